This design comes from an exercise in tuning for small area, a short achievable clock period and few clock cycles per item on the open sky130 flow, not from production work. Only simulation tests tie the RTL to the original design; equivalence was not proved. The runs stand in the order in which they began. Some may have run side by side, so a run need not build on the results above it, and the first need not be the original design. Not every run is shown, and edits may drop behaviour that the tests do not exercise.

**flow/run.sh**
```bash
#!/bin/bash
# synth_recipe.tcl (not shown) runs the flow's synth.tcl, then flattens the netlist and writes it again
# the make line also repeats each setting of config.mk as NAME=value (left out here)
make -C /OpenROAD-flow-scripts/flow DESIGN_CONFIG=/design/flow/config.mk WORK_HOME=/design/flow/orfs CLKGATE_MAP_FILE= SYNTH_SCRIPT=/design/flow/synth_recipe.tcl finish
```
**flow/config.mk**
```make
export PLATFORM = sky130hd
export DESIGN_NAME = top_sha
export DESIGN_NICKNAME = top_sha
export VERILOG_FILES = /design/flow/design.v
export SDC_FILE = /design/flow/constraint.sdc
export NUM_CORES = 4
export LEC_CHECK = 0
export CAP_MARGIN = 20
export CORE_MARGIN = 2
export CORE_UTILIZATION = 40
export SLEW_MARGIN = 20
```
**flow/constraint.sdc**
```tcl
create_clock -name core_clock -period 8.0 [get_ports {clk}]
set_input_delay 1.6000 -clock core_clock [delete_from_list [all_inputs] [get_ports {clk}]]
set_output_delay 1.6000 -clock core_clock [all_outputs]
set_load 0.01 [all_outputs]
```
**flow/design.v**
```verilog
`timescale 1ns / 1ps
module m_pader_parser(input clk,rst,byte_rdy,byte_stop,input [7:0] data_in,
								output reg overflow_err,flag_0_15,output reg [31:0] padd_out,output reg padding_done,output reg strt_a_h
    );
	 reg [511:0] block_512;  
	 reg [6:0] add_512_block;  
	 reg [63:0] m_size;   
	 reg temp_chk;  
	 reg [6:0] add_out0;
	 reg [6:0] add_out1;
	 reg [6:0] add_out2;
	 reg [6:0] add_out3;
	 reg overflow_err_v,flag_0_15_v,padding_done_v,strt_a_h_v;
	 reg [31:0] padd_out_v;
	 reg [6:0] wr_add;
	 reg [7:0] wr_byte;
	 reg wr_en;
	 integer j;
	 function [7:0] blk_byte;
		input [511:0] blk;
		input [6:0] adr;
		begin
			blk_byte = adr[6] ? 8'd0 : blk[{adr[5:0], 3'b000} +: 8];
		end
	 endfunction
	 always@(posedge clk)
	 begin
	 overflow_err_v = overflow_err;
	 flag_0_15_v = flag_0_15;
	 padd_out_v = padd_out;
	 padding_done_v = padding_done;
	 strt_a_h_v = strt_a_h;
	 if(rst==0)
	 begin
		add_out0=7'd0;
		add_out1=7'd1;
		add_out2=7'd2;
		add_out3=7'd3;
		add_512_block=7'd0;
		m_size=64'd0;
		padding_done_v=1'b0;
		padd_out_v=32'd0;
		overflow_err_v=1'b0;
		temp_chk=1'b0;
		flag_0_15_v=1'b0;
		strt_a_h_v=1'b0;
	 end
	 else
	 begin
	 if(byte_rdy)  
	 begin
	 for (j = 0; j < 64; j = j + 1)
		if (add_512_block == j) block_512[8*j +: 8] = data_in;
	 add_512_block=add_512_block+1;
	 end
	 else  	 
	 begin
		if(byte_stop)
		begin
			if(add_512_block<55)
			begin
				wr_en = 1'b0;
				wr_add = add_512_block;
				wr_byte = 8'b1_000_0000;
				if(temp_chk==0)
				begin
				padding_done_v=1'b0;  
				m_size[63:0]=(add_512_block)*8;  
				wr_en = 1'b1;  
				temp_chk=1'b1;
				end  
				if(add_512_block != 7'd0)
				begin
					if (wr_en)
						for (j = 0; j < 64; j = j + 1)
							if (wr_add == j) block_512[8*j +: 8] = wr_byte;
					add_512_block=add_512_block+1;
					wr_en = 1'b1;
					wr_add = add_512_block;
					wr_byte = 8'd0;
				end
				else
				begin
					overflow_err_v=1'b1;  
					padding_done_v=1'b0;  
				end
				if (wr_en)
					for (j = 0; j < 64; j = j + 1)
						if (wr_add == j) block_512[8*j +: 8] = wr_byte;
			end
			else
			begin
			strt_a_h_v=1'b1; 
			block_512[8*63 +: 8]=m_size[7:0];
			block_512[8*62 +: 8]=m_size[15:8];
			block_512[8*61 +: 8]=m_size[23:16];
			block_512[8*60 +: 8]=m_size[31:24];
			block_512[8*59 +: 8]=m_size[39:32];	 
			block_512[8*58 +: 8]=m_size[47:40];
			block_512[8*57 +: 8]=m_size[55:48];
			block_512[8*56 +: 8]=m_size[63:56];   
			padding_done_v=1'b1;  
			end
		end
		else
		begin
		end
	 end
	 if(add_512_block==55 && byte_stop==0)	 
	 begin
	 overflow_err_v=1'b1;
	 padding_done_v=1'b0;  
	 end
	 else
	 begin
	 overflow_err_v=1'b0;				 
	 end
	 if(padding_done_v==1)		 
	 begin
		if(add_out0==0 || add_out3<64)		 
		begin
			padd_out_v[7:0]=blk_byte(block_512, add_out3);
			padd_out_v[15:8]=blk_byte(block_512, add_out2);		 
			padd_out_v[23:16]=blk_byte(block_512, add_out1);
			padd_out_v[31:24]=blk_byte(block_512, add_out0);
			add_out0=add_out0+7'd4;
			add_out1=add_out1+7'd4;
			add_out2=add_out2+7'd4;		 
			add_out3=add_out3+7'd4;
		end
		else
		begin
			flag_0_15_v=1'b1;
		end
	 end
	 else
	 begin
	 end
	 end
	 overflow_err <= overflow_err_v;
	 flag_0_15 <= flag_0_15_v;
	 padd_out <= padd_out_v;
	 padding_done <= padding_done_v;
	 strt_a_h <= strt_a_h_v;
	 end
endmodule
`timescale 1ns / 1ps
module m_scheduler(input clk,rst,flag_0_15,padding_done,input [31:0] data_in,
							output reg [31:0] mreg_15,output reg [6:0] iteration_out
					);   
		reg temp_case;
		reg [6:0] counter_iteration;
		(*S="TRUE"*) reg [31:0] mreg_0,mreg_1,mreg_2,mreg_3,mreg_4,mreg_5,mreg_6,mreg_7,mreg_8,mreg_9,mreg_10,mreg_11,mreg_12,mreg_13,mreg_14;
		wire [31:0] sigma_0,sigma_1,m_in_mreg15;
		assign sigma_0=({mreg_1[6:0],mreg_1[31:7]} ^ {mreg_1[17:0],mreg_1[31:18]} ^ mreg_1[31:0]>>2'b11);
		assign sigma_1=({mreg_14[16:0],mreg_14[31:17]} ^ {mreg_14[18:0],mreg_14[31:19]} ^ mreg_14[31:0]>>4'b1010);
		assign m_in_mreg15=(mreg_0 + sigma_0 + mreg_9 + sigma_1);
		always@(posedge clk)
		begin
		if(rst==0)
		begin
		temp_case<=1'b0;
		iteration_out<=7'd0;
		counter_iteration<=7'd1;
		mreg_15<=32'd0;
		mreg_14<=32'd0;
		mreg_13<=32'd0;
		mreg_12<=32'd0;
		mreg_11<=32'd0;
		mreg_10<=32'd0;
		mreg_9<=32'd0;
		mreg_8<=32'd0;
		mreg_7<=32'd0;
		mreg_6<=32'd0;
		mreg_5<=32'd0;
		mreg_4<=32'd0;
		mreg_3<=32'd0;
		mreg_2<=32'd0;
		mreg_1<=32'd0;
		mreg_0<=32'd0;
		end
		else
		begin
		if(flag_0_15==0 && counter_iteration<17 && counter_iteration>0)
		begin
		mreg_15<=data_in;
		mreg_14<=mreg_15;
		mreg_13<=mreg_14;
		mreg_12<=mreg_13;
		mreg_11<=mreg_12;
		mreg_10<=mreg_11;
		mreg_9<=mreg_10;
		mreg_8<=mreg_9;
		mreg_7<=mreg_8;
		mreg_6<=mreg_7;
		mreg_5<=mreg_6;
		mreg_4<=mreg_5;
		mreg_3<=mreg_4;
		mreg_2<=mreg_3;
		mreg_1<=mreg_2;
		mreg_0<=mreg_1;
		end
		else				 
		begin
		if(counter_iteration!=64 && counter_iteration>0)
		begin
		mreg_15<=m_in_mreg15;
		mreg_14<=mreg_15;
		mreg_13<=mreg_14;
		mreg_12<=mreg_13;
		mreg_11<=mreg_12;
		mreg_10<=mreg_11;
		mreg_9<=mreg_10;
		mreg_8<=mreg_9;
		mreg_7<=mreg_8;
		mreg_6<=mreg_7;
		mreg_5<=mreg_6;
		mreg_4<=mreg_5;
		mreg_3<=mreg_4;
		mreg_2<=mreg_3;
		mreg_1<=mreg_2;
		mreg_0<=mreg_1;
		end
		end
			if(counter_iteration==0 && padding_done==0)
			begin
			counter_iteration<=7'd0;
			end
			else
			begin
				if(counter_iteration==64 && padding_done==1)
				begin
				counter_iteration<=7'd64;
				iteration_out<=67'd64;
				mreg_15<=mreg_15;
				end
				else
				begin
					if(padding_done==0)
					begin
					counter_iteration<=7'd1;
					end
					else
					begin
					case(temp_case)
					1'b0: temp_case<=1'b1;
					1'b1: begin
							iteration_out<=counter_iteration;
							counter_iteration<=counter_iteration+1;
							end
					endcase
					end
				end
			end
		end
		end
endmodule
`timescale 1ns / 1ps
module interative_processing(clk,rst,w,k,counter_iteration,padding_done,a_out,b_out,c_out,d_out,e_out,f_out,g_out,h_out
	);
	 input clk,rst,padding_done;
	 input [6:0] counter_iteration;
	 input [31:0] w,k;
	 output reg [31:0] a_out,b_out,c_out,d_out,e_out,f_out,g_out,h_out;
	 reg temp_case,temp_if;
	 reg [31:0] a_temp,b_temp,c_temp,d_temp,e_temp,f_temp,g_temp,h_temp;
	 reg [31:0] semation_0,semation_1,ch,maj;
	 reg [31:0] a_out_v,b_out_v,c_out_v,d_out_v,e_out_v,f_out_v,g_out_v,h_out_v;
	 always@(posedge clk)
	 begin
	 a_out_v = a_out;
	 b_out_v = b_out;
	 c_out_v = c_out;
	 d_out_v = d_out;
	 e_out_v = e_out;
	 f_out_v = f_out;
	 g_out_v = g_out;
	 h_out_v = h_out;
	 if(rst==0)
	 begin
			temp_case=1'b0;
			temp_if=1'b0;
			a_out_v=32'h6a09e667;
			b_out_v=32'hbb67ae85;
			c_out_v=32'h3c6ef372;
			d_out_v=32'ha54ff53a;
			e_out_v=32'h510e527f;
			f_out_v=32'h9b05688c;
			g_out_v=32'h1f83d9ab;
			h_out_v=32'h5be0cd19;
	 end
	 else
	 begin
			semation_0=({a_out_v[1:0],a_out_v[31:2]}) ^ ({a_out_v[12:0],a_out_v[31:13]}) ^ ({a_out_v[21:0],a_out_v[31:22]});  
			semation_1=({e_out_v[5:0],e_out_v[31:6]}) ^ ({e_out_v[10:0],e_out_v[31:11]}) ^ ({e_out_v[24:0],e_out_v[31:25]});
			maj=(a_out_v & b_out_v) ^ (a_out_v & c_out_v) ^ (b_out_v & c_out_v);
			ch=(e_out_v & f_out_v) ^ (~e_out_v & g_out_v);
			if(counter_iteration==65)
			begin
			a_out_v=a_out_v;
			b_out_v=b_out_v;
			c_out_v=c_out_v;
			d_out_v=d_out_v;
			e_out_v=e_out_v;
			f_out_v=f_out_v;
			g_out_v=g_out_v;
			h_out_v=h_out_v;
			end
			else
			begin
			if(padding_done==1)
			begin
			case(temp_case)
			1'b0: temp_case=1'b1;
			1'b1: temp_if=1'b1;
			endcase
			end
			if(temp_if==1 && counter_iteration!=64)
			begin
			a_temp= h_out_v + semation_1 + ch + k + w + semation_0 + maj; 	 
			b_temp= a_out_v;
			c_temp= b_out_v;
			d_temp= c_out_v;
			e_temp= d_out_v + h_out_v + semation_1 + ch + k + w;		 
			f_temp= e_out_v;
			g_temp= f_out_v;
	 		h_temp= g_out_v;
			a_out_v=a_temp;
			b_out_v=b_temp;
			c_out_v=c_temp;
			d_out_v=d_temp;  
			e_out_v=e_temp;
			f_out_v=f_temp;
			g_out_v=g_temp;
	 		h_out_v=h_temp;
			end
			end
	 end
	 a_out <= a_out_v;
	 b_out <= b_out_v;
	 c_out <= c_out_v;
	 d_out <= d_out_v;
	 e_out <= e_out_v;
	 f_out <= f_out_v;
	 g_out <= g_out_v;
	 h_out <= h_out_v;
	 end
endmodule
`timescale 1ns / 1ps
module m_digest(clk,rst,counter_iteration,a_in,b_in,c_in,d_in,e_in,f_in,g_in,h_in,m_digest_final,hashing_done
    );
	 output reg [255:0] m_digest_final;
	 input clk,rst;
	 input [6:0] counter_iteration;  
	 (*S="TRUE"*)input [31:0] a_in,b_in,c_in,d_in,e_in,f_in,g_in,h_in;
	 output reg hashing_done;
	 reg temp_delay;
	 reg [31:0] H0 ;
	 reg [31:0] H1 ;
	 reg [31:0] H2 ;
	 reg [31:0] H3 ;
	 reg [31:0] H4 ;
	 reg [31:0] H5 ;
	 reg [31:0] H6 ;
	 reg [31:0] H7 ;
	 reg [31:0] temp_H0;
	 reg [31:0] temp_H1;
	 reg [31:0] temp_H2;
	 reg [31:0] temp_H3;
	 reg [31:0] temp_H4;
	 reg [31:0] temp_H5;
	 reg [31:0] temp_H6;
	 reg [31:0] temp_H7;
	 reg [255:0] m_digest_final_v;
	 reg hashing_done_v;
	 always@(posedge clk)
	 begin
	 m_digest_final_v = m_digest_final;
	 hashing_done_v = hashing_done;
	 if(rst==0)
	 begin
	 temp_delay=1'b0;
	 m_digest_final_v=256'd0;
	 H0=32'h6a09e667;
	 H1=32'hbb67ae85;
	 H2=32'h3c6ef372;
	 H3=32'ha54ff53a;
	 H4=32'h510e527f;
	 H5=32'h9b05688c;
	 H6=32'h1f83d9ab;
	 H7=32'h5be0cd19;
	 temp_H0=32'd0;
	 temp_H1=32'd0;
	 temp_H2=32'd0;
	 temp_H3=32'd0;
	 temp_H4=32'd0;
	 temp_H5=32'd0;
	 temp_H6=32'd0;
	 temp_H7=32'd0;
	 hashing_done_v = 1'b0;
	 m_digest_final_v=256'd0;
	 end
	 else
	 begin
	 if(counter_iteration==7'd64)  
			 begin 
				hashing_done_v = 1'b1;
				temp_H0=H0+a_in;
				if(temp_H0<32'hFFFFFFFF || temp_H0==32'hFFFFFFFF)H0=temp_H0;
				else H0=temp_H0-32'hFFFFFFFF;
				temp_H1=H1+b_in;
				if(temp_H1<32'hFFFFFFFF || temp_H1==32'hFFFFFFFF)H1=temp_H1;
				else H1=temp_H1-32'hFFFFFFFF;
				temp_H2=H2+c_in;
				if(temp_H2<32'hFFFFFFFF || temp_H2==32'hFFFFFFFF)H2=temp_H2;
				else H2=temp_H2-32'hFFFFFFFF;
				temp_H3=H3+d_in;
				if(temp_H3<32'hFFFFFFFF || temp_H3==32'hFFFFFFFF)H3=temp_H3;
				else H3=temp_H3-32'hFFFFFFFF;
				temp_H4=H4+e_in;
				if(temp_H4<32'hFFFFFFFF || temp_H4==32'hFFFFFFFF)H4=temp_H4;
				else H4=temp_H4-32'hFFFFFFFF;
				temp_H5=H5+f_in;
				if(temp_H5<32'hFFFFFFFF || temp_H5==32'hFFFFFFFF)H5=temp_H5;
				else H5=temp_H5-32'hFFFFFFFF;
				temp_H6=H6+g_in;
				if(temp_H6<32'hFFFFFFFF || temp_H6==32'hFFFFFFFF)H6=temp_H6;
				else H6=temp_H6-32'hFFFFFFFF;
				temp_H7=H7+h_in;
				if(temp_H7<32'hFFFFFFFF || temp_H7==32'hFFFFFFFF)H7=temp_H7;
				else H7=temp_H7-32'hFFFFFFFF;
				if(temp_delay==0)
					begin
					temp_delay=temp_delay+1;
					m_digest_final_v={H0,H1,H2,H3,H4,H5,H6,H7};
					end
			 end else begin
      			hashing_done_v = 1'b0;
    		end
	 end
	 m_digest_final <= m_digest_final_v;
	 hashing_done <= hashing_done_v;
	 end
	 endmodule
`timescale 1ns / 1ps
module top_sha(input clk,rst,byte_rdy,byte_stop,input [7:0] data_in,
					output overflow_err,output [255:0] Hash_Digest, output hashing_done
    );
	 reg [31:0] K;
	 reg temp_case;
	 wire flag_0_15,padding_done;
	 wire [6:0] counter_iteration;
	 wire [31:0] data_in_padd,w_data_schdulr;
	 wire [31:0] a_out,b_out,c_out,d_out,e_out,f_out,g_out,h_out;
	 m_pader_parser			m_pad_pars(clk,rst,byte_rdy,byte_stop,data_in,overflow_err,flag_0_15,data_in_padd,padding_done,strt_a_h);
	 m_scheduler 				msg_scheduler(clk,rst,flag_0_15,padding_done,data_in_padd,w_data_schdulr,counter_iteration);
	 interative_processing	iter_processing(clk,rst,w_data_schdulr,K,counter_iteration,padding_done,a_out,b_out,c_out,d_out,e_out,f_out,g_out,h_out);
	 m_digest					m_out_digest(clk,rst,counter_iteration,a_out,b_out,c_out,d_out,e_out,f_out,g_out,h_out,Hash_Digest, hashing_done);
	 reg [31:0] K_v;
	 always@(posedge clk)
	 begin
	 K_v = K;
	 if(rst==0)
	 begin
	 K_v=32'd0;
	 temp_case=1'b0;
	 end
	 else
	 begin
	 if(padding_done==1)
	 begin
	 case(temp_case)
	 1'b0: temp_case=1'b1;
	 1'b1: begin
		 case(counter_iteration)
		 7'd0: K_v = 32'h71374491;
		 7'd1: K_v = 32'hb5c0fbcf;
		 7'd2: K_v = 32'he9b5dba5;
		 7'd3: K_v = 32'h3956c25b;
		 7'd4: K_v = 32'h59f111f1;
		 7'd5: K_v = 32'h923f82a4;
		 7'd6: K_v = 32'hab1c5ed5;
		 7'd7: K_v = 32'hd807aa98;
		 7'd8: K_v = 32'h12835b01;
		 7'd9: K_v = 32'h243185be;
		 7'd10: K_v = 32'h550c7dc3;
		 7'd11: K_v = 32'h72be5d74;
		 7'd12: K_v = 32'h80deb1fe;
		 7'd13: K_v = 32'h9bdc06a7;
		 7'd14: K_v = 32'hc19bf174;
		 7'd15: K_v = 32'he49b69c1;
		 7'd16: K_v = 32'hefbe4786;
		 7'd17: K_v = 32'h0fc19dc6;
		 7'd18: K_v = 32'h240ca1cc;
		 7'd19: K_v = 32'h2de92c6f;
		 7'd20: K_v = 32'h4a7484aa;
		 7'd21: K_v = 32'h5cb0a9dc;
		 7'd22: K_v = 32'h76f988da;
		 7'd23: K_v = 32'h983e5152;
		 7'd24: K_v = 32'ha831c66d;
		 7'd25: K_v = 32'hb00327c8;
		 7'd26: K_v = 32'hbf597fc7;
		 7'd27: K_v = 32'hc6e00bf3;
		 7'd28: K_v = 32'hd5a79147;
		 7'd29: K_v = 32'h06ca6351;
		 7'd30: K_v = 32'h14292967;
		 7'd31: K_v = 32'h27b70a85;
		 7'd32: K_v = 32'h2e1b2138;
		 7'd33: K_v = 32'h4d2c6dfc;
		 7'd34: K_v = 32'h53380d13;
		 7'd35: K_v = 32'h650a7354;
		 7'd36: K_v = 32'h766a0abb;
		 7'd37: K_v = 32'h81c2c92e;
		 7'd38: K_v = 32'h92722c85;
		 7'd39: K_v = 32'ha2bfe8a1;
		 7'd40: K_v = 32'ha81a664b;
		 7'd41: K_v = 32'hc24b8b70;
		 7'd42: K_v = 32'hc76c51a3;
		 7'd43: K_v = 32'hd192e819;
		 7'd44: K_v = 32'hd6990624;
		 7'd45: K_v = 32'hf40e3585;
		 7'd46: K_v = 32'h106aa070;
		 7'd47: K_v = 32'h19a4c116;
		 7'd48: K_v = 32'h1e376c08;
		 7'd49: K_v = 32'h2748774c;
		 7'd50: K_v = 32'h34b0bcb5;
		 7'd51: K_v = 32'h391c0cb3;
		 7'd52: K_v = 32'h4ed8aa4a;
		 7'd53: K_v = 32'h5b9cca4f;
		 7'd54: K_v = 32'h682e6ff3;
		 7'd55: K_v = 32'h748f82ee;
		 7'd56: K_v = 32'h78a5636f;
		 7'd57: K_v = 32'h84c87814;
		 7'd58: K_v = 32'h8cc70208;
		 7'd59: K_v = 32'h90befffa;
		 7'd60: K_v = 32'ha4506ceb;
		 7'd61: K_v = 32'hbef9a3f7;
		 7'd62: K_v = 32'hc67178f2;  
		 default:K_v=32'd0;
		 endcase
		 end
		 endcase			 
	 end
	 else
	 begin
	 K_v=32'h428a2f98;  
	 end
	 end
	 K <= K_v;
	 end
endmodule
```
==> results by group, run 1 <==
Run status
  – Status: timing/DRC/antenna clean

Detailed routing
  – Routed len/inst: between 20 and 25 µm
  – Vias per inst: roughly 5.7
  – Antenna Nets Post-Route: 0
  – Vias: 94.78k
  – WL final: between 300000 and 400000 µm
  – Residual DRC count: 0
  – DR pass1 iterations: 6
  – Drt first-iter violations: roughly 10k

Worst setup path
  – Critical path type: flop to flop
  – Reg2reg end: iter_processing.a_out[20]$_SDFFE_PN0P_
  – Critical Path Fanout Max: 7
  – Cell family with most CP delay: compound AO/OA/AOI/OAI gates
  – Critical path's largest stage delay: approximately 740 ps
  – CP arrival: roughly 7500 ps
  – Reg2reg path depth: 20
  – Worst path cell trace: xnor2_1 -> xnor2_1 -> fa_1 -> fa_1 -> fa_1 -> inv_1 -> fa_1 -> inv_1 -> ha_1 -> a21o_1 -> a21o_1 -> a2111oi_0 -> o21ai_0 -> and4_1 -> o21ai_0 -> o21ai_0 -> a21o_1 -> a21oi_1 -> xor2_1 -> o21ai_0
  – Crit path launch type: flop
  – FF-to-FF Start: iter_processing.a_out[23]$_SDFFE_PN0P_
  – Worst Setup End Kind: flop
  – CP Data Required Time: around 8700 ps
  – CP Buf/Inv Count: 2
  – CP max stage cell: a2111oi_0
  – R2R setup slack: 1180 ps

Timing
  – Relative slew slack: 0.1994
  – Crit share post-route: 0.8527
  – TNS Setup: 0 ps
  – RSZ-0062 raised after global routing: false
  – Fmax achieved: 146.6 MHz
  – Min Hold Slack: between 300 and 400 ps
  – Worst Tran Pin Value: approximately 1200 ps
  – Hold Fails Final Rpt: 0
  – Final setup vio count: 0
  – Period minus WS final: about 7000 ps
  – Pins Over Slew Limit: 0
  – Post-Route Skew: just under 80 ps

Clocking
  – Post_cts resized: 0
  – Clock root buffer: clkbuf_16
  – Cts bufs inserted: between 200 and 250
  – Clock transition at path regs: ~70 ps
  – Hold Buf Count CTS: 0
  – Clock sink total: between 1.5k and 2k
  – H-Tree Depth: 4
  – Clock latency (worst-skew pair): about 940 ps
  – Clock buffer depth: 4
  – CTS tree: yes
  – Post-CTS Setup Repair Bufs: 0

Yosys
  – Post-synth top area share: 0.2596
  – Number of flops mapped to enable cells by yosys: approximately 510
  – Number of register bits inferred by synthesis: 1946
  – Post-synthesis cell count: 13.08k
  – Top_reg_cell synth: dfxtp_1
  – Syn. warnings: 6
  – Register area share after synthesis: 0.3987
  – Synth Area per Inst: ~8.5 µm²
  – Net count after synthesis: approximately 14k
  – Ranking of synthesized cells by area: dfxtp_1, edfxtp_1, nand2_1, a21oi_1, fa_1
  – Yosys top cell by area: dfxtp_1
  – Post-synth ARST share: 0
  – Count of different cell masters after synthesis: 110
  – Syn Std Cell Area: about 0.11 mm²

Placed design
  – Hpwl dp: ~270000 µm
  – Number of I/O port buffers: around 270
  – Placed Cells incl. Taps: approximately 16k
  – GPL Wtd Cong: ~0.97

Final layout
  – Layout area overhead: 11.71%
  – Commonest cells after routing, fill and taps aside: nand2_1, a21oi_1, dfxtp_1
  – Leading cell type in the layout, fill and taps excluded: nand2_1
  – Final Net Count: 13.52k
  – Final core occ: 0.4479
  – Fraction of layout cells with a size suffix above 1: 0.06172
  – Fin cells: between 15k and 20k
  – Largest register FFs: roughly 510

Floorplan
  – FP Rows: ~190
  – Core ar.: 0.2758 mm²
  – Ports: 270
  – Die footprint: roughly 0.28 mm²
  – Starting Density: 0.4010
  – Chip height: about 530 µm
  – Die Wd: between 500 and 600 µm

Worst hold path
  – Hold Path Class: flop to flop
  – Hold endpoint: msg_scheduler.mreg_5[2]$_SDFFE_PN0P_
  – Hold depth: 2
  – Worst hold path startpoint: msg_scheduler.mreg_6[2]$_SDFFE_PN0P_

Global route
  – Total GRT Usage: 0.2630
  – Antenna violations before repair: 8
  – Total gr overflow: 0
  – First-pass GRT wire length: 570600 µm
  – Largest net degree at the start of global routing: approximately 210
  – Vias in the first global route: ~88k

Run
  – Maxcap violations: 0
[cell usage after synthesis (39+ instances only)]
cell / n
ha_1: 373
clkbuf_1: 810
buf_1: 52
fa_1: 314
o21ai_0: 488
and2_1: 55
nand4_1: 46
o21bai_1: 44
xnor2_1: 392
mux2_2: 69
o211ai_1: 182
a211oi_1: 144
xor2_1: 171
or3_1: 43
a221oi_1: 64
mux4_2: 39
mux2i_1: 299
nor2_1: 736
a31oi_1: 92
nor2b_1: 90
nand2_1: 2734
a22oi_1: 45
a21oi_1: 1669
buf_2: 54
nand2b_1: 76
o21a_1: 85
dfxtp_1: 1434
and3_1: 63
nor3_1: 128
nand3_1: 423
inv_1: 571
edfxtp_1: 512
a21o_1: 146
o22ai_1: 43
[routing by layer]
layer  GRT usage  vias to the layer above  part of all wire
met4      0.1088                       12             0.046
met3     0.04176                      717             0.080
met2      0.3990                     3867              0.44
li1            -                    44770                 -
met5           0                        -           0.00017
met1      0.3704                    45410              0.44
[per-stage QoR]
stage	worst slack, ps	area, µm²
after floorplan	2368	110600
after global placement	1309	115900
after detailed placement	1358	115900
after CTS	1330	123500
after global routing	798.0	123500
final	1179	123500
[worst max path at each step]
stage / from / end / cells after the start
final: iter_processing.a_out[23]$_SDFFE_PN0P_ / iter_processing.a_out[20]$_SDFFE_PN0P_ / 20
after global routing: iter_processing.e_out[27]$_SDFFE_PN0P_ / iter_processing.a_out[20]$_SDFFE_PN0P_ / 22
after CTS: iter_processing.a_out[23]$_SDFFE_PN0P_ / iter_processing.a_out[20]$_SDFFE_PN0P_ / 20
after detailed placement: iter_processing.a_out[23]$_SDFFE_PN0P_ / iter_processing.a_out[20]$_SDFFE_PN0P_ / 20
after global placement: iter_processing.a_out[23]$_SDFFE_PN0P_ / iter_processing.a_out[20]$_SDFFE_PN0P_ / 20
after floorplan: iter_processing.a_out[15]$_SDFFE_PN1P_ / iter_processing.a_out[20]$_SDFFE_PN0P_ / 23
[logic make-up after synthesis]
kind of cell | count (synthesis) | synth area share
flops | 1946 | 0.3987
fa+ha+maj | 715 | 0.1016
xor+xnor | 563 | 0.04459
simple gates | 4516 | 0.1726
mux | 407 | 0.04204
compound gates | 3426 | 0.1884
buf+inv | 1504 | 0.05205
[final cells by class]
| type | count | area (µm²) |
|---|---|---|
| fillers | 27370 | 152200 |
| clock buffers | 288 | 6206 |
| flip-flops and latches | 1946 | 44080 |
| clock inverters | 123 | 1401 |
| multi-input cells | 9627 | 60830 |
| well taps | 3705 | 4636 |
| repair buffers | 449 | 4182 |
| inverters | 578 | 2180 |
| diodes | 2 | 5.005 |
[worst register-to-register path: cells and delay by family (launching register included)]
family / cells / cell delay, ps
buffers and inverters: 2 / 110
XOR/XNOR: 3 / 720
AND/OR/NAND/NOR: 1 / 240
flip-flops: 1 / 600
adder cells (fa/ha/maj): 5 / 2230
AO/OA/AOI/OAI: 9 / 2770
Testbench counts, summed over its fixed seeds: cycles 47,232, items 384.
Power of run 1 is not shown: the default activity estimate is doubtful for this run.
==> run 2: changes to the inputs <==
==> flow/design.v (replaced) <==
`timescale 1ns / 1ps
module top_sha(input clk,rst,byte_rdy,byte_stop,input [7:0] data_in,
					output overflow_err,output [255:0] Hash_Digest, output hashing_done
    );
	localparam [31:0] IV0 = 32'h6a09e667, IV1 = 32'hbb67ae85,
	                  IV2 = 32'h3c6ef372, IV3 = 32'ha54ff53a,
	                  IV4 = 32'h510e527f, IV5 = 32'h9b05688c,
	                  IV6 = 32'h1f83d9ab, IV7 = 32'h5be0cd19;
	reg [5:0] len;           
	reg       stp;           
	reg [6:0] lcnt;          
	reg       kst;           
	reg       rv;            
	reg       rlast;         
	reg       done_r;
	reg       ovf_r;
	reg [23:0] abuf;         
	reg [31:0] w0,w1,w2,w3,w4,w5,w6,w7,w8,w9,w10,w11,w12,w13,w14,w15;
	reg [31:0] KW;
	reg [31:0] a,b,c,d,e,f,g,h;
	wire [5:0] len_nx = len + 6'd1;
	wire ld_msg = byte_rdy & (len[1:0] == 2'd3);
	wire ld_pad = stp & ~lcnt[6];
	wire ld     = ld_msg | ld_pad;
	reg [31:0] padw;
	always @(*) begin
		case (len[1:0])
			2'd0: padw = 32'h80000000;
			2'd1: padw = {abuf[7:0], 24'h800000};
			2'd2: padw = {abuf[15:0], 16'h8000};
			default: padw = {abuf[23:0], 8'h80};
		endcase
	end
	wire [31:0] s0w = {w1[6:0],w1[31:7]} ^ {w1[17:0],w1[31:18]} ^ (w1 >> 3);
	wire [31:0] s1w = {w14[16:0],w14[31:17]} ^ {w14[18:0],w14[31:19]} ^ (w14 >> 10);
	wire [31:0] wexp = s1w + w9 + s0w + w0;
	reg [31:0] wnew;
	always @(*) begin
		if (!stp)
			wnew = {abuf, data_in};
		else if (lcnt[6:4] != 3'd0)
			wnew = wexp;
		else if (lcnt[3:0] == len[5:2])
			wnew = padw;
		else if (lcnt[3:0] == 4'd15)
			wnew = {23'd0, len, 3'd0};
		else
			wnew = 32'd0;
	end
	reg [31:0] K;
	always @(*) begin
		case (lcnt[5:0])
			6'd1: K = 32'h428a2f98; 6'd2: K = 32'h71374491; 6'd3: K = 32'hb5c0fbcf; 6'd4: K = 32'he9b5dba5;
			6'd5: K = 32'h3956c25b; 6'd6: K = 32'h59f111f1; 6'd7: K = 32'h923f82a4; 6'd8: K = 32'hab1c5ed5;
			6'd9: K = 32'hd807aa98; 6'd10: K = 32'h12835b01; 6'd11: K = 32'h243185be; 6'd12: K = 32'h550c7dc3;
			6'd13: K = 32'h72be5d74; 6'd14: K = 32'h80deb1fe; 6'd15: K = 32'h9bdc06a7; 6'd16: K = 32'hc19bf174;
			6'd17: K = 32'he49b69c1; 6'd18: K = 32'hefbe4786; 6'd19: K = 32'h0fc19dc6; 6'd20: K = 32'h240ca1cc;
			6'd21: K = 32'h2de92c6f; 6'd22: K = 32'h4a7484aa; 6'd23: K = 32'h5cb0a9dc; 6'd24: K = 32'h76f988da;
			6'd25: K = 32'h983e5152; 6'd26: K = 32'ha831c66d; 6'd27: K = 32'hb00327c8; 6'd28: K = 32'hbf597fc7;
			6'd29: K = 32'hc6e00bf3; 6'd30: K = 32'hd5a79147; 6'd31: K = 32'h06ca6351; 6'd32: K = 32'h14292967;
			6'd33: K = 32'h27b70a85; 6'd34: K = 32'h2e1b2138; 6'd35: K = 32'h4d2c6dfc; 6'd36: K = 32'h53380d13;
			6'd37: K = 32'h650a7354; 6'd38: K = 32'h766a0abb; 6'd39: K = 32'h81c2c92e; 6'd40: K = 32'h92722c85;
			6'd41: K = 32'ha2bfe8a1; 6'd42: K = 32'ha81a664b; 6'd43: K = 32'hc24b8b70; 6'd44: K = 32'hc76c51a3;
			6'd45: K = 32'hd192e819; 6'd46: K = 32'hd6990624; 6'd47: K = 32'hf40e3585; 6'd48: K = 32'h106aa070;
			6'd49: K = 32'h19a4c116; 6'd50: K = 32'h1e376c08; 6'd51: K = 32'h2748774c; 6'd52: K = 32'h34b0bcb5;
			6'd53: K = 32'h391c0cb3; 6'd54: K = 32'h4ed8aa4a; 6'd55: K = 32'h5b9cca4f; 6'd56: K = 32'h682e6ff3;
			6'd57: K = 32'h748f82ee; 6'd58: K = 32'h78a5636f; 6'd59: K = 32'h84c87814; 6'd60: K = 32'h8cc70208;
			6'd61: K = 32'h90befffa; 6'd62: K = 32'ha4506ceb; 6'd63: K = 32'hbef9a3f7; default: K = 32'hc67178f2;
		endcase
	end
	wire [31:0] S0 = {a[1:0],a[31:2]} ^ {a[12:0],a[31:13]} ^ {a[21:0],a[31:22]};
	wire [31:0] S1 = {e[5:0],e[31:6]} ^ {e[10:0],e[31:11]} ^ {e[24:0],e[31:25]};
	wire [31:0] MJ = (a & b) | (c & (a | b));
	wire [31:0] CH = (e & f) | (~e & g);
	wire [31:0] a_nx = S0 + MJ + h + KW + S1 + CH;
	wire [31:0] e_nx = d + S1 + CH + h + KW;
	always @(posedge clk) begin
		if (!rst) begin
			len <= 6'd0;
			stp <= 1'b0;
			lcnt <= 7'd0;
			kst <= 1'b0;
			rv <= 1'b0;
			rlast <= 1'b0;
			done_r <= 1'b0;
			ovf_r <= 1'b0;
		end else begin
			if (byte_rdy) begin
				len <= len_nx;
				abuf <= {abuf[15:0], data_in};
			end
			if (byte_stop) stp <= 1'b1;
			ovf_r <= ((byte_rdy ? len_nx : len) == 6'd55) & ~byte_stop;
			if (ld) lcnt <= lcnt + 7'd1;
			kst <= ld;
			rv <= kst;
			if (kst) begin
				KW <= K + w15;
				rlast <= lcnt[6];
			end
			if (rv & rlast) done_r <= 1'b1;
		end
	end
	always @(posedge clk) begin
		if (ld) begin
			w0 <= w1; w1 <= w2; w2 <= w3; w3 <= w4; w4 <= w5; w5 <= w6; w6 <= w7; w7 <= w8;
			w8 <= w9; w9 <= w10; w10 <= w11; w11 <= w12; w12 <= w13; w13 <= w14; w14 <= w15;
			w15 <= wnew;
		end
	end
	always @(posedge clk) begin
		if (!rst) begin
			a <= IV0; b <= IV1; c <= IV2; d <= IV3;
			e <= IV4; f <= IV5; g <= IV6; h <= IV7;
		end else if (rv) begin
			a <= a_nx; b <= a; c <= b; d <= c;
			e <= e_nx; f <= e; g <= f; h <= g;
		end
	end
	assign Hash_Digest = {a + IV0, b + IV1, c + IV2, d + IV3,
	                      e + IV4, f + IV5, g + IV6, h + IV7};
	assign hashing_done = done_r;
	assign overflow_err = ovf_r;
endmodule
==> results by group, run 2 <==
Clocking
  – Post-CTS Setup Repair Bufs: 0 (unchanged)
  – Clock sink total: 875 (-55%)
  – Hold Buf Count CTS: 0 (unchanged)
  – Clock latency (worst-skew pair): 750 ps (-190 ps)
  – Cts bufs inserted: 97 (-56%)
  – Clock buffer depth: 3 (-1)
  – H-Tree Depth: 3 (-1)
  – Clock root buffer: clkbuf_16
  – Clock transition at path regs: 60 ps (about the same)
  – Post_cts resized: 0 (unchanged)
  – CTS tree: yes

Worst setup path
  – Worst Setup End Kind: output pin
  – CP max stage cell: clkdlybuf4s50_1
  – FF-to-FF Start: e[27]$_SDFFE_PN0P_
  – Critical Path Fanout Max: 7 (unchanged)
  – CP arrival: 5230 ps (-2310 ps)
  – Critical path's largest stage delay: 580 ps (-160 ps)
  – CP Data Required Time: 6400 ps (-2320 ps)
  – Reg2reg end: e[28]$_SDFFE_PN1P_
  – Crit path launch type: flop
  – Critical path type: flop to output pin
  – Crit. Startpoint: a[1]$_SDFFE_PN1P_
  – Worst Setup EP: Hash_Digest[254]
  – Reg2reg path depth: 18 (-10%)
  – Worst path cell trace: inv_1 -> ha_1 -> nand2b_1 -> a311o_1 -> a311oi_1 -> o21ai_1 -> a31oi_1 -> nor2_1 -> o21a_1 -> o21a_1 -> nor2_1 -> xor2_1 -> clkdlybuf4s50_1
  – R2R setup slack: 1590 ps (+410 ps)

Floorplan
  – FP Rows: 132 (-32%)
  – Core ar.: 0.1292 mm² (-53%)
  – Starting Density: 0.4018 (+0.0008121)
  – Die footprint: 0.1326 mm² (-53%)
  – Die Wd: 364.2 µm (-31%)
  – Ports: 270 (unchanged)
  – Chip height: 364.2 µm (-31%)

Detailed routing
  – DR pass1 iterations: 5 (-1)
  – Routed len/inst: 23.35 µm (+2.4%)
  – Vias per inst: 5.312 (-6.3%)
  – WL final: 159200 µm (-58%)
  – Residual DRC count: 0 (unchanged)
  – Drt first-iter violations: 3217 (-68%)
  – Vias: 36.21k (-62%)
  – Antenna Nets Post-Route: 0 (unchanged)

Yosys
  – Count of different cell masters after synthesis: 93 (-15%)
  – Yosys top cell by area: edfxtp_1
  – Number of register bits inferred by synthesis: 875 (-55%)
  – Syn Std Cell Area: 0.05189 mm² (-53%)
  – Register area share after synthesis: 0.4471 (+0.04847)
  – Ranking of synthesized cells by area: edfxtp_1, dfxtp_1, fa_1, xnor2_1, mux2i_1
  – Post-synthesis cell count: 4823 (-63%)
  – Top_reg_cell synth: edfxtp_1
  – Number of flops mapped to enable cells by yosys: 568 (+11%)
  – Post-synth top area share: 0.3287 (+0.06907)
  – Count leader, synth: edfxtp_1
  – Post-synth ARST share: 0 (unchanged)
  – Syn. warnings: 1 (-5)
  – Synth top cells by count: edfxtp_1, inv_1, xnor2_1
  – Net count after synthesis: 5269 (-62%)
  – Synth Area per Inst: 10.76 µm² (+27%)

Timing
  – Fmax achieved: 146.3 MHz (-0.18%)
  – Pins Over Slew Limit: 0 (unchanged)
  – Crit share post-route: 0.8542 (+0.001530)
  – Post-Route Skew: 79.37 ps (+1.226 ps)
  – Worst Tran Pin Value: 1172 ps (-24.02 ps)
  – RSZ-0062 raised after global routing: false
  – Period minus WS final: 6834 ps (+12.24 ps)
  – Final setup vio count: 0 (unchanged)
  – Relative slew slack: 0.2184 (+0.01896)
  – TNS Setup: 0 ps (unchanged)
  – Hold Fails Final Rpt: 0 (unchanged)

Placed design
  – Number of I/O port buffers: 269 (unchanged)
  – Hpwl dp: 121000 µm (-56%)
  – GPL Wtd Cong: 0.9485 (-2.1%)

Final layout
  – Commonest cells after routing, fill and taps aside: edfxtp_1, inv_1, xnor2_1
  – Leading cell type in the layout, fill and taps excluded: edfxtp_1
  – Fraction of layout cells with a size suffix above 1: 0.05203 (-0.009687)
  – Layout area overhead: 14.52%
  – Fillers: 12.21k (-55%)
  – Final Net Count: 5437 (-60%)

Global route
  – Vias in the first global route: 34.64k (-61%)
  – Total GRT Usage: 0.2375 (-0.02550)
  – First-pass GRT wire length: 231800 µm (-59%)
  – Largest net degree at the start of global routing: 203 (-2.9%)
  – Antenna violations before repair: 5 (-3)
  – Total gr overflow: 0 (unchanged)

Run status
  – Status: timing/DRC/antenna clean

Worst hold path
  – Hold Path Class: flop to flop

Run
  – Maxcap violations: 0 (unchanged)
## run 2: worst min path at each step
stage	from	end	slack, ps	cells past startpoint
detailed placement	w11[11]$_DFFE_PN_	w10[11]$_DFFE_PN_	400	0
floorplan	w11[0]$_DFFE_PN_	w10[0]$_DFFE_PN_	400	0
global placement	w5[14]$_DFFE_PN_	w4[14]$_DFFE_PN_	400	0
global route	w12[17]$_DFFE_PN_	w11[17]$_DFFE_PN_	360	0
finish	w13[18]$_DFFE_PN_	w12[18]$_DFFE_PN_	350	0
CTS	w13[18]$_DFFE_PN_	w12[18]$_DFFE_PN_	350	0
## run 2: cell families after synthesis
group | count (synthesis) | share of synthesized area
adder cells (fa/ha/maj) | 450 | 0.1480
AO/OA/AOI/OAI | 867 | 0.1103
XOR/XNOR | 578 | 0.09756
flip-flops | 875 | 0.4471
AND/OR/NAND/NOR | 1030 | 0.09433
buffers and inverters | 798 | 0.05852
multiplexers | 225 | 0.04417
## run 2: worst max-delay path: cells and delay by family (launching register included)
family	cells	cell delay (ps)
AND/OR/NAND/NOR	3	370
AO/OA/AOI/OAI	6	2110
adder cells (fa/ha/maj)	1	290
XOR/XNOR	1	240
buffers and inverters	2	1070
flip-flops	1	450
## run 2: final cells by class
| class | count | area [µm²] | area share |
|---|---|---|---|
| diodes | 2 | 5.005 | 0.00008422 |
| clock buffers | 118 | 2577 | 0.04337 |
| clock inverters | 64 | 629.4 | 0.01059 |
| inverters | 542 | 2034 | 0.03424 |
| multi-input cells | 3150 | 25660 | 0.4319 |
| flip-flops and latches | 875 | 23210 | 0.3905 |
| well taps | 1742 | 2180 | 0.03668 |
| repair buffers | 325 | 3129 | 0.05266 |
## run 2: per-layer routing
layer,vias to the layer above,share of wire,global-route usage
met2,1162,0.44,0.3624
met3,211,0.071,0.04202
met5,-,0.00030,0
li1,16800,-,-
met1,18040,0.46,0.3465
met4,8,0.025,0.06352
## run 2: through the flow
step                      setup WS, ps  hold WS (ps)  utilization  std cells  area, µm²
final                             1166         347.3       0.4601       6818      59430
after global routing             911.5         360.0       0.4601       6816      59420
after CTS                         1229         349.4       0.4600       6816      59420
after detailed placement          1819         404.5       0.4352       6634      56210
after global placement            1808         400.2       0.4352       6634      56210
after floorplan                   1309         400.3            -       4823      51900
Testbench counts for the RTL of run 2, summed over its fixed seeds: cycles 34,019, items 384.
Power of run 2 is not shown: the default activity estimate is doubtful for this run.
==> run 3: changes to the inputs <==
--- a/flow/design.v
+++ b/flow/design.v
@@ -16,3 +16,4 @@
 	reg       ovf_r;
-	reg [23:0] abuf;         
+	reg [31:0] abuf;         
+	reg       wrdy;          
 	reg [31:0] w0,w1,w2,w3,w4,w5,w6,w7,w8,w9,w10,w11,w12,w13,w14,w15;
@@ -21,3 +22,3 @@
 	wire [5:0] len_nx = len + 6'd1;
-	wire ld_msg = byte_rdy & (len[1:0] == 2'd3);
+	wire ld_msg = wrdy;
 	wire ld_pad = stp & ~lcnt[6];
@@ -39,3 +40,3 @@
 		if (!stp)
-			wnew = {abuf, data_in};
+			wnew = abuf;
 		else if (lcnt[6:4] != 3'd0)
@@ -74,4 +75,4 @@
 	wire [31:0] CH = (e & f) | (~e & g);
-	wire [31:0] a_nx = S0 + MJ + h + KW + S1 + CH;
-	wire [31:0] e_nx = d + S1 + CH + h + KW;
+	wire [31:0] a_nx = S0 + MJ + KW + S1 + CH;
+	wire [31:0] e_nx = d + S1 + CH + KW;
 	always @(posedge clk) begin
@@ -86,6 +87,8 @@
 			ovf_r <= 1'b0;
+			wrdy <= 1'b0;
 		end else begin
+			wrdy <= byte_rdy & (len[1:0] == 2'd3);
 			if (byte_rdy) begin
 				len <= len_nx;
-				abuf <= {abuf[15:0], data_in};
+				abuf <= {abuf[23:0], data_in};
 			end
@@ -97,3 +100,3 @@
 			if (kst) begin
-				KW <= K + w15;
+				KW <= K + w15 + (rv ? g : h);
 				rlast <= lcnt[6];
--- a/flow/config.mk
+++ b/flow/config.mk
@@ -10,2 +10,3 @@
 export CORE_UTILIZATION = 40
+export SETUP_SLACK_MARGIN = 4.0
 export SLEW_MARGIN = 20
==> results by group, run 3 <==
Worst hold path
  – Hold endpoint: w11[14]$_DFFE_PN_
  – Hold depth: 0 (unchanged)
  – Worst hold path startpoint: w12[14]$_DFFE_PN_
  – Hold Path Class: flop to flop

Timing
  – Hold Fails Final Rpt: 0 (unchanged)
  – Final setup vio count: 0 (unchanged)
  – Pins Over Slew Limit: 0 (unchanged)
  – TNS Setup: 0 ps (unchanged)
  – Period minus WS final: 4929 ps (-1904 ps)
  – Crit share post-route: 0.6162 (-0.2380)
  – RSZ-0062 raised after global routing: true
  – Post-Route Skew: 57.43 ps (-21.94 ps)
  – Worst Tran Pin Value: 1058 ps (-114.4 ps)
  – Fmax achieved: 202.9 MHz (+39%)
  – Relative slew slack: 0.2946 (+0.07625)

Yosys
  – Syn. warnings: 1 (unchanged)
  – Post-synthesis cell count: 4753 (-1.5%)
  – Synth top cells by count: edfxtp_1, inv_1, xnor2_1
  – Number of register bits inferred by synthesis: 884 (+1.0%)
  – Register area share after synthesis: 0.4557 (+0.008520)
  – Top_reg_cell synth: edfxtp_1
  – Count leader, synth: edfxtp_1
  – Count of different cell masters after synthesis: 104 (+12%)
  – Number of flops mapped to enable cells by yosys: 576 (+1.4%)
  – Post-synth ARST share: 0 (unchanged)
  – Syn Std Cell Area: 0.05149 mm² (-0.77%)
  – Synth Area per Inst: 10.83 µm² (+0.69%)
  – Net count after synthesis: 5169 (-1.9%)
  – Yosys top cell by area: edfxtp_1
  – Ranking of synthesized cells by area: edfxtp_1, dfxtp_1, fa_1, xnor2_1, ha_1
  – Post-synth top area share: 0.3359 (+0.007213)

Clocking
  – Hold Buf Count CTS: 0 (unchanged)
  – Cts bufs inserted: 95 (-2.1%)
  – Clock sink total: 884 (+1.0%)
  – Clock transition at path regs: 60 ps (about the same)
  – Clock root buffer: clkbuf_16
  – H-Tree Depth: 3 (unchanged)
  – CTS tree: yes
  – Clock latency (worst-skew pair): 710 ps (-40 ps)
  – Clock buffer depth: 3 (unchanged)

Run status
  – Status: timing/DRC/antenna clean

Detailed routing
  – Routed len/inst: 24.33 µm (+4.2%)
  – Vias: 39.00k (+7.7%)
  – Antenna Nets Post-Route: 0 (unchanged)
  – Residual DRC count: 0 (unchanged)
  – Vias per inst: 5.513 (+3.8%)
  – WL final: 172100 µm (+8.1%)
  – DR pass1 iterations: 8 (+3)
  – Drt first-iter violations: 4007 (+25%)

Final layout
  – Leading cell type in the layout, fill and taps excluded: edfxtp_1
  – Fraction of layout cells with a size suffix above 1: 0.3007 (+0.2487)
  – Final Net Count: 5745 (+5.7%)
  – Layout area overhead: 31.08%
  – Commonest cells after routing, fill and taps aside: edfxtp_1, inv_1, nand2_1

Placed design
  – Number of I/O port buffers: 269 (unchanged)
  – GPL Wtd Cong: 0.9356 (-1.4%)
  – Hpwl dp: 120100 µm (-0.72%)

Run
  – Maxcap violations: 0 (unchanged)

Worst setup path
  – R2R setup slack: 3250 ps (+1660 ps)
  – CP Data Required Time: 6400 ps (about the same)
  – Reg2reg path depth: 17 (-1)
  – Worst Setup End Kind: output pin
  – Critical path type: flop to output pin
  – CP arrival: 3330 ps (-1900 ps)
  – Critical Path Fanout Max: 4 (-3)
  – Reg2reg end: a[27]$_SDFFE_PN1P_
  – FF-to-FF Start: a[19]$_SDFFE_PN1P_
  – Crit path launch type: flop

Floorplan
  – Core ar.: 0.1277 mm² (-1.1%)
  – Chip height: 362.8 µm (-0.38%)
  – Ports: 270 (unchanged)
  – Die footprint: 0.1316 mm² (-0.76%)
  – FP Rows: 131 (-0.76%)
  – Die Wd: 362.8 µm (-0.38%)
  – Starting Density: 0.4033 (+0.001500)

Global route
  – Total GRT Usage: 0.2502 (+0.01273)
  – Total gr overflow: 0 (unchanged)
  – Largest net degree at the start of global routing: 167 (-18%)
  – First-pass GRT wire length: 246200 µm (+6.2%)
  – Antenna violations before repair: 12 (+7)
  – Vias in the first global route: 36.56k (+5.6%)
run 3: changes by cell type in the layout (fill, tap and decap cells not counted), moves of 95 or more:
cell / change
buf_4: +248
clkdlybuf4s50_1: -214
buf_6: +180
xnor2_1: -147
buf_2: +141
inv_1: -132
nor2b_1: -117
dfxtp_1: -98
xnor2_2: +95
run 3: cell families after synthesis:
family,synth area share
AOI/OAI and AO/OA,0.1153
xor gates and xnor gates,0.09812
DFF,0.4557
adders and majority gates,0.1390
buffers and inverters,0.05236
muxes,0.04624
and+or+nand+nor,0.09328
run 3: metal layers:
metal | track usage | routed length, µm | vias up | part of all wire
met1 | 0.3833 | 78870 | 19540 | 0.46
met4 | 0.08543 | 5713 | 2 | 0.033
met5 | 0 | 9 | - | 0.000052
li1 | - | - | 17590 | -
met2 | 0.3550 | 73710 | 1603 | 0.43
met3 | 0.04040 | 13750 | 264 | 0.080
run 3: final cells by class:
class,instances,area [µm²]
fillers,10880,60190
multi-input cells,3173,30510
flip-flops and latches,884,23770
repair buffers,739,6312
clock buffers,121,2515
well taps,1662,2079
inverters,436,1680
clock inverters,57,629.4
diodes,1,2.502
run 3: critical path: stages, from the launching register on:
cell	delay [ps]
dfxtp_4	370
ha_4	160
or4_4	460
a31o_4	270
a21oi_4	230
buf_4	150
buf_6	80
buf_6	100
nor2_4	40
buf_4	150
nor4_2	220
xor2_1	230
buf_2	160
run 3: how the worst max path moves through the flow:
| stage | depth (start not counted) | from | slack (ps) | to |
|---|---|---|---|---|
| 6_report | 12 | d[1]$_SDFFE_PN1P_ | 3070 | Hash_Digest[143] |
| 5_1_grt | 12 | d[1]$_SDFFE_PN1P_ | 3000 | Hash_Digest[143] |
| 4_1_cts | 13 | e[1]$_SDFFE_PN1P_ | 3010 | Hash_Digest[126] |
| 3_5_place_dp | 12 | a[0]$_SDFFE_PN1P_ | 2550 | Hash_Digest[252] |
| 3_3_place_gp | 10 | e[4]$_SDFFE_PN1P_ | 2560 | Hash_Digest[123] |
| 2_1_floorplan | 9 | stp$_SDFFE_PN0P_ | 2170 | K[5]$_DFF_P_ |
run 3: what timing repair did:
| action | 4_1_cts | 5_1_grt |
|---|---|---|
| resized for setup | 1474 | 506 |
| setup endpoints to repair | 404 | 362 |
| gates cloned | 0 | 1 |
| buffers inserted | 243 | 176 |
| pin swaps | 335 | 333 |
run 3: metrics by stage:
| stage | std cells | hold WS (ps) | setup slack, ps | util | cell area (µm²) |
|---|---|---|---|---|---|
| finish | 7073 | 395.9 | 3071 | 0.5286 | 67490 |
| global route | 7072 | 389.5 | 2998 | 0.5286 | 67490 |
| CTS | 6895 | 384.6 | 3009 | 0.5006 | 63920 |
| detailed placement | 6474 | 404.5 | 2546 | 0.4385 | 55980 |
| floorplan | 4753 | 400.3 | 2166 | - | 52080 |
| global placement | 6474 | 400.0 | 2561 | 0.4385 | 55980 |
Testbench counts for the RTL of run 3, summed over its fixed seeds: cycles 34,019, items 384.
Power of run 3 is not shown: the default activity estimate is doubtful for this run.
==> run 4: changes to the inputs <==
--- a/flow/config.mk
+++ b/flow/config.mk
@@ -10,3 +10,3 @@
 export CORE_UTILIZATION = 40
-export SETUP_SLACK_MARGIN = 4.0
+export SETUP_SLACK_MARGIN = 4.6
 export SLEW_MARGIN = 20
==> results by group, run 4 <==
Detailed routing
  – Drt first-iter violations: 4318 (+7.8%)
  – Vias per inst: 5.594 (+1.5%)
  – Vias: 40.08k (+2.8%)
  – Residual DRC count: 0 (unchanged)
  – Routed len/inst: 24.76 µm (+1.8%)
  – Antenna Nets Post-Route: 0 (unchanged)
  – WL final: 177400 µm (+3.1%)
  – DR pass1 iterations: 8 (unchanged)

Global route
  – Met1 Use GR: 0.3726 (-0.01068)
  – Vias in the first global route: 37.53k (+2.7%)
  – GR Util met3: 0.06678 (+0.02638)
  – First-pass GRT wire length: 249700 µm (+1.4%)
  – Met2 usage: 0.3667 (+0.01167)
  – Antenna violations before repair: 9 (-3)
  – Largest net degree at the start of global routing: 179 (+7.2%)
  – Gr busiest metal: met1
  – Total GRT Usage: 0.2551 (+0.004877)
  – Total gr overflow: 0 (unchanged)

Worst setup path
  – CP max stage cell: or4_4
  – CP Data Required Time: 6400 ps (about the same)
  – CP arrival: 3350 ps (+20 ps)
  – Worst path cell trace: ha_4 -> or4_4 -> a31o_4 -> a21oi_4 -> o211ai_4 -> nand2_2 -> a31oi_4 -> o211a_1 -> o21ai_2 -> xor2_1 -> buf_2
  – Critical path type: flop to output pin
  – Critical Path Fanout Max: 5 (+1)
  – Crit path launch type: flop
  – Cell family with most CP delay: compound AO/OA/AOI/OAI gates
  – Worst Setup End Kind: output pin
  – Critical path's largest stage delay: 460 ps (about the same)
  – CP Buf/Inv Count: 1 (-4)

Timing
  – RSZ-0062 raised after global routing: true
  – Worst Tran Pin Value: 1011 ps (-46.96 ps)
  – Hold Fails Final Rpt: 0 (unchanged)
  – Relative slew slack: 0.3201 (+0.02554)
  – TNS Setup: 0 ps (unchanged)
  – Min Hold Slack: 408.2 ps (+12.31 ps)
  – Fmax achieved: 201.9 MHz (-0.49%)
  – Crit share post-route: 0.6192 (+0.003064)
  – Post-Route Skew: 50.28 ps (-7.149 ps)
  – Final setup vio count: 0 (unchanged)
  – Pins Over Slew Limit: 0 (unchanged)
  – Period minus WS final: 4954 ps (+24.51 ps)

Floorplan
  – Die footprint: 0.1316 mm² (unchanged)
  – FP Rows: 131 (unchanged)
  – Core ar.: 0.1277 mm² (unchanged)
  – Die Wd: 362.8 µm (unchanged)
  – Starting Density: 0.4033 (unchanged)
  – Ports: 270 (unchanged)
  – Chip height: 362.8 µm (unchanged)

Yosys
  – Post-synth ARST share: 0 (unchanged)
  – Syn Std Cell Area: 0.05149 mm² (unchanged)
  – Syn. warnings: 1 (unchanged)
  – Net count after synthesis: 5169 (unchanged)
  – Ranking of synthesized cells by area: edfxtp_1, dfxtp_1, fa_1, xnor2_1, ha_1
  – Yosys top cell by area: edfxtp_1
  – Number of flops mapped to enable cells by yosys: 576 (unchanged)
  – Synth Area per Inst: 10.83 µm² (unchanged)
  – Top_reg_cell synth: edfxtp_1
  – Synth top cells by count: edfxtp_1, inv_1, xnor2_1
  – Count of different cell masters after synthesis: 104 (unchanged)
  – Post-synthesis cell count: 4753 (unchanged)
  – Post-synth top area share: 0.3359 (unchanged)
  – Count leader, synth: edfxtp_1
  – Register area share after synthesis: 0.4557 (unchanged)
  – Number of register bits inferred by synthesis: 884 (unchanged)

Clocking
  – Clock latency (worst-skew pair): 710 ps (about the same)
  – CTS tree: yes
  – Clock buffer depth: 3 (unchanged)
  – Cts bufs inserted: 94 (-1.1%)
  – H-Tree Depth: 3 (unchanged)
  – Clock transition at path regs: 60 ps (about the same)
  – Clock sink total: 884 (unchanged)
  – Clock root buffer: clkbuf_16

Final layout
  – Commonest cells after routing, fill and taps aside: edfxtp_1, inv_1, buf_4
  – Final Net Count: 5838 (+1.6%)
  – Reg area: 0.02379 mm² (about the same)
  – Multi-input logic area: 0.03189 mm² (+4.5%)
  – Layout area overhead: 36.33%
  – Fraction of layout cells with a size suffix above 1: 0.3545 (+0.05374)
  – Fillers: 10.52k (-3.4%)
  – Leading cell type in the layout, fill and taps excluded: edfxtp_1

Worst hold path
  – Hold Path Class: flop to flop

Run
  – Maxcap violations: 0 (unchanged)

Placed design
  – GPL Wtd Cong: 0.9274 (-0.88%)
  – Hpwl dp: 118700 µm (-1.2%)
  – Number of I/O port buffers: 269 (unchanged)

Run status
  – Status: timing/DRC/antenna clean
## run 4: through the flow
step / util / instance area (µm²) / setup slack, ps / std cells
global placement: 0.4398 / 56150 / 2648 / 6469
CTS: 0.5178 / 66120 / 3020 / 6968
floorplan: - / 52340 / 2166 / 4753
global route: 0.5498 / 70200 / 2928 / 7163
detailed placement: 0.4398 / 56150 / 2602 / 6469
finish: 0.5498 / 70200 / 3046 / 7164
## run 4: cell families (layout without fill, tap and decap cells)
logic type / count (synthesis) / in the layout / share of synthesized area
AOI/OAI and AO/OA: 891 / 891 / 0.1153
xor gates and xnor gates: 576 / 576 / 0.09812
adders and majority gates: 431 / 431 / 0.1390
buffers and inverters: 696 / 1440 / 0.05236
DFF: 884 / 884 / 0.4557
muxes: 232 / 232 / 0.04624
other: 0 / 1 / 0
and+or+nand+nor: 1043 / 1047 / 0.09328
## run 4: layer usage
layer	vias up	wire (µm)	part of all wire
met2	1764	76730	0.43
li1	17790	-	-
met1	20160	76670	0.43
met5	-	77	0.00043
met3	347	17740	0.10
met4	12	6165	0.035
## run 4: worst register-to-register path: stages, from the launching register on
cell	delay, ps
dfxtp_4	400
xnor2_2	300
xnor2_2	160
xor2_1	190
ha_1	280
inv_1	40
fa_1	470
inv_1	50
fa_1	490
ha_2	200
inv_2	50
fa_2	420
nor2b_4	180
o2111ai_4	150
nand4_1	210
a211oi_4	100
nor2_4	210
a41oi_4	190
o311ai_2	320
xnor2_1	150
a21oi_1	80
## run 4: repair_timing
item                                    4_1_cts  5_1_grt
pin swaps                                   371      348
endpoints found under the setup margin      634      446
hold buffers                                  0        0
gates cloned                                  5        6
buffers inserted                            319      189
resized for setup                          2028      532
## run 4: layout make-up
type	instances	share of cell area
Tap cell	1662	0.02962
Multi-Input combinational cell	3177	0.4543
Clock inverter	60	0.01112
Antenna cell	1	0.00003565
Sequential cell	884	0.3389
Timing Repair Buffer	829	0.1059
Clock buffer	115	0.03563
Inverter	436	0.02449
## run 4: path summary, 6_finish.rpt
path,slack (ps),depth (start not counted),endpoint,from
worst max-delay path,3050,11,Hash_Digest[159],d[2]$_SDFFE_PN0P_
worst min-delay path,410,0,w9[22]$_DFFE_PN_,w10[22]$_DFFE_PN_
worst max register to register,3200,20,a[31]$_SDFFE_PN0P_,a[14]$_SDFFE_PN1P_
worst min register to register,410,0,w9[22]$_DFFE_PN_,w10[22]$_DFFE_PN_
Power of run 4 is not shown: the default activity estimate is doubtful for this run.
==> run 5: changes to the inputs <==
==> flow/design.v (replaced) <==
`timescale 1ns / 1ps
module top_sha(input clk,rst,byte_rdy,byte_stop,input [7:0] data_in,
					output overflow_err,output [255:0] Hash_Digest, output hashing_done
    );
	localparam [31:0] IV0 = 32'h6a09e667, IV1 = 32'hbb67ae85,
	                  IV2 = 32'h3c6ef372, IV3 = 32'ha54ff53a,
	                  IV4 = 32'h510e527f, IV5 = 32'h9b05688c,
	                  IV6 = 32'h1f83d9ab, IV7 = 32'h5be0cd19;
	function [31:0] csa_s;
		input [31:0] x, y, z;
		csa_s = x ^ y ^ z;
	endfunction
	function [31:0] csa_c;
		input [31:0] x, y, z;
		csa_c = {((x & y) | (z & (x | y))), 1'b0} ;
	endfunction
	reg [5:0] len;           
	reg       stp;           
	reg [6:0] lcnt;          
	reg [5:0] kidx;          
	reg       kst;           
	reg       ev;            
	reg       av;            
	reg       elast;         
	reg       alast;         
	reg       done_r;
	reg       ovf_r;
	reg [23:0] abuf;         
	reg [31:0] w0,w1,w2,w3,w4,w5,w6,w7,w8,w9,w10,w11,w12,w13,w14,w15;
	reg [31:0] X;            
	reg [31:0] KW;           
	reg [31:0] DKW;          
	reg [31:0] T1;           
	reg [31:0] a,b,c,d,e,f,g,h;
	wire [5:0] len_nx = len + 6'd1;
	wire ld_msg = byte_rdy & (len[1:0] == 2'd3);
	wire ld_pad = (stp | byte_stop) & ~lcnt[6];
	wire ld     = ld_msg | ld_pad;
	reg [31:0] padw;
	always @(*) begin
		case (len[1:0])
			2'd0: padw = 32'h80000000;
			2'd1: padw = {abuf[7:0], 24'h800000};
			2'd2: padw = {abuf[15:0], 16'h8000};
			default: padw = {abuf[23:0], 8'h80};
		endcase
	end
	wire [31:0] s0w = {w2[6:0],w2[31:7]} ^ {w2[17:0],w2[31:18]} ^ (w2 >> 3);
	wire [31:0] s1w = {w15[16:0],w15[31:17]} ^ {w15[18:0],w15[31:19]} ^ (w15 >> 10);
	wire [31:0] xs1 = csa_s(w10, w1, s0w);
	wire [31:0] xc1 = csa_c(w10, w1, s0w);
	wire [31:0] wexp = csa_s(xs1, xc1, s1w) + csa_c(xs1, xc1, s1w);
	reg [31:0] wnew;
	always @(*) begin
		if (byte_rdy)
			wnew = {abuf, data_in};
		else if (lcnt[6:4] != 3'd0)
			wnew = X;
		else if (lcnt[3:0] == len[5:2])
			wnew = padw;
		else if (lcnt[3:0] == 4'd15)
			wnew = {23'd0, len, 3'd0};
		else
			wnew = 32'd0;
	end
	reg [31:0] K;
	always @(*) begin
		case (kidx)
			6'd0: K = 32'h428a2f98; 6'd1: K = 32'h71374491; 6'd2: K = 32'hb5c0fbcf; 6'd3: K = 32'he9b5dba5;
			6'd4: K = 32'h3956c25b; 6'd5: K = 32'h59f111f1; 6'd6: K = 32'h923f82a4; 6'd7: K = 32'hab1c5ed5;
			6'd8: K = 32'hd807aa98; 6'd9: K = 32'h12835b01; 6'd10: K = 32'h243185be; 6'd11: K = 32'h550c7dc3;
			6'd12: K = 32'h72be5d74; 6'd13: K = 32'h80deb1fe; 6'd14: K = 32'h9bdc06a7; 6'd15: K = 32'hc19bf174;
			6'd16: K = 32'he49b69c1; 6'd17: K = 32'hefbe4786; 6'd18: K = 32'h0fc19dc6; 6'd19: K = 32'h240ca1cc;
			6'd20: K = 32'h2de92c6f; 6'd21: K = 32'h4a7484aa; 6'd22: K = 32'h5cb0a9dc; 6'd23: K = 32'h76f988da;
			6'd24: K = 32'h983e5152; 6'd25: K = 32'ha831c66d; 6'd26: K = 32'hb00327c8; 6'd27: K = 32'hbf597fc7;
			6'd28: K = 32'hc6e00bf3; 6'd29: K = 32'hd5a79147; 6'd30: K = 32'h06ca6351; 6'd31: K = 32'h14292967;
			6'd32: K = 32'h27b70a85; 6'd33: K = 32'h2e1b2138; 6'd34: K = 32'h4d2c6dfc; 6'd35: K = 32'h53380d13;
			6'd36: K = 32'h650a7354; 6'd37: K = 32'h766a0abb; 6'd38: K = 32'h81c2c92e; 6'd39: K = 32'h92722c85;
			6'd40: K = 32'ha2bfe8a1; 6'd41: K = 32'ha81a664b; 6'd42: K = 32'hc24b8b70; 6'd43: K = 32'hc76c51a3;
			6'd44: K = 32'hd192e819; 6'd45: K = 32'hd6990624; 6'd46: K = 32'hf40e3585; 6'd47: K = 32'h106aa070;
			6'd48: K = 32'h19a4c116; 6'd49: K = 32'h1e376c08; 6'd50: K = 32'h2748774c; 6'd51: K = 32'h34b0bcb5;
			6'd52: K = 32'h391c0cb3; 6'd53: K = 32'h4ed8aa4a; 6'd54: K = 32'h5b9cca4f; 6'd55: K = 32'h682e6ff3;
			6'd56: K = 32'h748f82ee; 6'd57: K = 32'h78a5636f; 6'd58: K = 32'h84c87814; 6'd59: K = 32'h8cc70208;
			6'd60: K = 32'h90befffa; 6'd61: K = 32'ha4506ceb; 6'd62: K = 32'hbef9a3f7; 6'd63: K = 32'h307b5f59;
		endcase
	end
	wire [31:0] Kd = K ^ ((kidx == 6'd63) ? 32'h27049428 : 32'd0);
	wire [31:0] hsel = ev ? g : h;
	wire [31:0] dsel = (ev & av) ? b : (ev | av) ? c : d;
	wire [31:0] ks1 = csa_s(K, w15, hsel);
	wire [31:0] kc1 = csa_c(K, w15, hsel);
	wire [31:0] ds1 = csa_s(Kd, w15, hsel);
	wire [31:0] dc1 = csa_c(Kd, w15, hsel);
	wire [31:0] kw_nx = ks1 + kc1;
	wire [31:0] dkw_nx = csa_s(ds1, dc1, dsel) + csa_c(ds1, dc1, dsel);
	wire [31:0] S0 = {a[1:0],a[31:2]} ^ {a[12:0],a[31:13]} ^ {a[21:0],a[31:22]};
	wire [31:0] S1 = {e[5:0],e[31:6]} ^ {e[10:0],e[31:11]} ^ {e[24:0],e[31:25]};
	wire [31:0] MJ = (a & b) | (c & (a | b));
	wire [31:0] CH = (e & f) | (~e & g);
	wire [31:0] e_nx  = csa_s(S1, CH, DKW) + csa_c(S1, CH, DKW);
	wire [31:0] t1_nx = csa_s(S1, CH, KW) + csa_c(S1, CH, KW);
	wire [31:0] a_nx  = csa_s(S0, MJ, T1) + csa_c(S0, MJ, T1);
	always @(posedge clk) begin
		if (!rst) begin
			len <= 6'd0;
			stp <= 1'b0;
			lcnt <= 7'd0;
			kidx <= 6'd0;
			kst <= 1'b0;
			ev <= 1'b0;
			av <= 1'b0;
			elast <= 1'b0;
			alast <= 1'b0;
			done_r <= 1'b0;
			ovf_r <= 1'b0;
		end else begin
			if (byte_rdy) begin
				len <= len_nx;
				abuf <= {abuf[15:0], data_in};
			end
			if (byte_stop) stp <= 1'b1;
			ovf_r <= ((byte_rdy ? len_nx : len) == 6'd55) & ~byte_stop;
			if (ld) lcnt <= lcnt + 7'd1;
			kst <= ld;
			ev <= kst;
			av <= ev;
			if (kst) begin
				kidx <= kidx + 6'd1;
				elast <= (kidx == 6'd63);
			end
			if (ev) alast <= elast;
			if (av & alast) done_r <= 1'b1;
		end
	end
	always @(posedge clk) begin
		if (kst) begin
			KW <= kw_nx;
			DKW <= dkw_nx;
		end
	end
	always @(posedge clk) begin
		if (ld) begin
			w0 <= w1; w1 <= w2; w2 <= w3; w3 <= w4; w4 <= w5; w5 <= w6; w6 <= w7; w7 <= w8;
			w8 <= w9; w9 <= w10; w10 <= w11; w11 <= w12; w12 <= w13; w13 <= w14; w14 <= w15;
			w15 <= wnew;
			X <= wexp;
		end
	end
	always @(posedge clk) begin
		if (!rst) begin
			a <= IV0; b <= IV1; c <= IV2; d <= IV3;
			e <= IV4; f <= IV5; g <= IV6; h <= IV7;
		end else begin
			if (av) begin
				a <= a_nx;
				if (alast) begin
					b <= a + IV1; c <= b + IV2; d <= c + IV3;
				end else begin
					b <= a; c <= b; d <= c;
				end
			end
			if (ev) begin
				e <= e_nx;
				T1 <= t1_nx;
				if (elast) begin
					f <= e + IV5; g <= f + IV6; h <= g + IV7;
				end else begin
					f <= e; g <= f; h <= g;
				end
			end
		end
	end
	assign Hash_Digest = {a, b, c, d, e, f, g, h};
	assign hashing_done = done_r;
	assign overflow_err = ovf_r;
endmodule
--- a/flow/config.mk
+++ b/flow/config.mk
@@ -10,3 +10,3 @@
 export CORE_UTILIZATION = 40
-export SETUP_SLACK_MARGIN = 4.6
+export SETUP_SLACK_MARGIN = 4.5
 export SLEW_MARGIN = 20
==> results by group, run 5 <==
Placed design
  – Post-DP Area: 0.06042 mm² (+7.6%)
  – Hpwl dp: 141400 µm (+19%)
  – Placement Setup Slack: 2710 ps (+107.7 ps)
  – GPL Wtd Cong: 0.9719 (+4.8%)
  – Number of I/O port buffers: 269 (unchanged)

Worst setup path
  – CP Buf/Inv Count: 1 (unchanged)
  – CP arrival: 4990 ps (+1640 ps)
  – Worst path cell trace: buf_6 -> mux2i_1 -> o21ai_0 -> fa_1 -> ha_1 -> o21a_1 -> o41ai_4 -> a31oi_2 -> or2_1 -> a311o_1 -> a21oi_2 -> xnor2_1
  – Worst Setup End Kind: flop
  – Cell family with most CP delay: compound AO/OA/AOI/OAI gates
  – Reg2reg end: DKW[31]$_DFFE_PP_
  – CP Data Required Time: 8430 ps (+2030 ps)
  – Worst Setup EP: DKW[31]$_DFFE_PP_
  – Crit path launch type: flop
  – CP max stage cell: o21ai_0
  – Reg2reg path depth: 12 (-40%)
  – FF-to-FF Start: av$_SDFF_PN0_
  – Critical Path Fanout Max: 13 (+8)
  – Crit. Startpoint: av$_SDFF_PN0_
  – Critical path type: flop to flop
  – Crit path depth: 12 (+1)
  – Critical path's largest stage delay: 780 ps (+320 ps)
  – R2R setup slack: 3440 ps (+240 ps)

Timing
  – RSZ-0062 raised after global routing: true
  – Hold Fails Final Rpt: 0 (unchanged)
  – Period minus WS final: 4564 ps (-390.2 ps)
  – Crit share post-route: 0.5704 (-0.04878)
  – Final setup vio count: 0 (unchanged)
  – Pins Over Slew Limit: 0 (unchanged)
  – Final worst slack: 3436 ps (+390.2 ps)
  – Worst Tran Pin Value: 1107 ps (+96.19 ps)
  – Relative slew slack: 0.2591 (-0.06109)
  – Post-Route Skew: 80.94 ps (+30.67 ps)
  – TNS Setup: 0 ps (unchanged)
  – Fmax achieved: 219.1 MHz (+8.6%)

Floorplan
  – Chip height: 377.0 µm (+3.9%)
  – Die Wd: 377.0 µm (+3.9%)
  – Core ar.: 0.1378 mm² (+7.9%)
  – FP Rows: 136 (+3.8%)
  – Ports: 270 (unchanged)
  – Starting Density: 0.4039 (+0.0005902)
  – Die footprint: 0.1422 mm² (+8.0%)

Final layout
  – Fillers: 12.30k (+17%)
  – Fraction of layout cells with a size suffix above 1: 0.2124 (-0.1421)
  – Design area: 0.07028 mm² (+0.12%)
  – Final core occ: 0.5099 (-0.03987)
  – Final Net Count: 6211 (+6.4%)
  – Leading cell type in the layout, fill and taps excluded: edfxtp_1
  – Layout area overhead: 26.26%
  – Commonest cells after routing, fill and taps aside: edfxtp_1, nand2_1, nor2_1

Clocking
  – Clock sink total: 947 (+7.1%)
  – Clock transition at path regs: 70 ps (about the same)
  – H-Tree Depth: 3 (unchanged)
  – Clock buffer depth: 3 (unchanged)
  – Clock latency (worst-skew pair): 760 ps (+50 ps)
  – Hold Buf Count CTS: 0 (unchanged)
  – Clock root buffer: clkbuf_16
  – CTS tree: yes
  – Cts bufs inserted: 106 (+13%)

Detailed routing
  – Routed len/inst: 26.55 µm (+7.2%)
  – Vias: 44.28k (+10%)
  – Drt first-iter violations: 4988 (+16%)
  – WL final: 202900 µm (+14%)
  – Residual DRC count: 0 (unchanged)
  – Vias per inst: 5.793 (+3.6%)
  – DR pass1 iterations: 6 (-2)
  – Antenna Nets Post-Route: 0 (unchanged)

Worst hold path
  – Hold Path Class: flop to flop

Run
  – Maxcap violations: 0 (unchanged)

Global route
  – First-pass GRT wire length: 290400 µm (+16%)
  – Antenna violations before repair: 9 (unchanged)
  – Total GRT Usage: 0.2773 (+0.02224)
  – Total gr overflow: 0 (unchanged)
  – Largest net degree at the start of global routing: 142 (-21%)
  – Vias in the first global route: 41.73k (+11%)

Yosys
  – Post-synth ARST share: 0 (unchanged)
  – Post-synth top area share: 0.3409 (+0.005022)
  – Number of register bits inferred by synthesis: 947 (+7.1%)
  – Net count after synthesis: 5801 (+12%)
  – Syn Std Cell Area: 0.05567 mm² (+8.1%)
  – Synth top cells by count: edfxtp_1, nand2_1, o21ai_0
  – Ranking of synthesized cells by area: edfxtp_1, dfxtp_1, fa_1, xnor2_1, ha_1
  – Register area share after synthesis: 0.4542 (-0.001440)
  – Count leader, synth: edfxtp_1
  – Number of flops mapped to enable cells by yosys: 632 (+9.7%)
  – Yosys top cell by area: edfxtp_1
  – Count of different cell masters after synthesis: 94 (-9.6%)
  – Post-synthesis cell count: 5347 (+12%)
  – Syn. warnings: 1 (unchanged)
  – Synth Area per Inst: 10.41 µm² (-3.9%)
  – Top_reg_cell synth: edfxtp_1

Run status
  – Status: timing/DRC/antenna clean
==> run 5: worst min-delay path by stage <==
stage | startpoint | to | slack [ps] | depth (start not counted)
floorplan | w11[0]$_DFFE_PP_ | w10[0]$_DFFE_PP_ | 400 | 0
global placement | w12[30]$_DFFE_PP_ | w11[30]$_DFFE_PP_ | 400 | 0
detailed placement | w11[11]$_DFFE_PP_ | w10[11]$_DFFE_PP_ | 400 | 0
CTS | w11[11]$_DFFE_PP_ | w10[11]$_DFFE_PP_ | 370 | 0
global route | w13[12]$_DFFE_PP_ | w12[12]$_DFFE_PP_ | 390 | 0
finish | w11[11]$_DFFE_PP_ | w10[11]$_DFFE_PP_ | 370 | 0
==> run 5: what timing repair did <==
item / in CTS / in global routing
endpoints found under the setup margin: 666 / 470
buffers inserted: 191 / 89
pin swaps: 190 / 166
gates resized for setup: 690 / 244
gates cloned: 11 / 0
==> run 5: cell type report <==
class,instances,area [µm²],area share
diodes,3,7.507,0.0001068
clock buffers,131,2828,0.04023
clock inverters,67,747.0,0.01063
inverters,346,1346,0.01916
multi-input cells,3740,31250,0.4446
flip-flops and latches,947,25700,0.3657
well taps,1794,2245,0.03194
repair buffers,616,6165,0.08771
==> run 5: metal layers <==
metal,up-vias,GRT usage,share of wire
met1,21970,0.3969,0.43
met3,422,0.05620,0.094
li1,19650,-,-
met2,2234,0.4116,0.43
met5,-,0,0.00025
met4,8,0.1062,0.044
==> run 5: through the flow <==
stage	hold slack, ps	instances
floorplan	400.3	5347
global placement	400.3	7152
detailed placement	404.5	7152
CTS	372.0	7552
global route	386.6	7641
finish	365.8	7644
==> run 5: kinds of logic after synthesis <==
family                     share of synthesized area
AOI/OAI and AO/OA                             0.1508
and+or+nand+nor                               0.1007
DFF                                           0.4542
buffers and inverters                        0.04525
xor gates and xnor gates                     0.09267
adders and majority gates                     0.1336
muxes                                        0.02286
==> run 5: worst register-to-register path, stage by stage (launching register included) <==
cell and delay (ps):
dfxtp_4 560, buf_6 270, mux2i_1 130, o21ai_0 780, fa_1 550, ha_1 400
o21a_1 190, o41ai_4 360, a31oi_2 180, or2_1 290, a311o_1 340, a21oi_2 140
xnor2_1 70
Testbench counts for the RTL of run 5, summed over its fixed seeds: cycles 34,019, items 384.
Power of run 5 is not shown: the default activity estimate is doubtful for this run.
==> run 6: changes to the inputs <==
--- a/flow/config.mk
+++ b/flow/config.mk
@@ -10,3 +10,3 @@
 export CORE_UTILIZATION = 40
-export SETUP_SLACK_MARGIN = 4.5
+export SETUP_SLACK_MARGIN = 5.0
 export SLEW_MARGIN = 20
==> results by group, run 6 <==
Final layout
  – Commonest cells after routing, fill and taps aside: edfxtp_1, nand2_1, buf_4
  – Fraction of layout cells with a size suffix above 1: 0.3256 (+0.1131)
  – Fin cells: 8006 (+4.7%)
  – Reg area: 0.02612 mm² (+1.6%)
  – Layout area overhead: 35.23%
  – Leading cell type in the layout, fill and taps excluded: edfxtp_1
  – Multi-input logic area: 0.03206 mm² (+2.6%)
  – Final Net Count: 6573 (+5.8%)
  – Fillers: 11.77k (-4.3%)

Placed design
  – Hpwl dp: 140800 µm (-0.44%)
  – GPL Wtd Cong: 0.9701 (-0.19%)
  – Placed Cells incl. Taps: 7155 (+0.042%)
  – Number of I/O port buffers: 269 (unchanged)

Clocking
  – H-Tree Depth: 3 (unchanged)
  – Hold Buf Count CTS: 0 (unchanged)
  – Clock transition at path regs: 60 ps (about the same)
  – Clock sink total: 947 (unchanged)
  – CTS tree: yes
  – Clock latency (worst-skew pair): 750 ps (about the same)
  – Clock buffer depth: 3 (unchanged)
  – Cts bufs inserted: 106 (unchanged)
  – Clock root buffer: clkbuf_16

Worst setup path
  – R2R setup slack: 3440 ps (about the same)
  – Worst Setup End Kind: flop
  – CP Buf/Inv Count: 2 (+1)
  – Crit path launch type: flop
  – Critical path's largest stage delay: 570 ps (-210 ps)
  – Worst path cell trace: and3_4 -> and3_4 -> buf_12 -> xnor2_4 -> fa_1 -> inv_1 -> fa_1 -> ha_4 -> nor2b_4 -> o21a_1 -> o21a_1 -> o41ai_4 -> a31oi_4 -> or2_4 -> a311o_1 -> a21oi_2 -> xnor2_1
  – CP arrival: 4990 ps (about the same)
  – Critical Path Fanout Max: 4 (-9)
  – Critical path type: flop to flop
  – CP Data Required Time: 8430 ps (about the same)
  – CP max stage cell: fa_1
  – Cell family with most CP delay: compound AO/OA/AOI/OAI gates

Timing
  – Fmax achieved: 219.5 MHz (+0.18%)
  – Pins Over Slew Limit: 0 (unchanged)
  – Worst Tran Pin Value: 1066 ps (-41.41 ps)
  – Relative slew slack: 0.2894 (+0.03033)
  – Final setup vio count: 0 (unchanged)
  – Post-Route Skew: 77.77 ps (-3.173 ps)
  – Crit share post-route: 0.5694 (-0.001001)
  – RSZ-0062 raised after global routing: true
  – Period minus WS final: 4556 ps (-8.010 ps)
  – Hold Fails Final Rpt: 0 (unchanged)

Yosys
  – Register area share after synthesis: 0.4542 (unchanged)
  – Syn Std Cell Area: 0.05567 mm² (unchanged)
  – Ranking of synthesized cells by area: edfxtp_1, dfxtp_1, fa_1, xnor2_1, ha_1
  – Post-synth ARST share: 0 (unchanged)
  – Post-synthesis cell count: 5347 (unchanged)
  – Number of register bits inferred by synthesis: 947 (unchanged)
  – Net count after synthesis: 5801 (unchanged)
  – Synth Area per Inst: 10.41 µm² (unchanged)
  – Syn. warnings: 1 (unchanged)
  – Count of different cell masters after synthesis: 94 (unchanged)
  – Post-synth top area share: 0.3409 (unchanged)
  – Top_reg_cell synth: edfxtp_1
  – Synth top cells by count: edfxtp_1, nand2_1, o21ai_0
  – Count leader, synth: edfxtp_1
  – Yosys top cell by area: edfxtp_1
  – Number of flops mapped to enable cells by yosys: 632 (unchanged)

Floorplan
  – Die Wd: 377.0 µm (unchanged)
  – Die footprint: 0.1422 mm² (unchanged)
  – Core ar.: 0.1378 mm² (unchanged)
  – FP Rows: 136 (unchanged)
  – Starting Density: 0.4039 (unchanged)
  – Ports: 270 (unchanged)
  – Chip height: 377.0 µm (unchanged)

Detailed routing
  – Residual DRC count: 0 (unchanged)
  – Vias: 46.22k (+4.4%)
  – DR pass1 iterations: 7 (+1)
  – Drt first-iter violations: 4866 (-2.4%)
  – Vias per inst: 5.773 (-0.34%)
  – Routed len/inst: 26.49 µm (-0.22%)
  – Antenna Nets Post-Route: 0 (unchanged)
  – WL final: 212100 µm (+4.5%)

Global route
  – Largest net degree at the start of global routing: 102 (-28%)
  – Total GRT Usage: 0.2880 (+0.01065)
  – Antenna violations before repair: 12 (+3)
  – First-pass GRT wire length: 301000 µm (+3.6%)
  – Total gr overflow: 0 (unchanged)
  – Vias in the first global route: 43.42k (+4.1%)

Run status
  – Status: timing/DRC/antenna clean

Worst hold path
  – Hold Path Class: flop to flop

Run
  – Maxcap violations: 0 (unchanged)
-- run 6: cell types whose count changed in the layout (fill, tap and decap cells not counted), moves of 16 or more --
| cell | delta |
|---|---|
| a21oi_1 | -16 |
| buf_12 | +20 |
| buf_2 | +35 |
| buf_4 | +180 |
| buf_6 | +243 |
| buf_8 | +39 |
| clkdlybuf4s15_1 | +17 |
| clkdlybuf4s15_2 | +66 |
| clkdlybuf4s50_1 | -235 |
| dfxtp_1 | -82 |
| dfxtp_2 | -45 |
| dfxtp_4 | +127 |
| ha_1 | -19 |
| o21ai_0 | -33 |
-- run 6: worst paths after layout --
kind | from | to | cells after the start
setup reg to reg | kidx[3]$_SDFFE_PN0P_ | DKW[31]$_DFFE_PP_ | 17
setup / recovery | kidx[3]$_SDFFE_PN0P_ | DKW[31]$_DFFE_PP_ | 17
hold reg to reg | w13[31]$_DFFE_PP_ | w12[31]$_DFFE_PP_ | 0
hold / removal | w13[31]$_DFFE_PP_ | w12[31]$_DFFE_PP_ | 0
-- run 6: timing repair --
item,CTS,global route
gates cloned,12,6
gates resized for setup,2222,385
buffers inserted,477,155
endpoints found under the setup margin,1081,758
pin swaps,243,238
-- run 6: logic make-up (layout without fill, tap and decap cells) --
kind of cell / after synthesis / in the layout / synth area share
AOI/OAI and AO/OA: 1330 / 1331 / 0.1508
and+or+nand+nor: 1238 / 1240 / 0.1007
DFF: 947 / 947 / 0.4542
buffers and inverters: 661 / 1522 / 0.04525
xor gates and xnor gates: 589 / 589 / 0.09267
adders and majority gates: 459 / 459 / 0.1336
muxes: 123 / 123 / 0.02286
other: 0 / 1 / 0
-- run 6: layout make-up --
type | count | share of cell area
tap | 1794 | 0.02982
clock inverter | 50 | 0.007197
inverter | 346 | 0.01808
clock buffer | 150 | 0.03959
multi-input combinational | 3742 | 0.4259
sequential | 947 | 0.3470
antenna | 1 | 0.00003324
timing repair buffer | 976 | 0.1324
-- run 6: stage by stage --
| stage | TNS (ps) | setup slack, ps | utilization | cell area (µm²) | hold slack (ps) |
|---|---|---|---|---|---|
| floorplan | -1259080 | -3446 | - | 56660 | 400.3 |
| global placement | 0 | 2714 | 0.4391 | 60520 | 400.0 |
| detailed placement | 0 | 2671 | 0.4391 | 60520 | 404.5 |
| CTS | 0 | 3460 | 0.5258 | 72480 | 406.5 |
| global route | 0 | 3313 | 0.5461 | 75280 | 418.8 |
| finish | 0 | 3444 | 0.5462 | 75280 | 384.7 |
-- run 6: per-layer routing --
| metal | share of wire | GRT usage | vias to the layer above |
|---|---|---|---|
| met3 | 0.10 | 0.06687 | 439 |
| met4 | 0.046 | 0.1188 | 14 |
| met1 | 0.42 | 0.4020 | 23050 |
| li1 | - | - | 20410 |
| met5 | 0.00045 | 0 | - |
| met2 | 0.44 | 0.4290 | 2309 |
Power of run 6 is not shown: the default activity estimate is doubtful for this run.
==> run 7: changes to the inputs <==
--- a/flow/design.v
+++ b/flow/design.v
@@ -31,3 +31,2 @@
 	reg [31:0] KW;           
-	reg [31:0] DKW;          
 	reg [31:0] T1;           
@@ -83,14 +82,9 @@
 			6'd56: K = 32'h748f82ee; 6'd57: K = 32'h78a5636f; 6'd58: K = 32'h84c87814; 6'd59: K = 32'h8cc70208;
-			6'd60: K = 32'h90befffa; 6'd61: K = 32'ha4506ceb; 6'd62: K = 32'hbef9a3f7; 6'd63: K = 32'h307b5f59;
+			6'd60: K = 32'h90befffa; 6'd61: K = 32'ha4506ceb; 6'd62: K = 32'hbef9a3f7; 6'd63: K = 32'h177fcb71;
 		endcase
 	end
-	wire [31:0] Kd = K ^ ((kidx == 6'd63) ? 32'h27049428 : 32'd0);
 	wire [31:0] hsel = ev ? g : h;
-	wire [31:0] dsel = (ev & av) ? b : (ev | av) ? c : d;
 	wire [31:0] ks1 = csa_s(K, w15, hsel);
 	wire [31:0] kc1 = csa_c(K, w15, hsel);
-	wire [31:0] ds1 = csa_s(Kd, w15, hsel);
-	wire [31:0] dc1 = csa_c(Kd, w15, hsel);
 	wire [31:0] kw_nx = ks1 + kc1;
-	wire [31:0] dkw_nx = csa_s(ds1, dc1, dsel) + csa_c(ds1, dc1, dsel);
 	wire [31:0] S0 = {a[1:0],a[31:2]} ^ {a[12:0],a[31:13]} ^ {a[21:0],a[31:22]};
@@ -99,4 +93,10 @@
 	wire [31:0] CH = (e & f) | (~e & g);
-	wire [31:0] e_nx  = csa_s(S1, CH, DKW) + csa_c(S1, CH, DKW);
-	wire [31:0] t1_nx = csa_s(S1, CH, KW) + csa_c(S1, CH, KW);
+	wire [31:0] dsel = av ? c : d;
+	wire [31:0] es1 = csa_s(dsel, KW, CH);
+	wire [31:0] ec1 = csa_c(dsel, KW, CH);
+	wire [31:0] e_nx  = csa_s(es1, ec1, S1) + csa_c(es1, ec1, S1);
+	wire [31:0] t1k = elast ? 32'h18fb93e8 : 32'd0;
+	wire [31:0] ts1 = csa_s(t1k, KW, CH);
+	wire [31:0] tc1 = csa_c(t1k, KW, CH);
+	wire [31:0] t1_nx = csa_s(ts1, tc1, S1) + csa_c(ts1, tc1, S1);
 	wire [31:0] a_nx  = csa_s(S0, MJ, T1) + csa_c(S0, MJ, T1);
@@ -135,6 +135,5 @@
 	always @(posedge clk) begin
-		if (kst) begin
-			KW <= kw_nx;
-			DKW <= dkw_nx;
-		end
+		KW <= kw_nx;
+		T1 <= t1_nx;
+		X <= wexp;
 	end
@@ -145,3 +144,2 @@
 			w15 <= wnew;
-			X <= wexp;
 		end
@@ -163,3 +161,2 @@
 				e <= e_nx;
-				T1 <= t1_nx;
 				if (elast) begin
--- a/flow/config.mk
+++ b/flow/config.mk
@@ -10,3 +10,3 @@
 export CORE_UTILIZATION = 40
-export SETUP_SLACK_MARGIN = 5.0
+export SETUP_SLACK_MARGIN = 4.0
 export SLEW_MARGIN = 20
==> results by group, run 7 <==
Run status
  – Status: timing/DRC/antenna clean

Detailed routing
  – Drt first-iter violations: 4520 (-7.1%)
  – Vias per inst: 5.575 (-3.4%)
  – DR pass1 iterations: 5 (-2)
  – Residual DRC count: 0 (unchanged)
  – Routed len/inst: 24.54 µm (-7.3%)
  – WL final: 178000 µm (-16%)
  – Vias: 40.43k (-13%)
  – Antenna Nets Post-Route: 0 (unchanged)

Final layout
  – Layout area overhead: 21.41%
  – Leading cell type in the layout, fill and taps excluded: edfxtp_1
  – Commonest cells after routing, fill and taps aside: edfxtp_1, inv_1, nand2_1
  – Final Net Count: 5867 (-11%)
  – Fraction of layout cells with a size suffix above 1: 0.1358 (-0.1898)

Timing
  – Pins Over Slew Limit: 0 (unchanged)
  – Final worst slack: 3607 ps (+162.2 ps)
  – Fmax achieved: 227.6 MHz (+3.7%)
  – TNS Setup: 0 ps (unchanged)
  – Relative slew slack: 0.2938 (+0.004369)
  – RSZ-0062 raised after global routing: true
  – Final setup vio count: 0 (unchanged)
  – Period minus WS final: 4393 ps (-162.1 ps)
  – Crit share post-route: 0.5492 (-0.02027)
  – Hold Fails Final Rpt: 0 (unchanged)
  – Worst Tran Pin Value: 1059 ps (-6.554 ps)
  – Post-Route Skew: 69.92 ps (-7.848 ps)
  – Min Hold Slack: 358.8 ps (-25.94 ps)

Floorplan
  – FP Rows: 132 (-2.9%)
  – Die footprint: 0.1341 mm² (-5.7%)
  – Die Wd: 366.2 µm (-2.9%)
  – Core ar.: 0.1298 mm² (-5.8%)
  – Ports: 270 (unchanged)
  – Chip height: 366.2 µm (-2.9%)
  – Starting Density: 0.4042 (about the same)

Global route
  – First-pass GRT wire length: 258700 µm (-14%)
  – Largest net degree at the start of global routing: 194 (+90%)
  – Total gr overflow: 0 (unchanged)
  – Antenna violations before repair: 4 (-8)
  – Vias in the first global route: 38.16k (-12%)
  – Total GRT Usage: 0.2566 (-0.03141)

Yosys
  – Register area share after synthesis: 0.4453 (-0.008922)
  – Syn Std Cell Area: 0.05247 mm² (-5.7%)
  – Number of register bits inferred by synthesis: 915 (-3.4%)
  – Count of different cell masters after synthesis: 87 (-7.4%)
  – Mux cell area share after synthesis: 0.02387 (+0.001013)
  – Post-synth top area share: 0.2885 (-0.05246)
  – Main combinational cell family by area after synthesis: compound AO/OA/AOI/OAI gates
  – Simple-gate share of the synthesized area: 0.09930 (-0.001371)
  – Syn. warnings: 1 (unchanged)
  – Count leader, synth: edfxtp_1
  – Synth top cells by count: edfxtp_1, inv_1, dfxtp_1
  – Synth Area in Compound Gates: 0.1461 (-0.004658)
  – Number of flops mapped to enable cells by yosys: 504 (-20%)
  – Ranking of synthesized cells by area: edfxtp_1, dfxtp_1, fa_1, xnor2_1, ha_1
  – Synth Area per Inst: 10.25 µm² (-1.6%)
  – Post-synth ARST share: 0 (unchanged)
  – Yosys top cell by area: edfxtp_1
  – Post-synthesis cell count: 5121 (-4.2%)
  – Xor/xnor share of the synthesized area: 0.09131 (-0.001358)
  – Top_reg_cell synth: edfxtp_1
  – Post-Synth Adder-Cell Area: 0.1381 (+0.004523)
  – Net count after synthesis: 5564 (-4.1%)

Worst setup path
  – Crit path launch type: flop
  – CP max stage cell: edfxtp_1
  – Critical path's largest stage delay: 510 ps (-60 ps)
  – CP Buf/Inv Count: 1 (-1)
  – Cell family with most CP delay: adder cells
  – CP Data Required Time: 8600 ps (+170 ps)
  – Worst Setup End Kind: flop
  – Worst path cell trace: xnor2_2 -> xnor2_1 -> fa_1 -> fa_1 -> ha_2 -> fa_2 -> a21o_1 -> and4_1 -> o211ai_1 -> o21ai_2 -> o31a_1 -> buf_4 -> a31oi_4 -> o21bai_1 -> a21oi_1 -> xnor2_1
  – CP arrival: 5000 ps (about the same)
  – Critical path type: flop to flop
  – Critical Path Fanout Max: 3 (-1)

Clocking
  – Clock buffer depth: 3 (unchanged)
  – Clock latency (worst-skew pair): 770 ps (+20 ps)
  – Clock sink total: 915 (-3.4%)
  – Cts bufs inserted: 100 (-5.7%)
  – H-Tree Depth: 3 (unchanged)
  – Clock root buffer: clkbuf_16
  – Hold Buf Count CTS: 0 (unchanged)
  – Clock transition at path regs: 60 ps (about the same)
  – CTS tree: yes

Placed design
  – GPL Wtd Cong: 0.9434 (-2.8%)
  – Hpwl dp: 126000 µm (-10%)
  – Number of I/O port buffers: 269 (unchanged)
  – Placement Setup Slack: 2492 ps (-179.3 ps)

Worst hold path
  – Hold Path Class: flop to flop

Run
  – Maxcap violations: 0 (unchanged)
[run 7: cell type report]
| type | instances | area, µm² |
|---|---|---|
| Multi-Input combinational cell | 3453 | 27970 |
| Timing Repair Buffer | 488 | 4732 |
| Antenna cell | 1 | 2.502 |
| Tap cell | 1742 | 2180 |
| Fill cell | 11930 | 66120 |
| Clock inverter | 56 | 772.0 |
| Clock buffer | 132 | 2774 |
| Sequential cell | 915 | 23500 |
| Inverter | 466 | 1769 |
[run 7: path summary, 6_finish.rpt]
kind                startpoint                end  slack, ps  cells after the start
max            w2[4]$_DFFE_PP_      X[17]$_DFF_P_       3610                     16
min          w14[20]$_DFFE_PP_  w13[20]$_DFFE_PP_        360                      0
max reg2reg    w2[4]$_DFFE_PP_      X[17]$_DFF_P_       3610                     16
min reg2reg  w14[20]$_DFFE_PP_  w13[20]$_DFFE_PP_        360                      0
[run 7: kinds of logic after synthesis]
logic type | count (synthesis)
flip-flops | 915
adder cells (fa/ha/maj) | 439
AND/OR/NAND/NOR | 1149
XOR/XNOR | 547
AO/OA/AOI/OAI | 1197
multiplexers | 121
buffers and inverters | 753
[run 7: metal layers]
metal	global-route usage	vias to the layer above	routed length, µm	share of wire
met1	0.3757	19940	80350	0.45
met4	0.09489	2	7343	0.041
met2	0.3839	1729	77530	0.44
li1	-	18430	-	-
met3	0.03702	338	12780	0.072
met5	0	-	13	0.000073
[run 7: what timing repair did]
item                                    4_1_cts  5_1_grt
pin swaps                                    99       94
resized for setup                           308      151
endpoints found under the hold margin         0        0
endpoints found under the setup margin      117       76
setup buffers                                96       43
cloned                                        2        2
[run 7: metrics by stage]
| stage | cell area [µm²] | utilization | cells |
|---|---|---|---|
| 6_report | 63700 | 0.4907 | 7253 |
| 5_1_grt | 63700 | 0.4907 | 7252 |
| 4_1_cts | 62710 | 0.4831 | 7206 |
| 3_5_place_dp | 56920 | 0.4385 | 6920 |
| 3_3_place_gp | 56920 | 0.4385 | 6920 |
| 2_1_floorplan | 52740 | - | 5121 |
Testbench counts for the RTL of run 7, summed over its fixed seeds: cycles 34,019, items 384.
Power of run 7 is not shown: the default activity estimate is doubtful for this run.
==> run 8: changes to the inputs <==
--- a/flow/config.mk
+++ b/flow/config.mk
@@ -7,2 +7,3 @@
 export LEC_CHECK = 0
+export ABC_AREA = 1
 export CAP_MARGIN = 20
@@ -10,3 +11,3 @@
 export CORE_UTILIZATION = 40
-export SETUP_SLACK_MARGIN = 4.0
+export SETUP_SLACK_MARGIN = 4.5
 export SLEW_MARGIN = 20
==> results by group, run 8 <==
Run status
  – Status: timing/DRC/antenna clean

Detailed routing
  – Vias per inst: 5.490 (-1.5%)
  – WL final: 232700 µm (+31%)
  – Vias: 52.00k (+29%)
  – Routed len/inst: 24.57 µm (+0.11%)
  – Drt first-iter violations: 5930 (+31%)
  – Antenna Nets Post-Route: 0 (unchanged)
  – DR pass1 iterations: 6 (+1)
  – Residual DRC count: 0 (unchanged)

Yosys
  – Number of flops mapped to enable cells by yosys: 504 (unchanged)
  – Post-Synth Adder-Cell Area: 0.1251 (-0.01299)
  – Synth Area per Inst: 8.065 µm² (-21%)
  – Count leader, synth: nand2_1
  – Xor/xnor share of the synthesized area: 0.05848 (-0.03284)
  – Yosys top cell by area: edfxtp_1
  – Syn. warnings: 1 (unchanged)
  – Mux cell area share after synthesis: 0.001566 (-0.02231)
  – Syn Std Cell Area: 0.05751 mm² (+9.6%)
  – Synth Area in Compound Gates: 0.1076 (-0.03856)
  – Net count after synthesis: 7574 (+36%)
  – Ranking of synthesized cells by area: edfxtp_1, dfxtp_1, nand2_1, fa_1, inv_1
  – Post-synth top area share: 0.2632 (-0.02532)
  – Count of different cell masters after synthesis: 54 (-38%)
  – Number of register bits inferred by synthesis: 915 (unchanged)
  – Register area share after synthesis: 0.4062 (-0.03908)
  – Post-synth ARST share: 0 (unchanged)
  – Synth top cells by count: nand2_1, inv_1, nand3_1
  – Simple-gate share of the synthesized area: 0.2109 (+0.1116)
  – Top_reg_cell synth: edfxtp_1
  – Post-synthesis cell count: 7131 (+39%)
  – Main combinational cell family by area after synthesis: simple AND/OR/NAND/NOR gates

Global route
  – Vias in the first global route: 49.26k (+29%)
  – First-pass GRT wire length: 333400 µm (+29%)
  – Largest net degree at the start of global routing: 148 (-24%)
  – Total GRT Usage: 0.3074 (+0.05079)
  – Antenna violations before repair: 11 (+7)
  – Total gr overflow: 0 (unchanged)

Final layout
  – Fraction of layout cells with a size suffix above 1: 0.1422 (+0.006424)
  – Fillers: 13.80k (+16%)
  – Fin cells: 9472 (+31%)
  – Layout area overhead: 23.12%
  – Leading cell type in the layout, fill and taps excluded: nand2_1
  – Commonest cells after routing, fill and taps aside: nand2_1, inv_1, nand3_1, edfxtp_1, nor2_1
  – Final Net Count: 7923 (+35%)

Timing
  – Period minus WS final: 3649 ps (-744.9 ps)
  – Relative slew slack: 0.2000 (-0.09372)
  – RSZ-0062 raised after global routing: true
  – Final setup vio count: 0 (unchanged)
  – Pins Over Slew Limit: 0 (unchanged)
  – Min Hold Slack: 376.3 ps (+17.53 ps)
  – Post-Route Skew: 83.42 ps (+13.50 ps)
  – Fmax achieved: 274.1 MHz (+20%)
  – Hold Fails Final Rpt: 0 (unchanged)
  – Worst Tran Pin Value: 1192 ps (+132.6 ps)
  – Crit share post-route: 0.4561 (-0.09311)

Worst setup path
  – Critical path type: flop to flop
  – Critical path's largest stage delay: 610 ps (+100 ps)
  – CP dominant cell by count: nand3_4
  – Crit path launch type: flop
  – Worst path cell trace: buf_6 -> xnor2_4 -> xnor2_2 -> fa_2 -> fa_1 -> ha_2 -> fa_2 -> nand3_2 -> nand2_2 -> nand3_2 -> nand2_4 -> nand3_4 -> nand3_4 -> nand3_4 -> nand2_1 -> nand2_1 -> nand2_2
  – CP Data Required Time: 8570 ps (-30 ps)
  – Critical Path Fanout Max: 4 (+1)
  – Worst Setup End Kind: flop
  – CP max stage cell: fa_2
  – CP arrival: 4220 ps (-780 ps)

Clocking
  – Clock sink total: 915 (unchanged)
  – Clock buffer depth: 3 (unchanged)
  – Clock root buffer: clkbuf_16
  – Clock transition at path regs: 60 ps (about the same)
  – Clock latency (worst-skew pair): 770 ps (about the same)
  – H-Tree Depth: 3 (unchanged)
  – CTS tree: yes
  – Cts bufs inserted: 103 (+3.0%)

Floorplan
  – Chip height: 383.2 µm (+4.6%)
  – Ports: 270 (unchanged)
  – Die Wd: 383.2 µm (+4.6%)
  – Die footprint: 0.1468 mm² (+9.5%)
  – FP Rows: 139 (+5.3%)
  – Core ar.: 0.1431 mm² (+10%)
  – Starting Density: 0.4018 (-0.002345)

Placed design
  – Hpwl dp: 174600 µm (+39%)
  – Number of I/O port buffers: 269 (unchanged)
  – Placed Cells incl. Taps: 9117 (+32%)
  – GPL Wtd Cong: 0.9829 (+4.2%)

Worst hold path
  – Hold Path Class: flop to flop

Run
  – Maxcap violations: 0 (unchanged)
-- run 8: layout make-up --
cell class	instances	area [µm²]	area share
multi-input combinational	4867	32040	0.4524
sequential	915	23680	0.3344
timing repair buffer	487	4945	0.06983
inverter	1105	4262	0.06018
clock buffer	141	2884	0.04073
tap	1903	2381	0.03362
clock inverter	52	609.3	0.008605
timing repair inverter	1	8.758	0.0001237
antenna	1	2.502	0.00003534
-- run 8: final timing paths --
check	from	endpoint	slack (ps)	cells past startpoint
max	w2[8]$_DFFE_PP_	X[23]$_DFF_P_	4350	17
min	w13[5]$_DFFE_PP_	w12[5]$_DFFE_PP_	380	0
max reg2reg	w2[8]$_DFFE_PP_	X[23]$_DFF_P_	4350	17
min reg2reg	w13[5]$_DFFE_PP_	w12[5]$_DFFE_PP_	380	0
-- run 8: timing repair --
item                       CTS  global route
resized for setup          641           396
hold buffers                 0             0
setup endpoints to repair  699           243
pin swaps                   82           106
cloned                       7             3
setup buffers               68            82
-- run 8: per-layer routing --
metal | GRT usage | share of wire
met1 | 0.4336 | 0.43
met2 | 0.4700 | 0.44
met3 | 0.05245 | 0.086
met4 | 0.1167 | 0.043
met5 | 0 | 0.00018
-- run 8: cell families (layout without fill, tap and decap cells) --
| group | count (synthesis) | after routing |
|---|---|---|
| adders and majority gates | 434 | 434 |
| xor gates and xnor gates | 384 | 384 |
| DFF | 915 | 915 |
| buffers and inverters | 1349 | 1786 |
| other | 0 | 1 |
| AOI/OAI and AO/OA | 1121 | 1121 |
| and+or+nand+nor | 2919 | 2919 |
| muxes | 9 | 9 |
-- run 8: critical path: cells and delay by family, from the launching register on --
kind                     cells  cell delay [ps]
XOR/XNOR                     2              280
adder cells (fa/ha/maj)      4             1640
buffers and inverters        1              180
flip-flops                   1              500
AND/OR/NAND/NOR             10              870
-- run 8: metrics by stage --
step,TNS [ps],setup WS [ps],area (µm²),util
after floorplan,-747870,-1553,57580,-
after global placement,0,3018,62090,0.4338
after detailed placement,0,3104,62090,0.4338
after CTS,0,4386,68320,0.4773
after global routing,0,4255,70810,0.4947
final,0,4351,70810,0.4947
Power of run 8 is not shown: the default activity estimate is doubtful for this run.
==> run 9: changes to the inputs <==
--- a/flow/config.mk
+++ b/flow/config.mk
@@ -11,3 +11,3 @@
 export CORE_UTILIZATION = 40
-export SETUP_SLACK_MARGIN = 4.5
+export SETUP_SLACK_MARGIN = 4.0
 export SLEW_MARGIN = 20
==> results by group, run 9 <==
Run status
  – Status: complete, but fails checks
  – Blocking Checks: antenna rules

Yosys
  – Syn Std Cell Area: 0.05751 mm² (unchanged)
  – Number of register bits inferred by synthesis: 915 (unchanged)
  – Number of flops mapped to enable cells by yosys: 504 (unchanged)
  – Register area share after synthesis: 0.4062 (unchanged)
  – Post-synthesis cell count: 7131 (unchanged)
  – Yosys top cell by area: edfxtp_1
  – Top_reg_cell synth: edfxtp_1
  – Post-synth top area share: 0.2632 (unchanged)
  – Synth top cells by count: nand2_1, inv_1, nand3_1
  – Count of different cell masters after synthesis: 54 (unchanged)
  – Syn. warnings: 1 (unchanged)
  – Ranking of synthesized cells by area: edfxtp_1, dfxtp_1, nand2_1, fa_1, inv_1
  – Synth Area per Inst: 8.065 µm² (unchanged)
  – Net count after synthesis: 7574 (unchanged)
  – Post-synth ARST share: 0 (unchanged)
  – Count leader, synth: nand2_1

Final layout
  – Final core occ: 0.4622 (-0.03252)
  – Commonest cells after routing, fill and taps aside: nand2_1, inv_1, nand3_1
  – Fillers: 14.14k (+2.5%)
  – Fraction of layout cells with a size suffix above 1: 0.05119 (-0.09099)
  – Layout area overhead: 15.03%
  – Leading cell type in the layout, fill and taps excluded: nand2_1
  – Final Net Count: 7786 (-1.7%)
  – Design area: 0.06616 mm² (-6.6%)

Floorplan
  – Core ar.: 0.1431 mm² (unchanged)
  – FP Rows: 139 (unchanged)
  – Chip height: 383.2 µm (unchanged)
  – Ports: 270 (unchanged)
  – Die Wd: 383.2 µm (unchanged)
  – Starting Density: 0.4018 (unchanged)
  – Die footprint: 0.1468 mm² (unchanged)

Global route
  – First-pass GRT wire length: 328700 µm (-1.4%)
  – Total gr overflow: 0 (unchanged)
  – Total GRT Usage: 0.3045 (-0.002865)
  – Largest net degree at the start of global routing: 202 (+36%)
  – Vias in the first global route: 48.11k (-2.3%)
  – Antenna violations before repair: 6 (-5)

Worst setup path
  – Critical Path Fanout Max: 56 (+52)
  – Reg2reg end: e[31]$_SDFFE_PN0P_
  – Critical path type: flop to flop
  – Worst Setup EP: e[31]$_SDFFE_PN0P_
  – FF-to-FF Start: av$_SDFF_PN0_
  – CP arrival: 4600 ps (+380 ps)
  – CP Data Required Time: 8650 ps (+80 ps)
  – Crit path launch type: flop
  – Crit. Startpoint: av$_SDFF_PN0_
  – R2R setup slack: 4050 ps (-300 ps)
  – Worst Setup End Kind: flop
  – Reg2reg path depth: 20 (+3)

Timing
  – Final setup vio count: 0 (unchanged)
  – Hold Fails Final Rpt: 0 (unchanged)
  – Period minus WS final: 3951 ps (+302.0 ps)
  – Pins Over Slew Limit: 0 (unchanged)
  – Fmax achieved: 253.1 MHz (-7.6%)
  – Post-Route Skew: 41.09 ps (-42.33 ps)
  – Crit share post-route: 0.4938 (+0.03775)
  – Relative slew slack: 0.2637 (+0.06363)
  – Final worst slack: 4049 ps (-302.0 ps)
  – RSZ-0062 raised after global routing: true
  – Worst Tran Pin Value: 1105 ps (-87.45 ps)
  – TNS Setup: 0 ps (unchanged)

Clocking
  – Clock transition at path regs: 60 ps (about the same)
  – Cts bufs inserted: 103 (unchanged)
  – Clock buffer depth: 3 (unchanged)
  – H-Tree Depth: 3 (unchanged)
  – CTS tree: yes
  – Clock root buffer: clkbuf_16
  – Clock sink total: 915 (unchanged)
  – Hold Buf Count CTS: 0 (unchanged)
  – Clock latency (worst-skew pair): 760 ps (about the same)

Detailed routing
  – Drt first-iter violations: 5422 (-8.6%)
  – Antenna Nets Post-Route: 1 (+1)
  – WL final: 228100 µm (-2.0%)
  – Routed len/inst: 24.44 µm (-0.52%)
  – Vias per inst: 5.419 (-1.3%)
  – Residual DRC count: 0 (unchanged)
  – Vias: 50.58k (-2.7%)
  – DR pass1 iterations: 6 (unchanged)

Run
  – Maxcap violations: 0 (unchanged)

Placed design
  – GPL Wtd Cong: 0.9671 (-1.6%)
  – Placement Setup Slack: 3346 ps (+242.2 ps)
  – Post-DP Area: 0.06211 mm² (about the same)
  – Number of I/O port buffers: 269 (unchanged)
  – Hpwl dp: 176400 µm (+1.0%)

Worst hold path
  – Hold Path Class: flop to flop
==> run 9: cell counts after synthesis <==
Identical to the previous run, type by type.
==> run 9: cell type report <==
type	count	area, µm²	share of cell area
flip-flops and latches	915	23440	0.3543
repair buffers	351	3432	0.05188
multi-input cells	4867	29140	0.4405
diodes	7	17.52	0.0002648
inverters	1105	4205	0.06356
well taps	1903	2381	0.03599
clock inverters	54	726.9	0.01099
clock buffers	132	2813	0.04252
==> run 9: metal layers <==
layer	up-vias	GRT usage	routed length, µm
met5	-	0	46
met4	4	0.1067	8963
met3	413	0.06038	20210
met2	2332	0.4598	97840
met1	24260	0.4326	101100
li1	23570	-	-
==> run 9: per-stage QoR <==
stage	std cells	hold slack, ps
after floorplan	7131	400.3
after global placement	9121	400.1
after detailed placement	9121	404.5
after CTS	9312	392.3
after global routing	9328	395.6
final	9334	394.5
==> run 9: cells by family (layout without fill, tap and decap cells) <==
group | after synthesis | after routing | synth area share
other | 0 | 7 | 0
AO/OA/AOI/OAI | 1121 | 1121 | 0.1076
flip-flops | 915 | 915 | 0.4062
adder cells (fa/ha/maj) | 434 | 434 | 0.1251
AND/OR/NAND/NOR | 2919 | 2919 | 0.2109
buffers and inverters | 1349 | 1642 | 0.09018
XOR/XNOR | 384 | 384 | 0.05848
multiplexers | 9 | 9 | 0.001566
==> run 9: critical path, cell delays in order, from the launching register on <==
cell and delay (ps):
dfxtp_4 420, buf_12 140, inv_16 60, nand2_1 70, inv_1 50, a21oi_1 710, fa_1 570, fa_1 510
inv_1 50, ha_1 320, inv_1 80, nor3_1 270, nand2_1 110, inv_1 70, nand2_1 50, nand2_1 70
a21oi_1 40, nand2_1 60, nand3_1 80, nand2_1 90, inv_1 40
==> run 9: worst min path at each step <==
stage / slack (ps) / startpoint / depth (start not counted) / end
after floorplan: 400 / w11[0]$_DFFE_PP_ / 0 / w10[0]$_DFFE_PP_
after global placement: 400 / w6[30]$_DFFE_PP_ / 0 / w5[30]$_DFFE_PP_
after detailed placement: 400 / w11[14]$_DFFE_PP_ / 0 / w10[14]$_DFFE_PP_
after CTS: 390 / w14[25]$_DFFE_PP_ / 0 / w13[25]$_DFFE_PP_
after global routing: 400 / w4[31]$_DFFE_PP_ / 0 / w3[31]$_DFFE_PP_
final: 390 / w14[18]$_DFFE_PP_ / 0 / w13[18]$_DFFE_PP_
==> run 9: what timing repair did <==
action | 4_1_cts | 5_1_grt
gates resized for setup | 34 | 100
buffers inserted | 5 | 14
endpoints found under the setup margin | 49 | 69
pin swaps | 0 | 2
gates cloned | 0 | 1
Power of run 9 is not shown: the default activity estimate is doubtful for this run.
==> run 10: changes to the inputs <==
--- a/flow/config.mk
+++ b/flow/config.mk
@@ -11,3 +11,3 @@
 export CORE_UTILIZATION = 40
-export SETUP_SLACK_MARGIN = 4.0
+export SETUP_SLACK_MARGIN = 5.0
 export SLEW_MARGIN = 20
==> results by group, run 10 <==
Detailed routing
  – Residual DRC count: 0 (unchanged)
  – Routed len/inst: 25.16 µm (+2.9%)
  – DR pass1 iterations: 6 (unchanged)
  – Drt first-iter violations: 6036 (+11%)
  – Vias: 54.95k (+8.6%)
  – Vias per inst: 5.556 (+2.5%)
  – Antenna Nets Post-Route: 0 (-1)
  – WL final: 248900 µm (+9.1%)

Worst setup path
  – Cell family with most CP delay: adder cells
  – Critical path's largest stage delay: 560 ps (-150 ps)
  – Crit path launch type: flop
  – Critical path type: flop to flop
  – CP arrival: 4280 ps (-320 ps)
  – Worst Setup End Kind: flop
  – Critical Path Fanout Max: 7 (-88%)
  – CP max stage cell: fa_1
  – CP Buf/Inv Count: 4 (-3)
  – CP dominant cell by count: nand2_1
  – Worst path cell trace: buf_12 -> buf_6 -> mux2i_4 -> fa_1 -> fa_1 -> inv_1 -> ha_4 -> nand2_4 -> nor2_4 -> nand2_1 -> nor2_1 -> nand2_1 -> nand3_1 -> nand3_2 -> nand2_1 -> inv_1
  – CP Data Required Time: 8640 ps (about the same)

Yosys
  – Post-synthesis cell count: 7131 (unchanged)
  – Count of different cell masters after synthesis: 54 (unchanged)
  – Synth Area per Inst: 8.065 µm² (unchanged)
  – Ranking of synthesized cells by area: edfxtp_1, dfxtp_1, nand2_1, fa_1, inv_1
  – Syn Std Cell Area: 0.05751 mm² (unchanged)
  – Post-synth ARST share: 0 (unchanged)
  – Net count after synthesis: 7574 (unchanged)
  – Synth top cells by count: nand2_1, inv_1, nand3_1
  – Yosys top cell by area: edfxtp_1
  – Top_reg_cell synth: edfxtp_1
  – Number of flops mapped to enable cells by yosys: 504 (unchanged)
  – Count leader, synth: nand2_1
  – Register area share after synthesis: 0.4062 (unchanged)
  – Post-synth top area share: 0.2632 (unchanged)
  – Syn. warnings: 1 (unchanged)
  – Number of register bits inferred by synthesis: 915 (unchanged)

Final layout
  – Final Net Count: 8335 (+7.1%)
  – Fillers: 12.86k (-9.0%)
  – Leading cell type in the layout, fill and taps excluded: nand2_1
  – Layout area overhead: 38.20%
  – Fraction of layout cells with a size suffix above 1: 0.3071 (+0.2559)
  – Commonest cells after routing, fill and taps aside: nand2_1, inv_1, edfxtp_1

Timing
  – Pins Over Slew Limit: 0 (unchanged)
  – Hold Fails Final Rpt: 0 (unchanged)
  – Worst Tran Pin Value: 1070 ps (-34.76 ps)
  – Fmax achieved: 274.8 MHz (+8.5%)
  – Min Hold Slack: 399.9 ps (+5.448 ps)
  – Crit share post-route: 0.4549 (-0.03887)
  – RSZ-0062 raised after global routing: true
  – Final setup vio count: 0 (unchanged)
  – Post-Route Skew: 59.52 ps (+18.42 ps)
  – Relative slew slack: 0.2868 (+0.02317)
  – Period minus WS final: 3640 ps (-311.0 ps)

Clocking
  – Cts bufs inserted: 105 (+1.9%)
  – Clock root buffer: clkbuf_16
  – CTS tree: yes
  – Clock latency (worst-skew pair): 770 ps (about the same)
  – Clock sink total: 915 (unchanged)
  – H-Tree Depth: 3 (unchanged)
  – Hold Buf Count CTS: 0 (unchanged)
  – Clock buffer depth: 3 (unchanged)
  – Clock transition at path regs: 60 ps (about the same)

Placed design
  – Number of I/O port buffers: 269 (unchanged)
  – GPL Wtd Cong: 0.9876 (+2.1%)
  – Hpwl dp: 172500 µm (-2.2%)

Global route
  – Total gr overflow: 0 (unchanged)
  – Antenna violations before repair: 10 (+4)
  – First-pass GRT wire length: 353500 µm (+7.5%)
  – Largest net degree at the start of global routing: 111 (-45%)
  – Total GRT Usage: 0.3271 (+0.02258)
  – Vias in the first global route: 52.14k (+8.4%)

Floorplan
  – Starting Density: 0.4018 (unchanged)
  – Ports: 270 (unchanged)
  – FP Rows: 139 (unchanged)
  – Chip height: 383.2 µm (unchanged)
  – Die footprint: 0.1468 mm² (unchanged)
  – Die Wd: 383.2 µm (unchanged)
  – Core ar.: 0.1431 mm² (unchanged)

Run
  – Maxcap violations: 0 (unchanged)

Run status
  – Status: timing/DRC/antenna clean

Worst hold path
  – Hold Path Class: flop to flop
-- run 10: kinds of logic after synthesis --
family,share of synthesized area
muxes,0.001566
xor gates and xnor gates,0.05848
AOI/OAI and AO/OA,0.1076
buffers and inverters,0.09018
DFF,0.4062
adders and majority gates,0.1251
and+or+nand+nor,0.2109
-- run 10: final cells by class --
type | count | area, µm² | share of cell area
Inverter | 1105 | 4325 | 0.05442
Antenna cell | 2 | 5.005 | 0.00006297
Clock buffer | 121 | 2748 | 0.03457
Multi-Input combinational cell | 4867 | 35990 | 0.4529
Sequential cell | 915 | 24120 | 0.3035
Clock inverter | 79 | 1119 | 0.01407
Timing Repair Buffer | 889 | 8673 | 0.1091
Tap cell | 1903 | 2381 | 0.02996
Timing Repair inverter | 9 | 112.6 | 0.001417
-- run 10: per-layer routing --
layer	track usage	vias up	routed length, µm	share of wire
met1	0.4417	26560	101600	0.41
met2	0.4926	2942	106300	0.43
met5	0	-	37	0.00015
met4	0.1680	6	15970	0.064
li1	-	24670	-	-
met3	0.07024	769	25000	0.10
-- run 10: what timing repair did --
item / 4_1_cts / 5_1_grt
pin swaps: 179 / 434
resized for setup: 2200 / 937
gates cloned: 20 / 1
setup buffers: 390 / 165
endpoints found under the setup margin: 952 / 553
-- run 10: final timing paths --
| check | cells after the start | slack, ps | from | end |
|---|---|---|---|---|
| worst max-delay path | 16 | 4360 | av$_SDFF_PN0_ | e[27]$_SDFFE_PN0P_ |
| worst min-delay path | 0 | 400 | w12[3]$_DFFE_PP_ | w11[3]$_DFFE_PP_ |
| worst max register to register | 16 | 4360 | av$_SDFF_PN0_ | e[27]$_SDFFE_PN0P_ |
| worst min register to register | 0 | 400 | w12[3]$_DFFE_PP_ | w11[3]$_DFFE_PP_ |
-- run 10: worst register-to-register path: stages (launching register included) --
cell and delay [ps]:
dfxtp_4 360, buf_12 160, buf_6 130, mux2i_4 430, fa_1 570, fa_1 560
inv_1 80, ha_4 330, nand2_4 90, nor2_4 170, nand2_1 110, nor2_1 110
nand2_1 80, nand3_1 140, nand3_2 130, nand2_1 80, inv_1 40
-- run 10: per-stage QoR --
step / setup TNS, ps / utilization / cell area (µm²) / cells / worst slack (ps)
finish: 0 / 0.5553 / 79480 / 9890 / 4360
CTS: 0 / 0.5181 / 74150 / 9722 / 4502
global route: 0 / 0.5553 / 79480 / 9888 / 4262
global placement: 0 / 0.4361 / 62410 / 9112 / 3240
detailed placement: 0 / 0.4361 / 62410 / 9112 / 3222
floorplan: -747870 / - / 58130 / 7131 / -1553
Power of run 10 is not shown: the default activity estimate is doubtful for this run.
==> run 11: changes to the inputs <==
--- a/flow/design.v
+++ b/flow/design.v
@@ -27,4 +27,3 @@
 	reg       ovf_r;
-	reg [23:0] abuf;         
-	reg [31:0] w0,w1,w2,w3,w4,w5,w6,w7,w8,w9,w10,w11,w12,w13,w14,w15;
+	reg [31:0] w1,w2,w3,w4,w5,w6,w7,w8,w9,w10,w11,w12,w13,w14,w15;
 	reg [31:0] X;            
@@ -37,2 +36,4 @@
 	wire ld     = ld_msg | ld_pad;
+	wire sh     = (byte_rdy & (len[1:0] == 2'd0) & (len != 6'd0)) |
+	              (ld_pad & ~((lcnt == {3'd0, len[5:2]}) & (len[1:0] != 2'd0)));
 	reg [31:0] padw;
@@ -41,5 +42,5 @@
 			2'd0: padw = 32'h80000000;
-			2'd1: padw = {abuf[7:0], 24'h800000};
-			2'd2: padw = {abuf[15:0], 16'h8000};
-			default: padw = {abuf[23:0], 8'h80};
+			2'd1: padw = {w15[7:0], 24'h800000};
+			2'd2: padw = {w15[15:0], 16'h8000};
+			default: padw = {w15[23:0], 8'h80};
 		endcase
@@ -54,3 +55,3 @@
 		if (byte_rdy)
-			wnew = {abuf, data_in};
+			wnew = {w15[23:0], data_in};
 		else if (lcnt[6:4] != 3'd0)
@@ -94,9 +95,7 @@
 	wire [31:0] dsel = av ? c : d;
-	wire [31:0] es1 = csa_s(dsel, KW, CH);
-	wire [31:0] ec1 = csa_c(dsel, KW, CH);
-	wire [31:0] e_nx  = csa_s(es1, ec1, S1) + csa_c(es1, ec1, S1);
+	wire [31:0] us = csa_s(KW, CH, S1);
+	wire [31:0] uc = csa_c(KW, CH, S1);
+	wire [31:0] e_nx  = csa_s(us, uc, dsel) + csa_c(us, uc, dsel);
 	wire [31:0] t1k = elast ? 32'h18fb93e8 : 32'd0;
-	wire [31:0] ts1 = csa_s(t1k, KW, CH);
-	wire [31:0] tc1 = csa_c(t1k, KW, CH);
-	wire [31:0] t1_nx = csa_s(ts1, tc1, S1) + csa_c(ts1, tc1, S1);
+	wire [31:0] t1_nx = csa_s(us, uc, t1k) + csa_c(us, uc, t1k);
 	wire [31:0] a_nx  = csa_s(S0, MJ, T1) + csa_c(S0, MJ, T1);
@@ -118,3 +117,2 @@
 				len <= len_nx;
-				abuf <= {abuf[15:0], data_in};
 			end
@@ -140,7 +138,8 @@
 	always @(posedge clk) begin
-		if (ld) begin
-			w0 <= w1; w1 <= w2; w2 <= w3; w3 <= w4; w4 <= w5; w5 <= w6; w6 <= w7; w7 <= w8;
+		if (sh) begin
+			w1 <= w2; w2 <= w3; w3 <= w4; w4 <= w5; w5 <= w6; w6 <= w7; w7 <= w8;
 			w8 <= w9; w9 <= w10; w10 <= w11; w11 <= w12; w12 <= w13; w13 <= w14; w14 <= w15;
+		end
+		if (byte_rdy | ld_pad)
 			w15 <= wnew;
-		end
 	end
--- a/flow/config.mk
+++ b/flow/config.mk
@@ -11,3 +11,3 @@
 export CORE_UTILIZATION = 40
-export SETUP_SLACK_MARGIN = 5.0
+export SETUP_SLACK_MARGIN = 4.3
 export SLEW_MARGIN = 20
==> results by group, run 11 <==
Clocking
  – Clock latency (worst-skew pair): 760 ps (about the same)
  – Clock root buffer: clkbuf_16
  – Cts bufs inserted: 103 (-1.9%)
  – Clock transition at path regs: 70 ps (about the same)
  – H-Tree Depth: 3 (unchanged)
  – Hold Buf Count CTS: 0 (unchanged)
  – Clock sink total: 891 (-2.6%)
  – Clock buffer depth: 3 (unchanged)
  – CTS tree: yes

Worst setup path
  – Worst Setup End Kind: flop
  – CP Data Required Time: 8600 ps (-40 ps)
  – Critical Path Fanout Max: 89 (+82)
  – Crit path launch type: flop
  – FF-to-FF Start: ev$_SDFF_PN0_
  – Critical path type: flop to flop
  – Crit. Startpoint: ev$_SDFF_PN0_
  – CP arrival: 4270 ps (about the same)

Yosys
  – Synth top cells by count: nand2_1, inv_1, nand3_1
  – Post-synth ARST share: 0 (unchanged)
  – Syn. warnings: 1 (unchanged)
  – Net count after synthesis: 7315 (-3.4%)
  – Synth Area per Inst: 8.050 µm² (-0.18%)
  – Syn Std Cell Area: 0.05559 mm² (-3.3%)
  – Count of different cell masters after synthesis: 59 (+9.3%)
  – Number of flops mapped to enable cells by yosys: 480 (-4.8%)
  – Top_reg_cell synth: edfxtp_1
  – Ranking of synthesized cells by area: edfxtp_1, dfxtp_1, nand2_1, fa_1, inv_1
  – Post-synth top area share: 0.2593 (-0.003849)
  – Yosys top cell by area: edfxtp_1
  – Count leader, synth: nand2_1
  – Register area share after synthesis: 0.4073 (+0.001107)
  – Number of register bits inferred by synthesis: 891 (-2.6%)
  – Post-synthesis cell count: 6905 (-3.2%)

Floorplan
  – FP Rows: 136 (-2.2%)
  – Chip height: 376.8 µm (-1.7%)
  – Die Wd: 376.8 µm (-1.7%)
  – Ports: 270 (unchanged)
  – Core ar.: 0.1377 mm² (-3.8%)
  – Die footprint: 0.1420 mm² (-3.3%)
  – Starting Density: 0.4038 (+0.001982)

Placed design
  – GPL Wtd Cong: 0.9939 (+0.64%)
  – Hpwl dp: 165100 µm (-4.3%)
  – Number of I/O port buffers: 269 (unchanged)

Global route
  – Total GRT Usage: 0.3009 (-0.02614)
  – Total gr overflow: 0 (unchanged)
  – Largest net degree at the start of global routing: 120 (+8.1%)
  – Antenna violations before repair: 7 (-3)
  – First-pass GRT wire length: 316600 µm (-10%)
  – Vias in the first global route: 46.91k (-10%)

Final layout
  – Final Net Count: 7562 (-9.3%)
  – Leading cell type in the layout, fill and taps excluded: nand2_1
  – Fraction of layout cells with a size suffix above 1: 0.08913 (-0.2180)
  – Commonest cells after routing, fill and taps aside: nand2_1, inv_1, nand3_1
  – Layout area overhead: 17.53%

Worst hold path
  – Hold Path Class: flop to flop
  – Worst hold path startpoint: w13[29]$_DFFE_PP_

Detailed routing
  – DR pass1 iterations: 6 (unchanged)
  – Routed len/inst: 24.17 µm (-3.9%)
  – Vias per inst: 5.543 (-0.24%)
  – Antenna Nets Post-Route: 0 (unchanged)
  – Residual DRC count: 0 (unchanged)
  – Drt first-iter violations: 5279 (-13%)
  – Vias: 50.06k (-8.9%)
  – WL final: 218300 µm (-12%)

Timing
  – Pins Over Slew Limit: 0 (unchanged)
  – Crit share post-route: 0.4581 (+0.003199)
  – RSZ-0062 raised after global routing: true
  – Post-Route Skew: 44.53 ps (-14.99 ps)
  – Period minus WS final: 3665 ps (+25.59 ps)
  – Final setup vio count: 0 (unchanged)
  – Fmax achieved: 272.8 MHz (-0.70%)
  – Hold Fails Final Rpt: 0 (unchanged)
  – Min Hold Slack: 404.1 ps (+4.243 ps)
  – Worst Tran Pin Value: 1182 ps (+111.8 ps)
  – Relative slew slack: 0.2040 (-0.08287)

Run
  – Maxcap violations: 0 (unchanged)

Run status
  – Status: timing/DRC/antenna clean
-- run 11: critical path: stages (launching register included) --
cell      delay (ps)
dfxtp_4          550
inv_16           170
o21ai_1          520
fa_1             530
ha_1             360
inv_1            150
o21ai_0          140
o21bai_1         200
o21bai_1         190
a21oi_1          280
xor2_1           360
-- run 11: cell type report --
cell class	instances	area, µm²
repair buffers	392	3826
well taps	1794	2245
clock inverters	59	716.9
multi-input cells	4788	29120
clock buffers	131	2793
repair inverters	1	5.005
inverters	975	3749
flip-flops and latches	891	22880
fillers	13400	72330
diodes	1	2.502
-- run 11: final timing paths --
| path | end | slack [ps] | cells after the start |
|---|---|---|---|
| worst min-delay path | w12[29]$_DFFE_PP_ | 400 | 0 |
| worst max-delay path | KW[23]$_DFF_P_ | 4330 | 10 |
| worst min register to register | w12[29]$_DFFE_PP_ | 400 | 0 |
| worst max register to register | KW[23]$_DFF_P_ | 4330 | 10 |
-- run 11: cell families (layout without fill, tap and decap cells) --
family,Yosys count,in the layout,share of synthesized area
compound gates,1151,1151,0.1138
other cells,0,1,0
buf+inv,1226,1558,0.08549
fa+ha+maj,400,400,0.1178
xor+xnor,375,375,0.05909
simple gates,2860,2860,0.2161
flops,891,891,0.4073
mux,2,2,0.0003602
-- run 11: stage by stage --
| stage | worst slack (ps) | cell area, µm² | utilization | instances | setup TNS (ps) |
|---|---|---|---|---|---|
| final | 4335 | 65330 | 0.4746 | 9032 | 0 |
| after global routing | 4234 | 65330 | 0.4746 | 9031 | 0 |
| after CTS | 4250 | 63890 | 0.4641 | 8968 | 0 |
| after detailed placement | 3238 | 59840 | 0.4347 | 8760 | 0 |
| after global placement | 3293 | 59840 | 0.4347 | 8760 | 0 |
| after floorplan | -1491 | 55620 | - | 6905 | -668120 |
-- run 11: repair_timing --
item                       in CTS  in global routing
gates cloned                    1                  4
resized for setup             165                276
setup buffers                  17                 58
setup endpoints to repair     467                525
pin swaps                       1                 35
-- run 11: metal layers --
metal  GRT usage  share of wire  wire [µm]  vias up
met2      0.4458           0.43      92980     2543
met3     0.05260          0.091      19940      458
li1            -              -          -    23140
met1      0.4304           0.44      95270    23920
met4      0.1291          0.046      10090        4
met5           0       0.000096         21        -
Testbench counts for the RTL of run 11, summed over its fixed seeds: cycles 34,019, items 384.
Power of run 11 is not shown: the default activity estimate is doubtful for this run.
==> run 12: changes to the inputs <==
==> flow/flow/run.sh (new file) <==
#!/bin/bash
# Standard layout, with the smallest buffer on the ports.
set -euo pipefail
export BUFFER_PORTS_ARGS="-buffer_cell sky130_fd_sc_hd__buf_1"
bash standard.sh > standard_make.log 2>&1
==> flow/standard.sh (new file) <==
#!/bin/bash
# synth_recipe.tcl (not shown) runs the flow's synth.tcl, then flattens the netlist and writes it again
# the make line also repeats each setting of config.mk as NAME=value (left out here)
make -C /OpenROAD-flow-scripts/flow DESIGN_CONFIG=/design/flow/config.mk WORK_HOME=/design/flow/orfs CLKGATE_MAP_FILE= SYNTH_SCRIPT=/design/flow/synth_recipe.tcl "${@:-finish}"
removed: flow/run.sh
==> results by group, run 12 <==
Global route
  – First-pass GRT wire length: 317400 µm (+0.25%)
  – Total gr overflow: 0 (unchanged)
  – Largest net degree at the start of global routing: 221 (+84%)
  – Vias in the first global route: 47.08k (+0.36%)
  – Antenna violations before repair: 8 (+1)
  – Total GRT Usage: 0.3021 (+0.001211)

Yosys
  – Count of different cell masters after synthesis: 59 (unchanged)
  – Post-synthesis cell count: 6905 (unchanged)
  – Syn. warnings: 1 (unchanged)
  – Net count after synthesis: 7315 (unchanged)
  – Number of register bits inferred by synthesis: 891 (unchanged)
  – Number of flops mapped to enable cells by yosys: 480 (unchanged)
  – Synth top cells by count: nand2_1, inv_1, nand3_1
  – Syn Std Cell Area: 0.05559 mm² (unchanged)
  – Ranking of synthesized cells by area: edfxtp_1, dfxtp_1, nand2_1, fa_1, inv_1
  – Post-synth top area share: 0.2593 (unchanged)
  – Count leader, synth: nand2_1
  – Yosys top cell by area: edfxtp_1
  – Top_reg_cell synth: edfxtp_1
  – Post-synth ARST share: 0 (unchanged)
  – Synth Area per Inst: 8.050 µm² (unchanged)
  – Register area share after synthesis: 0.4073 (unchanged)

Worst setup path
  – R2R setup slack: 4320 ps (about the same)
  – CP Buf/Inv Count: 3 (+1)
  – Critical path type: flop to flop
  – Worst Setup End Kind: flop
  – CP arrival: 4270 ps (about the same)
  – Reg2reg path depth: 14 (+4)
  – Crit path launch type: flop
  – FF-to-FF Start: av$_SDFF_PN0_
  – Cell family with most CP delay: simple AND/OR/NAND/NOR gates
  – Critical path's largest stage delay: 530 ps (-20 ps)
  – Reg2reg end: e[26]$_SDFFE_PN0P_
  – CP max stage cell: fa_1
  – Critical Path Fanout Max: 74 (-17%)
  – CP Data Required Time: 8600 ps (about the same)
  – Worst path cell trace: inv_12 -> nand2_1 -> o21ai_1 -> fa_1 -> ha_2 -> nand2_1 -> nor2_1 -> inv_1 -> nor3_2 -> nand3_1 -> nand3_1 -> nand3_1 -> nand2_1 -> inv_1

Timing
  – Post-Route Skew: 70.74 ps (+26.21 ps)
  – Final setup vio count: 0 (unchanged)
  – Pins Over Slew Limit: 0 (unchanged)
  – RSZ-0062 raised after global routing: true
  – Crit share post-route: 0.4597 (+0.001551)
  – Fmax achieved: 271.9 MHz (-0.34%)
  – TNS Setup: 0 ps (unchanged)
  – Hold Fails Final Rpt: 0 (unchanged)
  – Period minus WS final: 3678 ps (+12.41 ps)
  – Worst Tran Pin Value: 1205 ps (+23.25 ps)
  – Relative slew slack: 0.1883 (-0.01567)

Floorplan
  – Die Wd: 376.8 µm (unchanged)
  – Starting Density: 0.4038 (unchanged)
  – Ports: 270 (unchanged)
  – Chip height: 376.8 µm (unchanged)
  – Core ar.: 0.1377 mm² (unchanged)
  – FP Rows: 136 (unchanged)
  – Die footprint: 0.1420 mm² (unchanged)

Clocking
  – Clock latency (worst-skew pair): 760 ps (about the same)
  – Cts bufs inserted: 102 (-0.97%)
  – CTS tree: yes
  – Clock root buffer: clkbuf_16
  – Clock buffer depth: 3 (unchanged)
  – H-Tree Depth: 3 (unchanged)
  – Clock transition at path regs: 60 ps (about the same)
  – Clock sink total: 891 (unchanged)

Worst hold path
  – Hold depth: 0 (unchanged)
  – Worst hold path startpoint: w12[12]$_DFFE_PP_
  – Hold Path Class: flop to flop
  – Hold endpoint: w11[12]$_DFFE_PP_

Final layout
  – Commonest cells after routing, fill and taps aside: nand2_1, inv_1, nand3_1
  – Layout area overhead: 15.06%
  – Fillers: 13.58k (+1.3%)
  – Design area: 0.06396 mm² (-2.1%)
  – Leading cell type in the layout, fill and taps excluded: nand2_1
  – Final Net Count: 7570 (+0.11%)
  – Fraction of layout cells with a size suffix above 1: 0.09674 (+0.007618)
  – Fin cells: 9043 (+0.12%)

Detailed routing
  – Drt first-iter violations: 6113 (+16%)
  – WL final: 220800 µm (+1.1%)
  – Vias: 50.36k (+0.58%)
  – Antenna Nets Post-Route: 0 (unchanged)
  – DR pass1 iterations: 7 (+1)
  – Residual DRC count: 0 (unchanged)
  – Routed len/inst: 24.42 µm (+1.0%)
  – Vias per inst: 5.569 (+0.46%)

Placed design
  – Hpwl dp: 167700 µm (+1.6%)
  – Number of I/O port buffers: 269 (unchanged)
  – Placed Cells incl. Taps: 8758 (-0.023%)
  – GPL Wtd Cong: 0.9912 (-0.27%)
  – Post-DP Area: 0.05815 mm² (-2.8%)

Run status
  – Status: timing/DRC/antenna clean

Run
  – Maxcap violations: 0 (unchanged)
## run 12: cell counts after synthesis
No cell type changed its count.
## run 12: worst reg2reg max path, delay by kind of cell, from the launching register on
kind / cells / cell delay (ps)
buffers and inverters: 3 / 450
adders and majority gates: 2 / 950
and+or+nand+nor: 8 / 1280
DFF: 1 / 420
AOI/OAI and AO/OA: 1 / 410
## run 12: repair_timing
| item | CTS | global route |
|---|---|---|
| resized for setup | 189 | 296 |
| hold buffers | 0 | 0 |
| pin swaps | 4 | 38 |
| cloned | 0 | 5 |
| endpoints found under the setup margin | 506 | 514 |
| hold endpoints to repair | 0 | 0 |
| setup buffers | 18 | 69 |
## run 12: metal layers
metal,global-route usage,share of wire
met4,0.1193,0.044
met2,0.4520,0.43
met1,0.4345,0.44
met5,0,0.000059
met3,0.04964,0.092
## run 12: through the flow
stage                     utilization  setup slack [ps]  hold WS [ps]
after floorplan                     -             -1491         400.3
after global placement         0.4224              3378         400.2
after detailed placement       0.4224              3357         404.5
after CTS                      0.4528              4210         391.3
after global routing           0.4646              4235         380.5
final                          0.4646              4322         391.4
## run 12: cell type report
type	count	area (µm²)	share of cell area
multi-input combinational	4788	29360	0.4590
inverter	975	3764	0.05884
tap	1794	2245	0.03509
sequential	891	22860	0.3574
antenna	3	7.507	0.0001174
clock buffer	126	2764	0.04321
timing repair inverter	1	5.005	0.00007825
clock inverter	64	803.3	0.01256
timing repair buffer	401	2151	0.03363
## run 12: cell families after synthesis
group                      share of synthesized area
AOI/OAI and AO/OA                             0.1138
buffers and inverters                        0.08549
xor gates and xnor gates                     0.05909
adders and majority gates                     0.1178
and+or+nand+nor                               0.2161
DFF                                           0.4073
muxes                                      0.0003602
## run 12: how the worst max path moves through the flow
stage / startpoint / to / slack (ps) / depth (start not counted)
floorplan: byte_stop / w10[0]$_DFFE_PP_ / -1490 / 4
global route: w2[20]$_DFFE_PP_ / X[31]$_DFF_P_ / 4240 / 17
finish: av$_SDFF_PN0_ / e[26]$_SDFFE_PN0P_ / 4320 / 14
global placement: byte_rdy / w2[29]$_DFFE_PP_ / 3380 / 6
detailed placement: byte_rdy / w4[28]$_DFFE_PP_ / 3360 / 6
CTS: av$_SDFF_PN0_ / e[21]$_SDFFE_PN0P_ / 4210 / 19
Power of run 12 is not shown: default switching activity piles up to over one toggle a cycle in this logic, so the estimate is an artifact.
==> run 13: changes to the inputs <==
--- a/flow/design.v
+++ b/flow/design.v
@@ -19,3 +19,3 @@
 	reg [6:0] lcnt;          
-	reg [5:0] kidx;          
+	reg [6:0] kidx;          
 	reg       kst;           
@@ -24,2 +24,4 @@
 	reg       elast;         
+	reg       efin;          
+	reg       edone;         
 	reg       alast;         
@@ -34,3 +36,3 @@
 	wire ld_msg = byte_rdy & (len[1:0] == 2'd3);
-	wire ld_pad = (stp | byte_stop) & ~lcnt[6];
+	wire ld_pad = (stp | byte_stop) & (lcnt < 7'd67);
 	wire ld     = ld_msg | ld_pad;
@@ -56,3 +58,5 @@
 			wnew = {w15[23:0], data_in};
-		else if (lcnt[6:4] != 3'd0)
+		else if (lcnt[6])
+			wnew = 32'd0;
+		else if (lcnt[5:4] != 2'd0)
 			wnew = X;
@@ -68,18 +72,19 @@
 		case (kidx)
-			6'd0: K = 32'h428a2f98; 6'd1: K = 32'h71374491; 6'd2: K = 32'hb5c0fbcf; 6'd3: K = 32'he9b5dba5;
-			6'd4: K = 32'h3956c25b; 6'd5: K = 32'h59f111f1; 6'd6: K = 32'h923f82a4; 6'd7: K = 32'hab1c5ed5;
-			6'd8: K = 32'hd807aa98; 6'd9: K = 32'h12835b01; 6'd10: K = 32'h243185be; 6'd11: K = 32'h550c7dc3;
-			6'd12: K = 32'h72be5d74; 6'd13: K = 32'h80deb1fe; 6'd14: K = 32'h9bdc06a7; 6'd15: K = 32'hc19bf174;
-			6'd16: K = 32'he49b69c1; 6'd17: K = 32'hefbe4786; 6'd18: K = 32'h0fc19dc6; 6'd19: K = 32'h240ca1cc;
-			6'd20: K = 32'h2de92c6f; 6'd21: K = 32'h4a7484aa; 6'd22: K = 32'h5cb0a9dc; 6'd23: K = 32'h76f988da;
-			6'd24: K = 32'h983e5152; 6'd25: K = 32'ha831c66d; 6'd26: K = 32'hb00327c8; 6'd27: K = 32'hbf597fc7;
-			6'd28: K = 32'hc6e00bf3; 6'd29: K = 32'hd5a79147; 6'd30: K = 32'h06ca6351; 6'd31: K = 32'h14292967;
-			6'd32: K = 32'h27b70a85; 6'd33: K = 32'h2e1b2138; 6'd34: K = 32'h4d2c6dfc; 6'd35: K = 32'h53380d13;
-			6'd36: K = 32'h650a7354; 6'd37: K = 32'h766a0abb; 6'd38: K = 32'h81c2c92e; 6'd39: K = 32'h92722c85;
-			6'd40: K = 32'ha2bfe8a1; 6'd41: K = 32'ha81a664b; 6'd42: K = 32'hc24b8b70; 6'd43: K = 32'hc76c51a3;
-			6'd44: K = 32'hd192e819; 6'd45: K = 32'hd6990624; 6'd46: K = 32'hf40e3585; 6'd47: K = 32'h106aa070;
-			6'd48: K = 32'h19a4c116; 6'd49: K = 32'h1e376c08; 6'd50: K = 32'h2748774c; 6'd51: K = 32'h34b0bcb5;
-			6'd52: K = 32'h391c0cb3; 6'd53: K = 32'h4ed8aa4a; 6'd54: K = 32'h5b9cca4f; 6'd55: K = 32'h682e6ff3;
-			6'd56: K = 32'h748f82ee; 6'd57: K = 32'h78a5636f; 6'd58: K = 32'h84c87814; 6'd59: K = 32'h8cc70208;
-			6'd60: K = 32'h90befffa; 6'd61: K = 32'ha4506ceb; 6'd62: K = 32'hbef9a3f7; 6'd63: K = 32'h177fcb71;
+			7'd0: K = 32'h428a2f98; 7'd1: K = 32'h71374491; 7'd2: K = 32'hb5c0fbcf; 7'd3: K = 32'he9b5dba5;
+			7'd4: K = 32'h3956c25b; 7'd5: K = 32'h59f111f1; 7'd6: K = 32'h923f82a4; 7'd7: K = 32'hab1c5ed5;
+			7'd8: K = 32'hd807aa98; 7'd9: K = 32'h12835b01; 7'd10: K = 32'h243185be; 7'd11: K = 32'h550c7dc3;
+			7'd12: K = 32'h72be5d74; 7'd13: K = 32'h80deb1fe; 7'd14: K = 32'h9bdc06a7; 7'd15: K = 32'hc19bf174;
+			7'd16: K = 32'he49b69c1; 7'd17: K = 32'hefbe4786; 7'd18: K = 32'h0fc19dc6; 7'd19: K = 32'h240ca1cc;
+			7'd20: K = 32'h2de92c6f; 7'd21: K = 32'h4a7484aa; 7'd22: K = 32'h5cb0a9dc; 7'd23: K = 32'h76f988da;
+			7'd24: K = 32'h983e5152; 7'd25: K = 32'ha831c66d; 7'd26: K = 32'hb00327c8; 7'd27: K = 32'hbf597fc7;
+			7'd28: K = 32'hc6e00bf3; 7'd29: K = 32'hd5a79147; 7'd30: K = 32'h06ca6351; 7'd31: K = 32'h14292967;
+			7'd32: K = 32'h27b70a85; 7'd33: K = 32'h2e1b2138; 7'd34: K = 32'h4d2c6dfc; 7'd35: K = 32'h53380d13;
+			7'd36: K = 32'h650a7354; 7'd37: K = 32'h766a0abb; 7'd38: K = 32'h81c2c92e; 7'd39: K = 32'h92722c85;
+			7'd40: K = 32'ha2bfe8a1; 7'd41: K = 32'ha81a664b; 7'd42: K = 32'hc24b8b70; 7'd43: K = 32'hc76c51a3;
+			7'd44: K = 32'hd192e819; 7'd45: K = 32'hd6990624; 7'd46: K = 32'hf40e3585; 7'd47: K = 32'h106aa070;
+			7'd48: K = 32'h19a4c116; 7'd49: K = 32'h1e376c08; 7'd50: K = 32'h2748774c; 7'd51: K = 32'h34b0bcb5;
+			7'd52: K = 32'h391c0cb3; 7'd53: K = 32'h4ed8aa4a; 7'd54: K = 32'h5b9cca4f; 7'd55: K = 32'h682e6ff3;
+			7'd56: K = 32'h748f82ee; 7'd57: K = 32'h78a5636f; 7'd58: K = 32'h84c87814; 7'd59: K = 32'h8cc70208;
+			7'd60: K = 32'h90befffa; 7'd61: K = 32'ha4506ceb; 7'd62: K = 32'hbef9a3f7; 7'd63: K = 32'h177fcb71;
+			7'd64: K = IV7; 7'd65: K = IV6; 7'd66: K = IV5; default: K = 32'd0;
 		endcase
@@ -106,3 +111,5 @@
 			lcnt <= 7'd0;
-			kidx <= 6'd0;
+			kidx <= 7'd0;
+			efin <= 1'b0;
+			edone <= 1'b0;
 			kst <= 1'b0;
@@ -123,9 +130,11 @@
 			ev <= kst;
-			av <= ev;
+			av <= ev & ~efin;
 			if (kst) begin
-				kidx <= kidx + 6'd1;
-				elast <= (kidx == 6'd63);
+				kidx <= kidx + 7'd1;
+				elast <= (kidx == 7'd63);
+				efin <= kidx[6];
+				edone <= (kidx == 7'd66);
 			end
 			if (ev) alast <= elast;
-			if (av & alast) done_r <= 1'b1;
+			if (ev & edone) done_r <= 1'b1;
 		end
@@ -159,8 +168,4 @@
 			if (ev) begin
-				e <= e_nx;
-				if (elast) begin
-					f <= e + IV5; g <= f + IV6; h <= g + IV7;
-				end else begin
-					f <= e; g <= f; h <= g;
-				end
+				e <= efin ? KW : e_nx;
+				f <= e; g <= f; h <= g;
 			end
@@ -168,3 +173,3 @@
 	end
-	assign Hash_Digest = {a, b, c, d, e, f, g, h};
+	assign Hash_Digest = {a, b, c, d, h, e, f, g};
 	assign hashing_done = done_r;
==> flow/run.sh (new file) <==
#!/bin/bash
# synth_recipe.tcl (not shown) runs the flow's synth.tcl, then flattens the netlist and writes it again
# the make line also repeats each setting of config.mk as NAME=value (left out here)
make -C /OpenROAD-flow-scripts/flow DESIGN_CONFIG=/design/flow/config.mk WORK_HOME=/design/flow/orfs CLKGATE_MAP_FILE= SYNTH_SCRIPT=/design/flow/synth_recipe.tcl finish
removed: flow/flow/run.sh
removed: flow/standard.sh
==> results by group, run 13 <==
Yosys
  – Syn. warnings: 1 (unchanged)
  – Register area share after synthesis: 0.4383 (+0.03095)
  – Synth Area per Inst: 8.587 µm² (+6.7%)
  – Count leader, synth: nand2_1
  – Synth top cells by count: nand2_1, inv_1, edfxtp_1
  – Ranking of synthesized cells by area: edfxtp_1, dfxtp_1, nand2_1, fa_1, inv_1
  – Post-synthesis cell count: 6032 (-13%)
  – Post-synth top area share: 0.2783 (+0.01897)
  – Top_reg_cell synth: edfxtp_1
  – Net count after synthesis: 6441 (-12%)
  – Syn Std Cell Area: 0.05180 mm² (-6.8%)
  – Number of register bits inferred by synthesis: 894 (+0.34%)
  – Yosys top cell by area: edfxtp_1
  – Count of different cell masters after synthesis: 58 (-1.7%)
  – Number of flops mapped to enable cells by yosys: 480 (unchanged)
  – Post-synth ARST share: 0 (unchanged)

Worst setup path
  – Worst Setup EP: Hash_Digest[168]
  – Worst Setup End Kind: output pin
  – FF-to-FF Start: w2[19]$_DFFE_PP_
  – Critical Path Fanout Max: 5 (-93%)
  – CP Data Required Time: 6400 ps (-2200 ps)
  – CP Buf/Inv Count: 1 (-2)
  – Reg2reg path depth: 16 (+2)
  – CP max stage cell: dfxtp_1
  – Crit path depth: 1 (-13)
  – Crit. Startpoint: c[8]$_SDFFE_PN1P_
  – Critical path's largest stage delay: 710 ps (+180 ps)
  – CP arrival: 2110 ps (-2160 ps)
  – Worst path cell trace: clkdlybuf4s50_1
  – Critical path type: flop to output pin
  – Crit path launch type: flop
  – R2R setup slack: 4300 ps (-20 ps)
  – Reg2reg end: X[26]$_DFF_P_
  – Cell family with most CP delay: flip-flops

Timing
  – Period minus WS final: 3710 ps (+32.21 ps)
  – Final setup vio count: 0 (unchanged)
  – Hold Fails Final Rpt: 0 (unchanged)
  – Fmax achieved: 269.6 MHz (-0.87%)
  – Relative slew slack: 0.2456 (+0.05727)
  – Post-Route Skew: 54.23 ps (-16.51 ps)
  – Worst Tran Pin Value: 1132 ps (-73.17 ps)
  – Crit share post-route: 0.4637 (+0.004026)
  – Pins Over Slew Limit: 0 (unchanged)
  – RSZ-0062 raised after global routing: true
  – TNS Setup: 0 ps (unchanged)

Run
  – Maxcap violations: 0 (unchanged)

Floorplan
  – Die Wd: 363.9 µm (-3.4%)
  – Core ar.: 0.1290 mm² (-6.3%)
  – FP Rows: 132 (-2.9%)
  – Starting Density: 0.4016 (-0.002220)
  – Die footprint: 0.1324 mm² (-6.7%)
  – Chip height: 363.9 µm (-3.4%)
  – Ports: 270 (unchanged)

Final layout
  – Final Net Count: 6708 (-11%)
  – Fillers: 12.35k (-9.1%)
  – Leading cell type in the layout, fill and taps excluded: nand2_1
  – Fraction of layout cells with a size suffix above 1: 0.1034 (+0.006673)
  – Inserted Diodes: 0 (-3)
  – Commonest cells after routing, fill and taps aside: nand2_1, inv_1, edfxtp_1
  – Layout area overhead: 19.48%

Placed design
  – GPL Wtd Cong: 0.9884 (-0.28%)
  – Number of I/O port buffers: 269 (unchanged)
  – Hpwl dp: 153400 µm (-8.6%)

Clocking
  – Cts bufs inserted: 98 (-3.9%)
  – Clock sink total: 894 (+0.34%)
  – CTS tree: yes
  – Clock root buffer: clkbuf_16
  – Clock transition at path regs: 60 ps (about the same)
  – Clock buffer depth: 3 (unchanged)
  – H-Tree Depth: 3 (unchanged)
  – Clock latency (worst-skew pair): 740 ps (-20 ps)

Worst hold path
  – Hold depth: 0 (unchanged)
  – Hold Path Class: flop to flop

Detailed routing
  – DR pass1 iterations: 8 (+1)
  – Vias per inst: 5.483 (-1.5%)
  – Residual DRC count: 0 (unchanged)
  – WL final: 203400 µm (-7.9%)
  – Drt first-iter violations: 5236 (-14%)
  – Routed len/inst: 25.04 µm (+2.6%)
  – Vias: 44.54k (-12%)
  – Antenna Nets Post-Route: 0 (unchanged)

Global route
  – Total gr overflow: 0 (unchanged)
  – Antenna violations before repair: 3 (-5)
  – Largest net degree at the start of global routing: 208 (-5.9%)
  – Total GRT Usage: 0.2999 (-0.002208)
  – Vias in the first global route: 41.50k (-12%)
  – First-pass GRT wire length: 289300 µm (-8.9%)

Run status
  – Status: timing/DRC/antenna clean
[run 13: changes by cell type in the layout (fill, tap and decap cells not counted), sizes merged, moves of 15 or more]
cell / before / now
nand2: 1582 / 1263
buf: 397 / 127
clkdlybuf4s50: 0 / 267
inv: 961 / 763
nand3: 549 / 407
nor3: 112 / 63
o21ai: 481 / 432
nand4: 100 / 54
o21bai: 47 / 21
xnor2: 160 / 185
a21oi: 439 / 424
[run 13: logic make-up after synthesis]
group,after synthesis,synth area share
buffers and inverters,991,0.07319
and+or+nand+nor,2296,0.1829
xor gates and xnor gates,387,0.06558
AOI/OAI and AO/OA,1063,0.1135
adders and majority gates,401,0.1265
DFF,894,0.4383
[run 13: timing repair]
action	CTS	global route
resized for setup	189	305
pin swaps	11	55
hold buffers	0	0
gates cloned	1	1
endpoints found under the setup margin	502	308
setup buffers	39	49
[run 13: layout make-up]
type,instances,area (µm²),area share
clock buffer,117,2544,0.04110
sequential,894,22890,0.3698
timing repair buffer,397,3865,0.06245
multi-input combinational,4147,26690,0.4313
inverter,761,2903,0.04690
tap,1742,2180,0.03522
clock inverter,66,819.5,0.01324
[run 13: worst min-delay path by stage]
| stage | from | to |
|---|---|---|
| after detailed placement | w11[22]$_DFFE_PP_ | w10[22]$_DFFE_PP_ |
| final | w13[17]$_DFFE_PP_ | w12[17]$_DFFE_PP_ |
| after global placement | w3[17]$_DFFE_PP_ | w2[17]$_DFFE_PP_ |
| after CTS | w9[17]$_DFFE_PP_ | w8[17]$_DFFE_PP_ |
| after global routing | w5[6]$_DFFE_PP_ | w4[6]$_DFFE_PP_ |
| after floorplan | w11[0]$_DFFE_PP_ | w10[0]$_DFFE_PP_ |
[run 13: metrics by stage]
step                      area (µm²)    util  hold WS (ps)  setup slack [ps]  cells
final                          61890  0.4798         395.9              4290   8124
after global placement         56090  0.4349         400.6              3179   7850
after detailed placement       56090  0.4349         404.5              3148   7850
after global routing           61890  0.4798         395.4              4188   8124
after CTS                      60310  0.4675         387.9              4217   8073
after floorplan                51820       -         400.3             -1013   6032
[run 13: layer usage]
| metal | GRT usage | vias to the layer above | routed length [µm] |
|---|---|---|---|
| met1 | 0.4482 | 21580 | 93090 |
| li1 | - | 20430 | - |
| met4 | 0.09804 | 2 | 7787 |
| met3 | 0.05432 | 393 | 17200 |
| met2 | 0.4351 | 2141 | 85340 |
| met5 | 0 | - | 14 |
Testbench counts for the RTL of run 13, summed over its fixed seeds: cycles 34,787, items 384.
Power of run 13 is not shown: the default activity estimate is doubtful for this run.
==> run 14: changes to the inputs <==
==> flow/flow/run.sh (new file) <==
#!/bin/bash
# Standard layout, with the smallest buffer on the ports.
set -euo pipefail
export BUFFER_PORTS_ARGS="-buffer_cell sky130_fd_sc_hd__buf_1"
bash standard.sh > standard_make.log 2>&1
==> flow/standard.sh (new file) <==
#!/bin/bash
# synth_recipe.tcl (not shown) runs the flow's synth.tcl, then flattens the netlist and writes it again
# the make line also repeats each setting of config.mk as NAME=value (left out here)
make -C /OpenROAD-flow-scripts/flow DESIGN_CONFIG=/design/flow/config.mk WORK_HOME=/design/flow/orfs CLKGATE_MAP_FILE= SYNTH_SCRIPT=/design/flow/synth_recipe.tcl "${@:-finish}"
--- a/flow/config.mk
+++ b/flow/config.mk
@@ -11,3 +11,3 @@
 export CORE_UTILIZATION = 40
-export SETUP_SLACK_MARGIN = 4.3
+export SETUP_SLACK_MARGIN = 4.6
 export SLEW_MARGIN = 20
removed: flow/run.sh
==> results by group, run 14 <==
Placed design
  – GPL Wtd Cong: 1.014 (+2.6%)
  – Number of I/O port buffers: 269 (unchanged)
  – Hpwl dp: 143200 µm (-6.6%)
  – Placed Cells incl. Taps: 7847 (-0.038%)

Yosys
  – Ranking of synthesized cells by area: edfxtp_1, dfxtp_1, nand2_1, fa_1, inv_1
  – Syn Std Cell Area: 0.05180 mm² (unchanged)
  – Net count after synthesis: 6441 (unchanged)
  – Yosys top cell by area: edfxtp_1
  – Syn. warnings: 1 (unchanged)
  – Post-synth ARST share: 0 (unchanged)
  – Count leader, synth: nand2_1
  – Top_reg_cell synth: edfxtp_1
  – Synth top cells by count: nand2_1, inv_1, edfxtp_1
  – Number of register bits inferred by synthesis: 894 (unchanged)
  – Post-synth top area share: 0.2783 (unchanged)
  – Synth Area per Inst: 8.587 µm² (unchanged)
  – Post-synthesis cell count: 6032 (unchanged)
  – Number of flops mapped to enable cells by yosys: 480 (unchanged)
  – Count of different cell masters after synthesis: 58 (unchanged)
  – Register area share after synthesis: 0.4383 (unchanged)

Timing
  – Worst Tran Pin Value: 1021 ps (-110.6 ps)
  – Crit share post-route: 0.4686 (+0.004874)
  – RSZ-0062 raised after global routing: true
  – Fmax achieved: 266.8 MHz (-1.0%)
  – Final setup vio count: 0 (unchanged)
  – Post-Route Skew: 28.68 ps (-25.55 ps)
  – Relative slew slack: 0.3183 (+0.07275)
  – Period minus WS final: 3749 ps (+38.99 ps)
  – Pins Over Slew Limit: 0 (unchanged)
  – Hold Fails Final Rpt: 0 (unchanged)

Clocking
  – CTS tree: yes
  – Hold Buf Count CTS: 0 (unchanged)
  – Cts bufs inserted: 98 (unchanged)
  – Clock sink total: 894 (unchanged)
  – Clock buffer depth: 3 (unchanged)
  – H-Tree Depth: 3 (unchanged)
  – Clock root buffer: clkbuf_16
  – Clock transition at path regs: 70 ps (about the same)
  – Clock latency (worst-skew pair): 730 ps (about the same)

Worst hold path
  – Worst hold path startpoint: w13[21]$_DFFE_PP_
  – Hold Path Class: flop to flop

Final layout
  – Final core occ: 0.4940 (+0.01417)
  – Fraction of layout cells with a size suffix above 1: 0.1761 (+0.07271)
  – Fin cells: 8260 (+1.7%)
  – Commonest cells after routing, fill and taps aside: nand2_1, inv_1, edfxtp_1
  – Layout area overhead: 23.01%
  – Leading cell type in the layout, fill and taps excluded: nand2_1
  – Final Net Count: 6847 (+2.1%)
  – Inserted Diodes: 0 (unchanged)
  – Fillers: 12.13k (-1.7%)

Detailed routing
  – Drt first-iter violations: 5062 (-3.3%)
  – Met3 Wirelength: 19120 µm (+11%)
  – Residual DRC count: 0 (unchanged)
  – Antenna Nets Post-Route: 0 (unchanged)
  – Vias per inst: 5.513 (+0.56%)
  – WL final: 196400 µm (-3.5%)
  – Routed met2 length: 83420 µm (-2.3%)
  – Uppermost layer routed: met5
  – DR pass1 iterations: 6 (-2)
  – Vias: 45.54k (+2.2%)
  – Met1 wire length: 84040 µm (-9.7%)
  – Routed len/inst: 23.77 µm (-5.1%)

Worst setup path
  – CP Data Required Time: 8650 ps (+2250 ps)
  – Crit. Startpoint: w2[8]$_DFFE_PP_
  – Critical Path Fanout Max: 4 (-1)
  – Worst Setup End Kind: flop
  – FF-to-FF Start: w2[8]$_DFFE_PP_
  – CP arrival: 4400 ps (+2290 ps)
  – Crit path launch type: flop
  – Critical path type: flop to flop

Floorplan
  – Die Wd: 363.9 µm (unchanged)
  – FP Rows: 132 (unchanged)
  – Core ar.: 0.1290 mm² (unchanged)
  – Ports: 270 (unchanged)
  – Starting Density: 0.4016 (unchanged)
  – Chip height: 363.9 µm (unchanged)
  – Die footprint: 0.1324 mm² (unchanged)

Global route
  – Vias in the first global route: 41.72k (+0.52%)
  – Largest net degree at the start of global routing: 151 (-27%)
  – Antenna violations before repair: 3 (unchanged)
  – First-pass GRT wire length: 277500 µm (-4.1%)
  – Total GRT Usage: 0.2837 (-0.01627)
  – Total gr overflow: 0 (unchanged)

Run status
  – Status: timing/DRC/antenna clean

Run
  – Maxcap violations: 0 (unchanged)
==> run 14: cell counts after synthesis <==
No cell type changed its count.
==> run 14: routing by layer <==
metal	GRT usage	vias to the layer above
met2	0.4197	2408
met3	0.05074	478
li1	-	20690
met4	0.1180	2
met1	0.4077	21960
met5	0	-
==> run 14: area by class of cell <==
type,instances,area [µm²],area share
Clock buffer,133,2695,0.04230
Sequential cell,894,22960,0.3603
Multi-Input combinational cell,4147,28980,0.4548
Inverter,761,2982,0.04680
Timing Repair inverter,3,27.53,0.0004320
Clock inverter,47,504.2,0.007914
Timing Repair Buffer,533,3393,0.05326
Tap cell,1742,2180,0.03421
==> run 14: kinds of logic after synthesis <==
| logic type | Yosys count | synth area share |
|---|---|---|
| AND/OR/NAND/NOR | 2296 | 0.1829 |
| AO/OA/AOI/OAI | 1063 | 0.1135 |
| buffers and inverters | 991 | 0.07319 |
| flip-flops | 894 | 0.4383 |
| adder cells (fa/ha/maj) | 401 | 0.1265 |
| XOR/XNOR | 387 | 0.06558 |
==> run 14: worst max-delay path: stages (launching register included) <==
cell	delay [ps]
edfxtp_1	460
buf_6	170
xnor2_4	230
xnor2_4	170
fa_1	470
fa_1	500
ha_2	200
inv_2	40
fa_2	420
o21ai_4	200
a21oi_4	110
o21ai_4	200
nand2_1	90
nand2_2	100
nand2_2	60
nand2_2	80
xor2_2	170
==> run 14: worst paths after layout <==
kind | end | slack (ps) | cells past startpoint
setup / recovery | X[21]$_DFF_P_ | 4250 | 16
hold / removal | w12[21]$_DFFE_PP_ | 410 | 0
setup reg to reg | X[21]$_DFF_P_ | 4250 | 16
hold reg to reg | w12[21]$_DFFE_PP_ | 410 | 0
==> run 14: metrics by stage <==
| stage | hold WS (ps) | setup WS, ps | instance area [µm²] | setup TNS [ps] |
|---|---|---|---|---|
| after floorplan | 400.3 | -1013 | 51840 | -453670 |
| after global placement | 400.2 | 3110 | 54400 | 0 |
| after detailed placement | 404.5 | 3138 | 54400 | 0 |
| after CTS | 405.6 | 4298 | 60670 | 0 |
| after global routing | 414.0 | 4092 | 63710 | 0 |
| final | 410.3 | 4251 | 63710 | 0 |
==> run 14: repair_timing <==
action,in CTS,in global routing
endpoints found under the setup margin,585,428
pin swaps,120,222
gates resized for setup,561,518
cloned,2,5
setup buffers,119,107
hold endpoints to repair,0,0
Power of run 14 is not shown: default switching activity piles up to over one toggle a cycle in this logic, so the estimate is an artifact.
==> run 15: changes to the inputs <==
--- a/flow/config.mk
+++ b/flow/config.mk
@@ -10,4 +10,4 @@
 export CORE_MARGIN = 2
-export CORE_UTILIZATION = 40
-export SETUP_SLACK_MARGIN = 4.6
+export CORE_UTILIZATION = 55
+export SETUP_SLACK_MARGIN = 4.4
 export SLEW_MARGIN = 20
==> results by group, run 15 <==
Run status
  – Status: timing/DRC/antenna clean

Placed design
  – Number of I/O port buffers: 269 (unchanged)
  – Hpwl dp: 139000 µm (-2.9%)
  – GPL Wtd Cong: 1.055 (+4.0%)

Detailed routing
  – Vias per inst: 6.107 (+11%)
  – Vias: 46.83k (+2.8%)
  – DR pass1 iterations: 10 (+4)
  – WL final: 201500 µm (+2.6%)
  – Routed len/inst: 26.27 µm (+11%)
  – Antenna Nets Post-Route: 0 (unchanged)
  – Residual DRC count: 0 (unchanged)
  – Drt first-iter violations: 6919 (+37%)

Timing
  – Relative slew slack: 0.3030 (-0.01528)
  – Period minus WS final: 3907 ps (+158.0 ps)
  – Pins Over Slew Limit: 0 (unchanged)
  – Hold Fails Final Rpt: 0 (unchanged)
  – TNS Setup: 0 ps (unchanged)
  – Post-Route Skew: 72.60 ps (+43.93 ps)
  – Final setup vio count: 0 (unchanged)
  – Crit share post-route: 0.4883 (+0.01974)
  – Worst Tran Pin Value: 1045 ps (+24.41 ps)
  – RSZ-0062 raised after global routing: true
  – Fmax achieved: 256.0 MHz (-4.0%)

Clocking
  – CTS tree: yes
  – Clock transition at path regs: 70 ps (about the same)
  – Clock buffer depth: 3 (unchanged)
  – Clock root buffer: clkbuf_16
  – H-Tree Depth: 3 (unchanged)
  – Clock latency (worst-skew pair): 740 ps (about the same)
  – Cts bufs inserted: 94 (-4.1%)
  – Clock sink total: 894 (unchanged)

Worst setup path
  – Crit path launch type: flop
  – Crit. Startpoint: w2[13]$_DFFE_PP_
  – Critical Path Fanout Max: 5 (+1)
  – CP arrival: 4460 ps (+60 ps)
  – FF-to-FF Start: w2[13]$_DFFE_PP_
  – Worst Setup End Kind: flop
  – Critical path type: flop to flop
  – CP Data Required Time: 8560 ps (-90 ps)

Global route
  – Vias in the first global route: 43.05k (+3.2%)
  – Largest net degree at the start of global routing: 104 (-31%)
  – Total GRT Usage: 0.3948 (+0.1111)
  – First-pass GRT wire length: 284400 µm (+2.5%)
  – Antenna violations before repair: 1 (-2)
  – Total gr overflow: 0 (unchanged)

Yosys
  – Top_reg_cell synth: edfxtp_1
  – Synth top cells by count: nand2_1, inv_1, edfxtp_1
  – Syn. warnings: 1 (unchanged)
  – Ranking of synthesized cells by area: edfxtp_1, dfxtp_1, nand2_1, fa_1, inv_1
  – Count leader, synth: nand2_1
  – Yosys top cell by area: edfxtp_1
  – Net count after synthesis: 6441 (unchanged)
  – Synth Area per Inst: 8.587 µm² (unchanged)
  – Post-synth ARST share: 0 (unchanged)
  – Number of register bits inferred by synthesis: 894 (unchanged)
  – Syn Std Cell Area: 0.05180 mm² (unchanged)
  – Post-synthesis cell count: 6032 (unchanged)
  – Post-synth top area share: 0.2783 (unchanged)
  – Register area share after synthesis: 0.4383 (unchanged)
  – Count of different cell masters after synthesis: 58 (unchanged)
  – Number of flops mapped to enable cells by yosys: 480 (unchanged)

Final layout
  – Final core occ: 0.6521 (+0.1581)
  – Final Net Count: 6742 (-1.5%)
  – Leading cell type in the layout, fill and taps excluded: nand2_1
  – Commonest cells after routing, fill and taps aside: nand2_1, inv_1, edfxtp_1
  – Fraction of layout cells with a size suffix above 1: 0.1243 (-0.05185)
  – Layout area overhead: 17.49%

Worst hold path
  – Worst hold path startpoint: w14[20]$_DFFE_PP_
  – Hold Path Class: flop to flop

Floorplan
  – FP Rows: 112 (-15%)
  – Die Wd: 310.9 µm (-15%)
  – Die footprint: 0.09665 mm² (-27%)
  – Starting Density: 0.5550 (+0.1534)
  – Ports: 270 (unchanged)
  – Core ar.: 0.09333 mm² (-28%)
  – Chip height: 310.9 µm (-15%)

Run
  – Maxcap violations: 0 (unchanged)
-- run 15: changes by cell type in the layout (fill, tap and decap cells not counted), sizes merged --
cell      delta
clkinv       -1
diode        +1
inv         +14
clkinvlp     -6
bufinv       +8
bufbuf       +2
buf         -99
clkbuf      -23
-- run 15: worst paths after layout --
kind | cells after the start | to | slack [ps]
setup / recovery | 15 | X[27]$_DFF_P_ | 4090
hold / removal | 0 | w13[20]$_DFFE_PP_ | 370
setup reg to reg | 15 | X[27]$_DFF_P_ | 4090
hold reg to reg | 0 | w13[20]$_DFFE_PP_ | 370
-- run 15: worst max-delay path, stage by stage, from the launching register on --
cell	delay, ps
edfxtp_1	540
xnor2_2	310
xor2_2	300
fa_1	530
fa_1	520
inv_1	40
ha_1	380
nand2_1	180
nor2_2	70
nor2_2	160
o21bai_1	100
a21oi_1	180
nand2_2	100
nand2_2	90
nand2_4	70
xor2_4	160
-- run 15: what timing repair did --
item / CTS / global route
buffers inserted: 80 / 56
endpoints found under the setup margin: 554 / 307
pin swaps: 84 / 113
resized for setup: 380 / 309
gates cloned: 5 / 2
hold buffers: 0 / 0
-- run 15: final cells by class --
type | count | area (µm²)
sequential | 894 | 22910
tap | 1254 | 1569
timing repair buffer | 433 | 2569
inverter | 761 | 2923
multi-input combinational | 4147 | 27550
clock buffer | 113 | 2465
fill | 7629 | 32470
timing repair inverter | 2 | 12.51
antenna | 1 | 2.502
clock inverter | 63 | 857.1
-- run 15: stage by stage --
stage	hold slack, ps	setup slack (ps)	area, µm²	cells
3_5_place_dp	404.5	2698	53690	7348
3_3_place_gp	400.1	2569	53690	7348
6_report	372.8	4093	60860	7668
4_1_cts	371.3	4245	59220	7609
2_1_floorplan	400.3	-1013	51820	6032
5_1_grt	391.7	4006	60850	7667
-- run 15: logic make-up after synthesis --
kind of cell / share of synthesized area
AND/OR/NAND/NOR: 0.1829
AO/OA/AOI/OAI: 0.1135
buffers and inverters: 0.07319
flip-flops: 0.4383
adder cells (fa/ha/maj): 0.1265
XOR/XNOR: 0.06558
-- run 15: layer usage --
metal / share of wire / global-route usage / routed length, µm / vias to the layer above
li1: - / - / - / 20490
met1: 0.39 / 0.5616 / 79130 / 22330
met2: 0.43 / 0.5783 / 86250 / 3343
met3: 0.12 / 0.08958 / 24770 / 662
met4: 0.056 / 0.1726 / 11310 / 2
met5: 0.000065 / 0 / 13 / -
Power of run 15 is left out for the same reason.
==> run 16: changes to the inputs <==
--- a/flow/config.mk
+++ b/flow/config.mk
@@ -10,4 +10,4 @@
 export CORE_MARGIN = 2
-export CORE_UTILIZATION = 55
-export SETUP_SLACK_MARGIN = 4.4
+export CORE_UTILIZATION = 40
+export SETUP_SLACK_MARGIN = 4.3
 export SLEW_MARGIN = 20
==> results by group, run 16 <==
Run status
  – Status: timing/DRC/antenna clean

Floorplan
  – Die footprint: 0.1324 mm² (+37%)
  – Starting Density: 0.4016 (-0.1534)
  – FP Rows: 132 (+18%)
  – Die Wd: 363.9 µm (+17%)
  – Core ar.: 0.1290 mm² (+38%)
  – Ports: 270 (unchanged)
  – Chip height: 363.9 µm (+17%)

Final layout
  – Design area: 0.06107 mm² (+0.36%)
  – Layout area overhead: 17.91%
  – Leading cell type in the layout, fill and taps excluded: nand2_1
  – Reg area: 0.02289 mm² (about the same)
  – Fraction of layout cells with a size suffix above 1: 0.1174 (-0.006907)
  – Final Net Count: 6733 (-0.13%)
  – Final core occ: 0.4735 (-0.1786)
  – Commonest cells after routing, fill and taps aside: nand2_1, inv_1, edfxtp_1
  – Fillers: 12.54k (+64%)
  – Multi-input logic area: 0.02712 mm² (-1.6%)

Clocking
  – Cts bufs inserted: 99 (+5.3%)
  – Clock buffer depth: 3 (unchanged)
  – Clock latency (worst-skew pair): 760 ps (+20 ps)
  – Clock sink total: 894 (unchanged)
  – Clock transition at path regs: 60 ps (about the same)
  – CTS tree: yes
  – Hold Buf Count CTS: 0 (unchanged)
  – Clock root buffer: clkbuf_16
  – H-Tree Depth: 3 (unchanged)

Yosys
  – Count leader, synth: nand2_1
  – Syn Std Cell Area: 0.05180 mm² (unchanged)
  – Simple-gate share of the synthesized area: 0.1829 (unchanged)
  – Post-synth top area share: 0.2783 (unchanged)
  – Mux cell area share after synthesis: 0 (unchanged)
  – Synth Area in Compound Gates: 0.1135 (unchanged)
  – Post-synth ARST share: 0 (unchanged)
  – Count of different cell masters after synthesis: 58 (unchanged)
  – Synth top cells by count: nand2_1, inv_1, edfxtp_1
  – Main combinational cell family by area after synthesis: simple AND/OR/NAND/NOR gates
  – Net count after synthesis: 6441 (unchanged)
  – Top_reg_cell synth: edfxtp_1
  – Xor/xnor share of the synthesized area: 0.06558 (unchanged)
  – Yosys top cell by area: edfxtp_1
  – Syn. warnings: 1 (unchanged)
  – Number of flops mapped to enable cells by yosys: 480 (unchanged)
  – Register area share after synthesis: 0.4383 (unchanged)
  – Post-synthesis cell count: 6032 (unchanged)
  – Synth Area per Inst: 8.587 µm² (unchanged)
  – Ranking of synthesized cells by area: edfxtp_1, dfxtp_1, nand2_1, fa_1, inv_1
  – Number of register bits inferred by synthesis: 894 (unchanged)
  – Post-Synth Adder-Cell Area: 0.1265 (unchanged)

Worst setup path
  – Worst Setup End Kind: flop
  – Critical path type: flop to flop
  – Reg2reg path depth: 16 (+1)
  – Reg2reg end: X[30]$_DFF_P_
  – CP Data Required Time: 8620 ps (+60 ps)
  – Crit path launch type: flop
  – R2R setup slack: 4270 ps (+180 ps)
  – Crit. Startpoint: w2[20]$_DFFE_PP_
  – Critical Path Fanout Max: 4 (-1)
  – CP arrival: 4350 ps (-110 ps)
  – FF-to-FF Start: w2[20]$_DFFE_PP_

Detailed routing
  – Vias: 44.71k (-4.5%)
  – WL final: 199200 µm (-1.1%)
  – Vias per inst: 5.486 (-10%)
  – Antenna Nets Post-Route: 0 (unchanged)
  – Routed len/inst: 24.44 µm (-7.0%)
  – Drt first-iter violations: 5270 (-24%)
  – Residual DRC count: 0 (unchanged)
  – DR pass1 iterations: 9 (-1)

Timing
  – Worst Tran Pin Value: 979.5 ps (-65.99 ps)
  – Final setup vio count: 0 (unchanged)
  – Crit share post-route: 0.4660 (-0.02237)
  – Pins Over Slew Limit: 0 (unchanged)
  – Period minus WS final: 3728 ps (-179.0 ps)
  – RSZ-0062 raised after global routing: true
  – Post-Route Skew: 56.71 ps (-15.89 ps)
  – TNS Setup: 0 ps (unchanged)
  – Hold Fails Final Rpt: 0 (unchanged)
  – Final worst slack: 4272 ps (+179.0 ps)
  – Fmax achieved: 268.3 MHz (+4.8%)
  – Relative slew slack: 0.3470 (+0.04399)

Worst hold path
  – Hold endpoint: w8[6]$_DFFE_PP_
  – Hold Path Class: flop to flop
  – Worst hold path startpoint: w9[6]$_DFFE_PP_
  – Hold depth: 0 (unchanged)

Run
  – Maxcap violations: 0 (unchanged)

Placed design
  – Hpwl dp: 149800 µm (+7.8%)
  – Placement Setup Slack: 3104 ps (+405.6 ps)
  – Number of I/O port buffers: 269 (unchanged)
  – GPL Wtd Cong: 1.010 (-4.3%)
  – Post-DP Area: 0.05440 mm² (+1.3%)

Global route
  – Antenna violations before repair: 3 (+2)
  – Total GRT Usage: 0.2916 (-0.1032)
  – Vias in the first global route: 41.39k (-3.8%)
  – Largest net degree at the start of global routing: 204 (+96%)
  – Total gr overflow: 0 (unchanged)
  – First-pass GRT wire length: 283800 µm (-0.18%)
[run 16: cell counts after synthesis]
Identical to the previous run, type by type.
[run 16: routing by layer]
metal  global-route usage  routed length [µm]  share of wire
met1               0.4315               89670           0.45
met2               0.4292               85360           0.43
met3              0.05197               17040          0.086
met4              0.09381                7119          0.036
met5                    0                  13       0.000065
[run 16: kinds of logic after synthesis]
logic type	after synthesis
AOI/OAI and AO/OA	1063
xor gates and xnor gates	387
adders and majority gates	401
buffers and inverters	991
DFF	894
and+or+nand+nor	2296
[run 16: stage by stage]
stage | cells | hold slack (ps)
floorplan | 6032 | 400.3
global placement | 7849 | 400.1
detailed placement | 7849 | 404.5
CTS | 8075 | 381.2
global route | 8149 | 382.5
finish | 8150 | 379.4
[run 16: repair_timing]
action,CTS,global route
gates resized for setup,216,372
cloned,0,4
setup buffers,42,69
pin swaps,22,91
hold endpoints to repair,0,0
endpoints found under the setup margin,113,222
[run 16: area by class of cell]
| type | count | share of cell area |
|---|---|---|
| Inverter | 761 | 0.04775 |
| Clock buffer | 121 | 0.04343 |
| Clock inverter | 63 | 0.01430 |
| Antenna cell | 1 | 0.00004097 |
| Timing Repair Buffer | 420 | 0.03980 |
| Tap cell | 1742 | 0.03569 |
| Sequential cell | 894 | 0.3749 |
| Timing Repair inverter | 1 | 0.00008195 |
| Multi-Input combinational cell | 4147 | 0.4440 |
[run 16: worst max path at each step]
stage                         end  slack, ps  cells after the start
6_report            X[30]$_DFF_P_       4270                     16
5_1_grt             X[30]$_DFF_P_       4160                     16
4_1_cts        e[30]$_SDFFE_PN1P_       4170                     17
3_5_place_dp   e[30]$_SDFFE_PN1P_       3100                     18
3_3_place_gp   e[30]$_SDFFE_PN1P_       3080                     18
2_1_floorplan    w10[0]$_DFFE_PP_      -1010                      5
[run 16: worst max-delay path: stages (launching register included)]
cell	delay (ps)
edfxtp_1	360
buf_4	190
xnor2_2	160
xnor2_2	160
fa_1	620
inv_2	60
fa_1	570
inv_1	60
ha_1	280
nand3_1	80
nand2_2	80
a21oi_4	280
inv_1	90
a21o_1	210
nand3_1	80
nand2_1	80
xor2_1	210
Power of run 16 is not shown: the default activity estimate is doubtful for this run.
==> run 17: changes to the inputs <==
--- a/flow/design.v
+++ b/flow/design.v
@@ -25,4 +25,4 @@
 	reg       efin;          
-	reg       edone;         
-	reg       alast;         
+	reg       afin;          
+	reg [1:0] ac;            
 	reg       done_r;
@@ -105,3 +105,7 @@
 	wire [31:0] t1_nx = csa_s(us, uc, t1k) + csa_c(us, uc, t1k);
-	wire [31:0] a_nx  = csa_s(S0, MJ, T1) + csa_c(S0, MJ, T1);
+	wire [31:0] ak  = (ac == 2'd0) ? IV3 : (ac == 2'd1) ? IV2 : IV1;
+	wire [31:0] ax0 = afin ? 32'd0 : S0;
+	wire [31:0] ax1 = afin ? ak : MJ;
+	wire [31:0] ax2 = afin ? d : T1;
+	wire [31:0] a_nx  = csa_s(ax0, ax1, ax2) + csa_c(ax0, ax1, ax2);
 	always @(posedge clk) begin
@@ -113,3 +117,2 @@
 			efin <= 1'b0;
-			edone <= 1'b0;
 			kst <= 1'b0;
@@ -118,3 +121,4 @@
 			elast <= 1'b0;
-			alast <= 1'b0;
+			afin <= 1'b0;
+			ac <= 2'd0;
 			done_r <= 1'b0;
@@ -130,3 +134,3 @@
 			ev <= kst;
-			av <= ev & ~efin;
+			av <= ev;
 			if (kst) begin
@@ -135,6 +139,6 @@
 				efin <= kidx[6];
-				edone <= (kidx == 7'd66);
 			end
-			if (ev) alast <= elast;
-			if (ev & edone) done_r <= 1'b1;
+			if (ev) afin <= efin;
+			if (av & afin) ac <= ac + 2'd1;
+			if (av & afin & (ac == 2'd2)) done_r <= 1'b1;
 		end
@@ -160,8 +164,3 @@
 			if (av) begin
-				a <= a_nx;
-				if (alast) begin
-					b <= a + IV1; c <= b + IV2; d <= c + IV3;
-				end else begin
-					b <= a; c <= b; d <= c;
-				end
+				a <= a_nx; b <= a; c <= b; d <= c;
 			end
@@ -173,3 +172,3 @@
 	end
-	assign Hash_Digest = {a, b, c, d, h, e, f, g};
+	assign Hash_Digest = {d, a, b, c, h, e, f, g};
 	assign hashing_done = done_r;
==> results by group, run 17 <==
Clocking
  – Cts bufs inserted: 98 (-1.0%)
  – Clock latency (worst-skew pair): 750 ps (about the same)
  – CTS tree: yes
  – Clock transition at path regs: 60 ps (about the same)
  – Clock buffer depth: 3 (unchanged)
  – Clock sink total: 895 (+0.11%)
  – Hold Buf Count CTS: 0 (unchanged)
  – H-Tree Depth: 3 (unchanged)
  – Clock root buffer: clkbuf_16

Yosys
  – Post-synth ARST share: 0 (unchanged)
  – Count of different cell masters after synthesis: 54 (-6.9%)
  – Post-synthesis cell count: 5428 (-10%)
  – Register area share after synthesis: 0.4627 (+0.02440)
  – Main combinational cell family by area after synthesis: simple AND/OR/NAND/NOR gates
  – Synth top cells by count: nand2_1, inv_1, edfxtp_1
  – Synth Area in Compound Gates: 0.1054 (-0.008103)
  – Simple-gate share of the synthesized area: 0.1665 (-0.01638)
  – Count leader, synth: nand2_1
  – Yosys top cell by area: edfxtp_1
  – Ranking of synthesized cells by area: edfxtp_1, dfxtp_1, nand2_1, fa_1, inv_1
  – Post-synth top area share: 0.2935 (+0.01524)
  – Synth Area per Inst: 9.047 µm² (+5.4%)
  – Syn. warnings: 1 (unchanged)
  – Net count after synthesis: 5837 (-9.4%)
  – Number of flops mapped to enable cells by yosys: 480 (unchanged)
  – Xor/xnor share of the synthesized area: 0.05918 (-0.006397)
  – Mux cell area share after synthesis: 0.005096 (+0.005096)
  – Number of register bits inferred by synthesis: 895 (+0.11%)
  – Post-Synth Adder-Cell Area: 0.1343 (+0.007743)
  – Top_reg_cell synth: edfxtp_1
  – Syn Std Cell Area: 0.04911 mm² (-5.2%)

Final layout
  – Layout area overhead: 17.23%
  – Fin cells: 7451 (-8.6%)
  – Leading cell type in the layout, fill and taps excluded: nand2_1
  – Fillers: 11.73k (-6.5%)
  – Commonest cells after routing, fill and taps aside: nand2_1, inv_1, edfxtp_1
  – Final Net Count: 6151 (-8.6%)
  – Design area: 0.05757 mm² (-5.7%)
  – Fraction of layout cells with a size suffix above 1: 0.1152 (-0.002139)
  – Final core occ: 0.4724 (-0.001116)

Detailed routing
  – Vias: 40.45k (-9.5%)
  – Met3 Wirelength: 15850 µm (-7.0%)
  – Uppermost layer routed: met4
  – Residual DRC count: 0 (unchanged)
  – Routed len/inst: 24.43 µm (about the same)
  – Vias per inst: 5.429 (-1.0%)
  – Drt first-iter violations: 4536 (-14%)
  – DR pass1 iterations: 7 (-2)
  – Met1 wire length: 82410 µm (-8.1%)
  – WL final: 182000 µm (-8.6%)
  – Routed met2 length: 77600 µm (-9.1%)
  – Antenna Nets Post-Route: 0 (unchanged)

Worst setup path
  – Cell family with most CP delay: adder cells
  – Critical path type: flop to flop
  – CP max stage cell: fa_1
  – R2R setup slack: 4350 ps (+80 ps)
  – Worst path cell trace: buf_4 -> xnor2_2 -> xnor2_1 -> fa_1 -> fa_1 -> ha_2 -> inv_1 -> fa_2 -> o21ai_4 -> a21oi_4 -> o21ai_4 -> buf_4 -> nand3_1 -> nand3_2 -> xor2_2
  – CP arrival: 4270 ps (-80 ps)
  – CP Data Required Time: 8620 ps (about the same)
  – Critical path's largest stage delay: 530 ps (-90 ps)
  – Worst Setup End Kind: flop
  – CP Buf/Inv Count: 3 (-1)
  – Crit path launch type: flop
  – Critical Path Fanout Max: 4 (unchanged)

Floorplan
  – Chip height: 354.4 µm (-2.6%)
  – Core ar.: 0.1219 mm² (-5.5%)
  – FP Rows: 128 (-3.0%)
  – Starting Density: 0.4029 (+0.001371)
  – Die Wd: 354.4 µm (-2.6%)
  – Ports: 270 (unchanged)
  – Die footprint: 0.1256 mm² (-5.1%)

Timing
  – Fmax achieved: 274.0 MHz (+2.1%)
  – Relative slew slack: 0.2999 (-0.04716)
  – Final setup vio count: 0 (unchanged)
  – Post-Route Skew: 52.96 ps (-3.747 ps)
  – Hold Fails Final Rpt: 0 (unchanged)
  – Worst Tran Pin Value: 1039 ps (+59.76 ps)
  – Pins Over Slew Limit: 0 (unchanged)
  – Crit share post-route: 0.4562 (-0.009761)
  – RSZ-0062 raised after global routing: true
  – Period minus WS final: 3650 ps (-78.09 ps)

Worst hold path
  – Hold Path Class: flop to flop

Run
  – Maxcap violations: 0 (unchanged)

Global route
  – Total GRT Usage: 0.2789 (-0.01268)
  – Vias in the first global route: 37.08k (-10%)
  – Largest net degree at the start of global routing: 178 (-13%)
  – First-pass GRT wire length: 256900 µm (-9.5%)
  – Antenna violations before repair: 5 (+2)
  – Total gr overflow: 0 (unchanged)

Placed design
  – GPL Wtd Cong: 0.9876 (-2.2%)
  – Placed Cells incl. Taps: 7155 (-8.8%)
  – Number of I/O port buffers: 269 (unchanged)
  – Hpwl dp: 137200 µm (-8.5%)
  – Post-DP Area: 0.05168 mm² (-5.0%)

Run status
  – Status: timing/DRC/antenna clean
## run 17: stage by stage
stage | hold slack [ps] | TNS, ps | worst slack, ps
floorplan | 400.3 | -453670 | -1013
CTS | 397.4 | 0 | 4231
global route | 404.0 | 0 | 4189
detailed placement | 404.5 | 0 | 3062
global placement | 400.1 | 0 | 3128
finish | 400.8 | 0 | 4350
## run 17: kinds of logic (layout without fill, tap and decap cells)
family / count (synthesis) / count (layout)
AND/OR/NAND/NOR: 1966 / 1966
AO/OA/AOI/OAI: 945 / 945
flip-flops: 895 / 895
buffers and inverters: 861 / 1256
adder cells (fa/ha/maj): 405 / 405
XOR/XNOR: 331 / 331
multiplexers: 25 / 25
other: 0 / 3
## run 17: layout make-up
cell class	count	area, µm²	share of cell area
Antenna cell	3	7.507	0.0001304
Clock buffer	126	2650	0.04603
Clock inverter	55	686.9	0.01193
Inverter	658	2536	0.04405
Multi-Input combinational cell	3672	24390	0.4236
Sequential cell	895	22860	0.3971
Tap cell	1625	2033	0.03532
Timing Repair Buffer	416	2404	0.04175
Timing Repair inverter	1	5.005	0.00008693
## run 17: layer usage
| layer | up-vias | global-route usage |
|---|---|---|
| met2 | 1859 | 0.4094 |
| met1 | 19710 | 0.4163 |
| met5 | - | 0 |
| li1 | 18570 | - |
| met4 | 0 | 0.08432 |
| met3 | 317 | 0.05095 |
## run 17: final timing paths
check             cells after the start        startpoint          endpoint
setup / recovery                     15  w2[19]$_DFFE_PP_     X[25]$_DFF_P_
hold / removal                        0  w14[2]$_DFFE_PP_  w13[2]$_DFFE_PP_
setup reg to reg                     15  w2[19]$_DFFE_PP_     X[25]$_DFF_P_
hold reg to reg                       0  w14[2]$_DFFE_PP_  w13[2]$_DFFE_PP_
## run 17: repair_timing
action,in CTS,in global routing
gates cloned,0,4
pin swaps,15,54
endpoints found under the setup margin,143,214
buffers inserted,31,77
gates resized for setup,181,263
## run 17: worst reg2reg max path, delay by kind of cell, from the launching register on
kind                     cells  cell delay (ps)
adder cells (fa/ha/maj)      4             1600
XOR/XNOR                     3              510
AO/OA/AOI/OAI                3              480
flip-flops                   1              430
buffers and inverters        3              360
AND/OR/NAND/NOR              2              180
Testbench counts for the RTL of run 17, summed over its fixed seeds: cycles 35,171, items 384.
Power of run 17 is not shown: the default activity estimate is doubtful for this run.
==> run 18: changes to the inputs <==
--- a/flow/design.v
+++ b/flow/design.v
@@ -36,3 +36,4 @@
 	wire ld_msg = byte_rdy & (len[1:0] == 2'd3);
-	wire ld_pad = (stp | byte_stop) & (lcnt < 7'd67);
+	wire ld_pad = (stp | byte_stop) & (lcnt < 7'd67) & ~kst;
+	wire kstep  = kst | ld_pad;
 	wire ld     = ld_msg | ld_pad;
@@ -54,17 +55,17 @@
 	wire [31:0] wexp = csa_s(xs1, xc1, s1w) + csa_c(xs1, xc1, s1w);
-	reg [31:0] wnew;
+	reg [31:0] wpad;
 	always @(*) begin
-		if (byte_rdy)
-			wnew = {w15[23:0], data_in};
-		else if (lcnt[6])
-			wnew = 32'd0;
+		if (lcnt[6])
+			wpad = 32'd0;
 		else if (lcnt[5:4] != 2'd0)
-			wnew = X;
+			wpad = X;
 		else if (lcnt[3:0] == len[5:2])
-			wnew = padw;
+			wpad = padw;
 		else if (lcnt[3:0] == 4'd15)
-			wnew = {23'd0, len, 3'd0};
+			wpad = {23'd0, len, 3'd0};
 		else
-			wnew = 32'd0;
+			wpad = 32'd0;
 	end
+	wire [31:0] wnew = byte_rdy ? {w15[23:0], data_in} : wpad;
+	wire [31:0] wkw  = kst ? w15 : wpad;
 	reg [31:0] K;
@@ -92,4 +93,4 @@
 	wire [31:0] hsel = ev ? g : h;
-	wire [31:0] ks1 = csa_s(K, w15, hsel);
-	wire [31:0] kc1 = csa_c(K, w15, hsel);
+	wire [31:0] ks1 = csa_s(K, wkw, hsel);
+	wire [31:0] kc1 = csa_c(K, wkw, hsel);
 	wire [31:0] kw_nx = ks1 + kc1;
@@ -132,6 +133,6 @@
 			if (ld) lcnt <= lcnt + 7'd1;
-			kst <= ld;
-			ev <= kst;
+			kst <= ld_msg;
+			ev <= kstep;
 			av <= ev;
-			if (kst) begin
+			if (kstep) begin
 				kidx <= kidx + 7'd1;
==> results by group, run 18 <==
Detailed routing
  – WL final: 184200 µm (+1.2%)
  – Antenna Nets Post-Route: 0 (unchanged)
  – DR pass1 iterations: 6 (-1)
  – Vias: 41.47k (+2.5%)
  – Routed len/inst: 24.35 µm (-0.35%)
  – Drt first-iter violations: 4489 (-1.0%)
  – Vias per inst: 5.482 (+0.98%)
  – Residual DRC count: 0 (unchanged)

Yosys
  – Post-Synth Adder-Cell Area: 0.1337 (-0.0005700)
  – Post-synth top area share: 0.2914 (-0.002131)
  – Simple-gate share of the synthesized area: 0.1643 (-0.002271)
  – Yosys top cell by area: edfxtp_1
  – Xor/xnor share of the synthesized area: 0.06144 (+0.002251)
  – Synth Area per Inst: 9.095 µm² (+0.53%)
  – Net count after synthesis: 5848 (+0.19%)
  – Count leader, synth: nand2_1
  – Register area share after synthesis: 0.4593 (-0.003359)
  – Top_reg_cell synth: edfxtp_1
  – Main combinational cell family by area after synthesis: simple AND/OR/NAND/NOR gates
  – Post-synth ARST share: 0 (unchanged)
  – Post-synthesis cell count: 5439 (+0.20%)
  – Ranking of synthesized cells by area: edfxtp_1, dfxtp_1, nand2_1, fa_1, ha_1
  – Synth Area in Compound Gates: 0.1067 (+0.001309)
  – Syn Std Cell Area: 0.04947 mm² (+0.73%)
  – Number of flops mapped to enable cells by yosys: 480 (unchanged)
  – Number of register bits inferred by synthesis: 895 (unchanged)
  – Synth top cells by count: nand2_1, inv_1, edfxtp_1
  – Count of different cell masters after synthesis: 57 (+5.6%)
  – Mux cell area share after synthesis: 0.006475 (+0.001379)
  – Syn. warnings: 1 (unchanged)

Worst setup path
  – Crit path launch type: flop
  – Critical Path Fanout Max: 5 (+1)
  – R2R setup slack: 4230 ps (-120 ps)
  – CP max stage cell: edfxtp_1
  – Reg2reg end: X[27]$_DFF_P_
  – Worst Setup End Kind: flop
  – Worst Setup EP: X[27]$_DFF_P_
  – CP arrival: 4410 ps (+140 ps)
  – FF-to-FF Start: w2[25]$_DFFE_PP_
  – CP Data Required Time: 8640 ps (+20 ps)
  – Critical path type: flop to flop
  – Critical path's largest stage delay: 510 ps (-20 ps)
  – Reg2reg path depth: 16 (+1)
  – CP dominant cell by count: nand2_1
  – Worst path cell trace: buf_6 -> xnor2_2 -> xor2_2 -> fa_1 -> fa_1 -> inv_1 -> ha_4 -> nand2_2 -> nor4_4 -> nand4_1 -> nand3_2 -> nand2_1 -> nand2_2 -> nand2_1 -> nand2_1 -> xor2_1
  – Crit. Startpoint: w2[25]$_DFFE_PP_

Placed design
  – Hpwl dp: 132700 µm (-3.2%)
  – GPL Wtd Cong: 0.9741 (-1.4%)
  – Placed Cells incl. Taps: 7153 (-0.028%)
  – Number of I/O port buffers: 269 (unchanged)

Run status
  – Status: timing/DRC/antenna clean

Global route
  – Vias in the first global route: 38.74k (+4.5%)
  – Total gr overflow: 0 (unchanged)
  – Largest net degree at the start of global routing: 207 (+16%)
  – First-pass GRT wire length: 260100 µm (+1.3%)
  – Total GRT Usage: 0.2779 (-0.001030)
  – Antenna violations before repair: 3 (-2)

Timing
  – Worst Tran Pin Value: 1115 ps (+76.15 ps)
  – Hold Fails Final Rpt: 0 (unchanged)
  – Crit share post-route: 0.4714 (+0.01520)
  – Pins Over Slew Limit: 0 (unchanged)
  – RSZ-0062 raised after global routing: true
  – Period minus WS final: 3771 ps (+121.6 ps)
  – Final setup vio count: 0 (unchanged)
  – Post-Route Skew: 54.12 ps (+1.154 ps)
  – Fmax achieved: 265.2 MHz (-3.2%)
  – Relative slew slack: 0.2564 (-0.04345)

Clocking
  – Clock sink total: 895 (unchanged)
  – H-Tree Depth: 3 (unchanged)
  – Clock buffer depth: 3 (unchanged)
  – Clock transition at path regs: 60 ps (about the same)
  – Hold Buf Count CTS: 0 (unchanged)
  – CTS tree: yes
  – Clock root buffer: clkbuf_16
  – Cts bufs inserted: 100 (+2.0%)
  – Clock latency (worst-skew pair): 750 ps (about the same)

Final layout
  – Fillers: 11.42k (-2.6%)
  – Fraction of layout cells with a size suffix above 1: 0.1898 (+0.07458)
  – Reg area: 0.02290 mm² (+0.17%)
  – Commonest cells after routing, fill and taps aside: nand2_1, inv_1, edfxtp_1
  – Leading cell type in the layout, fill and taps excluded: nand2_1
  – Layout area overhead: 22.87%
  – Final Net Count: 6253 (+1.7%)
  – Fin cells: 7565 (+1.5%)
  – Multi-input logic area: 0.02655 mm² (+8.9%)

Floorplan
  – FP Rows: 129 (+0.78%)
  – Die footprint: 0.1265 mm² (+0.72%)
  – Core ar.: 0.1232 mm² (+1.0%)
  – Chip height: 355.7 µm (+0.36%)
  – Ports: 270 (unchanged)
  – Die Wd: 355.7 µm (+0.36%)
  – Starting Density: 0.4017 (-0.001256)

Worst hold path
  – Hold Path Class: flop to flop

Run
  – Maxcap violations: 0 (unchanged)
[run 18: layout make-up]
class	instances	share of cell area
Timing Repair inverter	2	0.0002059
Clock buffer	123	0.04461
Multi-Input combinational cell	3680	0.4369
Sequential cell	895	0.3768
Inverter	646	0.04084
Tap cell	1637	0.03370
Antenna cell	1	0.00004117
Timing Repair Buffer	519	0.05435
Clock inverter	62	0.01264
[run 18: cells by family after synthesis]
| logic type | count (synthesis) |
|---|---|
| DFF | 895 |
| and+or+nand+nor | 1926 |
| adders and majority gates | 407 |
| xor gates and xnor gates | 347 |
| AOI/OAI and AO/OA | 964 |
| buffers and inverters | 868 |
| muxes | 32 |
[run 18: what timing repair did]
action / 4_1_cts / 5_1_grt
setup endpoints to repair: 360 / 327
pin swaps: 64 / 178
cloned: 5 / 4
hold endpoints to repair: 0 / 0
resized for setup: 382 / 542
setup buffers: 75 / 142
[run 18: worst min-delay path by stage]
stage / start / to / cells past startpoint
6_report: w11[27]$_DFFE_PP_ / w10[27]$_DFFE_PP_ / 0
3_5_place_dp: w11[15]$_DFFE_PP_ / w10[15]$_DFFE_PP_ / 0
2_1_floorplan: w11[0]$_DFFE_PP_ / w10[0]$_DFFE_PP_ / 0
4_1_cts: w11[27]$_DFFE_PP_ / w10[27]$_DFFE_PP_ / 0
3_3_place_gp: w6[2]$_DFFE_PP_ / w5[2]$_DFFE_PP_ / 0
5_1_grt: w11[27]$_DFFE_PP_ / w10[27]$_DFFE_PP_ / 0
[run 18: layer usage]
metal / share of wire / wire, µm / vias up / track usage
li1: - / - / 18780 / -
met1: 0.43 / 78650 / 20180 / 0.3904
met2: 0.44 / 80480 / 2084 / 0.4182
met3: 0.088 / 16170 / 427 / 0.05245
met4: 0.048 / 8884 / 2 / 0.1196
met5: 0.000071 / 13 / - / 0
[run 18: per-stage QoR]
step | worst slack, ps | utilization | setup TNS [ps] | hold slack [ps] | cell area (µm²)
2_1_floorplan | -4473 | - | -2003800 | 400.3 | 49520
3_3_place_gp | 2904 | 0.4214 | 0 | 400.3 | 51900
3_5_place_dp | 2948 | 0.4214 | 0 | 404.5 | 51900
4_1_cts | 4244 | 0.4655 | 0 | 401.4 | 57330
5_1_grt | 4042 | 0.4935 | 0 | 408.7 | 60780
6_report | 4229 | 0.4935 | 0 | 401.5 | 60780
[run 18: worst max-delay path, delay by kind of cell (launching register included)]
kind / cells / cell delay, ps
fa+ha+maj: 3 / 1290
simple gates: 8 / 1050
xor+xnor: 3 / 570
flops: 1 / 510
buf+inv: 2 / 270
Testbench counts for the RTL of run 18, summed over its fixed seeds: cycles 34,898, items 384.
Power of run 18 is left out: the tool's default activity adds up to more than one toggle a clock period on the data nets, which glitch-free logic cannot reach.
==> run 19: changes to the inputs <==
--- a/flow/design.v
+++ b/flow/design.v
@@ -36,4 +36,3 @@
 	wire ld_msg = byte_rdy & (len[1:0] == 2'd3);
-	wire ld_pad = (stp | byte_stop) & (lcnt < 7'd67) & ~kst;
-	wire kstep  = kst | ld_pad;
+	wire ld_pad = (stp | byte_stop) & (lcnt < 7'd67);
 	wire ld     = ld_msg | ld_pad;
@@ -55,17 +54,17 @@
 	wire [31:0] wexp = csa_s(xs1, xc1, s1w) + csa_c(xs1, xc1, s1w);
-	reg [31:0] wpad;
+	reg [31:0] wnew;
 	always @(*) begin
-		if (lcnt[6])
-			wpad = 32'd0;
+		if (byte_rdy)
+			wnew = {w15[23:0], data_in};
+		else if (lcnt[6])
+			wnew = 32'd0;
 		else if (lcnt[5:4] != 2'd0)
-			wpad = X;
+			wnew = X;
 		else if (lcnt[3:0] == len[5:2])
-			wpad = padw;
+			wnew = padw;
 		else if (lcnt[3:0] == 4'd15)
-			wpad = {23'd0, len, 3'd0};
+			wnew = {23'd0, len, 3'd0};
 		else
-			wpad = 32'd0;
+			wnew = 32'd0;
 	end
-	wire [31:0] wnew = byte_rdy ? {w15[23:0], data_in} : wpad;
-	wire [31:0] wkw  = kst ? w15 : wpad;
 	reg [31:0] K;
@@ -93,4 +92,4 @@
 	wire [31:0] hsel = ev ? g : h;
-	wire [31:0] ks1 = csa_s(K, wkw, hsel);
-	wire [31:0] kc1 = csa_c(K, wkw, hsel);
+	wire [31:0] ks1 = csa_s(K, w15, hsel);
+	wire [31:0] kc1 = csa_c(K, w15, hsel);
 	wire [31:0] kw_nx = ks1 + kc1;
@@ -133,6 +132,6 @@
 			if (ld) lcnt <= lcnt + 7'd1;
-			kst <= ld_msg;
-			ev <= kstep;
+			kst <= ld;
+			ev <= kst;
 			av <= ev;
-			if (kstep) begin
+			if (kst) begin
 				kidx <= kidx + 7'd1;
--- a/flow/config.mk
+++ b/flow/config.mk
@@ -11,2 +11,4 @@
 export CORE_UTILIZATION = 40
+export CTS_BUF_LIST = sky130_fd_sc_hd__clkbuf_8
+export CTS_CLUSTER_SIZE = 30
 export SETUP_SLACK_MARGIN = 4.3
==> results by group, run 19 <==
Yosys
  – Post-synthesis cell count: 5428 (-0.20%)
  – Number of flops mapped to enable cells by yosys: 480 (unchanged)
  – Synth Area per Inst: 9.047 µm² (-0.52%)
  – Synth top cells by count: nand2_1, inv_1, edfxtp_1
  – Syn Std Cell Area: 0.04911 mm² (-0.73%)
  – Yosys top cell by area: edfxtp_1
  – Count leader, synth: nand2_1
  – Net count after synthesis: 5837 (-0.19%)
  – Post-synth ARST share: 0 (unchanged)
  – Syn. warnings: 1 (unchanged)
  – Count of different cell masters after synthesis: 54 (-5.3%)
  – Ranking of synthesized cells by area: edfxtp_1, dfxtp_1, nand2_1, fa_1, inv_1
  – Number of register bits inferred by synthesis: 895 (unchanged)
  – Top_reg_cell synth: edfxtp_1
  – Post-synth top area share: 0.2935 (+0.002131)
  – Register area share after synthesis: 0.4627 (+0.003359)

Timing
  – Relative slew slack: 0.2988 (+0.04240)
  – Hold Fails Final Rpt: 0 (unchanged)
  – Fmax achieved: 273.0 MHz (+3.0%)
  – Period minus WS final: 3663 ps (-108.1 ps)
  – Worst Tran Pin Value: 1052 ps (-63.60 ps)
  – Crit share post-route: 0.4579 (-0.01352)
  – RSZ-0062 raised after global routing: true
  – Post-Route Skew: 71.08 ps (+16.96 ps)
  – Final setup vio count: 0 (unchanged)
  – Pins Over Slew Limit: 0 (unchanged)

Global route
  – Met1 Use GR: 0.4172 (+0.02679)
  – First-pass GRT wire length: 257700 µm (-0.92%)
  – Met2 usage: 0.4087 (-0.009538)
  – Antenna violations before repair: 5 (+2)
  – Vias in the first global route: 37.50k (-3.2%)
  – Total gr overflow: 0 (unchanged)
  – Gr busiest metal: met1
  – Total GRT Usage: 0.2804 (+0.002526)
  – Largest net degree at the start of global routing: 178 (-14%)
  – GR Util met3: 0.05604 (+0.003596)

Clocking
  – H-Tree Depth: 4 (+1)
  – Clock buffer depth: 3 (unchanged)
  – Hold Buf Count CTS: 0 (unchanged)
  – Clock root buffer: clkbuf_8
  – Clock transition at path regs: 60 ps (about the same)
  – CTS tree: yes
  – Clock latency (worst-skew pair): 910 ps (+160 ps)
  – Cts bufs inserted: 154 (+54%)
  – Clock sink total: 895 (unchanged)

Detailed routing
  – Antenna Nets Post-Route: 0 (unchanged)
  – Routed len/inst: 24.24 µm (-0.45%)
  – Residual DRC count: 0 (unchanged)
  – DR pass1 iterations: 8 (+2)
  – Vias per inst: 5.410 (-1.3%)
  – WL final: 182800 µm (-0.78%)
  – Drt first-iter violations: 4614 (+2.8%)
  – Vias: 40.79k (-1.6%)

Final layout
  – Final Net Count: 6199 (-0.86%)
  – Layout area overhead: 16.88%
  – Fraction of layout cells with a size suffix above 1: 0.1240 (-0.06580)
  – Leading cell type in the layout, fill and taps excluded: nand2_1
  – Design area: 0.05740 mm² (-5.6%)
  – Fillers: 11.81k (+3.4%)
  – Commonest cells after routing, fill and taps aside: nand2_1, inv_1, edfxtp_1

Floorplan
  – Ports: 270 (unchanged)
  – Core ar.: 0.1219 mm² (-1.0%)
  – Chip height: 354.4 µm (-0.36%)
  – Starting Density: 0.4029 (+0.001256)
  – Die Wd: 354.4 µm (-0.36%)
  – FP Rows: 128 (-0.78%)
  – Die footprint: 0.1256 mm² (-0.72%)

Worst setup path
  – Critical Path Fanout Max: 8 (+3)
  – Worst Setup End Kind: flop
  – CP arrival: 4390 ps (-20 ps)
  – CP Data Required Time: 8720 ps (+80 ps)
  – Crit path launch type: flop
  – Critical path type: flop to flop

Placed design
  – GPL Wtd Cong: 0.9876 (+1.4%)
  – Post-DP Area: 0.05168 mm² (-0.43%)
  – Hpwl dp: 137200 µm (+3.3%)
  – Number of I/O port buffers: 269 (unchanged)

Worst hold path
  – Hold Path Class: flop to flop

Run status
  – Status: timing/DRC/antenna clean

Run
  – Maxcap violations: 0 (unchanged)
[run 19: critical path: stages (launching register included)]
cell and delay (ps):
dfxtp_4 450, xnor2_1 150, xnor2_1 110, fa_1 610, inv_1 80, fa_1 480, inv_1 50, ha_1 380
nand2_2 160, inv_1 90, nand2_1 90, nand2_1 120, nand2_1 100, nand2_1 70, a21oi_1 210, nand2_1 80
nand2_1 60, nand3_1 60, nand2_1 110, a21oi_1 60
[run 19: metal layers]
metal  vias to the layer above  wire (µm)
met5                         -          0
met4                         0       6092
met3                       365      16400
met2                      1937      78110
met1                     19810      82150
li1                      18680          -
[run 19: layout make-up]
| cell class | count | area, µm² | area share |
|---|---|---|---|
| clock inverter | 110 | 875.8 | 0.01526 |
| inverter | 658 | 2535 | 0.04416 |
| clock buffer | 167 | 2298 | 0.04004 |
| sequential | 895 | 22860 | 0.3982 |
| multi-input combinational | 3672 | 24510 | 0.4270 |
| tap | 1625 | 2033 | 0.03542 |
| timing repair buffer | 407 | 2267 | 0.03950 |
| timing repair inverter | 2 | 13.76 | 0.0002398 |
| antenna | 4 | 10.01 | 0.0001744 |
[run 19: worst paths after layout]
check | from | endpoint | slack [ps] | depth (start not counted)
setup / recovery | e[22]$_SDFFE_PN0P_ | e[29]$_SDFFE_PN0P_ | 4340 | 19
hold / removal | w8[24]$_DFFE_PP_ | w7[24]$_DFFE_PP_ | 400 | 0
setup reg to reg | e[22]$_SDFFE_PN0P_ | e[29]$_SDFFE_PN0P_ | 4340 | 19
hold reg to reg | w8[24]$_DFFE_PP_ | w7[24]$_DFFE_PP_ | 400 | 0
[run 19: cells by family (layout without fill, tap and decap cells)]
| group | after synthesis | after routing | synth area share |
|---|---|---|---|
| compound gates | 945 | 945 | 0.1054 |
| buf+inv | 861 | 1344 | 0.06683 |
| fa+ha+maj | 405 | 405 | 0.1343 |
| xor+xnor | 331 | 331 | 0.05918 |
| flops | 895 | 895 | 0.4627 |
| other cells | 0 | 4 | 0 |
| simple gates | 1966 | 1966 | 0.1665 |
| mux | 25 | 25 | 0.005096 |
[run 19: per-stage QoR]
step           hold WS, ps  setup WS, ps  std cells  setup TNS, ps  utilization
2_1_floorplan        400.3         -1013       5428        -453670            -
3_3_place_gp         400.1          3128       7155              0       0.4240
3_5_place_dp         404.5          3062       7155              0       0.4240
4_1_cts              393.9          4296       7461              0       0.4565
5_1_grt              413.7          4158       7538              0       0.4709
6_report             395.9          4337       7540              0       0.4710
[run 19: repair_timing]
action,in CTS,in global routing
resized for setup,170,284
setup buffers,29,72
gates cloned,0,3
pin swaps,13,54
setup endpoints to repair,121,165
Testbench counts for the RTL of run 19, summed over its fixed seeds: cycles 35,171, items 384.
Power of run 19 is not shown: the default activity estimate is doubtful for this run.
==> run 20: changes to the inputs <==
--- a/flow/config.mk
+++ b/flow/config.mk
@@ -11,5 +11,3 @@
 export CORE_UTILIZATION = 40
-export CTS_BUF_LIST = sky130_fd_sc_hd__clkbuf_8
-export CTS_CLUSTER_SIZE = 30
-export SETUP_SLACK_MARGIN = 4.3
+export SETUP_SLACK_MARGIN = 4.5
 export SLEW_MARGIN = 20
==> results by group, run 20 <==
Run status
  – Status: timing/DRC/antenna clean

Worst setup path
  – Reg2reg path depth: 16 (-3)
  – Crit path launch type: flop
  – Reg2reg end: X[21]$_DFF_P_
  – CP Data Required Time: 8650 ps (-70 ps)
  – Worst Setup End Kind: flop
  – Crit. Startpoint: w2[8]$_DFFE_PP_
  – CP arrival: 4350 ps (-40 ps)
  – Critical path type: flop to flop
  – Worst Setup EP: X[21]$_DFF_P_
  – Critical Path Fanout Max: 3 (-5)
  – R2R setup slack: 4300 ps (-40 ps)
  – FF-to-FF Start: w2[8]$_DFFE_PP_

Floorplan
  – Ports: 270 (unchanged)
  – Chip height: 354.4 µm (unchanged)
  – Die footprint: 0.1256 mm² (unchanged)
  – Starting Density: 0.4029 (unchanged)
  – Die Wd: 354.4 µm (unchanged)
  – FP Rows: 128 (unchanged)
  – Core ar.: 0.1219 mm² (unchanged)

Clocking
  – Clock buffer depth: 3 (unchanged)
  – Cts bufs inserted: 97 (-37%)
  – Clock sink total: 895 (unchanged)
  – H-Tree Depth: 3 (-1)
  – Clock root buffer: clkbuf_16
  – Clock latency (worst-skew pair): 740 ps (-170 ps)
  – CTS tree: yes
  – Clock transition at path regs: 60 ps (about the same)

Global route
  – First-pass GRT wire length: 257800 µm (about the same)
  – Total GRT Usage: 0.2783 (-0.002112)
  – Total gr overflow: 0 (unchanged)
  – Largest net degree at the start of global routing: 140 (-21%)
  – Antenna violations before repair: 1 (-4)
  – Vias in the first global route: 37.98k (+1.3%)

Yosys
  – Number of register bits inferred by synthesis: 895 (unchanged)
  – Yosys top cell by area: edfxtp_1
  – Top_reg_cell synth: edfxtp_1
  – Syn Std Cell Area: 0.04911 mm² (unchanged)
  – Post-synth top area share: 0.2935 (unchanged)
  – Post-synth ARST share: 0 (unchanged)
  – Count leader, synth: nand2_1
  – Ranking of synthesized cells by area: edfxtp_1, dfxtp_1, nand2_1, fa_1, inv_1
  – Synth Area per Inst: 9.047 µm² (unchanged)
  – Synth top cells by count: nand2_1, inv_1, edfxtp_1
  – Net count after synthesis: 5837 (unchanged)
  – Syn. warnings: 1 (unchanged)
  – Number of flops mapped to enable cells by yosys: 480 (unchanged)
  – Register area share after synthesis: 0.4627 (unchanged)
  – Count of different cell masters after synthesis: 54 (unchanged)
  – Post-synthesis cell count: 5428 (unchanged)

Timing
  – Final setup vio count: 0 (unchanged)
  – Pins Over Slew Limit: 0 (unchanged)
  – Fmax achieved: 270.2 MHz (-1.0%)
  – Relative slew slack: 0.2820 (-0.01677)
  – Final worst slack: 4299 ps (-38.39 ps)
  – Post-Route Skew: 70.04 ps (-1.036 ps)
  – TNS Setup: 0 ps (unchanged)
  – Hold Fails Final Rpt: 0 (unchanged)
  – RSZ-0062 raised after global routing: true
  – Worst Tran Pin Value: 1066 ps (+13.90 ps)
  – Crit share post-route: 0.4627 (+0.004799)
  – Period minus WS final: 3701 ps (+38.39 ps)

Detailed routing
  – Vias: 41.18k (+0.95%)
  – Routed len/inst: 24.14 µm (-0.42%)
  – WL final: 182300 µm (-0.26%)
  – Vias per inst: 5.453 (+0.79%)
  – DR pass1 iterations: 9 (+1)
  – Antenna Nets Post-Route: 0 (unchanged)
  – Residual DRC count: 0 (unchanged)
  – Drt first-iter violations: 5056 (+9.6%)

Run
  – Maxcap violations: 0 (unchanged)

Placed design
  – Number of I/O port buffers: 269 (unchanged)
  – Hpwl dp: 134800 µm (-1.7%)
  – Post-DP Area: 0.05169 mm² (about the same)
  – GPL Wtd Cong: 0.9850 (-0.26%)
  – Placement Setup Slack: 3185 ps (+122.9 ps)

Final layout
  – Final Net Count: 6258 (+0.95%)
  – Leading cell type in the layout, fill and taps excluded: nand2_1
  – Commonest cells after routing, fill and taps aside: nand2_1, inv_1, edfxtp_1
  – Reg area: 0.02286 mm² (about the same)
  – Design area: 0.06092 mm² (+6.1%)
  – Fraction of layout cells with a size suffix above 1: 0.1922 (+0.06817)
  – Fillers: 11.31k (-4.2%)
  – Multi-input logic area: 0.02687 mm² (+9.6%)
  – Layout area overhead: 24.05%
  – Inserted Diodes: 0 (-4)

Worst hold path
  – Hold depth: 0 (unchanged)
  – Hold Path Class: flop to flop
## run 20: cell counts after synthesis
No cell type changed its count.
## run 20: area by class of cell
cell class / count / share of cell area
multi-input combinational: 3672 / 0.4411
clock buffer: 132 / 0.04381
inverter: 658 / 0.04151
clock inverter: 45 / 0.008421
sequential: 895 / 0.3753
timing repair buffer: 524 / 0.05638
timing repair inverter: 1 / 0.00008215
tap: 1625 / 0.03337
## run 20: routing by layer
metal,global-route usage,up-vias,part of all wire
met3,0.04560,382,0.085
met5,0,-,0
met2,0.4079,1899,0.43
met1,0.4118,20120,0.45
li1,-,18780,-
met4,0.1036,0,0.042
## run 20: critical path, cell delays in order, from the launching register on
cell,delay (ps)
edfxtp_1,460
buf_6,160
xnor2_2,120
xnor2_1,190
fa_2,520
fa_1,530
ha_2,200
inv_2,40
fa_2,370
o21ai_4,180
a21oi_4,100
o21ai_2,190
nand2_1,80
nand2_2,130
nand2_2,70
nand2_2,100
xor2_2,180
## run 20: kinds of logic after synthesis
group / after synthesis / share of synthesized area
simple gates: 1966 / 0.1665
compound gates: 945 / 0.1054
flops: 895 / 0.4627
buf+inv: 861 / 0.06683
fa+ha+maj: 405 / 0.1343
xor+xnor: 331 / 0.05918
mux: 25 / 0.005096
## run 20: repair_timing
item | CTS | global route
hold buffers | 0 | 0
endpoints found under the setup margin | 429 | 544
setup buffers | 126 | 85
resized for setup | 505 | 512
pin swaps | 125 | 215
cloned | 0 | 6
## run 20: how the worst min path moves through the flow
| stage | start | to | slack (ps) |
|---|---|---|---|
| finish | w4[6]$_DFFE_PP_ | w3[6]$_DFFE_PP_ | 380 |
| global route | w9[9]$_DFFE_PP_ | w8[9]$_DFFE_PP_ | 400 |
| CTS | w3[31]$_DFFE_PP_ | w2[31]$_DFFE_PP_ | 380 |
| detailed placement | w11[18]$_DFFE_PP_ | w10[18]$_DFFE_PP_ | 400 |
| global placement | w13[0]$_DFFE_PP_ | w12[0]$_DFFE_PP_ | 400 |
| floorplan | w11[0]$_DFFE_PP_ | w10[0]$_DFFE_PP_ | 400 |
## run 20: through the flow
step,utilization,hold WS [ps],std cells
final,0.4999,381.3,7552
after global routing,0.4999,397.8,7552
after CTS,0.4754,381.2,7461
after detailed placement,0.4241,404.5,7158
after global placement,0.4241,400.0,7158
after floorplan,-,400.3,5428
Power of run 20 is left out: the tool's default activity adds up to more than one toggle a clock period on the data nets, which glitch-free logic cannot reach.
==> run 21: changes to the inputs <==
--- a/flow/config.mk
+++ b/flow/config.mk
@@ -11,3 +11,3 @@
 export CORE_UTILIZATION = 40
-export SETUP_SLACK_MARGIN = 4.5
+export SETUP_SLACK_MARGIN = 4.0
 export SLEW_MARGIN = 20
==> results by group, run 21 <==
Clocking
  – Cts bufs inserted: 98 (+1.0%)
  – CTS tree: yes
  – Clock latency (worst-skew pair): 740 ps (about the same)
  – Clock root buffer: clkbuf_16
  – Clock transition at path regs: 60 ps (about the same)
  – Clock buffer depth: 3 (unchanged)
  – Clock sink total: 895 (unchanged)
  – H-Tree Depth: 3 (unchanged)

Yosys
  – Number of flops mapped to enable cells by yosys: 480 (unchanged)
  – Net count after synthesis: 5837 (unchanged)
  – Register area share after synthesis: 0.4627 (unchanged)
  – Post-synth ARST share: 0 (unchanged)
  – Ranking of synthesized cells by area: edfxtp_1, dfxtp_1, nand2_1, fa_1, inv_1
  – Syn Std Cell Area: 0.04911 mm² (unchanged)
  – Count of different cell masters after synthesis: 54 (unchanged)
  – Synth top cells by count: nand2_1, inv_1, edfxtp_1
  – Post-synthesis cell count: 5428 (unchanged)
  – Synth Area per Inst: 9.047 µm² (unchanged)
  – Syn. warnings: 1 (unchanged)
  – Number of register bits inferred by synthesis: 895 (unchanged)
  – Post-synth top area share: 0.2935 (unchanged)
  – Top_reg_cell synth: edfxtp_1
  – Yosys top cell by area: edfxtp_1
  – Count leader, synth: nand2_1

Detailed routing
  – WL final: 178900 µm (-1.8%)
  – DR pass1 iterations: 6 (-3)
  – Drt first-iter violations: 4478 (-11%)
  – Antenna Nets Post-Route: 0 (unchanged)
  – Residual DRC count: 0 (unchanged)
  – Routed len/inst: 24.32 µm (+0.78%)
  – Vias: 39.66k (-3.7%)
  – Vias per inst: 5.392 (-1.1%)

Worst hold path
  – Worst hold path startpoint: w11[15]$_DFFE_PP_
  – Hold Path Class: flop to flop

Timing
  – Post-Route Skew: 50.73 ps (-19.31 ps)
  – RSZ-0062 raised after global routing: true
  – Hold Fails Final Rpt: 0 (unchanged)
  – Relative slew slack: 0.2835 (+0.001500)
  – Fmax achieved: 252.8 MHz (-6.4%)
  – Period minus WS final: 3956 ps (+254.6 ps)
  – Crit share post-route: 0.4945 (+0.03182)
  – Final setup vio count: 0 (unchanged)
  – Min Hold Slack: 401.5 ps (+20.16 ps)
  – Worst Tran Pin Value: 1063 ps (-2.226 ps)
  – Pins Over Slew Limit: 0 (unchanged)

Worst setup path
  – Crit. Startpoint: g[13]$_SDFFE_PN0P_
  – CP dominant cell by count: nand2_1
  – Critical Path Fanout Max: 4 (+1)
  – Critical path's largest stage delay: 600 ps (+70 ps)
  – FF-to-FF Start: g[13]$_SDFFE_PN0P_
  – Crit path launch type: flop
  – Worst Setup End Kind: flop
  – Cell family with most CP delay: adder cells
  – Critical path type: flop to flop
  – Worst path cell trace: inv_1 -> o21ai_1 -> fa_1 -> fa_1 -> ha_1 -> a21oi_1 -> o21ai_0 -> a21oi_1 -> nand2_1 -> nand2_1 -> nand2_1 -> nand2_1 -> nand2_1 -> nor2_1 -> o21ai_0
  – CP max stage cell: dfxtp_1
  – CP Buf/Inv Count: 1 (-1)
  – R2R setup slack: 4040 ps (-250 ps)
  – CP Data Required Time: 8590 ps (-60 ps)
  – CP arrival: 4550 ps (+200 ps)

Floorplan
  – Die Wd: 354.4 µm (unchanged)
  – Ports: 270 (unchanged)
  – Core ar.: 0.1219 mm² (unchanged)
  – Starting Density: 0.4029 (unchanged)
  – Die footprint: 0.1256 mm² (unchanged)
  – Chip height: 354.4 µm (unchanged)
  – FP Rows: 128 (unchanged)

Global route
  – First-pass GRT wire length: 255200 µm (-1.0%)
  – Total GRT Usage: 0.2770 (-0.001242)
  – Vias in the first global route: 36.78k (-3.1%)
  – Antenna violations before repair: 7 (+6)
  – Total gr overflow: 0 (unchanged)
  – Largest net degree at the start of global routing: 178 (+27%)

Placed design
  – Placed Cells incl. Taps: 7155 (-0.042%)
  – Hpwl dp: 137200 µm (+1.7%)
  – Number of I/O port buffers: 269 (unchanged)
  – GPL Wtd Cong: 0.9876 (+0.26%)

Final layout
  – Final Net Count: 6057 (-3.2%)
  – Fillers: 11.91k (+5.2%)
  – Fraction of layout cells with a size suffix above 1: 0.06528 (-0.1269)
  – Leading cell type in the layout, fill and taps excluded: nand2_1
  – Commonest cells after routing, fill and taps aside: nand2_1, inv_1, edfxtp_1
  – Fin cells: 7356 (-2.6%)
  – Layout area overhead: 13.24%

Run status
  – Status: timing/DRC/antenna clean

Run
  – Maxcap violations: 0 (unchanged)
run 21: cell counts after synthesis:
Identical to the previous run, type by type.
run 21: routing by layer:
metal,share of wire,GRT usage
met5,0.00010,0
met4,0.032,0.07508
met3,0.087,0.05203
met2,0.43,0.4083
met1,0.46,0.4146
run 21: path summary, 6_finish.rpt:
check | endpoint | cells after the start
max | e[24]$_SDFFE_PN1P_ | 15
min | w10[15]$_DFFE_PP_ | 0
min reg2reg | w10[15]$_DFFE_PP_ | 0
max reg2reg | e[24]$_SDFFE_PN1P_ | 15
run 21: logic make-up (layout without fill, tap and decap cells):
| group | count (synthesis) | in the layout | synth area share |
|---|---|---|---|
| AND/OR/NAND/NOR | 1966 | 1966 | 0.1665 |
| AO/OA/AOI/OAI | 945 | 945 | 0.1054 |
| flip-flops | 895 | 895 | 0.4627 |
| buffers and inverters | 861 | 1162 | 0.06683 |
| adder cells (fa/ha/maj) | 405 | 405 | 0.1343 |
| XOR/XNOR | 331 | 331 | 0.05918 |
| multiplexers | 25 | 25 | 0.005096 |
| other | 0 | 2 | 0 |
run 21: timing repair:
item	4_1_cts	5_1_grt
resized for setup	54	89
setup buffers	5	13
endpoints found under the setup margin	85	82
pin swaps	2	3
hold buffers	0	0
run 21: cell type report:
| class | count | area (µm²) | share of cell area |
|---|---|---|---|
| multi-input combinational | 3672 | 23380 | 0.4204 |
| sequential | 895 | 22800 | 0.4099 |
| clock buffer | 126 | 2650 | 0.04765 |
| inverter | 658 | 2514 | 0.04520 |
| tap | 1625 | 2033 | 0.03656 |
| timing repair buffer | 323 | 1548 | 0.02783 |
| clock inverter | 55 | 686.9 | 0.01235 |
| antenna | 2 | 5.005 | 0.00009000 |
run 21: metrics by stage:
step	area (µm²)	TNS, ps	worst slack (ps)	util
2_1_floorplan	49130	-453670	-1013	-
3_3_place_gp	51680	0	3128	0.4240
3_5_place_dp	51680	0	3062	0.4240
4_1_cts	55200	0	4002	0.4529
5_1_grt	55610	0	3934	0.4562
6_report	55610	0	4044	0.4563
Power of run 21 is not shown: the default activity estimate is doubtful for this run.
==> run 22: changes to the inputs <==
--- a/flow/config.mk
+++ b/flow/config.mk
@@ -11,3 +11,3 @@
 export CORE_UTILIZATION = 40
-export SETUP_SLACK_MARGIN = 4.0
+export SETUP_SLACK_MARGIN = 3.6
 export SLEW_MARGIN = 20
==> results by group, run 22 <==
Placed design
  – Post-DP Area: 0.05168 mm² (unchanged)
  – Number of I/O port buffers: 269 (unchanged)
  – Hpwl dp: 137200 µm (unchanged)
  – GPL Wtd Cong: 0.9876 (unchanged)

Final layout
  – Multi-input logic area: 0.02314 mm² (-1.0%)
  – Layout area overhead: 12.30%
  – Commonest cells after routing, fill and taps aside: nand2_1, inv_1, edfxtp_1
  – Leading cell type in the layout, fill and taps excluded: nand2_1
  – Reg area: 0.02275 mm² (-0.20%)
  – Fillers: 11.94k (+0.24%)
  – Final Net Count: 6041 (-0.26%)
  – Fraction of layout cells with a size suffix above 1: 0.05129 (-0.01400)
  – Design area: 0.05515 mm² (-0.83%)

Timing
  – Final setup vio count: 0 (unchanged)
  – Min Hold Slack: 400.2 ps (-1.306 ps)
  – Hold Fails Final Rpt: 0 (unchanged)
  – Relative slew slack: 0.2686 (-0.01491)
  – Worst Tran Pin Value: 1097 ps (+33.60 ps)
  – Crit share post-route: 0.5388 (+0.04428)
  – Period minus WS final: 4310 ps (+354.2 ps)
  – Pins Over Slew Limit: 0 (unchanged)
  – RSZ-0062 raised after global routing: false
  – Fmax achieved: 232.0 MHz (-8.2%)
  – Post-Route Skew: 55.67 ps (+4.940 ps)

Clocking
  – Cts bufs inserted: 98 (unchanged)
  – Clock latency (worst-skew pair): 740 ps (about the same)
  – H-Tree Depth: 3 (unchanged)
  – Clock root buffer: clkbuf_16
  – Clock transition at path regs: 60 ps (about the same)
  – Clock buffer depth: 3 (unchanged)
  – Clock sink total: 895 (unchanged)
  – CTS tree: yes

Worst setup path
  – Critical Path Fanout Max: 8 (+4)
  – Cell family with most CP delay: adder cells
  – CP dominant cell by count: nand2_1
  – Crit path launch type: flop
  – CP max stage cell: dfxtp_1
  – Critical path's largest stage delay: 710 ps (+110 ps)
  – Worst Setup End Kind: flop
  – CP arrival: 4920 ps (+370 ps)
  – Critical path type: flop to flop
  – CP Buf/Inv Count: 2 (+1)
  – Worst path cell trace: o21ai_0 -> fa_1 -> inv_1 -> fa_1 -> inv_1 -> ha_1 -> a21oi_1 -> o21ai_0 -> a21oi_1 -> nor2_1 -> nor2_1 -> nand2_1 -> nand2_1 -> nand3_1 -> nand2_1 -> nand2_1
  – CP Data Required Time: 8610 ps (+20 ps)

Yosys
  – Post-synth ARST share: 0 (unchanged)
  – Count of different cell masters after synthesis: 54 (unchanged)
  – Top_reg_cell synth: edfxtp_1
  – Post-synthesis cell count: 5428 (unchanged)
  – Syn Std Cell Area: 0.04911 mm² (unchanged)
  – Count leader, synth: nand2_1
  – Number of register bits inferred by synthesis: 895 (unchanged)
  – Post-synth top area share: 0.2935 (unchanged)
  – Synth Area per Inst: 9.047 µm² (unchanged)
  – Ranking of synthesized cells by area: edfxtp_1, dfxtp_1, nand2_1, fa_1, inv_1
  – Syn. warnings: 1 (unchanged)
  – Register area share after synthesis: 0.4627 (unchanged)
  – Synth top cells by count: nand2_1, inv_1, edfxtp_1
  – Number of flops mapped to enable cells by yosys: 480 (unchanged)
  – Yosys top cell by area: edfxtp_1
  – Net count after synthesis: 5837 (unchanged)

Global route
  – Antenna violations before repair: 6 (-1)
  – Total GRT Usage: 0.2766 (-0.0004435)
  – First-pass GRT wire length: 254800 µm (-0.14%)
  – Total gr overflow: 0 (unchanged)
  – Largest net degree at the start of global routing: 178 (unchanged)
  – Vias in the first global route: 36.73k (-0.15%)

Floorplan
  – Core ar.: 0.1219 mm² (unchanged)
  – Die footprint: 0.1256 mm² (unchanged)
  – FP Rows: 128 (unchanged)
  – Die Wd: 354.4 µm (unchanged)
  – Ports: 270 (unchanged)
  – Chip height: 354.4 µm (unchanged)
  – Starting Density: 0.4029 (unchanged)

Run
  – Maxcap violations: 0 (unchanged)

Detailed routing
  – DR pass1 iterations: 8 (+2)
  – Drt first-iter violations: 4716 (+5.3%)
  – Routed len/inst: 24.28 µm (-0.20%)
  – Antenna Nets Post-Route: 0 (unchanged)
  – Vias: 39.73k (+0.17%)
  – Vias per inst: 5.412 (+0.37%)
  – Residual DRC count: 0 (unchanged)
  – WL final: 178200 µm (-0.40%)

Run status
  – Status: timing/DRC/antenna clean

Worst hold path
  – Hold Path Class: flop to flop
run 22: cell types whose count changed in the layout (fill, tap and decap cells not counted), sizes merged:
| cell | before | now |
|---|---|---|
| buf | 322 | 306 |
| clkinvlp | 8 | 5 |
| inv | 658 | 661 |
| diode | 2 | 3 |
run 22: final cells by class:
class | instances | share of cell area
Multi-Input combinational cell | 3672 | 0.4196
Antenna cell | 3 | 0.0001361
Clock buffer | 126 | 0.04805
Clock inverter | 55 | 0.01246
Inverter | 658 | 0.04533
Sequential cell | 895 | 0.4125
Tap cell | 1625 | 0.03687
Timing Repair Buffer | 307 | 0.02507
run 22: worst register-to-register path: cells and delay by family, from the launching register on:
| kind | cells | cell delay, ps |
|---|---|---|
| buffers and inverters | 2 | 110 |
| AND/OR/NAND/NOR | 7 | 630 |
| flip-flops | 1 | 710 |
| AO/OA/AOI/OAI | 4 | 1250 |
| adder cells (fa/ha/maj) | 3 | 1520 |
run 22: final timing paths:
kind | startpoint | slack (ps) | to | cells past startpoint
max | e[17]$_SDFFE_PN1P_ | 3690 | e[28]$_SDFFE_PN1P_ | 16
min | w11[15]$_DFFE_PP_ | 400 | w10[15]$_DFFE_PP_ | 0
max reg2reg | e[17]$_SDFFE_PN1P_ | 3690 | e[28]$_SDFFE_PN1P_ | 16
min reg2reg | w11[15]$_DFFE_PP_ | 400 | w10[15]$_DFFE_PP_ | 0
run 22: metal layers:
metal  GRT usage  wire length, µm
met1      0.4138            81630
met2      0.4075            76050
met3     0.05203            15230
met4     0.07525             5282
met5           0               17
run 22: cell families after synthesis:
group | after synthesis | synth area share
compound gates | 945 | 0.1054
xor+xnor | 331 | 0.05918
flops | 895 | 0.4627
fa+ha+maj | 405 | 0.1343
buf+inv | 861 | 0.06683
simple gates | 1966 | 0.1665
mux | 25 | 0.005096
run 22: repair_timing:
action                                  CTS  global route
endpoints found under the setup margin   34            47
gates resized for setup                   7            28
buffers inserted                          0             2
hold endpoints to repair                  0             0
hold buffers                              0             0
run 22: through the flow:
| stage | instances | TNS [ps] | util | setup slack [ps] |
|---|---|---|---|---|
| 2_1_floorplan | 5428 | -453670 | - | -1013 |
| 3_3_place_gp | 7155 | 0 | 0.4240 | 3128 |
| 3_5_place_dp | 7155 | 0 | 0.4240 | 3062 |
| 4_1_cts | 7336 | 0 | 0.4516 | 3605 |
| 5_1_grt | 7338 | 0 | 0.4524 | 3605 |
| 6_report | 7341 | 0 | 0.4525 | 3690 |
Power of run 22 is not shown: the default activity estimate is doubtful for this run.
==> run 23: changes to the inputs <==
--- a/flow/design.v
+++ b/flow/design.v
@@ -19,7 +19,7 @@
 	reg [6:0] lcnt;          
-	reg [6:0] kidx;          
 	reg       kst;           
+	reg       klast;         
+	reg       kfin;          
 	reg       ev;            
 	reg       av;            
-	reg       elast;         
 	reg       efin;          
@@ -30,4 +30,7 @@
 	reg [31:0] w1,w2,w3,w4,w5,w6,w7,w8,w9,w10,w11,w12,w13,w14,w15;
+	reg [31:0] P;            
 	reg [31:0] X;            
+	reg [31:0] KpW;          
 	reg [31:0] KW;           
+	reg [31:0] DKW;          
 	reg [31:0] T1;           
@@ -49,25 +52,23 @@
 	end
-	wire [31:0] s0w = {w2[6:0],w2[31:7]} ^ {w2[17:0],w2[31:18]} ^ (w2 >> 3);
+	wire [31:0] s0w = {w3[6:0],w3[31:7]} ^ {w3[17:0],w3[31:18]} ^ (w3 >> 3);
 	wire [31:0] s1w = {w15[16:0],w15[31:17]} ^ {w15[18:0],w15[31:19]} ^ (w15 >> 10);
-	wire [31:0] xs1 = csa_s(w10, w1, s0w);
-	wire [31:0] xc1 = csa_c(w10, w1, s0w);
-	wire [31:0] wexp = csa_s(xs1, xc1, s1w) + csa_c(xs1, xc1, s1w);
-	reg [31:0] wnew;
+	wire [31:0] p_nx = csa_s(w11, s0w, w2) + csa_c(w11, s0w, w2);
+	wire [31:0] x_nx = s1w + P;
+	reg [31:0] wpad;
 	always @(*) begin
-		if (byte_rdy)
-			wnew = {w15[23:0], data_in};
-		else if (lcnt[6])
-			wnew = 32'd0;
+		if (lcnt[6])
+			wpad = 32'd0;
 		else if (lcnt[5:4] != 2'd0)
-			wnew = X;
+			wpad = X;
 		else if (lcnt[3:0] == len[5:2])
-			wnew = padw;
+			wpad = padw;
 		else if (lcnt[3:0] == 4'd15)
-			wnew = {23'd0, len, 3'd0};
+			wpad = {23'd0, len, 3'd0};
 		else
-			wnew = 32'd0;
+			wpad = 32'd0;
 	end
+	wire [31:0] wnew = byte_rdy ? {w15[23:0], data_in} : wpad;
 	reg [31:0] K;
 	always @(*) begin
-		case (kidx)
+		case (lcnt)
 			7'd0: K = 32'h428a2f98; 7'd1: K = 32'h71374491; 7'd2: K = 32'hb5c0fbcf; 7'd3: K = 32'he9b5dba5;
@@ -88,3 +89,4 @@
 			7'd60: K = 32'h90befffa; 7'd61: K = 32'ha4506ceb; 7'd62: K = 32'hbef9a3f7; 7'd63: K = 32'h177fcb71;
-			7'd64: K = IV7; 7'd65: K = IV6; 7'd66: K = IV5; default: K = 32'd0;
+			7'd64: K = 32'h5be0cd19; 7'd65: K = 32'h1f83d9ab; 7'd66: K = 32'h9b05688c;
+			default: K = 32'd0;
 		endcase
@@ -92,5 +94,6 @@
 	wire [31:0] hsel = ev ? g : h;
-	wire [31:0] ks1 = csa_s(K, w15, hsel);
-	wire [31:0] kc1 = csa_c(K, w15, hsel);
-	wire [31:0] kw_nx = ks1 + kc1;
+	wire [31:0] dsel = (ev & av) ? b : (ev | av) ? c : d;
+	wire [31:0] kcor = klast ? 32'h18fb93e8 : 32'd0;
+	wire [31:0] kw_nx  = csa_s(KpW, hsel, kcor) + csa_c(KpW, hsel, kcor);
+	wire [31:0] dkw_nx = csa_s(KpW, hsel, dsel) + csa_c(KpW, hsel, dsel);
 	wire [31:0] S0 = {a[1:0],a[31:2]} ^ {a[12:0],a[31:13]} ^ {a[21:0],a[31:22]};
@@ -99,8 +102,4 @@
 	wire [31:0] CH = (e & f) | (~e & g);
-	wire [31:0] dsel = av ? c : d;
-	wire [31:0] us = csa_s(KW, CH, S1);
-	wire [31:0] uc = csa_c(KW, CH, S1);
-	wire [31:0] e_nx  = csa_s(us, uc, dsel) + csa_c(us, uc, dsel);
-	wire [31:0] t1k = elast ? 32'h18fb93e8 : 32'd0;
-	wire [31:0] t1_nx = csa_s(us, uc, t1k) + csa_c(us, uc, t1k);
+	wire [31:0] e_nx  = csa_s(DKW, CH, S1) + csa_c(DKW, CH, S1);
+	wire [31:0] t1_nx = csa_s(KW, CH, S1) + csa_c(KW, CH, S1);
 	wire [31:0] ak  = (ac == 2'd0) ? IV3 : (ac == 2'd1) ? IV2 : IV1;
@@ -115,8 +114,8 @@
 			lcnt <= 7'd0;
-			kidx <= 7'd0;
-			efin <= 1'b0;
 			kst <= 1'b0;
+			klast <= 1'b0;
+			kfin <= 1'b0;
 			ev <= 1'b0;
 			av <= 1'b0;
-			elast <= 1'b0;
+			efin <= 1'b0;
 			afin <= 1'b0;
@@ -133,9 +132,7 @@
 			kst <= ld;
+			klast <= (lcnt == 7'd63);
+			kfin <= lcnt[6];
 			ev <= kst;
 			av <= ev;
-			if (kst) begin
-				kidx <= kidx + 7'd1;
-				elast <= (kidx == 7'd63);
-				efin <= kidx[6];
-			end
+			if (kst) efin <= kfin;
 			if (ev) afin <= efin;
@@ -146,5 +143,8 @@
 	always @(posedge clk) begin
+		KpW <= K + wnew;
 		KW <= kw_nx;
+		DKW <= dkw_nx;
 		T1 <= t1_nx;
-		X <= wexp;
+		P <= p_nx;
+		X <= x_nx;
 	end
--- a/flow/config.mk
+++ b/flow/config.mk
@@ -11,3 +11,3 @@
 export CORE_UTILIZATION = 40
-export SETUP_SLACK_MARGIN = 3.6
+export SETUP_SLACK_MARGIN = 4.3
 export SLEW_MARGIN = 20
==> results by group, run 23 <==
Run status
  – Status: timing/DRC/antenna clean

Detailed routing
  – Routed len/inst: 25.26 µm (+4.0%)
  – Vias per inst: 5.504 (+1.7%)
  – Residual DRC count: 0 (unchanged)
  – Drt first-iter violations: 4892 (+3.7%)
  – WL final: 207800 µm (+17%)
  – DR pass1 iterations: 7 (-1)
  – Antenna Nets Post-Route: 0 (unchanged)
  – Vias: 45.28k (+14%)

Timing
  – Relative slew slack: 0.2394 (-0.02920)
  – Min Hold Slack: 395.9 ps (-4.301 ps)
  – Post-Route Skew: 62.17 ps (+6.506 ps)
  – Pins Over Slew Limit: 0 (unchanged)
  – Final setup vio count: 0 (unchanged)
  – Period minus WS final: 3682 ps (-628.2 ps)
  – Fmax achieved: 271.6 MHz (+17%)
  – Final worst slack: 4318 ps (+628.2 ps)
  – RSZ-0062 raised after global routing: true
  – Crit share post-route: 0.4603 (-0.07853)
  – Hold Fails Final Rpt: 0 (unchanged)
  – Worst Tran Pin Value: 1141 ps (+43.81 ps)

Yosys
  – Yosys top cell by area: edfxtp_1
  – Post-Synth Adder-Cell Area: 0.1361 (+0.001846)
  – Mux cell area share after synthesis: 0.005207 (+0.0001110)
  – Top_reg_cell synth: dfxtp_1
  – Synth top cells by count: nand2_1, inv_1, a21oi_1
  – Simple-gate share of the synthesized area: 0.1598 (-0.006771)
  – Post-synth ARST share: 0 (unchanged)
  – Count leader, synth: nand2_1
  – Ranking of synthesized cells by area: edfxtp_1, dfxtp_1, nand2_1, ha_1, fa_1
  – Synth Area in Compound Gates: 0.1260 (+0.02060)
  – Number of flops mapped to enable cells by yosys: 448 (-6.7%)
  – Number of register bits inferred by synthesis: 953 (+6.5%)
  – Post-synthesis cell count: 6066 (+12%)
  – Syn. warnings: 1 (unchanged)
  – Xor/xnor share of the synthesized area: 0.06996 (+0.01078)
  – Register area share after synthesis: 0.4377 (-0.02496)
  – Main combinational cell family by area after synthesis: simple AND/OR/NAND/NOR gates
  – Post-synth top area share: 0.2499 (-0.04359)
  – Synth Area per Inst: 8.874 µm² (-1.9%)
  – Net count after synthesis: 6554 (+12%)
  – Syn Std Cell Area: 0.05383 mm² (+9.6%)
  – Count of different cell masters after synthesis: 57 (+5.6%)

Run
  – Maxcap violations: 0 (unchanged)

Clocking
  – Clock buffer depth: 3 (unchanged)
  – Hold Buf Count CTS: 0 (unchanged)
  – Cts bufs inserted: 106 (+8.2%)
  – H-Tree Depth: 3 (unchanged)
  – Clock latency (worst-skew pair): 750 ps (about the same)
  – Clock root buffer: clkbuf_16
  – Clock sink total: 953 (+6.5%)
  – Clock transition at path regs: 60 ps (about the same)
  – CTS tree: yes

Worst setup path
  – Worst Setup End Kind: flop
  – Critical path type: flop to flop
  – CP Data Required Time: 8530 ps (-80 ps)
  – Critical Path Fanout Max: 6 (-2)
  – Crit path launch type: flop
  – CP arrival: 4210 ps (-710 ps)

Global route
  – Antenna violations before repair: 3 (-3)
  – Vias in the first global route: 42.31k (+15%)
  – Total GRT Usage: 0.2926 (+0.01603)
  – Total gr overflow: 0 (unchanged)
  – First-pass GRT wire length: 292800 µm (+15%)
  – Largest net degree at the start of global routing: 190 (+6.7%)

Placed design
  – Placement Setup Slack: 2337 ps (-725.6 ps)
  – Placed Cells incl. Taps: 7932 (+11%)
  – Hpwl dp: 158300 µm (+15%)
  – Number of I/O port buffers: 269 (unchanged)
  – Post-DP Area: 0.05667 mm² (+9.7%)
  – GPL Wtd Cong: 1.011 (+2.3%)

Final layout
  – Fin cells: 8227 (+12%)
  – Leading cell type in the layout, fill and taps excluded: nand2_1
  – Fraction of layout cells with a size suffix above 1: 0.1065 (+0.05525)
  – Commonest cells after routing, fill and taps aside: nand2_1, inv_1, a21oi_1
  – Layout area overhead: 16.85%
  – Design area: 0.06290 mm² (+14%)
  – Final Net Count: 6857 (+14%)

Worst hold path
  – Hold Path Class: flop to flop

Floorplan
  – Ports: 270 (unchanged)
  – Die Wd: 370.8 µm (+4.6%)
  – Die footprint: 0.1375 mm² (+9.5%)
  – Chip height: 370.8 µm (+4.6%)
  – Starting Density: 0.4034 (+0.0004064)
  – FP Rows: 134 (+4.7%)
  – Core ar.: 0.1335 mm² (+9.5%)
run 23: cell types whose count changed after synthesis, moves of 28 or more:
cell	change
edfxtp_1	-32
xnor2_1	+28
nand2_1	+125
nor2_1	-47
xor2_1	+72
dfxtp_1	+90
a21oi_1	+155
o221ai_1	+29
ha_1	+105
inv_1	+47
run 23: repair_timing:
| action | 4_1_cts | 5_1_grt |
|---|---|---|
| gates resized for setup | 204 | 250 |
| setup buffers | 34 | 51 |
| cloned | 7 | 5 |
| pin swaps | 20 | 41 |
| setup endpoints to repair | 164 | 119 |
run 23: layout make-up:
type / instances / area [µm²]
antenna: 1 / 2.502
sequential: 953 / 23680
timing repair buffer: 394 / 2354
clock buffer: 136 / 2898
timing repair inverter: 4 / 30.03
fill: 12970 / 70560
multi-input combinational: 4209 / 28230
inverter: 701 / 2759
tap: 1768 / 2212
clock inverter: 61 / 740.7
run 23: worst paths after layout:
kind              depth (start not counted)                 to  slack (ps)          startpoint
setup reg to reg                         12     T1[17]$_DFF_P_        4320  e[10]$_SDFFE_PN0P_
hold reg to reg                           0  w12[29]$_DFFE_PP_         400   w13[29]$_DFFE_PP_
hold / removal                            0  w12[29]$_DFFE_PP_         400   w13[29]$_DFFE_PP_
setup / recovery                         12     T1[17]$_DFF_P_        4320  e[10]$_SDFFE_PN0P_
run 23: metrics by stage:
step | utilization | setup TNS [ps]
2_1_floorplan | - | -477450
3_3_place_gp | 0.4246 | 0
3_5_place_dp | 0.4246 | 0
4_1_cts | 0.4601 | 0
5_1_grt | 0.4713 | 0
6_report | 0.4713 | 0
run 23: cells by family (layout without fill, tap and decap cells):
kind of cell    count (synthesis)  count (layout)
buf+inv                       907            1296
compound gates               1208            1208
mux                            28              28
flops                         953             953
other cells                     0               1
fa+ha+maj                     478             478
xor+xnor                      430             430
simple gates                 2062            2065
run 23: layer usage:
metal	routed length (µm)	vias up	share of wire	global-route usage
met5	13	-	0.000063	0
met4	9282	2	0.045	0.1159
met3	18090	432	0.087	0.05762
met2	88250	2045	0.42	0.4321
met1	92150	21890	0.44	0.4193
li1	-	20910	-	-
run 23: critical path, cell delays in order, from the launching register on:
cell     delay, ps
dfxtp_2        430
xor2_2         190
xor2_2         330
inv_1          110
fa_1           520
inv_1           50
ha_2           400
nand3_1        100
nand2_1        170
a21oi_1        130
o31ai_2        330
a31oi_1        190
xnor2_2        520
Testbench counts for the RTL of run 23, summed over its fixed seeds: cycles 35,171, items 384.
Power of run 23 is not shown: the default activity estimate is doubtful for this run.
==> run 24: changes to the inputs <==
--- a/flow/config.mk
+++ b/flow/config.mk
@@ -11,3 +11,3 @@
 export CORE_UTILIZATION = 40
-export SETUP_SLACK_MARGIN = 4.3
+export SETUP_SLACK_MARGIN = 4.7
 export SLEW_MARGIN = 20
==> results by group, run 24 <==
Placed design
  – Hpwl dp: 159400 µm (+0.64%)
  – GPL Wtd Cong: 0.9967 (-1.4%)
  – Number of I/O port buffers: 269 (unchanged)
  – Post-DP Area: 0.05683 mm² (+0.28%)
  – Placement Setup Slack: 2877 ps (+540.1 ps)

Detailed routing
  – Antenna Nets Post-Route: 0 (unchanged)
  – Routed len/inst: 25.80 µm (+2.2%)
  – Vias: 47.78k (+5.5%)
  – DR pass1 iterations: 7 (unchanged)
  – Drt first-iter violations: 5472 (+12%)
  – Residual DRC count: 0 (unchanged)
  – Vias per inst: 5.611 (+1.9%)
  – WL final: 219700 µm (+5.7%)

Yosys
  – Count leader, synth: nand2_1
  – Main combinational cell family by area after synthesis: simple AND/OR/NAND/NOR gates
  – Yosys top cell by area: edfxtp_1
  – Post-synth top area share: 0.2499 (unchanged)
  – Count of different cell masters after synthesis: 57 (unchanged)
  – Ranking of synthesized cells by area: edfxtp_1, dfxtp_1, nand2_1, ha_1, fa_1
  – Register area share after synthesis: 0.4377 (unchanged)
  – Net count after synthesis: 6554 (unchanged)
  – Mux cell area share after synthesis: 0.005207 (unchanged)
  – Synth top cells by count: nand2_1, inv_1, a21oi_1
  – Post-synth ARST share: 0 (unchanged)
  – Number of register bits inferred by synthesis: 953 (unchanged)
  – Number of flops mapped to enable cells by yosys: 448 (unchanged)
  – Simple-gate share of the synthesized area: 0.1598 (unchanged)
  – Syn Std Cell Area: 0.05383 mm² (unchanged)
  – Syn. warnings: 1 (unchanged)
  – Post-Synth Adder-Cell Area: 0.1361 (unchanged)
  – Synth Area per Inst: 8.874 µm² (unchanged)
  – Top_reg_cell synth: dfxtp_1
  – Post-synthesis cell count: 6066 (unchanged)
  – Xor/xnor share of the synthesized area: 0.06996 (unchanged)
  – Synth Area in Compound Gates: 0.1260 (unchanged)

Run status
  – Status: timing/DRC/antenna clean

Global route
  – First-pass GRT wire length: 307900 µm (+5.2%)
  – Antenna violations before repair: 3 (unchanged)
  – Total gr overflow: 0 (unchanged)
  – Largest net degree at the start of global routing: 142 (-25%)
  – Vias in the first global route: 44.71k (+5.7%)
  – Total GRT Usage: 0.3061 (+0.01347)

Timing
  – Hold Fails Final Rpt: 0 (unchanged)
  – Post-Route Skew: 43.44 ps (-18.74 ps)
  – Fmax achieved: 278.4 MHz (+2.5%)
  – Relative slew slack: 0.2604 (+0.02095)
  – Final setup vio count: 0 (unchanged)
  – RSZ-0062 raised after global routing: true
  – TNS Setup: 0 ps (unchanged)
  – Period minus WS final: 3593 ps (-89.54 ps)
  – Min Hold Slack: 396.1 ps (+0.1600 ps)
  – Final worst slack: 4408 ps (+89.54 ps)
  – Pins Over Slew Limit: 0 (unchanged)
  – Crit share post-route: 0.4491 (-0.01119)
  – Worst Tran Pin Value: 1108 ps (-32.95 ps)

Clocking
  – Clock latency (worst-skew pair): 760 ps (about the same)
  – CTS tree: yes
  – Clock buffer depth: 3 (unchanged)
  – Clock root buffer: clkbuf_16
  – H-Tree Depth: 3 (unchanged)
  – Clock transition at path regs: 60 ps (about the same)
  – Clock sink total: 953 (unchanged)
  – Cts bufs inserted: 107 (+0.94%)

Final layout
  – Commonest cells after routing, fill and taps aside: nand2_1, inv_1, edfxtp_1
  – Layout area overhead: 31.59%
  – Final Net Count: 7142 (+4.2%)
  – Fraction of layout cells with a size suffix above 1: 0.2521 (+0.1456)
  – Design area: 0.07084 mm² (+13%)
  – Leading cell type in the layout, fill and taps excluded: nand2_1

Floorplan
  – FP Rows: 134 (unchanged)
  – Die Wd: 370.8 µm (unchanged)
  – Chip height: 370.8 µm (unchanged)
  – Ports: 270 (unchanged)
  – Core ar.: 0.1335 mm² (unchanged)
  – Die footprint: 0.1375 mm² (unchanged)
  – Starting Density: 0.4034 (unchanged)

Worst setup path
  – Worst path cell trace: buf_8 -> buf_12 -> nor2_4 -> buf_6 -> buf_12 -> inv_12 -> o311ai_4 -> ha_4 -> nand2_2 -> nand2_2 -> inv_2 -> nor2_1 -> nor2_1 -> nand2_1 -> a21o_1 -> buf_4 -> buf_6 -> nand4_1 -> nand2_1 -> xor2_1
  – Cell family with most CP delay: buffers and inverters
  – Critical path's largest stage delay: 390 ps (-130 ps)
  – CP Buf/Inv Count: 8 (+6)
  – CP max stage cell: o311ai_4
  – CP Data Required Time: 8620 ps (+90 ps)
  – Crit path launch type: primary input
  – Worst Setup End Kind: flop
  – Critical path type: primary input to flop
  – Critical Path Fanout Max: 11 (+5)
  – CP arrival: 4210 ps (about the same)

Run
  – Maxcap violations: 0 (unchanged)

Worst hold path
  – Hold Path Class: flop to flop
run 24: worst reg2reg max path, stage by stage (launching register included):
cell	delay, ps
dfxtp_4	460
nand2_4	80
buf_12	130
clkinv_4	40
nor2_4	50
buf_6	130
buf_16	140
a211oi_4	420
fa_1	540
ha_4	190
fa_2	410
nand3_2	110
nand3_4	100
a21oi_4	220
inv_2	60
nand2_2	60
nand2_2	60
a21boi_2	160
xnor2_1	120
run 24: logic make-up (layout without fill, tap and decap cells):
family	count (synthesis)	after routing
compound gates	1208	1208
other cells	0	1
flops	953	953
fa+ha+maj	478	478
buf+inv	907	1586
simple gates	2062	2063
xor+xnor	430	430
mux	28	28
run 24: timing repair:
| item | CTS | global route |
|---|---|---|
| setup endpoints to repair | 270 | 152 |
| hold endpoints to repair | 0 | 0 |
| pin swaps | 186 | 268 |
| gates resized for setup | 868 | 708 |
| gates cloned | 19 | 6 |
| setup buffers | 202 | 153 |
| hold buffers | 0 | 0 |
run 24: metrics by stage:
step                cells  utilization
floorplan            6066            -
global placement     7933       0.4258
detailed placement   7933       0.4258
CTS                  8355       0.4970
global route         8514       0.5308
finish               8515       0.5308
run 24: layer usage:
metal	share of wire	GRT usage	vias up
met3	0.093	0.06240	573
met2	0.43	0.4562	2437
li1	-	-	21500
met5	0.000059	0	-
met4	0.050	0.1264	2
met1	0.43	0.4320	23260
run 24: final cells by class:
type | instances | area [µm²]
well taps | 1768 | 2212
inverters | 701 | 2833
clock inverters | 69 | 828.3
diodes | 1 | 2.502
multi-input cells | 4207 | 33030
repair buffers | 681 | 5264
clock buffers | 132 | 2851
fillers | 12080 | 62620
flip-flops and latches | 953 | 23780
repair inverters | 3 | 32.53
run 24: path summary, 6_finish.rpt:
| kind | startpoint | end | slack (ps) | depth (start not counted) |
|---|---|---|---|---|
| min | w13[2]$_DFFE_PP_ | w12[2]$_DFFE_PP_ | 400 | 0 |
| max reg2reg | av$_SDFF_PN0_ | DKW[23]$_DFF_P_ | 4480 | 18 |
| min reg2reg | w13[2]$_DFFE_PP_ | w12[2]$_DFFE_PP_ | 400 | 0 |
| max | byte_rdy | KpW[27]$_DFF_P_ | 4410 | 20 |
Power of run 24 is not shown: the default activity estimate is doubtful for this run.
==> run 25: changes to the inputs <==
==> flow/design.v: back to that of run 17 <==
--- a/flow/config.mk
+++ b/flow/config.mk
@@ -11,3 +11,4 @@
 export CORE_UTILIZATION = 40
-export SETUP_SLACK_MARGIN = 4.7
+export PLACE_DENSITY = 0.72
+export SETUP_SLACK_MARGIN = 4.3
 export SLEW_MARGIN = 20
==> results by group, run 25 <==
Run status
  – Status: timing/DRC/antenna clean

Detailed routing
  – Vias: 40.95k (-14%)
  – Routed met2 length: 74000 µm (-21%)
  – Routed len/inst: 23.47 µm (-9.0%)
  – Drt first-iter violations: 5049 (-7.7%)
  – Antenna Nets Post-Route: 0 (unchanged)
  – Uppermost layer routed: met4
  – WL final: 174800 µm (-20%)
  – Met3 Wirelength: 18940 µm (-7.3%)
  – Vias per inst: 5.498 (-2.0%)
  – Met1 wire length: 73830 µm (-22%)
  – DR pass1 iterations: 7 (unchanged)
  – Residual DRC count: 0 (unchanged)

Global route
  – Largest net degree at the start of global routing: 227 (+60%)
  – Antenna violations before repair: 3 (unchanged)
  – Total gr overflow: 0 (unchanged)
  – First-pass GRT wire length: 249000 µm (-19%)
  – Total GRT Usage: 0.2658 (-0.04027)
  – Vias in the first global route: 37.60k (-16%)

Floorplan
  – FP Rows: 128 (-4.5%)
  – Die Wd: 354.4 µm (-4.4%)
  – Core ar.: 0.1219 mm² (-8.7%)
  – Starting Density: 0.4029 (-0.0004064)
  – Die footprint: 0.1256 mm² (-8.7%)
  – Ports: 270 (unchanged)
  – Chip height: 354.4 µm (-4.4%)

Final layout
  – Final Net Count: 6147 (-14%)
  – Final core occ: 0.4738 (-0.05704)
  – Layout area overhead: 17.57%
  – Commonest cells after routing, fill and taps aside: nand2_1, inv_1, edfxtp_1
  – Fraction of layout cells with a size suffix above 1: 0.1189 (-0.1333)
  – Leading cell type in the layout, fill and taps excluded: nand2_1

Yosys
  – Synth Area per Inst: 9.047 µm² (+2.0%)
  – Syn. warnings: 1 (unchanged)
  – Top_reg_cell synth: edfxtp_1
  – Number of flops mapped to enable cells by yosys: 480 (+7.1%)
  – Synth top cells by count: nand2_1, inv_1, edfxtp_1
  – Count of different cell masters after synthesis: 54 (-5.3%)
  – Ranking of synthesized cells by area: edfxtp_1, dfxtp_1, nand2_1, fa_1, inv_1
  – Net count after synthesis: 5837 (-11%)
  – Syn Std Cell Area: 0.04911 mm² (-8.8%)
  – Post-synthesis cell count: 5428 (-11%)
  – Register area share after synthesis: 0.4627 (+0.02496)
  – Count leader, synth: nand2_1
  – Number of register bits inferred by synthesis: 895 (-6.1%)
  – Post-synth ARST share: 0 (unchanged)
  – Post-synth top area share: 0.2935 (+0.04359)
  – Yosys top cell by area: edfxtp_1

Timing
  – Pins Over Slew Limit: 0 (unchanged)
  – Worst Tran Pin Value: 1123 ps (+15.29 ps)
  – RSZ-0062 raised after global routing: true
  – Relative slew slack: 0.2512 (-0.009183)
  – Final setup vio count: 0 (unchanged)
  – Period minus WS final: 3813 ps (+220.8 ps)
  – Post-Route Skew: 52.05 ps (+8.619 ps)
  – Fmax achieved: 262.2 MHz (-5.8%)
  – Crit share post-route: 0.4767 (+0.02760)
  – Hold Fails Final Rpt: 0 (unchanged)

Clocking
  – CTS tree: yes
  – Clock sink total: 895 (-6.1%)
  – H-Tree Depth: 3 (unchanged)
  – Clock root buffer: clkbuf_16
  – Cts bufs inserted: 95 (-11%)
  – Clock buffer depth: 3 (unchanged)
  – Hold Buf Count CTS: 0 (unchanged)
  – Clock latency (worst-skew pair): 720 ps (-40 ps)
  – Clock transition at path regs: 60 ps (about the same)

Placed design
  – Hpwl dp: 130800 µm (-18%)
  – Number of I/O port buffers: 269 (unchanged)
  – GPL Wtd Cong: 1.004 (+0.68%)

Worst setup path
  – CP max stage cell: fa_2
  – CP Data Required Time: 8580 ps (-40 ps)
  – Critical path type: flop to flop
  – Crit path launch type: flop
  – Critical Path Fanout Max: 8 (-3)
  – CP arrival: 4390 ps (+180 ps)
  – Critical path's largest stage delay: 650 ps (+260 ps)
  – Worst Setup End Kind: flop
  – Worst path cell trace: o21ai_0 -> fa_2 -> fa_1 -> ha_1 -> a21oi_1 -> nor2_1 -> a211oi_1 -> o21ai_0 -> a21oi_1 -> nand2_1 -> xor2_1

Run
  – Maxcap violations: 0 (unchanged)

Worst hold path
  – Hold Path Class: flop to flop
==> run 25: cell count changes after synthesis, sizes merged, moves of 19 or more <==
| cell | before | now |
|---|---|---|
| dfxtp | 505 | 415 |
| a31oi | 39 | 13 |
| ha | 296 | 191 |
| inv | 698 | 655 |
| fa | 180 | 206 |
| nand2 | 1236 | 1102 |
| nand4 | 49 | 30 |
| xor2 | 222 | 151 |
| o221ai | 35 | 6 |
| nor2 | 325 | 373 |
| a21oi | 518 | 364 |
| edfxtp | 448 | 480 |
| xnor2 | 208 | 180 |
==> run 25: layer usage <==
metal,GRT usage,vias to the layer above
li1,-,18550
met1,0.3830,19690
met2,0.3879,2315
met3,0.05769,394
met4,0.1055,0
met5,0,-
==> run 25: kinds of logic after synthesis <==
family	share of synthesized area
AOI/OAI and AO/OA	0.1054
xor gates and xnor gates	0.05918
adders and majority gates	0.1343
buffers and inverters	0.06683
DFF	0.4627
muxes	0.005096
and+or+nand+nor	0.1665
==> run 25: metrics by stage <==
| stage | cell area, µm² | hold WS, ps | setup WS [ps] | instances | setup TNS, ps |
|---|---|---|---|---|---|
| 2_1_floorplan | 49130 | 400.3 | -1013 | 5428 | -453670 |
| 3_3_place_gp | 51600 | 400.2 | 3449 | 7144 | 0 |
| 3_5_place_dp | 51600 | 404.5 | 3482 | 7144 | 0 |
| 4_1_cts | 55950 | 366.1 | 4268 | 7368 | 0 |
| 5_1_grt | 57730 | 376.5 | 4113 | 7446 | 0 |
| 6_report | 57740 | 375.0 | 4187 | 7449 | 0 |
==> run 25: repair_timing <==
action	4_1_cts	5_1_grt
setup buffers	41	76
setup endpoints to repair	141	207
pin swaps	34	65
resized for setup	195	264
cloned	3	1
==> run 25: area by class of cell <==
type	instances	area (µm²)
timing repair buffer	416	2456
clock inverter	65	744.5
antenna	3	7.507
fill	11280	64140
multi-input combinational	3672	24560
tap	1625	2033
clock buffer	115	2562
sequential	895	22850
inverter	658	2525
==> run 25: worst paths after layout <==
kind | from | end | slack (ps) | cells after the start
max | e[27]$_SDFFE_PN0P_ | T1[31]$_DFF_P_ | 4190 | 11
min | w11[22]$_DFFE_PP_ | w10[22]$_DFFE_PP_ | 380 | 0
max reg2reg | e[27]$_SDFFE_PN0P_ | T1[31]$_DFF_P_ | 4190 | 11
min reg2reg | w11[22]$_DFFE_PP_ | w10[22]$_DFFE_PP_ | 380 | 0
==> run 25: critical path: cells and delay by family (launching register included) <==
family                     cells  cell delay [ps]
adders and majority gates      3             1470
AOI/OAI and AO/OA              5             1350
DFF                            1              420
xor gates and xnor gates       1              290
and+or+nand+nor                2              170
Testbench counts for the RTL of run 25, summed over its fixed seeds: cycles 35,171, items 384.
Power of run 25 is not shown: the default activity estimate is doubtful for this run.
==> run 26: changes to the inputs <==
--- a/flow/config.mk
+++ b/flow/config.mk
@@ -11,4 +11,4 @@
 export CORE_UTILIZATION = 40
-export PLACE_DENSITY = 0.72
 export SETUP_SLACK_MARGIN = 4.3
 export SLEW_MARGIN = 20
+export TNS_END_PERCENT = 5
==> results by group, run 26 <==
Detailed routing
  – Met1 wire length: 81370 µm (+10%)
  – Antenna Nets Post-Route: 0 (unchanged)
  – Uppermost layer routed: met4
  – Vias per inst: 5.429 (-1.2%)
  – Routed len/inst: 24.40 µm (+4.0%)
  – Routed met2 length: 77440 µm (+4.6%)
  – Residual DRC count: 0 (unchanged)
  – Drt first-iter violations: 4657 (-7.8%)
  – Met3 Wirelength: 16420 µm (-13%)
  – Vias: 40.29k (-1.6%)
  – WL final: 181100 µm (+3.6%)
  – DR pass1 iterations: 8 (+1)

Clocking
  – Cts bufs inserted: 98 (+3.2%)
  – Clock latency (worst-skew pair): 750 ps (+30 ps)
  – CTS tree: yes
  – Clock transition at path regs: 60 ps (about the same)
  – Clock root buffer: clkbuf_16
  – Clock sink total: 895 (unchanged)
  – H-Tree Depth: 3 (unchanged)
  – Hold Buf Count CTS: 0 (unchanged)
  – Clock buffer depth: 3 (unchanged)

Floorplan
  – Starting Density: 0.4029 (unchanged)
  – Ports: 270 (unchanged)
  – Chip height: 354.4 µm (unchanged)
  – Die footprint: 0.1256 mm² (unchanged)
  – Core ar.: 0.1219 mm² (unchanged)
  – Die Wd: 354.4 µm (unchanged)
  – FP Rows: 128 (unchanged)

Worst hold path
  – Hold Path Class: flop to flop
  – Worst hold path startpoint: w11[15]$_DFFE_PP_

Yosys
  – Synth top cells by count: nand2_1, inv_1, edfxtp_1
  – Post-synth top area share: 0.2935 (unchanged)
  – Top_reg_cell synth: edfxtp_1
  – Number of flops mapped to enable cells by yosys: 480 (unchanged)
  – Net count after synthesis: 5837 (unchanged)
  – Ranking of synthesized cells by area: edfxtp_1, dfxtp_1, nand2_1, fa_1, inv_1
  – Register area share after synthesis: 0.4627 (unchanged)
  – Count leader, synth: nand2_1
  – Yosys top cell by area: edfxtp_1
  – Number of register bits inferred by synthesis: 895 (unchanged)
  – Post-synth ARST share: 0 (unchanged)
  – Syn Std Cell Area: 0.04911 mm² (unchanged)
  – Count of different cell masters after synthesis: 54 (unchanged)
  – Post-synthesis cell count: 5428 (unchanged)
  – Syn. warnings: 1 (unchanged)
  – Synth Area per Inst: 9.047 µm² (unchanged)

Timing
  – TNS Setup: 0 ps (unchanged)
  – Post-Route Skew: 52.32 ps (+0.2626 ps)
  – Fmax achieved: 265.0 MHz (+1.1%)
  – Hold Fails Final Rpt: 0 (unchanged)
  – Period minus WS final: 3773 ps (-40.42 ps)
  – Worst Tran Pin Value: 1085 ps (-38.64 ps)
  – Pins Over Slew Limit: 0 (unchanged)
  – RSZ-0062 raised after global routing: true
  – Crit share post-route: 0.4716 (-0.005053)
  – Final setup vio count: 0 (unchanged)
  – Relative slew slack: 0.2770 (+0.02576)

Placed design
  – Hpwl dp: 137200 µm (+4.9%)
  – GPL Wtd Cong: 0.9876 (-1.6%)
  – Number of I/O port buffers: 269 (unchanged)

Global route
  – Largest net degree at the start of global routing: 178 (-22%)
  – First-pass GRT wire length: 256200 µm (+2.9%)
  – Antenna violations before repair: 5 (+2)
  – Total GRT Usage: 0.2782 (+0.01235)
  – Vias in the first global route: 36.98k (-1.6%)
  – Total gr overflow: 0 (unchanged)

Worst setup path
  – Crit path launch type: flop
  – Critical Path Fanout Max: 5 (-3)
  – CP Data Required Time: 8570 ps (about the same)
  – Critical path type: flop to flop
  – Critical path's largest stage delay: 600 ps (-50 ps)
  – CP max stage cell: fa_1
  – Crit. Startpoint: e[10]$_SDFFE_PN0P_
  – FF-to-FF Start: e[10]$_SDFFE_PN0P_
  – Worst path cell trace: buf_6 -> clkinvlp_4 -> xor2_2 -> fa_1 -> inv_1 -> fa_1 -> inv_1 -> ha_4 -> nand2_1 -> nor2_2 -> inv_2 -> nor2_2 -> nand4_1 -> nand4_1 -> nand3_1 -> nand2_1 -> a21oi_1
  – R2R setup slack: 4230 ps (+40 ps)
  – Worst Setup End Kind: flop
  – CP arrival: 4340 ps (-50 ps)

Final layout
  – Commonest cells after routing, fill and taps aside: nand2_1, inv_1, edfxtp_1
  – Final Net Count: 6120 (-0.44%)
  – Layout area overhead: 15.94%
  – Fraction of layout cells with a size suffix above 1: 0.09876 (-0.02012)
  – Leading cell type in the layout, fill and taps excluded: nand2_1
  – Fillers: 11.79k (+4.6%)

Run status
  – Status: timing/DRC/antenna clean

Run
  – Maxcap violations: 0 (unchanged)
-- run 26: path summary, 6_finish.rpt --
path | end | depth (start not counted)
max reg2reg | e[20]$_SDFFE_PN0P_ | 17
min | w10[15]$_DFFE_PP_ | 0
max | e[20]$_SDFFE_PN0P_ | 17
min reg2reg | w10[15]$_DFFE_PP_ | 0
-- run 26: through the flow --
stage | instance area [µm²] | std cells | setup WS [ps] | hold slack (ps) | util
2_1_floorplan | 49130 | 5428 | -1013 | 400.3 | -
5_1_grt | 56930 | 7417 | 4123 | 404.0 | 0.4671
6_report | 56940 | 7420 | 4227 | 401.0 | 0.4672
3_5_place_dp | 51680 | 7155 | 3062 | 404.5 | 0.4240
3_3_place_gp | 51680 | 7155 | 3128 | 400.1 | 0.4240
4_1_cts | 55520 | 7352 | 4167 | 397.4 | 0.4555
-- run 26: cell families (layout without fill, tap and decap cells) --
group	after synthesis	count (layout)	synth area share
buffers and inverters	861	1225	0.06683
XOR/XNOR	331	331	0.05918
AO/OA/AOI/OAI	945	945	0.1054
AND/OR/NAND/NOR	1966	1966	0.1665
adder cells (fa/ha/maj)	405	405	0.1343
flip-flops	895	895	0.4627
multiplexers	25	25	0.005096
other	0	3	0
-- run 26: area by class of cell --
cell class / count / area (µm²) / share of cell area
tap: 1625 / 2033 / 0.03571
timing repair buffer: 386 / 2112 / 0.03709
antenna: 3 / 7.507 / 0.0001318
inverter: 658 / 2535 / 0.04452
multi-input combinational: 3672 / 24070 / 0.4228
sequential: 895 / 22840 / 0.4011
clock buffer: 126 / 2650 / 0.04654
clock inverter: 55 / 686.9 / 0.01206
-- run 26: layer usage --
layer / GRT usage / vias to the layer above
li1: - / 18500
met1: 0.4151 / 19550
met2: 0.4085 / 1928
met3: 0.05054 / 303
met4: 0.08449 / 0
met5: 0 / -
-- run 26: what timing repair did --
item	in CTS	in global routing
pin swaps	6	40
setup buffers	16	63
cloned	0	2
endpoints found under the setup margin	143	228
gates resized for setup	118	234
-- run 26: critical path, delay by kind of cell, from the launching register on --
family / cells / cell delay (ps)
and+or+nand+nor: 7 / 1030
buffers and inverters: 5 / 610
AOI/OAI and AO/OA: 1 / 50
DFF: 1 / 320
adders and majority gates: 3 / 1390
xor gates and xnor gates: 1 / 210
Power of run 26 is not shown: the default activity estimate is doubtful for this run.
==> run 27: changes to the inputs <==
--- a/flow/config.mk
+++ b/flow/config.mk
@@ -8,3 +8,3 @@
 export ABC_AREA = 1
-export CAP_MARGIN = 20
+export CAP_MARGIN = 5
 export CORE_MARGIN = 2
@@ -12,3 +12,2 @@
 export SETUP_SLACK_MARGIN = 4.3
-export SLEW_MARGIN = 20
-export TNS_END_PERCENT = 5
+export SLEW_MARGIN = 5
==> results by group, run 27 <==
Worst setup path
  – Worst Setup End Kind: flop
  – CP arrival: 4300 ps (-40 ps)
  – Critical path type: flop to flop
  – Crit. Startpoint: g[16]$_SDFFE_PN1P_
  – CP Data Required Time: 8580 ps (about the same)
  – Crit path launch type: flop
  – Critical Path Fanout Max: 4 (-1)
  – FF-to-FF Start: g[16]$_SDFFE_PN1P_

Yosys
  – Post-synth ARST share: 0 (unchanged)
  – Top_reg_cell synth: edfxtp_1
  – Syn Std Cell Area: 0.04911 mm² (unchanged)
  – Count of different cell masters after synthesis: 54 (unchanged)
  – Post-synthesis cell count: 5428 (unchanged)
  – Syn. warnings: 1 (unchanged)
  – Ranking of synthesized cells by area: edfxtp_1, dfxtp_1, nand2_1, fa_1, inv_1
  – Register area share after synthesis: 0.4627 (unchanged)
  – Post-synth top area share: 0.2935 (unchanged)
  – Yosys top cell by area: edfxtp_1
  – Count leader, synth: nand2_1
  – Number of flops mapped to enable cells by yosys: 480 (unchanged)
  – Number of register bits inferred by synthesis: 895 (unchanged)
  – Synth top cells by count: nand2_1, inv_1, edfxtp_1
  – Net count after synthesis: 5837 (unchanged)
  – Synth Area per Inst: 9.047 µm² (unchanged)

Timing
  – Post-Route Skew: 49.23 ps (-3.088 ps)
  – Relative slew slack: 0.2988 (+0.02182)
  – Hold Fails Final Rpt: 0 (unchanged)
  – Final setup vio count: 0 (unchanged)
  – Final worst slack: 4272 ps (+45.16 ps)
  – Crit share post-route: 0.4660 (-0.005645)
  – Pins Over Slew Limit: 0 (unchanged)
  – Worst Tran Pin Value: 1052 ps (-32.73 ps)
  – Fmax achieved: 268.3 MHz (+1.2%)
  – Period minus WS final: 3728 ps (-45.16 ps)
  – RSZ-0062 raised after global routing: true

Placed design
  – GPL Wtd Cong: 0.9876 (unchanged)
  – Post-DP Area: 0.05168 mm² (unchanged)
  – Placement Setup Slack: 3062 ps (unchanged)
  – Hpwl dp: 137200 µm (unchanged)
  – Number of I/O port buffers: 269 (unchanged)

Final layout
  – Design area: 0.05756 mm² (+1.1%)
  – Layout area overhead: 17.21%
  – Leading cell type in the layout, fill and taps excluded: nand2_1
  – Multi-input logic area: 0.02444 mm² (+1.5%)
  – Reg area: 0.02285 mm² (about the same)
  – Fillers: 11.73k (-0.53%)
  – Fraction of layout cells with a size suffix above 1: 0.1148 (+0.01600)
  – Final Net Count: 6149 (+0.47%)
  – Commonest cells after routing, fill and taps aside: nand2_1, inv_1, edfxtp_1

Run
  – Maxcap violations: 0 (unchanged)

Detailed routing
  – Vias: 40.36k (+0.18%)
  – Antenna Nets Post-Route: 0 (unchanged)
  – Drt first-iter violations: 4559 (-2.1%)
  – WL final: 182100 µm (+0.58%)
  – Residual DRC count: 0 (unchanged)
  – Vias per inst: 5.419 (-0.20%)
  – Routed len/inst: 24.45 µm (+0.20%)
  – DR pass1 iterations: 8 (unchanged)

Global route
  – First-pass GRT wire length: 256900 µm (+0.24%)
  – Total gr overflow: 0 (unchanged)
  – Gr busiest metal: met1
  – Antenna violations before repair: 5 (unchanged)
  – Vias in the first global route: 37.08k (+0.25%)
  – Met1 Use GR: 0.4163 (+0.001220)
  – Met2 usage: 0.4094 (+0.0008984)
  – Largest net degree at the start of global routing: 178 (unchanged)
  – GR Util met3: 0.05095 (+0.0004113)
  – Total GRT Usage: 0.2789 (+0.0007271)

Run status
  – Status: timing/DRC/antenna clean

Worst hold path
  – Worst hold path startpoint: w11[15]$_DFFE_PP_
  – Hold Path Class: flop to flop

Floorplan
  – FP Rows: 128 (unchanged)
  – Chip height: 354.4 µm (unchanged)
  – Starting Density: 0.4029 (unchanged)
  – Die Wd: 354.4 µm (unchanged)
  – Die footprint: 0.1256 mm² (unchanged)
  – Ports: 270 (unchanged)
  – Core ar.: 0.1219 mm² (unchanged)

Clocking
  – Clock latency (worst-skew pair): 740 ps (about the same)
  – Clock root buffer: clkbuf_16
  – Cts bufs inserted: 98 (unchanged)
  – Clock sink total: 895 (unchanged)
  – Clock transition at path regs: 60 ps (about the same)
  – CTS tree: yes
  – H-Tree Depth: 3 (unchanged)
  – Clock buffer depth: 3 (unchanged)
==> run 27: changes by cell type in the layout (fill, tap and decap cells not counted), moves of 8 or more <==
cell / delta
a21oi_2: +13
ha_1: -12
buf_4: +24
o21ai_0: -9
xnor2_2: +12
ha_2: +8
dfxtp_1: -11
dfxtp_2: +11
o21ai_1: +8
a21oi_1: -13
xnor2_1: -13
==> run 27: layout make-up <==
class                      count  area share
tap                         1625     0.03532
clock inverter                55     0.01193
multi-input combinational   3672      0.4245
sequential                   895      0.3971
antenna                        2  0.00008695
clock buffer                 126     0.04604
timing repair buffer         414     0.04089
inverter                     658     0.04406
timing repair inverter         1  0.00008695
==> run 27: layer usage <==
layer / vias up / routed length, µm
li1: 18550 / -
met4: 0 / 5917
met1: 19720 / 82580
met3: 290 / 15690
met2: 1797 / 77940
met5: - / 0
==> run 27: cells by family after synthesis <==
kind of cell    synth area share
compound gates            0.1054
xor+xnor                 0.05918
fa+ha+maj                 0.1343
buf+inv                  0.06683
flops                     0.4627
mux                     0.005096
simple gates              0.1665
==> run 27: what timing repair did <==
action,CTS,global route
endpoints found under the hold margin,0,0
cloned,0,3
hold buffers,0,0
setup endpoints to repair,143,305
gates resized for setup,181,264
buffers inserted,31,76
pin swaps,15,50
==> run 27: per-stage QoR <==
step / utilization / instances / hold slack, ps / setup TNS [ps]
2_1_floorplan: - / 5428 / 400.3 / -453670
3_3_place_gp: 0.4240 / 7155 / 400.1 / 0
3_5_place_dp: 0.4240 / 7155 / 404.5 / 0
4_1_cts: 0.4585 / 7367 / 397.4 / 0
5_1_grt: 0.4722 / 7446 / 404.0 / 0
6_report: 0.4723 / 7448 / 401.6 / 0
==> run 27: worst paths after layout <==
kind / cells past startpoint / end / slack (ps)
worst max-delay path: 19 / e[29]$_SDFFE_PN0P_ / 4270
worst min register to register: 0 / w10[15]$_DFFE_PP_ / 400
worst min-delay path: 0 / w10[15]$_DFFE_PP_ / 400
worst max register to register: 19 / e[29]$_SDFFE_PN0P_ / 4270
==> run 27: critical path: stages, from the launching register on <==
cell and delay, ps:
dfxtp_1 420, inv_1 80, o21ai_1 340, fa_1 560, inv_1 100, fa_1 410, inv_1 80, ha_1 290
nand2_1 200, inv_1 90, nand2_1 100, nand2_1 140, nand2_1 100, nand2_1 70, a21oi_1 210, nand2_1 80
nand2_1 60, nand3_1 60, nand2_1 130, a21oi_2 50
Power of run 27 is not shown: the default activity estimate is doubtful for this run.
==> run 28: changes to the inputs <==
--- a/flow/config.mk
+++ b/flow/config.mk
@@ -8,6 +8,8 @@
 export ABC_AREA = 1
-export CAP_MARGIN = 5
+export CAP_MARGIN = 20
 export CORE_MARGIN = 2
 export CORE_UTILIZATION = 40
+export CTS_BUF_LIST = sky130_fd_sc_hd__clkbuf_4 sky130_fd_sc_hd__clkbuf_8
+export CTS_CLUSTER_SIZE = 30
 export SETUP_SLACK_MARGIN = 4.3
-export SLEW_MARGIN = 5
+export SLEW_MARGIN = 20
==> results by group, run 28 <==
Yosys
  – Number of flops mapped to enable cells by yosys: 480 (unchanged)
  – Count leader, synth: nand2_1
  – Yosys top cell by area: edfxtp_1
  – Number of register bits inferred by synthesis: 895 (unchanged)
  – Syn Std Cell Area: 0.04911 mm² (unchanged)
  – Net count after synthesis: 5837 (unchanged)
  – Top_reg_cell synth: edfxtp_1
  – Post-Synth Adder-Cell Area: 0.1343 (unchanged)
  – Post-synth top area share: 0.2935 (unchanged)
  – Xor/xnor share of the synthesized area: 0.05918 (unchanged)
  – Register area share after synthesis: 0.4627 (unchanged)
  – Synth Area in Compound Gates: 0.1054 (unchanged)
  – Synth Area per Inst: 9.047 µm² (unchanged)
  – Count of different cell masters after synthesis: 54 (unchanged)
  – Mux cell area share after synthesis: 0.005096 (unchanged)
  – Synth top cells by count: nand2_1, inv_1, edfxtp_1
  – Post-synth ARST share: 0 (unchanged)
  – Main combinational cell family by area after synthesis: simple AND/OR/NAND/NOR gates
  – Ranking of synthesized cells by area: edfxtp_1, dfxtp_1, nand2_1, fa_1, inv_1
  – Simple-gate share of the synthesized area: 0.1665 (unchanged)
  – Post-synthesis cell count: 5428 (unchanged)
  – Syn. warnings: 1 (unchanged)

Final layout
  – Leading cell type in the layout, fill and taps excluded: nand2_1
  – Layout area overhead: 17.60%
  – Final Net Count: 6206 (+0.93%)
  – Commonest cells after routing, fill and taps aside: nand2_1, inv_1, edfxtp_1
  – Design area: 0.05775 mm² (+0.33%)
  – Fraction of layout cells with a size suffix above 1: 0.1350 (+0.02025)

Clocking
  – Cts bufs inserted: 154 (+57%)
  – H-Tree Depth: 4 (+1)
  – Clock buffer depth: 3 (unchanged)
  – Hold Buf Count CTS: 0 (unchanged)
  – Clock transition at path regs: 70 ps (about the same)
  – Clock sink total: 895 (unchanged)
  – Clock root buffer: clkbuf_8
  – Clock latency (worst-skew pair): 920 ps (+180 ps)
  – CTS tree: yes

Detailed routing
  – Antenna Nets Post-Route: 0 (unchanged)
  – Residual DRC count: 0 (unchanged)
  – Routed len/inst: 24.21 µm (-0.99%)
  – Drt first-iter violations: 4623 (+1.4%)
  – DR pass1 iterations: 6 (-2)
  – Vias: 40.74k (+0.94%)
  – WL final: 182700 µm (+0.32%)
  – Vias per inst: 5.398 (-0.39%)

Worst setup path
  – Critical path type: flop to flop
  – Critical Path Fanout Max: 5 (+1)
  – Crit path depth: 19 (unchanged)
  – CP max stage cell: fa_2
  – Reg2reg path depth: 19 (unchanged)
  – CP Data Required Time: 8740 ps (+160 ps)
  – Crit path launch type: flop
  – CP dominant cell by count: nand2_1
  – Cell family with most CP delay: adder cells
  – Worst Setup End Kind: flop
  – Critical path's largest stage delay: 620 ps (+60 ps)
  – CP Buf/Inv Count: 3 (-1)
  – CP arrival: 4410 ps (+110 ps)
  – Worst path cell trace: buf_6 -> clkinvlp_4 -> buf_12 -> xor2_4 -> fa_2 -> fa_1 -> ha_4 -> a21oi_2 -> nor2_1 -> nor2_1 -> nand2_2 -> nand2_1 -> nand2_2 -> nand2_1 -> nand2_1 -> nand2_1 -> nand2_1 -> nor2_2 -> o21ai_1

Timing
  – Hold Fails Final Rpt: 0 (unchanged)
  – Post-Route Skew: 76.00 ps (+26.77 ps)
  – RSZ-0062 raised after global routing: true
  – Crit share post-route: 0.4590 (-0.006976)
  – Final setup vio count: 0 (unchanged)
  – Fmax achieved: 272.3 MHz (+1.5%)
  – Worst Tran Pin Value: 1053 ps (+0.7220 ps)
  – Period minus WS final: 3672 ps (-55.81 ps)
  – Relative slew slack: 0.2983 (-0.0004810)
  – Min Hold Slack: 400.8 ps (-0.7370 ps)
  – Pins Over Slew Limit: 0 (unchanged)

Global route
  – First-pass GRT wire length: 257700 µm (+0.31%)
  – Total gr overflow: 0 (unchanged)
  – Antenna violations before repair: 6 (+1)
  – Total GRT Usage: 0.2804 (+0.001493)
  – Largest net degree at the start of global routing: 178 (unchanged)
  – Vias in the first global route: 37.47k (+1.1%)

Placed design
  – Post-DP Area: 0.05168 mm² (unchanged)
  – GPL Wtd Cong: 0.9876 (unchanged)
  – Hpwl dp: 137200 µm (unchanged)
  – Number of I/O port buffers: 269 (unchanged)

Floorplan
  – Ports: 270 (unchanged)
  – Die footprint: 0.1256 mm² (unchanged)
  – Chip height: 354.4 µm (unchanged)
  – Core ar.: 0.1219 mm² (unchanged)
  – FP Rows: 128 (unchanged)
  – Die Wd: 354.4 µm (unchanged)
  – Starting Density: 0.4029 (unchanged)

Worst hold path
  – Hold Path Class: flop to flop
  – Hold depth: 0 (unchanged)

Run
  – Maxcap violations: 0 (unchanged)

Run status
  – Status: timing/DRC/antenna clean
==> run 28: metrics by stage <==
step | setup TNS (ps) | util | worst slack [ps] | instances
after floorplan | -453670 | - | -1013 | 5428
after global placement | 0 | 0.4240 | 3128 | 7155
after detailed placement | 0 | 0.4240 | 3062 | 7155
after CTS | 0 | 0.4579 | 4296 | 7461
after global routing | 0 | 0.4738 | 4197 | 7545
final | 0 | 0.4739 | 4328 | 7547
==> run 28: worst reg2reg max path, cell delays in order (launching register included) <==
cell        delay [ps]
dfxtp_2            320
buf_6              140
clkinvlp_4         210
buf_12             190
xor2_4             190
fa_2               620
fa_1               470
ha_4               190
a21oi_2            200
nor2_1              90
nor2_1             120
nand2_2            110
nand2_1             90
nand2_2             90
nand2_1             90
nand2_1             90
nand2_1             70
nand2_1             60
nor2_2             130
o21ai_1             80
==> run 28: worst paths after layout <==
kind	from	endpoint	slack [ps]
max	e[10]$_SDFFE_PN0P_	e[24]$_SDFFE_PN1P_	4330
min	w8[24]$_DFFE_PP_	w7[24]$_DFFE_PP_	400
max reg2reg	e[10]$_SDFFE_PN0P_	e[24]$_SDFFE_PN1P_	4330
min reg2reg	w8[24]$_DFFE_PP_	w7[24]$_DFFE_PP_	400
==> run 28: kinds of logic after synthesis <==
family	count (synthesis)
xor+xnor	331
compound gates	945
flops	895
mux	25
buf+inv	861
simple gates	1966
fa+ha+maj	405
==> run 28: what timing repair did <==
action | 4_1_cts | 5_1_grt
cloned | 0 | 3
pin swaps | 13 | 73
endpoints found under the setup margin | 121 | 161
resized for setup | 174 | 300
setup buffers | 29 | 79
==> run 28: per-layer routing <==
metal / up-vias / routed length [µm] / global-route usage
li1: 18690 / - / -
met4: 0 / 6112 / 0.08593
met2: 1906 / 77940 / 0.4090
met3: 341 / 16280 / 0.05676
met5: - / 0 / 0
met1: 19800 / 82380 / 0.4167
==> run 28: cell type report <==
type / instances / area (µm²)
timing repair inverter: 2 / 13.76
tap: 1625 / 2033
multi-input combinational: 3672 / 24580
clock buffer: 213 / 2644
sequential: 895 / 22860
inverter: 658 / 2535
fill: 11790 / 64120
clock inverter: 64 / 703.2
antenna: 4 / 10.01
timing repair buffer: 414 / 2374
Power of run 28 is not shown: the default activity estimate is doubtful for this run.
==> run 29: changes to the inputs <==
--- a/flow/config.mk
+++ b/flow/config.mk
@@ -11,5 +11,3 @@
 export CORE_UTILIZATION = 40
-export CTS_BUF_LIST = sky130_fd_sc_hd__clkbuf_4 sky130_fd_sc_hd__clkbuf_8
-export CTS_CLUSTER_SIZE = 30
-export SETUP_SLACK_MARGIN = 4.3
+export SETUP_SLACK_MARGIN = 4.2
 export SLEW_MARGIN = 20
==> results by group, run 29 <==
Run status
  – Status: timing/DRC/antenna clean

Yosys
  – Number of register bits inferred by synthesis: 895 (unchanged)
  – Syn. warnings: 1 (unchanged)
  – Synth Area in Compound Gates: 0.1054 (unchanged)
  – Number of flops mapped to enable cells by yosys: 480 (unchanged)
  – Count of different cell masters after synthesis: 54 (unchanged)
  – Ranking of synthesized cells by area: edfxtp_1, dfxtp_1, nand2_1, fa_1, inv_1
  – Main combinational cell family by area after synthesis: simple AND/OR/NAND/NOR gates
  – Count leader, synth: nand2_1
  – Post-synth top area share: 0.2935 (unchanged)
  – Post-synth ARST share: 0 (unchanged)
  – Post-synthesis cell count: 5428 (unchanged)
  – Xor/xnor share of the synthesized area: 0.05918 (unchanged)
  – Simple-gate share of the synthesized area: 0.1665 (unchanged)
  – Yosys top cell by area: edfxtp_1
  – Synth Area per Inst: 9.047 µm² (unchanged)
  – Post-Synth Adder-Cell Area: 0.1343 (unchanged)
  – Mux cell area share after synthesis: 0.005096 (unchanged)
  – Register area share after synthesis: 0.4627 (unchanged)
  – Synth top cells by count: nand2_1, inv_1, edfxtp_1
  – Syn Std Cell Area: 0.04911 mm² (unchanged)
  – Top_reg_cell synth: edfxtp_1
  – Net count after synthesis: 5837 (unchanged)

Floorplan
  – Ports: 270 (unchanged)
  – Die footprint: 0.1256 mm² (unchanged)
  – Chip height: 354.4 µm (unchanged)
  – Die Wd: 354.4 µm (unchanged)
  – Core ar.: 0.1219 mm² (unchanged)
  – Starting Density: 0.4029 (unchanged)
  – FP Rows: 128 (unchanged)

Timing
  – Min Hold Slack: 402.0 ps (+1.203 ps)
  – Pins Over Slew Limit: 0 (unchanged)
  – RSZ-0062 raised after global routing: true
  – Relative slew slack: 0.2880 (-0.01035)
  – Period minus WS final: 3764 ps (+91.68 ps)
  – Crit share post-route: 0.4705 (+0.01146)
  – Hold Fails Final Rpt: 0 (unchanged)
  – Fmax achieved: 265.7 MHz (-2.4%)
  – Final setup vio count: 0 (unchanged)
  – TNS Setup: 0 ps (unchanged)
  – Worst Tran Pin Value: 1068 ps (+15.52 ps)
  – Post-Route Skew: 52.85 ps (-23.15 ps)

Placed design
  – Number of I/O port buffers: 269 (unchanged)
  – Hpwl dp: 137200 µm (unchanged)
  – GPL Wtd Cong: 0.9876 (unchanged)

Detailed routing
  – Drt first-iter violations: 4890 (+5.8%)
  – Antenna Nets Post-Route: 0 (unchanged)
  – Vias per inst: 5.414 (+0.30%)
  – Routed len/inst: 24.33 µm (+0.50%)
  – DR pass1 iterations: 8 (+2)
  – Vias: 40.07k (-1.6%)
  – WL final: 180100 µm (-1.4%)
  – Residual DRC count: 0 (unchanged)

Worst setup path
  – Crit path launch type: flop
  – Reg2reg path depth: 15 (-4)
  – R2R setup slack: 4240 ps (-90 ps)
  – Critical path's largest stage delay: 540 ps (-80 ps)
  – Crit path depth: 15 (-4)
  – CP Buf/Inv Count: 4 (+1)
  – Worst Setup End Kind: flop
  – Cell family with most CP delay: adder cells
  – CP arrival: 4410 ps (about the same)
  – CP max stage cell: edfxtp_1
  – Critical Path Fanout Max: 4 (-1)
  – Critical path type: flop to flop
  – CP Data Required Time: 8650 ps (-90 ps)
  – Worst path cell trace: xnor2_1 -> xnor2_1 -> fa_1 -> inv_1 -> fa_1 -> inv_1 -> ha_1 -> a21oi_2 -> o21ai_4 -> a21oi_4 -> inv_1 -> a21o_1 -> buf_4 -> a21oi_1 -> xnor2_1

Global route
  – Vias in the first global route: 36.92k (-1.5%)
  – Largest net degree at the start of global routing: 178 (unchanged)
  – First-pass GRT wire length: 256000 µm (-0.64%)
  – Antenna violations before repair: 6 (unchanged)
  – Total gr overflow: 0 (unchanged)
  – Total GRT Usage: 0.2780 (-0.002434)

Final layout
  – Final Net Count: 6102 (-1.7%)
  – Fraction of layout cells with a size suffix above 1: 0.09179 (-0.04322)
  – Fillers: 11.81k (+0.20%)
  – Commonest cells after routing, fill and taps aside: nand2_1, inv_1, edfxtp_1
  – Layout area overhead: 15.29%
  – Leading cell type in the layout, fill and taps excluded: nand2_1

Worst hold path
  – Hold Path Class: flop to flop
  – Hold depth: 0 (unchanged)

Clocking
  – Clock latency (worst-skew pair): 740 ps (-180 ps)
  – CTS tree: yes
  – Clock transition at path regs: 60 ps (about the same)
  – Hold Buf Count CTS: 0 (unchanged)
  – Clock buffer depth: 3 (unchanged)
  – Clock root buffer: clkbuf_16
  – Clock sink total: 895 (unchanged)
  – Cts bufs inserted: 98 (-36%)
  – H-Tree Depth: 3 (-1)

Run
  – Maxcap violations: 0 (unchanged)
run 29: cell counts after synthesis:
Identical to the previous run, type by type.
run 29: final timing paths:
kind,start,end
worst max-delay path,w2[11]$_DFFE_PP_,X[19]$_DFF_P_
worst max register to register,w2[11]$_DFFE_PP_,X[19]$_DFF_P_
worst min-delay path,w11[15]$_DFFE_PP_,w10[15]$_DFFE_PP_
worst min register to register,w11[15]$_DFFE_PP_,w10[15]$_DFFE_PP_
run 29: area by class of cell:
cell class / count / area [µm²] / area share
antenna: 2 / 5.005 / 0.00008840
inverter: 658 / 2535 / 0.04477
clock buffer: 126 / 2650 / 0.04681
clock inverter: 55 / 686.9 / 0.01213
multi-input combinational: 3672 / 23910 / 0.4224
timing repair buffer: 368 / 1954 / 0.03452
sequential: 895 / 22840 / 0.4034
tap: 1625 / 2033 / 0.03591
run 29: what timing repair did:
action	in CTS	in global routing
endpoints found under the setup margin	123	105
gates resized for setup	128	193
gates cloned	0	1
setup buffers	18	44
pin swaps	7	21
run 29: cells by family after synthesis:
logic type / Yosys count
AO/OA/AOI/OAI: 945
XOR/XNOR: 331
adder cells (fa/ha/maj): 405
buffers and inverters: 861
flip-flops: 895
multiplexers: 25
AND/OR/NAND/NOR: 1966
run 29: metal layers:
layer | track usage | vias to the layer above | wire (µm)
met5 | 0 | - | 11
met3 | 0.05105 | 297 | 15840
li1 | - | 18450 | -
met1 | 0.4149 | 19520 | 81580
met4 | 0.07797 | 2 | 5614
met2 | 0.4106 | 1797 | 77040
run 29: metrics by stage:
step                std cells  setup slack, ps  cell area, µm²  utilization
detailed placement       7155             3062           51680       0.4240
floorplan                5428            -1013           49130            -
finish                   7401             4236           56620       0.4645
global route             7399             4112           56610       0.4645
CTS                      7354             4199           55590       0.4561
global placement         7155             3128           51680       0.4240
Power of run 29 is not shown: the default activity estimate is doubtful for this run.

## separate check: timing with driven ports
How much do the figures lean on ideal ports? The routed layouts below were timed once more, with nothing changed but the port constraints.
Step 1 assumes that a clkbuf_16 drives the clock port and a buf_2 every other input.
Step 2 also shifts input and output timing later by t, the mid clock arrival at the registers, as if the neighbouring blocks saw the same clock.
Three values: ideal ports, drivers, drivers and shift; two values: the first two.
run | t (ns) | slack for setup (ns) | worst data-port slew with drivers (ns)
run 1 | 0.988 | 1.179 / 1.179 / 1.179 | 0.10
run 2 | 0.787 | 1.166 / 1.089 / 1.592 | 0.05
run 3 | 0.762 | 3.071 / 2.998 / 3.254 | 0.12
run 4 | 0.764 | 3.046 / 2.972 / 3.195 | 0.06
run 5 | 0.804 | 3.436 / 3.436 / 3.436 | 0.06
run 6 | 0.788 | 3.444 / 3.444 / 3.444 | 0.40
run 7 | 0.810 | 3.607 / 3.607 / 3.304 | 0.07
run 8 | 0.810 | 4.351 / 4.351 / 3.778 | 0.16
run 9 | 0.816 | 4.049 / 4.004 / 3.384 | 0.14
run 10 | 0.816 | 4.360 / 4.360 / 4.253 | 0.16
run 11 | 0.822 | 4.335 / 4.280 / 3.669 | 0.06
run 12 | 0.806 | 4.322 / 4.322 / 3.586 | 0.13
run 13 | 0.795 | 4.290 / 4.214 / 3.513 | 0.13
run 14 | 0.788 | 4.251 / 4.251 / 3.864 | 0.05
run 15 | 0.776 | 4.093 / 4.093 / 3.642 | 0.14
run 16 | 0.804 | 4.272 / 4.272 / 3.658 | 0.13
run 17 | 0.789 | 4.350 / 4.350 / 3.618 | 0.06
run 18 | 0.795 | 4.229 / 4.229 / 3.594 | 0.06
run 19 | 0.936 | 4.337 / 4.337 / 3.474 | 0.06
run 20 | 0.786 | 4.299 / 4.299 / 3.920 | 0.14
run 21 | 0.786 | 4.044 / 4.044 / 3.358 | 0.06
run 22 | 0.784 | 3.690 / 3.690 / 3.234 | 0.06
run 23 | 0.793 | 4.318 / 4.318 / 3.560 | 0.04
run 24 | 0.812 | 4.407 / 4.441 / 3.629 | 0.05
run 25 | 0.764 | 4.187 / 4.187 / 3.574 | 0.04
run 26 | 0.788 | 4.227 / 4.227 / 3.609 | 0.06
run 27 | 0.786 | 4.272 / 4.272 / 3.645 | 0.06
run 28 | 0.945 | 4.328 / 4.328 / 3.466 | 0.06
run 29 | 0.785 | 4.236 / 4.236 / 3.553 | 0.06
The setup slack of run 19, which loses most, moves by 0.000 ns with the drivers and by -0.863 ns with both steps.
